This is an optimization exercise on Yosys and OpenROAD, whose aim is small area, a short achievable clock period and few clock cycles per item, not a production implementation.
At most, simulation tests tie the RTL to the original design; equivalence was not proved.
The runs stand in the order in which they began. Some may have run side by side, so a run need not build on the results above it, and the first need not be the original design.
The series may have gaps, and a smaller design here may also do less where the tests do not look.
No functional check of the RTL was part of runs 3 to 6, 10, 12 to 19, 24, 26, 30, 31, 33, 36, 40 and 43.

## flow/config.mk

```make
export PLATFORM = sky130hd
export DESIGN_NAME = ATCONV
export DESIGN_NICKNAME = ATCONV
export VERILOG_FILES = /design/flow/design.v
export SDC_FILE = /design/flow/constraint.sdc
export NUM_CORES = 4
export LEC_CHECK = 0
export CAP_MARGIN = 20
export CORE_MARGIN = 2
export CORE_UTILIZATION = 40
export SLEW_MARGIN = 20
```

## flow/constraint.sdc

```tcl
create_clock -name core_clock -period 10.0 [get_ports {clk}]
set_input_delay 2.0000 -clock core_clock [delete_from_list [all_inputs] [get_ports {clk}]]
set_output_delay 2.0000 -clock core_clock [all_outputs]
set_load 0.01 [all_outputs]
```

## flow/design.v

```verilog
`timescale 1ns/10ps
module  ATCONV(
	input		clk,
	input		reset,
	output 	    busy,	
	input		ready,	
	output reg	[11:0]	iaddr,
	input signed [12:0]	idata,
	output	reg 	cwr,
	output  reg	[11:0]	caddr_wr,
	output reg 	[12:0] 	cdata_wr,
	output	reg 	crd,
	output reg	[11:0] 	caddr_rd,
	input 	[12:0] 	cdata_rd,
	output reg 	csel
	);
	reg [2:0] cur_state, next_state;
	localparam IDLE = 3'd0;
	localparam READ_IMAGE = 3'd1;
	localparam WRITE_MEM0 = 3'd2;
	localparam READ_MEM0 = 3'd3;
	localparam WRITE_MEM1 = 3'd4;
	localparam FINISH = 3'd5;
	reg [5:0] col, row;
	reg [4:0] tempX_L0, tempY_L0;
	reg [3:0] cnt;
	wire [3:0] is_pad;
	assign is_pad[0] = (col < 6'd2);
	assign is_pad[1] = (col > 6'd61);
	assign is_pad[2] = (row < 6'd2);
	assign is_pad[3] = (row > 6'd61);
	assign busy = !(cur_state == FINISH || cur_state == IDLE);
    reg signed [12:0] kernal;
	reg signed [29:0] conv_sum;
	reg [12:0] max;
	always @(posedge clk or posedge reset) begin
		if(reset) cur_state <= IDLE; 
		else cur_state <= next_state;
	end
	always @(*) begin
		case(cur_state)
			IDLE: begin
				if(ready == 1'b1) next_state = READ_IMAGE;
				else next_state = IDLE;
			end
			READ_IMAGE: begin
				if(cnt == 4'd11) next_state = WRITE_MEM0;
				else next_state = READ_IMAGE;
			end
			WRITE_MEM0: begin
				if(row == 6'd63 && col == 6'd63) next_state = READ_MEM0;
				else next_state = READ_IMAGE;
			end
			READ_MEM0: begin
				if(cnt == 4'd5) next_state = WRITE_MEM1;
				else next_state = READ_MEM0;
			end
			WRITE_MEM1: begin
				if(row == 6'd62 && col == 6'd62) next_state = FINISH;
				else next_state = READ_MEM0;
			end
			FINISH: begin
				next_state = IDLE;
			end
			default: begin
				next_state = IDLE;
			end
		endcase
	end
	always @(posedge clk or posedge reset) begin
		if(reset) begin
			col <= 6'd0;
			row <= 6'd0;
			cnt <= 4'd0;
			tempX_L0 <= 5'd0;
			tempY_L0 <= 5'd0;
			csel <= 1'b0;
			cwr <= 1'b0;
			crd <= 1'b0;
			max <= 13'd0;
			iaddr <= 12'd0;
			caddr_rd <= 12'd0;
			caddr_wr <= 12'd0;
			cdata_wr <= 13'd0;
		end
		else begin
			case(cur_state)
				READ_IMAGE: begin
					case(cnt)
						4'd0: begin   
							case({is_pad[2], is_pad[0]})
								2'b00: iaddr <= {row-6'd2, col-6'd2};
								2'b01: iaddr <= {row-6'd2, 6'd0};
								2'b10: iaddr <= {6'd0, col-6'd2};
								2'b11: iaddr <= {6'd0, 6'd0};
						    endcase
							conv_sum <= 30'd0;
						end
						4'd1: begin   
							if(is_pad[2] == 1'b1) iaddr <= {6'd0, col};
							else iaddr <= {row-6'd2, col};
							conv_sum <= $signed(idata) * kernal;
						end
						4'd2: begin   
							case({is_pad[2], is_pad[1]})
								2'b00: iaddr <= {row-6'd2, col+6'd2};
								2'b01: iaddr <= {row-6'd2, 6'd63};
								2'b10: iaddr <= {6'd0, col+6'd2};
								2'b11: iaddr <= {6'd0, 6'd63};
							endcase
							conv_sum <= conv_sum + $signed(idata) * kernal;
						end
						4'd3: begin   
							if(is_pad[0] == 1'b1) iaddr <= {row, 6'd0};
							else iaddr <= {row, col-6'd2};
							conv_sum <= conv_sum + $signed(idata) * kernal;
						end
						4'd4: begin   
							iaddr <= {row, col};
							conv_sum <= conv_sum + $signed(idata) * kernal;
						end
						4'd5: begin   
							if(is_pad[1] == 1'b1) iaddr <= {row, 6'd63};
							else iaddr <= {row, col+6'd2};
							conv_sum <= conv_sum + $signed(idata) * kernal;
						end
						4'd6: begin   
							case({is_pad[3], is_pad[0]})
								2'b00: iaddr <= {row+6'd2, col-6'd2};
								2'b01: iaddr <= {row+6'd2, 6'd0};
								2'b10: iaddr <= {6'd63, col-6'd2};
								2'b11: iaddr <= {6'd63, 6'd0};
							endcase
							conv_sum <= conv_sum + $signed(idata) * kernal;
						end
						4'd7: begin   
							if(is_pad[3] == 1'b1) iaddr <= {6'd63, col};
							else iaddr <= {row+6'd2, col};
							conv_sum <= conv_sum + $signed(idata) * kernal;
						end
						4'd8: begin   
							case({is_pad[3], is_pad[1]})
								2'b00: iaddr <= {row+6'd2, col+6'd2};
								2'b01: iaddr <= {row+6'd2, 6'd63};
								2'b10: iaddr <= {6'd63, col+6'd2};
								2'b11: iaddr <= {6'd63, 6'd63};
							endcase
							conv_sum <= conv_sum + $signed(idata) * kernal;
						end
						4'd9: begin
							conv_sum <= conv_sum + $signed(idata) * kernal;
						end
						4'd10: begin
							conv_sum <= conv_sum + $signed(13'h1FF4);
						end
						4'd11: begin
							caddr_wr <= {row, col};
							cdata_wr <= (conv_sum[16] || conv_sum[16:4] <= 13'd11)? 13'd0 : conv_sum[16:4]-13'd11;
						end
					endcase
					if(cnt == 11) begin
						cnt <= 4'd0;
						cwr <= 1'b1;
						csel <= 1'b0;
					end
					else 
						cnt <= cnt + 4'd1;
				end
				WRITE_MEM0: begin
					cwr <= 1'b0;
					if(col == 6'd63) begin
						col <= 6'd0;
						row <= row + 6'd1;
					end
					else 
						col <= col + 6'd1;
					if(row == 6'd63 && col == 6'd63) begin
						row <= 6'd0;
						col <= 6'd0;
						cwr <= 1'b0;
						crd <= 1'b1;
						csel <= 1'b0;
					end
				end
				READ_MEM0: begin
					case(cnt)
						4'd0: begin
							caddr_rd <= {row, col};
							max <= 13'd0;
						end
						4'd1: begin
							caddr_rd <= {row, col+6'd1};
							max <= cdata_rd;
						end
						4'd2: begin
							caddr_rd <= {row+6'd1, col};
							max <= (max > cdata_rd)? max : cdata_rd; 
						end
						4'd3: begin
							caddr_rd <= {row+6'd1, col+6'd1};
							max <= (max > cdata_rd)? max : cdata_rd; 
						end
						4'd4: begin
							max <= (max > cdata_rd)? max : cdata_rd;
						end
						4'd5: begin 
							caddr_wr <= {tempY_L0, tempX_L0};
							if(max != 13'd0) begin
								if(max[3:0] != 13'd0) cdata_wr <= (max[12:4] + 1) << 4;
								else cdata_wr <= max[12:4] << 4;
							end
							else 
								cdata_wr <= 13'd0;
						end
					endcase
					if(cnt == 4'd5) begin
						cnt <= 4'd0;
						cwr <= 1'b1;
						crd <= 1'b0;
						csel <= 1'b1;
					end
					else 
						cnt <= cnt + 4'd1;
				end
				WRITE_MEM1: begin
					if(tempX_L0 == 5'd31) begin
						tempY_L0 <= tempY_L0 + 5'd1;
						tempX_L0 <= 5'd0;
					end
					else 
						tempX_L0 <= tempX_L0 + 5'd1;
					if(col == 6'd62) begin
						col <= 6'd0;
						row <= row + 6'd2;
					end
					else
						col <= col + 6'd2;
					if(row == 6'd62 && col == 6'd62) begin
						cwr <= 1'b0;
						crd <= 1'b0;
						csel <= 1'b0;
					end
					else begin
						cwr <= 1'b0;
						crd <= 1'b1;
						csel <= 1'b0;
					end
				end
				FINISH: begin
					row <= 6'd0;
					col <= 6'd0;
					tempX_L0 <= 5'd0;
					tempY_L0 <= 5'd0;
				end
			endcase
		end
	end
	always @(*) begin
		case(cnt)
			4'd1: kernal = 13'h1FFF;
			4'd2: kernal = 13'h1FFE;
			4'd3: kernal = 13'h1FFF;
			4'd4: kernal = 13'h1FFC;
			4'd5: kernal = 13'h0010;
			4'd6: kernal = 13'h1FFC;
			4'd7: kernal = 13'h1FFF;
			4'd8: kernal = 13'h1FFE;
			4'd9: kernal = 13'h1FFF;
			default: kernal = 13'h0;
		endcase
	end
endmodule
```

## flow/run.sh

```bash
#!/bin/bash
# synth_recipe.tcl (not shown) runs the flow's synth.tcl, then flattens the netlist and writes it again
# the make line also repeats each setting of config.mk as NAME=value (left out here)
make -C /OpenROAD-flow-scripts/flow DESIGN_CONFIG=/design/flow/config.mk WORK_HOME=/design/flow/orfs CLKGATE_MAP_FILE= SYNTH_SCRIPT=/design/flow/synth_recipe.tcl finish
```

==> results of run 1 <==
==> Yosys cell counts, drive strengths merged (3+ instances only) <==
cell type	instances	area [µm²]
nand4	7	43.8
edfxtp	17	510
o41ai	3	26.3
o21a	19	143
nand2	125	472
or3	8	50.1
and3	13	81.3
xor2	28	245
mux2i	4	40.0
nor3	26	130
a22o	18	158
nand3	31	155
a21o	18	135
o221ai	12	105
maj3	3	30.0
nand3b	4	30.0
a211oi	11	87.6
buf	4	20.0
nor2b	24	150
fa	66	1320
o22ai	11	75.1
nor4	4	25.0
or2	4	25.0
a22oi	14	105
a221o	3	30.0
ha	125	1560
dfrtp	94	2350
and2	30	188
mux2	5	60.1
a21boi	4	30.0
inv	125	469
o21ai	76	380
clkbuf	67	251
a21oi	85	425
a31oi	22	138
a211o	3	26.3
o31ai	6	45.0
nor2	95	357
a221oi	3	26.3
nor4b	5	43.8
nand2b	19	119
a311oi	5	43.8
o211ai	3	22.5
xnor2	49	429
==> cell type report <==
class,count,area (µm²)
fill,2846,15600
tap,384,480
inverter,125,472
multi-input combinational,1024,7910
clock inverter,4,55.1
sequential,111,2860
clock buffer,11,233
timing repair buffer,92,893
==> metrics by stage <==
stage | setup slack [ns] | area (µm²)
5_1_grt | 0.647 | 12900
3_3_place_gp | 1.02 | 12600
2_1_floorplan | 1.97 | 11500
4_1_cts | 1.34 | 12900
3_5_place_dp | 0.957 | 12600
6_report | 1.26 | 12900
==> worst paths after layout <==
check	to	slack (ns)	depth (start not counted)	startpoint
worst max-delay path	conv_sum[16]	1.26	28	idata[4]
worst min-delay path	iaddr[11]	0.48	2	iaddr[11]
worst max register to register	conv_sum[16]	1.87	32	cnt[3]
worst min register to register	iaddr[11]	0.48	2	iaddr[11]
max in group asynchronous	iaddr[11]	6.68	3	reset
min in group asynchronous	cdata_wr[3]	2.13	2	reset
==> routing by layer <==
metal | part of all wire | vias to the layer above
met4 | 0.014 | 0
li1 | - | 4698
met3 | 0.036 | 27
met1 | 0.48 | 4719
met2 | 0.47 | 202
met5 | 0 | -
==> worst min-delay path, cell delays in order (launching register included) <==
cell and delay [ns]:
dfrtp_1 0.35, nand2_1 0.04, o21ai_0 0.06
==> registers in the layout, indices dropped and copies added (netlist names), 3 cells and up <==
name       flops
tempY_L0       5
caddr_wr      12
col            6
row            6
cdata_wr      13
caddr_rd      12
cnt            4
conv_sum      17
max           13
cur_state      3
iaddr         12
tempX_L0       5
==> kinds of logic (layout without fill, tap and decap cells) <==
kind of cell             Yosys count  count (layout)  synth area share
multiplexers                       9               9           0.00871
adder cells (fa/ha/maj)          194             194             0.254
buffers and inverters            196             232            0.0645
AO/OA/AOI/OAI                    342             342             0.195
AND/OR/NAND/NOR                  400             400             0.166
XOR/XNOR                          79              79            0.0626
flip-flops                       111             111             0.249
==> results.toml, run 1 <==
[outcome]
status = "no timing/DRC/antenna violations"

[sta]
fmax_mhz = 114
tightest_slew_ns = 1.07
slew_headroom = 0.290
period_share = 0.874
hold_viol = 0
fin_setup_tns_ns = 0
fin_crit_ns = 8.74
clock_skew_ns = 0.00795
rsz0062_at_grt = "no"
whs_ns = 0.481
setup_violations = 0
drv_slew = 0

[synthesis]
synthCells = 1331
synthFlopType = "dfrtp_1"
yosysSeqAreaShare = 0.249
ys_warn_count = 1
syn_area_mm2 = 0.0115
syn_avg_cell_area_um2 = 8.63
synth-async-reset-ratio = 0.847
ys_seq_elements = 111
synth_edf_count = 17
synthesis.nets = 1551
ys_types = 75

[grt]
globalRouteMet2Util = 0.325
groute.usage.overall = 0.199
grt_overflow = 0
met1_usage = 0.283
grt_busiest_layer = "met2"
antenna_found_initial = 0
use_met3 = 0.0224
grt_pass1_vias = 9501
grt_pass1_wl_um = 49200
grt_max_degree = 65

[drt]
ant_nets = 0
post_drt_wl_per_cell_um = 16.8
via_per_inst = 5.51
drtIter0Drc = 597
wl_um = 29400
drc = 0
dr.pass1.iters = 5
vias = 9646

[place]
dp_hpwl_um = 22600
dp_cells = 1736
gp_congestion = 0.877
port_buffers = 81

[critical_path]
startpoint_type = "primary input"
cp.arrival_ns = 8.85
slowest_delay_ns = 0.84
cp_data_required_time_ns = 10.11
cp_slowest_cell = "clkdlybuf4s50_1"
crit_family = "adder cells"
critical_path.max_fanout = 16
crit_type = "in2reg"
cpMostUsedCell = "ha_1"
path_buf_inv = 2
cp-end-kind = "flop"

[clock_tree]
path_clk_slew_ns = 0.08
clk_path_buf_depth = 2
cts_buffers = 9
cts_tree = "built"
holdBufCountCts = 0
ctsHtreeMaxLevel = 3
cts.sinks = 111
post_cts_buffers = 0
root_buffer = "clkbuf_16"
clk_latency_ns = 0.36
cts.repair.resized = 0

[die]
die-area_mm2 = 0.0301
pin_count = 82
fp.dieH_um = 174
core_mm2 = 0.0285
fp.dieW_um = 174
num_rows = 62
start_util = 0.404

[layout]
final_common_cell = "ha_1"
final_layout_size_suffix_gt1_frac = 0.0307
area.growth.synth_to_final_pct = 12.3
stdcell_count = 1751
utilization = 0.453
most-common-layout-cells = "ha_1, nand2_1, inv_1"
fin_nets = 1583
num_antenna_cells = 0

[job]
cap_violations = 0

[worst_hold_path]
worst_hold_path_type = "reg2reg"
Testbench counts, summed over its fixed seeds: cycles 1,933,368, images 32.
Power of run 1 is not shown: the default activity estimate is doubtful for this run.
==> run 2, diff against run 1 <==
==> flow/design.v (replaced) <==
`timescale 1ns/10ps
module  ATCONV(
	input		clk,
	input		reset,
	output 	    busy,
	input		ready,
	output reg	[11:0]	iaddr,
	input signed [12:0]	idata,
	output	reg 	cwr,
	output  reg	[11:0]	caddr_wr,
	output reg 	[12:0] 	cdata_wr,
	output	reg 	crd,
	output  	[11:0] 	caddr_rd,
	input 	[12:0] 	cdata_rd,
	output reg 	csel
	);
	localparam K = 4;           
	localparam L = K + 2;       
	reg        run;
	reg [2:0]  ci;
	reg [5:0]  s;
	reg        cp;
	reg [4:0]  b;
	assign busy = run;
	wire tail   = b[4] & (s == 6'd2);
	wire last_i = tail ? (ci == 3'd4) : (ci == L-1);
	reg [2:0] n_ci;
	reg [5:0] n_s;
	reg       n_cp;
	reg [4:0] n_b;
	always @(*) begin
		n_ci = ci + 3'd1;
		n_s  = s;
		n_cp = cp;
		n_b  = b;
		if (last_i) begin
			n_ci = 3'd0;
			if (b[4]) begin
				if (s != 6'd2) n_s = s + 6'd1;
			end else if (s == 6'd32) begin
				n_s = 6'd0;
				n_cp = ~cp;
				if (cp) n_b = b + 5'd1;
			end else
				n_s = s + 6'd1;
		end
	end
	wire [7:0] n_row = {n_b[4:1], 3'b000} + {7'd0, n_b[0]} + {4'd0, n_ci, 1'b0} - 8'd2;
	wire [5:0] n_rowc = n_row[7] ? 6'd0 : (n_row[6] ? 6'd63 : n_row[5:0]);
	wire [5:0] n_sm1 = n_s - 6'd1;
	wire [5:0] n_col = (n_s == 6'd0) ? 6'd0 :
	                   n_cp ? {n_sm1[4:0], 1'b1} :
	                   (n_s[5] ? 6'd63 : {n_s[4:0], 1'b0});
	wire wv = run & (ci >= 3'd2) &
	          (((s != 6'd0) & ~b[4] & ~(cp & (s == 6'd1))) |
	           ((s == 6'd0) & ~cp & (b != 5'd0)));
	wire init = (s == 6'd0);
	reg [12:0] pix, x1, x2;
	always @(posedge clk) begin
		pix <= idata;
		x1  <= pix;
		x2  <= x1;
	end
	wire [15:0] u  = {{3{x2[12]}}, x2} + {{3{pix[12]}}, pix};
	wire [15:0] v  = u + {{1{x1[12]}}, x1, 2'b00};                  
	wire [16:0] cc = {x1, 4'b0000} - {u, 1'b0} - 17'd188;           
	reg  [15:0] Vr;
	reg  [16:0] Cr;
	always @(posedge clk) begin
		Vr <= v;
		Cr <= cc;
	end
	reg [17*L-1:0] Pring;
	reg [16*L-1:0] Nring;
	wire [16:0] Ph = Pring[16:0];
	wire [16:0] Nh = {Nring[15], Nring[15:0]};
	wire [16:0] Vx = {Vr[15], Vr};
	reg [1:0] wvp, inp;      
	always @(posedge clk or posedge reset) begin
		if (reset) begin
			wvp <= 2'b00;
			inp <= 2'b00;
		end else begin
			wvp <= {wvp[0], wv};
			inp <= {inp[0], init};
		end
	end
	wire wv2 = wvp[1];
	wire in2 = inp[1];
	wire [16:0] t2 = Ph - (in2 ? Nh : Vx);      
	wire [16:0] Pn = Cr - (in2 ? Vx : Nh);
	always @(posedge clk) begin
		Pring <= {Pn, Pring[17*L-1:17]};
		Nring <= {Vr, Nring[16*L-1:16]};
	end
	wire ok0 = ~t2[16] & (|t2[15:4]) & (t2[15:4] < 12'hFF5);
	wire [12:0] l0 = ok0 ? {1'b0, t2[15:4]} : 13'd0;
	reg [5:0] wrow, wcol;
	always @(posedge clk or posedge reset) begin
		if (reset) begin
			wrow <= 6'd0;
			wcol <= 6'd0;
		end else if (wv2) begin
			if (wrow[2:1] != 2'b11)
				wrow <= wrow + 6'd2;
			else begin
				if (wcol == 6'd63) begin
					wcol <= 6'd0;
					wrow <= wrow[0] ? wrow + 6'd1 : wrow - 6'd5;
				end else begin
					wrow <= wrow - 6'd6;
					wcol <= (wcol == 6'd62) ? 6'd1 : wcol + 6'd2;
				end
			end
		end
	end
	reg [12:0] pc;             
	reg        pst, pwp;
	reg        rv, r0;
	reg [12:0] rdr, mx;
	assign caddr_rd = {pc[11:7], pc[1], pc[6:2], pc[0]};
	wire [12:0] pcn = pc + {12'd0, crd};
	wire [3:0]  g   = b[4:1];
	wire [3:0]  pg  = {1'b0, pcn[11:9]};
	wire        pen = ~pcn[12] & (((s >= 6'd2) | cp | b[0]) ? (pg < g) : (pg + 4'd1 < g));
	wire [9:0]  l1a = pc[11:2] - 10'd1;
	wire [8:0]  mxi = mx[12:4] + 9'd1;
	wire [12:0] l1 = (mx[3:0] != 4'd0) ? {mxi, 4'b0000} : mx;
	wire wr1  = run & (n_ci == 3'd3) & pwp;
	wire done = cwr & csel & (caddr_wr[9:0] == 10'h3FF);
	always @(posedge clk) begin
		rdr <= cdata_rd;
		if (rv) mx <= (r0 | (rdr > mx)) ? rdr : mx;
	end
	always @(posedge clk or posedge reset) begin
		if (reset) begin
			run <= 1'b0;
			ci <= 3'd0; s <= 6'd0; cp <= 1'b0; b <= 5'd0;
			iaddr <= 12'd0;
			pc <= 13'd0; pst <= 1'b0; pwp <= 1'b0;
			rv <= 1'b0; r0 <= 1'b0;
			crd <= 1'b0; cwr <= 1'b0; csel <= 1'b0;
			caddr_wr <= 12'd0; cdata_wr <= 13'd0;
		end else begin
			rv <= crd;
			r0 <= crd & (ci == 3'd1);
			if (!run) begin
				run <= ready;
				cwr <= 1'b0;
				crd <= 1'b0;
				csel <= 1'b0;
			end else if (done) begin
				run <= 1'b0;
				ci <= 3'd0; s <= 6'd0; cp <= 1'b0; b <= 5'd0;
				iaddr <= 12'd0;
				pc <= 13'd0; pst <= 1'b0; pwp <= 1'b0;
				crd <= 1'b0; cwr <= 1'b0; csel <= 1'b0;
			end else begin
				ci <= n_ci; s <= n_s; cp <= n_cp; b <= n_b;
				iaddr <= {n_rowc, n_col};
				pc <= pcn;
				if (n_ci == 3'd1) begin
					pst <= pen;
					pwp <= pst;
					crd <= pen;
				end else if (n_ci == 3'd3 || n_ci == 3'd5)
					crd <= 1'b0;
				else
					crd <= pst;
				if (wv2) begin
					cwr <= 1'b1; csel <= 1'b0;
					caddr_wr <= {wrow, wcol};
					cdata_wr <= l0;
				end else if (wr1) begin
					cwr <= 1'b1; csel <= 1'b1;
					caddr_wr <= {2'b00, l1a};
					cdata_wr <= l1;
				end else begin
					cwr <= 1'b0; csel <= 1'b0;
				end
			end
		end
	end
endmodule
==> results.toml, run 2 <==
[die]
die-area_mm2 = 0.0400
start_util = 0.407
fp.dieH_um = 200
num_rows = 71
core_mm2 = 0.0378
fp.dieW_um = 200
pin_count = 82

[synthesis]
syn_avg_cell_area_um2 = 11.2
synthCells = 1379
ys_types = 94
synth-async-reset-ratio = 0.232
ys_top_cells_by_count = "dfxtp_1, ha_1, inv_1"
yosysMostFrequentCell = "dfxtp_1"
syn_area_mm2 = 0.0154
ys_seq_elements = 383
synth_edf_count = 13
yosysSeqAreaShare = 0.536
synth_area_leaders = "dfxtp_1, dfrtp_1, ha_1, xnor2_1, edfxtp_1"
synth_top_area_frac = 0.366
synthesis.nets = 1542
ys_warn_count = 1
synthFlopType = "dfxtp_1"
synth_top_area_cell = "dfxtp_1"

[place]
gp_congestion = 0.782
port_buffers = 81
placed_area_mm2 = 0.0166
dp_hpwl_um = 20000

[clock_tree]
holdBufCountCts = 0
clk_path_buf_depth = 3
cts_tree = "built"
root_buffer = "clkbuf_16"
post_cts_buffers = 0
clk_latency_ns = 0.55
ctsHtreeMaxLevel = 2
cts.repair.resized = 0
cts.sinks = 383
cts_buffers = 41
path_clk_slew_ns = 0.06

[sta]
period_share = 0.427
fin_setup_tns_ns = 0
setup_violations = 0
clock_skew_ns = 0.0212
fmax_mhz = 234
drv_slew = 0
rsz0062_at_grt = "no"
hold_viol = 0
fin_crit_ns = 4.27
slew_headroom = 0.319
tightest_slew_ns = 1.01

[critical_path]
startpoint_type = "flop"
cp-end-kind = "flop"
crit_type = "reg2reg"
cp.arrival_ns = 4.72
cp_data_required_time_ns = 10.44
critical_path.max_fanout = 7

[drt]
via_per_inst = 4.88
wl_um = 28100
vias = 9777
dr.pass1.iters = 5
route.met3.wl_um = 1380
wl_met1_um = 13400
top_layer = "met4"
wl_met2_um = 12600
drc = 0
ant_nets = 0
drtIter0Drc = 401
post_drt_wl_per_cell_um = 14.0

[outcome]
status = "no timing/DRC/antenna violations"

[layout]
area.growth.synth_to_final_pct = 18.0
reg_top3 = "Pring (102), Nring (96), Cr (16)"
n_fill_cell = 3372
num_antenna_cells = 0
fin_nets = 1623
final_layout_size_suffix_gt1_frac = 0.0891
largest_reg_flops = 102
multi_input_area_mm2 = 0.00648
final_common_cell = "dfxtp_1"
most-common-layout-cells = "dfxtp_1, ha_1, inv_1"
max_flop_register = "Pring"
final_area_mm2 = 0.0181
seq_area_mm2 = 0.00824

[grt]
grt_overflow = 0
grt_pass1_vias = 9653
grt_max_degree = 51
groute.usage.overall = 0.146
grt_pass1_wl_um = 47100
antenna_found_initial = 0

[worst_hold_path]
worst_hold_path_type = "reg2reg"

[job]
cap_violations = 0
## run 2: cell types whose count changed after synthesis, sizes merged, moves of 18 or more
cell,change
inv,-31
mux2i,+31
and2,-26
dfxtp,+281
nand2,-47
clkbuf,-34
nor2,-30
fa,-63
xnor2,+25
o2bb2ai,+18
## run 2: worst max-delay path, stage by stage (launching register included)
cell and delay [ns]:
dfrtp_1 0.44, inv_1 0.14, ha_1 0.15, or4b_1 0.48, or2_2 0.34, nor3_2 0.30
nand2_1 0.20, mux2i_1 0.23, ha_1 0.28, nor3_2 0.26, nor2b_1 0.08, ha_1 0.21
o21ai_1 0.18, nand2b_1 0.09, a21oi_1 0.20, xnor2_1 0.18, a21o_1 0.20, a31o_1 0.21
## run 2: kinds of logic (layout without fill, tap and decap cells)
logic type / after synthesis / count (layout) / synth area share
buf+inv: 146 / 260 / 0.0426
fa+ha+maj: 134 / 134 / 0.110
flops: 383 / 383 / 0.536
compound gates: 290 / 290 / 0.132
simple gates: 284 / 284 / 0.0938
mux: 39 / 39 / 0.0260
xor+xnor: 103 / 103 / 0.0587
## run 2: path summary, 6_finish.rpt
check,startpoint,end,slack (ns),cells after the start
max,s[0],iaddr[10],5.73,17
min,Pring[98],Pring[81],0.31,0
max reg2reg,s[0],iaddr[10],5.73,17
min reg2reg,Pring[98],Pring[81],0.31,0
max in group asynchronous,reset,inp[1],6.98,3
min in group asynchronous,reset,iaddr[9],1.85,2
## run 2: per-stage QoR
step	util	hold WS, ns	cells	worst slack [ns]
after detailed placement	0.440	0.312	1928	5.72
after CTS	0.481	0.321	2004	5.71
final	0.481	0.313	2004	5.73
after global placement	0.440	0.310	1928	5.82
after floorplan	-	0.310	1379	5.69
after global routing	0.481	0.327	2004	5.33
## run 2: layout make-up
class                      instances  area share
sequential                       383       0.454
multi-input combinational        850       0.357
clock buffer                      55      0.0721
timing repair buffer              89      0.0480
tap                              511      0.0352
inverter                          95      0.0197
clock inverter                    21      0.0134
## run 2: routing by layer
| layer | global-route usage | vias to the layer above |
|---|---|---|
| met1 | 0.190 | 4590 |
| met2 | 0.242 | 169 |
| met4 | 0.0502 | 0 |
| met5 | 0 | - |
| met3 | 0.0314 | 48 |
| li1 | - | 4970 |
Testbench counts for the RTL of run 2, summed over its fixed seeds: cycles 223,776, images 32.
Power of run 2 is not shown: the default activity estimate is doubtful for this run.
==> run 3, diff against run 2 <==
==> flow/design.v (replaced) <==
`timescale 1ns/10ps
module  ATCONV(
	input		clk,
	input		reset,
	output 	    busy,
	input		ready,
	output reg	[11:0]	iaddr,
	input signed [12:0]	idata,
	output	reg 	cwr,
	output  reg	[11:0]	caddr_wr,
	output reg 	[12:0] 	cdata_wr,
	output	reg 	crd,
	output  	[11:0] 	caddr_rd,
	input 	[12:0] 	cdata_rd,
	output reg 	csel
	);
	localparam K = 4;           
	localparam L = K + 2;       
	reg        run;
	reg [2:0]  ci;
	reg [5:0]  s;
	reg        cp;
	reg [4:0]  b;
	assign busy = run;
	wire tail   = b[4] & (s == 6'd2);
	wire last_i = tail ? (ci == 3'd4) : (ci == L-1);
	reg [2:0] n_ci;
	reg [5:0] n_s;
	reg       n_cp;
	reg [4:0] n_b;
	always @(*) begin
		n_ci = ci + 3'd1;
		n_s  = s;
		n_cp = cp;
		n_b  = b;
		if (last_i) begin
			n_ci = 3'd0;
			if (b[4]) begin
				if (s != 6'd2) n_s = s + 6'd1;
			end else if (s == 6'd32) begin
				n_s = 6'd0;
				n_cp = ~cp;
				if (cp) n_b = b + 5'd1;
			end else
				n_s = s + 6'd1;
		end
	end
	wire [7:0] row  = {b[4:1], 3'b000} + {7'd0, b[0]} + {4'd0, ci, 1'b0} - 8'd2;
	wire [5:0] rowc = row[7] ? 6'd0 : (row[6] ? 6'd63 : row[5:0]);
	wire [5:0] sm1  = s - 6'd1;
	wire [5:0] col  = (s == 6'd0) ? 6'd0 :
	                  cp ? {sm1[4:0], 1'b1} :
	                  (s[5] ? 6'd63 : {s[4:0], 1'b0});
	wire wv = (ci >= 3'd2) &
	          (((s != 6'd0) & ~b[4] & ~(cp & (s == 6'd1))) |
	           ((s == 6'd0) & ~cp & (b != 5'd0)));
	wire init = (s == 6'd0);
	reg [12:0] pix, x1, x2;
	always @(posedge clk) begin
		pix <= idata;
		x1  <= pix;
		x2  <= x1;
	end
	wire [15:0] sx2 = {{3{x2[12]}}, x2};
	wire [15:0] spx = {{3{pix[12]}}, pix};
	wire [15:0] v   = sx2 + spx + {x1[12], x1, 2'b00};                                   
	wire [16:0] cc  = {x1, 4'b0000} - {sx2[15], sx2, 1'b0} - {spx[15], spx, 1'b0} - 17'd188;  
	reg  [15:0] Vr;
	reg  [16:0] Cr;
	always @(posedge clk) begin
		Vr <= v;
		Cr <= cc;
	end
	reg [17*L-1:0] Pring;
	reg [16*L-1:0] Nring;
	wire [16:0] Ph = Pring[16:0];
	wire [16:0] Nh = {Nring[15], Nring[15:0]};
	wire [16:0] Vx = {Vr[15], Vr};
	reg [2:0] wvp, inp;      
	always @(posedge clk or posedge reset) begin
		if (reset) begin
			wvp <= 3'b000;
			inp <= 3'b000;
		end else begin
			wvp <= {wvp[1:0], wv & run};
			inp <= {inp[1:0], init};
		end
	end
	wire wv2 = wvp[2];
	wire in2 = inp[2];
	wire [16:0] t2 = Ph - (in2 ? Nh : Vx);      
	wire [16:0] Pn = Cr - (in2 ? Vx : Nh);
	always @(posedge clk) begin
		Pring <= {Pn, Pring[17*L-1:17]};
		Nring <= {Vr, Nring[16*L-1:16]};
	end
	wire ok0 = ~t2[16] & (|t2[15:4]) & (t2[15:4] < 12'hFF5);
	wire [12:0] l0 = {1'b0, t2[15:4] & {12{ok0}}};
	reg [5:0] wrow, wcol;
	always @(posedge clk or posedge reset) begin
		if (reset) begin
			wrow <= 6'd0;
			wcol <= 6'd0;
		end else if (wv2) begin
			if (wrow[2:1] != 2'b11)
				wrow <= wrow + 6'd2;
			else begin
				if (wcol == 6'd63) begin
					wcol <= 6'd0;
					wrow <= wrow[0] ? wrow + 6'd1 : wrow - 6'd5;
				end else begin
					wrow <= wrow - 6'd6;
					wcol <= (wcol == 6'd62) ? 6'd1 : wcol + 6'd2;
				end
			end
		end
	end
	reg [12:0] pc;             
	reg        pst, pwp, c0;
	reg        rv, r0;
	reg [12:0] rdr, mx;
	assign caddr_rd = {pc[11:7], pc[1], pc[6:2], pc[0]};
	wire [3:0]  ng  = pc[12:9] + {3'd0, crd & (&pc[8:0])};
	wire [3:0]  g   = b[4:1];
	wire        pen = ~ng[3] & (((s >= 6'd2) | cp | b[0]) ? (ng < g) : (ng + 4'd1 < g));
	wire [9:0]  l1a = pc[11:2] - 10'd1;
	wire [8:0]  mxi = mx[12:4] + 9'd1;
	wire [12:0] l1 = (mx[3:0] != 4'd0) ? {mxi, 4'b0000} : mx;
	wire wr1  = (ci == 3'd3) & pwp;
	wire done = cwr & csel & (caddr_wr[9:0] == 10'h3FF);
	always @(posedge clk) begin
		rdr <= cdata_rd;
		if (rv) mx <= (r0 | (rdr > mx)) ? rdr : mx;
		cdata_wr <= wr1 ? l1 : l0;
		caddr_wr <= wr1 ? {2'b00, l1a} : {wrow, wcol};
		if (!run) iaddr <= 12'd0;
		else iaddr <= {rowc, col};
	end
	always @(posedge clk or posedge reset) begin
		if (reset) begin
			run <= 1'b0;
			ci <= 3'd1; s <= 6'd0; cp <= 1'b0; b <= 5'd0;
			pc <= 13'd0; pst <= 1'b0; pwp <= 1'b0; c0 <= 1'b0;
			rv <= 1'b0; r0 <= 1'b0;
			crd <= 1'b0; cwr <= 1'b0; csel <= 1'b0;
		end else begin
			rv <= crd;
			r0 <= c0;
			if (!run) begin
				run <= ready;
				cwr <= 1'b0;
				crd <= 1'b0;
				csel <= 1'b0;
				c0 <= 1'b0;
			end else if (done) begin
				run <= 1'b0;
				ci <= 3'd1; s <= 6'd0; cp <= 1'b0; b <= 5'd0;
				pc <= 13'd0; pst <= 1'b0; pwp <= 1'b0; c0 <= 1'b0;
				crd <= 1'b0; cwr <= 1'b0; csel <= 1'b0;
			end else begin
				ci <= n_ci; s <= n_s; cp <= n_cp; b <= n_b;
				pc <= pc + {12'd0, crd};
				if (ci == 3'd1) begin
					pst <= pen;
					pwp <= pst;
					crd <= pen;
					c0  <= pen;
				end else begin
					c0 <= 1'b0;
					crd <= (ci == 3'd3 || ci == 3'd5) ? 1'b0 : pst;
				end
				cwr  <= wv2 | wr1;
				csel <= wr1;
			end
		end
	end
endmodule
==> results.toml, run 3 <==
[layout]
max_flop_register = "Pring"
num_antenna_cells = 0
final_common_cell = "dfxtp_1"
most-common-layout-cells = "dfxtp_1, ha_1, clkdlybuf4s50_1"
largest_reg_flops = 102
utilization = 0.476
final_layout_size_suffix_gt1_frac = 0.0674
area.growth.synth_to_final_pct = 17.8
reg_top3 = "Pring (102), Nring (96), Cr (16)"
fin_nets = 1547

[clock_tree]
ctsHtreeMaxLevel = 2
root_buffer = "clkbuf_16"
cts.sinks = 386
cts.repair.resized = 0
holdBufCountCts = 0
cts_buffers = 40
clk_path_buf_depth = 3
cts_tree = "built"
post_cts_buffers = 0
path_clk_slew_ns = 0.06
clk_latency_ns = 0.54

[die]
fp.dieH_um = 196
core_mm2 = 0.0364
fp.dieW_um = 196
num_rows = 70
start_util = 0.404
die-area_mm2 = 0.0383
pin_count = 82

[sta]
rsz0062_at_grt = "no"
period_share = 0.381
fmax_mhz = 262
fin_setup_tns_ns = 0
hold_viol = 0
setup_violations = 0
slew_headroom = 0.501
whs_ns = 0.318
setup_slack_ns = 6.19
fin_crit_ns = 3.81
drv_slew = 0
clock_skew_ns = 0.0132
tightest_slew_ns = 0.748

[critical_path]
r2r_start = "inp[2]"
crit_chain = "buf_4, mux2i_1, ha_1, or3_1, o22ai_1, o211ai_2, a211oi_1, xor2_1, or4_1, nand2b_1, o21ai_4, o22ai_1"
crit_start = "inp[2]"
cpMostUsedCell = "o22ai_1"
r2r_slack_ns = 6.19
reg2regPathDepth = 12
cp_slowest_cell = "or4_1"
crit_family = "compound AO/OA/AOI/OAI gates"
startpoint_type = "flop"
slowest_delay_ns = 0.45
cp-end-kind = "flop"
crit_type = "reg2reg"
cp_data_required_time_ns = 10.39
r2r_end = "cdata_wr[5]"
critical_path.max_fanout = 32
cp.arrival_ns = 4.20
path_buf_inv = 1

[drt]
ant_nets = 0
drc = 0
wl_um = 25200
vias = 8807
drtIter0Drc = 338
via_per_inst = 4.73
dr.pass1.iters = 4
post_drt_wl_per_cell_um = 13.5

[synthesis]
yosysMostFrequentCell = "dfxtp_1"
synth_top_area_cell = "dfxtp_1"
syn_area_mm2 = 0.0147
synthSimpleGateAreaFrac = 0.0877
synth_xor_area_frac = 0.0625
ys_seq_elements = 386
synthFlopType = "dfxtp_1"
synth_top_area_frac = 0.433
ys_warn_count = 1
ys_types = 64
synth-async-reset-ratio = 0.142
synthAdderAreaFrac = 0.144
synthCells = 1276
synthesis.nets = 1458
ys_top_cells_by_count = "dfxtp_1, ha_1, inv_1"
yosysSeqAreaShare = 0.553
synth_area_leaders = "dfxtp_1, ha_1, dfrtp_1, xnor2_1, fa_1"
synth_edf_count = 13
synthMuxAreaShare = 0.0260
synth_compound_area_frac = 0.0921
synth_top_family_by_area = "adder cells"
syn_avg_cell_area_um2 = 11.5

[grt]
antenna_found_initial = 0
grt_overflow = 0
grt_pass1_wl_um = 42900
grt_max_degree = 56
grt_pass1_vias = 8755
groute.usage.overall = 0.138

[place]
preCtsSetupSlack_ns = 6.15
gp_congestion = 0.798
port_buffers = 81
dp_hpwl_um = 18000

[worst_hold_path]
min-delay-start = "Pring[65]"
worst_hold_path_type = "reg2reg"
hold_path_depth = 0
holdPathEnd = "Pring[48]"

[outcome]
status = "no timing/DRC/antenna violations"

[job]
cap_violations = 0
-- run 3: cell types whose count changed after synthesis, moves of 12 or more --
cell       before  now
xnor2_1        74   62
inv_1          94   80
dfrtp_1        89   54
dfxtp_1       281  318
a21oi_1        77   65
xor2_1         29   43
o2bb2ai_1      18    0
fa_1            3   27
-- run 3: cell type report --
type / count / area, µm²
Inverter: 80 / 300
Tap cell: 468 / 586
Clock buffer: 58 / 1240
Sequential cell: 386 / 8140
Clock inverter: 13 / 145
Multi-Input combinational cell: 770 / 6060
Fill cell: 3287 / 19100
Timing Repair Buffer: 87 / 863
-- run 3: per-stage QoR --
step                      cells  cell area (µm²)
after floorplan            1276            14700
after global placement     1790            15900
after detailed placement   1790            15900
after CTS                  1861            17300
after global routing       1862            17300
final                      1862            17300
-- run 3: worst max path at each step --
stage	endpoint	cells after the start
finish	cdata_wr[5]	12
detailed placement	cdata_wr[5]	12
floorplan	cdata_wr[10]	14
global route	cdata_wr[5]	12
global placement	cdata_wr[5]	12
CTS	cdata_wr[5]	12
-- run 3: cells by family after synthesis --
group / Yosys count
xor gates and xnor gates: 105
DFF: 386
adders and majority gates: 153
muxes: 38
and+or+nand+nor: 259
buffers and inverters: 120
AOI/OAI and AO/OA: 215
-- run 3: worst reg2reg max path: stages, from the launching register on --
cell and delay (ns):
dfrtp_2 0.34, buf_4 0.44, mux2i_1 0.20, ha_1 0.21
or3_1 0.36, o22ai_1 0.29, o211ai_2 0.19, a211oi_1 0.41
xor2_1 0.14, or4_1 0.45, nand2b_1 0.22, o21ai_4 0.27
o22ai_1 0.14
-- run 3: per-layer routing --
layer,share of wire,vias up,global-route usage
li1,-,4538,-
met1,0.50,4083,0.191
met2,0.43,139,0.212
met3,0.046,47,0.0327
met4,0.025,0,0.0474
met5,0,-,0
Power of run 3 is not shown: the default activity estimate is doubtful for this run.
==> run 4, diff against run 3 <==
--- a/flow/config.mk
+++ b/flow/config.mk
@@ -5,6 +5,7 @@
 export SDC_FILE = /design/flow/constraint.sdc
 export NUM_CORES = 4
 export LEC_CHECK = 0
+export ABC_CLOCK_PERIOD_IN_PS = 2000
 export CAP_MARGIN = 20
 export CORE_MARGIN = 2
 export CORE_UTILIZATION = 40
==> results.toml, run 4 <==
[synthesis]
synthesis.nets = 1458
syn_area_mm2 = 0.0147
ys_top_cells_by_count = "dfxtp_1, ha_1, inv_1"
synth_top_area_frac = 0.433
synth-async-reset-ratio = 0.142
synth_area_leaders = "dfxtp_1, ha_1, dfrtp_1, xnor2_1, fa_1"
synthCells = 1276
synth_edf_count = 13
syn_avg_cell_area_um2 = 11.5
yosysSeqAreaShare = 0.553
synthFlopType = "dfxtp_1"
synth_top_area_cell = "dfxtp_1"
ys_warn_count = 1
ys_types = 64
yosysMostFrequentCell = "dfxtp_1"
ys_seq_elements = 386

[critical_path]
r2r_start = "inp[2]"
path_buf_inv = 1
startpoint_type = "flop"
cp-end-kind = "flop"
critical_path.max_fanout = 32
crit_start = "inp[2]"
cp_data_required_time_ns = 10.39
crit_chain = "buf_4, mux2i_1, ha_1, or3_1, o22ai_1, o211ai_2, a211oi_1, xor2_1, or4_1, nand2b_1, o21ai_4, o22ai_1"
crit_family = "compound AO/OA/AOI/OAI gates"
cpMostUsedCell = "o22ai_1"
slowest_delay_ns = 0.45
cp.arrival_ns = 4.20
crit_type = "reg2reg"
cp_slowest_cell = "or4_1"

[grt]
grt_overflow = 0
grt_max_degree = 56
groute.usage.overall = 0.138
antenna_found_initial = 0
grt_pass1_vias = 8755
grt_pass1_wl_um = 42900

[drt]
dr.pass1.iters = 4
drc = 0
post_drt_wl_per_cell_um = 13.5
vias = 8807
ant_nets = 0
via_per_inst = 4.73
drtIter0Drc = 338
wl_um = 25200

[clock_tree]
clk_latency_ns = 0.54
cts.sinks = 386
clk_path_buf_depth = 3
root_buffer = "clkbuf_16"
holdBufCountCts = 0
cts_tree = "built"
cts.repair.resized = 0
cts_buffers = 40
post_cts_buffers = 0
ctsHtreeMaxLevel = 2
path_clk_slew_ns = 0.06

[worst_hold_path]
worst_hold_path_type = "reg2reg"
min-delay-start = "Pring[65]"

[sta]
fmax_mhz = 262
drv_slew = 0
clock_skew_ns = 0.0132
period_share = 0.381
setup_violations = 0
tightest_slew_ns = 0.748
hold_viol = 0
rsz0062_at_grt = "no"
fin_crit_ns = 3.81
fin_setup_tns_ns = 0
slew_headroom = 0.501

[layout]
fin_nets = 1547
most-common-layout-cells = "dfxtp_1, ha_1, clkdlybuf4s50_1"
max_flop_register = "Pring"
reg_top3 = "Pring (102), Nring (96), Cr (16)"
n_fill_cell = 3287
largest_reg_flops = 102
final_common_cell = "dfxtp_1"
num_antenna_cells = 0
area.growth.synth_to_final_pct = 17.8
final_layout_size_suffix_gt1_frac = 0.0674

[place]
port_buffers = 81
gp_congestion = 0.798
dp_hpwl_um = 18000

[die]
start_util = 0.404
fp.dieH_um = 196
num_rows = 70
die-area_mm2 = 0.0383
pin_count = 82
fp.dieW_um = 196
core_mm2 = 0.0364

[job]
cap_violations = 0

[outcome]
status = "no timing/DRC/antenna violations"
==> run 4: cell counts after synthesis <==
No cell type changed its count.
==> run 4: cell type report <==
class                   count  area, µm²  share of cell area
repair buffers             87        863              0.0498
flip-flops and latches    386       8140               0.469
inverters                  80        300              0.0173
clock inverters            13        145             0.00838
well taps                 468        586              0.0338
clock buffers              58       1240              0.0713
multi-input cells         770       6060               0.350
==> run 4: logic make-up (layout without fill, tap and decap cells) <==
| logic type | Yosys count | in the layout | share of synthesized area |
|---|---|---|---|
| adders and majority gates | 153 | 153 | 0.144 |
| and+or+nand+nor | 259 | 259 | 0.0877 |
| buffers and inverters | 120 | 238 | 0.0346 |
| AOI/OAI and AO/OA | 215 | 215 | 0.0921 |
| xor gates and xnor gates | 105 | 105 | 0.0625 |
| muxes | 38 | 38 | 0.0260 |
| DFF | 386 | 386 | 0.553 |
==> run 4: metal layers <==
layer | wire [µm] | vias to the layer above | GRT usage
li1 | - | 4538 | -
met1 | 12700 | 4083 | 0.191
met3 | 1160 | 47 | 0.0327
met2 | 10700 | 139 | 0.212
met4 | 623 | 0 | 0.0474
met5 | 0 | - | 0
==> run 4: worst paths after layout <==
| kind | end | slack (ns) | cells after the start |
|---|---|---|---|
| setup reg to reg | cdata_wr[5] | 6.19 | 12 |
| hold / removal | Pring[48] | 0.32 | 0 |
| setup / recovery | cdata_wr[5] | 6.19 | 12 |
| min in group asynchronous | s[3] | 1.99 | 3 |
| hold reg to reg | Pring[48] | 0.32 | 0 |
| max in group asynchronous | inp[2] | 7.47 | 3 |
==> run 4: stage by stage <==
stage          cell area (µm²)   util  worst slack [ns]  hold slack, ns  cells
2_1_floorplan            14700      -              6.04           0.310   1276
3_3_place_gp             15900  0.437              6.29           0.310   1790
3_5_place_dp             15900  0.437              6.15           0.312   1790
4_1_cts                  17300  0.475              6.13           0.319   1861
5_1_grt                  17300  0.476              5.86           0.324   1862
6_report                 17300  0.476              6.19           0.318   1862
Power of run 4 is not shown: the default activity estimate is doubtful for this run.
==> run 5, diff against run 4 <==
==> flow/config.mk (replaced) <==
export PLATFORM = sky130hd
export DESIGN_NAME = ATCONV
export DESIGN_NICKNAME = ATCONV
export VERILOG_FILES = /design/flow/design.v
export SDC_FILE = /design/flow/constraint.sdc
export NUM_CORES = 4
export LEC_CHECK = 0
export CAP_MARGIN = 20
export CORE_MARGIN = 2
export CORE_UTILIZATION = 65
export PLACE_DENSITY = 0.75
export SLEW_MARGIN = 20
==> results.toml, run 5 <==
[layout]
n_fill_cell = 1517
fin_nets = 1543
final_area_mm2 = 0.0170
num_antenna_cells = 0
largest_reg_flops = 102
max_flop_register = "Pring"
multi_input_area_mm2 = 0.00606
final_common_cell = "dfxtp_1"
stdcell_count = 1675
seq_area_mm2 = 0.00813
area.growth.synth_to_final_pct = 15.6
final_layout_size_suffix_gt1_frac = 0.0640
reg_top3 = "Pring (102), Nring (96), Cr (16)"
most-common-layout-cells = "dfxtp_1, ha_1, clkdlybuf4s50_1"

[drt]
dr.pass1.iters = 5
post_drt_wl_per_cell_um = 15.1
via_per_inst = 5.34
vias = 8939
ant_nets = 0
drc = 0
drtIter0Drc = 512
wl_um = 25300

[clock_tree]
root_buffer = "clkbuf_16"
holdBufCountCts = 0
cts.sinks = 386
cts_buffers = 38
ctsHtreeMaxLevel = 2
cts.repair.resized = 0
post_cts_buffers = 0
clk_path_buf_depth = 3
clk_latency_ns = 0.51
path_clk_slew_ns = 0.06
cts_tree = "built"

[synthesis]
syn_avg_cell_area_um2 = 11.5
synth_edf_count = 13
synth_compound_area_frac = 0.0921
synth-async-reset-ratio = 0.142
yosysMostFrequentCell = "dfxtp_1"
synthAdderAreaFrac = 0.144
ys_types = 64
synthCells = 1276
synthMuxAreaShare = 0.0260
syn_area_mm2 = 0.0147
ys_warn_count = 1
ys_top_cells_by_count = "dfxtp_1, ha_1, inv_1"
yosysSeqAreaShare = 0.553
synth_area_leaders = "dfxtp_1, ha_1, dfrtp_1, xnor2_1, fa_1"
synthesis.nets = 1458
synthFlopType = "dfxtp_1"
synthSimpleGateAreaFrac = 0.0877
synth_top_family_by_area = "adder cells"
synth_top_area_cell = "dfxtp_1"
ys_seq_elements = 386
synth_xor_area_frac = 0.0625
synth_top_area_frac = 0.433

[critical_path]
path_buf_inv = 1
slowest_delay_ns = 0.88
critical_path.max_fanout = 29
crit_family = "flip-flops"
cp_slowest_cell = "dfrtp_1"
cp.arrival_ns = 2.05
startpoint_type = "flop"
crit_type = "reg2out"
crit_chain = "clkdlybuf4s50_1"
cp-end-kind = "output pin"
cp_data_required_time_ns = 8.00

[die]
num_rows = 55
fp.dieH_um = 154
die-area_mm2 = 0.0238
start_util = 0.655
core_mm2 = 0.0224
pin_count = 82
fp.dieW_um = 154

[sta]
fin_setup_tns_ns = 0
hold_viol = 0
setup_violations = 0
rsz0062_at_grt = "no"
fmax_mhz = 247
period_share = 0.405
clock_skew_ns = 0.0142
tightest_slew_ns = 0.992
fin_crit_ns = 4.05
drv_slew = 0
slew_headroom = 0.337

[grt]
groute.usage.overall = 0.217
grt_max_degree = 56
grt_pass1_wl_um = 42300
antenna_found_initial = 0
grt_overflow = 0
grt_pass1_vias = 9037

[outcome]
status = "no timing/DRC/antenna violations"

[place]
dp_hpwl_um = 17900
dp_cells = 1606
placed_area_mm2 = 0.0157
gp_congestion = 0.867
port_buffers = 81

[worst_hold_path]
worst_hold_path_type = "reg2reg"

[job]
cap_violations = 0
## run 5: stage by stage
step	hold slack [ns]	worst slack, ns	util
2_1_floorplan	0.310	6.04	-
3_3_place_gp	0.310	6.37	0.700
3_5_place_dp	0.312	6.26	0.700
4_1_cts	0.325	5.94	0.758
5_1_grt	0.329	5.85	0.758
6_report	0.323	5.95	0.758
## run 5: area by class of cell
class	instances	share of cell area
Sequential cell	386	0.478
Multi-Input combinational cell	770	0.356
Clock buffer	52	0.0639
Timing Repair Buffer	85	0.0494
Tap cell	285	0.0210
Inverter	80	0.0177
Clock inverter	17	0.0132
## run 5: path summary, 6_finish.rpt
check	slack, ns	start	depth (start not counted)	endpoint
min in group asynchronous	2.01	reset	3	pc[8]
worst max-delay path	5.95	run	1	busy
worst min register to register	0.32	Nring[41]	0	Nring[25]
worst max register to register	6.23	inp[2]	12	cdata_wr[10]
max in group asynchronous	7.51	reset	3	b[2]
worst min-delay path	0.32	Nring[41]	0	Nring[25]
## run 5: kinds of logic (layout without fill, tap and decap cells)
logic type / count (synthesis) / after routing
flops: 386 / 386
simple gates: 259 / 259
compound gates: 215 / 215
fa+ha+maj: 153 / 153
buf+inv: 120 / 234
xor+xnor: 105 / 105
mux: 38 / 38
## run 5: metal layers
metal	global-route usage	share of wire
met5	0	0
met3	0.0342	0.038
met4	0.0595	0.018
met2	0.358	0.47
met1	0.300	0.48
Power of run 5 is not shown: the default activity estimate is doubtful for this run.
==> run 6, diff against run 5 <==
--- a/flow/config.mk
+++ b/flow/config.mk
@@ -7,6 +7,6 @@
 export LEC_CHECK = 0
 export CAP_MARGIN = 20
 export CORE_MARGIN = 2
-export CORE_UTILIZATION = 65
-export PLACE_DENSITY = 0.75
+export CORE_UTILIZATION = 40
+export CTS_BUF_LIST = sky130_fd_sc_hd__clkbuf_4 sky130_fd_sc_hd__clkbuf_8
 export SLEW_MARGIN = 20
==> results.toml, run 6 <==
[critical_path]
cp_data_required_time_ns = 10.43
reg2regPathDepth = 12
r2r_end = "cdata_wr[5]"
cp-end-kind = "flop"
r2r_slack_ns = 6.17
cp.arrival_ns = 4.26
critical_path.max_fanout = 32
startpoint_type = "flop"
crit_type = "reg2reg"
crit_start = "inp[2]"
crit_chain = "buf_4, mux2i_1, ha_1, or3_1, o22ai_1, o211ai_2, a211oi_1, xor2_1, or4_1, nand2b_1, o21ai_4, o22ai_1"
slowest_delay_ns = 0.45
cp_slowest_cell = "buf_4"
cpMostUsedCell = "o22ai_1"
r2r_start = "inp[2]"

[sta]
fmax_mhz = 261
setup_violations = 0
tightest_slew_ns = 0.761
slew_headroom = 0.493
hold_viol = 0
period_share = 0.383
clock_skew_ns = 0.0256
whs_ns = 0.302
fin_setup_tns_ns = 0
rsz0062_at_grt = "no"
drv_slew = 0
fin_crit_ns = 3.83

[synthesis]
synth_top_area_cell = "dfxtp_1"
synthCells = 1276
ys_top_cells_by_count = "dfxtp_1, ha_1, inv_1"
syn_area_mm2 = 0.0147
synthesis.nets = 1458
synth_top_area_frac = 0.433
ys_types = 64
yosysSeqAreaShare = 0.553
yosysMostFrequentCell = "dfxtp_1"
syn_avg_cell_area_um2 = 11.5
synth_edf_count = 13
synthFlopType = "dfxtp_1"
synth_area_leaders = "dfxtp_1, ha_1, dfrtp_1, xnor2_1, fa_1"
ys_seq_elements = 386
ys_warn_count = 1
synth-async-reset-ratio = 0.142

[layout]
multi_input_area_mm2 = 0.00606
largest_reg_flops = 102
final_layout_size_suffix_gt1_frac = 0.103
final_area_mm2 = 0.0175
reg_top3 = "Pring (102), Nring (96), Cr (16)"
fin_nets = 1574
num_antenna_cells = 0
n_fill_cell = 3293
seq_area_mm2 = 0.00814
max_flop_register = "Pring"
most-common-layout-cells = "dfxtp_1, ha_1, clkbuf_8"
utilization = 0.480
final_common_cell = "dfxtp_1"
area.growth.synth_to_final_pct = 18.9

[die]
start_util = 0.404
die-area_mm2 = 0.0383
num_rows = 70
fp.dieW_um = 196
pin_count = 82
fp.dieH_um = 196
core_mm2 = 0.0364

[place]
gp_congestion = 0.798
placed_area_mm2 = 0.0159
port_buffers = 81
dp_hpwl_um = 18000

[outcome]
status = "no timing/DRC/antenna violations"

[clock_tree]
path_clk_slew_ns = 0.06
cts.sinks = 386
clk_latency_ns = 0.58
clk_path_buf_depth = 3
cts_buffers = 68
post_cts_buffers = 0
cts_tree = "built"
holdBufCountCts = 0
root_buffer = "clkbuf_8"
cts.repair.resized = 0
ctsHtreeMaxLevel = 3

[drt]
post_drt_wl_per_cell_um = 13.3
dr.pass1.iters = 4
drc = 0
via_per_inst = 4.69
wl_um = 25400
vias = 8951
drtIter0Drc = 330
ant_nets = 0

[grt]
grt_pass1_wl_um = 43200
grt_pass1_vias = 9069
groute.usage.overall = 0.139
grt_overflow = 0
grt_max_degree = 56
antenna_found_initial = 0

[worst_hold_path]
min-delay-start = "Pring[21]"
hold_path_depth = 0
worst_hold_path_type = "reg2reg"
holdPathEnd = "Pring[4]"

[job]
cap_violations = 0
[run 6: layout make-up]
type | count | area share
repair buffers | 86 | 0.0485
multi-input cells | 770 | 0.347
clock buffers | 97 | 0.0724
clock inverters | 20 | 0.0166
flip-flops and latches | 386 | 0.465
inverters | 80 | 0.0172
well taps | 468 | 0.0335
[run 6: worst max path at each step]
stage	end	slack, ns	cells after the start
after global routing	cdata_wr[5]	5.86	12
after global placement	cdata_wr[5]	6.29	12
final	cdata_wr[5]	6.17	12
after CTS	cdata_wr[5]	6.13	12
after floorplan	cdata_wr[10]	6.04	14
after detailed placement	cdata_wr[5]	6.15	12
[run 6: routing by layer]
layer / GRT usage / vias to the layer above / share of wire
met4: 0.0575 / 0 / 0.026
met1: 0.189 / 4162 / 0.50
met3: 0.0354 / 48 / 0.042
met2: 0.211 / 151 / 0.43
met5: 0 / - / 0
li1: - / 4590 / -
[run 6: cells by family after synthesis]
group | Yosys count | share of synthesized area
flops | 386 | 0.553
simple gates | 259 | 0.0877
compound gates | 215 | 0.0921
fa+ha+maj | 153 | 0.144
buf+inv | 120 | 0.0346
xor+xnor | 105 | 0.0625
mux | 38 | 0.0260
[run 6: critical path, delay by kind of cell, from the launching register on]
family                   cells  cell delay, ns
AO/OA/AOI/OAI                5            1.32
AND/OR/NAND/NOR              3            1.03
buffers and inverters        1            0.45
flip-flops                   1            0.34
adder cells (fa/ha/maj)      1            0.21
multiplexers                 1            0.16
XOR/XNOR                     1            0.14
[run 6: through the flow]
stage,worst slack [ns],std cells
after global routing,5.86,1907
final,6.17,1907
after floorplan,6.04,1276
after detailed placement,6.15,1790
after global placement,6.29,1790
after CTS,6.13,1907
Power of run 6 is not shown: the default activity estimate is doubtful for this run.
==> run 7, diff against run 6 <==
==> flow/design.v (replaced) <==
`timescale 1ns/10ps
module  ATCONV(
	input		clk,
	input		reset,
	output 	    busy,
	input		ready,
	output reg	[11:0]	iaddr,
	input signed [12:0]	idata,
	output	reg 	cwr,
	output  reg	[11:0]	caddr_wr,
	output reg 	[12:0] 	cdata_wr,
	output	reg 	crd,
	output  	[11:0] 	caddr_rd,
	input 	[12:0] 	cdata_rd,
	output reg 	csel
	);
	localparam K = 4;           
	localparam L = K + 2;       
	reg        run;
	reg [2:0]  ci;
	reg [5:0]  s;
	reg        cp;
	reg [4:0]  b;
	assign busy = run;
	wire tail   = b[4] & (s == 6'd2);
	wire last_i = tail ? (ci == 3'd4) : (ci == L-1);
	reg [2:0] n_ci;
	reg [5:0] n_s;
	reg       n_cp;
	reg [4:0] n_b;
	always @(*) begin
		n_ci = ci + 3'd1;
		n_s  = s;
		n_cp = cp;
		n_b  = b;
		if (last_i) begin
			n_ci = 3'd0;
			if (b[4]) begin
				if (s != 6'd2) n_s = s + 6'd1;
			end else if (s == 6'd32) begin
				n_s = 6'd0;
				n_cp = ~cp;
				if (cp) n_b = b + 5'd1;
			end else
				n_s = s + 6'd1;
		end
	end
	wire [7:0] row  = {b[4:1], 3'b000} + {7'd0, b[0]} + {4'd0, ci, 1'b0} - 8'd2;
	wire [5:0] rowc = row[7] ? 6'd0 : (row[6] ? 6'd63 : row[5:0]);
	wire [5:0] sm1  = s - 6'd1;
	wire [5:0] s32  = 6'd32 - s;
	wire [5:0] col  = cp ? ((s == 6'd0) ? 6'd0 : {sm1[4:0], 1'b1})
	                     : ((s == 6'd0) ? 6'd63 : {s32[4:0], 1'b0});
	wire wv = (ci >= 3'd2) &
	          (((s >= 6'd2) & ~b[4]) | ((s == 6'd0) & ((b != 5'd0) | cp)));
	wire fl = (s == 6'd0);      
	reg [12:0] pix, x1, x2;
	always @(posedge clk) begin
		pix <= idata;
		x1  <= pix;
		x2  <= x1;
	end
	reg [3:0] wvp;           
	reg [1:0] flp;           
	always @(posedge clk or posedge reset) begin
		if (reset) begin
			wvp <= 4'b0000;
			flp <= 2'b00;
		end else begin
			wvp <= {wvp[2:0], wv & run};
			flp <= {flp[0], fl};
		end
	end
	reg [17*L-1:0] Pring;
	reg [16*L-1:0] Nring;
	wire [15:0] sx2 = {{3{x2[12]}}, x2};
	wire [15:0] spx = {{3{pix[12]}}, pix};
	wire [15:0] v   = sx2 + spx + {x1[12], x1, 2'b00};                                   
	wire [16:0] cc  = {x1, 4'b0000} - {sx2[15], sx2, 1'b0} - {spx[15], spx, 1'b0} - 17'd188;  
	reg  [15:0] Vr, Xo;
	reg  [16:0] Cr;
	always @(posedge clk) begin
		Vr <= v;
		Xo <= flp[1] ? Nring[31:16] : v;
		Cr <= cc;
	end
	wire [16:0] t2 = Pring[16:0] - {Xo[15], Xo};           
	wire [16:0] Pn = Cr - {Nring[15], Nring[15:0]};
	reg  [12:0] t2r;
	always @(posedge clk) begin
		Pring <= {Pn, Pring[17*L-1:17]};
		Nring <= {Vr, Nring[16*L-1:16]};
		t2r   <= t2[16:4];
	end
	wire ok0 = ~t2r[12] & (|t2r[11:0]) & (t2r[11:0] < 12'hFF5);
	wire [12:0] l0 = {1'b0, t2r[11:0] & {12{ok0}}};
	reg [5:0] wrow, wcol;
	always @(posedge clk or posedge reset) begin
		if (reset) begin
			wrow <= 6'd0;
			wcol <= 6'd62;
		end else if (wvp[3]) begin
			if (wrow[2:1] != 2'b11)
				wrow <= wrow + 6'd2;
			else begin
				wrow <= wrow - 6'd6;
				if (wcol == 6'd63) begin
					wcol <= 6'd62;
					wrow <= wrow[0] ? wrow + 6'd1 : wrow - 6'd5;
				end else if (wcol == 6'd0)
					wcol <= 6'd1;
				else if (wcol[0])
					wcol <= wcol + 6'd2;
				else
					wcol <= wcol - 6'd2;
			end
		end
	end
	reg [12:0] pc;             
	reg        pst, pwp, c0;
	reg [12:0] mx;
	assign caddr_rd = {pc[11:7], pc[1], pc[6:2], pc[0]};
	wire [3:0]  ng  = pc[12:9] + {3'd0, crd & (&pc[8:0])};
	wire [3:0]  g   = b[4:1];
	wire        pen = ~ng[3] & (((s >= 6'd2) | cp | b[0]) ? (ng < g) : (ng + 4'd1 < g));
	wire [9:0]  l1a = pc[11:2] - 10'd1;
	wire [8:0]  mxi = mx[12:4] + 9'd1;
	wire [12:0] l1 = (mx[3:0] != 4'd0) ? {mxi, 4'b0000} : mx;
	wire wr1  = (ci == 3'd4) & pwp;
	wire done = cwr & csel & (caddr_wr[9:0] == 10'h3FF);
	always @(posedge clk) begin
		if (crd) mx <= (c0 | (cdata_rd > mx)) ? cdata_rd : mx;
		cdata_wr <= wr1 ? l1 : l0;
		caddr_wr <= wr1 ? {2'b00, l1a} : {wrow, wcol};
		if (!run) iaddr <= 12'd63;
		else iaddr <= {rowc, col};
	end
	always @(posedge clk or posedge reset) begin
		if (reset) begin
			run <= 1'b0;
			ci <= 3'd1; s <= 6'd0; cp <= 1'b0; b <= 5'd0;
			pc <= 13'd0; pst <= 1'b0; pwp <= 1'b0; c0 <= 1'b0;
			crd <= 1'b0; cwr <= 1'b0; csel <= 1'b0;
		end else begin
			if (!run) begin
				run <= ready;
				cwr <= 1'b0;
				crd <= 1'b0;
				csel <= 1'b0;
				c0 <= 1'b0;
			end else if (done) begin
				run <= 1'b0;
				ci <= 3'd1; s <= 6'd0; cp <= 1'b0; b <= 5'd0;
				pc <= 13'd0; pst <= 1'b0; pwp <= 1'b0; c0 <= 1'b0;
				crd <= 1'b0; cwr <= 1'b0; csel <= 1'b0;
			end else begin
				ci <= n_ci; s <= n_s; cp <= n_cp; b <= n_b;
				pc <= pc + {12'd0, crd};
				if (ci == 3'd3) begin
					pst <= pen;
					pwp <= pst;
					crd <= pen;
					c0  <= pen;
				end else begin
					c0 <= 1'b0;
					crd <= (ci == 3'd4 || ci == 3'd5) ? 1'b0 : pst;
				end
				cwr  <= wvp[3] | wr1;
				csel <= wr1;
			end
		end
	end
endmodule
--- a/flow/config.mk
+++ b/flow/config.mk
@@ -8,5 +8,4 @@
 export CAP_MARGIN = 20
 export CORE_MARGIN = 2
 export CORE_UTILIZATION = 40
-export CTS_BUF_LIST = sky130_fd_sc_hd__clkbuf_4 sky130_fd_sc_hd__clkbuf_8
 export SLEW_MARGIN = 20
==> results.toml, run 7 <==
[layout]
largest_reg_flops = 102
fin_nets = 1639
reg_top3 = "Pring (102), Nring (96)"
final_layout_size_suffix_gt1_frac = 0.0747
num_antenna_cells = 0
final_area_mm2 = 0.0179
most-common-layout-cells = "dfxtp_1, ha_1, inv_1"
max_flop_register = "Pring"
n_fill_cell = 3406
final_common_cell = "dfxtp_1"
area.growth.synth_to_final_pct = 17.9

[place]
port_buffers = 81
placed_area_mm2 = 0.0165
gp_congestion = 0.790
dp_hpwl_um = 18700

[drt]
drtIter0Drc = 427
post_drt_wl_per_cell_um = 12.7
dr.pass1.iters = 5
ant_nets = 0
top_layer = "met4"
drc = 0
vias = 9374
wl_um = 25400
wl_met1_um = 12600
route.met3.wl_um = 1190
via_per_inst = 4.69
wl_met2_um = 11000

[synthesis]
syn_avg_cell_area_um2 = 11.2
synthesis.nets = 1546
yosysSeqAreaShare = 0.553
synth-async-reset-ratio = 0.133
synth_top_area_frac = 0.439
synthFlopType = "dfxtp_1"
ys_top_cells_by_count = "dfxtp_1, ha_1, inv_1"
ys_types = 74
synthCells = 1361
yosysMostFrequentCell = "dfxtp_1"
syn_area_mm2 = 0.0152
ys_warn_count = 1
synth_edf_count = 13
ys_seq_elements = 400
synth_area_leaders = "dfxtp_1, ha_1, dfrtp_1, fa_1, xnor2_1"
synth_top_area_cell = "dfxtp_1"

[clock_tree]
clk_path_buf_depth = 3
clk_latency_ns = 0.56
path_clk_slew_ns = 0.06
post_cts_buffers = 0
cts.sinks = 400
ctsHtreeMaxLevel = 2
cts.repair.resized = 0
cts_buffers = 41
holdBufCountCts = 0
cts_tree = "built"
root_buffer = "clkbuf_16"

[critical_path]
cp.arrival_ns = 4.11
crit_type = "in2reg"
r2r_slack_ns = 6.70
cp-end-kind = "flop"
critical_path.max_fanout = 8
startpoint_type = "primary input"
cp_data_required_time_ns = 10.27

[die]
fp.dieH_um = 199
start_util = 0.405
die-area_mm2 = 0.0396
core_mm2 = 0.0376
fp.dieW_um = 199
num_rows = 71
pin_count = 82

[grt]
grt_overflow = 0
groute.usage.overall = 0.135
grt_max_degree = 54
grt_pass1_wl_um = 43200
antenna_found_initial = 0
grt_pass1_vias = 9173

[sta]
period_share = 0.384
clock_skew_ns = 0.0135
drv_slew = 0
slew_headroom = 0.432
fmax_mhz = 260
fin_crit_ns = 3.84
fin_setup_tns_ns = 0
tightest_slew_ns = 0.846
setup_violations = 0
rsz0062_at_grt = "no"
hold_viol = 0

[worst_hold_path]
worst_hold_path_type = "reg2reg"

[outcome]
status = "no timing/DRC/antenna violations"

[job]
cap_violations = 0
## run 7: cell types whose count changed after synthesis, moves of 10 or more
cell,delta
dfxtp_1,+16
nand3_1,+13
inv_1,+30
mux2_2,+15
or2_2,-10
nor2_1,+24
nand2_1,+12
mux2i_1,-35
## run 7: cell families (layout without fill, tap and decap cells)
family                   Yosys count  count (layout)  synth area share
flip-flops                       400             400             0.553
AND/OR/NAND/NOR                  308             308            0.0973
AO/OA/AOI/OAI                    233             233            0.0985
adder cells (fa/ha/maj)          156             156             0.142
buffers and inverters            148             273            0.0399
XOR/XNOR                          98              98            0.0564
multiplexers                      18              18            0.0132
## run 7: final cells by class
type                       count  area (µm²)  share of cell area
sequential                   400        8410               0.469
multi-input combinational    813        6200               0.346
clock buffer                  55        1150              0.0641
timing repair buffer          87         856              0.0477
tap                          511         639              0.0356
inverter                     111         417              0.0232
clock inverter                20         270              0.0151
## run 7: worst max-delay path: stages
cell and delay, ns:
clkdlybuf4s50_1 0.44, ha_1 0.30, nor2b_1 0.13, o21a_1 0.12, o21ai_0 0.07, nand2b_1 0.07
a21oi_1 0.07, o21a_1 0.17, a21oi_1 0.46, buf_4 0.28
## run 7: per-stage QoR
| step | hold WS (ns) | instances | setup WS, ns | utilization |
|---|---|---|---|---|
| 2_1_floorplan | 0.310 | 1361 | 6.09 | - |
| 3_3_place_gp | 0.310 | 1921 | 5.33 | 0.439 |
| 3_5_place_dp | 0.312 | 1922 | 5.57 | 0.440 |
| 4_1_cts | 0.313 | 1997 | 6.20 | 0.477 |
| 5_1_grt | 0.322 | 1997 | 6.05 | 0.477 |
| 6_report | 0.315 | 1997 | 6.16 | 0.477 |
## run 7: worst paths after layout
check	start	to	depth (start not counted)
max in group asynchronous	reset	b[2]	3
min in group asynchronous	reset	wrow[0]	3
max reg2reg	pc[2]	pst	14
min reg2reg	Pring[22]	Pring[5]	0
max	cdata_rd[1]	mx[1]	10
min	Pring[22]	Pring[5]	0
## run 7: per-layer routing
metal	global-route usage	up-vias
met4	0.0511	0
met3	0.0309	44
met5	0	-
met1	0.180	4334
met2	0.213	175
li1	-	4821
Testbench counts for the RTL of run 7, summed over its fixed seeds: cycles 223,808, images 32.
Power of run 7 is not shown: the default activity estimate is doubtful for this run.
==> run 8, diff against run 7 <==
==> flow/flow/run.sh (new file) <==
#!/bin/bash
set -euo pipefail
export BUFFER_PORTS_ARGS="-buffer_cell sky130_fd_sc_hd__buf_4"
export SETUP_SLACK_MARGIN=6.5
bash standard.sh > standard.log 2>&1
==> flow/standard.sh (new file) <==
#!/bin/bash
# synth_recipe.tcl (not shown) runs the flow's synth.tcl, then flattens the netlist and writes it again
# the make line also repeats each setting of config.mk as NAME=value (left out here)
make -C /OpenROAD-flow-scripts/flow DESIGN_CONFIG=/design/flow/config.mk WORK_HOME=/design/flow/orfs CLKGATE_MAP_FILE= SYNTH_SCRIPT=/design/flow/synth_recipe.tcl "${@:-finish}"
removed: flow/run.sh
==> results.toml, run 8 <==
[drt]
drtIter0Drc = 316
wl_um = 25900
post_drt_wl_per_cell_um = 12.9
vias = 9358
dr.pass1.iters = 5
drc = 0
via_per_inst = 4.68
ant_nets = 0

[critical_path]
cp_slowest_cell = "dfrtp_1"
r2r_end = "Cr[14]"
startpoint_type = "flop"
r2r_slack_ns = 6.77
path_buf_inv = 1
crit_cells = 1
cp_data_required_time_ns = 8.00
crit_chain = "buf_4"
crit_end = "caddr_rd[3]"
reg2regPathDepth = 12
cp.arrival_ns = 1.29
crit_start = "pc[4]"
r2r_start = "pix[1]"
crit_type = "reg2out"
slowest_delay_ns = 0.55
critical_path.max_fanout = 11
cp-end-kind = "output pin"
crit_family = "flip-flops"

[sta]
fmax_mhz = 304
setup_slack_ns = 6.71
period_share = 0.329
hold_viol = 0
fin_crit_ns = 3.29
setup_violations = 0
tightest_slew_ns = 0.830
fin_setup_tns_ns = 0
drv_slew = 0
slew_headroom = 0.442
clock_skew_ns = 0.0290
rsz0062_at_grt = "no"

[grt]
grt_overflow = 0
groute.usage.overall = 0.136
grt_max_degree = 54
grt_pass1_wl_um = 43300
antenna_found_initial = 0
grt_pass1_vias = 9173

[synthesis]
synthCells = 1361
yosysMostFrequentCell = "dfxtp_1"
syn_avg_cell_area_um2 = 11.2
synthFlopType = "dfxtp_1"
synth-async-reset-ratio = 0.133
synth_top_area_frac = 0.439
yosysSeqAreaShare = 0.553
synthesis.nets = 1546
ys_top_cells_by_count = "dfxtp_1, ha_1, inv_1"
ys_warn_count = 1
synth_top_area_cell = "dfxtp_1"
synth_edf_count = 13
syn_area_mm2 = 0.0152
ys_seq_elements = 400
ys_types = 74
synth_area_leaders = "dfxtp_1, ha_1, dfrtp_1, fa_1, xnor2_1"

[die]
die-area_mm2 = 0.0396
fp.dieH_um = 199
start_util = 0.405
pin_count = 82
num_rows = 71
fp.dieW_um = 199
core_mm2 = 0.0376

[place]
placed_area_mm2 = 0.0163
dp_hpwl_um = 18900
port_buffers = 81
gp_congestion = 0.792
preCtsSetupSlack_ns = 6.19

[clock_tree]
path_clk_slew_ns = 0.06
ctsHtreeMaxLevel = 2
clk_path_buf_depth = 3
cts_buffers = 42
root_buffer = "clkbuf_16"
post_cts_buffers = 0
cts_tree = "built"
clk_latency_ns = 0.57
cts.sinks = 400

[layout]
final_area_mm2 = 0.0178
n_fill_cell = 3470
final_layout_size_suffix_gt1_frac = 0.136
largest_reg_flops = 102
most-common-layout-cells = "dfxtp_1, ha_1, inv_1"
reg_top3 = "Pring (102), Nring (96)"
num_antenna_cells = 0
utilization = 0.474
area.growth.synth_to_final_pct = 17.1
fin_nets = 1639
final_common_cell = "dfxtp_1"
max_flop_register = "Pring"

[job]
cap_violations = 0

[worst_hold_path]
worst_hold_path_type = "reg2reg"

[outcome]
status = "no timing/DRC/antenna violations"
## run 8: changes by cell type in the layout (fill, tap and decap cells not counted), moves of 2 or more
cell	delta
buf_4	+80
clkbuf_1	-4
clkbuf_16	+2
clkdlybuf4s50_1	-81
clkinvlp_4	+3
dfrtp_1	-2
dfrtp_2	+2
nor3_1	-2
nor3_2	+2
## run 8: cell type report
type / instances / area, µm² / share of cell area
repair buffers: 86 / 646 / 0.0362
multi-input cells: 813 / 6220 / 0.349
inverters: 111 / 417 / 0.0234
clock buffers: 54 / 1200 / 0.0673
clock inverters: 24 / 288 / 0.0161
well taps: 511 / 639 / 0.0359
flip-flops and latches: 400 / 8410 / 0.472
## run 8: cells by family (layout without fill, tap and decap cells)
logic type | after synthesis | in the layout | share of synthesized area
flops | 400 | 400 | 0.553
simple gates | 308 | 308 | 0.0973
compound gates | 233 | 233 | 0.0985
fa+ha+maj | 156 | 156 | 0.142
buf+inv | 148 | 275 | 0.0399
xor+xnor | 98 | 98 | 0.0564
mux | 18 | 18 | 0.0132
## run 8: worst min-delay path by stage
stage                   start        end  slack (ns)  cells after the start
global placement    Pring[52]  Pring[35]        0.31                      0
finish              Nring[40]  Nring[24]        0.30                      0
detailed placement  Nring[40]  Nring[24]        0.31                      0
CTS                 Nring[40]  Nring[24]        0.31                      0
global route        Nring[40]  Nring[24]        0.31                      0
floorplan           Nring[32]  Nring[16]        0.31                      0
## run 8: per-layer routing
metal | up-vias | global-route usage | share of wire
met5 | - | 0 | 0
met4 | 0 | 0.0473 | 0.022
met3 | 39 | 0.0310 | 0.047
met2 | 141 | 0.220 | 0.44
met1 | 4353 | 0.178 | 0.49
li1 | 4825 | - | -
## run 8: timing repair
| action | in CTS | in global routing |
|---|---|---|
| resized for setup | 0 | 3 |
| endpoints found under the setup margin | 0 | 3 |
| hold buffers | 0 | 0 |
## run 8: metrics by stage
step,hold WS (ns),instances
5_1_grt,0.310,1999
3_5_place_dp,0.312,1921
4_1_cts,0.306,1999
6_report,0.295,1999
2_1_floorplan,0.310,1361
3_3_place_gp,0.310,1921
Power of run 8 is not shown: the default activity estimate is doubtful for this run.
==> run 9, diff against run 8 <==
--- a/flow/config.mk
+++ b/flow/config.mk
@@ -8,4 +8,6 @@
 export CAP_MARGIN = 20
 export CORE_MARGIN = 2
 export CORE_UTILIZATION = 40
+export CTS_CLUSTER_DIAMETER = 80
+export CTS_CLUSTER_SIZE = 20
 export SLEW_MARGIN = 20
==> results.toml, run 9 <==
[clock_tree]
clk_latency_ns = 0.56
cts_tree = "built"
cts.sinks = 400
ctsHtreeMaxLevel = 1
root_buffer = "clkbuf_16"
post_cts_buffers = 0
cts_buffers = 27
cts.repair.resized = 0
holdBufCountCts = 0
clk_path_buf_depth = 3
path_clk_slew_ns = 0.08

[critical_path]
slowest_delay_ns = 0.56
cp-end-kind = "output pin"
cp_data_required_time_ns = 8.00
crit_type = "reg2out"
cp.arrival_ns = 1.30
critical_path.max_fanout = 11
crit_chain = "buf_4"
cp_slowest_cell = "dfrtp_1"
path_buf_inv = 1
startpoint_type = "flop"
crit_family = "flip-flops"

[drt]
wl_um = 25300
post_drt_wl_per_cell_um = 12.9
vias = 9213
drc = 0
dr.pass1.iters = 4
via_per_inst = 4.70
drtIter0Drc = 315
ant_nets = 0

[layout]
fin_nets = 1624
max_flop_register = "Pring"
area.growth.synth_to_final_pct = 12.9
final_common_cell = "dfxtp_1"
num_antenna_cells = 0
final_layout_size_suffix_gt1_frac = 0.114
reg_top3 = "Pring (102), Nring (96)"
largest_reg_flops = 102
most-common-layout-cells = "dfxtp_1, ha_1, inv_1"

[synthesis]
ys_warn_count = 1
yosysMostFrequentCell = "dfxtp_1"
synth_xor_area_frac = 0.0564
synth_edf_count = 13
synth_top_area_cell = "dfxtp_1"
yosysSeqAreaShare = 0.553
synthAdderAreaFrac = 0.142
synthMuxAreaShare = 0.0132
synth_area_leaders = "dfxtp_1, ha_1, dfrtp_1, fa_1, xnor2_1"
synthFlopType = "dfxtp_1"
synth_top_family_by_area = "adder cells"
syn_area_mm2 = 0.0152
synth_compound_area_frac = 0.0985
synthesis.nets = 1546
synth_top_area_frac = 0.439
synthCells = 1361
syn_avg_cell_area_um2 = 11.2
ys_seq_elements = 400
synth-async-reset-ratio = 0.133
ys_top_cells_by_count = "dfxtp_1, ha_1, inv_1"
synthSimpleGateAreaFrac = 0.0973
ys_types = 74

[sta]
clock_skew_ns = 0.0306
fmax_mhz = 303
drv_slew = 0
setup_violations = 0
hold_viol = 0
tightest_slew_ns = 0.848
period_share = 0.330
slew_headroom = 0.431
fin_crit_ns = 3.30
fin_setup_tns_ns = 0
rsz0062_at_grt = "no"

[grt]
antenna_found_initial = 0
grt_overflow = 0
grt_max_degree = 54
grt_pass1_wl_um = 42400
grt_pass1_vias = 8929
groute.usage.overall = 0.131

[die]
fp.dieH_um = 199
start_util = 0.405
num_rows = 71
die-area_mm2 = 0.0396
core_mm2 = 0.0376
fp.dieW_um = 199
pin_count = 82

[worst_hold_path]
worst_hold_path_type = "reg2reg"

[job]
cap_violations = 0

[outcome]
status = "no timing/DRC/antenna violations"

[place]
dp_hpwl_um = 18900
port_buffers = 81
gp_congestion = 0.792
[run 9: final timing paths]
| kind | startpoint | end | slack, ns | cells after the start |
|---|---|---|---|---|
| max | pc[4] | caddr_rd[3] | 6.70 | 1 |
| min | Pring[25] | Pring[8] | 0.32 | 0 |
| max reg2reg | pix[1] | Cr[14] | 6.79 | 12 |
| min reg2reg | Pring[25] | Pring[8] | 0.32 | 0 |
| max in group asynchronous | reset | pc[2] | 7.85 | 3 |
| min in group asynchronous | reset | run | 1.63 | 3 |
[run 9: kinds of logic after synthesis]
| logic type | Yosys count |
|---|---|
| buffers and inverters | 148 |
| adder cells (fa/ha/maj) | 156 |
| AND/OR/NAND/NOR | 308 |
| flip-flops | 400 |
| XOR/XNOR | 98 |
| AO/OA/AOI/OAI | 233 |
| multiplexers | 18 |
[run 9: area by class of cell]
cell class / instances / area, µm²
Inverter: 111 / 417
Sequential cell: 400 / 8410
Clock inverter: 7 / 110
Multi-Input combinational cell: 813 / 6220
Tap cell: 511 / 639
Clock buffer: 33 / 741
Fill cell: 3537 / 20400
Timing Repair Buffer: 86 / 646
[run 9: through the flow]
stage	utilization	area [µm²]	worst slack [ns]	hold WS (ns)	instances
floorplan	-	15200	6.50	0.310	1361
global placement	0.435	16300	6.23	0.310	1921
detailed placement	0.435	16300	6.19	0.312	1921
CTS	0.457	17200	6.67	0.323	1961
global route	0.457	17200	6.54	0.328	1961
finish	0.457	17200	6.70	0.317	1961
[run 9: per-layer routing]
metal  vias up  GRT usage  routed length [µm]
met3        32     0.0195                 910
met1      4301      0.179               12700
met4         0     0.0381                 527
met2       117      0.216               11100
met5         -          0                   0
li1       4763          -                   -
Power of run 9 is not shown: the default activity estimate is doubtful for this run.
==> run 10, diff against run 9 <==
--- a/flow/design.v
+++ b/flow/design.v
@@ -10,12 +10,39 @@
 	output  reg	[11:0]	caddr_wr,
 	output reg 	[12:0] 	cdata_wr,
 	output	reg 	crd,
-	output  	[11:0] 	caddr_rd,
+	output  reg	[11:0] 	caddr_rd,
 	input 	[12:0] 	cdata_rd,
 	output reg 	csel
 	);
 	localparam K = 4;           
 	localparam L = K + 2;       
+	function [16:0] bk17;
+		input [16:0] x, z;
+		input ci;
+		reg [16:0] p, g, p0;
+		integer k, i, s;
+		begin
+			p = x ^ z; g = x & z; p0 = p;
+			g[0] = g[0] | (p[0] & ci);
+			for (k = 0; k < 5; k = k + 1) begin
+				s = 1 << k;
+				for (i = 0; i < 17; i = i + 1)
+					if (((i + 1) % (2*s)) == 0) begin
+						g[i] = g[i] | (p[i] & g[i - s]);
+						p[i] = p[i] & p[i - s];
+					end
+			end
+			for (k = 3; k >= 0; k = k - 1) begin
+				s = 1 << k;
+				for (i = 0; i < 17; i = i + 1)
+					if (i >= 3*s - 1 && ((i + 1 - s) % (2*s)) == 0) begin
+						g[i] = g[i] | (p[i] & g[i - s]);
+						p[i] = p[i] & p[i - s];
+					end
+			end
+			bk17 = p0 ^ {g[15:0], ci};
+		end
+	endfunction
 	reg        run;
 	reg [2:0]  ci;
 	reg [5:0]  s;
@@ -60,32 +87,33 @@
 		x1  <= pix;
 		x2  <= x1;
 	end
-	reg [3:0] wvp;           
-	reg [1:0] flp;           
+	reg [4:0] wvp;           
+	reg [2:0] flp;           
 	always @(posedge clk or posedge reset) begin
 		if (reset) begin
-			wvp <= 4'b0000;
-			flp <= 2'b00;
+			wvp <= 5'b00000;
+			flp <= 3'b000;
 		end else begin
-			wvp <= {wvp[2:0], wv & run};
-			flp <= {flp[0], fl};
+			wvp <= {wvp[3:0], wv & run};
+			flp <= {flp[1:0], fl};
 		end
 	end
 	reg [17*L-1:0] Pring;
 	reg [16*L-1:0] Nring;
-	wire [15:0] sx2 = {{3{x2[12]}}, x2};
-	wire [15:0] spx = {{3{pix[12]}}, pix};
-	wire [15:0] v   = sx2 + spx + {x1[12], x1, 2'b00};                                   
-	wire [16:0] cc  = {x1, 4'b0000} - {sx2[15], sx2, 1'b0} - {spx[15], spx, 1'b0} - 17'd188;  
+	reg  [14:0] ur;
+	always @(posedge clk)
+		ur <= {{2{x2[12]}}, x2} + {{2{pix[12]}}, pix} + 15'd47;
+	wire [15:0] v  = {ur[14], ur} + {x2[12], x2, 2'b00};         
+	wire [16:0] cc = {x2, 4'b0000} - {ur[14], ur, 1'b0};         
 	reg  [15:0] Vr, Xo;
 	reg  [16:0] Cr;
 	always @(posedge clk) begin
 		Vr <= v;
-		Xo <= flp[1] ? Nring[31:16] : v;
+		Xo <= flp[2] ? Nring[31:16] : v;
 		Cr <= cc;
 	end
-	wire [16:0] t2 = Pring[16:0] - {Xo[15], Xo};           
-	wire [16:0] Pn = Cr - {Nring[15], Nring[15:0]};
+	wire [16:0] t2 = bk17(Pring[16:0], ~{Xo[15], Xo}, 1'b1);    
+	wire [16:0] Pn = bk17(Cr, ~{Nring[15], Nring[15:0]}, 1'b1);
 	reg  [12:0] t2r;
 	always @(posedge clk) begin
 		Pring <= {Pn, Pring[17*L-1:17]};
@@ -99,7 +127,7 @@
 		if (reset) begin
 			wrow <= 6'd0;
 			wcol <= 6'd62;
-		end else if (wvp[3]) begin
+		end else if (wvp[4]) begin
 			if (wrow[2:1] != 2'b11)
 				wrow <= wrow + 6'd2;
 			else begin
@@ -117,56 +145,68 @@
 		end
 	end
 	reg [12:0] pc;             
-	reg        pst, pwp, c0;
-	reg [12:0] mx;
-	assign caddr_rd = {pc[11:7], pc[1], pc[6:2], pc[0]};
+	reg        pst, pwp, c0, r0, rv, lastw;
+	reg [12:0] rdr, mx;
+	reg [3:0]  rg;             
 	wire [3:0]  ng  = pc[12:9] + {3'd0, crd & (&pc[8:0])};
-	wire [3:0]  g   = b[4:1];
-	wire        pen = ~ng[3] & (((s >= 6'd2) | cp | b[0]) ? (ng < g) : (ng + 4'd1 < g));
+	wire        pen = ~ng[3] & (ng < rg);
 	wire [9:0]  l1a = pc[11:2] - 10'd1;
 	wire [8:0]  mxi = mx[12:4] + 9'd1;
 	wire [12:0] l1 = (mx[3:0] != 4'd0) ? {mxi, 4'b0000} : mx;
-	wire wr1  = (ci == 3'd4) & pwp;
-	wire done = cwr & csel & (caddr_wr[9:0] == 10'h3FF);
-	always @(posedge clk) begin
-		if (crd) mx <= (c0 | (cdata_rd > mx)) ? cdata_rd : mx;
+	wire [2:0] st  = tail ? 3'd3 : 3'd4;
+	wire wr1  = (ci == 3'd0) & pwp;
+	always @(posedge clk) begin
+		rdr <= cdata_rd;
+		if (rv) mx <= (r0 | (rdr > mx)) ? rdr : mx;
 		cdata_wr <= wr1 ? l1 : l0;
 		caddr_wr <= wr1 ? {2'b00, l1a} : {wrow, wcol};
 		if (!run) iaddr <= 12'd63;
 		else iaddr <= {rowc, col};
+		if (!run) caddr_rd <= 12'd0;
+		else begin
+			caddr_rd[0]    <= pc[0] ^ crd;
+			caddr_rd[6]    <= pc[1] ^ (crd & pc[0]);
+			caddr_rd[5:1]  <= pc[6:2] + {4'd0, crd & (&pc[1:0])};
+			caddr_rd[11:7] <= pc[11:7] + {4'd0, crd & (&pc[6:0])};
+		end
 	end
 	always @(posedge clk or posedge reset) begin
 		if (reset) begin
 			run <= 1'b0;
 			ci <= 3'd1; s <= 6'd0; cp <= 1'b0; b <= 5'd0;
 			pc <= 13'd0; pst <= 1'b0; pwp <= 1'b0; c0 <= 1'b0;
+			r0 <= 1'b0; rv <= 1'b0; lastw <= 1'b0; rg <= 4'd0;
 			crd <= 1'b0; cwr <= 1'b0; csel <= 1'b0;
 		end else begin
+			r0 <= c0;
+			rv <= crd;
+			rg <= ((s >= 6'd2) | cp | b[0]) ? b[4:1] : ((b[4:1] == 4'd0) ? 4'd0 : b[4:1] - 4'd1);
 			if (!run) begin
 				run <= ready;
 				cwr <= 1'b0;
 				crd <= 1'b0;
 				csel <= 1'b0;
 				c0 <= 1'b0;
-			end else if (done) begin
+			end else if (lastw) begin
 				run <= 1'b0;
 				ci <= 3'd1; s <= 6'd0; cp <= 1'b0; b <= 5'd0;
-				pc <= 13'd0; pst <= 1'b0; pwp <= 1'b0; c0 <= 1'b0;
+				pc <= 13'd0; pst <= 1'b0; pwp <= 1'b0; c0 <= 1'b0; lastw <= 1'b0;
 				crd <= 1'b0; cwr <= 1'b0; csel <= 1'b0;
 			end else begin
 				ci <= n_ci; s <= n_s; cp <= n_cp; b <= n_b;
 				pc <= pc + {12'd0, crd};
-				if (ci == 3'd3) begin
+				if (ci == st) begin
 					pst <= pen;
 					pwp <= pst;
 					crd <= pen;
 					c0  <= pen;
 				end else begin
 					c0 <= 1'b0;
-					crd <= (ci == 3'd4 || ci == 3'd5) ? 1'b0 : pst;
+					crd <= (ci == st + 3'd1 || ci == 3'd1 || ci == 3'd2) ? pst : 1'b0;
 				end
-				cwr  <= wvp[3] | wr1;
-				csel <= wr1;
+				cwr   <= wvp[4] | wr1;
+				csel  <= wr1;
+				lastw <= wr1 & (l1a == 10'h3FF);
 			end
 		end
 	end
==> flow/flow/run.sh (replaced) <==
#!/bin/bash
set -euo pipefail
export BUFFER_PORTS_ARGS="-buffer_cell sky130_fd_sc_hd__buf_4"
export SETUP_SLACK_MARGIN=7.0
bash standard.sh > standard.log 2>&1
--- a/flow/config.mk
+++ b/flow/config.mk
@@ -8,6 +8,6 @@
 export CAP_MARGIN = 20
 export CORE_MARGIN = 2
 export CORE_UTILIZATION = 40
-export CTS_CLUSTER_DIAMETER = 80
-export CTS_CLUSTER_SIZE = 20
+export CTS_CLUSTER_DIAMETER = 100
+export CTS_CLUSTER_SIZE = 25
 export SLEW_MARGIN = 20
==> results.toml, run 10 <==
[outcome]
status = "no timing/DRC/antenna violations"

[sta]
slew_headroom = 0.321
setup_violations = 0
fmax_mhz = 325
setup_slack_ns = 6.92
hold_viol = 0
tightest_slew_ns = 1.01
clock_skew_ns = 0.0176
fin_setup_tns_ns = 0
period_share = 0.308
fin_crit_ns = 3.08
drv_slew = 0
rsz0062_at_grt = "yes"

[grt]
grt_max_degree = 63
grt_overflow = 0
groute.usage.overall = 0.131
antenna_found_initial = 0
grt_pass1_vias = 9638
grt_pass1_wl_um = 46200

[layout]
num_antenna_cells = 0
reg_top3 = "Pring (102), Nring (96)"
final_common_cell = "dfxtp_1"
area.growth.synth_to_final_pct = 12.8
largest_reg_flops = 102
most-common-layout-cells = "dfxtp_1, inv_1, ha_1"
fin_nets = 1743
final_layout_size_suffix_gt1_frac = 0.127
max_flop_register = "Pring"
n_fill_cell = 3736

[synthesis]
ys_seq_elements = 449
synth-async-reset-ratio = 0.138
synthFlopType = "dfxtp_1"
synth_top_area_cell = "dfxtp_1"
ys_warn_count = 1
yosysSeqAreaShare = 0.575
synth_edf_count = 13
syn_avg_cell_area_um2 = 11.1
synth_top_area_frac = 0.456
ys_top_cells_by_count = "dfxtp_1, inv_1, ha_1"
syn_area_mm2 = 0.0164
synth_area_leaders = "dfxtp_1, ha_1, dfrtp_1, inv_1, xnor2_1"
ys_types = 71
synthCells = 1482
yosysMostFrequentCell = "dfxtp_1"
synthesis.nets = 1664

[place]
preCtsSetupSlack_ns = 6.96
port_buffers = 81
gp_congestion = 0.825
dp_hpwl_um = 19800

[drt]
wl_um = 27600
drtIter0Drc = 486
vias = 10000
dr.pass1.iters = 5
drc = 0
via_per_inst = 4.76
ant_nets = 0
post_drt_wl_per_cell_um = 13.1

[clock_tree]
cts.sinks = 449
cts_tree = "built"
cts_buffers = 22
clk_path_buf_depth = 3
root_buffer = "clkbuf_16"
path_clk_slew_ns = 0.10
clk_latency_ns = 0.54
ctsHtreeMaxLevel = 1

[die]
fp.dieH_um = 207
die-area_mm2 = 0.0427
start_util = 0.404
core_mm2 = 0.0406
fp.dieW_um = 207
num_rows = 74
pin_count = 82

[critical_path]
r2r_start = "crd"
cp-end-kind = "output pin"
crit_end = "crd"
crit_start = "crd"
slowest_delay_ns = 0.41
r2r_slack_ns = 7.10
startpoint_type = "flop"
cp_slowest_cell = "dfrtp_1"
crit_family = "flip-flops"
cp.arrival_ns = 1.08
cp_data_required_time_ns = 8.00
critical_path.max_fanout = 2
reg2regPathDepth = 12
crit_type = "reg2out"
path_buf_inv = 1
r2r_end = "pst"
crit_cells = 1
crit_chain = "buf_6"

[worst_hold_path]
min-delay-start = "Nring[94]"
worst_hold_path_type = "reg2reg"

[job]
cap_violations = 0
## run 10: cell count changes after synthesis, sizes merged, moves of 9 or more
cell | before | now
nor2 | 81 | 71
fa | 28 | 18
and2 | 8 | 18
dfxtp | 334 | 374
nand2 | 79 | 94
o21ai | 61 | 70
buf | 18 | 4
nand3 | 38 | 28
a21oi | 68 | 78
dfrtp | 47 | 56
clkbuf | 19 | 28
inv | 111 | 148
## run 10: stage by stage
stage / instances / area (µm²) / hold slack [ns] / util
after floorplan: 1482 / 16400 / 0.310 / -
after global placement: 2068 / 17600 / 0.310 / 0.433
after detailed placement: 2068 / 17600 / 0.312 / 0.433
after CTS: 2102 / 18500 / 0.318 / 0.455
after global routing: 2102 / 18500 / 0.323 / 0.456
final: 2102 / 18500 / 0.318 / 0.456
## run 10: worst min-delay path by stage
stage,depth (start not counted),slack [ns],to
after floorplan,0,0.31,Nring[16]
after global placement,0,0.31,Pring[51]
after detailed placement,0,0.31,Nring[32]
after CTS,0,0.32,Nring[78]
after global routing,0,0.32,Nring[95]
final,0,0.32,Nring[78]
## run 10: logic make-up after synthesis
group,share of synthesized area
adders and majority gates,0.125
xor gates and xnor gates,0.0517
AOI/OAI and AO/OA,0.0985
DFF,0.575
and+or+nand+nor,0.0996
buffers and inverters,0.0418
muxes,0.00869
## run 10: layout make-up
| type | instances | area [µm²] | share of cell area |
|---|---|---|---|
| clock buffers | 31 | 616 | 0.0332 |
| clock inverters | 2 | 28.8 | 0.00155 |
| well taps | 532 | 666 | 0.0359 |
| inverters | 148 | 559 | 0.0302 |
| flip-flops and latches | 449 | 9500 | 0.513 |
| multi-input cells | 853 | 6300 | 0.340 |
| repair buffers | 87 | 852 | 0.0460 |
## run 10: per-layer routing
layer | share of wire | GRT usage | routed length [µm]
met1 | 0.50 | 0.183 | 13800
met3 | 0.041 | 0.0220 | 1120
met5 | 0 | 0 | 0
met4 | 0.015 | 0.0265 | 428
met2 | 0.45 | 0.213 | 12300
## run 10: repair_timing
item	CTS	global route
setup endpoints to repair	56	57
resized for setup	82	26
hold buffers	0	0
buffers inserted	1	0
Power of run 10 is not shown: the default activity estimate is doubtful for this run.
==> run 11, diff against run 10 <==
==> flow/design.v: back to that of run 7 <==
==> flow/flow/run.sh (replaced) <==
#!/bin/bash
set -euo pipefail
export BUFFER_PORTS_ARGS="-buffer_cell sky130_fd_sc_hd__buf_4"
export SETUP_SLACK_MARGIN=6.5
bash standard.sh > standard.log 2>&1
==> results.toml, run 11 <==
[layout]
n_fill_cell = 3572
area.growth.synth_to_final_pct = 11.1
reg_top3 = "Pring (102), Nring (96)"
stdcell_count = 1950
largest_reg_flops = 102
num_antenna_cells = 0
fin_nets = 1617
most-common-layout-cells = "dfxtp_1, ha_1, inv_1"
utilization = 0.450
max_flop_register = "Pring"
final_common_cell = "dfxtp_1"
final_layout_size_suffix_gt1_frac = 0.106

[clock_tree]
cts.sinks = 400
cts_tree = "built"
root_buffer = "clkbuf_16"
clk_latency_ns = 0.52
path_clk_slew_ns = 0.10
clk_path_buf_depth = 3
holdBufCountCts = 0
cts_buffers = 20
ctsHtreeMaxLevel = 1

[sta]
slew_headroom = 0.431
hold_viol = 0
setup_violations = 0
fin_setup_tns_ns = 0
rsz0062_at_grt = "no"
fin_crit_ns = 3.27
period_share = 0.327
clock_skew_ns = 0.0145
setup_slack_ns = 6.73
fmax_mhz = 305
drv_slew = 0
tightest_slew_ns = 0.847

[drt]
ant_nets = 0
dr.pass1.iters = 4
post_drt_wl_per_cell_um = 12.8
via_per_inst = 4.69
drc = 0
wl_met1_um = 12600
wl_um = 24900
top_layer = "met4"
wl_met2_um = 11000
drtIter0Drc = 347
vias = 9142
route.met3.wl_um = 829

[die]
start_util = 0.405
num_rows = 71
fp.dieH_um = 199
fp.dieW_um = 199
core_mm2 = 0.0376
pin_count = 82
die-area_mm2 = 0.0396

[synthesis]
synth_top_area_cell = "dfxtp_1"
ys_warn_count = 1
synthCells = 1361
yosysSeqAreaShare = 0.553
ys_seq_elements = 400
synthesis.nets = 1546
syn_avg_cell_area_um2 = 11.2
synth_edf_count = 13
syn_area_mm2 = 0.0152
synthFlopType = "dfxtp_1"
synth-async-reset-ratio = 0.133
synth_area_leaders = "dfxtp_1, ha_1, dfrtp_1, fa_1, xnor2_1"
ys_types = 74
synth_top_area_frac = 0.439
yosysMostFrequentCell = "dfxtp_1"
ys_top_cells_by_count = "dfxtp_1, ha_1, inv_1"

[grt]
grt_pass1_wl_um = 42100
grt_max_degree = 54
grt_pass1_vias = 8933
groute.usage.overall = 0.129
antenna_found_initial = 0
grt_overflow = 0

[outcome]
status = "no timing/DRC/antenna violations"

[critical_path]
cp.arrival_ns = 1.27
path_buf_inv = 1
critical_path.max_fanout = 11
cp_slowest_cell = "dfrtp_1"
crit_type = "reg2out"
crit_chain = "buf_4"
crit_family = "flip-flops"
crit_start = "pc[4]"
reg2regPathDepth = 12
slowest_delay_ns = 0.56
cp-end-kind = "output pin"
r2r_end = "Cr[14]"
r2r_start = "pix[1]"
r2r_slack_ns = 6.79
startpoint_type = "flop"
cp_data_required_time_ns = 8.00

[worst_hold_path]
worst_hold_path_type = "reg2reg"
hold_path_depth = 0
holdPathEnd = "Nring[75]"
min-delay-start = "Nring[91]"

[place]
preCtsSetupSlack_ns = 6.19
dp_hpwl_um = 18900
gp_congestion = 0.792
dp_cells = 1921
port_buffers = 81

[job]
cap_violations = 0
[run 11: cell types whose count changed in the layout (fill, tap and decap cells not counted), moves of 15 or more]
| cell | delta |
|---|---|
| nand2_1 | -15 |
| buf_4 | +52 |
| o21ai_0 | -17 |
| dfxtp_2 | -47 |
| buf_6 | -53 |
| inv_1 | -37 |
[run 11: repair_timing]
action / in CTS / in global routing
resized for setup: 0 / 3
endpoints found under the setup margin: 0 / 3
setup buffers: 0 / 0
[run 11: final cells by class]
type | instances | area (µm²) | share of cell area
Sequential cell | 400 | 8410 | 0.497
Multi-Input combinational cell | 813 | 6220 | 0.368
Timing Repair Buffer | 86 | 646 | 0.0382
Tap cell | 511 | 639 | 0.0378
Clock buffer | 26 | 544 | 0.0322
Inverter | 111 | 417 | 0.0246
Clock inverter | 3 | 32.5 | 0.00192
[run 11: logic make-up after synthesis]
family	after synthesis	share of synthesized area
AOI/OAI and AO/OA	233	0.0985
xor gates and xnor gates	98	0.0564
adders and majority gates	156	0.142
buffers and inverters	148	0.0399
DFF	400	0.553
muxes	18	0.0132
and+or+nand+nor	308	0.0973
[run 11: worst max-delay path by stage]
stage	endpoint	slack [ns]	depth (start not counted)
floorplan	mx[0]	6.50	8
global placement	mx[0]	6.23	9
detailed placement	mx[1]	6.19	9
CTS	pst	6.67	14
global route	pst	6.52	14
finish	caddr_rd[3]	6.73	1
[run 11: stage by stage]
stage | hold slack (ns) | instance area (µm²)
floorplan | 0.310 | 15200
global placement | 0.310 | 16300
detailed placement | 0.312 | 16300
CTS | 0.324 | 16900
global route | 0.330 | 16900
finish | 0.321 | 16900
[run 11: routing by layer]
metal,up-vias,GRT usage
met4,0,0.0301
met3,25,0.0175
met2,115,0.214
met5,-,0
li1,4742,-
met1,4260,0.179
Testbench counts for the RTL of run 11, summed over its fixed seeds: cycles 223,808, images 32.
Power of run 11 is not shown: the default activity estimate is doubtful for this run.
==> run 12, diff against run 11 <==
--- a/flow/design.v
+++ b/flow/design.v
@@ -16,6 +16,46 @@
 	);
 	localparam K = 4;           
 	localparam L = K + 2;       
+	function [16:0] bk17;
+		input [16:0] x, z;
+		input ci;
+		reg [16:0] p, g, p0;
+		integer k, i, s;
+		begin
+			p = x ^ z; g = x & z; p0 = p;
+			g[0] = g[0] | (p[0] & ci);
+			for (k = 0; k < 5; k = k + 1) begin
+				s = 1 << k;
+				for (i = 0; i < 17; i = i + 1)
+					if (((i + 1) % (2*s)) == 0) begin
+						g[i] = g[i] | (p[i] & g[i - s]);
+						p[i] = p[i] & p[i - s];
+					end
+			end
+			for (k = 3; k >= 0; k = k - 1) begin
+				s = 1 << k;
+				for (i = 0; i < 17; i = i + 1)
+					if (i >= 3*s - 1 && ((i + 1 - s) % (2*s)) == 0) begin
+						g[i] = g[i] | (p[i] & g[i - s]);
+						p[i] = p[i] & p[i - s];
+					end
+			end
+			bk17 = p0 ^ {g[15:0], ci};
+		end
+	endfunction
+	function [12:0] inc13;
+		input [12:0] x;
+		input ci;
+		reg c;
+		integer i;
+		begin
+			c = ci;
+			for (i = 0; i < 13; i = i + 1) begin
+				inc13[i] = x[i] ^ c;
+				c = c & x[i];
+			end
+		end
+	endfunction
 	reg        run;
 	reg [2:0]  ci;
 	reg [5:0]  s;
@@ -61,31 +101,32 @@
 		x2  <= x1;
 	end
 	reg [3:0] wvp;           
-	reg [1:0] flp;           
+	reg [2:0] flp;           
 	always @(posedge clk or posedge reset) begin
 		if (reset) begin
 			wvp <= 4'b0000;
-			flp <= 2'b00;
+			flp <= 3'b000;
 		end else begin
 			wvp <= {wvp[2:0], wv & run};
-			flp <= {flp[0], fl};
+			flp <= {flp[1:0], fl};
 		end
 	end
 	reg [17*L-1:0] Pring;
 	reg [16*L-1:0] Nring;
 	wire [15:0] sx2 = {{3{x2[12]}}, x2};
 	wire [15:0] spx = {{3{pix[12]}}, pix};
-	wire [15:0] v   = sx2 + spx + {x1[12], x1, 2'b00};                                   
-	wire [16:0] cc  = {x1, 4'b0000} - {sx2[15], sx2, 1'b0} - {spx[15], spx, 1'b0} - 17'd188;  
-	reg  [15:0] Vr, Xo;
+	wire [15:0] v   = sx2 + spx + {x1[12], x1, 2'b00} + 16'd94;                 
+	wire [16:0] cc  = {x1, 4'b0000} - {sx2[15], sx2, 1'b0} - {spx[15], spx, 1'b0};  
+	reg  [15:0] Vr;
 	reg  [16:0] Cr;
 	always @(posedge clk) begin
 		Vr <= v;
-		Xo <= flp[1] ? Nring[31:16] : v;
 		Cr <= cc;
 	end
-	wire [16:0] t2 = Pring[16:0] - {Xo[15], Xo};           
-	wire [16:0] Pn = Cr - {Nring[15], Nring[15:0]};
+	wire [15:0] Nh = Nring[15:0];
+	wire [15:0] Xo = flp[2] ? Nh : Vr;
+	wire [16:0] t2 = bk17(Pring[16:0], ~{Xo[15], Xo}, 1'b1);    
+	wire [16:0] Pn = bk17(Cr, ~{Nh[15], Nh}, 1'b1);
 	reg  [12:0] t2r;
 	always @(posedge clk) begin
 		Pring <= {Pn, Pring[17*L-1:17]};
@@ -120,9 +161,9 @@
 	reg        pst, pwp, c0;
 	reg [12:0] mx;
 	assign caddr_rd = {pc[11:7], pc[1], pc[6:2], pc[0]};
+	reg  [3:0]  rg;            
 	wire [3:0]  ng  = pc[12:9] + {3'd0, crd & (&pc[8:0])};
-	wire [3:0]  g   = b[4:1];
-	wire        pen = ~ng[3] & (((s >= 6'd2) | cp | b[0]) ? (ng < g) : (ng + 4'd1 < g));
+	wire        pen = ~ng[3] & (ng < rg);
 	wire [9:0]  l1a = pc[11:2] - 10'd1;
 	wire [8:0]  mxi = mx[12:4] + 9'd1;
 	wire [12:0] l1 = (mx[3:0] != 4'd0) ? {mxi, 4'b0000} : mx;
@@ -139,9 +180,10 @@
 		if (reset) begin
 			run <= 1'b0;
 			ci <= 3'd1; s <= 6'd0; cp <= 1'b0; b <= 5'd0;
-			pc <= 13'd0; pst <= 1'b0; pwp <= 1'b0; c0 <= 1'b0;
+			pc <= 13'd0; pst <= 1'b0; pwp <= 1'b0; c0 <= 1'b0; rg <= 4'd0;
 			crd <= 1'b0; cwr <= 1'b0; csel <= 1'b0;
 		end else begin
+			rg <= ((s >= 6'd2) | cp | b[0]) ? b[4:1] : ((b[4:1] == 4'd0) ? 4'd0 : b[4:1] - 4'd1);
 			if (!run) begin
 				run <= ready;
 				cwr <= 1'b0;
@@ -155,7 +197,7 @@
 				crd <= 1'b0; cwr <= 1'b0; csel <= 1'b0;
 			end else begin
 				ci <= n_ci; s <= n_s; cp <= n_cp; b <= n_b;
-				pc <= pc + {12'd0, crd};
+				pc <= inc13(pc, crd);
 				if (ci == 3'd3) begin
 					pst <= pen;
 					pwp <= pst;
==> results.toml, run 12 <==
[synthesis]
synthFlopType = "dfxtp_1"
synth_xor_area_frac = 0.0464
syn_area_mm2 = 0.0151
synth-async-reset-ratio = 0.149
synth_top_family_by_area = "adder cells"
synthMuxAreaShare = 0.0134
yosysSeqAreaShare = 0.544
ys_warn_count = 1
synthesis.nets = 1541
ys_seq_elements = 389
synthAdderAreaFrac = 0.168
synth_top_area_cell = "dfxtp_1"
ys_types = 69
synthCells = 1335
synth_edf_count = 13
synthSimpleGateAreaFrac = 0.0887
synth_top_area_frac = 0.421
ys_top_cells_by_count = "dfxtp_1, inv_1, ha_1"
yosysMostFrequentCell = "dfxtp_1"
synth_area_leaders = "dfxtp_1, ha_1, dfrtp_1, fa_1, inv_1"
syn_avg_cell_area_um2 = 11.3
synth_compound_area_frac = 0.0915

[critical_path]
cp.arrival_ns = 1.41
cp_slowest_cell = "dfrtp_1"
startpoint_type = "flop"
crit_start = "run"
cp-end-kind = "output pin"
path_buf_inv = 2
crit_family = "buffers and inverters"
r2r_slack_ns = 6.86
cp_data_required_time_ns = 8.00
critical_path.max_fanout = 54
slowest_delay_ns = 0.35
reg2regPathDepth = 15
r2r_start = "crd"
r2r_end = "pc[12]"
crit_chain = "buf_6, buf_4"
crit_type = "reg2out"

[layout]
max_flop_register = "Pring"
stdcell_count = 1924
reg_top3 = "Pring (102), Nring (96), Cr (16)"
largest_reg_flops = 102
final_common_cell = "dfxtp_1"
final_area_mm2 = 0.0168
num_antenna_cells = 0
final_layout_size_suffix_gt1_frac = 0.0948
fin_nets = 1611
n_fill_cell = 3473
most-common-layout-cells = "dfxtp_1, inv_1, ha_1"
area.growth.synth_to_final_pct = 11.1

[outcome]
status = "no timing/DRC/antenna violations"

[sta]
clock_skew_ns = 0.0186
fmax_mhz = 293
hold_viol = 0
fin_setup_tns_ns = 0
tightest_slew_ns = 1.01
slew_headroom = 0.325
period_share = 0.341
setup_violations = 0
fin_crit_ns = 3.41
rsz0062_at_grt = "no"
whs_ns = 0.319
drv_slew = 0

[grt]
groute.usage.overall = 0.132
grt_pass1_vias = 8790
grt_overflow = 0
grt_max_degree = 59
antenna_found_initial = 0
grt_pass1_wl_um = 42700

[drt]
vias = 8958
ant_nets = 0
dr.pass1.iters = 5
via_per_inst = 4.66
drc = 0
post_drt_wl_per_cell_um = 13.1
wl_um = 25300
drtIter0Drc = 443

[die]
num_rows = 71
fp.dieH_um = 198
start_util = 0.404
pin_count = 82
die-area_mm2 = 0.0393
core_mm2 = 0.0374
fp.dieW_um = 198

[clock_tree]
root_buffer = "clkbuf_16"
clk_path_buf_depth = 3
ctsHtreeMaxLevel = 1
clk_latency_ns = 0.53
cts_tree = "built"
holdBufCountCts = 0
path_clk_slew_ns = 0.09
cts_buffers = 20
cts.sinks = 389

[worst_hold_path]
worst_hold_path_type = "reg2reg"
min-delay-start = "Pring[83]"
holdPathEnd = "Pring[66]"
hold_path_depth = 0

[job]
cap_violations = 0

[place]
port_buffers = 81
dp_hpwl_um = 19300
dp_cells = 1894
placed_area_mm2 = 0.0162
gp_congestion = 0.876
## run 12: changes by cell type after synthesis, sizes merged, moves of 11 or more
cell / before / now
dfxtp: 334 / 318
fa: 28 / 43
inv: 111 / 142
mux2: 16 / 2
mux2i: 2 / 18
nand3: 38 / 24
nor2: 81 / 48
nor3: 28 / 17
o22ai: 4 / 15
xor2: 35 / 23
## run 12: repair_timing
action,4_1_cts,5_1_grt
gates resized for setup,1,1
setup endpoints to repair,1,3
buffers inserted,0,0
## run 12: how the worst max path moves through the flow
| stage | endpoint | slack (ns) | cells past startpoint |
|---|---|---|---|
| 2_1_floorplan | mx[0] | 6.54 | 5 |
| 3_3_place_gp | mx[0] | 6.30 | 8 |
| 3_5_place_dp | mx[12] | 6.29 | 8 |
| 4_1_cts | busy | 6.56 | 2 |
| 5_1_grt | busy | 6.52 | 2 |
| 6_report | busy | 6.59 | 2 |
## run 12: cell type report
type	instances	area (µm²)	area share
Sequential cell	389	8220	0.490
Multi-Input combinational cell	768	6170	0.368
Tap cell	511	639	0.0381
Timing Repair Buffer	84	634	0.0378
Clock buffer	26	544	0.0324
Inverter	142	533	0.0318
Clock inverter	4	43.8	0.00261
## run 12: per-layer routing
layer,global-route usage,vias to the layer above,routed length (µm)
met5,0,-,0
met4,0.0273,0,481
met3,0.0186,28,873
met2,0.217,130,11100
met1,0.186,4189,12800
li1,-,4611,-
## run 12: kinds of logic (layout without fill, tap and decap cells)
| family | count (synthesis) | in the layout |
|---|---|---|
| compound gates | 225 | 225 |
| flops | 389 | 389 |
| simple gates | 266 | 266 |
| mux | 20 | 20 |
| xor+xnor | 80 | 80 |
| buf+inv | 178 | 256 |
| fa+ha+maj | 177 | 177 |
## run 12: metrics by stage
step                 util  worst slack [ns]
floorplan               -              6.54
CTS                 0.449              6.56
global placement    0.433              6.30
detailed placement  0.433              6.29
finish              0.449              6.59
global route        0.449              6.52
Power of run 12 is not shown: the default activity estimate is doubtful for this run.
==> run 13, diff against run 12 <==
--- a/flow/design.v
+++ b/flow/design.v
@@ -16,33 +16,6 @@
 	);
 	localparam K = 4;           
 	localparam L = K + 2;       
-	function [16:0] bk17;
-		input [16:0] x, z;
-		input ci;
-		reg [16:0] p, g, p0;
-		integer k, i, s;
-		begin
-			p = x ^ z; g = x & z; p0 = p;
-			g[0] = g[0] | (p[0] & ci);
-			for (k = 0; k < 5; k = k + 1) begin
-				s = 1 << k;
-				for (i = 0; i < 17; i = i + 1)
-					if (((i + 1) % (2*s)) == 0) begin
-						g[i] = g[i] | (p[i] & g[i - s]);
-						p[i] = p[i] & p[i - s];
-					end
-			end
-			for (k = 3; k >= 0; k = k - 1) begin
-				s = 1 << k;
-				for (i = 0; i < 17; i = i + 1)
-					if (i >= 3*s - 1 && ((i + 1 - s) % (2*s)) == 0) begin
-						g[i] = g[i] | (p[i] & g[i - s]);
-						p[i] = p[i] & p[i - s];
-					end
-			end
-			bk17 = p0 ^ {g[15:0], ci};
-		end
-	endfunction
 	function [12:0] inc13;
 		input [12:0] x;
 		input ci;
@@ -125,8 +98,8 @@
 	end
 	wire [15:0] Nh = Nring[15:0];
 	wire [15:0] Xo = flp[2] ? Nh : Vr;
-	wire [16:0] t2 = bk17(Pring[16:0], ~{Xo[15], Xo}, 1'b1);    
-	wire [16:0] Pn = bk17(Cr, ~{Nh[15], Nh}, 1'b1);
+	wire [16:0] t2 = Pring[16:0] - {Xo[15], Xo};    
+	wire [16:0] Pn = Cr - {Nh[15], Nh};
 	reg  [12:0] t2r;
 	always @(posedge clk) begin
 		Pring <= {Pn, Pring[17*L-1:17]};
==> results.toml, run 13 <==
[synthesis]
yosysMostFrequentCell = "dfxtp_1"
synthFlopType = "dfxtp_1"
synth_area_leaders = "dfxtp_1, ha_1, dfrtp_1, xnor2_1, fa_1"
synth_edf_count = 13
synthCells = 1339
yosysSeqAreaShare = 0.549
ys_warn_count = 1
synth_top_area_cell = "dfxtp_1"
ys_types = 62
syn_avg_cell_area_um2 = 11.2
ys_top_cells_by_count = "dfxtp_1, ha_1, inv_1"
ys_seq_elements = 389
syn_area_mm2 = 0.0150
synth-async-reset-ratio = 0.149
synth_top_area_frac = 0.425
synthesis.nets = 1532

[layout]
num_antenna_cells = 0
final_layout_size_suffix_gt1_frac = 0.0947
reg_top3 = "Pring (102), Nring (96), Cr (16)"
final_common_cell = "dfxtp_1"
fin_nets = 1610
max_flop_register = "Pring"
largest_reg_flops = 102
most-common-layout-cells = "dfxtp_1, ha_1, inv_1"
area.growth.synth_to_final_pct = 11.5

[critical_path]
startpoint_type = "flop"
cp.arrival_ns = 1.35
crit_type = "reg2out"
crit_end = "busy"
r2r_slack_ns = 6.77
cp-end-kind = "output pin"
reg2regPathDepth = 14
r2r_end = "Vr[14]"
critical_path.max_fanout = 38
r2r_start = "x1[0]"
crit_start = "run"
cp_data_required_time_ns = 8.00

[grt]
grt_max_degree = 59
antenna_found_initial = 0
groute.usage.overall = 0.136
grt_overflow = 0
grt_pass1_vias = 9083
grt_pass1_wl_um = 43400

[clock_tree]
cts_buffers = 20
clk_latency_ns = 0.53
root_buffer = "clkbuf_16"
path_clk_slew_ns = 0.10
clk_path_buf_depth = 3
cts.sinks = 389
ctsHtreeMaxLevel = 1
cts_tree = "built"

[drt]
dr.pass1.iters = 4
via_per_inst = 4.78
drtIter0Drc = 347
ant_nets = 0
wl_um = 26200
drc = 0
vias = 9053
post_drt_wl_per_cell_um = 13.8

[sta]
drv_slew = 0
fmax_mhz = 299
tightest_slew_ns = 0.940
clock_skew_ns = 0.0267
slew_headroom = 0.368
rsz0062_at_grt = "yes"
hold_viol = 0
fin_setup_tns_ns = 0
fin_crit_ns = 3.35
setup_violations = 0
period_share = 0.335

[place]
gp_congestion = 0.852
dp_hpwl_um = 19600
port_buffers = 81

[die]
pin_count = 82
core_mm2 = 0.0368
die-area_mm2 = 0.0390
fp.dieW_um = 198
fp.dieH_um = 198
start_util = 0.407
num_rows = 70

[worst_hold_path]
hold_path_depth = 0
worst_hold_path_type = "reg2reg"

[outcome]
status = "no timing/DRC/antenna violations"

[job]
cap_violations = 0
[run 13: cell count changes after synthesis, moves of 7 or more]
cell      before  now
a21oi_1       64   74
o22ai_1       15    4
nor3_1        17   24
nand2b_1      14    7
nor2_1        48   59
inv_1        142  127
nor2b_1        8   17
xnor2_1       57   73
fa_1          43   30
a21o_1        24   31
[run 13: critical path, stage by stage (launching register included)]
cell and delay, ns:
dfrtp_1 0.35, buf_6 0.27, buf_4 0.18
[run 13: layout make-up]
cell class                      count  area [µm²]
Clock buffer                       27         558
Clock inverter                      3        43.8
Fill cell                        3406       20100
Inverter                          128         480
Multi-Input combinational cell    792        6150
Sequential cell                   389        8220
Tap cell                          468         586
Timing Repair Buffer               86         662
[run 13: stage by stage]
stage,cell area (µm²),setup slack [ns],instances,hold slack (ns),utilization
finish,16700,6.65,1893,0.308,0.454
global route,16700,6.50,1893,0.313,0.454
CTS,16700,6.55,1892,0.314,0.453
detailed placement,16100,6.02,1862,0.312,0.437
global placement,16100,6.05,1862,0.310,0.437
floorplan,15000,6.34,1339,0.310,-
[run 13: worst min-delay path by stage]
stage                    from   endpoint
floorplan           Nring[16]   Nring[0]
global placement    Pring[60]  Pring[43]
detailed placement  Nring[29]  Nring[13]
CTS                 Pring[91]  Pring[74]
global route        Pring[91]  Pring[74]
finish              Pring[34]  Pring[17]
[run 13: kinds of logic (layout without fill, tap and decap cells)]
| kind of cell | Yosys count | after routing | share of synthesized area |
|---|---|---|---|
| and+or+nand+nor | 272 | 272 | 0.0889 |
| buffers and inverters | 158 | 244 | 0.0434 |
| xor gates and xnor gates | 92 | 92 | 0.0538 |
| adders and majority gates | 164 | 164 | 0.152 |
| AOI/OAI and AO/OA | 247 | 247 | 0.102 |
| DFF | 389 | 389 | 0.549 |
| muxes | 17 | 17 | 0.0114 |
[run 13: timing repair]
action / 4_1_cts / 5_1_grt
pin swaps: 0 / 1
buffers inserted: 0 / 1
endpoints found under the setup margin: 1 / 12
resized for setup: 1 / 2
hold buffers: 0 / 0
[run 13: per-layer routing]
metal / routed length, µm / part of all wire / global-route usage
met4: 736 / 0.028 / 0.0412
met5: 0 / 0 / 0
met2: 11800 / 0.45 / 0.229
met1: 12900 / 0.49 / 0.182
met3: 800 / 0.031 / 0.0174
Power of run 13 is not shown: the default activity estimate is doubtful for this run.
==> run 14, diff against run 13 <==
--- a/flow/design.v
+++ b/flow/design.v
@@ -30,11 +30,12 @@
 		end
 	endfunction
 	reg        run;
+	reg        busy_r;    
 	reg [2:0]  ci;
 	reg [5:0]  s;
 	reg        cp;
 	reg [4:0]  b;
-	assign busy = run;
+	assign busy = busy_r;
 	wire tail   = b[4] & (s == 6'd2);
 	wire last_i = tail ? (ci == 3'd4) : (ci == L-1);
 	reg [2:0] n_ci;
@@ -141,7 +142,7 @@
 	wire [8:0]  mxi = mx[12:4] + 9'd1;
 	wire [12:0] l1 = (mx[3:0] != 4'd0) ? {mxi, 4'b0000} : mx;
 	wire wr1  = (ci == 3'd4) & pwp;
-	wire done = cwr & csel & (caddr_wr[9:0] == 10'h3FF);
+	reg  done;     
 	always @(posedge clk) begin
 		if (crd) mx <= (c0 | (cdata_rd > mx)) ? cdata_rd : mx;
 		cdata_wr <= wr1 ? l1 : l0;
@@ -149,8 +150,11 @@
 		if (!run) iaddr <= 12'd63;
 		else iaddr <= {rowc, col};
 	end
+	always @(posedge clk)
+		busy_r <= ~reset & (run ? ~done : ready);
 	always @(posedge clk or posedge reset) begin
 		if (reset) begin
+			done <= 1'b0;
 			run <= 1'b0;
 			ci <= 3'd1; s <= 6'd0; cp <= 1'b0; b <= 5'd0;
 			pc <= 13'd0; pst <= 1'b0; pwp <= 1'b0; c0 <= 1'b0; rg <= 4'd0;
@@ -166,7 +170,7 @@
 			end else if (done) begin
 				run <= 1'b0;
 				ci <= 3'd1; s <= 6'd0; cp <= 1'b0; b <= 5'd0;
-				pc <= 13'd0; pst <= 1'b0; pwp <= 1'b0; c0 <= 1'b0;
+				pc <= 13'd0; pst <= 1'b0; pwp <= 1'b0; c0 <= 1'b0; done <= 1'b0;
 				crd <= 1'b0; cwr <= 1'b0; csel <= 1'b0;
 			end else begin
 				ci <= n_ci; s <= n_s; cp <= n_cp; b <= n_b;
@@ -182,6 +186,7 @@
 				end
 				cwr  <= wvp[3] | wr1;
 				csel <= wr1;
+				done <= wr1 & (l1a == 10'h3FF);
 			end
 		end
 	end
==> flow/flow/run.sh (replaced) <==
#!/bin/bash
set -euo pipefail
export BUFFER_PORTS_ARGS="-buffer_cell sky130_fd_sc_hd__buf_2"
export SETUP_SLACK_MARGIN=6.5
bash standard.sh > standard.log 2>&1
--- a/flow/config.mk
+++ b/flow/config.mk
@@ -9,5 +9,5 @@
 export CORE_MARGIN = 2
 export CORE_UTILIZATION = 40
 export CTS_CLUSTER_DIAMETER = 100
-export CTS_CLUSTER_SIZE = 25
+export CTS_CLUSTER_SIZE = 30
 export SLEW_MARGIN = 20
==> results.toml, run 14 <==
[outcome]
status = "no timing/DRC/antenna violations"

[synthesis]
synthesis.nets = 1537
synth_edf_count = 13
synth-async-reset-ratio = 0.151
ys_top_cells_by_count = "dfxtp_1, ha_1, inv_1"
syn_avg_cell_area_um2 = 11.3
synthFlopType = "dfxtp_1"
synth_top_area_frac = 0.421
ys_seq_elements = 391
yosysSeqAreaShare = 0.545
synth_area_leaders = "dfxtp_1, ha_1, dfrtp_1, fa_1, xnor2_1"
synthCells = 1343
ys_types = 75
yosysMostFrequentCell = "dfxtp_1"
syn_area_mm2 = 0.0152
ys_warn_count = 1
synth_top_area_cell = "dfxtp_1"

[sta]
tightest_slew_ns = 1.07
fin_setup_tns_ns = 0
rsz0062_at_grt = "no"
fmax_mhz = 298
period_share = 0.335
fin_crit_ns = 3.35
setup_violations = 0
drv_slew = 0
hold_viol = 0
slew_headroom = 0.282
clock_skew_ns = 0.0145

[die]
fp.dieW_um = 199
die-area_mm2 = 0.0395
num_rows = 71
fp.dieH_um = 199
core_mm2 = 0.0375
start_util = 0.404
pin_count = 82

[grt]
grt_pass1_wl_um = 43600
groute.usage.overall = 0.135
grt_overflow = 0
antenna_found_initial = 0
grt_max_degree = 61
grt_pass1_vias = 8832

[layout]
num_antenna_cells = 0
max_flop_register = "Pring"
fin_nets = 1604
largest_reg_flops = 102
most-common-layout-cells = "dfxtp_1, ha_1, inv_1"
final_common_cell = "dfxtp_1"
area.growth.synth_to_final_pct = 8.99
reg_top3 = "Pring (102), Nring (96), Cr (16)"
n_fill_cell = 3556
final_layout_size_suffix_gt1_frac = 0.0961

[drt]
drtIter0Drc = 444
wl_um = 26300
vias = 9118
ant_nets = 0
post_drt_wl_per_cell_um = 13.6
via_per_inst = 4.73
dr.pass1.iters = 5
drc = 0

[critical_path]
crit_type = "reg2out"
r2r_end = "Vr[14]"
r2r_slack_ns = 6.76
cp_slowest_cell = "dfrtp_1"
crit_family = "flip-flops"
cp-end-kind = "output pin"
startpoint_type = "flop"
reg2regPathDepth = 13
r2r_start = "x1[0]"
crit_chain = "buf_2"
path_buf_inv = 1
critical_path.max_fanout = 11
cp_data_required_time_ns = 8.00
slowest_delay_ns = 0.61
cp.arrival_ns = 1.35

[clock_tree]
post_cts_buffers = 0
root_buffer = "clkbuf_16"
path_clk_slew_ns = 0.11
clk_latency_ns = 0.52
cts.sinks = 391
ctsHtreeMaxLevel = 1
cts.repair.resized = 0
clk_path_buf_depth = 3
holdBufCountCts = 0
cts_buffers = 17
cts_tree = "built"

[worst_hold_path]
worst_hold_path_type = "reg2reg"
min-delay-start = "Pring[83]"
hold_path_depth = 0
holdPathEnd = "Pring[66]"

[place]
gp_congestion = 0.826
port_buffers = 81
dp_hpwl_um = 19700

[job]
cap_violations = 0
run 14: changes by cell type after synthesis, moves of 6 or more:
| cell | previous run | this run |
|---|---|---|
| nand2b_1 | 7 | 14 |
| nand2_1 | 82 | 72 |
| inv_1 | 127 | 116 |
| a21oi_1 | 74 | 68 |
| a211oi_1 | 5 | 11 |
| a22o_1 | 0 | 11 |
| nor3_1 | 24 | 18 |
| xnor2_1 | 73 | 60 |
| a31oi_1 | 5 | 15 |
run 14: per-stage QoR:
| step | cells | hold WS, ns | utilization | setup WS (ns) | area (µm²) |
|---|---|---|---|---|---|
| final | 1926 | 0.328 | 0.441 | 6.65 | 16500 |
| after global routing | 1926 | 0.335 | 0.441 | 6.56 | 16500 |
| after CTS | 1926 | 0.333 | 0.441 | 6.59 | 16500 |
| after detailed placement | 1902 | 0.312 | 0.428 | 6.22 | 16000 |
| after global placement | 1902 | 0.310 | 0.428 | 6.28 | 16000 |
| after floorplan | 1343 | 0.310 | - | 6.56 | 15200 |
run 14: worst max-delay path by stage:
stage	startpoint	endpoint	slack (ns)	cells past startpoint
floorplan	cdata_rd[4]	mx[0]	6.56	7
global placement	cdata_rd[4]	mx[3]	6.28	8
detailed placement	cdata_rd[4]	mx[5]	6.22	8
CTS	pc[7]	caddr_rd[7]	6.59	1
global route	pc[7]	caddr_rd[7]	6.56	1
finish	pc[7]	caddr_rd[7]	6.65	1
run 14: final cells by class:
cell class	count	area, µm²	area share
flip-flops and latches	391	8260	0.500
multi-input cells	798	6260	0.379
well taps	511	639	0.0387
inverters	117	443	0.0268
repair buffers	85	435	0.0264
clock buffers	18	429	0.0260
clock inverters	6	50.0	0.00303
run 14: layer usage:
metal	part of all wire	track usage
met1	0.50	0.193
met2	0.44	0.215
met3	0.040	0.0198
met4	0.021	0.0368
met5	0	0
run 14: worst reg2reg max path, cell delays in order (launching register included):
cell,delay [ns]
dfxtp_1,0.40
inv_1,0.06
ha_1,0.29
fa_1,0.46
inv_1,0.08
ha_1,0.17
inv_1,0.06
fa_1,0.41
nor2b_1,0.11
o21ai_0,0.09
a21o_1,0.21
a211oi_1,0.45
a221oi_1,0.21
xnor2_1,0.16
run 14: kinds of logic after synthesis:
| kind of cell | count (synthesis) | synth area share |
|---|---|---|
| simple gates | 267 | 0.0867 |
| flops | 391 | 0.545 |
| fa+ha+maj | 165 | 0.151 |
| xor+xnor | 80 | 0.0462 |
| mux | 21 | 0.0143 |
| buf+inv | 154 | 0.0428 |
| compound gates | 265 | 0.114 |
Power of run 14 is not shown: the default activity estimate is doubtful for this run.
==> run 15, diff against run 14 <==
--- a/flow/config.mk
+++ b/flow/config.mk
@@ -9,5 +9,5 @@
 export CORE_MARGIN = 2
 export CORE_UTILIZATION = 40
 export CTS_CLUSTER_DIAMETER = 100
-export CTS_CLUSTER_SIZE = 30
+export CTS_CLUSTER_SIZE = 25
 export SLEW_MARGIN = 20
==> results.toml, run 15 <==
[synthesis]
yosysMostFrequentCell = "dfxtp_1"
ys_warn_count = 1
synth_top_area_cell = "dfxtp_1"
syn_avg_cell_area_um2 = 11.3
syn_area_mm2 = 0.0152
synth_edf_count = 13
ys_seq_elements = 391
synthFlopType = "dfxtp_1"
synthCells = 1343
synth-async-reset-ratio = 0.151
synth_top_area_frac = 0.421
ys_types = 75
synthesis.nets = 1537
synth_area_leaders = "dfxtp_1, ha_1, dfrtp_1, fa_1, xnor2_1"
yosysSeqAreaShare = 0.545
ys_top_cells_by_count = "dfxtp_1, ha_1, inv_1"

[critical_path]
r2r_start = "x1[0]"
reg2regPathDepth = 13
crit_type = "reg2out"
cp.arrival_ns = 1.36
crit_family = "flip-flops"
crit_chain = "buf_2"
slowest_delay_ns = 0.60
startpoint_type = "flop"
critical_path.max_fanout = 11
cp_slowest_cell = "dfrtp_1"
cp-end-kind = "output pin"
cp_data_required_time_ns = 8.00
crit_start = "pc[7]"
path_buf_inv = 1
crit_cells = 1

[drt]
drtIter0Drc = 500
via_per_inst = 4.73
drc = 0
post_drt_wl_per_cell_um = 13.7
dr.pass1.iters = 6
vias = 9152
ant_nets = 0
wl_um = 26500

[grt]
grt_max_degree = 61
groute.usage.overall = 0.137
grt_overflow = 0
antenna_found_initial = 0
grt_pass1_vias = 8852
grt_pass1_wl_um = 44000

[clock_tree]
post_cts_buffers = 0
path_clk_slew_ns = 0.10
clk_latency_ns = 0.54
ctsHtreeMaxLevel = 1
cts.sinks = 391
cts.repair.resized = 0
cts_tree = "built"
root_buffer = "clkbuf_16"
holdBufCountCts = 0
clk_path_buf_depth = 3
cts_buffers = 20

[die]
core_mm2 = 0.0375
fp.dieH_um = 199
start_util = 0.404
pin_count = 82
die-area_mm2 = 0.0395
fp.dieW_um = 199
num_rows = 71

[layout]
fin_nets = 1608
num_antenna_cells = 0
largest_reg_flops = 102
n_fill_cell = 3562
seq_area_mm2 = 0.00826
final_common_cell = "dfxtp_1"
max_flop_register = "Pring"
multi_input_area_mm2 = 0.00626
most-common-layout-cells = "dfxtp_1, ha_1, inv_1"
final_layout_size_suffix_gt1_frac = 0.0970
area.growth.synth_to_final_pct = 9.81
reg_top3 = "Pring (102), Nring (96), Cr (16)"
stdcell_count = 1933

[place]
dp_cells = 1902
port_buffers = 81
dp_hpwl_um = 19700
gp_congestion = 0.826
preCtsSetupSlack_ns = 6.22

[sta]
setup_violations = 0
fmax_mhz = 297
rsz0062_at_grt = "no"
fin_crit_ns = 3.36
fin_setup_tns_ns = 0
slew_headroom = 0.282
clock_skew_ns = 0.0165
tightest_slew_ns = 1.07
whs_ns = 0.316
period_share = 0.336
setup_slack_ns = 6.64
drv_slew = 0
hold_viol = 0

[worst_hold_path]
hold_path_depth = 0
min-delay-start = "Pring[97]"
worst_hold_path_type = "reg2reg"

[outcome]
status = "no timing/DRC/antenna violations"

[job]
cap_violations = 0
[run 15: routing by layer]
layer | track usage | part of all wire | wire [µm] | vias up
met1 | 0.194 | 0.50 | 13300 | 4244
met4 | 0.0379 | 0.018 | 472 | 0
li1 | - | - | - | 4711
met5 | 0 | 0 | 0 | -
met2 | 0.217 | 0.44 | 11600 | 160
met3 | 0.0231 | 0.043 | 1130 | 37
[run 15: path summary, 6_finish.rpt]
path                          endpoint  slack, ns
setup / recovery           caddr_rd[7]       6.64
hold / removal               Pring[80]       0.32
setup reg to reg                Vr[14]       6.75
hold reg to reg              Pring[80]       0.32
max in group asynchronous         s[4]       7.78
min in group asynchronous       pc[11]       1.70
[run 15: per-stage QoR]
step | instance area (µm²) | utilization
final | 16600 | 0.444
after global routing | 16600 | 0.444
after CTS | 16600 | 0.444
after detailed placement | 16000 | 0.428
after global placement | 16000 | 0.428
after floorplan | 15200 | -
[run 15: logic make-up after synthesis]
family | count (synthesis) | share of synthesized area
fa+ha+maj | 165 | 0.151
flops | 391 | 0.545
mux | 21 | 0.0143
xor+xnor | 80 | 0.0462
compound gates | 265 | 0.114
buf+inv | 154 | 0.0428
simple gates | 267 | 0.0867
[run 15: layout make-up]
type / instances / area share
Timing Repair Buffer: 86 / 0.0265
Inverter: 117 / 0.0266
Multi-Input combinational cell: 798 / 0.376
Sequential cell: 391 / 0.496
Tap cell: 511 / 0.0384
Clock inverter: 2 / 0.00218
Clock buffer: 28 / 0.0338
Power of run 15 is not shown: the default activity estimate is doubtful for this run.
==> run 16, diff against run 15 <==
--- a/flow/design.v
+++ b/flow/design.v
@@ -9,8 +9,8 @@
 	output	reg 	cwr,
 	output  reg	[11:0]	caddr_wr,
 	output reg 	[12:0] 	cdata_wr,
-	output	reg 	crd,
-	output  	[11:0] 	caddr_rd,
+	output	reg 	crd,       
+	output  reg	[11:0] 	caddr_rd,
 	input 	[12:0] 	cdata_rd,
 	output reg 	csel
 	);
@@ -52,7 +52,7 @@
 			if (b[4]) begin
 				if (s != 6'd2) n_s = s + 6'd1;
 			end else if (s == 6'd32) begin
-				n_s = 6'd0;
+				n_s = cp ? 6'd0 : 6'd1;
 				n_cp = ~cp;
 				if (cp) n_b = b + 5'd1;
 			end else
@@ -65,9 +65,8 @@
 	wire [5:0] s32  = 6'd32 - s;
 	wire [5:0] col  = cp ? ((s == 6'd0) ? 6'd0 : {sm1[4:0], 1'b1})
 	                     : ((s == 6'd0) ? 6'd63 : {s32[4:0], 1'b0});
-	wire wv = (ci >= 3'd2) &
-	          (((s >= 6'd2) & ~b[4]) | ((s == 6'd0) & ((b != 5'd0) | cp)));
-	wire fl = (s == 6'd0);      
+	wire fl = (s == 6'd0) | (cp & (s == 6'd1));    
+	wire wv = (ci >= 3'd2) & (((s >= 6'd2) & ~b[4]) | (fl & ((b != 5'd0) | cp)));
 	reg [12:0] pix, x1, x2;
 	always @(posedge clk) begin
 		pix <= idata;
@@ -89,7 +88,7 @@
 	reg [16*L-1:0] Nring;
 	wire [15:0] sx2 = {{3{x2[12]}}, x2};
 	wire [15:0] spx = {{3{pix[12]}}, pix};
-	wire [15:0] v   = sx2 + spx + {x1[12], x1, 2'b00} + 16'd94;                 
+	wire [15:0] v   = sx2 + spx + {x1[12], x1, 2'b00};                          
 	wire [16:0] cc  = {x1, 4'b0000} - {sx2[15], sx2, 1'b0} - {spx[15], spx, 1'b0};  
 	reg  [15:0] Vr;
 	reg  [16:0] Cr;
@@ -100,7 +99,7 @@
 	wire [15:0] Nh = Nring[15:0];
 	wire [15:0] Xo = flp[2] ? Nh : Vr;
 	wire [16:0] t2 = Pring[16:0] - {Xo[15], Xo};    
-	wire [16:0] Pn = Cr - {Nh[15], Nh};
+	wire [16:0] Pn = Cr - {Nh[15], Nh} - 17'd188;
 	reg  [12:0] t2r;
 	always @(posedge clk) begin
 		Pring <= {Pn, Pring[17*L-1:17]};
@@ -134,19 +133,24 @@
 	reg [12:0] pc;             
 	reg        pst, pwp, c0;
 	reg [12:0] mx;
-	assign caddr_rd = {pc[11:7], pc[1], pc[6:2], pc[0]};
+	reg        rd;             
+	wire [12:0] pcn = inc13(pc, rd);
 	reg  [3:0]  rg;            
-	wire [3:0]  ng  = pc[12:9] + {3'd0, crd & (&pc[8:0])};
-	wire        pen = ~ng[3] & (ng < rg);
+	wire rd_next = run & ~done & ((ci == 3'd3) ? pen : ((ci == 3'd4 || ci == 3'd5) ? 1'b0 : pst));
+	wire [10:0] nb  = pc[12:2] + {10'd0, rd & (&pc[1:0])};     
+	wire        pen = ~nb[10] & (({1'b0, nb[9:7]} < rg) |
+	                  (({1'b0, nb[9:7]} == b[4:1]) & b[0] & cp & ({1'b0, nb[6:2]} + 6'd4 <= s)));
 	wire [9:0]  l1a = pc[11:2] - 10'd1;
 	wire [8:0]  mxi = mx[12:4] + 9'd1;
 	wire [12:0] l1 = (mx[3:0] != 4'd0) ? {mxi, 4'b0000} : mx;
 	wire wr1  = (ci == 3'd4) & pwp;
 	reg  done;     
 	always @(posedge clk) begin
-		if (crd) mx <= (c0 | (cdata_rd > mx)) ? cdata_rd : mx;
+		if (rd) mx <= (c0 | (cdata_rd > mx)) ? cdata_rd : mx;
+		crd <= rd_next;
+		caddr_rd <= (run & ~done) ? {pcn[11:9], pcn[3:2], pcn[1], pcn[8:4], pcn[0]} : 12'd0;
 		cdata_wr <= wr1 ? l1 : l0;
-		caddr_wr <= wr1 ? {2'b00, l1a} : {wrow, wcol};
+		caddr_wr <= wr1 ? {2'b00, l1a[9:7], l1a[1:0], l1a[6:2]} : {wrow, wcol};
 		if (!run) iaddr <= 12'd63;
 		else iaddr <= {rowc, col};
 	end
@@ -158,31 +162,31 @@
 			run <= 1'b0;
 			ci <= 3'd1; s <= 6'd0; cp <= 1'b0; b <= 5'd0;
 			pc <= 13'd0; pst <= 1'b0; pwp <= 1'b0; c0 <= 1'b0; rg <= 4'd0;
-			crd <= 1'b0; cwr <= 1'b0; csel <= 1'b0;
+			rd <= 1'b0; cwr <= 1'b0; csel <= 1'b0;
 		end else begin
 			rg <= ((s >= 6'd2) | cp | b[0]) ? b[4:1] : ((b[4:1] == 4'd0) ? 4'd0 : b[4:1] - 4'd1);
 			if (!run) begin
 				run <= ready;
 				cwr <= 1'b0;
-				crd <= 1'b0;
+				rd <= 1'b0;
 				csel <= 1'b0;
 				c0 <= 1'b0;
 			end else if (done) begin
 				run <= 1'b0;
 				ci <= 3'd1; s <= 6'd0; cp <= 1'b0; b <= 5'd0;
 				pc <= 13'd0; pst <= 1'b0; pwp <= 1'b0; c0 <= 1'b0; done <= 1'b0;
-				crd <= 1'b0; cwr <= 1'b0; csel <= 1'b0;
+				rd <= 1'b0; cwr <= 1'b0; csel <= 1'b0;
 			end else begin
 				ci <= n_ci; s <= n_s; cp <= n_cp; b <= n_b;
-				pc <= inc13(pc, crd);
+				pc <= pcn;
 				if (ci == 3'd3) begin
 					pst <= pen;
 					pwp <= pst;
-					crd <= pen;
+					rd <= pen;
 					c0  <= pen;
 				end else begin
 					c0 <= 1'b0;
-					crd <= (ci == 3'd4 || ci == 3'd5) ? 1'b0 : pst;
+					rd <= (ci == 3'd4 || ci == 3'd5) ? 1'b0 : pst;
 				end
 				cwr  <= wvp[3] | wr1;
 				csel <= wr1;
--- a/flow/config.mk
+++ b/flow/config.mk
@@ -9,5 +9,5 @@
 export CORE_MARGIN = 2
 export CORE_UTILIZATION = 40
 export CTS_CLUSTER_DIAMETER = 100
-export CTS_CLUSTER_SIZE = 25
+export CTS_CLUSTER_SIZE = 30
 export SLEW_MARGIN = 20
==> results.toml, run 16 <==
[clock_tree]
cts.sinks = 404
cts.repair.resized = 0
path_clk_slew_ns = 0.11
cts_buffers = 18
post_cts_buffers = 0
clk_path_buf_depth = 3
root_buffer = "clkbuf_16"
ctsHtreeMaxLevel = 1
clk_latency_ns = 0.54
cts_tree = "built"
holdBufCountCts = 0

[grt]
grt_max_degree = 61
grt_pass1_vias = 9344
grt_overflow = 0
grt_pass1_wl_um = 45700
antenna_found_initial = 0
groute.usage.overall = 0.135

[synthesis]
ys_top_cells_by_count = "dfxtp_1, ha_1, inv_1"
ys_types = 79
yosysSeqAreaShare = 0.543
syn_area_mm2 = 0.0157
synth_top_area_cell = "dfxtp_1"
synth_edf_count = 13
syn_avg_cell_area_um2 = 11.2
synth_area_leaders = "dfxtp_1, ha_1, dfrtp_1, xnor2_1, fa_1"
ys_warn_count = 1
synthesis.nets = 1595
ys_seq_elements = 404
synthCells = 1395
synthFlopType = "dfxtp_1"
yosysMostFrequentCell = "dfxtp_1"
synth_top_area_frac = 0.424
synth-async-reset-ratio = 0.146

[sta]
period_share = 0.340
fin_crit_ns = 3.40
fin_setup_tns_ns = 0
hold_viol = 0
tightest_slew_ns = 0.999
clock_skew_ns = 0.0242
setup_violations = 0
slew_headroom = 0.329
fmax_mhz = 295
drv_slew = 0
rsz0062_at_grt = "yes"

[layout]
most-common-layout-cells = "dfxtp_1, ha_1, inv_1"
area.growth.synth_to_final_pct = 9.71
utilization = 0.445
reg_top3 = "Pring (102), Nring (96), Cr (16)"
num_antenna_cells = 0
stdcell_count = 1999
largest_reg_flops = 102
max_flop_register = "Pring"
final_layout_size_suffix_gt1_frac = 0.0932
final_common_cell = "dfxtp_1"
fin_nets = 1672

[drt]
dr.pass1.iters = 4
vias = 9428
wl_um = 27100
via_per_inst = 4.72
ant_nets = 0
drtIter0Drc = 371
post_drt_wl_per_cell_um = 13.5
drc = 0

[die]
num_rows = 72
fp.dieH_um = 202
start_util = 0.406
fp.dieW_um = 202
core_mm2 = 0.0386
pin_count = 82
die-area_mm2 = 0.0408

[outcome]
status = "no timing/DRC/antenna violations"

[critical_path]
crit_type = "in2reg"
cp_data_required_time_ns = 10.19
cp.arrival_ns = 3.58
r2r_end = "rd"
reg2regPathDepth = 13
cp-end-kind = "flop"
r2r_slack_ns = 6.69
r2r_start = "pc[4]"
critical_path.max_fanout = 13
startpoint_type = "primary input"

[worst_hold_path]
min-delay-start = "Pring[74]"
holdPathEnd = "Pring[57]"
worst_hold_path_type = "reg2reg"
hold_path_depth = 0

[place]
dp_cells = 1970
port_buffers = 81
gp_congestion = 0.808
dp_hpwl_um = 20300

[job]
cap_violations = 0
-- run 16: cell count changes after synthesis, moves of 9 or more --
cell | before | now
nand2_1 | 72 | 81
buf_4 | 12 | 2
nand2b_1 | 14 | 4
dfxtp_1 | 319 | 332
and2_1 | 6 | 23
xnor2_1 | 60 | 75
inv_1 | 116 | 129
-- run 16: worst max path at each step --
stage                     start     to  slack [ns]  cells after the start
finish              cdata_rd[1]  mx[3]        6.60                      9
global route              pc[3]     rd        6.46                     15
CTS                 cdata_rd[1]  mx[3]        6.62                      9
detailed placement  cdata_rd[1]  mx[3]        6.03                      9
global placement    cdata_rd[1]  mx[0]        6.05                      9
floorplan           cdata_rd[1]  mx[0]        6.37                      8
-- run 16: layout make-up --
type                       instances  area (µm²)
clock inverter                     5        50.0
tap                              518         648
fill                            3577       21400
timing repair buffer              83         420
multi-input combinational        833        6560
clock buffer                      24         515
inverter                         132         499
sequential                       404        8520
-- run 16: metrics by stage --
stage / setup slack (ns) / hold WS, ns / cell area, µm²
2_1_floorplan: 6.37 / 0.310 / 15700
3_3_place_gp: 6.05 / 0.310 / 16600
3_5_place_dp: 6.03 / 0.312 / 16600
4_1_cts: 6.62 / 0.323 / 17200
5_1_grt: 6.46 / 0.334 / 17200
6_report: 6.60 / 0.313 / 17200
-- run 16: logic make-up after synthesis --
family                     after synthesis  synth area share
and+or+nand+nor                        283            0.0881
muxes                                   24            0.0155
adders and majority gates              171             0.151
xor gates and xnor gates               101            0.0573
AOI/OAI and AO/OA                      254             0.104
DFF                                    404             0.543
buffers and inverters                  158            0.0409
-- run 16: per-layer routing --
layer	GRT usage	vias to the layer above	share of wire	routed length [µm]
met2	0.228	142	0.45	12300
li1	-	4871	-	-
met4	0.0276	0	0.016	438
met1	0.185	4387	0.49	13300
met5	0	-	0	0
met3	0.0210	28	0.038	1020
-- run 16: critical path: stages --
cell,delay (ns)
buf_2,0.12
ha_4,0.25
nor2b_1,0.12
o21a_1,0.12
o21a_1,0.10
o21a_1,0.10
o21ai_1,0.06
a211o_1,0.30
a21oi_4,0.40
Power of run 16 is not shown: the default activity estimate is doubtful for this run.
==> run 17, diff against run 16 <==
--- a/flow/design.v
+++ b/flow/design.v
@@ -9,8 +9,8 @@
 	output	reg 	cwr,
 	output  reg	[11:0]	caddr_wr,
 	output reg 	[12:0] 	cdata_wr,
-	output	reg 	crd,       
-	output  reg	[11:0] 	caddr_rd,
+	output	reg 	crd,
+	output  	[11:0] 	caddr_rd,
 	input 	[12:0] 	cdata_rd,
 	output reg 	csel
 	);
@@ -88,7 +88,7 @@
 	reg [16*L-1:0] Nring;
 	wire [15:0] sx2 = {{3{x2[12]}}, x2};
 	wire [15:0] spx = {{3{pix[12]}}, pix};
-	wire [15:0] v   = sx2 + spx + {x1[12], x1, 2'b00};                          
+	wire [15:0] v   = sx2 + spx + {x1[12], x1, 2'b00} + 16'd94;                 
 	wire [16:0] cc  = {x1, 4'b0000} - {sx2[15], sx2, 1'b0} - {spx[15], spx, 1'b0};  
 	reg  [15:0] Vr;
 	reg  [16:0] Cr;
@@ -99,7 +99,7 @@
 	wire [15:0] Nh = Nring[15:0];
 	wire [15:0] Xo = flp[2] ? Nh : Vr;
 	wire [16:0] t2 = Pring[16:0] - {Xo[15], Xo};    
-	wire [16:0] Pn = Cr - {Nh[15], Nh} - 17'd188;
+	wire [16:0] Pn = Cr - {Nh[15], Nh};
 	reg  [12:0] t2r;
 	always @(posedge clk) begin
 		Pring <= {Pn, Pring[17*L-1:17]};
@@ -133,11 +133,9 @@
 	reg [12:0] pc;             
 	reg        pst, pwp, c0;
 	reg [12:0] mx;
-	reg        rd;             
-	wire [12:0] pcn = inc13(pc, rd);
+	assign caddr_rd = {pc[11:9], pc[3:2], pc[1], pc[8:4], pc[0]};
 	reg  [3:0]  rg;            
-	wire rd_next = run & ~done & ((ci == 3'd3) ? pen : ((ci == 3'd4 || ci == 3'd5) ? 1'b0 : pst));
-	wire [10:0] nb  = pc[12:2] + {10'd0, rd & (&pc[1:0])};     
+	wire [10:0] nb  = pc[12:2] + {10'd0, crd & (&pc[1:0])};    
 	wire        pen = ~nb[10] & (({1'b0, nb[9:7]} < rg) |
 	                  (({1'b0, nb[9:7]} == b[4:1]) & b[0] & cp & ({1'b0, nb[6:2]} + 6'd4 <= s)));
 	wire [9:0]  l1a = pc[11:2] - 10'd1;
@@ -146,9 +144,7 @@
 	wire wr1  = (ci == 3'd4) & pwp;
 	reg  done;     
 	always @(posedge clk) begin
-		if (rd) mx <= (c0 | (cdata_rd > mx)) ? cdata_rd : mx;
-		crd <= rd_next;
-		caddr_rd <= (run & ~done) ? {pcn[11:9], pcn[3:2], pcn[1], pcn[8:4], pcn[0]} : 12'd0;
+		if (crd) mx <= (c0 | (cdata_rd > mx)) ? cdata_rd : mx;
 		cdata_wr <= wr1 ? l1 : l0;
 		caddr_wr <= wr1 ? {2'b00, l1a[9:7], l1a[1:0], l1a[6:2]} : {wrow, wcol};
 		if (!run) iaddr <= 12'd63;
@@ -162,31 +158,31 @@
 			run <= 1'b0;
 			ci <= 3'd1; s <= 6'd0; cp <= 1'b0; b <= 5'd0;
 			pc <= 13'd0; pst <= 1'b0; pwp <= 1'b0; c0 <= 1'b0; rg <= 4'd0;
-			rd <= 1'b0; cwr <= 1'b0; csel <= 1'b0;
+			crd <= 1'b0; cwr <= 1'b0; csel <= 1'b0;
 		end else begin
 			rg <= ((s >= 6'd2) | cp | b[0]) ? b[4:1] : ((b[4:1] == 4'd0) ? 4'd0 : b[4:1] - 4'd1);
 			if (!run) begin
 				run <= ready;
 				cwr <= 1'b0;
-				rd <= 1'b0;
+				crd <= 1'b0;
 				csel <= 1'b0;
 				c0 <= 1'b0;
 			end else if (done) begin
 				run <= 1'b0;
 				ci <= 3'd1; s <= 6'd0; cp <= 1'b0; b <= 5'd0;
 				pc <= 13'd0; pst <= 1'b0; pwp <= 1'b0; c0 <= 1'b0; done <= 1'b0;
-				rd <= 1'b0; cwr <= 1'b0; csel <= 1'b0;
+				crd <= 1'b0; cwr <= 1'b0; csel <= 1'b0;
 			end else begin
 				ci <= n_ci; s <= n_s; cp <= n_cp; b <= n_b;
-				pc <= pcn;
+				pc <= inc13(pc, crd);
 				if (ci == 3'd3) begin
 					pst <= pen;
 					pwp <= pst;
-					rd <= pen;
+					crd <= pen;
 					c0  <= pen;
 				end else begin
 					c0 <= 1'b0;
-					rd <= (ci == 3'd4 || ci == 3'd5) ? 1'b0 : pst;
+					crd <= (ci == 3'd4 || ci == 3'd5) ? 1'b0 : pst;
 				end
 				cwr  <= wvp[3] | wr1;
 				csel <= wr1;
--- a/flow/config.mk
+++ b/flow/config.mk
@@ -9,5 +9,5 @@
 export CORE_MARGIN = 2
 export CORE_UTILIZATION = 40
 export CTS_CLUSTER_DIAMETER = 100
-export CTS_CLUSTER_SIZE = 30
+export CTS_CLUSTER_SIZE = 25
 export SLEW_MARGIN = 20
==> results.toml, run 17 <==
[drt]
vias = 9636
wl_um = 27400
ant_nets = 0
via_per_inst = 4.83
drtIter0Drc = 403
drc = 0
dr.pass1.iters = 5
post_drt_wl_per_cell_um = 13.7

[die]
fp.dieW_um = 200
fp.dieH_um = 200
core_mm2 = 0.0378
die-area_mm2 = 0.0402
pin_count = 82
start_util = 0.408
num_rows = 71

[sta]
fmax_mhz = 300
tightest_slew_ns = 0.964
setup_violations = 0
fin_setup_tns_ns = 0
period_share = 0.333
hold_viol = 0
rsz0062_at_grt = "no"
slew_headroom = 0.353
fin_crit_ns = 3.33
drv_slew = 0
clock_skew_ns = 0.0133

[critical_path]
crit_family = "flip-flops"
cp_data_required_time_ns = 8.00
cp.arrival_ns = 1.33
cp_slowest_cell = "dfrtp_1"
r2r_start = "crd"
path_buf_inv = 1
cp-end-kind = "output pin"
slowest_delay_ns = 0.58
crit_chain = "buf_2"
startpoint_type = "flop"
crit_type = "reg2out"
critical_path.max_fanout = 11
crit_start = "pc[4]"

[job]
cap_violations = 0

[grt]
grt_max_degree = 61
grt_pass1_wl_um = 46300
antenna_found_initial = 0
groute.usage.overall = 0.138
grt_overflow = 0
grt_pass1_vias = 9542

[clock_tree]
root_buffer = "clkbuf_16"
clk_latency_ns = 0.54
clk_path_buf_depth = 3
ctsHtreeMaxLevel = 1
path_clk_slew_ns = 0.10
cts.sinks = 391
cts_buffers = 20
post_cts_buffers = 0
holdBufCountCts = 0
cts_tree = "built"

[layout]
reg_top3 = "Pring (102), Nring (96), Cr (16)"
most-common-layout-cells = "dfxtp_1, ha_1, inv_1"
n_fill_cell = 3559
max_flop_register = "Pring"
largest_reg_flops = 102
num_antenna_cells = 0
area.growth.synth_to_final_pct = 10.0
final_layout_size_suffix_gt1_frac = 0.0916
fin_nets = 1676
final_common_cell = "dfxtp_1"

[synthesis]
synth_area_leaders = "dfxtp_1, ha_1, dfrtp_1, xnor2_1, fa_1"
synthFlopType = "dfxtp_1"
ys_top_cells_by_count = "dfxtp_1, ha_1, inv_1"
synth_top_area_frac = 0.414
synthesis.nets = 1603
ys_seq_elements = 391
synth_edf_count = 13
yosysMostFrequentCell = "dfxtp_1"
syn_area_mm2 = 0.0154
syn_avg_cell_area_um2 = 11.0
synthCells = 1405
synth_top_area_cell = "dfxtp_1"
yosysSeqAreaShare = 0.535
synth-async-reset-ratio = 0.151
ys_types = 72
ys_warn_count = 1

[worst_hold_path]
worst_hold_path_type = "reg2reg"
min-delay-start = "Pring[48]"

[place]
port_buffers = 81
dp_hpwl_um = 20600
gp_congestion = 0.868

[outcome]
status = "no timing/DRC/antenna violations"
[run 17: final timing paths]
check                              end  depth (start not counted)  slack [ns]
setup / recovery           caddr_rd[1]                          1        6.67
min in group asynchronous        pc[5]                          3        1.68
hold reg to reg              Pring[31]                          0        0.32
setup reg to reg                   crd                         15        6.82
hold / removal               Pring[31]                          0        0.32
max in group asynchronous          crd                          3        7.77
[run 17: area by class of cell]
class	instances	area, µm²	area share
clock buffers	24	515	0.0304
multi-input cells	850	6560	0.387
repair buffers	85	435	0.0257
clock inverters	5	66.3	0.00391
flip-flops and latches	391	8260	0.487
inverters	130	492	0.0290
well taps	511	639	0.0377
[run 17: what timing repair did]
action / 4_1_cts / 5_1_grt
hold endpoints to repair: 0 / 0
gates resized for setup: 1 / 7
endpoints found under the setup margin: 2 / 4
pin swaps: 0 / 0
[run 17: per-layer routing]
metal	global-route usage	routed length, µm
met3	0.0221	1110
met2	0.224	12100
met4	0.0357	513
met1	0.192	13600
met5	0	0
[run 17: cell families (layout without fill, tap and decap cells)]
| group | Yosys count | count (layout) | share of synthesized area |
|---|---|---|---|
| xor+xnor | 97 | 97 | 0.0551 |
| buf+inv | 164 | 244 | 0.0434 |
| fa+ha+maj | 169 | 169 | 0.152 |
| compound gates | 257 | 257 | 0.104 |
| mux | 20 | 20 | 0.0131 |
| simple gates | 307 | 307 | 0.0972 |
| flops | 391 | 391 | 0.535 |
[run 17: per-stage QoR]
step / utilization / area, µm² / cells / hold WS (ns) / setup slack, ns
floorplan: - / 15500 / 1405 / 0.310 / 6.51
global placement: 0.432 / 16400 / 1967 / 0.310 / 6.27
detailed placement: 0.432 / 16400 / 1967 / 0.312 / 6.25
CTS: 0.447 / 16900 / 1996 / 0.316 / 6.56
global route: 0.449 / 17000 / 1996 / 0.329 / 6.52
finish: 0.449 / 17000 / 1996 / 0.323 / 6.67
Power of run 17 is not shown: the default activity estimate is doubtful for this run.
==> run 18, diff against run 17 <==
--- a/flow/design.v
+++ b/flow/design.v
@@ -9,8 +9,8 @@
 	output	reg 	cwr,
 	output  reg	[11:0]	caddr_wr,
 	output reg 	[12:0] 	cdata_wr,
-	output	reg 	crd,
-	output  	[11:0] 	caddr_rd,
+	output	reg 	crd,       
+	output  reg	[11:0] 	caddr_rd,
 	input 	[12:0] 	cdata_rd,
 	output reg 	csel
 	);
@@ -88,7 +88,7 @@
 	reg [16*L-1:0] Nring;
 	wire [15:0] sx2 = {{3{x2[12]}}, x2};
 	wire [15:0] spx = {{3{pix[12]}}, pix};
-	wire [15:0] v   = sx2 + spx + {x1[12], x1, 2'b00} + 16'd94;                 
+	wire [15:0] v   = sx2 + spx + {x1[12], x1, 2'b00};                          
 	wire [16:0] cc  = {x1, 4'b0000} - {sx2[15], sx2, 1'b0} - {spx[15], spx, 1'b0};  
 	reg  [15:0] Vr;
 	reg  [16:0] Cr;
@@ -99,7 +99,7 @@
 	wire [15:0] Nh = Nring[15:0];
 	wire [15:0] Xo = flp[2] ? Nh : Vr;
 	wire [16:0] t2 = Pring[16:0] - {Xo[15], Xo};    
-	wire [16:0] Pn = Cr - {Nh[15], Nh};
+	wire [16:0] Pn = Cr - {Nh[15], Nh} - 17'd188;
 	reg  [12:0] t2r;
 	always @(posedge clk) begin
 		Pring <= {Pn, Pring[17*L-1:17]};
@@ -133,18 +133,24 @@
 	reg [12:0] pc;             
 	reg        pst, pwp, c0;
 	reg [12:0] mx;
-	assign caddr_rd = {pc[11:9], pc[3:2], pc[1], pc[8:4], pc[0]};
+	reg        rd;             
+	reg        done;           
+	wire [12:0] pcn = inc13(pc, rd);
 	reg  [3:0]  rg;            
-	wire [10:0] nb  = pc[12:2] + {10'd0, crd & (&pc[1:0])};    
-	wire        pen = ~nb[10] & (({1'b0, nb[9:7]} < rg) |
-	                  (({1'b0, nb[9:7]} == b[4:1]) & b[0] & cp & ({1'b0, nb[6:2]} + 6'd4 <= s)));
+	reg        pen;
+	wire [10:0] nb  = pc[12:2] + {10'd0, pst};     
+	wire        pen_n = ~nb[10] & (({1'b0, nb[9:7]} < rg) |
+	                    (({1'b0, nb[9:7]} == b[4:1]) & b[0] & cp & ({1'b0, nb[6:2]} + 6'd4 <= s)));
+	wire rd_next = run & ~done & ((ci == 3'd3) ? pen : ((ci == 3'd4 || ci == 3'd5) ? 1'b0 : pst));
 	wire [9:0]  l1a = pc[11:2] - 10'd1;
 	wire [8:0]  mxi = mx[12:4] + 9'd1;
 	wire [12:0] l1 = (mx[3:0] != 4'd0) ? {mxi, 4'b0000} : mx;
 	wire wr1  = (ci == 3'd4) & pwp;
-	reg  done;     
 	always @(posedge clk) begin
-		if (crd) mx <= (c0 | (cdata_rd > mx)) ? cdata_rd : mx;
+		if (rd) mx <= (c0 | (cdata_rd > mx)) ? cdata_rd : mx;
+		crd <= rd_next;
+		pen <= pen_n;
+		caddr_rd <= (run & ~done) ? {pcn[11:9], pcn[3:2], pcn[1], pcn[8:4], pcn[0]} : 12'd0;
 		cdata_wr <= wr1 ? l1 : l0;
 		caddr_wr <= wr1 ? {2'b00, l1a[9:7], l1a[1:0], l1a[6:2]} : {wrow, wcol};
 		if (!run) iaddr <= 12'd63;
@@ -158,31 +164,31 @@
 			run <= 1'b0;
 			ci <= 3'd1; s <= 6'd0; cp <= 1'b0; b <= 5'd0;
 			pc <= 13'd0; pst <= 1'b0; pwp <= 1'b0; c0 <= 1'b0; rg <= 4'd0;
-			crd <= 1'b0; cwr <= 1'b0; csel <= 1'b0;
+			rd <= 1'b0; cwr <= 1'b0; csel <= 1'b0;
 		end else begin
 			rg <= ((s >= 6'd2) | cp | b[0]) ? b[4:1] : ((b[4:1] == 4'd0) ? 4'd0 : b[4:1] - 4'd1);
 			if (!run) begin
 				run <= ready;
 				cwr <= 1'b0;
-				crd <= 1'b0;
+				rd <= 1'b0;
 				csel <= 1'b0;
 				c0 <= 1'b0;
 			end else if (done) begin
 				run <= 1'b0;
 				ci <= 3'd1; s <= 6'd0; cp <= 1'b0; b <= 5'd0;
 				pc <= 13'd0; pst <= 1'b0; pwp <= 1'b0; c0 <= 1'b0; done <= 1'b0;
-				crd <= 1'b0; cwr <= 1'b0; csel <= 1'b0;
+				rd <= 1'b0; cwr <= 1'b0; csel <= 1'b0;
 			end else begin
 				ci <= n_ci; s <= n_s; cp <= n_cp; b <= n_b;
-				pc <= inc13(pc, crd);
+				pc <= pcn;
 				if (ci == 3'd3) begin
 					pst <= pen;
 					pwp <= pst;
-					crd <= pen;
+					rd <= pen;
 					c0  <= pen;
 				end else begin
 					c0 <= 1'b0;
-					crd <= (ci == 3'd4 || ci == 3'd5) ? 1'b0 : pst;
+					rd <= (ci == 3'd4 || ci == 3'd5) ? 1'b0 : pst;
 				end
 				cwr  <= wvp[3] | wr1;
 				csel <= wr1;
--- a/flow/config.mk
+++ b/flow/config.mk
@@ -9,5 +9,5 @@
 export CORE_MARGIN = 2
 export CORE_UTILIZATION = 40
 export CTS_CLUSTER_DIAMETER = 100
-export CTS_CLUSTER_SIZE = 25
+export CTS_CLUSTER_SIZE = 30
 export SLEW_MARGIN = 20
==> results.toml, run 18 <==
[outcome]
status = "no timing/DRC/antenna violations"

[place]
placed_area_mm2 = 0.0167
dp_cells = 1966
gp_congestion = 0.816
dp_hpwl_um = 20100
port_buffers = 81

[synthesis]
yosysMostFrequentCell = "dfxtp_1"
ys_types = 79
synth_top_area_frac = 0.425
synthCells = 1390
synth_edf_count = 13
synth-async-reset-ratio = 0.146
synth_top_area_cell = "dfxtp_1"
ys_top_cells_by_count = "dfxtp_1, ha_1, inv_1"
syn_avg_cell_area_um2 = 11.3
syn_area_mm2 = 0.0157
ys_warn_count = 1
synthFlopType = "dfxtp_1"
yosysSeqAreaShare = 0.545
synthesis.nets = 1590
ys_seq_elements = 405
synth_area_leaders = "dfxtp_1, ha_1, dfrtp_1, xnor2_1, fa_1"

[worst_hold_path]
holdPathEnd = "Pring[14]"
hold_path_depth = 0
min-delay-start = "Pring[31]"
worst_hold_path_type = "reg2reg"

[drt]
wl_um = 26900
post_drt_wl_per_cell_um = 13.5
via_per_inst = 4.73
drtIter0Drc = 478
ant_nets = 0
vias = 9434
dr.pass1.iters = 5
drc = 0

[clock_tree]
cts_tree = "built"
cts.sinks = 405
clk_latency_ns = 0.54
holdBufCountCts = 0
cts.repair.resized = 0
root_buffer = "clkbuf_16"
post_cts_buffers = 0
path_clk_slew_ns = 0.11
cts_buffers = 18
clk_path_buf_depth = 3
ctsHtreeMaxLevel = 1

[critical_path]
critical_path.max_fanout = 13
cp.arrival_ns = 3.54
slowest_delay_ns = 0.36
cp_slowest_cell = "o21a_2"
reg2regPathDepth = 14
cp_data_required_time_ns = 10.20
crit_type = "in2reg"
r2r_slack_ns = 6.92
startpoint_type = "primary input"
r2r_start = "pc[0]"
crit_chain = "buf_2, ha_4, and4_1, nand2_1, o21bai_1, a31o_2, a21oi_1, o21a_2"
cp-end-kind = "flop"
crit_start = "cdata_rd[8]"
r2r_end = "pc[11]"

[layout]
n_fill_cell = 3613
final_common_cell = "dfxtp_1"
fin_nets = 1668
final_layout_size_suffix_gt1_frac = 0.102
most-common-layout-cells = "dfxtp_1, ha_1, inv_1"
max_flop_register = "Pring"
num_antenna_cells = 0
stdcell_count = 1993
area.growth.synth_to_final_pct = 10.2
largest_reg_flops = 102
utilization = 0.447
final_area_mm2 = 0.0173
reg_top3 = "Pring (102), Nring (96), Cr (16)"

[sta]
fin_crit_ns = 3.34
tightest_slew_ns = 1.01
fin_setup_tns_ns = 0
rsz0062_at_grt = "no"
hold_viol = 0
fmax_mhz = 300
drv_slew = 0
setup_violations = 0
clock_skew_ns = 0.0176
period_share = 0.334
slew_headroom = 0.324

[die]
num_rows = 72
start_util = 0.406
die-area_mm2 = 0.0408
pin_count = 82
fp.dieW_um = 202
core_mm2 = 0.0386
fp.dieH_um = 202

[grt]
groute.usage.overall = 0.134
grt_pass1_wl_um = 45100
grt_max_degree = 61
antenna_found_initial = 0
grt_pass1_vias = 9272
grt_overflow = 0

[job]
cap_violations = 0
run 18: cell count changes after synthesis, sizes merged, moves of 9 or more:
cell,previous run,this run
nand2b,14,5
a21oi,64,82
dfxtp,319,333
a21o,20,31
xnor2,78,69
xor2,19,35
o21ai,83,58
run 18: worst max path at each step:
stage,end,slack (ns),cells past startpoint
after floorplan,mx[0],6.42,7
after global placement,mx[0],6.13,8
after CTS,mx[1],6.69,8
final,mx[1],6.66,8
after detailed placement,mx[1],6.09,8
after global routing,mx[1],6.56,9
run 18: logic make-up after synthesis:
family	share of synthesized area
AND/OR/NAND/NOR	0.0859
multiplexers	0.0144
XOR/XNOR	0.0581
AO/OA/AOI/OAI	0.109
adder cells (fa/ha/maj)	0.151
buffers and inverters	0.0375
flip-flops	0.545
run 18: area by class of cell:
type,count,area [µm²],share of cell area
inverter,125,473,0.0274
multi-input combinational,832,6620,0.383
tap,518,648,0.0375
timing repair buffer,86,443,0.0256
clock inverter,5,68.8,0.00398
sequential,405,8540,0.494
clock buffer,22,497,0.0287
run 18: metrics by stage:
step                setup slack (ns)  hold WS (ns)
floorplan                       6.42         0.310
global placement                6.13         0.310
detailed placement              6.09         0.312
finish                          6.66         0.329
global route                    6.56         0.336
CTS                             6.69         0.323
run 18: worst max-delay path: cells and delay by family:
family	cells	cell delay, ns
AOI/OAI and AO/OA	4	0.89
adders and majority gates	1	0.25
buffers and inverters	1	0.12
and+or+nand+nor	2	0.28
run 18: metal layers:
layer | global-route usage | share of wire | wire [µm]
met3 | 0.0192 | 0.040 | 1080
met5 | 0 | 0 | 0
met1 | 0.189 | 0.50 | 13400
met2 | 0.216 | 0.44 | 11900
met4 | 0.0341 | 0.019 | 508
Power of run 18 is not shown: the default activity estimate is doubtful for this run.
==> run 19, diff against run 18 <==
--- a/flow/design.v
+++ b/flow/design.v
@@ -135,7 +135,7 @@
 	reg [12:0] mx;
 	reg        rd;             
 	reg        done;           
-	wire [12:0] pcn = inc13(pc, rd);
+	wire [12:0] pcn = pc + {12'd0, rd};
 	reg  [3:0]  rg;            
 	reg        pen;
 	wire [10:0] nb  = pc[12:2] + {10'd0, pst};     
==> results.toml, run 19 <==
[die]
fp.dieW_um = 202
pin_count = 82
num_rows = 72
core_mm2 = 0.0386
fp.dieH_um = 202
die-area_mm2 = 0.0407
start_util = 0.405

[critical_path]
startpoint_type = "primary input"
r2r_slack_ns = 6.86
reg2regPathDepth = 13
crit_start = "cdata_rd[1]"
cp-end-kind = "flop"
crit_type = "in2reg"
crit_cells = 9
crit_end = "mx[1]"
cpMostUsedCell = "o21a_1"
r2r_end = "pen"
cp.arrival_ns = 3.47
critical_path.max_fanout = 13
cp_data_required_time_ns = 10.16
r2r_start = "pc[2]"
crit_chain = "buf_2, ha_1, nor2b_1, o21a_1, o21ai_0, nand2b_1, a21oi_1, o21a_1, a21oi_4"
cp_slowest_cell = "a21oi_4"
path_buf_inv = 1
crit_family = "compound AO/OA/AOI/OAI gates"
slowest_delay_ns = 0.42

[synthesis]
synthFlopType = "dfxtp_1"
synthesis.nets = 1599
ys_top_cells_by_count = "dfxtp_1, ha_1, inv_1"
synth-async-reset-ratio = 0.146
yosysMostFrequentCell = "dfxtp_1"
synth_area_leaders = "dfxtp_1, ha_1, dfrtp_1, xnor2_1, fa_1"
syn_area_mm2 = 0.0157
synth_top_area_cell = "dfxtp_1"
ys_warn_count = 1
syn_avg_cell_area_um2 = 11.1
yosysSeqAreaShare = 0.545
ys_types = 65
synthCells = 1408
synth_edf_count = 13
ys_seq_elements = 405
synth_top_area_frac = 0.426

[layout]
final_area_mm2 = 0.0171
max_flop_register = "Pring"
multi_input_area_mm2 = 0.00655
n_fill_cell = 3623
fin_nets = 1677
seq_area_mm2 = 0.00854
final_common_cell = "dfxtp_1"
final_layout_size_suffix_gt1_frac = 0.0851
area.growth.synth_to_final_pct = 9.34
num_antenna_cells = 0
largest_reg_flops = 102
most-common-layout-cells = "dfxtp_1, ha_1, inv_1"
reg_top3 = "Pring (102), Nring (96), Cr (16)"

[clock_tree]
cts_tree = "built"
clk_latency_ns = 0.52
holdBufCountCts = 0
clk_path_buf_depth = 3
cts_buffers = 17
path_clk_slew_ns = 0.11
cts.sinks = 405
ctsHtreeMaxLevel = 1
root_buffer = "clkbuf_16"

[grt]
groute.usage.overall = 0.137
grt_overflow = 0
grt_max_degree = 61
grt_pass1_wl_um = 46300
globalRouteMet2Util = 0.224
met1_usage = 0.192
antenna_found_initial = 0
grt_busiest_layer = "met2"
use_met3 = 0.0213
grt_pass1_vias = 9506

[place]
dp_hpwl_um = 20700
gp_congestion = 0.855
placed_area_mm2 = 0.0167
port_buffers = 81

[sta]
fmax_mhz = 302
period_share = 0.331
drv_slew = 0
tightest_slew_ns = 0.982
clock_skew_ns = 0.0179
fin_crit_ns = 3.31
rsz0062_at_grt = "no"
slew_headroom = 0.340
hold_viol = 0
fin_setup_tns_ns = 0
setup_violations = 0

[drt]
dr.pass1.iters = 4
drc = 0
vias = 9510
drtIter0Drc = 361
ant_nets = 0
post_drt_wl_per_cell_um = 13.7
wl_um = 27500
via_per_inst = 4.73

[job]
cap_violations = 0

[worst_hold_path]
worst_hold_path_type = "reg2reg"

[outcome]
status = "no timing/DRC/antenna violations"
-- run 19: cells by family after synthesis --
family,Yosys count,synth area share
xor gates and xnor gates,120,0.0671
muxes,21,0.0134
and+or+nand+nor,288,0.0895
adders and majority gates,162,0.144
AOI/OAI and AO/OA,256,0.103
buffers and inverters,156,0.0376
DFF,405,0.545
-- run 19: through the flow --
step | hold WS, ns | util | instances | worst slack [ns]
6_report | 0.319 | 0.443 | 2010 | 6.69
5_1_grt | 0.338 | 0.443 | 2010 | 6.54
4_1_cts | 0.323 | 0.443 | 2010 | 6.55
3_5_place_dp | 0.312 | 0.431 | 1985 | 6.11
3_3_place_gp | 0.310 | 0.431 | 1985 | 6.15
2_1_floorplan | 0.310 | - | 1408 | 6.50
-- run 19: what timing repair did --
action	4_1_cts	5_1_grt
setup buffers	0	0
endpoints found under the setup margin	0	1
resized for setup	0	1
-- run 19: worst min-delay path by stage --
| stage | startpoint | to | cells after the start |
|---|---|---|---|
| 3_5_place_dp | Nring[28] | Nring[12] | 0 |
| 6_report | Pring[45] | Pring[28] | 0 |
| 4_1_cts | Pring[45] | Pring[28] | 0 |
| 2_1_floorplan | Nring[16] | Nring[0] | 0 |
| 5_1_grt | Nring[72] | Nring[56] | 0 |
| 3_3_place_gp | Pring[69] | Pring[52] | 0 |
-- run 19: final cells by class --
| type | instances | share of cell area |
|---|---|---|
| Inverter | 131 | 0.0289 |
| Timing Repair Buffer | 84 | 0.0250 |
| Tap cell | 518 | 0.0379 |
| Multi-Input combinational cell | 847 | 0.382 |
| Clock buffer | 23 | 0.0262 |
| Sequential cell | 405 | 0.499 |
| Clock inverter | 2 | 0.000877 |
-- run 19: routing by layer --
layer | part of all wire | wire [µm]
met1 | 0.50 | 13700
met2 | 0.44 | 12200
met3 | 0.037 | 1010
met4 | 0.019 | 529
met5 | 0 | 0
Power of run 19 is not shown: the default activity estimate is doubtful for this run.
==> run 20, diff against run 19 <==
--- a/flow/design.v
+++ b/flow/design.v
@@ -132,22 +132,33 @@
 	end
 	reg [12:0] pc;             
 	reg        pst, pwp, c0;
-	reg [12:0] mx;
+	reg        rv, r0;
+	reg [12:0] rdr, mx;
 	reg        rd;             
 	reg        done;           
 	wire [12:0] pcn = pc + {12'd0, rd};
+	wire [2:0] st = tail ? 3'd2 : 3'd3;
+	wire [2:0] wc = tail ? 3'd4 : 3'd5;
 	reg  [3:0]  rg;            
-	reg        pen;
-	wire [10:0] nb  = pc[12:2] + {10'd0, pst};     
-	wire        pen_n = ~nb[10] & (({1'b0, nb[9:7]} < rg) |
-	                    (({1'b0, nb[9:7]} == b[4:1]) & b[0] & cp & ({1'b0, nb[6:2]} + 6'd4 <= s)));
-	wire rd_next = run & ~done & ((ci == 3'd3) ? pen : ((ci == 3'd4 || ci == 3'd5) ? 1'b0 : pst));
+	reg         pen;
+	wire [2:0]  pg  = pc[11:9];
+	wire [4:0]  pj  = pc[8:4];
+	wire [3:0]  pg1 = {1'b0, pg} + 4'd1;
+	wire        lst = b[0] & cp;                       
+	wire        r_same = ({1'b0, pg} < rg) | (({1'b0, pg} == b[4:1]) & lst & ({1'b0, pj} + 6'd4 <= s));
+	wire        r_j1   = ({1'b0, pg} < rg) | (({1'b0, pg} == b[4:1]) & lst & ({1'b0, pj} + 6'd5 <= s));
+	wire        r_g1   = ~pg1[3] & ((pg1 < rg) | ((pg1 == b[4:1]) & lst & (s >= 6'd4)));
+	wire        pen_n  = ~pc[12] & ((~pst | (pc[3:2] != 2'b11)) ? r_same :
+	                                (pj != 5'd31) ? r_j1 : r_g1);
+	wire rd_next = run & ~done & ((ci == st) ? pen :
+	               ((ci == st + 3'd1) | (ci == 3'd0) | (ci == 3'd1)) ? pst : 1'b0);
 	wire [9:0]  l1a = pc[11:2] - 10'd1;
 	wire [8:0]  mxi = mx[12:4] + 9'd1;
 	wire [12:0] l1 = (mx[3:0] != 4'd0) ? {mxi, 4'b0000} : mx;
-	wire wr1  = (ci == 3'd4) & pwp;
-	always @(posedge clk) begin
-		if (rd) mx <= (c0 | (cdata_rd > mx)) ? cdata_rd : mx;
+	wire wr1  = (ci == wc) & pwp;
+	always @(posedge clk) begin
+		rdr <= cdata_rd;
+		if (rv) mx <= (r0 | (rdr > mx)) ? rdr : mx;
 		crd <= rd_next;
 		pen <= pen_n;
 		caddr_rd <= (run & ~done) ? {pcn[11:9], pcn[3:2], pcn[1], pcn[8:4], pcn[0]} : 12'd0;
@@ -164,8 +175,11 @@
 			run <= 1'b0;
 			ci <= 3'd1; s <= 6'd0; cp <= 1'b0; b <= 5'd0;
 			pc <= 13'd0; pst <= 1'b0; pwp <= 1'b0; c0 <= 1'b0; rg <= 4'd0;
+			rv <= 1'b0; r0 <= 1'b0;
 			rd <= 1'b0; cwr <= 1'b0; csel <= 1'b0;
 		end else begin
+			rv <= rd;
+			r0 <= c0;
 			rg <= ((s >= 6'd2) | cp | b[0]) ? b[4:1] : ((b[4:1] == 4'd0) ? 4'd0 : b[4:1] - 4'd1);
 			if (!run) begin
 				run <= ready;
@@ -181,14 +195,11 @@
 			end else begin
 				ci <= n_ci; s <= n_s; cp <= n_cp; b <= n_b;
 				pc <= pcn;
-				if (ci == 3'd3) begin
+				rd <= rd_next;
+				c0 <= (ci == st) & pen;
+				if (ci == st) begin
 					pst <= pen;
 					pwp <= pst;
-					rd <= pen;
-					c0  <= pen;
-				end else begin
-					c0 <= 1'b0;
-					rd <= (ci == 3'd4 || ci == 3'd5) ? 1'b0 : pst;
 				end
 				cwr  <= wvp[3] | wr1;
 				csel <= wr1;
==> results.toml, run 20 <==
[synthesis]
ys_types = 78
synthesis.nets = 1693
synth_area_leaders = "dfxtp_1, ha_1, dfrtp_1, xnor2_1, fa_1"
synthCells = 1486
ys_seq_elements = 420
ys_top_cells_by_count = "dfxtp_1, ha_1, inv_1"
synth_top_area_frac = 0.422
synthFlopType = "dfxtp_1"
syn_avg_cell_area_um2 = 11.1
synth_top_area_cell = "dfxtp_1"
yosysMostFrequentCell = "dfxtp_1"
synth-async-reset-ratio = 0.145
yosysSeqAreaShare = 0.539
syn_area_mm2 = 0.0164
ys_warn_count = 1
synth_edf_count = 13

[drt]
drc = 0
post_drt_wl_per_cell_um = 14.2
ant_nets = 0
dr.pass1.iters = 5
via_per_inst = 4.92
drtIter0Drc = 428
wl_um = 29800
vias = 10300

[clock_tree]
cts_buffers = 19
post_cts_buffers = 0
root_buffer = "clkbuf_16"
path_clk_slew_ns = 0.11
holdBufCountCts = 0
cts.sinks = 420
cts_tree = "built"
clk_latency_ns = 0.55
clk_path_buf_depth = 3
ctsHtreeMaxLevel = 1
cts.repair.resized = 0

[place]
port_buffers = 81
gp_congestion = 0.849
dp_hpwl_um = 22200

[sta]
drv_slew = 0
fin_setup_tns_ns = 0
hold_viol = 0
slew_headroom = 0.317
fmax_mhz = 323
rsz0062_at_grt = "no"
fin_crit_ns = 3.09
setup_violations = 0
tightest_slew_ns = 1.02
whs_ns = 0.303
clock_skew_ns = 0.0282
period_share = 0.309

[die]
core_mm2 = 0.0406
fp.dieH_um = 207
pin_count = 82
fp.dieW_um = 207
start_util = 0.404
num_rows = 74
die-area_mm2 = 0.0427

[critical_path]
critical_path.max_fanout = 1
crit_family = "flip-flops"
startpoint_type = "flop"
crit_start = "crd"
slowest_delay_ns = 0.39
cp_slowest_cell = "dfxtp_1"
reg2regPathDepth = 8
r2r_start = "flp[2]"
cp_data_required_time_ns = 8.00
crit_type = "reg2out"
cp.arrival_ns = 1.09
cp-end-kind = "output pin"
crit_cells = 1
crit_chain = "buf_2"
path_buf_inv = 1

[grt]
antenna_found_initial = 0
grt_pass1_vias = 10100
grt_pass1_wl_um = 49400
grt_max_degree = 63
groute.usage.overall = 0.143
grt_overflow = 0

[layout]
num_antenna_cells = 0
fin_nets = 1765
final_layout_size_suffix_gt1_frac = 0.0799
reg_top3 = "Pring (102), Nring (96), Cr (16)"
final_common_cell = "dfxtp_1"
max_flop_register = "Pring"
area.growth.synth_to_final_pct = 9.18
largest_reg_flops = 102
most-common-layout-cells = "dfxtp_1, ha_1, inv_1"

[worst_hold_path]
min-delay-start = "Nring[95]"
hold_path_depth = 0
worst_hold_path_type = "reg2reg"

[job]
cap_violations = 0

[outcome]
status = "no timing/DRC/antenna violations"
==> run 20: changes by cell type after synthesis, sizes merged, moves of 13 or more <==
cell	before	now
a21oi	74	90
xnor2	101	77
o21ai	55	74
ha	132	148
dfxtp	333	346
==> run 20: final timing paths <==
kind	end	slack [ns]
worst min register to register	Nring[79]	0.30
worst min-delay path	Nring[79]	0.30
max in group asynchronous	cp	7.72
worst max-delay path	crd	6.91
worst max register to register	t2r[10]	6.96
min in group asynchronous	pc[6]	1.67
==> run 20: through the flow <==
step	std cells	area (µm²)	utilization	setup slack, ns
after floorplan	1486	16400	-	6.68
after global placement	2069	17400	0.428	6.85
after detailed placement	2069	17400	0.428	6.85
after CTS	2096	17900	0.441	6.89
after global routing	2096	17900	0.441	6.69
final	2096	17900	0.441	6.91
==> run 20: area by class of cell <==
type | count | area [µm²]
clock inverters | 4 | 71.3
clock buffers | 23 | 490
inverters | 127 | 480
repair buffers | 83 | 420
well taps | 532 | 666
multi-input cells | 907 | 6960
flip-flops and latches | 420 | 8850
fillers | 3813 | 22700
==> run 20: cells by family after synthesis <==
logic type / Yosys count / share of synthesized area
DFF: 420 / 0.539
xor gates and xnor gates: 106 / 0.0565
AOI/OAI and AO/OA: 288 / 0.110
and+or+nand+nor: 314 / 0.0950
buffers and inverters: 159 / 0.0378
muxes: 21 / 0.0129
adders and majority gates: 178 / 0.149
==> run 20: metal layers <==
metal,routed length (µm),vias up,track usage
li1,-,5234,-
met1,15000,4850,0.202
met2,12900,187,0.231
met3,1280,36,0.0207
met4,580,0,0.0347
met5,0,-,0
Testbench counts for the RTL of run 20, summed over its fixed seeds: cycles 216,096, images 32.
Power of run 20 is not shown: the default activity estimate is doubtful for this run.
==> run 21, diff against run 20 <==
--- a/flow/design.v
+++ b/flow/design.v
@@ -108,28 +108,29 @@
 	end
 	wire ok0 = ~t2r[12] & (|t2r[11:0]) & (t2r[11:0] < 12'hFF5);
 	wire [12:0] l0 = {1'b0, t2r[11:0] & {12{ok0}}};
-	reg [5:0] wrow, wcol;
+	reg [2:0] wg;
+	reg [1:0] wj;
+	reg       wrp, wpar;
+	reg [4:0] wk;
 	always @(posedge clk or posedge reset) begin
 		if (reset) begin
-			wrow <= 6'd0;
-			wcol <= 6'd62;
+			wg <= 3'd0; wj <= 2'd0; wrp <= 1'b0; wpar <= 1'b0; wk <= 5'd0;
 		end else if (wvp[3]) begin
-			if (wrow[2:1] != 2'b11)
-				wrow <= wrow + 6'd2;
-			else begin
-				wrow <= wrow - 6'd6;
-				if (wcol == 6'd63) begin
-					wcol <= 6'd62;
-					wrow <= wrow[0] ? wrow + 6'd1 : wrow - 6'd5;
-				end else if (wcol == 6'd0)
-					wcol <= 6'd1;
-				else if (wcol[0])
-					wcol <= wcol + 6'd2;
-				else
-					wcol <= wcol - 6'd2;
+			wj <= wj + 2'd1;
+			if (wj == 2'b11) begin
+				wk <= wk + 5'd1;
+				if (wk == 5'd31) begin
+					wpar <= ~wpar;
+					if (wpar) begin
+						wrp <= ~wrp;
+						if (wrp) wg <= wg + 3'd1;
+					end
+				end
 			end
 		end
 	end
+	wire [5:0] wrow = {wg, wj, wrp};
+	wire [5:0] wcol = {wk ^ {5{~wpar}}, wpar};
 	reg [12:0] pc;             
 	reg        pst, pwp, c0;
 	reg        rv, r0;
==> results.toml, run 21 <==
[outcome]
status = "no timing/DRC/antenna violations"

[grt]
grt_pass1_vias = 9742
met1_usage = 0.199
groute.usage.overall = 0.142
grt_max_degree = 63
antenna_found_initial = 0
grt_overflow = 0
grt_busiest_layer = "met2"
globalRouteMet2Util = 0.234
use_met3 = 0.0156
grt_pass1_wl_um = 49000

[place]
dp_hpwl_um = 21700
preCtsSetupSlack_ns = 6.84
port_buffers = 81
dp_cells = 2011
gp_congestion = 0.854

[sta]
drv_slew = 0
tightest_slew_ns = 1.00
period_share = 0.323
fin_crit_ns = 3.23
hold_viol = 0
fmax_mhz = 310
slew_headroom = 0.333
fin_setup_tns_ns = 0
setup_slack_ns = 6.77
clock_skew_ns = 0.0187
rsz0062_at_grt = "no"
setup_violations = 0

[die]
start_util = 0.406
fp.dieH_um = 205
core_mm2 = 0.0398
pin_count = 82
fp.dieW_um = 205
num_rows = 73
die-area_mm2 = 0.0420

[critical_path]
crit_family = "compound AO/OA/AOI/OAI gates"
slowest_delay_ns = 0.63
critical_path.max_fanout = 3
cp.arrival_ns = 3.67
crit_type = "reg2reg"
cp_data_required_time_ns = 10.44
startpoint_type = "flop"
cp_slowest_cell = "or4b_2"
path_buf_inv = 1
crit_chain = "inv_1, ha_1, fa_1, a211oi_1, o21bai_1, o2bb2ai_1, o41ai_1, or4b_2, o211ai_1"
cp-end-kind = "flop"

[clock_tree]
ctsHtreeMaxLevel = 1
cts_tree = "built"
path_clk_slew_ns = 0.11
cts_buffers = 18
cts.sinks = 420
clk_path_buf_depth = 3
root_buffer = "clkbuf_16"
cts.repair.resized = 0
holdBufCountCts = 0
post_cts_buffers = 0
clk_latency_ns = 0.53

[layout]
seq_area_mm2 = 0.00884
most-common-layout-cells = "dfxtp_1, ha_1, inv_1"
fin_nets = 1707
final_layout_size_suffix_gt1_frac = 0.0878
area.growth.synth_to_final_pct = 9.23
n_fill_cell = 3777
num_antenna_cells = 0
final_common_cell = "dfxtp_1"
multi_input_area_mm2 = 0.00670
max_flop_register = "Pring"
reg_top3 = "Pring (102), Nring (96), Cr (16)"
largest_reg_flops = 102
stdcell_count = 2039

[drt]
post_drt_wl_per_cell_um = 14.2
drtIter0Drc = 376
vias = 9956
drc = 0
via_per_inst = 4.88
dr.pass1.iters = 6
wl_um = 29000
ant_nets = 0

[synthesis]
synth_area_leaders = "dfxtp_1, ha_1, dfrtp_1, xnor2_1, fa_1"
syn_area_mm2 = 0.0162
syn_avg_cell_area_um2 = 11.3
yosysSeqAreaShare = 0.547
synth_edf_count = 13
synthFlopType = "dfxtp_1"
yosysMostFrequentCell = "dfxtp_1"
ys_seq_elements = 420
synthCells = 1436
synthesis.nets = 1637
ys_warn_count = 1
synth-async-reset-ratio = 0.145
ys_top_cells_by_count = "dfxtp_1, ha_1, inv_1"
synth_top_area_cell = "dfxtp_1"
ys_types = 77
synth_top_area_frac = 0.429

[worst_hold_path]
worst_hold_path_type = "reg2reg"

[job]
cap_violations = 0
run 21: logic make-up (layout without fill, tap and decap cells):
logic type	Yosys count	count (layout)	share of synthesized area
multiplexers	25	25	0.0160
flip-flops	420	420	0.547
buffers and inverters	160	238	0.0384
AO/OA/AOI/OAI	268	268	0.108
adder cells (fa/ha/maj)	172	172	0.147
AND/OR/NAND/NOR	281	281	0.0841
XOR/XNOR	110	110	0.0596
run 21: per-stage QoR:
step	instance area [µm²]	utilization	hold slack (ns)
3_3_place_gp	17100	0.429	0.310
6_report	17700	0.443	0.330
2_1_floorplan	16200	-	0.310
4_1_cts	17700	0.443	0.333
3_5_place_dp	17100	0.430	0.312
5_1_grt	17700	0.443	0.329
run 21: cell type report:
| class | count | share of cell area |
|---|---|---|
| clock buffers | 24 | 0.0286 |
| clock inverters | 4 | 0.00213 |
| inverters | 125 | 0.0268 |
| multi-input cells | 856 | 0.380 |
| flip-flops and latches | 420 | 0.501 |
| well taps | 525 | 0.0372 |
| repair buffers | 85 | 0.0247 |
run 21: final timing paths:
check	start	endpoint	slack, ns	cells after the start
min in group asynchronous	reset	csel	1.70	3
setup / recovery	pix[1]	Cr[15]	6.77	9
hold / removal	Pring[66]	Pring[49]	0.33	0
max in group asynchronous	reset	rg[2]	7.74	3
hold reg to reg	Pring[66]	Pring[49]	0.33	0
setup reg to reg	pix[1]	Cr[15]	6.77	9
run 21: worst reg2reg max path: cells and delay by family (launching register included):
kind            cells  cell delay, ns
simple gates        1            0.63
compound gates      5            1.28
buf+inv             1            0.05
flops               1            0.36
fa+ha+maj           2            0.84
run 21: metal layers:
| layer | up-vias | routed length, µm |
|---|---|---|
| met1 | 4757 | 14300 |
| met3 | 32 | 837 |
| met4 | 0 | 721 |
| li1 | 5033 | - |
| met2 | 134 | 13100 |
| met5 | - | 0 |
Testbench counts for the RTL of run 21, summed over its fixed seeds: cycles 216,096, images 32.
Power of run 21 is not shown: the default activity estimate is doubtful for this run.
==> run 22, diff against run 21 <==
==> flow/flow/run.sh (replaced) <==
#!/bin/bash
set -euo pipefail
export BUFFER_PORTS_ARGS="-buffer_cell sky130_fd_sc_hd__buf_2"
export SETUP_SLACK_MARGIN=7.2
bash standard.sh > standard.log 2>&1
==> results.toml, run 22 <==
[sta]
period_share = 0.304
hold_viol = 0
drv_slew = 0
clock_skew_ns = 0.0160
fin_setup_tns_ns = 0
rsz0062_at_grt = "yes"
setup_violations = 0
tightest_slew_ns = 0.913
whs_ns = 0.331
fin_crit_ns = 3.04
fmax_mhz = 329
slew_headroom = 0.386

[synthesis]
syn_avg_cell_area_um2 = 11.3
ys_warn_count = 1
ys_top_cells_by_count = "dfxtp_1, ha_1, inv_1"
ys_types = 77
synth_edf_count = 13
synth-async-reset-ratio = 0.145
synth_area_leaders = "dfxtp_1, ha_1, dfrtp_1, xnor2_1, fa_1"
synth_top_area_cell = "dfxtp_1"
synth_top_area_frac = 0.429
synthFlopType = "dfxtp_1"
synthesis.nets = 1637
synthCells = 1436
yosysMostFrequentCell = "dfxtp_1"
yosysSeqAreaShare = 0.547
ys_seq_elements = 420
syn_area_mm2 = 0.0162

[critical_path]
cp_slowest_cell = "dfrtp_1"
crit_type = "reg2out"
cp_data_required_time_ns = 8.00
startpoint_type = "flop"
path_buf_inv = 1
slowest_delay_ns = 0.38
cp.arrival_ns = 1.04
cp-end-kind = "output pin"
critical_path.max_fanout = 1
crit_chain = "buf_2"
crit_family = "flip-flops"

[clock_tree]
cts.sinks = 420
holdBufCountCts = 0
cts_tree = "built"
clk_latency_ns = 0.53
clk_path_buf_depth = 3
ctsHtreeMaxLevel = 1
cts_buffers = 18
root_buffer = "clkbuf_16"
path_clk_slew_ns = 0.11

[drt]
wl_um = 29500
dr.pass1.iters = 4
ant_nets = 0
vias = 9932
drc = 0
drtIter0Drc = 390
post_drt_wl_per_cell_um = 14.4
via_per_inst = 4.84

[grt]
antenna_found_initial = 0
grt_pass1_vias = 9859
grt_overflow = 0
grt_pass1_wl_um = 48800
groute.usage.overall = 0.142
grt_max_degree = 63

[die]
pin_count = 82
start_util = 0.406
core_mm2 = 0.0398
fp.dieW_um = 205
num_rows = 73
die-area_mm2 = 0.0420
fp.dieH_um = 205

[layout]
num_antenna_cells = 0
fin_nets = 1720
utilization = 0.454
reg_top3 = "Pring (102), Nring (96), Cr (16)"
stdcell_count = 2052
most-common-layout-cells = "dfxtp_1, ha_1, inv_1"
final_common_cell = "dfxtp_1"
final_layout_size_suffix_gt1_frac = 0.128
largest_reg_flops = 102
max_flop_register = "Pring"
area.growth.synth_to_final_pct = 11.9

[outcome]
status = "no timing/DRC/antenna violations"

[place]
dp_cells = 2011
port_buffers = 81
gp_congestion = 0.831
dp_hpwl_um = 21800

[job]
cap_violations = 0

[worst_hold_path]
worst_hold_path_type = "reg2reg"
## run 22: cell counts after synthesis
No cell type changed its count.
## run 22: area by class of cell
class / instances / area (µm²)
clock buffer: 24 / 504
multi-input combinational: 856 / 6830
clock inverter: 4 / 37.5
timing repair buffer: 98 / 691
tap: 525 / 657
sequential: 420 / 8890
inverter: 125 / 473
fill: 3712 / 21700
## run 22: through the flow
| stage | setup WS (ns) | cell area (µm²) |
|---|---|---|
| floorplan | 6.68 | 16200 |
| global placement | 6.81 | 17100 |
| detailed placement | 6.84 | 17100 |
| CTS | 6.93 | 17900 |
| global route | 6.91 | 18100 |
| finish | 6.96 | 18100 |
## run 22: final timing paths
path	start	end	slack, ns	depth (start not counted)
max in group asynchronous	reset	flp[2]	7.67	3
min	Nring[85]	Nring[69]	0.33	0
min reg2reg	Nring[85]	Nring[69]	0.33	0
min in group asynchronous	reset	csel	1.70	3
max	cwr	cwr	6.96	1
max reg2reg	pix[2]	Vr[15]	7.33	8
## run 22: kinds of logic after synthesis
logic type / Yosys count / synth area share
adders and majority gates: 172 / 0.147
xor gates and xnor gates: 110 / 0.0596
DFF: 420 / 0.547
buffers and inverters: 160 / 0.0384
and+or+nand+nor: 281 / 0.0841
muxes: 25 / 0.0160
AOI/OAI and AO/OA: 268 / 0.108
## run 22: repair_timing
item                                    in CTS  in global routing
buffers inserted                             2                 11
pin swaps                                    3                  3
endpoints found under the setup margin      81                 71
resized for setup                           38                 39
## run 22: metal layers
layer / track usage / vias to the layer above / part of all wire
li1: - / 5060 / -
met1: 0.194 / 4689 / 0.49
met2: 0.239 / 147 / 0.46
met3: 0.0175 / 36 / 0.032
met4: 0.0344 / 0 / 0.021
met5: 0 / - / 0
Power of run 22 is not shown: the default activity estimate is doubtful for this run.
==> run 23, diff against run 22 <==
==> flow/flow/run.sh (replaced) <==
#!/bin/bash
set -euo pipefail
export BUFFER_PORTS_ARGS="-buffer_cell sky130_fd_sc_hd__buf_2"
export SETUP_SLACK_MARGIN=6.9
bash standard.sh > standard.log 2>&1
==> results.toml, run 23 <==
[grt]
grt_max_degree = 63
grt_pass1_vias = 9689
groute.usage.overall = 0.139
antenna_found_initial = 0
grt_overflow = 0
grt_pass1_wl_um = 47900

[die]
pin_count = 82
start_util = 0.406
num_rows = 73
core_mm2 = 0.0398
fp.dieH_um = 205
die-area_mm2 = 0.0420
fp.dieW_um = 205

[critical_path]
path_buf_inv = 1
cp_slowest_cell = "dfrtp_1"
crit_type = "reg2out"
cp-end-kind = "output pin"
crit_family = "flip-flops"
cp_data_required_time_ns = 8.00
slowest_delay_ns = 0.37
cp.arrival_ns = 1.03
startpoint_type = "flop"
critical_path.max_fanout = 1
crit_chain = "buf_2"

[synthesis]
synthesis.nets = 1637
yosysSeqAreaShare = 0.547
syn_avg_cell_area_um2 = 11.3
synth_compound_area_frac = 0.108
ys_seq_elements = 420
synth_xor_area_frac = 0.0596
synth_top_area_cell = "dfxtp_1"
synth_area_leaders = "dfxtp_1, ha_1, dfrtp_1, xnor2_1, fa_1"
synth_edf_count = 13
synthFlopType = "dfxtp_1"
synthSimpleGateAreaFrac = 0.0841
ys_top_cells_by_count = "dfxtp_1, ha_1, inv_1"
syn_area_mm2 = 0.0162
ys_types = 77
synthAdderAreaFrac = 0.147
synth_top_area_frac = 0.429
yosysMostFrequentCell = "dfxtp_1"
synth_top_family_by_area = "adder cells"
synthMuxAreaShare = 0.0160
ys_warn_count = 1
synth-async-reset-ratio = 0.145
synthCells = 1436

[sta]
hold_viol = 0
slew_headroom = 0.421
clock_skew_ns = 0.0198
drv_slew = 0
fmax_mhz = 330
period_share = 0.303
rsz0062_at_grt = "yes"
tightest_slew_ns = 0.860
setup_violations = 0
fin_setup_tns_ns = 0
fin_crit_ns = 3.03

[drt]
ant_nets = 0
post_drt_wl_per_cell_um = 14.2
via_per_inst = 4.83
drc = 0
wl_um = 28900
dr.pass1.iters = 5
vias = 9842
drtIter0Drc = 411

[layout]
largest_reg_flops = 102
reg_top3 = "Pring (102), Nring (96), Cr (16)"
max_flop_register = "Pring"
fin_nets = 1708
most-common-layout-cells = "dfxtp_1, ha_1, inv_1"
final_layout_size_suffix_gt1_frac = 0.0911
num_antenna_cells = 0
final_common_cell = "dfxtp_1"
n_fill_cell = 3755
area.growth.synth_to_final_pct = 9.47

[clock_tree]
clk_latency_ns = 0.53
cts.sinks = 420
cts_tree = "built"
clk_path_buf_depth = 3
path_clk_slew_ns = 0.11
root_buffer = "clkbuf_16"
cts_buffers = 18
ctsHtreeMaxLevel = 1

[place]
dp_hpwl_um = 21700
gp_congestion = 0.856
port_buffers = 81

[outcome]
status = "no timing/DRC/antenna violations"

[job]
cap_violations = 0

[worst_hold_path]
worst_hold_path_type = "reg2reg"
run 23: path summary, 6_finish.rpt:
kind                                start   endpoint  slack [ns]  cells past startpoint
worst min-delay path            Pring[76]  Pring[59]        0.32                      0
min in group asynchronous           reset       csel        1.71                      3
worst max-delay path                  cwr        cwr        6.97                      1
worst max register to register     pix[1]     Vr[15]        7.02                     10
worst min register to register  Pring[76]  Pring[59]        0.32                      0
max in group asynchronous           reset     flp[2]        7.73                      3
run 23: per-stage QoR:
| step | instance area (µm²) | utilization | setup slack [ns] | std cells | hold slack [ns] |
|---|---|---|---|---|---|
| 6_report | 17700 | 0.444 | 6.97 | 2039 | 0.316 |
| 5_1_grt | 17700 | 0.444 | 6.88 | 2039 | 0.332 |
| 4_1_cts | 17700 | 0.444 | 6.95 | 2038 | 0.325 |
| 3_5_place_dp | 17100 | 0.430 | 6.72 | 2011 | 0.312 |
| 3_3_place_gp | 17100 | 0.429 | 6.85 | 2011 | 0.310 |
| 2_1_floorplan | 16200 | - | 6.68 | 1436 | 0.310 |
run 23: layout make-up:
class	count	area (µm²)	share of cell area
Clock buffer	25	518	0.0293
Multi-Input combinational cell	856	6720	0.380
Sequential cell	420	8850	0.500
Clock inverter	2	32.5	0.00184
Tap cell	525	657	0.0371
Timing Repair Buffer	86	443	0.0250
Inverter	125	473	0.0267
run 23: cell families (layout without fill, tap and decap cells):
| kind of cell | after synthesis | count (layout) |
|---|---|---|
| xor gates and xnor gates | 110 | 110 |
| DFF | 420 | 420 |
| adders and majority gates | 172 | 172 |
| muxes | 25 | 25 |
| buffers and inverters | 160 | 238 |
| and+or+nand+nor | 281 | 281 |
| AOI/OAI and AO/OA | 268 | 268 |
run 23: repair_timing:
item,CTS,global route
setup endpoints to repair,27,3
cloned,0,0
hold buffers,0,0
pin swaps,0,1
setup buffers,0,1
gates resized for setup,3,5
run 23: metal layers:
layer  GRT usage  part of all wire  routed length, µm
met5           0                 0                  0
met4      0.0352             0.021                614
met3      0.0164             0.029                833
met2       0.235              0.45              13100
met1       0.191              0.50              14300
Power of run 23 is not shown: the default activity estimate is doubtful for this run.
==> run 24, diff against run 23 <==
--- a/flow/design.v
+++ b/flow/design.v
@@ -10,7 +10,7 @@
 	output  reg	[11:0]	caddr_wr,
 	output reg 	[12:0] 	cdata_wr,
 	output	reg 	crd,       
-	output  reg	[11:0] 	caddr_rd,
+	output  	[11:0] 	caddr_rd,
 	input 	[12:0] 	cdata_rd,
 	output reg 	csel
 	);
@@ -138,6 +138,7 @@
 	reg        rd;             
 	reg        done;           
 	wire [12:0] pcn = pc + {12'd0, rd};
+	assign caddr_rd = {pc[11:9], pc[3:2], pc[1], pc[8:4], pc[0]};
 	wire [2:0] st = tail ? 3'd2 : 3'd3;
 	wire [2:0] wc = tail ? 3'd4 : 3'd5;
 	reg  [3:0]  rg;            
@@ -162,7 +163,6 @@
 		if (rv) mx <= (r0 | (rdr > mx)) ? rdr : mx;
 		crd <= rd_next;
 		pen <= pen_n;
-		caddr_rd <= (run & ~done) ? {pcn[11:9], pcn[3:2], pcn[1], pcn[8:4], pcn[0]} : 12'd0;
 		cdata_wr <= wr1 ? l1 : l0;
 		caddr_wr <= wr1 ? {2'b00, l1a[9:7], l1a[1:0], l1a[6:2]} : {wrow, wcol};
 		if (!run) iaddr <= 12'd63;
==> results.toml, run 24 <==
[outcome]
status = "no timing/DRC/antenna violations"

[synthesis]
syn_area_mm2 = 0.0162
synth_top_area_cell = "dfxtp_1"
ys_top_cells_by_count = "dfxtp_1, ha_1, inv_1"
ys_seq_elements = 408
ys_warn_count = 1
synthFlopType = "dfxtp_1"
synth-async-reset-ratio = 0.150
synth_top_area_frac = 0.414
synthesis.nets = 1657
synth_area_leaders = "dfxtp_1, ha_1, dfrtp_1, xnor2_1, fa_1"
syn_avg_cell_area_um2 = 11.1
yosysSeqAreaShare = 0.532
ys_types = 88
yosysMostFrequentCell = "dfxtp_1"
synthCells = 1456
synth_edf_count = 13

[clock_tree]
cts.sinks = 408
path_clk_slew_ns = 0.11
clk_latency_ns = 0.52
cts_buffers = 18
cts_tree = "built"
ctsHtreeMaxLevel = 1
root_buffer = "clkbuf_16"
clk_path_buf_depth = 3
holdBufCountCts = 0

[worst_hold_path]
hold_path_depth = 0
worst_hold_path_type = "reg2reg"

[sta]
fmax_mhz = 322
hold_viol = 0
rsz0062_at_grt = "yes"
period_share = 0.310
fin_setup_tns_ns = 0
fin_crit_ns = 3.10
whs_ns = 0.317
tightest_slew_ns = 1.08
setup_violations = 0
drv_slew = 0
slew_headroom = 0.273
clock_skew_ns = 0.0173

[drt]
dr.pass1.iters = 5
top_layer = "met4"
drc = 0
wl_met2_um = 12500
ant_nets = 0
route.met3.wl_um = 849
post_drt_wl_per_cell_um = 13.6
via_per_inst = 4.83
drtIter0Drc = 475
vias = 9973
wl_um = 28100
wl_met1_um = 14100

[layout]
final_common_cell = "dfxtp_1"
reg_top3 = "Pring (102), Nring (96), Cr (16)"
area.growth.synth_to_final_pct = 9.94
fin_nets = 1733
largest_reg_flops = 102
most-common-layout-cells = "dfxtp_1, ha_1, inv_1"
final_layout_size_suffix_gt1_frac = 0.108
max_flop_register = "Pring"
seq_area_mm2 = 0.00862
multi_input_area_mm2 = 0.00686
num_antenna_cells = 0
n_fill_cell = 3758
stdcell_count = 2065

[die]
pin_count = 82
die-area_mm2 = 0.0420
start_util = 0.406
fp.dieW_um = 205
core_mm2 = 0.0398
num_rows = 73
fp.dieH_um = 205

[grt]
antenna_found_initial = 0
groute.usage.overall = 0.137
grt_overflow = 0
grt_pass1_vias = 9727
grt_pass1_wl_um = 47300
grt_max_degree = 63

[critical_path]
crit_cells = 1
cp-end-kind = "output pin"
crit_chain = "buf_6"
crit_type = "reg2out"
cp_data_required_time_ns = 8.00
reg2regPathDepth = 7
cp_slowest_cell = "dfrtp_2"
cp.arrival_ns = 1.10
path_buf_inv = 1
slowest_delay_ns = 0.45
startpoint_type = "flop"
crit_family = "flip-flops"
critical_path.max_fanout = 3

[place]
dp_hpwl_um = 21100
dp_cells = 2023
gp_congestion = 0.832
port_buffers = 81

[job]
cap_violations = 0
-- run 24: changes by cell type in the layout (fill, tap and decap cells not counted), moves of 13 or more --
| cell | previous run | this run |
|---|---|---|
| a21o_1 | 30 | 17 |
| nor2_1 | 83 | 70 |
| o21ai_0 | 40 | 71 |
| o21ai_1 | 15 | 1 |
| o22ai_1 | 19 | 6 |
| xnor2_1 | 84 | 67 |
-- run 24: per-stage QoR --
stage                util  setup slack (ns)  cell area, µm²
global route        0.446              6.86           17800
global placement    0.428              6.87           17000
floorplan               -              6.68           16200
finish              0.446              6.90           17800
detailed placement  0.428              6.87           17000
CTS                 0.445              6.86           17700
-- run 24: layer usage --
layer,vias up,track usage
met2,158,0.222
met1,4675,0.194
met3,38,0.0153
met4,0,0.0339
met5,-,0
li1,5102,-
-- run 24: timing repair --
item                                    in CTS  in global routing
resized for setup                           15                  9
endpoints found under the setup margin      12                 21
setup buffers                               12                  2
-- run 24: layout make-up --
cell class	instances	area share
clock buffer	24	0.0278
clock inverter	4	0.00282
inverter	134	0.0285
multi-input combinational	873	0.386
sequential	408	0.485
tap	525	0.0370
timing repair buffer	97	0.0331
-- run 24: worst paths after layout --
| path | from | to | slack [ns] |
|---|---|---|---|
| worst max-delay path | pc[4] | caddr_rd[1] | 6.90 |
| worst min-delay path | Pring[65] | Pring[48] | 0.32 |
| worst max register to register | pix[4] | Cr[15] | 7.09 |
| worst min register to register | Pring[65] | Pring[48] | 0.32 |
| max in group asynchronous | reset | pc[9] | 7.72 |
| min in group asynchronous | reset | pc[5] | 1.70 |
-- run 24: cells by family (layout without fill, tap and decap cells) --
| family | count (synthesis) | count (layout) | synth area share |
|---|---|---|---|
| flip-flops | 408 | 408 | 0.532 |
| AND/OR/NAND/NOR | 321 | 321 | 0.104 |
| AO/OA/AOI/OAI | 258 | 258 | 0.104 |
| buffers and inverters | 175 | 259 | 0.0445 |
| adder cells (fa/ha/maj) | 172 | 172 | 0.147 |
| XOR/XNOR | 98 | 98 | 0.0531 |
| multiplexers | 24 | 24 | 0.0152 |
Power of run 24 is not shown: the default activity estimate is doubtful for this run.
==> run 25, diff against run 24 <==
--- a/flow/design.v
+++ b/flow/design.v
@@ -10,7 +10,7 @@
 	output  reg	[11:0]	caddr_wr,
 	output reg 	[12:0] 	cdata_wr,
 	output	reg 	crd,       
-	output  	[11:0] 	caddr_rd,
+	output  reg	[11:0] 	caddr_rd,
 	input 	[12:0] 	cdata_rd,
 	output reg 	csel
 	);
@@ -138,7 +138,6 @@
 	reg        rd;             
 	reg        done;           
 	wire [12:0] pcn = pc + {12'd0, rd};
-	assign caddr_rd = {pc[11:9], pc[3:2], pc[1], pc[8:4], pc[0]};
 	wire [2:0] st = tail ? 3'd2 : 3'd3;
 	wire [2:0] wc = tail ? 3'd4 : 3'd5;
 	reg  [3:0]  rg;            
@@ -163,6 +162,7 @@
 		if (rv) mx <= (r0 | (rdr > mx)) ? rdr : mx;
 		crd <= rd_next;
 		pen <= pen_n;
+		caddr_rd <= (run & ~done) ? {pcn[11:9], pcn[3:2], pcn[1], pcn[8:4], pcn[0]} : 12'd0;
 		cdata_wr <= wr1 ? l1 : l0;
 		caddr_wr <= wr1 ? {2'b00, l1a[9:7], l1a[1:0], l1a[6:2]} : {wrow, wcol};
 		if (!run) iaddr <= 12'd63;
--- a/flow/config.mk
+++ b/flow/config.mk
@@ -8,6 +8,6 @@
 export CAP_MARGIN = 20
 export CORE_MARGIN = 2
 export CORE_UTILIZATION = 40
-export CTS_CLUSTER_DIAMETER = 100
-export CTS_CLUSTER_SIZE = 30
+export CTS_CLUSTER_DIAMETER = 90
+export CTS_CLUSTER_SIZE = 34
 export SLEW_MARGIN = 20
==> results.toml, run 25 <==
[synthesis]
yosysMostFrequentCell = "dfxtp_1"
synth_top_area_cell = "dfxtp_1"
synthSimpleGateAreaFrac = 0.0841
yosysSeqAreaShare = 0.547
synth_edf_count = 13
synthFlopType = "dfxtp_1"
synthMuxAreaShare = 0.0160
syn_area_mm2 = 0.0162
synthAdderAreaFrac = 0.147
synth_top_family_by_area = "adder cells"
ys_warn_count = 1
synth_top_area_frac = 0.429
ys_types = 77
synth_xor_area_frac = 0.0596
synth_area_leaders = "dfxtp_1, ha_1, dfrtp_1, xnor2_1, fa_1"
synth_compound_area_frac = 0.108
synthesis.nets = 1637
synth-async-reset-ratio = 0.145
ys_top_cells_by_count = "dfxtp_1, ha_1, inv_1"
ys_seq_elements = 420
syn_avg_cell_area_um2 = 11.3
synthCells = 1436

[die]
core_mm2 = 0.0398
fp.dieH_um = 205
start_util = 0.406
fp.dieW_um = 205
pin_count = 82
die-area_mm2 = 0.0420
num_rows = 73

[sta]
tightest_slew_ns = 0.878
fin_setup_tns_ns = 0
clock_skew_ns = 0.0376
setup_violations = 0
rsz0062_at_grt = "yes"
fmax_mhz = 327
period_share = 0.306
drv_slew = 0
whs_ns = 0.326
hold_viol = 0
setup_slack_ns = 6.94
fin_crit_ns = 3.06
slew_headroom = 0.410

[layout]
num_antenna_cells = 0
area.growth.synth_to_final_pct = 9.86
largest_reg_flops = 102
final_common_cell = "dfxtp_1"
max_flop_register = "Pring"
multi_input_area_mm2 = 0.00672
n_fill_cell = 3751
fin_nets = 1708
seq_area_mm2 = 0.00885
final_layout_size_suffix_gt1_frac = 0.0924
most-common-layout-cells = "dfxtp_1, ha_1, inv_1"
reg_top3 = "Pring (102), Nring (96), Cr (16)"

[critical_path]
slowest_delay_ns = 0.39
crit_start = "csel"
startpoint_type = "flop"
cp-end-kind = "output pin"
crit_family = "flip-flops"
path_buf_inv = 1
cp.arrival_ns = 1.06
crit_type = "reg2out"
crit_chain = "buf_6"
r2r_start = "pix[1]"
cp_data_required_time_ns = 8.00
cp_slowest_cell = "dfrtp_1"
critical_path.max_fanout = 1

[clock_tree]
path_clk_slew_ns = 0.12
cts_tree = "built"
ctsHtreeMaxLevel = 1
cts.sinks = 420
cts_buffers = 18
clk_path_buf_depth = 3
holdBufCountCts = 0
clk_latency_ns = 0.54
root_buffer = "clkbuf_16"

[place]
gp_congestion = 0.856
port_buffers = 81
dp_hpwl_um = 21700
preCtsSetupSlack_ns = 6.72

[outcome]
status = "no timing/DRC/antenna violations"

[grt]
antenna_found_initial = 0
grt_pass1_wl_um = 47800
groute.usage.overall = 0.140
grt_overflow = 0
grt_pass1_vias = 9599
grt_max_degree = 63

[worst_hold_path]
min-delay-start = "Pring[28]"
worst_hold_path_type = "reg2reg"

[job]
cap_violations = 0

[drt]
drtIter0Drc = 403
vias = 9883
drc = 0
wl_um = 29000
post_drt_wl_per_cell_um = 14.2
via_per_inst = 4.84
dr.pass1.iters = 4
ant_nets = 0
## run 25: worst reg2reg max path: stages, from the launching register on
cell and delay [ns]:
dfxtp_1 0.36, inv_1 0.05, ha_1 0.35, ha_1 0.27
fa_1 0.42, a21o_1 0.21, a311oi_1 0.37, o31ai_1 0.15
a21oi_1 0.31, o21ai_0 0.20, a211oi_1 0.22
## run 25: through the flow
| step | std cells | cell area [µm²] | util |
|---|---|---|---|
| detailed placement | 2011 | 17100 | 0.430 |
| finish | 2040 | 17800 | 0.446 |
| floorplan | 1436 | 16200 | - |
| CTS | 2039 | 17700 | 0.445 |
| global route | 2040 | 17800 | 0.446 |
| global placement | 2011 | 17100 | 0.429 |
## run 25: final timing paths
check                                  to  slack, ns  cells after the start
worst min register to register  Pring[11]       0.33                      0
worst max-delay path                 csel       6.94                      1
min in group asynchronous             cwr       1.68                      3
worst max register to register     Vr[15]       7.03                     10
max in group asynchronous          flp[2]       7.73                      3
worst min-delay path            Pring[11]       0.33                      0
## run 25: layout make-up
class / count / area share
clock inverter: 5 / 0.00550
multi-input combinational: 856 / 0.378
timing repair buffer: 86 / 0.0253
clock buffer: 23 / 0.0288
sequential: 420 / 0.498
inverter: 125 / 0.0266
tap: 525 / 0.0370
## run 25: timing repair
action,CTS,global route
resized for setup,3,5
setup endpoints to repair,27,4
setup buffers,0,1
pin swaps,0,1
## run 25: cells by family (layout without fill, tap and decap cells)
group           Yosys count  after routing
buf+inv                 160            239
flops                   420            420
fa+ha+maj               172            172
compound gates          268            268
xor+xnor                110            110
simple gates            281            281
mux                      25             25
## run 25: per-layer routing
metal | up-vias | share of wire | track usage
met4 | 0 | 0.021 | 0.0324
met2 | 165 | 0.45 | 0.232
met1 | 4651 | 0.49 | 0.192
met3 | 36 | 0.038 | 0.0208
li1 | 5031 | - | -
met5 | - | 0 | 0
Testbench counts for the RTL of run 25, summed over its fixed seeds: cycles 216,096, images 32.
Power of run 25 is not shown: the default activity estimate is doubtful for this run.
==> run 26, diff against run 25 <==
--- a/flow/design.v
+++ b/flow/design.v
@@ -16,6 +16,29 @@
 	);
 	localparam K = 4;           
 	localparam L = K + 2;       
+	function gt13;
+		input [12:0] a, b;
+		reg g;
+		integer i;
+		begin
+			g = 1'b0;
+			for (i = 0; i < 13; i = i + 1)
+				g = (a[i] & ~b[i]) | (~(a[i] ^ b[i]) & g);
+			gt13 = g;
+		end
+	endfunction
+	function [9:0] dec10;
+		input [9:0] x;
+		reg c;
+		integer i;
+		begin
+			c = 1'b1;
+			for (i = 0; i < 10; i = i + 1) begin
+				dec10[i] = x[i] ^ c;
+				c = c & ~x[i];
+			end
+		end
+	endfunction
 	function [12:0] inc13;
 		input [12:0] x;
 		input ci;
@@ -153,13 +176,13 @@
 	                                (pj != 5'd31) ? r_j1 : r_g1);
 	wire rd_next = run & ~done & ((ci == st) ? pen :
 	               ((ci == st + 3'd1) | (ci == 3'd0) | (ci == 3'd1)) ? pst : 1'b0);
-	wire [9:0]  l1a = pc[11:2] - 10'd1;
+	wire [9:0]  l1a = dec10(pc[11:2]);
 	wire [8:0]  mxi = mx[12:4] + 9'd1;
 	wire [12:0] l1 = (mx[3:0] != 4'd0) ? {mxi, 4'b0000} : mx;
 	wire wr1  = (ci == wc) & pwp;
 	always @(posedge clk) begin
 		rdr <= cdata_rd;
-		if (rv) mx <= (r0 | (rdr > mx)) ? rdr : mx;
+		if (rv) mx <= (r0 | gt13(rdr, mx)) ? rdr : mx;
 		crd <= rd_next;
 		pen <= pen_n;
 		caddr_rd <= (run & ~done) ? {pcn[11:9], pcn[3:2], pcn[1], pcn[8:4], pcn[0]} : 12'd0;
--- a/flow/config.mk
+++ b/flow/config.mk
@@ -8,6 +8,6 @@
 export CAP_MARGIN = 20
 export CORE_MARGIN = 2
 export CORE_UTILIZATION = 40
-export CTS_CLUSTER_DIAMETER = 90
-export CTS_CLUSTER_SIZE = 34
+export CTS_CLUSTER_DIAMETER = 100
+export CTS_CLUSTER_SIZE = 30
 export SLEW_MARGIN = 20
==> results.toml, run 26 <==
[outcome]
status = "no timing/DRC/antenna violations"

[critical_path]
r2r_slack_ns = 7.08
cp-end-kind = "output pin"
crit_chain = "buf_6"
cp_data_required_time_ns = 8.00
cp.arrival_ns = 1.09
path_buf_inv = 1
slowest_delay_ns = 0.43
r2r_start = "pix[1]"
crit_start = "cwr"
critical_path.max_fanout = 1
cp_slowest_cell = "dfrtp_1"
crit_type = "reg2out"
reg2regPathDepth = 10
crit_family = "flip-flops"
r2r_end = "Cr[15]"
startpoint_type = "flop"

[sta]
period_share = 0.309
fmax_mhz = 323
whs_ns = 0.322
fin_crit_ns = 3.09
fin_setup_tns_ns = 0
tightest_slew_ns = 0.932
hold_viol = 0
slew_headroom = 0.373
clock_skew_ns = 0.0216
rsz0062_at_grt = "yes"
drv_slew = 0
setup_violations = 0

[worst_hold_path]
hold_path_depth = 0
min-delay-start = "Pring[84]"
holdPathEnd = "Pring[67]"
worst_hold_path_type = "reg2reg"

[clock_tree]
path_clk_slew_ns = 0.11
cts.sinks = 420
cts_tree = "built"
cts_buffers = 18
holdBufCountCts = 0
ctsHtreeMaxLevel = 1
clk_path_buf_depth = 3
post_cts_buffers = 0
root_buffer = "clkbuf_16"
clk_latency_ns = 0.54

[grt]
grt_overflow = 0
grt_pass1_vias = 8983
grt_pass1_wl_um = 44200
groute.usage.overall = 0.130
antenna_found_initial = 0
grt_max_degree = 63

[synthesis]
synth_edf_count = 13
ys_seq_elements = 420
synthFlopType = "dfxtp_1"
syn_avg_cell_area_um2 = 11.4
syn_area_mm2 = 0.0158
synthCells = 1379
synth_top_area_frac = 0.439
synth_top_area_cell = "dfxtp_1"
ys_warn_count = 1
synthesis.nets = 1582
ys_types = 65
yosysSeqAreaShare = 0.561
yosysMostFrequentCell = "dfxtp_1"
synth_area_leaders = "dfxtp_1, ha_1, dfrtp_1, xnor2_1, fa_1"
synth-async-reset-ratio = 0.145
ys_top_cells_by_count = "dfxtp_1, ha_1, inv_1"

[layout]
reg_top3 = "Pring (102), Nring (96), Cr (16)"
final_layout_size_suffix_gt1_frac = 0.0879
most-common-layout-cells = "dfxtp_1, ha_1, inv_1"
max_flop_register = "Pring"
final_area_mm2 = 0.0173
final_common_cell = "dfxtp_1"
num_antenna_cells = 0
fin_nets = 1663
area.growth.synth_to_final_pct = 9.87
largest_reg_flops = 102

[drt]
post_drt_wl_per_cell_um = 13.3
ant_nets = 0
dr.pass1.iters = 5
vias = 9348
drtIter0Drc = 504
wl_um = 26500
drc = 0
via_per_inst = 4.71

[die]
num_rows = 72
pin_count = 82
fp.dieW_um = 203
core_mm2 = 0.0387
die-area_mm2 = 0.0410
fp.dieH_um = 203
start_util = 0.407

[place]
port_buffers = 81
placed_area_mm2 = 0.0168
gp_congestion = 0.807
dp_hpwl_um = 19900

[job]
cap_violations = 0
==> run 26: changes by cell type after synthesis, sizes merged, moves of 6 or more <==
| cell | change |
|---|---|
| a21o | -9 |
| a21oi | -21 |
| buf | -8 |
| nor2 | -12 |
| nor2b | +6 |
| o21a | +10 |
==> run 26: stage by stage <==
| stage | instances | worst slack [ns] | utilization |
|---|---|---|---|
| floorplan | 1379 | 6.68 | - |
| global placement | 1958 | 6.88 | 0.433 |
| detailed placement | 1958 | 6.85 | 0.433 |
| CTS | 1985 | 6.88 | 0.446 |
| global route | 1985 | 6.88 | 0.447 |
| finish | 1985 | 6.91 | 0.447 |
==> run 26: worst max path at each step <==
| stage | cells after the start | slack [ns] | endpoint |
|---|---|---|---|
| CTS | 1 | 6.88 | cwr |
| finish | 1 | 6.91 | cwr |
| global route | 1 | 6.88 | cwr |
| floorplan | 2 | 6.68 | busy_r |
| global placement | 4 | 6.88 | busy_r |
| detailed placement | 9 | 6.85 | t2r[12] |
==> run 26: repair_timing <==
action,4_1_cts,5_1_grt
pin swaps,0,1
gates resized for setup,1,8
endpoints found under the setup margin,2,7
==> run 26: cell families (layout without fill, tap and decap cells) <==
family / Yosys count / after routing / share of synthesized area
DFF: 420 / 420 / 0.561
buffers and inverters: 146 / 234 / 0.0348
adders and majority gates: 174 / 174 / 0.152
xor gates and xnor gates: 105 / 105 / 0.0583
and+or+nand+nor: 280 / 280 / 0.0860
AOI/OAI and AO/OA: 233 / 233 / 0.0941
muxes: 21 / 21 / 0.0137
==> run 26: routing by layer <==
| metal | global-route usage | part of all wire | vias to the layer above |
|---|---|---|---|
| li1 | - | - | 4816 |
| met1 | 0.195 | 0.52 | 4354 |
| met2 | 0.198 | 0.42 | 147 |
| met3 | 0.0180 | 0.036 | 31 |
| met4 | 0.0355 | 0.019 | 0 |
| met5 | 0 | 0 | - |
==> run 26: final cells by class <==
type                       count  area (µm²)
multi-input combinational    813        6400
tap                          518         648
inverter                     123         465
sequential                   420        8850
fill                        3662       21400
clock buffer                  23         469
clock inverter                 4        50.0
timing repair buffer          84         434
Power of run 26 is not shown: the default activity estimate is doubtful for this run.
==> run 27, diff against run 26 <==
--- a/flow/design.v
+++ b/flow/design.v
@@ -16,29 +16,6 @@
 	);
 	localparam K = 4;           
 	localparam L = K + 2;       
-	function gt13;
-		input [12:0] a, b;
-		reg g;
-		integer i;
-		begin
-			g = 1'b0;
-			for (i = 0; i < 13; i = i + 1)
-				g = (a[i] & ~b[i]) | (~(a[i] ^ b[i]) & g);
-			gt13 = g;
-		end
-	endfunction
-	function [9:0] dec10;
-		input [9:0] x;
-		reg c;
-		integer i;
-		begin
-			c = 1'b1;
-			for (i = 0; i < 10; i = i + 1) begin
-				dec10[i] = x[i] ^ c;
-				c = c & ~x[i];
-			end
-		end
-	endfunction
 	function [12:0] inc13;
 		input [12:0] x;
 		input ci;
@@ -176,13 +153,13 @@
 	                                (pj != 5'd31) ? r_j1 : r_g1);
 	wire rd_next = run & ~done & ((ci == st) ? pen :
 	               ((ci == st + 3'd1) | (ci == 3'd0) | (ci == 3'd1)) ? pst : 1'b0);
-	wire [9:0]  l1a = dec10(pc[11:2]);
+	wire [9:0]  l1a = pc[11:2] - 10'd1;
 	wire [8:0]  mxi = mx[12:4] + 9'd1;
 	wire [12:0] l1 = (mx[3:0] != 4'd0) ? {mxi, 4'b0000} : mx;
 	wire wr1  = (ci == wc) & pwp;
 	always @(posedge clk) begin
 		rdr <= cdata_rd;
-		if (rv) mx <= (r0 | gt13(rdr, mx)) ? rdr : mx;
+		if (rv) mx <= (r0 | (rdr > mx)) ? rdr : mx;
 		crd <= rd_next;
 		pen <= pen_n;
 		caddr_rd <= (run & ~done) ? {pcn[11:9], pcn[3:2], pcn[1], pcn[8:4], pcn[0]} : 12'd0;
--- a/flow/config.mk
+++ b/flow/config.mk
@@ -10,4 +10,5 @@
 export CORE_UTILIZATION = 40
 export CTS_CLUSTER_DIAMETER = 100
 export CTS_CLUSTER_SIZE = 30
+export PLACE_DENSITY = 0.72
 export SLEW_MARGIN = 20
==> results.toml, run 27 <==
[clock_tree]
clk_path_buf_depth = 3
cts.sinks = 420
cts_tree = "built"
path_clk_slew_ns = 0.11
cts_buffers = 18
root_buffer = "clkbuf_16"
ctsHtreeMaxLevel = 1
clk_latency_ns = 0.52

[critical_path]
cp_slowest_cell = "dfxtp_1"
startpoint_type = "flop"
r2r_end = "Cr[15]"
crit_type = "reg2out"
cp_data_required_time_ns = 8.00
cp-end-kind = "output pin"
path_buf_inv = 1
r2r_slack_ns = 7.05
cp.arrival_ns = 1.05
slowest_delay_ns = 0.38
crit_chain = "buf_2"
critical_path.max_fanout = 1
crit_family = "flip-flops"
reg2regPathDepth = 9
r2r_start = "pix[8]"

[grt]
grt_overflow = 0
grt_pass1_wl_um = 48000
antenna_found_initial = 0
grt_max_degree = 63
groute.usage.overall = 0.139
grt_pass1_vias = 9848

[die]
start_util = 0.406
die-area_mm2 = 0.0420
pin_count = 82
fp.dieW_um = 205
core_mm2 = 0.0398
num_rows = 73
fp.dieH_um = 205

[worst_hold_path]
holdPathEnd = "Pring[81]"
worst_hold_path_type = "reg2reg"
hold_path_depth = 0
min-delay-start = "Pring[98]"

[layout]
fin_nets = 1706
n_fill_cell = 3674
utilization = 0.444
num_antenna_cells = 0
final_common_cell = "dfxtp_1"
max_flop_register = "Pring"
most-common-layout-cells = "dfxtp_1, ha_1, inv_1"
reg_top3 = "Pring (102), Nring (96), Cr (16)"
final_layout_size_suffix_gt1_frac = 0.0932
largest_reg_flops = 102
area.growth.synth_to_final_pct = 9.38

[drt]
drtIter0Drc = 456
vias = 10100
ant_nets = 0
dr.pass1.iters = 7
wl_um = 28900
post_drt_wl_per_cell_um = 14.2
drc = 0
via_per_inst = 4.93

[place]
dp_hpwl_um = 21600
gp_congestion = 0.886
preCtsSetupSlack_ns = 6.76
port_buffers = 81

[synthesis]
syn_area_mm2 = 0.0162
ys_top_cells_by_count = "dfxtp_1, ha_1, inv_1"
synth_top_area_frac = 0.429
synth_edf_count = 13
synthesis.nets = 1637
synthCells = 1436
synth_area_leaders = "dfxtp_1, ha_1, dfrtp_1, xnor2_1, fa_1"
yosysSeqAreaShare = 0.547
synthFlopType = "dfxtp_1"
ys_seq_elements = 420
ys_types = 77
ys_warn_count = 1
yosysMostFrequentCell = "dfxtp_1"
synth_top_area_cell = "dfxtp_1"
synth-async-reset-ratio = 0.145
syn_avg_cell_area_um2 = 11.3

[sta]
tightest_slew_ns = 0.809
setup_violations = 0
hold_viol = 0
setup_slack_ns = 6.95
clock_skew_ns = 0.0127
drv_slew = 0
slew_headroom = 0.461
rsz0062_at_grt = "no"
period_share = 0.305
fmax_mhz = 328
fin_setup_tns_ns = 0
fin_crit_ns = 3.05

[outcome]
status = "no timing/DRC/antenna violations"

[job]
cap_violations = 0
[run 27: cell types whose count changed in the layout (fill, tap and decap cells not counted), sizes merged, moves of 6 or more]
cell and change:
nor2b -6, a21o +9, a21oi +21, o21a -10, nor2 +12
[run 27: metal layers]
layer	part of all wire	GRT usage
met5	0	0
met2	0.45	0.231
met3	0.043	0.0156
met1	0.48	0.191
met4	0.022	0.0365
[run 27: worst max-delay path by stage]
stage / startpoint / endpoint / slack (ns) / cells past startpoint
floorplan: reset / busy_r / 6.68 / 2
global placement: s[3] / cdata_wr[3] / 6.85 / 5
detailed placement: s[3] / cdata_wr[6] / 6.76 / 6
CTS: pix[1] / Cr[15] / 6.92 / 9
global route: cwr / cwr / 6.90 / 1
finish: crd / crd / 6.95 / 1
[run 27: final cells by class]
type / instances / area, µm² / area share
sequential: 420 / 8850 / 0.501
inverter: 125 / 473 / 0.0268
timing repair buffer: 84 / 428 / 0.0242
multi-input combinational: 856 / 6740 / 0.381
clock inverter: 3 / 33.8 / 0.00191
tap: 525 / 657 / 0.0372
clock buffer: 25 / 498 / 0.0282
[run 27: cells by family (layout without fill, tap and decap cells)]
kind of cell,count (synthesis),count (layout),share of synthesized area
AOI/OAI and AO/OA,268,268,0.108
xor gates and xnor gates,110,110,0.0596
adders and majority gates,172,172,0.147
buffers and inverters,160,237,0.0384
DFF,420,420,0.547
muxes,25,25,0.0160
and+or+nand+nor,281,281,0.0841
[run 27: timing repair]
action	CTS	global route
hold buffers	0	0
endpoints found under the setup margin	27	1
gates resized for setup	3	8
pin swaps	0	1
hold endpoints to repair	0	0
buffers inserted	0	1
[run 27: per-stage QoR]
stage / cell area [µm²] / hold slack, ns / cells
6_report: 17700 / 0.325 / 2038
3_3_place_gp: 17100 / 0.310 / 2009
5_1_grt: 17700 / 0.335 / 2038
4_1_cts: 17600 / 0.322 / 2037
3_5_place_dp: 17100 / 0.312 / 2009
2_1_floorplan: 16200 / 0.310 / 1436
Testbench counts for the RTL of run 27, summed over its fixed seeds: cycles 216,096, images 32.
Power of run 27 is not shown: the default activity estimate is doubtful for this run.
==> run 28, diff against run 27 <==
--- a/flow/design.v
+++ b/flow/design.v
@@ -16,6 +16,29 @@
 	);
 	localparam K = 4;           
 	localparam L = K + 2;       
+	function gt13;
+		input [12:0] a, b;
+		reg g;
+		integer i;
+		begin
+			g = 1'b0;
+			for (i = 0; i < 13; i = i + 1)
+				g = (a[i] & ~b[i]) | (~(a[i] ^ b[i]) & g);
+			gt13 = g;
+		end
+	endfunction
+	function [9:0] dec10;
+		input [9:0] x;
+		reg c;
+		integer i;
+		begin
+			c = 1'b1;
+			for (i = 0; i < 10; i = i + 1) begin
+				dec10[i] = x[i] ^ c;
+				c = c & ~x[i];
+			end
+		end
+	endfunction
 	function [12:0] inc13;
 		input [12:0] x;
 		input ci;
@@ -153,13 +176,13 @@
 	                                (pj != 5'd31) ? r_j1 : r_g1);
 	wire rd_next = run & ~done & ((ci == st) ? pen :
 	               ((ci == st + 3'd1) | (ci == 3'd0) | (ci == 3'd1)) ? pst : 1'b0);
-	wire [9:0]  l1a = pc[11:2] - 10'd1;
+	wire [9:0]  l1a = dec10(pc[11:2]);
 	wire [8:0]  mxi = mx[12:4] + 9'd1;
 	wire [12:0] l1 = (mx[3:0] != 4'd0) ? {mxi, 4'b0000} : mx;
 	wire wr1  = (ci == wc) & pwp;
 	always @(posedge clk) begin
 		rdr <= cdata_rd;
-		if (rv) mx <= (r0 | (rdr > mx)) ? rdr : mx;
+		if (rv) mx <= (r0 | gt13(rdr, mx)) ? rdr : mx;
 		crd <= rd_next;
 		pen <= pen_n;
 		caddr_rd <= (run & ~done) ? {pcn[11:9], pcn[3:2], pcn[1], pcn[8:4], pcn[0]} : 12'd0;
@@ -168,8 +191,11 @@
 		if (!run) iaddr <= 12'd63;
 		else iaddr <= {rowc, col};
 	end
-	always @(posedge clk)
+	always @(posedge clk) begin
 		busy_r <= ~reset & (run ? ~done : ready);
+		cwr    <= ~reset & run & ~done & (wvp[3] | wr1);
+		csel   <= ~reset & run & ~done & wr1;
+	end
 	always @(posedge clk or posedge reset) begin
 		if (reset) begin
 			done <= 1'b0;
@@ -177,22 +203,20 @@
 			ci <= 3'd1; s <= 6'd0; cp <= 1'b0; b <= 5'd0;
 			pc <= 13'd0; pst <= 1'b0; pwp <= 1'b0; c0 <= 1'b0; rg <= 4'd0;
 			rv <= 1'b0; r0 <= 1'b0;
-			rd <= 1'b0; cwr <= 1'b0; csel <= 1'b0;
+			rd <= 1'b0;
 		end else begin
 			rv <= rd;
 			r0 <= c0;
 			rg <= ((s >= 6'd2) | cp | b[0]) ? b[4:1] : ((b[4:1] == 4'd0) ? 4'd0 : b[4:1] - 4'd1);
 			if (!run) begin
 				run <= ready;
-				cwr <= 1'b0;
 				rd <= 1'b0;
-				csel <= 1'b0;
 				c0 <= 1'b0;
 			end else if (done) begin
 				run <= 1'b0;
 				ci <= 3'd1; s <= 6'd0; cp <= 1'b0; b <= 5'd0;
 				pc <= 13'd0; pst <= 1'b0; pwp <= 1'b0; c0 <= 1'b0; done <= 1'b0;
-				rd <= 1'b0; cwr <= 1'b0; csel <= 1'b0;
+				rd <= 1'b0;
 			end else begin
 				ci <= n_ci; s <= n_s; cp <= n_cp; b <= n_b;
 				pc <= pcn;
@@ -202,8 +226,6 @@
 					pst <= pen;
 					pwp <= pst;
 				end
-				cwr  <= wvp[3] | wr1;
-				csel <= wr1;
 				done <= wr1 & (l1a == 10'h3FF);
 			end
 		end
--- a/flow/config.mk
+++ b/flow/config.mk
@@ -10,5 +10,4 @@
 export CORE_UTILIZATION = 40
 export CTS_CLUSTER_DIAMETER = 100
 export CTS_CLUSTER_SIZE = 30
-export PLACE_DENSITY = 0.72
 export SLEW_MARGIN = 20
==> results.toml, run 28 <==
[drt]
drc = 0
via_per_inst = 4.71
post_drt_wl_per_cell_um = 13.4
dr.pass1.iters = 5
drtIter0Drc = 393
ant_nets = 0
wl_um = 26900
vias = 9421

[grt]
grt_pass1_wl_um = 45700
antenna_found_initial = 0
grt_pass1_vias = 9309
groute.usage.overall = 0.135
grt_max_degree = 61
grt_overflow = 0

[die]
fp.dieH_um = 203
die-area_mm2 = 0.0411
core_mm2 = 0.0388
fp.dieW_um = 203
pin_count = 82
start_util = 0.407
num_rows = 72

[synthesis]
ys_top_cells_by_count = "dfxtp_1, ha_1, inv_1"
ys_warn_count = 1
synth-async-reset-ratio = 0.140
syn_area_mm2 = 0.0158
yosysSeqAreaShare = 0.559
synthesis.nets = 1589
synth_edf_count = 13
synth_top_area_frac = 0.441
synthCells = 1386
synth_area_leaders = "dfxtp_1, ha_1, dfrtp_1, xnor2_1, fa_1"
ys_seq_elements = 420
synth_top_area_cell = "dfxtp_1"
synthFlopType = "dfxtp_1"
yosysMostFrequentCell = "dfxtp_1"
ys_types = 64
syn_avg_cell_area_um2 = 11.4

[clock_tree]
cts_buffers = 19
path_clk_slew_ns = 0.11
ctsHtreeMaxLevel = 1
clk_path_buf_depth = 3
clk_latency_ns = 0.55
root_buffer = "clkbuf_16"
holdBufCountCts = 0
cts_tree = "built"
cts.sinks = 420

[critical_path]
critical_path.max_fanout = 1
crit_type = "reg2out"
r2r_slack_ns = 7.09
startpoint_type = "flop"
reg2regPathDepth = 13
cp_data_required_time_ns = 8.00
slowest_delay_ns = 0.35
path_buf_inv = 1
cp-end-kind = "output pin"
cp.arrival_ns = 1.03
r2r_start = "pc[2]"
cp_slowest_cell = "dfxtp_2"
crit_family = "flip-flops"
crit_chain = "buf_2"
r2r_end = "done"

[layout]
stdcell_count = 2002
n_fill_cell = 3639
max_flop_register = "Pring"
fin_nets = 1677
seq_area_mm2 = 0.00884
multi_input_area_mm2 = 0.00640
final_layout_size_suffix_gt1_frac = 0.0944
most-common-layout-cells = "dfxtp_1, ha_1, inv_1"
area.growth.synth_to_final_pct = 10.3
largest_reg_flops = 102
reg_top3 = "Pring (102), Nring (96), Cr (16)"
final_common_cell = "dfxtp_1"

[sta]
fin_crit_ns = 3.03
drv_slew = 0
period_share = 0.303
rsz0062_at_grt = "no"
hold_viol = 0
fmax_mhz = 330
clock_skew_ns = 0.0319
slew_headroom = 0.315
setup_violations = 0
whs_ns = 0.310
fin_setup_tns_ns = 0
tightest_slew_ns = 1.03

[place]
gp_congestion = 0.843
dp_hpwl_um = 20100
dp_cells = 1969
port_buffers = 81

[worst_hold_path]
min-delay-start = "Pring[101]"
holdPathEnd = "Pring[84]"
hold_path_depth = 0
worst_hold_path_type = "reg2reg"

[job]
cap_violations = 0

[outcome]
status = "no timing/DRC/antenna violations"
## run 28: cell types whose count changed after synthesis, moves of 5 or more
cell      previous run  this run
clkbuf_1            24        16
nand4_1             18        10
o21ai_1             14         3
buf_2                6         1
a211oi_1             8        16
xnor2_1             84        74
nor2_1              83        76
o21a_1               7        15
or2_2                2         8
a21oi_1             76        58
o21ai_0             41        58
## run 28: final cells by class
class / instances / area share
multi-input combinational: 818 / 0.368
antenna: 1 / 0.000144
timing repair buffer: 88 / 0.0263
clock inverter: 6 / 0.00503
inverter: 127 / 0.0276
tap: 518 / 0.0372
clock buffer: 24 / 0.0284
sequential: 420 / 0.508
## run 28: logic make-up (layout without fill, tap and decap cells)
family / Yosys count / count (layout) / share of synthesized area
compound gates: 247 / 247 / 0.0996
xor+xnor: 103 / 103 / 0.0571
fa+ha+maj: 174 / 174 / 0.152
buf+inv: 148 / 245 / 0.0357
flops: 420 / 420 / 0.559
mux: 22 / 22 / 0.0143
other cells: 0 / 1 / 0
simple gates: 272 / 272 / 0.0825
## run 28: how the worst max path moves through the flow
stage                      startpoint     endpoint  slack, ns  depth (start not counted)
final                     cdata_wr[1]  cdata_wr[1]       6.97                          1
after CTS                 cdata_wr[1]  cdata_wr[1]       6.92                          1
after global routing      cdata_wr[1]  cdata_wr[1]       6.91                          1
after detailed placement       flp[2]       t2r[9]       6.76                          9
after global placement         flp[2]      t2r[10]       6.81                          9
after floorplan                 reset       busy_r       6.71                          2
## run 28: per-stage QoR
stage                      util  instance area [µm²]  setup WS (ns)
after global routing      0.449                17400           6.91
after detailed placement  0.433                16800           6.76
after CTS                 0.448                17400           6.92
after global placement    0.433                16800           6.81
final                     0.449                17400           6.97
after floorplan               -                15800           6.71
## run 28: metal layers
| layer | vias up | track usage | routed length [µm] |
|---|---|---|---|
| li1 | 4863 | - | - |
| met1 | 4392 | 0.195 | 14000 |
| met2 | 134 | 0.213 | 11500 |
| met3 | 32 | 0.0231 | 972 |
| met4 | 0 | 0.0269 | 406 |
| met5 | - | 0 | 0 |
## run 28: repair_timing
action	in CTS	in global routing
buffers inserted	0	2
endpoints found under the setup margin	7	4
pin swaps	0	2
gates resized for setup	3	5
Testbench counts for the RTL of run 28, summed over its fixed seeds: cycles 216,096, images 32.
Power of run 28 is not shown: the default activity estimate is doubtful for this run.
==> run 29, diff against run 28 <==
--- a/flow/design.v
+++ b/flow/design.v
@@ -111,18 +111,14 @@
 	reg [16*L-1:0] Nring;
 	wire [15:0] sx2 = {{3{x2[12]}}, x2};
 	wire [15:0] spx = {{3{pix[12]}}, pix};
-	wire [15:0] v   = sx2 + spx + {x1[12], x1, 2'b00};                          
-	wire [16:0] cc  = {x1, 4'b0000} - {sx2[15], sx2, 1'b0} - {spx[15], spx, 1'b0};  
+	wire [15:0] v   = sx2 + spx + {x1[12], x1, 2'b00} + 16'd47;                 
 	reg  [15:0] Vr;
-	reg  [16:0] Cr;
-	always @(posedge clk) begin
+	always @(posedge clk)
 		Vr <= v;
-		Cr <= cc;
-	end
 	wire [15:0] Nh = Nring[15:0];
 	wire [15:0] Xo = flp[2] ? Nh : Vr;
 	wire [16:0] t2 = Pring[16:0] - {Xo[15], Xo};    
-	wire [16:0] Pn = Cr - {Nh[15], Nh} - 17'd188;
+	wire [16:0] Pn = {x2, 4'b0000} + {x2[12], x2, 3'b000} - {Vr, 1'b0} - {Nh[15], Nh};
 	reg  [12:0] t2r;
 	always @(posedge clk) begin
 		Pring <= {Pn, Pring[17*L-1:17]};
==> results.toml, run 29 <==
[outcome]
status = "no timing/DRC/antenna violations"

[layout]
fin_nets = 1581
final_layout_size_suffix_gt1_frac = 0.0959
area.growth.synth_to_final_pct = 10.1
utilization = 0.446
n_fill_cell = 3552
final_common_cell = "dfxtp_1"
reg_top3 = "Pring (102), Nring (96), Vr (16)"
most-common-layout-cells = "dfxtp_1, ha_1, inv_1"
num_antenna_cells = 0
largest_reg_flops = 102
max_flop_register = "Pring"

[critical_path]
critical_path.max_fanout = 1
r2r_end = "Pring[101]"
cp-end-kind = "output pin"
crit_family = "flip-flops"
slowest_delay_ns = 0.35
cp_slowest_cell = "dfxtp_1"
crit_type = "reg2out"
path_buf_inv = 1
reg2regPathDepth = 10
r2r_slack_ns = 7.02
cp.arrival_ns = 1.00
cp_data_required_time_ns = 8.00
r2r_start = "Vr[3]"
startpoint_type = "flop"
crit_chain = "buf_2"

[place]
dp_hpwl_um = 19200
port_buffers = 81
gp_congestion = 0.833

[sta]
drv_slew = 0
hold_viol = 0
period_share = 0.300
fin_setup_tns_ns = 0
tightest_slew_ns = 1.07
fin_crit_ns = 3.00
clock_skew_ns = 0.0143
fmax_mhz = 333
slew_headroom = 0.289
setup_violations = 0
rsz0062_at_grt = "yes"

[drt]
ant_nets = 0
vias = 8846
drc = 0
via_per_inst = 4.66
wl_um = 25800
post_drt_wl_per_cell_um = 13.6
drtIter0Drc = 432
dr.pass1.iters = 4

[grt]
grt_max_degree = 61
grt_pass1_wl_um = 42400
grt_overflow = 0
grt_pass1_vias = 8632
groute.usage.overall = 0.133
antenna_found_initial = 0

[die]
core_mm2 = 0.0375
start_util = 0.405
pin_count = 82
die-area_mm2 = 0.0395
fp.dieH_um = 199
num_rows = 71
fp.dieW_um = 199

[worst_hold_path]
holdPathEnd = "Nring[2]"
hold_path_depth = 0
worst_hold_path_type = "reg2reg"
min-delay-start = "Nring[18]"

[synthesis]
synth_compound_area_frac = 0.0927
synth_top_area_cell = "dfxtp_1"
synthCells = 1302
synth_area_leaders = "dfxtp_1, ha_1, dfrtp_1, fa_1, xnor2_1"
yosysMostFrequentCell = "dfxtp_1"
syn_area_mm2 = 0.0152
synthAdderAreaFrac = 0.162
synthSimpleGateAreaFrac = 0.0812
synthesis.nets = 1503
ys_top_cells_by_count = "dfxtp_1, ha_1, inv_1"
synthMuxAreaShare = 0.0136
synth_edf_count = 13
ys_warn_count = 1
yosysSeqAreaShare = 0.563
synthFlopType = "dfxtp_1"
syn_avg_cell_area_um2 = 11.6
synth-async-reset-ratio = 0.146
synth_xor_area_frac = 0.0520
synth_top_family_by_area = "adder cells"
synth_top_area_frac = 0.440
ys_types = 70
ys_seq_elements = 405

[clock_tree]
root_buffer = "clkbuf_16"
holdBufCountCts = 0
clk_latency_ns = 0.53
ctsHtreeMaxLevel = 1
clk_path_buf_depth = 3
path_clk_slew_ns = 0.11
cts_tree = "built"
cts.sinks = 405
cts_buffers = 18

[job]
cap_violations = 0
[run 29: cell types whose count changed in the layout (fill, tap and decap cells not counted), moves of 5 or more]
cell / delta
o21ai_1: +17
or2_2: -6
o21ai_0: -26
a211oi_1: -12
dfxtp_1: -14
nand3_1: -5
nor4_1: -5
a21o_1: -6
fa_1: +12
ha_1: -15
inv_1: -14
xor2_1: -14
nand4_1: +7
[run 29: cells by family (layout without fill, tap and decap cells)]
group / count (synthesis) / count (layout)
adder cells (fa/ha/maj): 172 / 172
AND/OR/NAND/NOR: 256 / 256
XOR/XNOR: 90 / 90
multiplexers: 20 / 20
AO/OA/AOI/OAI: 219 / 219
buffers and inverters: 140 / 225
flip-flops: 405 / 405
[run 29: cell type report]
| type | count | area, µm² | area share |
|---|---|---|---|
| Clock buffer | 22 | 487 | 0.0291 |
| Clock inverter | 5 | 56.3 | 0.00337 |
| Inverter | 112 | 424 | 0.0254 |
| Multi-Input combinational cell | 757 | 6120 | 0.366 |
| Sequential cell | 405 | 8540 | 0.511 |
| Tap cell | 511 | 639 | 0.0383 |
| Timing Repair Buffer | 86 | 443 | 0.0265 |
[run 29: layer usage]
layer / track usage / up-vias / wire length, µm
met1: 0.191 / 4134 / 13300
met3: 0.0178 / 30 / 947
li1: - / 4545 / -
met5: 0 / - / 0
met4: 0.0332 / 0 / 467
met2: 0.212 / 137 / 11000
[run 29: timing repair]
action	4_1_cts	5_1_grt
resized for setup	1	11
endpoints found under the setup margin	1	7
buffers inserted	0	1
pin swaps	0	2
[run 29: worst max path at each step]
stage                     start           to  slack (ns)  cells past startpoint
detailed placement        reset       busy_r        6.85                      4
CTS                       Vr[3]   Pring[100]        6.93                     10
global placement          reset       busy_r        6.87                      4
finish              caddr_wr[8]  caddr_wr[8]        7.00                      1
floorplan                 reset       busy_r        6.71                      2
global route              Vr[3]   Pring[100]        6.83                     10
[run 29: through the flow]
step                std cells  area [µm²]  setup slack [ns]  hold slack (ns)
floorplan                1302       15200              6.71            0.310
global placement         1870       16100              6.87            0.310
detailed placement       1870       16100              6.85            0.312
CTS                      1897       16700              6.93            0.330
global route             1898       16700              6.83            0.332
finish                   1898       16700              7.00            0.325
Testbench counts for the RTL of run 29, summed over its fixed seeds: cycles 216,096, images 32.
Power of run 29 is not shown: the default activity estimate is doubtful for this run.
==> run 30, diff against run 29 <==
--- a/flow/design.v
+++ b/flow/design.v
@@ -16,15 +16,15 @@
 	);
 	localparam K = 4;           
 	localparam L = K + 2;       
-	function gt13;
-		input [12:0] a, b;
+	function gt9;
+		input [8:0] a, b;
 		reg g;
 		integer i;
 		begin
 			g = 1'b0;
-			for (i = 0; i < 13; i = i + 1)
+			for (i = 0; i < 9; i = i + 1)
 				g = (a[i] & ~b[i]) | (~(a[i] ^ b[i]) & g);
-			gt13 = g;
+			gt9 = g;
 		end
 	endfunction
 	function [9:0] dec10;
@@ -153,7 +153,7 @@
 	reg [12:0] pc;             
 	reg        pst, pwp, c0;
 	reg        rv, r0;
-	reg [12:0] rdr, mx;
+	reg [8:0]  rdr, mx;
 	reg        rd;             
 	reg        done;           
 	wire [12:0] pcn = pc + {12'd0, rd};
@@ -173,12 +173,12 @@
 	wire rd_next = run & ~done & ((ci == st) ? pen :
 	               ((ci == st + 3'd1) | (ci == 3'd0) | (ci == 3'd1)) ? pst : 1'b0);
 	wire [9:0]  l1a = dec10(pc[11:2]);
-	wire [8:0]  mxi = mx[12:4] + 9'd1;
-	wire [12:0] l1 = (mx[3:0] != 4'd0) ? {mxi, 4'b0000} : mx;
+	wire [8:0]  mxi = {1'b0, mx[8:1]} + {8'd0, mx[0]};
+	wire [12:0] l1 = {mxi, 4'b0000};
 	wire wr1  = (ci == wc) & pwp;
 	always @(posedge clk) begin
-		rdr <= cdata_rd;
-		if (rv) mx <= (r0 | gt13(rdr, mx)) ? rdr : mx;
+		rdr <= {cdata_rd[11:4], |cdata_rd[3:0]};
+		if (rv) mx <= (r0 | gt9(rdr, mx)) ? rdr : mx;
 		crd <= rd_next;
 		pen <= pen_n;
 		caddr_rd <= (run & ~done) ? {pcn[11:9], pcn[3:2], pcn[1], pcn[8:4], pcn[0]} : 12'd0;
==> results.toml, run 30 <==
[drt]
vias = 8798
wl_um = 25300
ant_nets = 0
via_per_inst = 4.82
drtIter0Drc = 345
dr.pass1.iters = 4
post_drt_wl_per_cell_um = 13.8
drc = 0

[synthesis]
yosysMostFrequentCell = "dfxtp_1"
synth_top_area_frac = 0.444
syn_area_mm2 = 0.0148
synth-async-reset-ratio = 0.149
synthesis.nets = 1464
synth_area_leaders = "dfxtp_1, ha_1, dfrtp_1, fa_1, xnor2_1"
synthFlopType = "dfxtp_1"
yosysSeqAreaShare = 0.562
synthCells = 1267
syn_avg_cell_area_um2 = 11.7
ys_warn_count = 1
synth_edf_count = 9
synth_top_area_cell = "dfxtp_1"
ys_seq_elements = 397
ys_types = 70
ys_top_cells_by_count = "dfxtp_1, ha_1, inv_1"

[layout]
fin_nets = 1549
reg_top3 = "Pring (102), Nring (96), Vr (16)"
final_layout_size_suffix_gt1_frac = 0.113
largest_reg_flops = 102
num_antenna_cells = 0
most-common-layout-cells = "dfxtp_1, ha_1, inv_1"
final_common_cell = "dfxtp_1"
max_flop_register = "Pring"
area.growth.synth_to_final_pct = 10.6

[critical_path]
r2r_end = "Vr[14]"
cp_data_required_time_ns = 10.46
critical_path.max_fanout = 2
path_buf_inv = 3
crit_type = "reg2reg"
crit_family = "adder cells"
startpoint_type = "flop"
cpMostUsedCell = "inv_2"
cp.arrival_ns = 3.56
cp_slowest_cell = "fa_1"
crit_chain = "inv_2, ha_4, inv_2, fa_1, ha_2, inv_2, fa_2, nor2b_2, o31a_1, or4_4, a41o_1, o41ai_2, xnor2_1"
reg2regPathDepth = 13
r2r_slack_ns = 6.90
cp-end-kind = "flop"
slowest_delay_ns = 0.43
r2r_start = "x1[0]"

[sta]
slew_headroom = 0.399
fin_setup_tns_ns = 0
tightest_slew_ns = 0.899
hold_viol = 0
rsz0062_at_grt = "yes"
drv_slew = 0
fmax_mhz = 322
setup_violations = 0
period_share = 0.310
fin_crit_ns = 3.10
clock_skew_ns = 0.0206

[worst_hold_path]
worst_hold_path_type = "reg2reg"
min-delay-start = "Nring[21]"
holdPathEnd = "Nring[5]"
hold_path_depth = 0

[clock_tree]
cts_tree = "built"
ctsHtreeMaxLevel = 1
holdBufCountCts = 0
cts_buffers = 17
root_buffer = "clkbuf_16"
clk_latency_ns = 0.53
path_clk_slew_ns = 0.11
clk_path_buf_depth = 3
cts.sinks = 397

[place]
port_buffers = 80
gp_congestion = 0.809
dp_hpwl_um = 18800

[die]
core_mm2 = 0.0366
start_util = 0.405
fp.dieH_um = 197
fp.dieW_um = 197
pin_count = 82
die-area_mm2 = 0.0387
num_rows = 70

[grt]
grt_pass1_wl_um = 42300
groute.usage.overall = 0.133
grt_overflow = 0
antenna_found_initial = 0
grt_max_degree = 61
grt_pass1_vias = 8772

[job]
cap_violations = 0

[outcome]
status = "no timing/DRC/antenna violations"
run 30: changes by cell type in the layout (fill, tap and decap cells not counted), sizes merged, moves of 7 or more:
cell	previous run	this run
a21oi	58	43
buf	86	93
inv	114	105
nand2	61	68
nor2	77	61
o21ai	53	45
run 30: layout make-up:
class,count,area [µm²]
tap,468,586
clock inverter,4,38.8
multi-input combinational,738,6080
clock buffer,22,454
sequential,397,8350
timing repair buffer,93,510
fill,3404,20200
inverter,105,398
run 30: repair_timing:
action	CTS	global route
gates resized for setup	21	12
setup buffers	3	8
pin swaps	7	5
setup endpoints to repair	33	13
run 30: per-stage QoR:
step           instance area [µm²]  setup slack [ns]  std cells  utilization  hold slack (ns)
2_1_floorplan                14800              6.71       1267            -            0.310
3_3_place_gp                 15700              6.50       1790        0.430            0.310
3_5_place_dp                 15700              6.54       1790        0.430            0.312
4_1_cts                      16300              6.83       1819        0.446            0.319
5_1_grt                      16400              6.76       1827        0.448            0.325
6_report                     16400              6.90       1827        0.448            0.324
run 30: cells by family after synthesis:
kind of cell,Yosys count,share of synthesized area
flops,397,0.562
simple gates,258,0.0846
compound gates,197,0.0868
fa+ha+maj,168,0.162
buf+inv,132,0.0345
xor+xnor,93,0.0549
mux,22,0.0153
run 30: worst max-delay path by stage:
stage | from | slack (ns) | to | depth (start not counted)
2_1_floorplan | reset | 6.71 | busy_r | 2
3_3_place_gp | flp[2] | 6.50 | t2r[8] | 8
3_5_place_dp | flp[2] | 6.54 | t2r[8] | 8
4_1_cts | x1[0] | 6.83 | Vr[14] | 13
5_1_grt | pix[2] | 6.76 | Vr[14] | 13
6_report | x1[0] | 6.90 | Vr[14] | 13
run 30: routing by layer:
layer  global-route usage  vias to the layer above  part of all wire
met1                0.180                     4201              0.49
met5                    0                        -                 0
met4               0.0306                        0             0.016
met3               0.0195                       31             0.035
li1                     -                     4447                 -
met2                0.224                      119              0.46
Power of run 30 is not shown: the default activity estimate is doubtful for this run.
==> run 31, diff against run 30 <==
--- a/flow/design.v
+++ b/flow/design.v
@@ -111,14 +111,14 @@
 	reg [16*L-1:0] Nring;
 	wire [15:0] sx2 = {{3{x2[12]}}, x2};
 	wire [15:0] spx = {{3{pix[12]}}, pix};
-	wire [15:0] v   = sx2 + spx + {x1[12], x1, 2'b00} + 16'd47;                 
+	wire [15:0] v   = sx2 + spx + {x1[12], x1, 2'b00};                          
 	reg  [15:0] Vr;
 	always @(posedge clk)
 		Vr <= v;
 	wire [15:0] Nh = Nring[15:0];
 	wire [15:0] Xo = flp[2] ? Nh : Vr;
 	wire [16:0] t2 = Pring[16:0] - {Xo[15], Xo};    
-	wire [16:0] Pn = {x2, 4'b0000} + {x2[12], x2, 3'b000} - {Vr, 1'b0} - {Nh[15], Nh};
+	wire [16:0] Pn = {x2, 4'b0000} + {x2[12], x2, 3'b000} - {Vr, 1'b0} - {Nh[15], Nh} - 17'd188;
 	reg  [12:0] t2r;
 	always @(posedge clk) begin
 		Pring <= {Pn, Pring[17*L-1:17]};
==> results.toml, run 31 <==
[die]
num_rows = 69
start_util = 0.408
fp.dieW_um = 195
die-area_mm2 = 0.0379
pin_count = 82
fp.dieH_um = 195
core_mm2 = 0.0357

[critical_path]
cp.arrival_ns = 3.80
crit_type = "reg2reg"
r2r_slack_ns = 6.67
r2r_end = "Pring[101]"
critical_path.max_fanout = 3
cp_data_required_time_ns = 10.47
startpoint_type = "flop"
r2r_start = "x2[0]"
reg2regPathDepth = 14
cp-end-kind = "flop"

[synthesis]
synth_xor_area_frac = 0.0584
syn_area_mm2 = 0.0145
synthCells = 1216
synth-async-reset-ratio = 0.149
yosysSeqAreaShare = 0.573
synth_top_family_by_area = "adder cells"
synthMuxAreaShare = 0.0140
synth_area_leaders = "dfxtp_1, ha_1, dfrtp_1, fa_1, xnor2_1"
ys_seq_elements = 397
synthFlopType = "dfxtp_1"
synth_edf_count = 9
synthAdderAreaFrac = 0.166
ys_top_cells_by_count = "dfxtp_1, ha_1, inv_1"
yosysMostFrequentCell = "dfxtp_1"
ys_types = 62
synthesis.nets = 1413
synth_compound_area_frac = 0.0799
synth_top_area_frac = 0.453
synthSimpleGateAreaFrac = 0.0797
ys_warn_count = 1
synth_top_area_cell = "dfxtp_1"
syn_avg_cell_area_um2 = 12.0

[sta]
period_share = 0.333
fmax_mhz = 300
drv_slew = 0
fin_setup_tns_ns = 0
slew_headroom = 0.431
hold_viol = 0
tightest_slew_ns = 0.852
clock_skew_ns = 0.0295
setup_violations = 0
fin_crit_ns = 3.33
setup_slack_ns = 6.67
rsz0062_at_grt = "yes"

[place]
dp_cells = 1736
preCtsSetupSlack_ns = 6.61
gp_congestion = 0.813
port_buffers = 80
dp_hpwl_um = 18300

[clock_tree]
root_buffer = "clkbuf_16"
cts_buffers = 18
holdBufCountCts = 0
ctsHtreeMaxLevel = 1
clk_path_buf_depth = 3
cts_tree = "built"
path_clk_slew_ns = 0.10
cts.sinks = 397
clk_latency_ns = 0.53

[layout]
fin_nets = 1503
num_antenna_cells = 0
stdcell_count = 1773
largest_reg_flops = 102
max_flop_register = "Pring"
most-common-layout-cells = "dfxtp_1, ha_1, inv_1"
final_common_cell = "dfxtp_1"
area.growth.synth_to_final_pct = 12.2
reg_top3 = "Pring (102), Nring (96), Vr (16)"
final_layout_size_suffix_gt1_frac = 0.133

[outcome]
status = "no timing/DRC/antenna violations"

[drt]
post_drt_wl_per_cell_um = 13.8
wl_met1_um = 12000
route.met3.wl_um = 797
ant_nets = 0
via_per_inst = 4.74
wl_met2_um = 11200
wl_um = 24500
drc = 0
top_layer = "met4"
vias = 8401
dr.pass1.iters = 5
drtIter0Drc = 256

[grt]
grt_pass1_vias = 8647
grt_max_degree = 61
antenna_found_initial = 0
groute.usage.overall = 0.134
grt_pass1_wl_um = 41900
grt_overflow = 0

[worst_hold_path]
min-delay-start = "Nring[47]"
worst_hold_path_type = "reg2reg"
holdPathEnd = "Nring[31]"
hold_path_depth = 0

[job]
cap_violations = 0
[run 31: cell count changes in the layout (fill, tap and decap cells not counted), sizes merged, moves of 4 or more]
cell	change
nand2	-9
nor3	-6
and3	+5
xnor2	+5
o21a	-7
a21oi	+13
inv	-17
nand2b	+4
nor2	+4
and2	-7
nand3	-6
[run 31: layer usage]
metal  vias to the layer above  GRT usage
met1                      3992      0.182
met3                        26     0.0196
met2                       120      0.226
met4                         0     0.0316
li1                       4263          -
met5                         -          0
[run 31: final cells by class]
type,instances,area [µm²]
Inverter,87,330
Multi-Input combinational cell,707,6000
Sequential cell,397,8350
Tap cell,461,577
Clock buffer,21,462
Fill cell,3282,19300
Timing Repair Buffer,95,520
Clock inverter,5,77.6
[run 31: stage by stage]
stage          hold WS (ns)  instance area [µm²]   util
6_report              0.293                16300  0.458
3_3_place_gp          0.309                15600  0.437
5_1_grt               0.287                16300  0.458
2_1_floorplan         0.310                14700      -
4_1_cts               0.287                16300  0.456
3_5_place_dp          0.312                15600  0.437
[run 31: critical path, stage by stage, from the launching register on]
cell and delay (ns):
dfxtp_4 0.38, inv_2 0.04, fa_1 0.49, inv_2 0.04, fa_1 0.58, ha_4 0.23, ha_4 0.21, a211o_1 0.30
a21oi_2 0.20, o21ai_2 0.09, a41oi_2 0.17, nand2_1 0.10, a41o_1 0.19, a21oi_2 0.13, xnor2_1 0.12
[run 31: repair_timing]
| item | 4_1_cts | 5_1_grt |
|---|---|---|
| setup endpoints to repair | 9 | 38 |
| buffers inserted | 10 | 1 |
| pin swaps | 21 | 14 |
| gates resized for setup | 15 | 15 |
[run 31: cell families after synthesis]
group	count (synthesis)
AOI/OAI and AO/OA	184
xor gates and xnor gates	97
adders and majority gates	168
buffers and inverters	112
DFF	397
muxes	20
and+or+nand+nor	238
[run 31: worst max path at each step]
stage / cells after the start / from / endpoint / slack (ns)
after global placement: 11 / flp[2] / t2r[11] / 6.59
after detailed placement: 11 / flp[2] / t2r[11] / 6.61
final: 14 / x2[0] / Pring[101] / 6.67
after global routing: 14 / x2[0] / Pring[101] / 6.55
after floorplan: 2 / reset / busy_r / 6.71
after CTS: 14 / x2[0] / Pring[101] / 6.65
Power of run 31 is not shown: the default activity estimate is doubtful for this run.
==> run 32, diff against run 31 <==
--- a/flow/design.v
+++ b/flow/design.v
@@ -118,15 +118,18 @@
 	wire [15:0] Nh = Nring[15:0];
 	wire [15:0] Xo = flp[2] ? Nh : Vr;
 	wire [16:0] t2 = Pring[16:0] - {Xo[15], Xo};    
-	wire [16:0] Pn = {x2, 4'b0000} + {x2[12], x2, 3'b000} - {Vr, 1'b0} - {Nh[15], Nh} - 17'd188;
+	wire [16:0] Pn = {x2, 4'b0000} + {x2[12], x2, 3'b000} - {Vr, 1'b0} - {Nh[15], Nh};
 	reg  [12:0] t2r;
+	reg         t2f;
 	always @(posedge clk) begin
 		Pring <= {Pn, Pring[17*L-1:17]};
 		Nring <= {Vr, Nring[16*L-1:16]};
 		t2r   <= t2[16:4];
-	end
-	wire ok0 = ~t2r[12] & (|t2r[11:0]) & (t2r[11:0] < 12'hFF5);
-	wire [12:0] l0 = {1'b0, t2r[11:0] & {12{ok0}}};
+		t2f   <= (t2[3:2] == 2'b11);      
+	end
+	wire [12:0] tb  = t2r + 13'h1FF4 + {12'd0, t2f};
+	wire ok0 = ~tb[12] & (|tb[11:0]) & (tb[11:0] < 12'hFF5);
+	wire [12:0] l0 = {1'b0, tb[11:0] & {12{ok0}}};
 	reg [2:0] wg;
 	reg [1:0] wj;
 	reg       wrp, wpar;
==> results.toml, run 32 <==
[die]
die-area_mm2 = 0.0389
pin_count = 82
num_rows = 70
core_mm2 = 0.0367
fp.dieW_um = 197
start_util = 0.407
fp.dieH_um = 197

[grt]
groute.usage.overall = 0.133
grt_overflow = 0
antenna_found_initial = 0
grt_max_degree = 61
grt_pass1_vias = 8496
grt_pass1_wl_um = 42400

[critical_path]
cp_slowest_cell = "dfxtp_2"
reg2regPathDepth = 9
slowest_delay_ns = 0.36
crit_chain = "buf_2"
path_buf_inv = 1
critical_path.max_fanout = 1
cp_data_required_time_ns = 8.00
cp-end-kind = "output pin"
startpoint_type = "flop"
crit_family = "flip-flops"
cp.arrival_ns = 1.02
r2r_end = "Pring[100]"
r2r_slack_ns = 7.02
crit_type = "reg2out"
r2r_start = "x2[0]"

[sta]
drv_slew = 0
slew_headroom = 0.317
hold_viol = 0
fmax_mhz = 331
fin_crit_ns = 3.02
setup_slack_ns = 6.98
setup_violations = 0
rsz0062_at_grt = "yes"
period_share = 0.302
tightest_slew_ns = 1.02
fin_setup_tns_ns = 0
clock_skew_ns = 0.0189

[synthesis]
synthMuxAreaShare = 0.0164
synth_top_area_cell = "dfxtp_1"
yosysMostFrequentCell = "dfxtp_1"
synth-async-reset-ratio = 0.148
syn_area_mm2 = 0.0149
synth_compound_area_frac = 0.0992
synth_edf_count = 9
ys_top_cells_by_count = "dfxtp_1, ha_1, inv_1"
ys_seq_elements = 398
yosysSeqAreaShare = 0.560
synthCells = 1264
synthFlopType = "dfxtp_1"
synth_top_family_by_area = "adder cells"
synth_area_leaders = "dfxtp_1, ha_1, dfrtp_1, fa_1, xnor2_1"
synthesis.nets = 1451
synthAdderAreaFrac = 0.153
ys_warn_count = 1
syn_avg_cell_area_um2 = 11.8
synth_top_area_frac = 0.443
synthSimpleGateAreaFrac = 0.0779
ys_types = 66
synth_xor_area_frac = 0.0639

[worst_hold_path]
min-delay-start = "Nring[46]"
hold_path_depth = 0
worst_hold_path_type = "reg2reg"
holdPathEnd = "Nring[30]"

[drt]
drtIter0Drc = 293
dr.pass1.iters = 4
post_drt_wl_per_cell_um = 14.0
wl_um = 25500
ant_nets = 0
drc = 0
via_per_inst = 4.83
vias = 8769

[clock_tree]
cts_tree = "built"
cts.sinks = 398
cts_buffers = 18
ctsHtreeMaxLevel = 1
clk_path_buf_depth = 3
clk_latency_ns = 0.53
path_clk_slew_ns = 0.11
holdBufCountCts = 0
root_buffer = "clkbuf_16"

[layout]
final_layout_size_suffix_gt1_frac = 0.105
max_flop_register = "Pring"
num_antenna_cells = 0
reg_top3 = "Pring (102), Nring (96), Vr (16)"
n_fill_cell = 3378
stdcell_count = 1815
most-common-layout-cells = "dfxtp_1, ha_1, xnor2_1"
multi_input_area_mm2 = 0.00618
area.growth.synth_to_final_pct = 10.2
final_common_cell = "dfxtp_1"
seq_area_mm2 = 0.00837
utilization = 0.448
fin_nets = 1526
largest_reg_flops = 102

[job]
cap_violations = 0

[place]
dp_hpwl_um = 18800
port_buffers = 80
dp_cells = 1786
preCtsSetupSlack_ns = 6.72
gp_congestion = 0.825

[outcome]
status = "no timing/DRC/antenna violations"
## run 32: cell types whose count changed in the layout (fill, tap and decap cells not counted), sizes merged, moves of 7 or more
cell,before,now
nor3,16,30
o21ai,45,32
buf,95,84
ha,127,117
and3,13,5
nor2b,11,3
o22ai,13,20
xnor2,78,85
## run 32: how the worst max path moves through the flow
stage	from	end	slack, ns	cells after the start
floorplan	reset	busy_r	6.71	2
global placement	flp[2]	t2r[11]	6.73	8
detailed placement	flp[2]	t2r[11]	6.72	8
CTS	x2[1]	Vr[13]	6.91	9
global route	x2[7]	Vr[13]	6.84	8
finish	crd	crd	6.98	1
## run 32: metal layers
metal | vias up | routed length [µm] | track usage | part of all wire
met4 | 0 | 681 | 0.0407 | 0.027
met5 | - | 0 | 0 | 0
met3 | 35 | 725 | 0.0171 | 0.028
met1 | 4122 | 12800 | 0.190 | 0.50
met2 | 130 | 11200 | 0.210 | 0.44
li1 | 4482 | - | - | -
## run 32: kinds of logic after synthesis
logic type	count (synthesis)
AOI/OAI and AO/OA	222
muxes	24
xor gates and xnor gates	109
DFF	398
and+or+nand+nor	237
buffers and inverters	116
adders and majority gates	158
## run 32: layout make-up
class | instances | share of cell area
Sequential cell | 398 | 0.508
Clock inverter | 5 | 0.00403
Multi-Input combinational cell | 750 | 0.375
Timing Repair Buffer | 84 | 0.0262
Inverter | 87 | 0.0201
Clock buffer | 23 | 0.0304
Tap cell | 468 | 0.0356
## run 32: timing repair
item	in CTS	in global routing
cloned	0	0
pin swaps	1	2
resized for setup	3	18
setup endpoints to repair	9	16
setup buffers	1	0
## run 32: per-stage QoR
| stage | cell area, µm² | hold slack [ns] |
|---|---|---|
| CTS | 16400 | 0.321 |
| global route | 16500 | 0.326 |
| floorplan | 14900 | 0.310 |
| global placement | 15800 | 0.310 |
| detailed placement | 15800 | 0.312 |
| finish | 16500 | 0.321 |
Testbench counts for the RTL of run 32, summed over its fixed seeds: cycles 216,096, images 32.
Power of run 32 is not shown: the default activity estimate is doubtful for this run.
==> run 33, diff against run 32 <==
--- a/flow/design.v
+++ b/flow/design.v
@@ -162,17 +162,12 @@
 	wire [12:0] pcn = pc + {12'd0, rd};
 	wire [2:0] st = tail ? 3'd2 : 3'd3;
 	wire [2:0] wc = tail ? 3'd4 : 3'd5;
-	reg  [3:0]  rg;            
-	reg         pen;
-	wire [2:0]  pg  = pc[11:9];
-	wire [4:0]  pj  = pc[8:4];
-	wire [3:0]  pg1 = {1'b0, pg} + 4'd1;
-	wire        lst = b[0] & cp;                       
-	wire        r_same = ({1'b0, pg} < rg) | (({1'b0, pg} == b[4:1]) & lst & ({1'b0, pj} + 6'd4 <= s));
-	wire        r_j1   = ({1'b0, pg} < rg) | (({1'b0, pg} == b[4:1]) & lst & ({1'b0, pj} + 6'd5 <= s));
-	wire        r_g1   = ~pg1[3] & ((pg1 < rg) | ((pg1 == b[4:1]) & lst & (s >= 6'd4)));
-	wire        pen_n  = ~pc[12] & ((~pst | (pc[3:2] != 2'b11)) ? r_same :
-	                                (pj != 5'd31) ? r_j1 : r_g1);
+	reg  [6:0]  cr;
+	reg         pen, pil0;
+	reg         cr_inc1, cr_inc3;      
+	wire        cr_dec  = (ci == st) & pen & pil0;
+	wire        il0   = pst ? (pc[3:2] == 2'b11) : (pc[3:2] == 2'b00);    
+	wire        pen_n = ~pc[12] & (~il0 | (cr != 7'd0));
 	wire rd_next = run & ~done & ((ci == st) ? pen :
 	               ((ci == st + 3'd1) | (ci == 3'd0) | (ci == 3'd1)) ? pst : 1'b0);
 	wire [9:0]  l1a = dec10(pc[11:2]);
@@ -184,6 +179,9 @@
 		if (rv) mx <= (r0 | gt9(rdr, mx)) ? rdr : mx;
 		crd <= rd_next;
 		pen <= pen_n;
+		pil0 <= il0;
+		cr_inc1 <= last_i & b[0] & cp & (s >= 6'd3) & (s <= 6'd31);
+		cr_inc3 <= last_i & ~b[0] & ~cp & (s == 6'd1) & (b != 5'd0);
 		caddr_rd <= (run & ~done) ? {pcn[11:9], pcn[3:2], pcn[1], pcn[8:4], pcn[0]} : 12'd0;
 		cdata_wr <= wr1 ? l1 : l0;
 		caddr_wr <= wr1 ? {2'b00, l1a[9:7], l1a[1:0], l1a[6:2]} : {wrow, wcol};
@@ -200,13 +198,12 @@
 			done <= 1'b0;
 			run <= 1'b0;
 			ci <= 3'd1; s <= 6'd0; cp <= 1'b0; b <= 5'd0;
-			pc <= 13'd0; pst <= 1'b0; pwp <= 1'b0; c0 <= 1'b0; rg <= 4'd0;
+			pc <= 13'd0; pst <= 1'b0; pwp <= 1'b0; c0 <= 1'b0; cr <= 7'd0;
 			rv <= 1'b0; r0 <= 1'b0;
 			rd <= 1'b0;
 		end else begin
 			rv <= rd;
 			r0 <= c0;
-			rg <= ((s >= 6'd2) | cp | b[0]) ? b[4:1] : ((b[4:1] == 4'd0) ? 4'd0 : b[4:1] - 4'd1);
 			if (!run) begin
 				run <= ready;
 				rd <= 1'b0;
@@ -214,11 +211,12 @@
 			end else if (done) begin
 				run <= 1'b0;
 				ci <= 3'd1; s <= 6'd0; cp <= 1'b0; b <= 5'd0;
-				pc <= 13'd0; pst <= 1'b0; pwp <= 1'b0; c0 <= 1'b0; done <= 1'b0;
+				pc <= 13'd0; pst <= 1'b0; pwp <= 1'b0; c0 <= 1'b0; done <= 1'b0; cr <= 7'd0;
 				rd <= 1'b0;
 			end else begin
 				ci <= n_ci; s <= n_s; cp <= n_cp; b <= n_b;
 				pc <= pcn;
+				cr <= cr_inc1 ? cr + 7'd1 : cr_inc3 ? cr + 7'd3 : cr_dec ? cr - 7'd1 : cr;
 				rd <= rd_next;
 				c0 <= (ci == st) & pen;
 				if (ci == st) begin
==> results.toml, run 33 <==
[outcome]
status = "no timing/DRC/antenna violations"

[critical_path]
crit_type = "reg2reg"
startpoint_type = "flop"
cp.arrival_ns = 3.44
crit_start = "Vr[3]"
cp-end-kind = "flop"
cp_data_required_time_ns = 10.42
r2r_slack_ns = 6.99
r2r_end = "Pring[101]"
r2r_start = "Vr[3]"
critical_path.max_fanout = 4
reg2regPathDepth = 10

[clock_tree]
path_clk_slew_ns = 0.11
cts_buffers = 17
cts.sinks = 404
clk_path_buf_depth = 3
holdBufCountCts = 0
root_buffer = "clkbuf_16"
cts_tree = "built"
ctsHtreeMaxLevel = 1
clk_latency_ns = 0.53

[synthesis]
synth_top_area_cell = "dfxtp_1"
synth_top_area_frac = 0.448
synthesis.nets = 1450
yosysMostFrequentCell = "dfxtp_1"
ys_types = 61
ys_seq_elements = 404
synthCells = 1279
yosysSeqAreaShare = 0.571
ys_top_cells_by_count = "dfxtp_1, ha_1, inv_1"
synth_edf_count = 9
ys_warn_count = 1
synth_area_leaders = "dfxtp_1, dfrtp_1, ha_1, fa_1, xnor2_1"
syn_area_mm2 = 0.0149
syn_avg_cell_area_um2 = 11.6
synthFlopType = "dfxtp_1"
synth-async-reset-ratio = 0.153

[layout]
reg_top3 = "Pring (102), Nring (96), Vr (16)"
multi_input_area_mm2 = 0.00596
area.growth.synth_to_final_pct = 9.72
seq_area_mm2 = 0.00849
largest_reg_flops = 102
final_layout_size_suffix_gt1_frac = 0.0971
final_common_cell = "dfxtp_1"
stdcell_count = 1828
fin_nets = 1525
num_antenna_cells = 0
n_fill_cell = 3398
max_flop_register = "Pring"
most-common-layout-cells = "dfxtp_1, ha_1, inv_1"

[die]
fp.dieW_um = 197
die-area_mm2 = 0.0388
num_rows = 70
core_mm2 = 0.0366
pin_count = 82
fp.dieH_um = 197
start_util = 0.406

[drt]
wl_um = 24400
via_per_inst = 4.82
post_drt_wl_per_cell_um = 13.4
vias = 8816
drtIter0Drc = 437
drc = 0
dr.pass1.iters = 5
ant_nets = 0

[sta]
fmax_mhz = 332
clock_skew_ns = 0.0177
hold_viol = 0
period_share = 0.301
tightest_slew_ns = 0.940
slew_headroom = 0.372
whs_ns = 0.324
drv_slew = 0
fin_setup_tns_ns = 0
rsz0062_at_grt = "yes"
setup_slack_ns = 6.99
setup_violations = 0
fin_crit_ns = 3.01

[grt]
grt_max_degree = 64
groute.usage.overall = 0.128
grt_pass1_wl_um = 41500
grt_pass1_vias = 8626
grt_overflow = 0
antenna_found_initial = 0

[job]
cap_violations = 0

[place]
gp_congestion = 0.833
dp_hpwl_um = 17600
preCtsSetupSlack_ns = 6.53
dp_cells = 1803
port_buffers = 80

[worst_hold_path]
holdPathEnd = "Nring[53]"
min-delay-start = "Nring[69]"
worst_hold_path_type = "reg2reg"
hold_path_depth = 0
## run 33: cell count changes in the layout (fill, tap and decap cells not counted), moves of 6 or more
cell     previous run  this run
inv_1              84        94
o31ai_1             9         2
a21oi_1            60        70
nor3_1             30        22
ha_1              116        99
xnor2_1            85        78
o21ai_0            28        36
and3_1              5        12
a22o_1              0         6
a31oi_1             6        15
nor2_1             65        77
nor4_1              7        16
## run 33: routing by layer
layer  GRT usage  vias to the layer above  share of wire
met1       0.185                     4148           0.52
met3      0.0161                       31          0.034
met4      0.0370                        0          0.024
met5           0                        -              0
li1            -                     4490              -
met2       0.203                      147           0.43
## run 33: critical path, cell delays in order, from the launching register on
cell	delay, ns
dfxtp_1	0.38
inv_1	0.07
fa_1	0.48
fa_1	0.57
ha_4	0.24
a211oi_4	0.25
o21ai_1	0.14
a31o_2	0.25
a211oi_4	0.24
o21ai_0	0.15
xnor2_1	0.14
## run 33: worst max path at each step
stage,endpoint,slack (ns),depth (start not counted)
2_1_floorplan,busy_r,6.66,2
3_3_place_gp,Pring[101],6.54,10
3_5_place_dp,Pring[101],6.53,10
4_1_cts,Pring[101],6.92,10
5_1_grt,Pring[101],6.85,10
6_report,Pring[101],6.99,10
## run 33: area by class of cell
| cell class | instances | share of cell area |
|---|---|---|
| sequential | 404 | 0.520 |
| multi-input combinational | 750 | 0.365 |
| tap | 468 | 0.0359 |
| clock buffer | 22 | 0.0278 |
| timing repair buffer | 85 | 0.0268 |
| inverter | 96 | 0.0223 |
| clock inverter | 3 | 0.00184 |
## run 33: logic make-up after synthesis
logic type | synth area share
AND/OR/NAND/NOR | 0.0792
XOR/XNOR | 0.0589
flip-flops | 0.571
AO/OA/AOI/OAI | 0.100
multiplexers | 0.0179
buffers and inverters | 0.0327
adder cells (fa/ha/maj) | 0.141
## run 33: stage by stage
step / area (µm²) / utilization
finish: 16300 / 0.446
global route: 16300 / 0.446
CTS: 16300 / 0.445
detailed placement: 15800 / 0.431
global placement: 15800 / 0.431
floorplan: 14900 / -
## run 33: repair_timing
action | in CTS | in global routing
setup buffers | 0 | 0
pin swaps | 2 | 0
resized for setup | 6 | 10
setup endpoints to repair | 3 | 5
endpoints found under the hold margin | 0 | 0
Power of run 33 is not shown: the default activity estimate is doubtful for this run.
==> run 34, diff against run 33 <==
==> flow/design.v: back to that of run 32 <==
--- a/flow/config.mk
+++ b/flow/config.mk
@@ -7,7 +7,8 @@
 export LEC_CHECK = 0
 export CAP_MARGIN = 20
 export CORE_MARGIN = 2
-export CORE_UTILIZATION = 40
+export CORE_UTILIZATION = 55
 export CTS_CLUSTER_DIAMETER = 100
 export CTS_CLUSTER_SIZE = 30
+export PLACE_DENSITY = 0.7
 export SLEW_MARGIN = 20
==> results.toml, run 34 <==
[job]
cap_violations = 0

[synthesis]
yosysMostFrequentCell = "dfxtp_1"
ys_warn_count = 1
synth-async-reset-ratio = 0.148
synth_area_leaders = "dfxtp_1, ha_1, dfrtp_1, fa_1, xnor2_1"
synth_top_area_cell = "dfxtp_1"
syn_area_mm2 = 0.0149
synthFlopType = "dfxtp_1"
ys_types = 66
ys_seq_elements = 398
synthCells = 1264
yosysSeqAreaShare = 0.560
synth_edf_count = 9
syn_avg_cell_area_um2 = 11.8
synthesis.nets = 1451
ys_top_cells_by_count = "dfxtp_1, ha_1, inv_1"
synth_top_area_frac = 0.443

[place]
dp_hpwl_um = 18400
dp_cells = 1658
preCtsSetupSlack_ns = 6.62
gp_congestion = 0.843
port_buffers = 80

[drt]
route.met3.wl_um = 1110
top_layer = "met4"
wl_um = 24800
wl_met2_um = 11500
via_per_inst = 5.32
ant_nets = 0
drtIter0Drc = 448
post_drt_wl_per_cell_um = 14.7
vias = 8963
drc = 0
dr.pass1.iters = 4
wl_met1_um = 11800

[layout]
max_flop_register = "Pring"
multi_input_area_mm2 = 0.00617
utilization = 0.604
final_layout_size_suffix_gt1_frac = 0.103
largest_reg_flops = 102
stdcell_count = 1685
fin_nets = 1525
most-common-layout-cells = "dfxtp_1, ha_1, xnor2_1"
n_fill_cell = 2169
final_common_cell = "dfxtp_1"
seq_area_mm2 = 0.00836
reg_top3 = "Pring (102), Nring (96), Vr (16)"
num_antenna_cells = 0
area.growth.synth_to_final_pct = 8.50

[die]
pin_count = 82
num_rows = 60
start_util = 0.557
die-area_mm2 = 0.0285
fp.dieH_um = 169
core_mm2 = 0.0268
fp.dieW_um = 169

[outcome]
status = "no timing/DRC/antenna violations"

[critical_path]
crit_family = "flip-flops"
path_buf_inv = 1
cp-end-kind = "output pin"
crit_chain = "buf_2"
cp_slowest_cell = "dfxtp_1"
r2r_slack_ns = 7.03
critical_path.max_fanout = 1
cp_data_required_time_ns = 8.00
cp.arrival_ns = 1.00
crit_type = "reg2out"
slowest_delay_ns = 0.36
startpoint_type = "flop"

[sta]
period_share = 0.300
tightest_slew_ns = 0.916
fin_setup_tns_ns = 0
rsz0062_at_grt = "yes"
fmax_mhz = 333
clock_skew_ns = 0.0172
slew_headroom = 0.388
drv_slew = 0
setup_slack_ns = 7.00
setup_violations = 0
hold_viol = 0
fin_crit_ns = 3.00

[clock_tree]
cts_buffers = 17
holdBufCountCts = 0
clk_path_buf_depth = 3
root_buffer = "clkbuf_16"
path_clk_slew_ns = 0.11
cts_tree = "built"
clk_latency_ns = 0.52
ctsHtreeMaxLevel = 1
cts.sinks = 398

[grt]
grt_max_degree = 61
grt_pass1_wl_um = 41800
grt_pass1_vias = 8762
groute.usage.overall = 0.178
antenna_found_initial = 0
grt_overflow = 0

[worst_hold_path]
worst_hold_path_type = "reg2reg"
## run 34: worst paths after layout
| path | start | endpoint | cells past startpoint |
|---|---|---|---|
| max in group asynchronous | reset | flp[2] | 3 |
| worst max-delay path | caddr_wr[8] | caddr_wr[8] | 1 |
| worst min register to register | Pring[64] | Pring[47] | 0 |
| worst max register to register | s[0] | b[3] | 9 |
| worst min-delay path | Pring[64] | Pring[47] | 0 |
| min in group asynchronous | reset | wg[0] | 3 |
## run 34: area by class of cell
| class | instances | share of cell area |
|---|---|---|
| Clock buffer | 21 | 0.0272 |
| Clock inverter | 4 | 0.00239 |
| Inverter | 87 | 0.0204 |
| Multi-Input combinational cell | 750 | 0.381 |
| Sequential cell | 398 | 0.516 |
| Tap cell | 341 | 0.0263 |
| Timing Repair Buffer | 84 | 0.0266 |
## run 34: metal layers
layer / vias to the layer above / GRT usage
met4: 0 / 0.0412
li1: 4479 / -
met3: 33 / 0.0231
met2: 160 / 0.298
met5: - / 0
met1: 4291 / 0.249
## run 34: through the flow
| stage | hold slack [ns] | instance area [µm²] |
|---|---|---|
| 6_report | 0.324 | 16200 |
| 5_1_grt | 0.335 | 16200 |
| 4_1_cts | 0.326 | 16200 |
| 3_5_place_dp | 0.312 | 15700 |
| 3_3_place_gp | 0.310 | 15700 |
| 2_1_floorplan | 0.310 | 14900 |
## run 34: logic make-up (layout without fill, tap and decap cells)
logic type      after synthesis  in the layout  synth area share
mux                          24             24            0.0164
compound gates              222            222            0.0992
flops                       398            398             0.560
xor+xnor                    109            109            0.0639
fa+ha+maj                   158            158             0.153
simple gates                237            237            0.0779
buf+inv                     116            196            0.0299
## run 34: repair_timing
item,CTS,global route
hold endpoints to repair,0,0
setup buffers,2,0
endpoints found under the setup margin,17,11
resized for setup,5,14
pin swaps,1,0
Testbench counts for the RTL of run 34, summed over its fixed seeds: cycles 216,096, images 32.
Power of run 34 is not shown: the default activity estimate is doubtful for this run.
==> run 35, diff against run 34 <==
--- a/flow/design.v
+++ b/flow/design.v
@@ -36,19 +36,6 @@
 			for (i = 0; i < 10; i = i + 1) begin
 				dec10[i] = x[i] ^ c;
 				c = c & ~x[i];
-			end
-		end
-	endfunction
-	function [12:0] inc13;
-		input [12:0] x;
-		input ci;
-		reg c;
-		integer i;
-		begin
-			c = ci;
-			for (i = 0; i < 13; i = i + 1) begin
-				inc13[i] = x[i] ^ c;
-				c = c & x[i];
 			end
 		end
 	endfunction
@@ -82,12 +69,14 @@
 				n_s = s + 6'd1;
 		end
 	end
-	wire [7:0] row  = {b[4:1], 3'b000} + {7'd0, b[0]} + {4'd0, ci, 1'b0} - 8'd2;
-	wire [5:0] rowc = row[7] ? 6'd0 : (row[6] ? 6'd63 : row[5:0]);
-	wire [5:0] sm1  = s - 6'd1;
-	wire [5:0] s32  = 6'd32 - s;
-	wire [5:0] col  = cp ? ((s == 6'd0) ? 6'd0 : {sm1[4:0], 1'b1})
-	                     : ((s == 6'd0) ? 6'd63 : {s32[4:0], 1'b0});
+	wire       ci0  = (ci == 3'd0);
+	wire       ci5  = (ci == 3'd5);
+	wire [2:0] rgrp = b[3:1] + {2'b00, ci5} - {2'b00, ci0};
+	wire [1:0] cim1 = ci[1:0] - 2'd1;
+	wire [5:0] rowc = (ci0 & (b[4:1] == 4'd0)) ? 6'd0 :
+	                  (ci5 & (b[4:1] == 4'd7)) ? 6'd63 : {rgrp, cim1, b[0]};
+	wire [4:0] sm1  = s[4:0] - 5'd1;
+	wire [5:0] col  = (s == 6'd0) ? {6{~cp}} : {sm1 ^ {5{~cp}}, cp};
 	wire fl = (s == 6'd0) | (cp & (s == 6'd1));    
 	wire wv = (ci >= 3'd2) & (((s >= 6'd2) & ~b[4]) | (fl & ((b != 5'd0) | cp)));
 	reg [12:0] pix, x1, x2;
@@ -162,17 +151,12 @@
 	wire [12:0] pcn = pc + {12'd0, rd};
 	wire [2:0] st = tail ? 3'd2 : 3'd3;
 	wire [2:0] wc = tail ? 3'd4 : 3'd5;
-	reg  [3:0]  rg;            
-	reg         pen;
-	wire [2:0]  pg  = pc[11:9];
-	wire [4:0]  pj  = pc[8:4];
-	wire [3:0]  pg1 = {1'b0, pg} + 4'd1;
-	wire        lst = b[0] & cp;                       
-	wire        r_same = ({1'b0, pg} < rg) | (({1'b0, pg} == b[4:1]) & lst & ({1'b0, pj} + 6'd4 <= s));
-	wire        r_j1   = ({1'b0, pg} < rg) | (({1'b0, pg} == b[4:1]) & lst & ({1'b0, pj} + 6'd5 <= s));
-	wire        r_g1   = ~pg1[3] & ((pg1 < rg) | ((pg1 == b[4:1]) & lst & (s >= 6'd4)));
-	wire        pen_n  = ~pc[12] & ((~pst | (pc[3:2] != 2'b11)) ? r_same :
-	                                (pj != 5'd31) ? r_j1 : r_g1);
+	reg  [6:0]  cr;
+	reg         pen, pil0;
+	reg         cr_inc1, cr_inc3;      
+	wire        cr_dec  = (ci == st) & pen & pil0;
+	wire        il0   = pst ? (pc[3:2] == 2'b11) : (pc[3:2] == 2'b00);    
+	wire        pen_n = ~pc[12] & (~il0 | (cr != 7'd0));
 	wire rd_next = run & ~done & ((ci == st) ? pen :
 	               ((ci == st + 3'd1) | (ci == 3'd0) | (ci == 3'd1)) ? pst : 1'b0);
 	wire [9:0]  l1a = dec10(pc[11:2]);
@@ -184,6 +168,9 @@
 		if (rv) mx <= (r0 | gt9(rdr, mx)) ? rdr : mx;
 		crd <= rd_next;
 		pen <= pen_n;
+		pil0 <= il0;
+		cr_inc1 <= last_i & b[0] & cp & (s >= 6'd3) & (s <= 6'd31);
+		cr_inc3 <= last_i & ~b[0] & ~cp & (s == 6'd1) & (b != 5'd0);
 		caddr_rd <= (run & ~done) ? {pcn[11:9], pcn[3:2], pcn[1], pcn[8:4], pcn[0]} : 12'd0;
 		cdata_wr <= wr1 ? l1 : l0;
 		caddr_wr <= wr1 ? {2'b00, l1a[9:7], l1a[1:0], l1a[6:2]} : {wrow, wcol};
@@ -200,13 +187,12 @@
 			done <= 1'b0;
 			run <= 1'b0;
 			ci <= 3'd1; s <= 6'd0; cp <= 1'b0; b <= 5'd0;
-			pc <= 13'd0; pst <= 1'b0; pwp <= 1'b0; c0 <= 1'b0; rg <= 4'd0;
+			pc <= 13'd0; pst <= 1'b0; pwp <= 1'b0; c0 <= 1'b0; cr <= 7'd0;
 			rv <= 1'b0; r0 <= 1'b0;
 			rd <= 1'b0;
 		end else begin
 			rv <= rd;
 			r0 <= c0;
-			rg <= ((s >= 6'd2) | cp | b[0]) ? b[4:1] : ((b[4:1] == 4'd0) ? 4'd0 : b[4:1] - 4'd1);
 			if (!run) begin
 				run <= ready;
 				rd <= 1'b0;
@@ -214,11 +200,12 @@
 			end else if (done) begin
 				run <= 1'b0;
 				ci <= 3'd1; s <= 6'd0; cp <= 1'b0; b <= 5'd0;
-				pc <= 13'd0; pst <= 1'b0; pwp <= 1'b0; c0 <= 1'b0; done <= 1'b0;
+				pc <= 13'd0; pst <= 1'b0; pwp <= 1'b0; c0 <= 1'b0; done <= 1'b0; cr <= 7'd0;
 				rd <= 1'b0;
 			end else begin
 				ci <= n_ci; s <= n_s; cp <= n_cp; b <= n_b;
 				pc <= pcn;
+				cr <= cr_inc1 ? cr + 7'd1 : cr_inc3 ? cr + 7'd3 : cr_dec ? cr - 7'd1 : cr;
 				rd <= rd_next;
 				c0 <= (ci == st) & pen;
 				if (ci == st) begin
--- a/flow/config.mk
+++ b/flow/config.mk
@@ -7,8 +7,7 @@
 export LEC_CHECK = 0
 export CAP_MARGIN = 20
 export CORE_MARGIN = 2
-export CORE_UTILIZATION = 55
+export CORE_UTILIZATION = 40
 export CTS_CLUSTER_DIAMETER = 100
 export CTS_CLUSTER_SIZE = 30
-export PLACE_DENSITY = 0.7
 export SLEW_MARGIN = 20
==> results.toml, run 35 <==
[critical_path]
crit_chain = "buf_2"
cp_data_required_time_ns = 8.00
r2r_start = "Vr[3]"
slowest_delay_ns = 0.36
cp-end-kind = "output pin"
cp_slowest_cell = "dfxtp_1"
crit_type = "reg2out"
cp.arrival_ns = 1.01
startpoint_type = "flop"
crit_cells = 1
crit_family = "flip-flops"
path_buf_inv = 1
reg2regPathDepth = 12
critical_path.max_fanout = 1
r2r_slack_ns = 7.02
r2r_end = "Pring[99]"

[worst_hold_path]
holdPathEnd = "Pring[29]"
hold_path_depth = 0
min-delay-start = "Pring[46]"
worst_hold_path_type = "reg2reg"

[drt]
vias = 8217
drc = 0
dr.pass1.iters = 5
ant_nets = 0
drtIter0Drc = 304
via_per_inst = 4.68
post_drt_wl_per_cell_um = 13.0
wl_um = 22800

[die]
start_util = 0.408
pin_count = 82
die-area_mm2 = 0.0380
core_mm2 = 0.0357
fp.dieH_um = 195
num_rows = 69
fp.dieW_um = 195

[sta]
tightest_slew_ns = 0.955
drv_slew = 0
hold_viol = 0
clock_skew_ns = 0.0127
rsz0062_at_grt = "no"
setup_violations = 0
fin_setup_tns_ns = 0
fin_crit_ns = 3.01
period_share = 0.301
fmax_mhz = 332
slew_headroom = 0.363

[grt]
groute.usage.overall = 0.122
met1_usage = 0.174
grt_pass1_wl_um = 38600
grt_max_degree = 64
grt_busiest_layer = "met2"
globalRouteMet2Util = 0.194
antenna_found_initial = 0
grt_pass1_vias = 8045
grt_overflow = 0
use_met3 = 0.0213

[layout]
largest_reg_flops = 102
final_layout_size_suffix_gt1_frac = 0.115
multi_input_area_mm2 = 0.00574
num_antenna_cells = 0
max_flop_register = "Pring"
seq_area_mm2 = 0.00850
area.growth.synth_to_final_pct = 9.89
reg_top3 = "Pring (102), Nring (96), Vr (16)"
most-common-layout-cells = "dfxtp_1, ha_1, buf_2"
final_common_cell = "dfxtp_1"
n_fill_cell = 3350
fin_nets = 1458

[clock_tree]
cts.sinks = 404
clk_path_buf_depth = 3
path_clk_slew_ns = 0.11
ctsHtreeMaxLevel = 1
root_buffer = "clkbuf_16"
cts_tree = "built"
post_cts_buffers = 0
clk_latency_ns = 0.52
cts_buffers = 17

[synthesis]
ys_types = 64
synthFlopType = "dfxtp_1"
syn_avg_cell_area_um2 = 12.0
synthCells = 1213
ys_top_cells_by_count = "dfxtp_1, ha_1, inv_1"
ys_seq_elements = 404
syn_area_mm2 = 0.0146
synth_top_area_cell = "dfxtp_1"
yosysMostFrequentCell = "dfxtp_1"
synth_top_area_frac = 0.457
synthesis.nets = 1381
synth_area_leaders = "dfxtp_1, dfrtp_1, ha_1, fa_1, xnor2_1"
yosysSeqAreaShare = 0.582
ys_warn_count = 1
synth-async-reset-ratio = 0.153
synth_edf_count = 9

[outcome]
status = "no timing/DRC/antenna violations"

[job]
cap_violations = 0

[place]
dp_hpwl_um = 16700
port_buffers = 80
gp_congestion = 0.792
==> run 35: cells by family (layout without fill, tap and decap cells) <==
family	Yosys count	after routing	share of synthesized area
AO/OA/AOI/OAI	185	185	0.0801
flip-flops	404	404	0.582
AND/OR/NAND/NOR	247	247	0.0841
XOR/XNOR	109	109	0.0668
adder cells (fa/ha/maj)	139	139	0.141
multiplexers	24	24	0.0170
buffers and inverters	105	187	0.0289
==> run 35: per-layer routing <==
metal / share of wire / up-vias
li1: - / 4220
met1: 0.51 / 3860
met2: 0.43 / 114
met3: 0.042 / 23
met4: 0.012 / 0
met5: 0 / -
==> run 35: what timing repair did <==
action                     CTS  global route
hold buffers                 0             0
gates resized for setup      7            17
setup endpoints to repair    4             8
pin swaps                    0             5
==> run 35: final cells by class <==
type	instances	area share
clock inverter	4	0.00180
clock buffer	20	0.0279
tap	461	0.0360
timing repair buffer	84	0.0269
multi-input combinational	704	0.358
inverter	79	0.0187
sequential	404	0.531
==> run 35: metrics by stage <==
stage	setup slack, ns	area (µm²)	hold slack, ns	cells	utilization
final	6.99	16000	0.329	1756	0.448
after global placement	6.75	15500	0.310	1732	0.433
after CTS	6.87	16000	0.330	1756	0.447
after detailed placement	6.74	15500	0.312	1732	0.433
after global routing	6.90	16000	0.340	1756	0.448
after floorplan	6.66	14600	0.310	1213	-
==> run 35: how the worst max path moves through the flow <==
stage | start | to | slack [ns]
6_report | crd | crd | 6.99
5_1_grt | Vr[5] | Pring[101] | 6.90
4_1_cts | Vr[4] | Pring[101] | 6.87
3_5_place_dp | Vr[3] | Pring[101] | 6.74
3_3_place_gp | Vr[3] | Pring[101] | 6.75
2_1_floorplan | reset | busy_r | 6.66
Testbench counts for the RTL of run 35, summed over its fixed seeds: cycles 215,776, images 32.
Power of run 35 is not shown: the default activity estimate is doubtful for this run.
==> run 36, diff against run 35 <==
--- a/flow/design.v
+++ b/flow/design.v
@@ -153,7 +153,8 @@
 	wire [2:0] wc = tail ? 3'd4 : 3'd5;
 	reg  [6:0]  cr;
 	reg         pen, pil0;
-	reg         cr_inc1, cr_inc3;      
+	wire        cr_inc1 = last_i & b[0] & cp & (s >= 6'd3) & (s <= 6'd31);
+	wire        cr_inc3 = last_i & ~b[0] & ~cp & (s == 6'd1) & (b != 5'd0);
 	wire        cr_dec  = (ci == st) & pen & pil0;
 	wire        il0   = pst ? (pc[3:2] == 2'b11) : (pc[3:2] == 2'b00);    
 	wire        pen_n = ~pc[12] & (~il0 | (cr != 7'd0));
@@ -169,8 +170,6 @@
 		crd <= rd_next;
 		pen <= pen_n;
 		pil0 <= il0;
-		cr_inc1 <= last_i & b[0] & cp & (s >= 6'd3) & (s <= 6'd31);
-		cr_inc3 <= last_i & ~b[0] & ~cp & (s == 6'd1) & (b != 5'd0);
 		caddr_rd <= (run & ~done) ? {pcn[11:9], pcn[3:2], pcn[1], pcn[8:4], pcn[0]} : 12'd0;
 		cdata_wr <= wr1 ? l1 : l0;
 		caddr_wr <= wr1 ? {2'b00, l1a[9:7], l1a[1:0], l1a[6:2]} : {wrow, wcol};
==> results.toml, run 36 <==
[layout]
reg_top3 = "Pring (102), Nring (96), Vr (16)"
area.growth.synth_to_final_pct = 11.0
largest_reg_flops = 102
fin_nets = 1487
num_antenna_cells = 0
multi_input_area_mm2 = 0.00584
final_common_cell = "dfxtp_1"
most-common-layout-cells = "dfxtp_1, ha_1, inv_1"
seq_area_mm2 = 0.00847
max_flop_register = "Pring"
n_fill_cell = 3396
final_layout_size_suffix_gt1_frac = 0.126

[critical_path]
crit_type = "reg2out"
cp_slowest_cell = "dfxtp_1"
cp_data_required_time_ns = 8.00
critical_path.max_fanout = 1
cp.arrival_ns = 1.02
crit_family = "flip-flops"
crit_chain = "buf_2"
startpoint_type = "flop"
cp-end-kind = "output pin"
path_buf_inv = 1
slowest_delay_ns = 0.36

[place]
dp_hpwl_um = 17400
gp_congestion = 0.791
port_buffers = 80

[sta]
rsz0062_at_grt = "yes"
fin_setup_tns_ns = 0
drv_slew = 0
fmax_mhz = 331
period_share = 0.302
setup_violations = 0
hold_viol = 0
tightest_slew_ns = 1.04
fin_crit_ns = 3.02
clock_skew_ns = 0.0175
slew_headroom = 0.308

[drt]
wl_um = 24200
dr.pass1.iters = 4
drtIter0Drc = 313
via_per_inst = 4.80
drc = 0
ant_nets = 0
post_drt_wl_per_cell_um = 13.5
vias = 8620

[synthesis]
synthAdderAreaFrac = 0.137
syn_avg_cell_area_um2 = 11.9
synth_top_area_frac = 0.453
synth_top_area_cell = "dfxtp_1"
synthMuxAreaShare = 0.0177
synthSimpleGateAreaFrac = 0.0877
syn_area_mm2 = 0.0146
ys_types = 76
synth_area_leaders = "dfxtp_1, dfrtp_1, ha_1, fa_1, xnor2_1"
synthesis.nets = 1394
synth_edf_count = 9
synthFlopType = "dfxtp_1"
ys_top_cells_by_count = "dfxtp_1, ha_1, inv_1"
yosysSeqAreaShare = 0.578
synth_compound_area_frac = 0.0966
synth-async-reset-ratio = 0.154
yosysMostFrequentCell = "dfxtp_1"
synth_top_family_by_area = "adder cells"
ys_seq_elements = 402
synthCells = 1230
ys_warn_count = 1
synth_xor_area_frac = 0.0533

[clock_tree]
clk_path_buf_depth = 3
cts.sinks = 402
ctsHtreeMaxLevel = 1
root_buffer = "clkbuf_16"
path_clk_slew_ns = 0.11
cts_tree = "built"
holdBufCountCts = 0
cts_buffers = 17
clk_latency_ns = 0.53

[die]
fp.dieH_um = 195
fp.dieW_um = 195
start_util = 0.402
pin_count = 82
core_mm2 = 0.0363
num_rows = 70
die-area_mm2 = 0.0381

[grt]
grt_pass1_vias = 8459
groute.usage.overall = 0.127
antenna_found_initial = 0
met1_usage = 0.174
use_met3 = 0.0190
grt_max_degree = 65
grt_overflow = 0
grt_pass1_wl_um = 40200
grt_busiest_layer = "met2"
globalRouteMet2Util = 0.212

[outcome]
status = "no timing/DRC/antenna violations"

[job]
cap_violations = 0

[worst_hold_path]
worst_hold_path_type = "reg2reg"
==> run 36: cell types whose count changed in the layout (fill, tap and decap cells not counted), sizes merged, moves of 5 or more <==
cell	delta
buf	+12
xnor2	-10
xor2	-10
a21oi	+9
nor3	-9
and3	+8
a21o	-7
a211o	+6
nand2b	-6
nor4	-5
o21ai	+5
o31ai	+5
==> run 36: layout make-up <==
cell class	instances	area share
sequential	402	0.521
multi-input combinational	721	0.360
tap	468	0.0361
timing repair buffer	96	0.0321
clock buffer	23	0.0295
inverter	85	0.0199
clock inverter	2	0.00154
==> run 36: logic make-up (layout without fill, tap and decap cells) <==
family,Yosys count,in the layout
DFF,402,402
and+or+nand+nor,253,253
AOI/OAI and AO/OA,219,219
adders and majority gates,135,135
buffers and inverters,107,206
xor gates and xnor gates,89,89
muxes,25,25
==> run 36: worst register-to-register path, stage by stage (launching register included) <==
cell     delay (ns)
dfxtp_2        0.37
fa_1           0.56
fa_1           0.45
ha_4           0.25
buf_4          0.14
a211o_1        0.28
a21oi_2        0.20
o21ai_2        0.11
a41oi_2        0.19
o31ai_1        0.10
a21oi_1        0.16
xnor2_1        0.13
==> run 36: per-stage QoR <==
step	utilization	area (µm²)	setup WS, ns	cells	hold slack [ns]
global placement	0.427	15500	6.56	1761	0.310
detailed placement	0.427	15500	6.54	1761	0.312
floorplan	-	14600	6.64	1230	0.310
CTS	0.442	16100	6.91	1786	0.326
finish	0.447	16200	6.98	1797	0.323
global route	0.447	16200	6.85	1797	0.332
==> run 36: repair_timing <==
item	CTS	global route
endpoints found under the setup margin	7	10
pin swaps	3	14
buffers inserted	0	11
endpoints found under the hold margin	0	0
resized for setup	10	22
==> run 36: final timing paths <==
check,startpoint,endpoint,slack (ns),cells past startpoint
max,csel,csel,6.98,1
max reg2reg,x2[0],Pring[101],7.00,11
max in group asynchronous,reset,flp[2],7.61,3
min,Pring[28],Pring[11],0.32,0
min in group asynchronous,reset,wj[0],1.74,3
min reg2reg,Pring[28],Pring[11],0.32,0
==> run 36: per-layer routing <==
layer / part of all wire / wire, µm
met1: 0.50 / 12100
met5: 0 / 0
met4: 0.018 / 446
met2: 0.45 / 10800
met3: 0.035 / 842
Power of run 36 is not shown: the default activity estimate is doubtful for this run.
==> run 37, diff against run 36 <==
--- a/flow/design.v
+++ b/flow/design.v
@@ -153,8 +153,7 @@
 	wire [2:0] wc = tail ? 3'd4 : 3'd5;
 	reg  [6:0]  cr;
 	reg         pen, pil0;
-	wire        cr_inc1 = last_i & b[0] & cp & (s >= 6'd3) & (s <= 6'd31);
-	wire        cr_inc3 = last_i & ~b[0] & ~cp & (s == 6'd1) & (b != 5'd0);
+	reg         cr_inc1, cr_inc3;      
 	wire        cr_dec  = (ci == st) & pen & pil0;
 	wire        il0   = pst ? (pc[3:2] == 2'b11) : (pc[3:2] == 2'b00);    
 	wire        pen_n = ~pc[12] & (~il0 | (cr != 7'd0));
@@ -170,6 +169,8 @@
 		crd <= rd_next;
 		pen <= pen_n;
 		pil0 <= il0;
+		cr_inc1 <= last_i & b[0] & cp & (s >= 6'd3) & (s <= 6'd31);
+		cr_inc3 <= last_i & ~b[0] & ~cp & (s == 6'd1) & (b != 5'd0);
 		caddr_rd <= (run & ~done) ? {pcn[11:9], pcn[3:2], pcn[1], pcn[8:4], pcn[0]} : 12'd0;
 		cdata_wr <= wr1 ? l1 : l0;
 		caddr_wr <= wr1 ? {2'b00, l1a[9:7], l1a[1:0], l1a[6:2]} : {wrow, wcol};
--- a/flow/config.mk
+++ b/flow/config.mk
@@ -7,7 +7,8 @@
 export LEC_CHECK = 0
 export CAP_MARGIN = 20
 export CORE_MARGIN = 2
-export CORE_UTILIZATION = 40
+export CORE_UTILIZATION = 55
 export CTS_CLUSTER_DIAMETER = 100
 export CTS_CLUSTER_SIZE = 30
+export PLACE_DENSITY = 0.7
 export SLEW_MARGIN = 20
==> results.toml, run 37 <==
[layout]
multi_input_area_mm2 = 0.00571
reg_top3 = "Pring (102), Nring (96), Vr (16)"
n_fill_cell = 2086
stdcell_count = 1637
largest_reg_flops = 102
area.growth.synth_to_final_pct = 9.00
final_common_cell = "dfxtp_1"
num_antenna_cells = 0
seq_area_mm2 = 0.00850
most-common-layout-cells = "dfxtp_1, ha_1, buf_2"
final_layout_size_suffix_gt1_frac = 0.111
fin_nets = 1463
max_flop_register = "Pring"
final_area_mm2 = 0.0159

[job]
cap_violations = 0

[synthesis]
synthFlopType = "dfxtp_1"
ys_types = 64
synth-async-reset-ratio = 0.153
synthesis.nets = 1381
yosysSeqAreaShare = 0.582
synth_top_area_frac = 0.457
syn_avg_cell_area_um2 = 12.0
synth_edf_count = 9
synthCells = 1213
ys_seq_elements = 404
syn_area_mm2 = 0.0146
yosysMostFrequentCell = "dfxtp_1"
ys_top_cells_by_count = "dfxtp_1, ha_1, inv_1"
ys_warn_count = 1
synth_top_area_cell = "dfxtp_1"
synth_area_leaders = "dfxtp_1, dfrtp_1, ha_1, fa_1, xnor2_1"

[sta]
setup_violations = 0
rsz0062_at_grt = "yes"
clock_skew_ns = 0.0161
slew_headroom = 0.364
drv_slew = 0
tightest_slew_ns = 0.953
setup_slack_ns = 7.01
period_share = 0.299
fin_crit_ns = 2.99
fin_setup_tns_ns = 0
fmax_mhz = 335
hold_viol = 0

[drt]
wl_um = 21900
ant_nets = 0
dr.pass1.iters = 5
via_per_inst = 5.02
vias = 8222
drc = 0
drtIter0Drc = 395
post_drt_wl_per_cell_um = 13.4

[clock_tree]
clk_latency_ns = 0.52
clk_path_buf_depth = 3
root_buffer = "clkbuf_16"
cts_tree = "built"
cts_buffers = 17
path_clk_slew_ns = 0.11
cts.sinks = 404
holdBufCountCts = 0
ctsHtreeMaxLevel = 1

[worst_hold_path]
min-delay-start = "Pring[28]"
worst_hold_path_type = "reg2reg"

[place]
gp_congestion = 0.819
preCtsSetupSlack_ns = 6.71
placed_area_mm2 = 0.0153
port_buffers = 80
dp_cells = 1605
dp_hpwl_um = 16100

[critical_path]
startpoint_type = "flop"
critical_path.max_fanout = 4
crit_start = "Vr[4]"
crit_type = "reg2reg"
reg2regPathDepth = 12
r2r_slack_ns = 7.01
r2r_end = "Pring[101]"
cp_data_required_time_ns = 10.41
cp-end-kind = "flop"
r2r_start = "Vr[4]"
crit_end = "Pring[101]"
cp.arrival_ns = 3.40

[die]
core_mm2 = 0.0261
pin_count = 82
die-area_mm2 = 0.0278
fp.dieH_um = 167
num_rows = 59
start_util = 0.560
fp.dieW_um = 167

[grt]
groute.usage.overall = 0.160
grt_pass1_wl_um = 37600
grt_max_degree = 64
grt_overflow = 0
grt_pass1_vias = 8132
antenna_found_initial = 0

[outcome]
status = "no timing/DRC/antenna violations"
-- run 37: changes by cell type after synthesis, sizes merged, moves of 6 or more --
cell,previous run,this run
xnor2,66,76
xor2,23,33
a21oi,62,53
nor3,17,26
and3,10,2
a21o,12,19
a211o,7,1
nand2b,3,9
-- run 37: metrics by stage --
step | util | hold slack [ns]
floorplan | - | 0.310
CTS | 0.608 | 0.323
global route | 0.610 | 0.328
detailed placement | 0.587 | 0.312
global placement | 0.587 | 0.309
finish | 0.610 | 0.326
-- run 37: worst min-delay path by stage --
| stage | depth (start not counted) | end | slack [ns] |
|---|---|---|---|
| after floorplan | 0 | Nring[0] | 0.31 |
| after global placement | 0 | Pring[35] | 0.31 |
| after detailed placement | 0 | Nring[28] | 0.31 |
| after CTS | 0 | Pring[31] | 0.32 |
| after global routing | 0 | Pring[11] | 0.33 |
| final | 0 | Pring[11] | 0.33 |
-- run 37: logic make-up after synthesis --
family,count (synthesis),synth area share
DFF,404,0.582
and+or+nand+nor,247,0.0841
AOI/OAI and AO/OA,185,0.0801
adders and majority gates,139,0.141
xor gates and xnor gates,109,0.0668
buffers and inverters,105,0.0289
muxes,24,0.0170
-- run 37: per-layer routing --
metal	wire [µm]	global-route usage	vias up
li1	-	-	4231
met5	0	0	-
met3	806	0.0240	20
met1	11100	0.228	3845
met2	9700	0.262	126
met4	324	0.0345	0
-- run 37: critical path, stage by stage, from the launching register on --
cell and delay, ns:
dfxtp_1 0.36, inv_1 0.07, fa_1 0.53, fa_1 0.42, ha_1 0.36, o21ai_0 0.17
nor2_1 0.08, o21a_1 0.20, a21oi_2 0.19, o21ai_1 0.11, o21ai_1 0.14, o21ai_0 0.12
xnor2_1 0.14
-- run 37: cell type report --
type,count,area share
clock buffer,23,0.0282
timing repair buffer,89,0.0294
clock inverter,3,0.00315
tap,335,0.0264
inverter,79,0.0189
sequential,404,0.535
multi-input combinational,704,0.359
-- run 37: timing repair --
action                                  in CTS  in global routing
gates resized for setup                      5                 10
hold endpoints to repair                     0                  0
buffers inserted                             1                  5
endpoints found under the setup margin       8                 10
pin swaps                                    1                  2
Testbench counts for the RTL of run 37, summed over its fixed seeds: cycles 215,776, images 32.
Power of run 37 is not shown: the default activity estimate is doubtful for this run.
==> run 38, diff against run 37 <==
==> flow/flow/run.sh (replaced) <==
#!/bin/bash
set -euo pipefail
export BUFFER_PORTS_ARGS="-buffer_cell sky130_fd_sc_hd__buf_2"
export SETUP_SLACK_MARGIN=7.05
bash standard.sh > standard.log 2>&1
--- a/flow/config.mk
+++ b/flow/config.mk
@@ -7,8 +7,7 @@
 export LEC_CHECK = 0
 export CAP_MARGIN = 20
 export CORE_MARGIN = 2
-export CORE_UTILIZATION = 55
+export CORE_UTILIZATION = 40
 export CTS_CLUSTER_DIAMETER = 100
 export CTS_CLUSTER_SIZE = 30
-export PLACE_DENSITY = 0.7
 export SLEW_MARGIN = 20
==> results.toml, run 38 <==
[layout]
area.growth.synth_to_final_pct = 11.7
fin_nets = 1466
largest_reg_flops = 102
max_flop_register = "Pring"
reg_top3 = "Pring (102), Nring (96), Vr (16)"
num_antenna_cells = 0
most-common-layout-cells = "dfxtp_1, ha_1, nor2_1"
final_layout_size_suffix_gt1_frac = 0.145
final_common_cell = "dfxtp_1"

[place]
gp_congestion = 0.792
dp_hpwl_um = 16700
port_buffers = 80

[synthesis]
ys_warn_count = 1
syn_area_mm2 = 0.0146
ys_seq_elements = 404
synth_edf_count = 9
yosysSeqAreaShare = 0.582
synthesis.nets = 1381
synth_area_leaders = "dfxtp_1, dfrtp_1, ha_1, fa_1, xnor2_1"
synthCells = 1213
yosysMostFrequentCell = "dfxtp_1"
synth-async-reset-ratio = 0.153
synth_top_area_cell = "dfxtp_1"
synthFlopType = "dfxtp_1"
synth_top_area_frac = 0.457
ys_types = 64
ys_top_cells_by_count = "dfxtp_1, ha_1, inv_1"
syn_avg_cell_area_um2 = 12.0

[clock_tree]
clk_path_buf_depth = 3
cts_tree = "built"
path_clk_slew_ns = 0.11
holdBufCountCts = 0
cts.sinks = 404
clk_latency_ns = 0.52
ctsHtreeMaxLevel = 1
cts_buffers = 17
root_buffer = "clkbuf_16"

[sta]
rsz0062_at_grt = "yes"
hold_viol = 0
fin_setup_tns_ns = 0
fin_crit_ns = 2.98
clock_skew_ns = 0.0143
fmax_mhz = 335
slew_headroom = 0.371
tightest_slew_ns = 0.943
period_share = 0.298
drv_slew = 0
setup_violations = 0

[drt]
ant_nets = 0
dr.pass1.iters = 4
wl_um = 23100
via_per_inst = 4.67
drtIter0Drc = 317
post_drt_wl_per_cell_um = 13.1
drc = 0
vias = 8246

[grt]
grt_pass1_vias = 8077
grt_max_degree = 64
groute.usage.overall = 0.122
antenna_found_initial = 0
grt_overflow = 0
grt_pass1_wl_um = 38800

[critical_path]
cp.arrival_ns = 0.98
critical_path.max_fanout = 1
crit_cells = 1
cp-end-kind = "output pin"
crit_chain = "buf_6"
reg2regPathDepth = 12
startpoint_type = "flop"
crit_family = "flip-flops"
cp_slowest_cell = "dfxtp_2"
slowest_delay_ns = 0.35
crit_type = "reg2out"
cp_data_required_time_ns = 8.00
path_buf_inv = 1

[die]
fp.dieH_um = 195
num_rows = 69
fp.dieW_um = 195
core_mm2 = 0.0357
die-area_mm2 = 0.0380
pin_count = 82
start_util = 0.408

[worst_hold_path]
worst_hold_path_type = "reg2reg"
hold_path_depth = 0

[job]
cap_violations = 0

[outcome]
status = "no timing/DRC/antenna violations"
run 38: cell count changes in the layout (fill, tap and decap cells not counted), sizes merged:
cell    previous run  this run
bufinv             1         0
clkinv             0         2
buf               89        92
clkbuf            23        20
run 38: final cells by class:
type	instances	area (µm²)
fill	3332	19500
multi-input combinational	704	5780
clock buffer	20	447
clock inverter	4	28.8
tap	461	577
inverter	79	300
timing repair buffer	92	613
sequential	404	8530
run 38: final timing paths:
kind,slack [ns],from,to
setup / recovery,7.02,crd,crd
min in group asynchronous,1.75,reset,wg[1]
setup reg to reg,7.08,Nring[4],Pring[99]
max in group asynchronous,7.66,reset,pc[2]
hold reg to reg,0.33,Pring[46],Pring[29]
hold / removal,0.33,Pring[46],Pring[29]
run 38: cell families (layout without fill, tap and decap cells):
family	after synthesis	in the layout	synth area share
AND/OR/NAND/NOR	247	247	0.0841
AO/OA/AOI/OAI	185	185	0.0801
multiplexers	24	24	0.0170
XOR/XNOR	109	109	0.0668
buffers and inverters	105	195	0.0289
adder cells (fa/ha/maj)	139	139	0.141
flip-flops	404	404	0.582
run 38: what timing repair did:
item | 4_1_cts | 5_1_grt
endpoints found under the setup margin | 62 | 64
pin swaps | 5 | 14
resized for setup | 37 | 42
cloned | 0 | 0
buffers inserted | 3 | 5
run 38: per-layer routing:
metal / global-route usage / wire length, µm / part of all wire
met1: 0.175 / 11900 / 0.51
met2: 0.196 / 9970 / 0.43
met3: 0.0210 / 937 / 0.041
met4: 0.0235 / 282 / 0.012
met5: 0 / 0 / 0
run 38: stage by stage:
| stage | util | hold slack (ns) | cell area [µm²] | worst slack (ns) | std cells |
|---|---|---|---|---|---|
| after floorplan | - | 0.310 | 14600 | 6.66 | 1213 |
| after global placement | 0.433 | 0.310 | 15500 | 6.75 | 1732 |
| after detailed placement | 0.433 | 0.312 | 15500 | 6.74 | 1732 |
| after CTS | 0.451 | 0.330 | 16100 | 6.98 | 1759 |
| after global routing | 0.456 | 0.340 | 16300 | 6.97 | 1764 |
| final | 0.456 | 0.332 | 16300 | 7.02 | 1764 |
Power of run 38 is not shown: the default activity estimate is doubtful for this run.
==> run 39, diff against run 38 <==
==> flow/flow/run.sh (replaced) <==
#!/bin/bash
set -euo pipefail
export BUFFER_PORTS_ARGS="-buffer_cell sky130_fd_sc_hd__buf_2"
export SETUP_SLACK_MARGIN=6.75
bash standard.sh > standard.log 2>&1
==> results.toml, run 39 <==
[sta]
period_share = 0.310
drv_slew = 0
hold_viol = 0
clock_skew_ns = 0.0115
fmax_mhz = 322
slew_headroom = 0.358
fin_crit_ns = 3.10
rsz0062_at_grt = "no"
fin_setup_tns_ns = 0
tightest_slew_ns = 0.963
setup_violations = 0

[layout]
fin_nets = 1458
largest_reg_flops = 102
num_antenna_cells = 0
final_common_cell = "dfxtp_1"
final_layout_size_suffix_gt1_frac = 0.107
n_fill_cell = 3355
max_flop_register = "Pring"
most-common-layout-cells = "dfxtp_1, ha_1, buf_2"
area.growth.synth_to_final_pct = 9.56
reg_top3 = "Pring (102), Nring (96), Vr (16)"
final_area_mm2 = 0.0160

[drt]
wl_um = 22700
drc = 0
vias = 8206
post_drt_wl_per_cell_um = 12.9
ant_nets = 0
drtIter0Drc = 330
dr.pass1.iters = 4
via_per_inst = 4.67

[grt]
grt_overflow = 0
antenna_found_initial = 0
grt_pass1_wl_um = 38500
groute.usage.overall = 0.122
grt_max_degree = 64
grt_pass1_vias = 8038

[critical_path]
critical_path.max_fanout = 4
cp-end-kind = "flop"
startpoint_type = "flop"
crit_chain = "inv_1, fa_1, fa_1, ha_4, a211oi_1, nor2_1, o21a_1, a21oi_2, o21ai_0, nor2_1, o21bai_1, xor2_1"
cp.arrival_ns = 3.52
crit_type = "reg2reg"
cp_data_required_time_ns = 10.41
slowest_delay_ns = 0.57
cp_slowest_cell = "fa_1"

[die]
num_rows = 69
start_util = 0.408
fp.dieH_um = 195
pin_count = 82
core_mm2 = 0.0357
die-area_mm2 = 0.0380
fp.dieW_um = 195

[place]
placed_area_mm2 = 0.0155
gp_congestion = 0.792
dp_hpwl_um = 16700
port_buffers = 80

[synthesis]
synth_area_leaders = "dfxtp_1, dfrtp_1, ha_1, fa_1, xnor2_1"
syn_avg_cell_area_um2 = 12.0
yosysMostFrequentCell = "dfxtp_1"
syn_area_mm2 = 0.0146
synth_edf_count = 9
synth-async-reset-ratio = 0.153
ys_top_cells_by_count = "dfxtp_1, ha_1, inv_1"
synthFlopType = "dfxtp_1"
ys_warn_count = 1
synthCells = 1213
synthesis.nets = 1381
ys_types = 64
ys_seq_elements = 404
yosysSeqAreaShare = 0.582
synth_top_area_cell = "dfxtp_1"
synth_top_area_frac = 0.457

[outcome]
status = "no timing/DRC/antenna violations"

[clock_tree]
ctsHtreeMaxLevel = 1
root_buffer = "clkbuf_16"
clk_latency_ns = 0.52
path_clk_slew_ns = 0.11
cts_buffers = 17
clk_path_buf_depth = 3
cts_tree = "built"
cts.sinks = 404
post_cts_buffers = 0

[job]
cap_violations = 0

[worst_hold_path]
worst_hold_path_type = "reg2reg"
-- run 39: cell types whose count changed in the layout (fill, tap and decap cells not counted), sizes merged --
cell	delta
buf	-8
-- run 39: critical path, delay by kind of cell (launching register included) --
family / cells / cell delay (ns)
adders and majority gates: 3 / 1.27
xor gates and xnor gates: 1 / 0.15
AOI/OAI and AO/OA: 5 / 0.86
buffers and inverters: 1 / 0.05
DFF: 1 / 0.36
and+or+nand+nor: 2 / 0.29
-- run 39: cell families (layout without fill, tap and decap cells) --
logic type,after synthesis,after routing,synth area share
AO/OA/AOI/OAI,185,185,0.0801
XOR/XNOR,109,109,0.0668
adder cells (fa/ha/maj),139,139,0.141
buffers and inverters,105,187,0.0289
flip-flops,404,404,0.582
multiplexers,24,24,0.0170
AND/OR/NAND/NOR,247,247,0.0841
-- run 39: cell type report --
class                           instances  area [µm²]  area share
Clock buffer                           20         447      0.0280
Clock inverter                          4        28.8     0.00180
Inverter                               79         300      0.0188
Multi-Input combinational cell        704        5700       0.357
Sequential cell                       404        8490       0.532
Tap cell                              461         577      0.0361
Timing Repair Buffer                   84         430      0.0269
-- run 39: per-layer routing --
metal,part of all wire,up-vias,routed length (µm),global-route usage
li1,-,4220,-,-
met5,0,-,0,0
met4,0.012,0,282,0.0235
met1,0.52,3858,11700,0.174
met3,0.042,23,944,0.0213
met2,0.43,105,9770,0.194
-- run 39: what timing repair did --
item | 4_1_cts | 5_1_grt
pin swaps | 0 | 1
endpoints found under the setup margin | 2 | 4
hold buffers | 0 | 0
endpoints found under the hold margin | 0 | 0
gates cloned | 0 | 0
gates resized for setup | 1 | 10
-- run 39: final timing paths --
check	start	endpoint	slack (ns)	cells past startpoint
setup / recovery	Vr[3]	Pring[99]	6.90	12
hold / removal	Pring[46]	Pring[29]	0.33	0
setup reg to reg	Vr[3]	Pring[99]	6.90	12
hold reg to reg	Pring[46]	Pring[29]	0.33	0
max in group asynchronous	reset	pc[3]	7.69	3
min in group asynchronous	reset	wj[1]	1.76	3
-- run 39: metrics by stage --
step | utilization | cells | hold slack, ns | setup WS (ns)
after detailed placement | 0.433 | 1732 | 0.312 | 6.74
after CTS | 0.446 | 1756 | 0.330 | 6.78
after global placement | 0.433 | 1732 | 0.310 | 6.75
after global routing | 0.447 | 1756 | 0.340 | 6.75
after floorplan | - | 1213 | 0.310 | 6.66
final | 0.447 | 1756 | 0.333 | 6.90
Power of run 39 is not shown: the default activity estimate is doubtful for this run.
==> run 40, diff against run 39 <==
--- a/flow/design.v
+++ b/flow/design.v
@@ -36,6 +36,19 @@
 			for (i = 0; i < 10; i = i + 1) begin
 				dec10[i] = x[i] ^ c;
 				c = c & ~x[i];
+			end
+		end
+	endfunction
+	function [12:0] inc13;
+		input [12:0] x;
+		input ci;
+		reg c;
+		integer i;
+		begin
+			c = ci;
+			for (i = 0; i < 13; i = i + 1) begin
+				inc13[i] = x[i] ^ c;
+				c = c & x[i];
 			end
 		end
 	endfunction
@@ -148,7 +161,7 @@
 	reg [8:0]  rdr, mx;
 	reg        rd;             
 	reg        done;           
-	wire [12:0] pcn = pc + {12'd0, rd};
+	wire [12:0] pcn = inc13(pc, rd);
 	wire [2:0] st = tail ? 3'd2 : 3'd3;
 	wire [2:0] wc = tail ? 3'd4 : 3'd5;
 	reg  [6:0]  cr;
==> flow/flow/run.sh (replaced) <==
#!/bin/bash
set -euo pipefail
export BUFFER_PORTS_ARGS="-buffer_cell sky130_fd_sc_hd__buf_2"
export SETUP_SLACK_MARGIN=6.9
bash standard.sh > standard.log 2>&1
==> results.toml, run 40 <==
[outcome]
status = "no timing/DRC/antenna violations"

[sta]
fmax_mhz = 329
fin_setup_tns_ns = 0
drv_slew = 0
slew_headroom = 0.403
fin_crit_ns = 3.04
setup_violations = 0
hold_viol = 0
tightest_slew_ns = 0.896
clock_skew_ns = 0.0118
rsz0062_at_grt = "yes"
period_share = 0.304

[die]
num_rows = 70
pin_count = 82
die-area_mm2 = 0.0389
fp.dieH_um = 197
core_mm2 = 0.0367
fp.dieW_um = 197
start_util = 0.406

[critical_path]
crit_cells = 1
cp-end-kind = "output pin"
reg2regPathDepth = 9
startpoint_type = "flop"
slowest_delay_ns = 0.38
crit_type = "reg2out"
cp_slowest_cell = "dfxtp_1"
cp.arrival_ns = 1.04
r2r_end = "t2r[10]"
crit_start = "crd"
cp_data_required_time_ns = 8.00
crit_end = "crd"
r2r_start = "flp[2]"
r2r_slack_ns = 7.01
crit_chain = "buf_2"
critical_path.max_fanout = 1
crit_family = "flip-flops"
path_buf_inv = 1

[synthesis]
synth_top_area_cell = "dfxtp_1"
ys_seq_elements = 404
yosysMostFrequentCell = "dfxtp_1"
yosysSeqAreaShare = 0.569
synth_top_area_frac = 0.447
syn_area_mm2 = 0.0149
synthFlopType = "dfxtp_1"
synth_edf_count = 9
synth_compound_area_frac = 0.0907
ys_warn_count = 1
synthAdderAreaFrac = 0.146
synth_xor_area_frac = 0.0493
synth_top_family_by_area = "adder cells"
synth_area_leaders = "dfxtp_1, dfrtp_1, ha_1, fa_1, xnor2_1"
syn_avg_cell_area_um2 = 11.9
synthMuxAreaShare = 0.0214
synth-async-reset-ratio = 0.153
synthCells = 1250
synthesis.nets = 1428
ys_top_cells_by_count = "dfxtp_1, ha_1, inv_1"
synthSimpleGateAreaFrac = 0.0938
ys_types = 70

[clock_tree]
clk_path_buf_depth = 3
clk_latency_ns = 0.52
cts_tree = "built"
cts_buffers = 17
ctsHtreeMaxLevel = 1
path_clk_slew_ns = 0.11
root_buffer = "clkbuf_16"
cts.sinks = 404

[place]
gp_congestion = 0.823
port_buffers = 80
dp_hpwl_um = 17700

[layout]
n_fill_cell = 3424
final_layout_size_suffix_gt1_frac = 0.117
reg_top3 = "Pring (102), Nring (96), Vr (16)"
num_antenna_cells = 0
final_common_cell = "dfxtp_1"
largest_reg_flops = 102
fin_nets = 1505
max_flop_register = "Pring"
most-common-layout-cells = "dfxtp_1, ha_1, inv_1"
area.growth.synth_to_final_pct = 10.1

[grt]
grt_pass1_vias = 8726
groute.usage.overall = 0.127
grt_overflow = 0
grt_pass1_wl_um = 41100
antenna_found_initial = 0
grt_max_degree = 64

[drt]
ant_nets = 0
drtIter0Drc = 464
post_drt_wl_per_cell_um = 13.6
wl_um = 24500
via_per_inst = 4.87
vias = 8763
dr.pass1.iters = 4
drc = 0

[job]
cap_violations = 0

[worst_hold_path]
min-delay-start = "Nring[93]"
worst_hold_path_type = "reg2reg"
==> run 40: stage by stage <==
step | util | hold slack, ns | worst slack (ns) | cell area [µm²] | std cells
2_1_floorplan | - | 0.310 | 6.66 | 14900 | 1250
3_3_place_gp | 0.431 | 0.310 | 6.75 | 15800 | 1774
6_report | 0.448 | 0.326 | 6.96 | 16400 | 1800
3_5_place_dp | 0.431 | 0.312 | 6.75 | 15800 | 1774
4_1_cts | 0.445 | 0.328 | 6.85 | 16300 | 1799
5_1_grt | 0.448 | 0.337 | 6.77 | 16400 | 1800
==> run 40: how the worst min path moves through the flow <==
stage                      to  slack (ns)  cells past startpoint
CTS                  Pring[8]        0.33                      0
floorplan            Nring[0]        0.31                      0
detailed placement  Nring[71]        0.31                      0
global route        Nring[60]        0.34                      0
finish              Nring[77]        0.33                      0
global placement    Nring[17]        0.31                      0
==> run 40: logic make-up after synthesis <==
logic type | Yosys count
simple gates | 259
xor+xnor | 84
mux | 31
fa+ha+maj | 149
compound gates | 212
flops | 404
buf+inv | 111
==> run 40: cell type report <==
type                       instances  area (µm²)  share of cell area
clock inverter                     3        20.0             0.00122
clock buffer                      21         483              0.0294
inverter                          83         319              0.0194
timing repair inverter             1        5.00            0.000305
sequential                       404        8500               0.517
multi-input combinational        735        6080               0.370
timing repair buffer              85         438              0.0267
tap                              468         586              0.0357
==> run 40: routing by layer <==
metal  track usage  up-vias  wire length (µm)
met5             0        -                 0
met4        0.0270        0               369
met3        0.0203       26              1010
met2         0.208      141             10800
met1         0.178     4168             12300
li1              -     4428                 -
==> run 40: timing repair <==
item | CTS | global route
setup buffers | 1 | 0
hold buffers | 0 | 0
pin swaps | 0 | 2
gates resized for setup | 7 | 23
gates cloned | 0 | 1
endpoints found under the setup margin | 8 | 29
Power of run 40 is not shown: the default activity estimate is doubtful for this run.
==> run 41, diff against run 40 <==
--- a/flow/design.v
+++ b/flow/design.v
@@ -36,19 +36,6 @@
 			for (i = 0; i < 10; i = i + 1) begin
 				dec10[i] = x[i] ^ c;
 				c = c & ~x[i];
-			end
-		end
-	endfunction
-	function [12:0] inc13;
-		input [12:0] x;
-		input ci;
-		reg c;
-		integer i;
-		begin
-			c = ci;
-			for (i = 0; i < 13; i = i + 1) begin
-				inc13[i] = x[i] ^ c;
-				c = c & x[i];
 			end
 		end
 	endfunction
@@ -161,7 +148,7 @@
 	reg [8:0]  rdr, mx;
 	reg        rd;             
 	reg        done;           
-	wire [12:0] pcn = inc13(pc, rd);
+	wire [12:0] pcn = pc + {12'd0, rd};
 	wire [2:0] st = tail ? 3'd2 : 3'd3;
 	wire [2:0] wc = tail ? 3'd4 : 3'd5;
 	reg  [6:0]  cr;
--- a/flow/config.mk
+++ b/flow/config.mk
@@ -8,6 +8,6 @@
 export CAP_MARGIN = 20
 export CORE_MARGIN = 2
 export CORE_UTILIZATION = 40
-export CTS_CLUSTER_DIAMETER = 100
+export CTS_CLUSTER_DIAMETER = 70
 export CTS_CLUSTER_SIZE = 30
 export SLEW_MARGIN = 20
==> results.toml, run 41 <==
[outcome]
status = "no timing/DRC/antenna violations"

[synthesis]
ys_top_cells_by_count = "dfxtp_1, ha_1, inv_1"
yosysSeqAreaShare = 0.582
yosysMostFrequentCell = "dfxtp_1"
ys_types = 64
syn_avg_cell_area_um2 = 12.0
synthCells = 1213
synthesis.nets = 1381
synthFlopType = "dfxtp_1"
ys_seq_elements = 404
synth-async-reset-ratio = 0.153
synth_edf_count = 9
syn_area_mm2 = 0.0146
ys_warn_count = 1
synth_area_leaders = "dfxtp_1, dfrtp_1, ha_1, fa_1, xnor2_1"
synth_top_area_frac = 0.457
synth_top_area_cell = "dfxtp_1"

[grt]
grt_pass1_wl_um = 39100
grt_busiest_layer = "met2"
antenna_found_initial = 0
groute.usage.overall = 0.124
globalRouteMet2Util = 0.194
grt_max_degree = 64
grt_overflow = 0
grt_pass1_vias = 8157
use_met3 = 0.0229
met1_usage = 0.176

[sta]
rsz0062_at_grt = "yes"
setup_violations = 0
fin_setup_tns_ns = 0
period_share = 0.304
drv_slew = 0
tightest_slew_ns = 0.952
slew_headroom = 0.365
hold_viol = 0
fmax_mhz = 329
fin_crit_ns = 3.04
clock_skew_ns = 0.0145

[layout]
area.growth.synth_to_final_pct = 13.1
most-common-layout-cells = "dfxtp_1, ha_1, buf_2"
fin_nets = 1467
num_antenna_cells = 0
max_flop_register = "Pring"
reg_top3 = "Pring (102), Nring (96), Vr (16)"
final_layout_size_suffix_gt1_frac = 0.131
largest_reg_flops = 102
final_common_cell = "dfxtp_1"

[critical_path]
startpoint_type = "flop"
cp_slowest_cell = "dfxtp_1"
crit_chain = "buf_2"
crit_family = "flip-flops"
critical_path.max_fanout = 1
cp_data_required_time_ns = 8.00
path_buf_inv = 1
slowest_delay_ns = 0.35
cp-end-kind = "output pin"
crit_type = "reg2out"
cp.arrival_ns = 1.04

[die]
start_util = 0.408
pin_count = 82
fp.dieH_um = 195
fp.dieW_um = 195
die-area_mm2 = 0.0380
num_rows = 69
core_mm2 = 0.0357

[job]
cap_violations = 0

[drt]
via_per_inst = 4.66
wl_um = 22900
drtIter0Drc = 281
drc = 0
post_drt_wl_per_cell_um = 12.9
ant_nets = 0
vias = 8302
dr.pass1.iters = 4

[clock_tree]
root_buffer = "clkbuf_16"
cts_buffers = 26
clk_latency_ns = 0.56
cts.sinks = 404
ctsHtreeMaxLevel = 1
path_clk_slew_ns = 0.08
holdBufCountCts = 0
clk_path_buf_depth = 3
cts_tree = "built"

[place]
gp_congestion = 0.792
port_buffers = 80
dp_hpwl_um = 16700

[worst_hold_path]
worst_hold_path_type = "reg2reg"
run 41: cell types whose count changed after synthesis, moves of 5 or more:
cell	previous run	this run
and3_1	8	2
xor2_1	23	33
o211ai_1	6	0
and4b_1	5	0
a21o_1	24	19
o31ai_1	7	2
xnor2_1	61	75
ha_1	107	97
mux2i_1	24	18
inv_1	83	78
and2_1	22	9
nor3b_1	9	1
nor2_1	48	77
run 41: through the flow:
stage	area (µm²)	std cells	worst slack, ns	utilization	hold WS, ns
after floorplan	14600	1213	6.66	-	0.310
after global placement	15500	1732	6.75	0.433	0.310
after detailed placement	15500	1732	6.74	0.433	0.312
after CTS	16500	1780	6.87	0.460	0.322
after global routing	16500	1780	6.87	0.461	0.326
final	16500	1780	6.96	0.461	0.323
run 41: area by class of cell:
class / count / area [µm²]
repair buffers: 84 / 430
clock inverters: 19 / 259
fillers: 3301 / 19300
inverters: 79 / 300
multi-input cells: 704 / 5720
clock buffers: 29 / 703
well taps: 461 / 577
flip-flops and latches: 404 / 8500
run 41: metal layers:
metal | share of wire | wire length (µm)
met1 | 0.51 | 11700
met2 | 0.43 | 9840
met3 | 0.042 | 967
met4 | 0.017 | 388
met5 | 0 | 0
run 41: logic make-up after synthesis:
family / after synthesis / synth area share
flops: 404 / 0.582
simple gates: 247 / 0.0841
compound gates: 185 / 0.0801
mux: 24 / 0.0170
fa+ha+maj: 139 / 0.141
buf+inv: 105 / 0.0289
xor+xnor: 109 / 0.0668
run 41: final timing paths:
kind,start,to,slack (ns),depth (start not counted)
setup reg to reg,Vr[3],Pring[99],7.04,12
setup / recovery,crd,crd,6.96,1
max in group asynchronous,reset,ci[2],7.72,3
min in group asynchronous,reset,wg[1],1.71,3
hold reg to reg,Nring[63],Nring[47],0.32,0
hold / removal,Nring[63],Nring[47],0.32,0
run 41: timing repair:
| item | CTS | global route |
|---|---|---|
| buffers inserted | 0 | 0 |
| cloned | 0 | 0 |
| endpoints found under the setup margin | 3 | 9 |
| resized for setup | 6 | 16 |
| pin swaps | 0 | 4 |
Testbench counts for the RTL of run 41, summed over its fixed seeds: cycles 215,776, images 32.
Power of run 41 is not shown: the default activity estimate is doubtful for this run.
==> run 42, diff against run 41 <==
--- a/flow/config.mk
+++ b/flow/config.mk
@@ -8,6 +8,6 @@
 export CAP_MARGIN = 20
 export CORE_MARGIN = 2
 export CORE_UTILIZATION = 40
-export CTS_CLUSTER_DIAMETER = 70
-export CTS_CLUSTER_SIZE = 30
+export CTS_CLUSTER_DIAMETER = 130
+export CTS_CLUSTER_SIZE = 26
 export SLEW_MARGIN = 20
==> results.toml, run 42 <==
[die]
fp.dieH_um = 195
pin_count = 82
fp.dieW_um = 195
core_mm2 = 0.0357
die-area_mm2 = 0.0380
start_util = 0.408
num_rows = 69

[place]
port_buffers = 80
gp_congestion = 0.792
dp_hpwl_um = 16700

[sta]
fmax_mhz = 329
rsz0062_at_grt = "no"
tightest_slew_ns = 0.956
drv_slew = 0
hold_viol = 0
period_share = 0.304
slew_headroom = 0.363
setup_violations = 0
fin_crit_ns = 3.04
clock_skew_ns = 0.0292
fin_setup_tns_ns = 0

[clock_tree]
cts_tree = "built"
root_buffer = "clkbuf_16"
clk_path_buf_depth = 3
cts_buffers = 20
path_clk_slew_ns = 0.10
ctsHtreeMaxLevel = 1
clk_latency_ns = 0.56
holdBufCountCts = 0
cts.sinks = 404

[synthesis]
syn_avg_cell_area_um2 = 12.0
synthAdderAreaFrac = 0.141
synthesis.nets = 1381
synthSimpleGateAreaFrac = 0.0841
synthFlopType = "dfxtp_1"
synth_xor_area_frac = 0.0668
yosysSeqAreaShare = 0.582
synthMuxAreaShare = 0.0170
synth_area_leaders = "dfxtp_1, dfrtp_1, ha_1, fa_1, xnor2_1"
ys_seq_elements = 404
synth_top_area_cell = "dfxtp_1"
ys_warn_count = 1
synthCells = 1213
synth-async-reset-ratio = 0.153
ys_top_cells_by_count = "dfxtp_1, ha_1, inv_1"
synth_top_area_frac = 0.457
synth_top_family_by_area = "adder cells"
yosysMostFrequentCell = "dfxtp_1"
syn_area_mm2 = 0.0146
synth_compound_area_frac = 0.0801
synth_edf_count = 9
ys_types = 64

[critical_path]
cp_slowest_cell = "dfxtp_1"
crit_type = "reg2out"
path_buf_inv = 1
cp.arrival_ns = 1.04
startpoint_type = "flop"
crit_family = "flip-flops"
cp-end-kind = "output pin"
crit_chain = "buf_2"
critical_path.max_fanout = 1
cp_data_required_time_ns = 8.00
slowest_delay_ns = 0.35

[layout]
max_flop_register = "Pring"
num_antenna_cells = 0
fin_nets = 1461
largest_reg_flops = 102
final_common_cell = "dfxtp_1"
final_layout_size_suffix_gt1_frac = 0.114
multi_input_area_mm2 = 0.00574
reg_top3 = "Pring (102), Nring (96), Vr (16)"
most-common-layout-cells = "dfxtp_1, ha_1, buf_2"
area.growth.synth_to_final_pct = 10.7
n_fill_cell = 3334
seq_area_mm2 = 0.00850

[grt]
groute.usage.overall = 0.122
grt_max_degree = 64
grt_pass1_wl_um = 38600
grt_overflow = 0
grt_pass1_vias = 8051
antenna_found_initial = 0

[drt]
ant_nets = 0
drc = 0
vias = 8238
via_per_inst = 4.68
dr.pass1.iters = 4
drtIter0Drc = 289
wl_um = 22900
post_drt_wl_per_cell_um = 13.0

[worst_hold_path]
worst_hold_path_type = "reg2reg"

[job]
cap_violations = 0

[outcome]
status = "no timing/DRC/antenna violations"
run 42: metal layers:
layer	share of wire	vias to the layer above	GRT usage
li1	-	4228	-
met1	0.51	3869	0.175
met3	0.040	27	0.0206
met5	0	-	0
met4	0.015	0	0.0283
met2	0.43	114	0.193
run 42: per-stage QoR:
stage	utilization	cell area, µm²	hold slack [ns]	setup slack, ns	std cells
4_1_cts	0.450	16100	0.323	6.88	1761
5_1_grt	0.452	16100	0.332	6.90	1761
6_report	0.452	16100	0.323	6.96	1761
3_5_place_dp	0.433	15500	0.312	6.74	1732
2_1_floorplan	-	14600	0.310	6.66	1213
3_3_place_gp	0.433	15500	0.310	6.75	1732
run 42: area by class of cell:
class                      instances  area share
inverter                          79      0.0186
clock buffer                      26      0.0324
tap                              461      0.0357
multi-input combinational        704       0.355
timing repair buffer              84      0.0267
sequential                       404       0.526
clock inverter                     3     0.00473
run 42: path summary, 6_finish.rpt:
| path | startpoint | end | slack (ns) | cells after the start |
|---|---|---|---|---|
| min in group asynchronous | reset | wg[1] | 1.73 | 3 |
| setup reg to reg | Vr[3] | Pring[99] | 7.03 | 12 |
| hold reg to reg | Nring[95] | Nring[79] | 0.32 | 0 |
| max in group asynchronous | reset | pc[5] | 7.71 | 3 |
| setup / recovery | cdata_wr[2] | cdata_wr[2] | 6.96 | 1 |
| hold / removal | Nring[95] | Nring[79] | 0.32 | 0 |
run 42: cells by family (layout without fill, tap and decap cells):
group / after synthesis / after routing
buffers and inverters: 105 / 192
AOI/OAI and AO/OA: 185 / 185
muxes: 24 / 24
and+or+nand+nor: 247 / 247
xor gates and xnor gates: 109 / 109
adders and majority gates: 139 / 139
DFF: 404 / 404
run 42: what timing repair did:
action | in CTS | in global routing
buffers inserted | 0 | 0
pin swaps | 0 | 5
hold endpoints to repair | 0 | 0
resized for setup | 6 | 16
endpoints found under the setup margin | 3 | 7
Power of run 42 is not shown: the default activity estimate is doubtful for this run.
==> run 43, diff against run 42 <==
--- a/flow/design.v
+++ b/flow/design.v
@@ -171,7 +171,7 @@
 		pil0 <= il0;
 		cr_inc1 <= last_i & b[0] & cp & (s >= 6'd3) & (s <= 6'd31);
 		cr_inc3 <= last_i & ~b[0] & ~cp & (s == 6'd1) & (b != 5'd0);
-		caddr_rd <= (run & ~done) ? {pcn[11:9], pcn[3:2], pcn[1], pcn[8:4], pcn[0]} : 12'd0;
+		caddr_rd <= {pcn[11:9], pcn[3:2], pcn[1], pcn[8:4], pcn[0]};    
 		cdata_wr <= wr1 ? l1 : l0;
 		caddr_wr <= wr1 ? {2'b00, l1a[9:7], l1a[1:0], l1a[6:2]} : {wrow, wcol};
 		if (!run) iaddr <= 12'd63;
--- a/flow/config.mk
+++ b/flow/config.mk
@@ -8,6 +8,6 @@
 export CAP_MARGIN = 20
 export CORE_MARGIN = 2
 export CORE_UTILIZATION = 40
-export CTS_CLUSTER_DIAMETER = 130
-export CTS_CLUSTER_SIZE = 26
+export CTS_CLUSTER_DIAMETER = 100
+export CTS_CLUSTER_SIZE = 30
 export SLEW_MARGIN = 20
==> results.toml, run 43 <==
[layout]
most-common-layout-cells = "dfxtp_1, ha_1, buf_2"
reg_top3 = "Pring (102), Nring (96), Vr (16)"
final_common_cell = "dfxtp_1"
fin_nets = 1491
max_flop_register = "Pring"
final_layout_size_suffix_gt1_frac = 0.105
num_antenna_cells = 0
area.growth.synth_to_final_pct = 10.1
largest_reg_flops = 102

[grt]
groute.usage.overall = 0.128
antenna_found_initial = 0
grt_max_degree = 64
grt_overflow = 0
grt_pass1_wl_um = 40900
grt_pass1_vias = 8576

[critical_path]
startpoint_type = "flop"
cp_slowest_cell = "fa_1"
crit_family = "adder cells"
crit_start = "Vr[2]"
cpMostUsedCell = "fa_1"
slowest_delay_ns = 0.51
crit_chain = "inv_1, fa_1, ha_1, fa_1, a211oi_2, o211ai_1, nand2_1, o21ai_1, a311oi_1, xnor2_1"
cp.arrival_ns = 3.52
crit_type = "reg2reg"
cp_data_required_time_ns = 10.46
cp-end-kind = "flop"
r2r_slack_ns = 6.95
critical_path.max_fanout = 3
path_buf_inv = 1
r2r_start = "Vr[2]"

[synthesis]
synth-async-reset-ratio = 0.153
syn_area_mm2 = 0.0148
synth_edf_count = 9
synthesis.nets = 1414
ys_warn_count = 1
synthFlopType = "dfxtp_1"
synth_top_area_cell = "dfxtp_1"
synthCells = 1247
yosysSeqAreaShare = 0.574
synth_top_area_frac = 0.451
ys_seq_elements = 404
synth_area_leaders = "dfxtp_1, dfrtp_1, ha_1, fa_1, xnor2_1"
yosysMostFrequentCell = "dfxtp_1"
ys_types = 71
ys_top_cells_by_count = "dfxtp_1, ha_1, inv_1"
syn_avg_cell_area_um2 = 11.9

[die]
num_rows = 70
fp.dieW_um = 196
core_mm2 = 0.0365
fp.dieH_um = 196
pin_count = 82
start_util = 0.405
die-area_mm2 = 0.0385

[sta]
period_share = 0.305
fmax_mhz = 327
drv_slew = 0
slew_headroom = 0.356
fin_crit_ns = 3.05
rsz0062_at_grt = "yes"
tightest_slew_ns = 0.966
hold_viol = 0
fin_setup_tns_ns = 0
clock_skew_ns = 0.0230
setup_violations = 0

[clock_tree]
root_buffer = "clkbuf_16"
cts_tree = "built"
holdBufCountCts = 0
clk_latency_ns = 0.53
cts_buffers = 17
ctsHtreeMaxLevel = 1
cts.sinks = 404
post_cts_buffers = 0
clk_path_buf_depth = 3
path_clk_slew_ns = 0.11

[drt]
drc = 0
ant_nets = 0
dr.pass1.iters = 6
drtIter0Drc = 425
wl_um = 24800
via_per_inst = 4.83
vias = 8685
post_drt_wl_per_cell_um = 13.8

[worst_hold_path]
worst_hold_path_type = "reg2reg"
min-delay-start = "Pring[99]"

[outcome]
status = "no timing/DRC/antenna violations"

[place]
dp_hpwl_um = 17700
port_buffers = 80
gp_congestion = 0.816

[job]
cap_violations = 0
run 43: cell count changes in the layout (fill, tap and decap cells not counted), moves of 6 or more:
| cell | change |
|---|---|
| and3_1 | +8 |
| xor2_1 | -10 |
| o21ai_0 | +19 |
| dfxtp_2 | -6 |
| dfxtp_1 | +6 |
| o211ai_1 | +6 |
| nor2_1 | -21 |
| nand2_1 | +14 |
run 43: cells by family after synthesis:
logic type,synth area share
AOI/OAI and AO/OA,0.0980
xor gates and xnor gates,0.0580
adders and majority gates,0.138
buffers and inverters,0.0285
DFF,0.574
muxes,0.0216
and+or+nand+nor,0.0820
run 43: final timing paths:
path | endpoint | cells after the start
min | Pring[82] | 0
max reg2reg | Pring[101] | 10
min reg2reg | Pring[82] | 0
min in group asynchronous | pc[6] | 3
max | Pring[101] | 10
max in group asynchronous | pc[2] | 3
run 43: layer usage:
layer / vias up / global-route usage / share of wire
met1: 4094 / 0.182 / 0.51
met5: - / 0 / 0
met4: 0 / 0.0340 / 0.019
li1: 4415 / - / -
met2: 147 / 0.207 / 0.44
met3: 29 / 0.0174 / 0.036
run 43: repair_timing:
action / in CTS / in global routing
pin swaps: 1 / 4
endpoints found under the setup margin: 1 / 20
gates resized for setup: 3 / 12
gates cloned: 0 / 1
run 43: stage by stage:
step	setup slack, ns	std cells	utilization	cell area [µm²]	hold slack [ns]
2_1_floorplan	6.66	1247	-	14800	0.310
3_3_place_gp	6.81	1772	0.430	15700	0.310
3_5_place_dp	6.79	1772	0.430	15700	0.312
4_1_cts	6.93	1797	0.444	16200	0.327
5_1_grt	6.82	1798	0.446	16300	0.322
6_report	6.95	1798	0.446	16300	0.325
run 43: layout make-up:
type / count / area (µm²)
flip-flops and latches: 404 / 8490
fillers: 3397 / 20200
repair buffers: 85 / 438
clock buffers: 21 / 450
well taps: 468 / 586
clock inverters: 4 / 52.6
multi-input cells: 737 / 5970
inverters: 79 / 300
Power of run 43 is not shown: the default activity estimate is doubtful for this run.

-- static timing again, ports no longer ideal --
How much do the figures lean on ideal ports? The routed layouts below were timed once more, with nothing changed but the port constraints.
Step 1: set_driving_cell puts a clkbuf_16 on clk and a buf_2 on each other input, an assumption about the parent block.
Step 2, shift: input delay + t, output delay - t, t = (earliest + latest rising clock arrival at the registers) / 2. This alone moves slack from input paths to output paths.
Slacks: ideal / step 1 / step 2; pairs: ideal / step 1.
| run | shift t [ns] | setup WS [ns] | worst setup path at the end | worst register clock-pin slew, ns | cell pins on the clock port's net |
|---|---|---|---|---|---|
| run 1 | 0.404 | 1.261 / 1.273 / 0.869 | input to register | 0.08 / 0.08 | 1 |
| run 2 | 0.590 | 5.725 / 5.725 / 5.725 | register to register | 0.06 / 0.06 | 1 |
| run 3 | 0.583 | 6.187 / 6.187 / 6.187 | register to register | 0.07 / 0.07 | 1 |
| run 4 | 0.583 | 6.187 / 6.187 / 6.187 | register to register | 0.07 / 0.07 | 1 |
| run 5 | 0.550 | 5.953 / 5.906 / 6.226 | register to register | 0.06 / 0.06 | 1 |
| run 6 | 0.611 | 6.170 / 6.170 / 6.170 | register to register | 0.06 / 0.06 | 1 |
| run 7 | 0.611 | 6.161 / 6.189 / 5.578 | input to register | 0.06 / 0.06 | 1 |
| run 8 | 0.607 | 6.706 / 6.654 / 6.181 | input to register | 0.06 / 0.06 | 1 |
| run 9 | 0.597 | 6.704 / 6.652 / 6.192 | input to register | 0.08 / 0.08 | 1 |
| run 10 | 0.589 | 6.921 / 6.867 / 7.102 | register to register | 0.10 / 0.10 | 1 |
| run 11 | 0.569 | 6.726 / 6.672 / 6.193 | input to register | 0.10 / 0.10 | 1 |
| run 12 | 0.562 | 6.585 / 6.538 / 6.304 | input to register | 0.10 / 0.10 | 1 |
| run 13 | 0.569 | 6.652 / 6.605 / 6.166 | input to register | 0.10 / 0.10 | 1 |
| run 14 | 0.568 | 6.647 / 6.596 / 6.278 | input to register | 0.11 / 0.11 | 1 |
| run 15 | 0.581 | 6.637 / 6.587 / 6.262 | input to register | 0.10 / 0.10 | 1 |
| run 16 | 0.577 | 6.605 / 6.632 / 6.056 | input to register | 0.12 / 0.12 | 1 |
| run 17 | 0.583 | 6.670 / 6.618 / 6.225 | input to register | 0.10 / 0.10 | 1 |
| run 18 | 0.584 | 6.664 / 6.685 / 6.101 | input to register | 0.11 / 0.11 | 1 |
| run 19 | 0.560 | 6.691 / 6.724 / 6.164 | input to register | 0.11 / 0.11 | 1 |
| run 20 | 0.576 | 6.908 / 6.857 / 6.885 | input to register | 0.11 / 0.11 | 1 |
| run 21 | 0.574 | 6.769 / 6.769 / 6.769 | register to register | 0.11 / 0.11 | 1 |
| run 22 | 0.577 | 6.959 / 6.906 / 6.899 | input to register | 0.11 / 0.11 | 1 |
| run 23 | 0.573 | 6.966 / 6.913 / 6.906 | input to register | 0.11 / 0.11 | 1 |
| run 24 | 0.570 | 6.898 / 6.845 / 6.908 | input to register | 0.11 / 0.11 | 1 |
| run 25 | 0.582 | 6.939 / 6.885 / 6.905 | input to register | 0.12 / 0.12 | 1 |
| run 26 | 0.579 | 6.907 / 6.854 / 6.942 | input to register | 0.11 / 0.11 | 1 |
| run 27 | 0.566 | 6.947 / 6.901 / 6.894 | input to register | 0.12 / 0.12 | 1 |
| run 28 | 0.583 | 6.968 / 6.916 / 6.893 | input to register | 0.12 / 0.12 | 1 |
| run 29 | 0.575 | 6.997 / 6.943 / 6.877 | input to register | 0.11 / 0.11 | 1 |
| run 30 | 0.571 | 6.898 / 6.898 / 6.822 | input to register | 0.12 / 0.12 | 1 |
| run 31 | 0.562 | 6.670 / 6.670 / 6.670 | register to register | 0.11 / 0.11 | 1 |
| run 32 | 0.574 | 6.980 / 6.929 / 6.896 | input to register | 0.11 / 0.11 | 1 |
| run 33 | 0.570 | 6.988 / 6.959 / 6.868 | input to register | 0.11 / 0.11 | 1 |
| run 34 | 0.557 | 6.998 / 6.951 / 6.883 | input to register | 0.11 / 0.11 | 1 |
| run 35 | 0.564 | 6.985 / 6.935 / 6.841 | input to register | 0.11 / 0.11 | 1 |
| run 36 | 0.573 | 6.977 / 6.926 / 6.831 | input to register | 0.11 / 0.11 | 1 |
| run 37 | 0.559 | 7.013 / 6.966 / 6.883 | input to register | 0.11 / 0.11 | 1 |
| run 38 | 0.564 | 7.018 / 6.967 / 6.823 | input to register | 0.11 / 0.11 | 1 |
| run 39 | 0.563 | 6.896 / 6.896 / 6.843 | input to register | 0.11 / 0.11 | 1 |
| run 40 | 0.567 | 6.957 / 6.908 / 6.847 | input to register | 0.11 / 0.11 | 1 |
| run 41 | 0.606 | 6.960 / 6.907 / 6.839 | input to register | 0.10 / 0.10 | 1 |
| run 42 | 0.593 | 6.964 / 6.911 / 6.850 | input to register | 0.10 / 0.10 | 1 |
| run 43 | 0.568 | 6.946 / 6.929 / 6.845 | input to register | 0.11 / 0.11 | 1 |
After both steps every run listed still meets setup and hold. For run 7, which loses most, drivers alone change the setup slack by +0.028 ns; drivers and shift together by -0.583 ns.
